What follows belongs to an exercise in optimizing a design on an open flow for small area and a short achievable clock period; a production flow would make more cautious choices. At most, simulation tests tie the RTL to the original design; equivalence was not proved. Runs are listed by start time; runs that overlapped did not see each other's results, and the first one shown may already differ from the original design. The series may have gaps, and a smaller design here may also do less where the tests do not look. No functional check of the RTL was part of runs 3 to 5, 7, 8, 13 and 16. Power and IR drop assume default switching activity.

## flow/design.v

```verilog
`timescale 1ns / 1ps
module TempVerilogMultiplier(
	 input clk,
    input reset,
    input en,
	 input [31:0] in0,	
	 input [31:0] in1,
	 input [31:0] in2,	
	 input signedOp,
	 output [63:0] out0,
	 output [63:0] out0Pre
    );
	wire s;
	reg [63:0] result;
	wire [63:0] resultPre;
	wire [63:0] level0 [0:31]; 
	reg [63:0] level1 [0:7];
	reg [63:0] level2 [0:1];
	integer i;
	genvar j;
	assign s = signedOp;
	assign out0 = result;
	assign out0Pre = resultPre;
	generate 
		for (j=0; j<31; j=j+1) begin
			assign level0[j] =  (({sign32(in1,s), in1}) << j) & duplicate(in0[j]);
		end;
		for (j=31; j<32; j=j+1) begin
			assign level0[j] =  (s ? -(({sign32(in1,s), in1}) << j) : (({sign32(in1,s), in1}) << j)) & duplicate(in0[j]);
		end;
	endgenerate;
	always @(posedge clk) begin
		for (i=0; i<8; i=i+1) begin
			level1[i] <= level0[i] + level0[i+8] + level0[i+16] + level0[i+24];
		end;
		for (i=0; i<2; i=i+1) begin
			level2[i] <= level1[i] + level1[i+2] + level1[i+4] + level1[i+6];
		end;		
		result <= resultPre; 
	end;
	assign resultPre = level2[0] + level2[1];
	function [63:0] duplicate(b);
		integer k;
	begin
		for (k=0; k<64; k=k+1)
			duplicate[k] = b;
	end;	
	endfunction;
	function [31:0] sign32(input [31:0] b, input s);
		integer k;
	begin
		for (k=0; k<32; k=k+1)
			sign32[k] = b[31] & s;
	end;	
	endfunction;
endmodule
```

## flow/run.sh

```bash
#!/bin/bash
# synth_recipe.tcl (not shown) runs the flow's synth.tcl, then flattens the netlist and writes it again
# the make line also repeats each setting of config.mk as NAME=value (left out here)
make -C /OpenROAD-flow-scripts/flow DESIGN_CONFIG=/design/flow/config.mk WORK_HOME=/design/flow/orfs CLKGATE_MAP_FILE= SYNTH_SCRIPT=/design/flow/synth_recipe.tcl finish
```

## flow/config.mk

```make
export PLATFORM = sky130hd
export DESIGN_NAME = TempVerilogMultiplier
export DESIGN_NICKNAME = TempVerilogMultiplier
export VERILOG_FILES = /design/flow/design.v
export SDC_FILE = /design/flow/constraint.sdc
export NUM_CORES = 4
export LEC_CHECK = 0
export CAP_MARGIN = 20
export CORE_MARGIN = 2
export CORE_UTILIZATION = 40
export SLEW_MARGIN = 20
```

## flow/constraint.sdc

```tcl
create_clock -name core_clock -period 5.6 [get_ports {clk}]
set_input_delay 1.1200 -clock core_clock [delete_from_list [all_inputs] [get_ports {clk}]]
set_output_delay 1.1200 -clock core_clock [all_outputs]
set_load 0.01 [all_outputs]
```

==> metrics.csv, run 1 <==
metric,value,unit
Die ar.,187000,µm²
Fill cells,17347,
crit-path cells,"ha_1, a211o_1, a211oi_2, o22ai_4, a21oi_4, o31ai_4, a31o_4, a31o_2, a21oi_4, o21a_1, o21ai_0, xor2_1, clkdlybuf4s50_1",
synth-to-layout area growth,22.4,%
share of layout cells above drive strength 1,0.152,
Tmin final,5.43,ns
most frequent cell on the critical path,a21oi_4,
post-route clock skew,0.0278,ns
initial antenna violation count,29,
fmax,184,MHz
Synth top area share,0.205,
Overflow after GRT,0,
CP max stage cell,clkdlybuf4s50_1,
die width,433,µm
number of nets in the layout,11227,
top area cells in the synthesized netlist,"fa_1, dfxtp_1, ha_1, and2_1, inv_1",
"Slew Viols, Final",0,
critical path arrival,4.31,ns
crit share post-route,0.970,
crit end category,output pin,
Crit Path Max Fanout,4,
fraction of registers with async set/reset,0,
Post-synth EDFFs,0,
synth warn,3,
Fin Hold WS,0.329,ns
DRT iter0 DRCs,3531,
CP top delay family,compound AO/OA/AOI/OAI gates,
post-synth top area cell,fa_1,
"count leader, synth",inv_1,
Worst-Margin Slew,0.921,ns
Synth Register Bits,675,
TritonCTS buffer count,85,
drt pass-1 iters,6,
Worst EP required,4.48,ns
first-pass GRT wire length,362000,µm
via-per-instance ratio,5.13,
Total GRT Usage,0.253,
Cell Rows,157,
Final Hold Viols,0,
# DRC,0,
IO Port Bufs,193,
worst hold path class,reg2reg,
Post-synth top cells,"inv_1, and2_1, ha_1",
post-synth cell types,97,
# Max-Cap Violations,0,
Sink Count,675,
largest net degree at the start of global routing,34,
status,no timing/DRC/antenna violations,
final WL,237000,µm
antenna-violating nets left,0,
Slew headroom,0.382,
DR vias,62313,
"Top FF cell, synth",dfxtp_1,
WL per Instance,19.5,µm
Post-Syn Area per Cell,8.62,µm²
Post-Synthesis Net Count,10155,
vias in the first global route,63543,
die height,433,µm
sequential area share after synthesis,0.184,
Syn Inst Count,8531,
CP bufs+invs,1,
GP Congestion,0.967,
H-tree levels,3,
Worst Setup Start Kind,register,
max incr delay on CP,0.56,ns
critical setup path kind,reg2out,
# setup viols final,0,
Ports,228,
Root Buffer,clkbuf_16,
Starting Density,0.402,
Placeable Area,183000,µm²
"Cell Area, Synth",73500,µm²
"Clk pin slew, worst setup/hold paths",0.06,ns
CTS tree,done,
post-DP HPWL,194000,µm
Max Root-Sink Buffers,3,
"Clk Latency, worst-skew pair",0.74,ns
-- cells in the final DEF (no fill, tap or decap), types with 66 or more instances in the layout --
master / instances
a21o_1: 438
a21oi_1: 569
and2_1: 828
and3_1: 104
buf_12: 78
buf_4: 1096
clkbuf_16: 85
clkdlybuf4s50_1: 152
dfxtp_1: 670
fa_1: 751
ha_1: 766
inv_1: 1283
nand2_1: 534
nand2b_1: 72
nand3_1: 110
nand4_1: 102
nor2_1: 257
nor2b_1: 74
o21a_1: 66
o21ai_0: 263
o21bai_1: 82
xnor2_1: 352
xor2_1: 213
-- final cells by class --
cell class | count | area [µm²] | area share
Multi-Input combinational cell | 6191 | 54000 | 0.600
Sequential cell | 675 | 13500 | 0.150
Timing Repair Buffer | 1367 | 11600 | 0.128
Inverter | 1283 | 4820 | 0.0535
Tap cell | 2464 | 3080 | 0.0342
Clock buffer | 106 | 2330 | 0.0258
Clock inverter | 54 | 686 | 0.00762
Antenna cell | 16 | 40.0 | 0.000445
-- cells by family (layout without fill, tap and decap cells) --
| family | after synthesis | count (layout) | share of synthesized area |
|---|---|---|---|
| AOI/OAI and AO/OA | 1839 | 1839 | 0.163 |
| adders and majority gates | 1524 | 1524 | 0.336 |
| muxes | 4 | 4 | 0.000544 |
| buffers and inverters | 1665 | 2810 | 0.0853 |
| and+or+nand+nor | 2258 | 2258 | 0.164 |
| other | 0 | 16 | 0 |
| DFF | 675 | 675 | 0.184 |
| xor gates and xnor gates | 566 | 566 | 0.0674 |
-- what timing repair did --
item | 4_1_cts | 5_1_grt
endpoints found under the setup margin | 24 | 17
hold buffers | 0 | 0
gates resized for setup | 57 | 25
setup buffers | 1 | 3
endpoints found under the hold margin | 0 | 0
pin swaps | 5 | 8
-- layer usage --
| layer | share of wire | vias to the layer above | track usage |
|---|---|---|---|
| met5 | 0 | - | 0 |
| met3 | 0.059 | 424 | 0.0294 |
| li1 | - | 30109 | - |
| met1 | 0.44 | 30136 | 0.334 |
| met2 | 0.46 | 1644 | 0.424 |
| met4 | 0.037 | 0 | 0.0921 |
-- worst paths after layout --
kind,start,endpoint,slack [ns],cells past startpoint
worst max-delay path,level2[0][2]$_DFF_P_,out0Pre[58],0.17,13
worst min-delay path,level1[0][1]$_DFF_P_,level2[0][1]$_DFF_P_,0.33,0
worst max register to register,level1[2][18]$_DFF_P_,level2[0][51]$_DFF_P_,0.46,15
worst min register to register,level1[0][1]$_DFF_P_,level2[0][1]$_DFF_P_,0.33,0
-- stage by stage --
| step | setup TNS, ns | cells | utilization | setup slack (ns) | cell area [µm²] |
|---|---|---|---|---|---|
| finish | 0 | 12156 | 0.492 | 0.166 | 90000 |
| global route | -0.0142 | 12143 | 0.492 | -0.00853 | 90000 |
| detailed placement | -32.24 | 11976 | 0.474 | -0.545 | 86700 |
| CTS | -0.0422 | 12137 | 0.492 | -0.0387 | 89900 |
| global placement | -29.81 | 11976 | 0.474 | -0.538 | 86700 |
| floorplan | 0 | 8531 | - | 0.0220 | 73500 |
-- registers in the layout, summed over array words and instances, names as in the netlist --
register / flops
level2: 127
result: 64
level1: 484
Power of run 1 is not shown: the default activity estimate is doubtful for this run.
==> run 2: too many edits to list; what changed since run 1 <==
flow/design.v: 56 -> 2577 lines; modules unchanged: 0
  TempVerilogMultiplier: edited, 55 -> 2577 lines, shown in part
  code outside the modules changed too, not shown
==> module TempVerilogMultiplier, changes in run 2, first 80 of 2628 lines <==
@@ -1,55 +1,2577 @@
 module TempVerilogMultiplier(
-	 input clk,
+    input clk,
     input reset,
     input en,
-	 input [31:0] in0,	
-	 input [31:0] in1,
-	 input [31:0] in2,	
-	 input signedOp,
-	 output [63:0] out0,
-	 output [63:0] out0Pre
+    input [31:0] in0,
+    input [31:0] in1,
+    input [31:0] in2,
+    input signedOp,
+    output [63:0] out0,
+    output [63:0] out0Pre
     );
-	wire s;
-	reg [63:0] result;
-	wire [63:0] resultPre;
-	wire [63:0] level0 [0:31]; 
-	reg [63:0] level1 [0:7];
-	reg [63:0] level2 [0:1];
-	integer i;
-	genvar j;
-	assign s = signedOp;
-	assign out0 = result;
-	assign out0Pre = resultPre;
-	generate 
-		for (j=0; j<31; j=j+1) begin
-			assign level0[j] =  (({sign32(in1,s), in1}) << j) & duplicate(in0[j]);
-		end;
-		for (j=31; j<32; j=j+1) begin
-			assign level0[j] =  (s ? -(({sign32(in1,s), in1}) << j) : (({sign32(in1,s), in1}) << j)) & duplicate(in0[j]);
-		end;
-	endgenerate;
-	always @(posedge clk) begin
-		for (i=0; i<8; i=i+1) begin
-			level1[i] <= level0[i] + level0[i+8] + level0[i+16] + level0[i+24];
-		end;
-		for (i=0; i<2; i=i+1) begin
-			level2[i] <= level1[i] + level1[i+2] + level1[i+4] + level1[i+6];
-		end;		
-		result <= resultPre; 
-	end;
-	assign resultPre = level2[0] + level2[1];
-	function [63:0] duplicate(b);
-		integer k;
-	begin
-		for (k=0; k<64; k=k+1)
-			duplicate[k] = b;
-	end;	
-	endfunction;
-	function [31:0] sign32(input [31:0] b, input s);
-		integer k;
-	begin
-		for (k=0; k<32; k=k+1)
-			sign32[k] = b[31] & s;
-	end;	
-	endfunction;
+  reg [31:0] xr;
+  reg xs;
+  reg bneg0;
+  reg bone0;
+  reg btwo0;
+  reg bneg1;
+  reg bone1;
+  reg btwo1;
+  reg bneg2;
+  reg bone2;
+  reg btwo2;
+  reg bneg3;
+  reg bone3;
+  reg btwo3;
+  reg bneg4;
+  reg bone4;
+  reg btwo4;
+  reg bneg5;
==> metrics.csv, run 2 <==
metric,value,unit,change
leading registers by flop count,"result: 64 flops, xr: 32 flops",,
DR vias,22942,,-63%
max incr delay on CP,0.61,ns,+0.05 ns
synth-to-layout area growth,13.3,%,
largest net degree at the start of global routing,34,,unchanged
CP max stage cell,clkdlybuf4s50_1,,
Final Hold Viols,0,,unchanged
"Top FF cell, synth",dfxtp_1,,
Starting Density,0.402,,about the same
Die ar.,79800,µm²,-57%
Worst-Margin Slew,0.881,ns,-0.0397 ns
Fin Hold WS,0.481,ns,+0.153 ns
Tmin final,5.32,ns,-0.115 ns
Post-Synthesis Net Count,3881,,-62%
"Clk pin slew, worst setup/hold paths",0.06,ns,about the same
share of layout cells above drive strength 1,0.0809,,-0.0709
worst hold start,pr1_0$_DFF_P_,,
# Max-Cap Violations,0,,unchanged
Hold Buf Count CTS,0,,unchanged
r2r startpoint,xr[3]$_DFF_P_,,
"Clk Latency, worst-skew pair",0.58,ns,-0.16 ns
TritonCTS buffer count,36,,-58%
# setup viols final,0,,unchanged
post-DP HPWL,72500,µm,-63%
GP Congestion,0.943,,-2.5%
die height,282,µm,-35%
unrepaired setup endpoints after global routing,no,,
Placeable Area,77100,µm²,-58%
Top reg by flops,result,,
Synth top area share,0.302,,+0.0974
initial antenna violation count,3,,-90%
fmax,188,MHz,+2.2%
Syn Inst Count,3173,,-63%
Total GRT Usage,0.244,,-0.00864
first-pass GRT wire length,147000,µm,-59%
most frequent cell on the critical path,buf_4,,
synth warn,1,,-2
Worst EP required,4.48,ns,about the same
worst r2r dst,pr1_29$_DFF_P_,,
crit share post-route,0.950,,-0.0205
Worst Setup Start Kind,register,,
setup_tns,0,ns,unchanged
WL per Instance,22.6,µm,+16%
Final Util,0.456,,-0.0365
CP top delay family,compound AO/OA/AOI/OAI gates,,
R2R setup slack,0.69,ns,+0.23 ns
# DRC,0,,unchanged
Post-synth EDFFs,0,,unchanged
antenna-violating nets left,0,,unchanged
CP startpoint,pr0_0$_DFF_P_,,
"Slew Viols, Final",0,,unchanged
Slew headroom,0.412,,+0.0301
fraction of registers with async set/reset,0,,unchanged
Overflow after GRT,0,,unchanged
drt pass-1 iters,7,,+1
critical path arrival,4.20,ns,-0.11 ns
status,no timing/DRC/antenna violations,,
post-synth cell types,63,,-35%
CTS tree,done,,
IO Port Bufs,193,,unchanged
Hold Path End,result[0]$_DFF_P_,,
Cell Rows,102,,-35%
top area cells in the synthesized netlist,"fa_1, dfxtp_1, a22oi_1, xnor2_1, xor2_1",,
Crit Path Max Fanout,6,,+2
"commonest non-fill, non-tap cells in the layout","a22oi_1, fa_1, inv_1",,
WHS Path Cells,1,,+1
Post-Syn Area per Cell,9.77,µm²,+13%
Max Root-Sink Buffers,3,,unchanged
crit end category,output pin,,
crit-path cells,"ha_1, ha_1, a211o_1, nor3b_4, o211ai_1, buf_4, a21oi_1, buf_4, o311ai_2, buf_4, nand2_2, a21o_2, a21oi_1, xnor2_1, clkdlybuf4s50_1",,
post-synth top area cell,fa_1,,
Sink Count,273,,-60%
"leading cell type in the layout, fill and taps excluded",a22oi_1,,
Synth Register Bits,273,,-60%
Worst Reg-to-Reg Cells,11,,-4
"count leader, synth",a22oi_1,,
number of nets in the layout,3885,,-65%
"Cell Area, Synth",31000,µm²,-58%
CP bufs+invs,4,,+3
number of flip-flops in the largest register,64,,-87%
Root Buffer,clkbuf_16,,
DRT iter0 DRCs,2295,,-35%
Post-synth top cells,"a22oi_1, fa_1, inv_1",,
H-tree levels,2,,-1
critical setup path kind,reg2out,,
via-per-instance ratio,5.41,,+5.5%
Ports,228,,unchanged
vias in the first global route,23735,,-63%
post-route clock skew,0.0299,ns,+0.00203 ns
sequential area share after synthesis,0.176,,-0.00751
die width,282,µm,-35%
final WL,95700,µm,-60%
worst hold path class,reg2reg,,
[run 2: final cells by class]
class / count / area [µm²]
inverter: 458 / 1720
antenna: 1 / 2.50
tap: 1040 / 1300
multi-input combinational: 2052 / 22100
clock buffer: 45 / 1000
fill: 7376 / 42000
timing repair buffer: 356 / 3210
clock inverter: 18 / 270
sequential: 273 / 5480
[run 2: cells by family (layout without fill, tap and decap cells)]
| group | Yosys count | after routing | share of synthesized area |
|---|---|---|---|
| xor+xnor | 601 | 601 | 0.170 |
| fa+ha+maj | 608 | 608 | 0.359 |
| compound gates | 651 | 651 | 0.152 |
| simple gates | 192 | 192 | 0.0325 |
| buf+inv | 848 | 877 | 0.110 |
| other cells | 0 | 1 | 0 |
| flops | 273 | 273 | 0.176 |
[run 2: how the worst max path moves through the flow]
stage,depth (start not counted),to
floorplan,13,pr1_37$_DFF_P_
global placement,12,out0Pre[37]
detailed placement,12,out0Pre[37]
CTS,14,out0Pre[62]
global route,13,out0Pre[62]
finish,15,out0Pre[50]
[run 2: what timing repair did]
item | in CTS | in global routing
pin swaps | 0 | 1
cloned | 0 | 0
setup endpoints to repair | 1 | 10
resized for setup | 1 | 4
buffers inserted | 0 | 1
[run 2: routing by layer]
layer / GRT usage / part of all wire / wire [µm]
met5: 0 / 0.000084 / 8
met4: 0.0714 / 0.030 / 2830
met3: 0.0747 / 0.11 / 10900
met2: 0.374 / 0.44 / 42500
met1: 0.332 / 0.41 / 39500
[run 2: through the flow]
| stage | cell area [µm²] | setup WS (ns) | cells |
|---|---|---|---|
| after global placement | 33800 | 0.600 | 4178 |
| after detailed placement | 33800 | 0.624 | 4178 |
| after CTS | 35100 | 0.0168 | 4241 |
| after global routing | 35100 | 0.00250 | 4243 |
| final | 35100 | 0.280 | 4243 |
| after floorplan | 31000 | 0.892 | 3173 |
Power of run 2 is not shown: the default activity estimate is doubtful for this run.
## Run 3: large edit since run 2, in outline
flow/design.v: 2577 -> 3057 lines; modules unchanged: 0
  TempVerilogMultiplier: edited, 2577 -> 3057 lines, shown in part
==> module TempVerilogMultiplier as of run 3, first 127 of 3057 lines <==
module TempVerilogMultiplier(
    input clk,
    input reset,
    input en,
    input [31:0] in0,
    input [31:0] in1,
    input [31:0] in2,
    input signedOp,
    output [63:0] out0,
    output [63:0] out0Pre
    );
  reg [31:0] xr;
  reg xs;
  reg bneg0;
  reg bone0;
  reg btwo0;
  reg bneg1;
  reg bone1;
  reg btwo1;
  reg bneg2;
  reg bone2;
  reg btwo2;
  reg bneg3;
  reg bone3;
  reg btwo3;
  reg bneg4;
  reg bone4;
  reg btwo4;
  reg bneg5;
  reg bone5;
  reg btwo5;
  reg bneg6;
  reg bone6;
  reg btwo6;
  reg bneg7;
  reg bone7;
  reg btwo7;
  reg bneg8;
  reg bone8;
  reg btwo8;
  reg bneg9;
  reg bone9;
  reg btwo9;
  reg bneg10;
  reg bone10;
  reg btwo10;
  reg bneg11;
  reg bone11;
  reg btwo11;
  reg bneg12;
  reg bone12;
  reg btwo12;
  reg bneg13;
  reg bone13;
  reg btwo13;
  reg bneg14;
  reg bone14;
  reg btwo14;
  reg bneg15;
  reg bone15;
  reg btwo15;
  reg bone16;
  reg pr0_0;
  reg pr1_0;
  reg pr0_1;
  reg pr0_2;
  reg pr1_2;
  reg pr0_3;
  reg pr1_3;
  reg pr0_4;
  reg pr1_4;
  reg pr0_5;
  reg pr1_5;
  reg pr0_6;
  reg pr1_6;
  reg pr0_7;
  reg pr1_7;
  reg pr0_8;
  reg pr1_8;
  reg pr0_9;
  reg pr1_9;
  reg pr0_10;
  reg pr1_10;
  reg pr0_11;
  reg pr1_11;
  reg pr0_12;
  reg pr1_12;
  reg pr0_13;
  reg pr1_13;
  reg pr0_14;
  reg pr1_14;
  reg pr0_15;
  reg pr1_15;
  reg pr0_16;
  reg pr1_16;
  reg pr0_17;
  reg pr1_17;
  reg pr0_18;
  reg pr1_18;
  reg pr0_19;
  reg pr1_19;
  reg pr0_20;
  reg pr1_20;
  reg pr0_21;
  reg pr1_21;
  reg pr0_22;
  reg pr1_22;
  reg pr0_23;
  reg pr1_23;
  reg pr0_24;
  reg pr1_24;
  reg pr0_25;
  reg pr1_25;
  reg pr0_26;
  reg pr1_26;
  reg pr0_27;
  reg pr1_27;
  reg pr0_28;
  reg pr1_28;
  reg pr0_29;
  reg pr1_29;
  reg pr0_30;
  reg pr1_30;
  reg pr0_31;
  reg pr1_31;
  reg pr0_32;
  reg pr1_32;
--- a/flow/config.mk
+++ b/flow/config.mk
@@ -8,4 +8,5 @@
 export CAP_MARGIN = 20
 export CORE_MARGIN = 2
 export CORE_UTILIZATION = 40
+export SETUP_SLACK_MARGIN = 1.2
 export SLEW_MARGIN = 20
==> metrics.csv, run 3 <==
metric,value,unit,change
status,no timing/DRC/antenna violations,,
Worst Setup Start Kind,register,,
synth-to-layout area growth,19.8,%,
Synth Register Bits,273,,unchanged
Slew headroom,0.587,,+0.175
WL per Instance,24.7,µm,+9.4%
Total GRT Usage,0.251,,+0.00695
"count leader, synth",a22oi_1,,
# setup viols final,0,,unchanged
Tmin final,4.72,ns,-0.604 ns
share of layout cells above drive strength 1,0.202,,+0.121
number of diodes,0,,-1
CTS tree,done,,
GP Congestion,0.945,,+0.23%
r2r startpoint,bone16$_DFF_P_,,
initial antenna violation count,0,,-3
Overflow after GRT,0,,unchanged
Crit Path Max Fanout,4,,-2
CP startpoint,pr1_5$_DFF_P_,,
crit end category,output pin,,
Worst-Margin Slew,0.618,ns,-0.264 ns
Starting Density,0.404,,+0.00138
Post-Syn Area per Cell,10.3,µm²,+5.3%
post-synth cell types,51,,-19%
busiest grt layer,met2,,
unrepaired setup endpoints after global routing,yes,,
leading registers by flop count,"result: 64 flops, xr: 32 flops",,
number of nets in the layout,3722,,-4.2%
Root Buffer,clkbuf_16,,
antenna-violating nets left,0,,unchanged
vias in the first global route,24169,,+1.8%
sequential area share after synthesis,0.182,,+0.00592
Die ar.,77200,µm²,-3.2%
# Max-Cap Violations,0,,unchanged
Worst EP required,4.48,ns,about the same
worst hold path class,reg2reg,,
top area cells in the synthesized netlist,"fa_1, dfxtp_1, xor2_1, a22oi_1, ha_1",,
Top reg by flops,result,,
drt pass-1 iters,6,,-1
Worst Reg-to-Reg Cells,9,,-2
Post-synth top cells,"a22oi_1, xor2_1, fa_1",,
largest net degree at the start of global routing,35,,+2.9%
Final Hold Viols,0,,unchanged
DR vias,22979,,+0.16%
Post-synth EDFFs,0,,unchanged
TritonCTS buffer count,35,,-2.8%
grt met2 use,0.390,,+0.0162
"commonest non-fill, non-tap cells in the layout","a22oi_1, xor2_1, fa_1",,
via-per-instance ratio,5.73,,+6.0%
crit share post-route,0.842,,-0.108
fmax,212,MHz,+13%
Placeable Area,74300,µm²,-3.6%
setup_tns,0,ns,unchanged
"Clk Latency, worst-skew pair",0.57,ns,about the same
fraction of registers with async set/reset,0,,unchanged
Syn Inst Count,2916,,-8.1%
post-DP HPWL,72700,µm,+0.25%
number of flip-flops in the largest register,64,,unchanged
die width,278,µm,-1.6%
Post-Synthesis Net Count,3624,,-6.6%
"Top FF cell, synth",dfxtp_1,,
"leading cell type in the layout, fill and taps excluded",a22oi_1,,
DRT iter0 DRCs,2363,,+3.0%
"Cell Area, Synth",30000,µm²,-3.3%
Max Root-Sink Buffers,3,,unchanged
"Clk pin slew, worst setup/hold paths",0.06,ns,about the same
# DRC,0,,unchanged
Cell Rows,100,,-2.0%
H-tree levels,2,,unchanged
IO Port Bufs,193,,unchanged
Ports,228,,unchanged
Final Util,0.484,,+0.0279
Sink Count,273,,unchanged
critical setup path kind,reg2out,,
critical path arrival,3.60,ns,-0.60 ns
die height,278,µm,-1.6%
R2R setup slack,1.26,ns,+0.57 ns
worst hold start,pr1_0$_DFF_P_,,
met3 usage,0.0714,,-0.00324
synth warn,1,,unchanged
"Slew Viols, Final",0,,unchanged
worst r2r dst,pr1_43$_DFF_P_,,
grt met1 use,0.337,,+0.00540
first-pass GRT wire length,148000,µm,+0.65%
post-route clock skew,0.0293,ns,-0.000604 ns
final WL,98900,µm,+3.3%
Synth top area share,0.312,,+0.0102
Setup crit end,out0Pre[63],,
post-synth top area cell,fa_1,,
run 3: changes by cell type after synthesis, sizes merged, moves of 5 or more:
| cell | delta |
|---|---|
| inv | -241 |
| xnor2 | -184 |
| xor2 | +183 |
| nand2 | -5 |
| o21ai | +5 |
| buf | -5 |
run 3: worst min path at each step:
stage | end | slack [ns] | cells past startpoint
floorplan | pr0_0$_DFF_P_ | 0.33 | 0
CTS | result[0]$_DFF_P_ | 0.50 | 1
global route | result[0]$_DFF_P_ | 0.51 | 1
finish | result[0]$_DFF_P_ | 0.49 | 1
global placement | result[0]$_DFF_P_ | 0.46 | 1
detailed placement | result[0]$_DFF_P_ | 0.47 | 1
run 3: metal layers:
layer / wire length, µm / share of wire / vias up
met5: 0 / 0 / -
met4: 3850 / 0.039 / 0
met3: 11200 / 0.11 / 246
met2: 44500 / 0.45 / 1402
met1: 39300 / 0.40 / 11559
li1: - / - / 9772
run 3: worst max-delay path, cell delays in order (launching register included):
cell and delay, ns:
dfxtp_2 0.33, ha_4 0.27, o211ai_1 0.16, o211ai_4 0.31
nand4b_4 0.20, a2111oi_4 0.34, buf_6 0.20, o21ai_4 0.08
o21ai_4 0.16, a21oi_4 0.14, o311a_1 0.32, a311oi_2 0.27
buf_2 0.20
run 3: timing repair:
item,in CTS,in global routing
gates resized for setup,359,195
pin swaps,65,82
buffers inserted,23,73
hold buffers,0,0
setup endpoints to repair,101,82
cloned,1,1
run 3: cell families after synthesis:
family,synth area share
AND/OR/NAND/NOR,0.0301
buffers and inverters,0.0838
AO/OA/AOI/OAI,0.158
adder cells (fa/ha/maj),0.371
multiplexers,0.000334
flip-flops,0.182
XOR/XNOR,0.175
run 3: stage by stage:
stage               setup WS (ns)  hold WS, ns  instance area [µm²]  instances
floorplan                    1.18        0.329                30100       2916
global placement            0.579        0.463                32700       3848
detailed placement          0.538        0.469                32700       3848
CTS                         0.891        0.496                34700       3935
global route                0.771        0.510                35900       4009
finish                      0.884        0.489                35900       4009
run 3: final cells by class:
cell class / count / area [µm²]
multi-input combinational: 2037 / 23000
clock buffer: 45 / 973
inverter: 217 / 817
timing repair buffer: 450 / 4010
clock inverter: 18 / 249
sequential: 273 / 5720
fill: 6824 / 38400
tap: 969 / 1210
Power of run 3 is not shown: the default activity estimate is doubtful for this run.
--- run 4: outline of the changes from run 3 ---
flow/design.v: 3057 -> 2352 lines; modules unchanged: 0
  TempVerilogMultiplier: edited, 3057 -> 2352 lines, shown in part
==> module TempVerilogMultiplier, changes in run 4, first 113 of 5119 lines <==
@@ -11,60 +11,66 @@
     );
   reg [31:0] xr;
   reg xs;
+  reg [33:0] x3r;
   reg bneg0;
-  reg bone0;
-  reg btwo0;
+  reg bm1_0;
+  reg bm3_0;
+  reg bm2_0;
+  reg bm4_0;
   reg bneg1;
-  reg bone1;
-  reg btwo1;
+  reg bm1_1;
+  reg bm3_1;
+  reg bm2_1;
+  reg bm4_1;
   reg bneg2;
-  reg bone2;
-  reg btwo2;
+  reg bm1_2;
+  reg bm3_2;
+  reg bm2_2;
+  reg bm4_2;
   reg bneg3;
-  reg bone3;
-  reg btwo3;
+  reg bm1_3;
+  reg bm3_3;
+  reg bm2_3;
+  reg bm4_3;
   reg bneg4;
-  reg bone4;
-  reg btwo4;
+  reg bm1_4;
+  reg bm3_4;
+  reg bm2_4;
+  reg bm4_4;
   reg bneg5;
-  reg bone5;
-  reg btwo5;
+  reg bm1_5;
+  reg bm3_5;
+  reg bm2_5;
+  reg bm4_5;
   reg bneg6;
-  reg bone6;
-  reg btwo6;
+  reg bm1_6;
+  reg bm3_6;
+  reg bm2_6;
+  reg bm4_6;
   reg bneg7;
-  reg bone7;
-  reg btwo7;
+  reg bm1_7;
+  reg bm3_7;
+  reg bm2_7;
+  reg bm4_7;
   reg bneg8;
-  reg bone8;
-  reg btwo8;
+  reg bm1_8;
+  reg bm3_8;
+  reg bm2_8;
+  reg bm4_8;
   reg bneg9;
-  reg bone9;
-  reg btwo9;
+  reg bm1_9;
+  reg bm3_9;
+  reg bm2_9;
+  reg bm4_9;
   reg bneg10;
-  reg bone10;
-  reg btwo10;
-  reg bneg11;
-  reg bone11;
-  reg btwo11;
-  reg bneg12;
-  reg bone12;
-  reg btwo12;
-  reg bneg13;
-  reg bone13;
-  reg btwo13;
-  reg bneg14;
-  reg bone14;
-  reg btwo14;
-  reg bneg15;
-  reg bone15;
-  reg btwo15;
-  reg bone16;
+  reg bm1_10;
+  reg bm3_10;
+  reg bm2_10;
+  reg bm4_10;
   reg pr0_0;
   reg pr1_0;
   reg pr0_1;
   reg pr0_2;
-  reg pr1_2;
   reg pr0_3;
   reg pr1_3;
   reg pr0_4;
@@ -189,2869 +195,2158 @@
   reg pr1_63;
   reg [63:0] result;
   assign out0 = result;
-  wire pp1 = ((bone0 & xr[0])) ^ bneg0;
-  wire pp2 = ((bone0 & xr[1]) | (btwo0 & xr[0])) ^ bneg0;
-  wire pp3 = ((bone0 & xr[2]) | (btwo0 & xr[1])) ^ bneg0;
==> metrics.csv, run 4 <==
metric,value,unit,change
Max Root-Sink Buffers,3,,unchanged
"count leader, synth",xor2_1,,
setup_tns,0,ns,unchanged
Final Util,0.472,,-0.0113
sequential area share after synthesis,0.208,,+0.0257
Crit Path Max Fanout,4,,unchanged
fraction of registers with async set/reset,0,,unchanged
# setup viols final,0,,unchanged
synth-to-layout area growth,17.2,%,
initial antenna violation count,0,,unchanged
worst hold path class,reg2reg,,
top area cells in the synthesized netlist,"dfxtp_1, fa_1, xor2_1, a221oi_1, a22o_1",,
"Clk pin slew, worst setup/hold paths",0.06,ns,about the same
Worst Setup Start Kind,register,,
Slew headroom,0.309,,-0.278
H-tree levels,2,,unchanged
worst setup margin,0.646,ns,-0.238 ns
Post-Synthesis Net Count,3641,,+0.47%
R2R setup slack,1.27,ns,about the same
antenna-violating nets left,0,,unchanged
worst hold start,pr0_0$_DFF_P_,,
drt pass-1 iters,8,,+2
Die ar.,77100,µm²,-0.18%
post-route clock skew,0.0236,ns,-0.00571 ns
GP Congestion,0.970,,+2.6%
Synth Register Bits,311,,+14%
Sink Count,311,,+14%
DR vias,25546,,+11%
Post-synth top cells,"xor2_1, a221oi_1, a22o_1",,
critical path arrival,3.83,ns,+0.23 ns
CTS tree,done,,
Worst EP required,4.48,ns,about the same
via-per-instance ratio,6.25,,+9.0%
Post-Syn Area per Cell,9.74,µm²,-5.3%
Total GRT Usage,0.270,,+0.0190
DRT iter0 DRCs,2773,,+17%
number of nets in the layout,3658,,-1.7%
"leading cell type in the layout, fill and taps excluded",xor2_1,,
"Clk Latency, worst-skew pair",0.58,ns,about the same
Root Buffer,clkbuf_16,,
WL per Instance,26.1,µm,+5.9%
Hold Buf Count CTS,0,,unchanged
Fill cells,6969,,+2.1%
area of the multi-input gates,21900,µm²,-4.5%
WHS Path Cells,1,,unchanged
first-pass GRT wire length,160000,µm,+7.8%
Sequential cell area,6340,µm²,+11%
# DRC,0,,unchanged
die height,278,µm,about the same
Placeable Area,74300,µm²,unchanged
Tmin final,4.95,ns,+0.238 ns
critical setup path kind,reg2out,,
worst r2r dst,pr0_36$_DFF_P_,,
Leak Pwr,14.7,nW,
Final Hold Viols,0,,unchanged
die width,278,µm,about the same
share of layout cells above drive strength 1,0.181,,-0.0213
Cell Rows,100,,unchanged
leading registers by flop count,"result: 64 flops, x3r: 33 flops, xr: 32 flops",,
fmax,202,MHz,-4.8%
"commonest non-fill, non-tap cells in the layout","xor2_1, a22o_1, a221oi_1",,
IO Port Bufs,193,,unchanged
vias in the first global route,25608,,+6.0%
post-synth cell types,67,,+31%
Hold Path End,result[0]$_DFF_P_,,
dpl ws,0.331,ns,-0.208 ns
Worst-Margin Slew,1.04,ns,+0.418 ns
number of flip-flops in the largest register,64,,unchanged
Ports,228,,unchanged
TritonCTS buffer count,38,,+8.6%
synth warn,1,,unchanged
"Top FF cell, synth",dfxtp_1,,
Syn Inst Count,3075,,+5.5%
Synth top area share,0.208,,-0.104
Post-synth EDFFs,0,,unchanged
final WL,107000,µm,+8.0%
Starting Density,0.403,,-0.000758
Overflow after GRT,0,,unchanged
post-DP HPWL,78400,µm,+7.7%
unrepaired setup endpoints after global routing,yes,,
post-synth top area cell,dfxtp_1,,
maximum vdd ir drop,0.291,mV,
pwr/cell area,654,nW/µm²,
Fin Hold WS,0.486,ns,-0.00287 ns
"Slew Viols, Final",0,,unchanged
number of diodes,0,,unchanged
# Max-Cap Violations,0,,unchanged
r2r startpoint,x3r[30]$_DFF_P_,,
"Cell Area, Synth",29900,µm²,-0.19%
status,no timing/DRC/antenna violations,,
crit share post-route,0.885,,+0.0426
largest net degree at the start of global routing,36,,+2.9%
crit end category,output pin,,
Top reg by flops,result,,
Worst Reg-to-Reg Cells,11,,+2
-- run 4: layer usage --
layer  up-vias  GRT usage  share of wire
met4         2      0.124          0.051
met1     12468      0.355           0.40
met3       368     0.0861           0.12
li1      11037          -              -
met5         -    0.00750        0.00072
met2      1671      0.403           0.42
-- run 4: final cells by class --
class,count,share of cell area
clock buffer,45,0.0290
clock inverter,24,0.00784
inverter,207,0.0221
multi-input combinational,2120,0.625
sequential,311,0.181
tap,969,0.0345
timing repair buffer,414,0.101
-- run 4: repair_timing --
item | in CTS | in global routing
gates resized for setup | 275 | 153
setup buffers | 26 | 27
pin swaps | 53 | 65
setup endpoints to repair | 66 | 76
cloned | 0 | 0
-- run 4: worst max-delay path by stage --
stage	start	end	slack, ns	cells past startpoint
6_report	pr1_13$_DFF_P_	out0Pre[63]	0.65	17
2_1_floorplan	bneg2$_DFF_P_	pr1_35$_DFF_P_	1.30	12
3_3_place_gp	pr0_0$_DFF_P_	out0Pre[63]	0.33	13
4_1_cts	pr1_13$_DFF_P_	out0Pre[63]	0.61	17
5_1_grt	pr0_35$_DFF_P_	out0Pre[58]	0.47	14
3_5_place_dp	pr0_14$_DFF_P_	out0Pre[63]	0.33	13
-- run 4: cell families (layout without fill, tap and decap cells) --
group | after synthesis | in the layout | share of synthesized area
flops | 311 | 311 | 0.208
fa+ha+maj | 466 | 466 | 0.266
compound gates | 942 | 942 | 0.259
buf+inv | 644 | 690 | 0.0888
xor+xnor | 470 | 470 | 0.138
simple gates | 242 | 242 | 0.0403
-- run 4: through the flow --
stage          std cells  area, µm²  total power [mW]
2_1_floorplan       3075      29900              14.8
3_3_place_gp        3968      32500              19.4
3_5_place_dp        3968      32500              19.6
4_1_cts             4063      34400              22.5
5_1_grt             4090      35100              25.5
6_report            4090      35100              23.0
-- run 4: critical path, stage by stage, from the launching register on --
cell and delay [ns]:
dfxtp_1 0.33, ha_4 0.30, nand4_4 0.13, nor4b_4 0.38, a2111oi_4 0.09, buf_4 0.17, a211oi_4 0.25, buf_12 0.15
o31ai_4 0.07, buf_12 0.15, o31ai_4 0.22, buf_12 0.16, a31oi_4 0.10, o21ai_2 0.18, buf_4 0.15, a31oi_4 0.10
xnor2_2 0.15, buf_2 0.15
-- run 4: power breakdown --
part / switching [mW] / total (mW) / leakage [nW] / internal (mW)
clock: 1.05 / 2.52 / 0.632 / 1.47
sequential: 0.768 / 4.16 / 2.63 / 3.40
combinational: 8.63 / 16.3 / 11.5 / 7.66
total: 10.5 / 23.0 / 14.7 / 12.5
==> run 5, diff against run 4 <==
==> flow/design.v: back to that of run 3 <==
==> flow/flow/run.sh (new file) <==
#!/bin/bash
# Own layout flow: the standard ORFS flow with two changes:
#  - synthesis runs Yosys's synth with -noabc (in addition to -nofsm -noshare), so the
#    carry-save adder cells written in the RTL reach extract_fa as written (no inverters
#    between full adders); the final ABC mapping of the remaining logic is unchanged.
#  - port buffers are plain sky130_fd_sc_hd__buf_1 cells instead of the default choice.
set -euo pipefail
HERE=$(pwd)
sed 's/yosys synth -nofsm -noshare/yosys synth -nofsm -noshare -noabc/' synth_recipe.tcl > my_synth.tcl
EXTRA=()
if [[ -f flow/extra_make_args ]]; then
  while IFS= read -r line; do [[ -n "$line" ]] && EXTRA+=("$line"); done < flow/extra_make_args
fi
bash standard.sh SYNTH_SCRIPT="$HERE/my_synth.tcl" \
  "BUFFER_PORTS_ARGS=-buffer_cell sky130_fd_sc_hd__buf_1" "${EXTRA[@]}" finish > standard_flow.log 2>&1
==> flow/standard.sh (new file) <==
#!/bin/bash
# synth_recipe.tcl (not shown) runs the flow's synth.tcl, then flattens the netlist and writes it again
# the make line also repeats each setting of config.mk as NAME=value (left out here)
make -C /OpenROAD-flow-scripts/flow DESIGN_CONFIG=/design/flow/config.mk WORK_HOME=/design/flow/orfs CLKGATE_MAP_FILE= SYNTH_SCRIPT=/design/flow/synth_recipe.tcl "${@:-finish}"
removed: flow/run.sh
==> metrics.csv, run 5 <==
metric,value,unit,change
status,no timing/DRC/antenna violations,,
leading registers by flop count,"result: 64 flops, xr: 32 flops",,
Post-Synthesis Net Count,3544,,-2.7%
synth warn,1,,unchanged
post-synth cell types,60,,-10%
share of layout cells above drive strength 1,0.166,,-0.0144
Worst-Margin Slew,0.868,ns,-0.168 ns
Syn Inst Count,2836,,-7.8%
"Slew Viols, Final",0,,unchanged
WHS Path Cells,1,,unchanged
Post-synth EDFFs,0,,unchanged
setup_tns,0,ns,unchanged
die height,276,µm,-0.50%
crit end category,output pin,,
"Top FF cell, synth",dfxtp_1,,
"leading cell type in the layout, fill and taps excluded",xnor2_1,,
# Max-Cap Violations,0,,unchanged
Worst Setup Start Kind,register,,
Worst Reg-to-Reg Cells,8,,-3
Final Hold Viols,0,,unchanged
WL per Instance,25.5,µm,-2.6%
Fill cells,6723,,-3.5%
antenna-violating nets left,0,,unchanged
Hold Buf Count CTS,0,,unchanged
synth-to-layout area growth,14.6,%,
worst hold path class,reg2reg,,
IO Port Bufs,193,,unchanged
critical path arrival,3.63,ns,-0.20 ns
critical setup path kind,reg2out,,
Max Root-Sink Buffers,3,,unchanged
Post-Syn Area per Cell,10.5,µm²,+7.3%
"Clk Latency, worst-skew pair",0.57,ns,about the same
top area cells in the synthesized netlist,"fa_1, dfxtp_1, xnor2_1, a22oi_1, ha_1",,
Crit Path Max Fanout,6,,+2
Worst EP required,4.48,ns,about the same
worst r2r dst,pr1_35$_DFF_P_,,
first-pass GRT wire length,146000,µm,-8.4%
# setup viols final,0,,unchanged
vias in the first global route,24110,,-5.8%
Total GRT Usage,0.249,,-0.0215
GP Congestion,0.927,,-4.4%
worst hold start,pr0_1$_DFF_P_,,
R2R setup slack,1.22,ns,-0.05 ns
Sequential cell area,5710,µm²,-9.9%
fmax,211,MHz,+4.3%
number of nets in the layout,3584,,-2.0%
Sink Count,273,,-12%
Die ar.,76300,µm²,-0.99%
CTS tree,done,,
Synth top area share,0.316,,+0.108
Root Buffer,clkbuf_16,,
"commonest non-fill, non-tap cells in the layout","xnor2_1, a22oi_1, fa_1",,
H-tree levels,2,,unchanged
fraction of registers with async set/reset,0,,unchanged
Top reg by flops,result,,
Cell Rows,99,,-1.0%
Slew headroom,0.421,,+0.111
number of flip-flops in the largest register,64,,unchanged
CP startpoint,pr0_9$_DFF_P_,,
Tmin final,4.75,ns,-0.205 ns
Hold Path End,result[1]$_DFF_P_,,
sequential area share after synthesis,0.184,,-0.0236
DRT iter0 DRCs,2503,,-9.7%
Ports,228,,unchanged
drt pass-1 iters,7,,-1
Overflow after GRT,0,,unchanged
post-synth top area cell,fa_1,,
die width,276,µm,-0.50%
"Clk pin slew, worst setup/hold paths",0.06,ns,about the same
"count leader, synth",xnor2_1,,
Post-synth top cells,"xnor2_1, a22oi_1, fa_1",,
unrepaired setup endpoints after global routing,yes,,
largest net degree at the start of global routing,35,,-2.8%
Starting Density,0.405,,+0.00203
via-per-instance ratio,5.94,,-4.9%
final WL,98200,µm,-8.1%
Placeable Area,73200,µm²,-1.5%
crit share post-route,0.848,,-0.0365
post-route clock skew,0.0379,ns,+0.0143 ns
"Cell Area, Synth",29600,µm²,-1.0%
post-DP HPWL,70200,µm,-10%
TritonCTS buffer count,36,,-5.3%
DR vias,22911,,-10%
Synth Register Bits,273,,-12%
area of the multi-input gates,22900,µm²,+4.4%
# DRC,0,,unchanged
r2r startpoint,bone15$_DFF_P_,,
initial antenna violation count,4,,+4
[run 5: changes by cell type in the layout (fill, tap and decap cells not counted), sizes merged, moves of 140 or more]
cell	previous run	this run
a221oi	343	5
xor2	362	49
a22o	341	0
xnor2	108	538
fa	284	468
clkdlybuf4s50	140	0
a22oi	12	512
[run 5: metal layers]
metal / vias to the layer above / track usage / part of all wire
li1: 9618 / - / -
met5: - / 0 / 0.00026
met1: 11606 / 0.324 / 0.40
met4: 4 / 0.0957 / 0.042
met3: 268 / 0.0753 / 0.11
met2: 1415 / 0.388 / 0.45
[run 5: final cells by class]
type,instances,share of cell area
antenna,2,0.000147
inverter,74,0.00829
timing repair buffer,392,0.0799
multi-input combinational,2099,0.674
clock buffer,48,0.0302
sequential,273,0.168
clock inverter,12,0.00376
tap,959,0.0353
[run 5: cells by family after synthesis]
kind of cell	after synthesis	share of synthesized area
fa+ha+maj	608	0.375
simple gates	249	0.0392
buf+inv	464	0.0669
compound gates	654	0.161
mux	1	0.000338
flops	273	0.184
xor+xnor	587	0.173
[run 5: worst max-delay path, cell delays in order, from the launching register on]
cell      delay (ns)
dfxtp_2         0.33
ha_4            0.27
nand4_1         0.22
a211oi_4        0.29
buf_6           0.15
nor2_4          0.05
o21ai_4         0.23
o221ai_4        0.16
buf_8           0.18
o31a_1          0.34
buf_4           0.17
and2b_2         0.23
a21oi_2         0.06
xnor2_1         0.21
buf_2           0.16
[run 5: worst max-delay path by stage]
stage / end / slack, ns / cells past startpoint
2_1_floorplan: pr1_29$_DFF_P_ / 1.21 / 10
3_3_place_gp: out0Pre[62] / 0.57 / 12
3_5_place_dp: out0Pre[62] / 0.53 / 12
4_1_cts: out0Pre[59] / 0.86 / 12
5_1_grt: out0Pre[60] / 0.72 / 14
6_report: out0Pre[60] / 0.85 / 14
[run 5: per-stage QoR]
stage	setup WS (ns)	cell area, µm²	instances	hold WS [ns]	utilization
global route	0.723	34000	3858	0.530	0.464
floorplan	1.21	29700	2836	0.329	-
detailed placement	0.530	31000	3744	0.496	0.423
finish	0.850	34000	3859	0.500	0.464
global placement	0.569	31000	3744	0.491	0.423
CTS	0.865	33000	3822	0.514	0.451
[run 5: what timing repair did]
action | in CTS | in global routing
gates cloned | 1 | 6
endpoints found under the setup margin | 83 | 62
setup buffers | 17 | 29
gates resized for setup | 216 | 165
pin swaps | 35 | 56
endpoints found under the hold margin | 0 | 0
Power of run 5 is not shown: the default activity estimate is doubtful for this run.
==> run 6: too many edits to list; what changed since run 5 <==
flow/design.v: 3057 -> 2305 lines; modules unchanged: 0
  TempVerilogMultiplier: edited, 3057 -> 2305 lines, shown in part
==> module TempVerilogMultiplier, changes in run 6, first 125 of 5318 lines <==
@@ -11,3047 +11,2295 @@
     );
   reg [31:0] xr;
   reg xs;
+  reg [33:0] x3r;
   reg bneg0;
-  reg bone0;
-  reg btwo0;
+  reg bm1_0;
+  reg bm3_0;
+  reg bm2_0;
+  reg bm4_0;
   reg bneg1;
-  reg bone1;
-  reg btwo1;
+  reg bm1_1;
+  reg bm3_1;
+  reg bm2_1;
+  reg bm4_1;
   reg bneg2;
-  reg bone2;
-  reg btwo2;
+  reg bm1_2;
+  reg bm3_2;
+  reg bm2_2;
+  reg bm4_2;
   reg bneg3;
-  reg bone3;
-  reg btwo3;
+  reg bm1_3;
+  reg bm3_3;
+  reg bm2_3;
+  reg bm4_3;
   reg bneg4;
-  reg bone4;
-  reg btwo4;
+  reg bm1_4;
+  reg bm3_4;
+  reg bm2_4;
+  reg bm4_4;
   reg bneg5;
-  reg bone5;
-  reg btwo5;
+  reg bm1_5;
+  reg bm3_5;
+  reg bm2_5;
+  reg bm4_5;
   reg bneg6;
-  reg bone6;
-  reg btwo6;
+  reg bm1_6;
+  reg bm3_6;
+  reg bm2_6;
+  reg bm4_6;
   reg bneg7;
-  reg bone7;
-  reg btwo7;
+  reg bm1_7;
+  reg bm3_7;
+  reg bm2_7;
+  reg bm4_7;
   reg bneg8;
-  reg bone8;
-  reg btwo8;
+  reg bm1_8;
+  reg bm3_8;
+  reg bm2_8;
+  reg bm4_8;
   reg bneg9;
-  reg bone9;
-  reg btwo9;
+  reg bm1_9;
+  reg bm3_9;
+  reg bm2_9;
+  reg bm4_9;
   reg bneg10;
-  reg bone10;
-  reg btwo10;
-  reg bneg11;
-  reg bone11;
-  reg btwo11;
-  reg bneg12;
-  reg bone12;
-  reg btwo12;
-  reg bneg13;
-  reg bone13;
-  reg btwo13;
-  reg bneg14;
-  reg bone14;
-  reg btwo14;
-  reg bneg15;
-  reg bone15;
-  reg btwo15;
-  reg bone16;
-  reg pr0_0;
-  reg pr1_0;
-  reg pr0_1;
-  reg pr0_2;
-  reg pr1_2;
-  reg pr0_3;
-  reg pr1_3;
-  reg pr0_4;
-  reg pr1_4;
-  reg pr0_5;
-  reg pr1_5;
-  reg pr0_6;
-  reg pr1_6;
-  reg pr0_7;
-  reg pr1_7;
-  reg pr0_8;
-  reg pr1_8;
-  reg pr0_9;
-  reg pr1_9;
-  reg pr0_10;
-  reg pr1_10;
-  reg pr0_11;
-  reg pr1_11;
-  reg pr0_12;
-  reg pr1_12;
-  reg pr0_13;
-  reg pr1_13;
-  reg pr0_14;
-  reg pr1_14;
-  reg pr0_15;
-  reg pr1_15;
==> metrics.csv, run 6 <==
metric,value,unit,change
status,no timing/DRC/antenna violations,,
final WL,106000,µm,+7.5%
critical setup path kind,reg2reg,,
post-DP HPWL,77600,µm,+10%
Post-synth EDFFs,0,,unchanged
Root Buffer,clkbuf_16,,
clock power share,0.104,,
Sink Count,306,,+12%
Post-Synthesis Net Count,3555,,+0.31%
leading registers by flop count,"result: 64 flops, x3r: 33 flops, xr: 32 flops",,
dpl ws,0.621,ns,+0.0902 ns
Final Hold Viols,0,,unchanged
Syn Inst Count,2984,,+5.2%
Crit Path Max Fanout,19,,+13
worst hold path class,reg2reg,,
post-synth cell types,68,,+13%
synth-to-layout area growth,14.1,%,
Cell Rows,99,,unchanged
# setup viols final,0,,unchanged
first-pass GRT wire length,157000,µm,+7.2%
pwr/cell area,704,nW/µm²,
via-per-instance ratio,6.42,,+8.1%
worst setup margin,1.23,ns,+0.381 ns
Synth Register Bits,306,,+12%
share of layout cells above drive strength 1,0.185,,+0.0189
die height,276,µm,-0.15%
unrepaired setup endpoints after global routing,yes,,
number of nets in the layout,3519,,-1.8%
post-synth top area cell,dfxtp_1,,
GP Congestion,0.961,,+3.6%
CTS tree,done,,
"Top FF cell, synth",dfxtp_1,,
sw frac,0.453,,
"leading cell type in the layout, fill and taps excluded",xnor2_1,,
TritonCTS buffer count,37,,+2.8%
maximum vdd ir drop,0.520,mV,
vias in the first global route,24605,,+2.1%
crit end category,register,,
# DRC,0,,unchanged
"Clk pin slew, worst setup/hold paths",0.06,ns,about the same
Tmin final,4.37,ns,-0.381 ns
H-tree levels,2,,unchanged
setup_tns,0,ns,unchanged
Overflow after GRT,0,,unchanged
antenna-violating nets left,0,,unchanged
Die ar.,76100,µm²,-0.30%
Post-synth top cells,"xnor2_1, clkbuf_1, a221oi_1",,
drt pass-1 iters,16,,+9
Leak Pwr,12.9,nW,
sequential area share after synthesis,0.207,,+0.0229
Total GRT Usage,0.271,,+0.0223
Psw,10.8,mW,
P_int,13.0,mW,
# Max-Cap Violations,0,,unchanged
crit share post-route,0.780,,-0.0681
"count leader, synth",xnor2_1,,
Max Root-Sink Buffers,3,,unchanged
critical path arrival,4.83,ns,+1.20 ns
number of flip-flops in the largest register,64,,unchanged
combinational share of power,0.711,,
DRT iter0 DRCs,3141,,+25%
Ports,228,,unchanged
post-route clock skew,0.0224,ns,-0.0154 ns
initial antenna violation count,3,,-1
Hold Buf Count CTS,0,,unchanged
Synth top area share,0.207,,-0.109
IO Port Bufs,193,,unchanged
Slew headroom,0.422,,+0.000831
"Clk Latency, worst-skew pair",0.58,ns,about the same
Top reg by flops,result,,
Worst EP required,6.06,ns,+1.58 ns
Sequential Power Share,0.185,,
top area cells in the synthesized netlist,"dfxtp_1, fa_1, xnor2_1, a221oi_1, a22o_1",,
fraction of registers with async set/reset,0,,unchanged
Worst-Margin Slew,0.867,ns,-0.0000610 ns
Placeable Area,73100,µm²,-0.17%
die width,276,µm,-0.15%
largest net degree at the start of global routing,36,,+2.9%
DR vias,25261,,+10%
"Slew Viols, Final",0,,unchanged
WL per Instance,26.8,µm,+5.4%
fmax,229,MHz,+8.7%
Worst Setup Start Kind,register,,
synth warn,1,,unchanged
"Cell Area, Synth",29600,µm²,-0.31%
Post-Syn Area per Cell,9.90,µm²,-5.3%
"commonest non-fill, non-tap cells in the layout","xnor2_1, a22o_1, a221oi_1",,
Starting Density,0.404,,-0.000563
-- run 6: cell types whose count changed after synthesis, sizes merged, moves of 28 or more --
cell / before / now
inv: 74 / 112
clkbuf: 293 / 363
a22o: 0 / 341
a31oi: 1 / 29
fa: 468 / 284
a221oi: 5 / 344
dfxtp: 273 / 306
xor2: 49 / 81
xnor2: 538 / 388
a22oi: 512 / 12
a21o: 11 / 41
ha: 140 / 187
nand2: 101 / 69
-- run 6: cell type report --
| type | count | area (µm²) |
|---|---|---|
| diodes | 3 | 7.51 |
| clock buffers | 52 | 1070 |
| clock inverters | 14 | 189 |
| fillers | 6868 | 39400 |
| inverters | 112 | 420 |
| multi-input cells | 2119 | 22200 |
| flip-flops and latches | 306 | 6360 |
| well taps | 959 | 1200 |
| repair buffers | 372 | 2260 |
-- run 6: stage by stage --
step	utilization	cells	cell area, µm²	power, mW	hold WS, ns
final	0.462	3937	33700	23.7	0.349
after global routing	0.462	3937	33700	26.7	0.358
after CTS	0.451	3927	33000	23.8	0.351
after detailed placement	0.423	3851	30900	20.9	0.339
after global placement	0.423	3851	30900	20.5	0.338
after floorplan	-	2984	29700	16.5	0.332
-- run 6: path summary, 6_finish.rpt --
kind                            slack [ns]  depth (start not counted)                 to          start
worst max-delay path                  1.23                         10       rg41$_DFF_P_  bm1_8$_DFF_P_
worst min register to register        0.35                          0  result[5]$_DFF_P_   plo5$_DFF_P_
worst min-delay path                  0.35                          0  result[5]$_DFF_P_   plo5$_DFF_P_
worst max register to register        1.23                         10       rg41$_DFF_P_  bm1_8$_DFF_P_
-- run 6: kinds of logic (layout without fill, tap and decap cells) --
group / after synthesis / after routing / share of synthesized area
compound gates: 945 / 945 / 0.263
xor+xnor: 469 / 469 / 0.139
fa+ha+maj: 471 / 471 / 0.272
buf+inv: 559 / 550 / 0.0791
flops: 306 / 306 / 0.207
mux: 2 / 2 / 0.000677
other cells: 0 / 3 / 0
simple gates: 232 / 232 / 0.0390
-- run 6: worst max-delay path: stages, from the launching register on --
cell      delay [ns]
dfxtp_2         0.65
buf_4           0.37
a221oi_1        0.16
xnor2_1         0.35
fa_1            0.52
fa_1            0.41
fa_1            0.48
fa_1            0.40
fa_1            0.43
ha_1            0.31
a21o_1          0.16
-- run 6: layer usage --
metal  vias up  track usage  routed length [µm]
li1      10783            -                   -
met1     12421        0.373               44300
met2      1712        0.393               43500
met3       345       0.0919               13700
met4         0       0.0948                4190
met5         -            0                   0
-- run 6: power groups by stage --
stage	Sequential, mW	Combinational, mW	Clock [mW]
global route	4.44	19.6	2.63
floorplan	3.98	12.6	0
CTS	4.31	17.0	2.56
finish	4.38	16.9	2.47
detailed placement	4.33	16.5	0
global placement	4.31	16.2	0
-- run 6: timing repair --
action | CTS | global route
setup endpoints to repair | 72 | 39
pin swaps | 28 | 53
setup buffers | 10 | 7
gates resized for setup | 218 | 153
==> run 7: too many edits to list; what changed since run 6 <==
flow/design.v: 2305 -> 2321 lines; modules unchanged: 0
  TempVerilogMultiplier: edited, 2305 -> 2321 lines, shown in part
==> module TempVerilogMultiplier as of run 7, first 138 of 2321 lines <==
module TempVerilogMultiplier(
    input clk,
    input reset,
    input en,
    input [31:0] in0,
    input [31:0] in1,
    input [31:0] in2,
    input signedOp,
    output [63:0] out0,
    output [63:0] out0Pre
    );
  reg [31:0] xr;
  reg xs;
  reg [33:0] x3r;
  reg bneg0;
  reg bm1_0;
  reg bm3_0;
  reg bm2_0;
  reg bm4_0;
  reg bneg1;
  reg bm1_1;
  reg bm3_1;
  reg bm2_1;
  reg bm4_1;
  reg bneg2;
  reg bm1_2;
  reg bm3_2;
  reg bm2_2;
  reg bm4_2;
  reg bneg3;
  reg bm1_3;
  reg bm3_3;
  reg bm2_3;
  reg bm4_3;
  reg bneg4;
  reg bm1_4;
  reg bm3_4;
  reg bm2_4;
  reg bm4_4;
  reg bneg5;
  reg bm1_5;
  reg bm3_5;
  reg bm2_5;
  reg bm4_5;
  reg bneg6;
  reg bm1_6;
  reg bm3_6;
  reg bm2_6;
  reg bm4_6;
  reg bneg7;
  reg bm1_7;
  reg bm3_7;
  reg bm2_7;
  reg bm4_7;
  reg bneg8;
  reg bm1_8;
  reg bm3_8;
  reg bm2_8;
  reg bm4_8;
  reg bneg9;
  reg bm1_9;
  reg bm3_9;
  reg bm2_9;
  reg bm4_9;
  reg bneg10;
  reg bm1_10;
  reg bm3_10;
  reg bm2_10;
  reg bm4_10;
  reg plo0;
  reg plo1;
  reg plo2;
  reg plo3;
  reg plo4;
  reg plo5;
  reg plo6;
  reg plo7;
  reg rp0;
  reg rg0;
  reg rp1;
  reg rg1;
  reg rp2;
  reg rg2;
  reg rp3;
  reg rg3;
  reg rp4;
  reg rg4;
  reg rp5;
  reg rg5;
  reg rp6;
  reg rg6;
  reg rp7;
  reg rg7;
  reg rp8;
  reg rg8;
  reg rp9;
  reg rg9;
  reg rp10;
  reg rg10;
  reg rp11;
  reg rg11;
  reg rp12;
  reg rg12;
  reg rp13;
  reg rg13;
  reg rp14;
  reg rg14;
  reg rp15;
  reg rg15;
  reg rp16;
  reg rg16;
  reg rp17;
  reg rg17;
  reg rp18;
  reg rg18;
  reg rp19;
  reg rg19;
  reg rp20;
  reg rg20;
  reg rp21;
  reg rg21;
  reg rp22;
  reg rg22;
  reg rp23;
  reg rg23;
  reg rp24;
  reg rg24;
  reg rp25;
  reg rg25;
  reg rp26;
  reg rg26;
  reg rp27;
  reg rg27;
  reg rp28;
  reg rg28;
  reg rp29;
  reg rg29;
  reg rp30;
==> metrics.csv, run 7 <==
metric,value,unit,change
unrepaired setup endpoints after global routing,yes,,
"Top FF cell, synth",dfxtp_1,,
status,no timing/DRC/antenna violations,,
Placeable Area,71400,µm²,-2.4%
"Clk Latency, worst-skew pair",0.57,ns,about the same
"Slew Viols, Final",0,,unchanged
share of layout cells above drive strength 1,0.210,,+0.0248
pwr/cell area,701,nW/µm²,-0.45%
Ports,228,,unchanged
DR vias,24872,,-1.5%
initial antenna violation count,2,,-1
final WL,108000,µm,+2.0%
Syn Inst Count,2892,,-3.1%
H-tree levels,2,,unchanged
post-DP HPWL,74000,µm,-4.7%
Top reg by flops,result,,
leading registers by flop count,"result: 64 flops, x3r: 33 flops, xr: 32 flops",,
Post-synth EDFFs,0,,unchanged
post-synth top area cell,fa_1,,
die height,272,µm,-1.4%
Post-Synthesis Net Count,3440,,-3.2%
worst hold start,plo1$_DFF_P_,,
Overflow after GRT,0,,unchanged
R2R setup slack,1.12,ns,-0.12 ns
synth-to-layout area growth,16.7,%,
Slew headroom,0.508,,+0.0863
synth warn,1,,unchanged
"leading cell type in the layout, fill and taps excluded",xnor2_1,,
setup_tns,0,ns,unchanged
vias in the first global route,24658,,+0.22%
critical setup path kind,reg2reg,,
GP Congestion,0.938,,-2.4%
Max Root-Sink Buffers,3,,unchanged
sequential area share after synthesis,0.201,,-0.00670
worst r2r dst,rg27$_DFF_P_,,
fmax,223,MHz,-2.6%
critical path arrival,4.93,ns,+0.10 ns
Synth top area share,0.215,,+0.00723
Synth Register Bits,288,,-5.9%
Tmin final,4.48,ns,+0.117 ns
Post-Syn Area per Cell,9.94,µm²,+0.35%
Sink Count,288,,-5.9%
Leak Pwr,12.6,nW,-2.4%
"Clk pin slew, worst setup/hold paths",0.06,ns,about the same
# setup viols final,0,,unchanged
WHS Path Cells,0,,unchanged
"commonest non-fill, non-tap cells in the layout","xnor2_1, a22o_1, a221oi_1, fa_1, dfxtp_1",,
maximum vdd ir drop,0.476,mV,-8.6%
"count leader, synth",xnor2_1,,
r2r startpoint,bm3_2$_DFF_P_,,
Post-synth top cells,"xnor2_1, clkbuf_1, a221oi_1",,
Fill cells,6624,,-3.6%
largest net degree at the start of global routing,36,,unchanged
IO Port Bufs,193,,unchanged
Crit Path Max Fanout,8,,-11
Worst EP required,6.04,ns,-0.02 ns
TritonCTS buffer count,35,,-5.4%
number of nets in the layout,3425,,-2.7%
crit share post-route,0.801,,+0.0208
Final Power,23.5,mW,-1.0%
drt pass-1 iters,8,,-8
Starting Density,0.403,,-0.00160
via-per-instance ratio,6.46,,+0.69%
number of flip-flops in the largest register,64,,unchanged
Worst Setup Start Kind,register,,
first-pass GRT wire length,157000,µm,-0.23%
post-route clock skew,0.0260,ns,+0.00354 ns
number of diodes,0,,-3
Hold Path End,result[1]$_DFF_P_,,
die width,272,µm,-1.4%
Die ar.,74000,µm²,-2.7%
antenna-violating nets left,0,,unchanged
top area cells in the synthesized netlist,"fa_1, dfxtp_1, xnor2_1, a221oi_1, a22o_1",,
"Cell Area, Synth",28700,µm²,-2.7%
post-synth cell types,60,,-12%
# DRC,0,,unchanged
WL per Instance,28.0,µm,+4.3%
Cell Rows,98,,-1.0%
Worst Reg-to-Reg Cells,12,,+2
DRT iter0 DRCs,3304,,+5.2%
worst hold path class,reg2reg,,
CTS tree,done,,
crit end category,register,,
Root Buffer,clkbuf_16,,
Worst-Margin Slew,0.738,ns,-0.129 ns
fraction of registers with async set/reset,0,,unchanged
# Max-Cap Violations,0,,unchanged
Final Hold Viols,0,,unchanged
Total GRT Usage,0.278,,+0.00717
[run 7: worst max-delay path by stage]
stage,from,end,cells past startpoint
after floorplan,bm3_6$_DFF_P_,rg27$_DFF_P_,13
after global placement,bm3_4$_DFF_P_,rg23$_DFF_P_,12
after detailed placement,xr[27]$_DFF_P_,rg39$_DFF_P_,11
after CTS,rp22$_DFF_P_,out0Pre[63],10
after global routing,xr[25]$_DFF_P_,rg27$_DFF_P_,12
final,bm3_2$_DFF_P_,rg27$_DFF_P_,12
[run 7: logic make-up (layout without fill, tap and decap cells)]
kind of cell / after synthesis / in the layout / synth area share
XOR/XNOR: 472 / 472 / 0.144
buffers and inverters: 549 / 557 / 0.0801
flip-flops: 288 / 288 / 0.201
AND/OR/NAND/NOR: 235 / 235 / 0.0403
adder cells (fa/ha/maj): 448 / 448 / 0.275
AO/OA/AOI/OAI: 900 / 900 / 0.260
[run 7: report_power, final]
part	leakage, nW	internal (mW)	switching, mW
logic	9.57	8.11	8.83
clock network	0.606	1.50	0.938
registers	2.44	3.31	0.803
total	12.6	12.9	10.6
[run 7: per-stage QoR]
step | area [µm²] | hold slack, ns | utilization | instances | setup WS, ns
2_1_floorplan | 28900 | 0.332 | - | 2892 | 1.20
3_3_place_gp | 30100 | 0.332 | 0.421 | 3739 | 0.732
3_5_place_dp | 30100 | 0.333 | 0.421 | 3739 | 0.649
4_1_cts | 32300 | 0.347 | 0.453 | 3815 | 1.16
5_1_grt | 33500 | 0.352 | 0.470 | 3850 | 1.05
6_report | 33500 | 0.345 | 0.470 | 3850 | 1.12
[run 7: what timing repair did]
item	CTS	global route
cloned	1	3
gates resized for setup	244	176
hold buffers	0	0
setup buffers	15	32
endpoints found under the setup margin	81	45
pin swaps	56	68
[run 7: final cells by class]
cell class                      instances  area, µm²  area share
Clock inverter                         16        233     0.00694
Clock buffer                           44       1000      0.0298
Multi-Input combinational cell       2055      22000       0.657
Inverter                               99        372      0.0111
Tap cell                              950       1190      0.0354
Timing Repair Buffer                  398       2750      0.0819
Sequential cell                       288       5970       0.178
[run 7: critical path: stages, from the launching register on]
cell and delay (ns):
dfxtp_4 0.40, buf_4 0.18, a22o_1 0.23, a221oi_2 0.19
xnor2_1 0.14, fa_2 0.45, fa_2 0.44, fa_2 0.55
fa_1 0.45, fa_2 0.40, fa_1 0.44, ha_1 0.32
a21o_1 0.16
[run 7: metal layers]
layer | vias to the layer above | share of wire | track usage
li1 | 10467 | - | -
met1 | 12308 | 0.40 | 0.372
met2 | 1739 | 0.42 | 0.408
met3 | 356 | 0.13 | 0.0925
met4 | 2 | 0.048 | 0.123
met5 | - | 0.00012 | 0
==> run 8, diff against run 7 <==
--- a/flow/config.mk
+++ b/flow/config.mk
@@ -8,5 +8,5 @@
 export CAP_MARGIN = 20
 export CORE_MARGIN = 2
 export CORE_UTILIZATION = 40
-export SETUP_SLACK_MARGIN = 1.2
+export SETUP_SLACK_MARGIN = 1.0
 export SLEW_MARGIN = 20
==> metrics.csv, run 8 <==
metric,value,unit,change
Placeable Area,71400,µm²,unchanged
simple logic cell fraction of the synthesized area,0.0403,,unchanged
Post-synth top cells,"xnor2_1, clkbuf_1, a221oi_1",,
stages on the worst setup path,11,,-1
worst hold start,plo5$_DFF_P_,,
# DRC,0,,unchanged
Final Instance Area,32700,µm²,-2.6%
"count leader, synth",xnor2_1,,
Fill cells,6650,,+0.39%
synth-to-layout area growth,13.6,%,
crit-path cells,"buf_4, a22o_1, a221oi_1, xnor2_1, fa_2, fa_1, fa_1, fa_1, fa_1, fa_1, ha_1",,
Post-synth EDFFs,0,,unchanged
leading registers by flop count,"result: 64 flops, x3r: 33 flops, xr: 32 flops",,
Root Buffer,clkbuf_16,,
Final Power,22.9,mW,-2.4%
"Cell Area, Synth",28700,µm²,unchanged
Ports,228,,unchanged
Leak Pwr,12.4,nW,-1.8%
Max Used Layer,met5,,
sequential area share after synthesis,0.201,,unchanged
TritonCTS buffer count,38,,+8.6%
Top reg by flops,result,,
unrepaired setup endpoints after global routing,yes,,
WL per Instance,27.0,µm,-3.4%
WHS Path Cells,0,,unchanged
post-synth top area cell,fa_1,,
CP top delay family,adder cells,,
WL met2,44200,µm,-2.6%
largest net degree at the start of global routing,36,,unchanged
Starting Density,0.403,,unchanged
fmax,218,MHz,-2.2%
number of flip-flops in the largest register,64,,unchanged
worst hold path class,reg2reg,,
Post-Synthesis Net Count,3440,,unchanged
Post-Synth Adder-Cell Area,0.275,,unchanged
Cell Rows,98,,unchanged
r2r startpoint,bm3_1$_DFF_P_,,
GP Congestion,0.944,,+0.66%
Finished Layout Cells,3856,,+0.16%
crit share post-route,0.819,,+0.0183
Worst Reg-to-Reg Cells,11,,-1
fraction of registers with async set/reset,0,,unchanged
post-DP HPWL,74600,µm,+0.81%
via-per-instance ratio,6.41,,-0.73%
post-synth cell types,60,,unchanged
initial antenna violation count,2,,unchanged
max incr delay on CP,0.62,ns,+0.07 ns
IO Port Bufs,193,,unchanged
antenna-violating nets left,0,,unchanged
Tmin final,4.59,ns,+0.102 ns
number of nets in the layout,3425,,unchanged
critical path arrival,5.05,ns,+0.12 ns
post-synthesis mux area share,0,,unchanged
Worst Setup Start Kind,register,,
H-tree levels,2,,unchanged
top area cells in the synthesized netlist,"fa_1, dfxtp_1, xnor2_1, a221oi_1, a22o_1",,
Final Hold Viols,0,,unchanged
synth warn,1,,unchanged
CP max stage cell,fa_1,,
vias in the first global route,25028,,+1.5%
Synth top area share,0.215,,unchanged
"Slew Viols, Final",0,,unchanged
drt pass-1 iters,7,,-1
first-pass GRT wire length,155000,µm,-0.95%
die width,272,µm,unchanged
WL met3,13600,µm,-4.3%
complex-gate fraction of the synthesized area,0.260,,unchanged
post-route clock skew,0.0292,ns,+0.00322 ns
met1 WL,42000,µm,-2.2%
Sink Count,288,,unchanged
Max Root-Sink Buffers,3,,unchanged
pwr/cell area,702,nW/µm²,+0.24%
most frequent cell on the critical path,fa_1,,
DRT iter0 DRCs,2952,,-11%
Placed Cells incl. Taps,3766,,+0.72%
setup_tns,0,ns,unchanged
Crit Path Max Fanout,14,,+6
CP bufs+invs,1,,unchanged
# Max-Cap Violations,0,,unchanged
share of layout cells above drive strength 1,0.162,,-0.0479
worst r2r dst,rp21$_DFF_P_,,
CTS tree,done,,
XOR/XNOR share of the synthesized area,0.144,,unchanged
status,no timing/DRC/antenna violations,,
final WL,104000,µm,-3.3%
"commonest non-fill, non-tap cells in the layout","xnor2_1, a22o_1, a221oi_1",,
DR vias,24728,,-0.58%
die height,272,µm,unchanged
crit end category,register,,
R2R setup slack,1.01,ns,-0.10 ns
Slew headroom,0.425,,-0.0830
main combinational cell family by area after synthesis,adder cells,,
Worst-Margin Slew,0.861,ns,+0.123 ns
Worst EP required,6.06,ns,+0.02 ns
"leading cell type in the layout, fill and taps excluded",xnor2_1,,
Die ar.,74000,µm²,unchanged
"Top FF cell, synth",dfxtp_1,,
Placed Area,30300,µm²,+0.69%
Post-Syn Area per Cell,9.94,µm²,unchanged
critical setup path kind,reg2reg,,
Hold Path End,result[5]$_DFF_P_,,
Total GRT Usage,0.275,,-0.00346
"Clk pin slew, worst setup/hold paths",0.06,ns,about the same
Syn Inst Count,2892,,unchanged
"Clk Latency, worst-skew pair",0.57,ns,about the same
maximum vdd ir drop,0.474,mV,-0.45%
# setup viols final,0,,unchanged
Overflow after GRT,0,,unchanged
Synth Register Bits,288,,unchanged
## run 8: cell types whose count changed in the layout (fill, tap and decap cells not counted), moves of 7 or more
cell      previous run  this run
a221oi_1           218       278
a221oi_2           124        64
fa_1               218       270
fa_2                90        38
buf_4              141       170
buf_6               34        16
xnor2_1            376       386
xnor2_2             14         4
dfxtp_4             43        35
ha_1               132       140
buf_8                9         2
## run 8: worst max path at each step
| stage | from | end | slack, ns |
|---|---|---|---|
| after floorplan | bm3_1$_DFF_P_ | rg33$_DFF_P_ | 1.05 |
| after global placement | xr[28]$_DFF_P_ | rg27$_DFF_P_ | 0.57 |
| after detailed placement | xr[28]$_DFF_P_ | rg27$_DFF_P_ | 0.52 |
| after CTS | xr[30]$_DFF_P_ | rg27$_DFF_P_ | 0.98 |
| after global routing | xr[25]$_DFF_P_ | rg27$_DFF_P_ | 0.95 |
| final | bm3_1$_DFF_P_ | rp21$_DFF_P_ | 1.01 |
## run 8: timing repair
| item | in CTS | in global routing |
|---|---|---|
| buffers inserted | 7 | 14 |
| hold buffers | 0 | 0 |
| gates resized for setup | 87 | 156 |
| pin swaps | 2 | 30 |
| gates cloned | 0 | 0 |
| endpoints found under the setup margin | 50 | 34 |
## run 8: cells by family (layout without fill, tap and decap cells)
family	Yosys count	in the layout
xor gates and xnor gates	472	472
buffers and inverters	549	562
other	0	1
adders and majority gates	448	448
and+or+nand+nor	235	235
DFF	288	288
AOI/OAI and AO/OA	900	900
## run 8: layout make-up
class                   count  area [µm²]  area share
diodes                      1        2.50   0.0000766
clock buffers              44        1000      0.0307
clock inverters            24         328      0.0100
inverters                  99         372      0.0114
multi-input cells        2055       21300       0.653
flip-flops and latches    288        5950       0.182
well taps                 950        1190      0.0364
repair buffers            395        2500      0.0765
## run 8: where the power goes
group,internal [mW],leakage (nW),switching [mW],total (mW)
Sequential,3.31,2.44,0.806,4.12
Combinational,7.62,9.33,8.62,16.2
Clock,1.58,0.631,0.993,2.57
Total,12.5,12.4,10.4,22.9
## run 8: per-layer routing
layer	vias up	GRT usage
met5	-	0.00513
met4	4	0.112
met3	318	0.0993
met2	1717	0.408
met1	12225	0.361
li1	10464	-
## run 8: metrics by stage
step                 util  hold slack (ns)  setup WS [ns]
floorplan               -            0.332           1.05
global placement    0.424            0.331          0.568
detailed placement  0.424            0.338          0.520
CTS                 0.447            0.345          0.978
global route        0.458            0.354          0.949
finish              0.458            0.347           1.01
## Run 9: large edit since run 8, in outline
flow/design.v: 2321 -> 2527 lines; modules unchanged: 0
  TempVerilogMultiplier: edited, 2321 -> 2527 lines, shown in part
==> module TempVerilogMultiplier as of run 9, first 138 of 2527 lines <==
module TempVerilogMultiplier(
    input clk,
    input reset,
    input en,
    input [31:0] in0,
    input [31:0] in1,
    input [31:0] in2,
    input signedOp,
    output [63:0] out0,
    output [63:0] out0Pre
    );
  reg [31:0] xr;
  reg xs;
  reg [33:0] x3r;
  reg bneg0;
  reg bm1_0;
  reg bm3_0;
  reg bm2_0;
  reg bm4_0;
  reg bneg1;
  reg bm1_1;
  reg bm3_1;
  reg bm2_1;
  reg bm4_1;
  reg bneg2;
  reg bm1_2;
  reg bm3_2;
  reg bm2_2;
  reg bm4_2;
  reg bneg3;
  reg bm1_3;
  reg bm3_3;
  reg bm2_3;
  reg bm4_3;
  reg bneg4;
  reg bm1_4;
  reg bm3_4;
  reg bm2_4;
  reg bm4_4;
  reg bneg5;
  reg bm1_5;
  reg bm3_5;
  reg bm2_5;
  reg bm4_5;
  reg bneg6;
  reg bm1_6;
  reg bm3_6;
  reg bm2_6;
  reg bm4_6;
  reg bneg7;
  reg bm1_7;
  reg bm3_7;
  reg bm2_7;
  reg bm4_7;
  reg bneg8;
  reg bm1_8;
  reg bm3_8;
  reg bm2_8;
  reg bm4_8;
  reg bneg9;
  reg bm1_9;
  reg bm3_9;
  reg bm2_9;
  reg bm4_9;
  reg bneg10;
  reg bm1_10;
  reg bm3_10;
  reg bm2_10;
  reg bm4_10;
  reg plo0;
  reg plo1;
  reg plo2;
  reg plo3;
  reg plo4;
  reg plo5;
  reg plo6;
  reg rp0;
  reg rg0;
  reg rp1;
  reg rg1;
  reg rp2;
  reg rg2;
  reg rp3;
  reg rg3;
  reg rp4;
  reg rg4;
  reg rp5;
  reg rg5;
  reg rp6;
  reg rg6;
  reg rp7;
  reg rg7;
  reg rp8;
  reg rg8;
  reg rp9;
  reg rg9;
  reg rp10;
  reg rg10;
  reg rp11;
  reg rg11;
  reg rp12;
  reg rg12;
  reg rp13;
  reg rg13;
  reg rp14;
  reg rg14;
  reg rp15;
  reg rg15;
  reg rp16;
  reg rg16;
  reg rp17;
  reg rg17;
  reg rp18;
  reg rg18;
  reg rp19;
  reg rg19;
  reg rp20;
  reg rg20;
  reg rp21;
  reg rg21;
  reg rp22;
  reg rg22;
  reg rp23;
  reg rg23;
  reg rp24;
  reg rg24;
  reg rp25;
  reg rg25;
  reg rp26;
  reg rg26;
  reg rp27;
  reg rg27;
  reg rp28;
  reg rg28;
  reg rp29;
  reg rg29;
  reg rp30;
  reg rg30;
--- a/flow/config.mk
+++ b/flow/config.mk
@@ -8,5 +8,5 @@
 export CAP_MARGIN = 20
 export CORE_MARGIN = 2
 export CORE_UTILIZATION = 40
-export SETUP_SLACK_MARGIN = 1.0
+export SETUP_SLACK_MARGIN = 1.2
 export SLEW_MARGIN = 20
==> metrics.csv, run 9 <==
metric,value,unit,change
Top reg by flops,result,,
Post-synth top cells,"xnor2_1, clkbuf_1, a221oi_1",,
Total GRT Usage,0.270,,-0.00481
sequential area share after synthesis,0.210,,+0.00980
Die ar.,75000,µm²,+1.3%
critical setup path kind,reg2reg,,
DR vias,24576,,-0.61%
status,no timing/DRC/antenna violations,,
Placeable Area,71700,µm²,+0.52%
initial antenna violation count,6,,+4
number of flip-flops in the largest register,64,,unchanged
crit share post-route,0.781,,-0.0382
final WL,104000,µm,-0.20%
Final Instance Area,34000,µm²,+4.0%
largest net degree at the start of global routing,36,,unchanged
Worst-Margin Slew,0.671,ns,-0.190 ns
R2R setup slack,1.23,ns,+0.21 ns
WL met2,43800,µm,-1.0%
Slew headroom,0.553,,+0.128
synth warn,1,,unchanged
die height,274,µm,+0.64%
Post-synth EDFFs,0,,unchanged
"count leader, synth",xnor2_1,,
CTS tree,done,,
synth-to-layout area growth,16.7,%,
CP startpoint,bm3_3$_DFF_P_,,
post-DP HPWL,74500,µm,-0.12%
setup_tns,0,ns,unchanged
WL per Instance,26.7,µm,-1.1%
worst r2r dst,rg31$_DFF_P_,,
# Max-Cap Violations,0,,unchanged
post-route clock skew,0.0342,ns,+0.00503 ns
WL met3,13900,µm,+2.1%
Worst EP required,6.03,ns,-0.03 ns
critical path arrival,4.81,ns,-0.24 ns
leading registers by flop count,"result: 64 flops, x3r: 33 flops, xr: 32 flops",,
"Slew Viols, Final",0,,unchanged
Overflow after GRT,0,,unchanged
post-synth cell types,58,,-3.3%
fraction of registers with async set/reset,0,,unchanged
crit end category,register,,
fmax,229,MHz,+4.9%
Worst Setup Start Kind,register,,
met1 WL,42600,µm,+1.3%
Root Buffer,clkbuf_16,,
Starting Density,0.406,,+0.00315
IO Port Bufs,193,,unchanged
# setup viols final,0,,unchanged
post-synth top area cell,dfxtp_1,,
Post-Synthesis Net Count,3471,,+0.90%
Syn Inst Count,2886,,-0.21%
Synth Register Bits,306,,+6.3%
antenna-violating nets left,0,,unchanged
Finished Layout Cells,3891,,+0.91%
GP Congestion,0.943,,-0.15%
"leading cell type in the layout, fill and taps excluded",xnor2_1,,
Cell Rows,98,,unchanged
Worst Reg-to-Reg Cells,12,,+1
r2r startpoint,bm3_3$_DFF_P_,,
Post-Syn Area per Cell,10.1,µm²,+1.5%
"Clk Latency, worst-skew pair",0.57,ns,about the same
Placed Cells incl. Taps,3746,,-0.53%
Placed Area,30500,µm²,+0.63%
TritonCTS buffer count,37,,-2.6%
"Cell Area, Synth",29100,µm²,+1.3%
# DRC,0,,unchanged
vias in the first global route,24534,,-2.0%
Synth top area share,0.210,,-0.00413
number of nets in the layout,3494,,+2.0%
top area cells in the synthesized netlist,"dfxtp_1, fa_1, xnor2_1, a221oi_1, a22o_1",,
"Clk pin slew, worst setup/hold paths",0.06,ns,about the same
Setup crit end,rg31$_DFF_P_,,
worst hold path class,reg2reg,,
unrepaired setup endpoints after global routing,yes,,
H-tree levels,2,,unchanged
Final Hold Viols,0,,unchanged
share of layout cells above drive strength 1,0.214,,+0.0515
via-per-instance ratio,6.32,,-1.5%
Crit Path Max Fanout,10,,-4
drt pass-1 iters,8,,+1
Max Root-Sink Buffers,3,,unchanged
"commonest non-fill, non-tap cells in the layout","xnor2_1, a22o_1, a221oi_1",,
first-pass GRT wire length,155000,µm,-0.33%
Max Used Layer,met4,,
Sink Count,306,,+6.3%
Tmin final,4.37,ns,-0.214 ns
Ports,228,,unchanged
"Top FF cell, synth",dfxtp_1,,
die width,274,µm,+0.64%
DRT iter0 DRCs,2826,,-4.3%
run 9: layer usage:
layer,global-route usage,vias to the layer above
li1,-,10513
met4,0.0982,0
met3,0.102,291
met2,0.394,1584
met1,0.361,12188
met5,0,-
run 9: cells by family (layout without fill, tap and decap cells):
| family | count (synthesis) | in the layout | share of synthesized area |
|---|---|---|---|
| adder cells (fa/ha/maj) | 485 | 485 | 0.286 |
| flip-flops | 306 | 306 | 0.210 |
| AND/OR/NAND/NOR | 202 | 202 | 0.0313 |
| other | 0 | 6 | 0 |
| multiplexers | 4 | 4 | 0.00146 |
| buffers and inverters | 544 | 593 | 0.0784 |
| AO/OA/AOI/OAI | 892 | 892 | 0.257 |
| XOR/XNOR | 453 | 453 | 0.136 |
run 9: what timing repair did:
item                       in CTS  in global routing
cloned                          1                  2
pin swaps                      45                 95
setup endpoints to repair      66                 44
setup buffers                  15                 56
hold buffers                    0                  0
gates resized for setup       220                192
run 9: worst min path at each step:
| stage | startpoint | to | slack [ns] | cells past startpoint |
|---|---|---|---|---|
| after floorplan | plo0$_DFF_P_ | result[0]$_DFF_P_ | 0.33 | 0 |
| after global placement | plo6$_DFF_P_ | result[6]$_DFF_P_ | 0.34 | 0 |
| after detailed placement | plo3$_DFF_P_ | result[3]$_DFF_P_ | 0.34 | 0 |
| after CTS | plo2$_DFF_P_ | result[2]$_DFF_P_ | 0.35 | 0 |
| after global routing | plo2$_DFF_P_ | result[2]$_DFF_P_ | 0.35 | 0 |
| final | plo2$_DFF_P_ | result[2]$_DFF_P_ | 0.34 | 0 |
run 9: stage by stage:
stage / hold slack (ns) / worst slack, ns / util
2_1_floorplan: 0.332 / 1.20 / -
3_3_place_gp: 0.340 / 0.713 / 0.425
3_5_place_dp: 0.340 / 0.683 / 0.425
4_1_cts: 0.346 / 1.20 / 0.455
5_1_grt: 0.352 / 1.09 / 0.474
6_report: 0.343 / 1.23 / 0.474
run 9: cell type report:
class	instances	area (µm²)
Fill cell	6622	37700
Multi-Input combinational cell	2036	22000
Sequential cell	306	6360
Timing Repair Buffer	430	2840
Tap cell	950	1190
Clock buffer	49	1030
Inverter	98	368
Clock inverter	16	208
Antenna cell	6	15.0
run 9: critical path, cell delays in order (launching register included):
cell	delay (ns)
dfxtp_4	0.38
buf_6	0.16
a22o_1	0.24
a221oi_2	0.19
xor2_1	0.27
fa_1	0.48
inv_2	0.13
fa_2	0.45
fa_1	0.56
fa_1	0.43
fa_1	0.47
ha_1	0.32
a21o_1	0.16
Power of run 9 is not shown: the default activity estimate is doubtful for this run.
==> run 10, diff against run 9 <==
--- a/flow/config.mk
+++ b/flow/config.mk
@@ -8,5 +8,7 @@
 export CAP_MARGIN = 20
 export CORE_MARGIN = 2
 export CORE_UTILIZATION = 40
+export CTS_CLUSTER_DIAMETER = 150
+export CTS_CLUSTER_SIZE = 30
 export SETUP_SLACK_MARGIN = 1.2
 export SLEW_MARGIN = 20
==> metrics.csv, run 10 <==
metric,value,unit,change
antenna-violating nets left,0,,unchanged
Crit Path Max Fanout,4,,-6
Max Root-Sink Buffers,3,,unchanged
number of flip-flops in the largest register,64,,unchanged
H-tree levels,1,,-1
initial antenna violation count,6,,unchanged
Final Hold Viols,0,,unchanged
"Slew Viols, Final",0,,unchanged
largest net degree at the start of global routing,36,,unchanged
post-DP HPWL,74500,µm,unchanged
Sink Count,306,,unchanged
Post-synth EDFFs,0,,unchanged
"Cell Area, Synth",29100,µm²,unchanged
"leading cell type in the layout, fill and taps excluded",xnor2_1,,
crit end category,output pin,,
"count leader, synth",xnor2_1,,
drt pass-1 iters,8,,unchanged
Root Buffer,clkbuf_16,,
IO Port Bufs,193,,unchanged
"Clk pin slew, worst setup/hold paths",0.11,ns,+0.05 ns
Total GRT Usage,0.269,,-0.00111
R2R setup slack,1.22,ns,about the same
Overflow after GRT,0,,unchanged
fmax,226,MHz,-1.4%
post-route clock skew,0.0282,ns,-0.00601 ns
critical setup path kind,reg2out,,
Worst Reg-to-Reg Cells,12,,unchanged
max incr delay on CP,0.49,ns,-0.07 ns
CP bufs+invs,2,,unchanged
"Clk Latency, worst-skew pair",0.57,ns,about the same
Placeable Area,71700,µm²,unchanged
vias in the first global route,24413,,-0.49%
Worst EP required,4.48,ns,-1.55 ns
Post-synth top cells,"xnor2_1, clkbuf_1, a221oi_1",,
crit share post-route,0.792,,+0.0108
WHS Path Cells,0,,unchanged
die width,274,µm,unchanged
# Max-Cap Violations,0,,unchanged
critical path arrival,3.31,ns,-1.50 ns
top area cells in the synthesized netlist,"dfxtp_1, fa_1, xnor2_1, a221oi_1, a22o_1",,
Top reg by flops,result,,
sequential area share after synthesis,0.210,,unchanged
Post-Synthesis Net Count,3471,,unchanged
CTS tree,done,,
first-pass GRT wire length,155000,µm,about the same
worst hold path class,reg2reg,,
Ports,228,,unchanged
Hold Path End,result[6]$_DFF_P_,,
number of nets in the layout,3465,,-0.83%
Post-Syn Area per Cell,10.1,µm²,unchanged
leading registers by flop count,"result: 64 flops, x3r: 33 flops, xr: 32 flops",,
post-synth top area cell,dfxtp_1,,
share of layout cells above drive strength 1,0.202,,-0.0120
synth-to-layout area growth,13.3,%,
WL per Instance,27.0,µm,+0.83%
worst hold start,plo6$_DFF_P_,,
status,no timing/DRC/antenna violations,,
synth warn,1,,unchanged
DRT iter0 DRCs,2876,,+1.8%
r2r startpoint,bm3_3$_DFF_P_,,
Synth Register Bits,306,,unchanged
setup_tns,0,ns,unchanged
crit-path cells,"a311oi_4, o31ai_4, a32oi_4, a211oi_4, o211ai_1, a21oi_2, buf_4, or4b_4, o311ai_4, buf_2",,
CP max stage cell,or4b_4,,
post-synth cell types,58,,unchanged
"commonest non-fill, non-tap cells in the layout","xnor2_1, a22o_1, a221oi_1",,
Die ar.,75000,µm²,unchanged
unrepaired setup endpoints after global routing,yes,,
# setup viols final,0,,unchanged
Starting Density,0.406,,unchanged
Worst Setup Start Kind,register,,
via-per-instance ratio,6.40,,+1.3%
Worst-Margin Slew,0.668,ns,-0.00269 ns
Slew headroom,0.554,,+0.00179
fraction of registers with async set/reset,0,,unchanged
die height,274,µm,unchanged
Tmin final,4.43,ns,+0.0603 ns
Syn Inst Count,2886,,unchanged
final WL,103000,µm,-0.55%
Hold Buf Count CTS,0,,unchanged
CP top delay family,compound AO/OA/AOI/OAI gates,,
TritonCTS buffer count,14,,-62%
worst r2r dst,rg31$_DFF_P_,,
# DRC,0,,unchanged
DR vias,24563,,-0.053%
GP Congestion,0.943,,unchanged
"Top FF cell, synth",dfxtp_1,,
Cell Rows,98,,unchanged
Synth top area share,0.210,,unchanged
-- run 10: cell types whose count changed in the layout (fill, tap and decap cells not counted), moves of 4 or more --
cell | previous run | this run
bufinv_16 | 4 | 0
dfxtp_1 | 211 | 203
fa_2 | 66 | 62
buf_4 | 185 | 192
clkbuf_16 | 39 | 16
buf_6 | 38 | 22
dfxtp_2 | 50 | 55
clkbuf_1 | 6 | 0
fa_1 | 233 | 237
buf_8 | 2 | 6
clkbuf_8 | 6 | 1
-- run 10: kinds of logic (layout without fill, tap and decap cells) --
logic type               after synthesis  count (layout)  synth area share
buffers and inverters                544             540            0.0784
AND/OR/NAND/NOR                      202             202            0.0313
adder cells (fa/ha/maj)              485             485             0.286
flip-flops                           306             306             0.210
multiplexers                           4               4           0.00146
other                                  0               6                 0
XOR/XNOR                             453             453             0.136
AO/OA/AOI/OAI                        892             892             0.257
-- run 10: repair_timing --
item	4_1_cts	5_1_grt
setup endpoints to repair	64	47
buffers inserted	28	38
gates resized for setup	217	183
pin swaps	46	89
cloned	1	1
-- run 10: area by class of cell --
class / instances / area, µm²
fillers: 6715 / 38800
diodes: 6 / 15.0
clock buffers: 16 / 389
flip-flops and latches: 306 / 6370
well taps: 950 / 1190
repair buffers: 424 / 2720
multi-input cells: 2036 / 21900
inverters: 98 / 368
clock inverters: 2 / 25.0
-- run 10: worst max-delay path by stage --
stage                        from      endpoint  slack [ns]  cells after the start
floorplan           bm3_5$_DFF_P_  rg29$_DFF_P_        1.20                     13
CTS                   rg9$_DFF_P_   out0Pre[52]        1.15                     10
global placement    bm4_2$_DFF_P_  rg23$_DFF_P_        0.71                     12
global route          rg9$_DFF_P_   out0Pre[52]        1.03                     10
detailed placement  bm4_2$_DFF_P_  rg23$_DFF_P_        0.68                     12
finish                rg9$_DFF_P_   out0Pre[52]        1.17                     10
-- run 10: metrics by stage --
step	util	cells	cell area (µm²)	hold slack [ns]	setup WS [ns]
after floorplan	-	2886	29200	0.332	1.20
after global placement	0.425	3746	30500	0.340	0.713
after global routing	0.460	3838	33000	0.366	1.03
after detailed placement	0.425	3746	30500	0.340	0.683
after CTS	0.444	3793	31900	0.360	1.15
final	0.460	3838	33000	0.358	1.17
-- run 10: per-layer routing --
metal,GRT usage,vias up,share of wire
met5,0,-,0
met4,0.0933,0,0.035
met3,0.0851,290,0.13
met2,0.396,1684,0.42
met1,0.369,12155,0.41
li1,-,10434,-
Power of run 10 is not shown: the default activity estimate is doubtful for this run.
==> run 11, diff against run 10 <==
--- a/flow/config.mk
+++ b/flow/config.mk
@@ -10,5 +10,5 @@
 export CORE_UTILIZATION = 40
 export CTS_CLUSTER_DIAMETER = 150
 export CTS_CLUSTER_SIZE = 30
-export SETUP_SLACK_MARGIN = 1.2
+export SETUP_SLACK_MARGIN = 1.0
 export SLEW_MARGIN = 20
==> metrics.csv, run 11 <==
metric,value,unit,change
crit share post-route,0.817,,+0.0253
Synth top area share,0.210,,unchanged
worst setup margin,1.02,ns,-0.142 ns
DRT iter0 DRCs,2968,,+3.2%
number of flip-flops in the largest register,64,,unchanged
number of nets in the layout,3422,,-1.2%
vias in the first global route,24239,,-0.71%
critical setup path kind,reg2reg,,
crit end category,register,,
WL per Instance,27.4,µm,+1.7%
post-synth cell types,58,,unchanged
share of layout cells above drive strength 1,0.128,,-0.0733
Cell Rows,98,,unchanged
maximum vdd ir drop,0.521,mV,
fmax,219,MHz,-3.1%
worst hold path class,reg2reg,,
synth-to-layout area growth,8.38,%,
dpl ws,0.726,ns,+0.0429 ns
Total GRT Usage,0.271,,+0.00195
post-route clock skew,0.0216,ns,-0.00657 ns
Sink Count,306,,unchanged
Fill cells,6847,,+2.0%
critical path arrival,5.05,ns,+1.74 ns
unrepaired setup endpoints after global routing,yes,,
Ports,228,,unchanged
Final Hold Viols,0,,unchanged
"Slew Viols, Final",0,,unchanged
Slew headroom,0.365,,-0.189
die height,274,µm,unchanged
H-tree levels,1,,unchanged
die width,274,µm,unchanged
Root Buffer,clkbuf_16,,
Starting Density,0.406,,unchanged
synth warn,1,,unchanged
post-DP HPWL,76700,µm,+2.9%
Crit Path Max Fanout,21,,+17
Post-synth top cells,"xnor2_1, clkbuf_1, a221oi_1",,
Hold Buf Count CTS,0,,unchanged
first-pass GRT wire length,155000,µm,about the same
Overflow after GRT,0,,unchanged
via-per-instance ratio,6.38,,-0.31%
Post-Synthesis Net Count,3471,,unchanged
final WL,104000,µm,+0.36%
Synth Register Bits,306,,unchanged
CTS tree,done,,
IO Port Bufs,193,,unchanged
number of diodes,0,,-6
sequential area share after synthesis,0.210,,unchanged
Top reg by flops,result,,
Final Util,0.440,,-0.0198
"Top FF cell, synth",dfxtp_1,,
top area cells in the synthesized netlist,"dfxtp_1, fa_1, xnor2_1, a221oi_1, a22o_1",,
# Max-Cap Violations,0,,unchanged
"leading cell type in the layout, fill and taps excluded",xnor2_1,,
Post-synth EDFFs,0,,unchanged
Die ar.,75000,µm²,unchanged
"Cell Area, Synth",29100,µm²,unchanged
Tmin final,4.58,ns,+0.142 ns
initial antenna violation count,0,,-6
GP Congestion,0.964,,+2.2%
Max Root-Sink Buffers,3,,unchanged
"Clk Latency, worst-skew pair",0.56,ns,about the same
"count leader, synth",xnor2_1,,
# setup viols final,0,,unchanged
"Clk pin slew, worst setup/hold paths",0.11,ns,about the same
fraction of registers with async set/reset,0,,unchanged
largest net degree at the start of global routing,36,,unchanged
drt pass-1 iters,6,,-2
post-synth top area cell,dfxtp_1,,
Worst EP required,6.07,ns,+1.59 ns
Worst-Margin Slew,0.951,ns,+0.283 ns
Post-Syn Area per Cell,10.1,µm²,unchanged
TritonCTS buffer count,14,,unchanged
setup_tns,0,ns,unchanged
# DRC,0,,unchanged
"commonest non-fill, non-tap cells in the layout","xnor2_1, a22o_1, a221oi_1",,
Placeable Area,71700,µm²,unchanged
pwr/cell area,705,nW/µm²,
Leak Pwr,12.3,nW,
leading registers by flop count,"result: 64 flops, x3r: 33 flops, xr: 32 flops",,
status,no timing/DRC/antenna violations,,
Syn Inst Count,2886,,unchanged
Worst Setup Start Kind,register,,
DR vias,24168,,-1.6%
antenna-violating nets left,0,,unchanged
[run 11: cell counts after synthesis]
No cell type changed its count.
[run 11: path summary, 6_finish.rpt]
| kind | from | end | slack, ns | cells after the start |
|---|---|---|---|---|
| worst max-delay path | xr[12]$_DFF_P_ | rg31$_DFF_P_ | 1.02 | 12 |
| worst max register to register | xr[12]$_DFF_P_ | rg31$_DFF_P_ | 1.02 | 12 |
| worst min-delay path | plo0$_DFF_P_ | result[0]$_DFF_P_ | 0.35 | 0 |
| worst min register to register | plo0$_DFF_P_ | result[0]$_DFF_P_ | 0.35 | 0 |
[run 11: cells by family (layout without fill, tap and decap cells)]
logic type / Yosys count / in the layout / synth area share
xor gates and xnor gates: 453 / 453 / 0.136
muxes: 4 / 4 / 0.00146
and+or+nand+nor: 202 / 202 / 0.0313
buffers and inverters: 544 / 496 / 0.0784
adders and majority gates: 485 / 485 / 0.286
DFF: 306 / 306 / 0.210
AOI/OAI and AO/OA: 892 / 892 / 0.257
[run 11: worst max-delay path, cell delays in order, from the launching register on]
cell,delay (ns)
dfxtp_1,0.32
buf_4,0.23
a22o_1,0.24
a221oi_1,0.35
xnor2_1,0.19
fa_1,0.45
fa_1,0.41
fa_2,0.39
fa_1,0.54
fa_1,0.42
fa_1,0.47
ha_1,0.30
a21o_1,0.15
[run 11: area by class of cell]
cell class	count	area, µm²	share of cell area
well taps	950	1190	0.0377
clock inverters	2	32.5	0.00103
flip-flops and latches	306	6260	0.198
clock buffers	15	375	0.0119
inverters	98	368	0.0117
repair buffers	381	2230	0.0707
multi-input cells	2036	21100	0.669
[run 11: layer usage]
layer | up-vias | wire, µm | global-route usage
met5 | - | 0 | 0
met4 | 0 | 3140 | 0.0827
met3 | 273 | 13500 | 0.0876
met2 | 1584 | 43800 | 0.396
met1 | 11980 | 43500 | 0.377
li1 | 10331 | - | -
[run 11: power by group]
part,internal [mW],switching [mW]
registers,3.49,0.832
clock network,0.495,0.748
logic,7.86,8.82
[run 11: stage by stage]
step                      hold slack (ns)  instances  area, µm²  total power, mW
after CTS                           0.342       3785      31200             22.4
final                               0.346       3788      31600             22.2
after detailed placement            0.336       3761      30500             20.8
after global placement              0.337       3761      30500             20.4
after global routing                0.348       3788      31600             25.2
after floorplan                     0.332       2886      29100             16.4
[run 11: repair_timing]
item | in CTS | in global routing
gates cloned | 0 | 1
endpoints found under the setup margin | 31 | 24
pin swaps | 6 | 15
gates resized for setup | 72 | 85
buffers inserted | 7 | 2
==> run 12, diff against run 11 <==
--- a/flow/config.mk
+++ b/flow/config.mk
@@ -10,5 +10,5 @@
 export CORE_UTILIZATION = 40
 export CTS_CLUSTER_DIAMETER = 150
 export CTS_CLUSTER_SIZE = 30
-export SETUP_SLACK_MARGIN = 1.0
+export SETUP_SLACK_MARGIN = 0.8
 export SLEW_MARGIN = 20
==> metrics.csv, run 12 <==
metric,value,unit,change
Root Buffer,clkbuf_16,,
status,no timing/DRC/antenna violations,,
Top reg by flops,result,,
Ports,228,,unchanged
Post-Syn Area per Cell,10.1,µm²,unchanged
die width,274,µm,unchanged
Crit Path Max Fanout,11,,-48%
Placed Area,30500,µm²,unchanged
die height,274,µm,unchanged
Max Root-Sink Buffers,3,,unchanged
crit share post-route,0.848,,+0.0309
number of diodes,0,,unchanged
Starting Density,0.406,,unchanged
Final Hold Viols,0,,unchanged
unrepaired setup endpoints after global routing,yes,,
"Clk Latency, worst-skew pair",0.56,ns,about the same
Placeable Area,71700,µm²,unchanged
Syn Inst Count,2886,,unchanged
Worst-Margin Slew,0.963,ns,+0.0118 ns
worst setup margin,0.852,ns,-0.173 ns
Sink Count,306,,unchanged
WHS Path Cells,0,,unchanged
DRT iter0 DRCs,2788,,-6.1%
Cell Rows,98,,unchanged
CTS tree,done,,
via-per-instance ratio,6.41,,+0.40%
main combinational cell family by area after synthesis,adder cells,,
first-pass GRT wire length,154000,µm,-0.36%
GP Congestion,0.964,,unchanged
largest net degree at the start of global routing,36,,unchanged
WL per Instance,27.3,µm,-0.29%
Sequential Power Share,0.195,,about the same
setup_tns,0,ns,unchanged
XOR/XNOR share of the synthesized area,0.136,,unchanged
number of nets in the layout,3412,,-0.29%
"count leader, synth",xnor2_1,,
H-tree levels,1,,unchanged
Post-synth EDFFs,0,,unchanged
Slew headroom,0.357,,-0.00789
critical path arrival,5.22,ns,+0.17 ns
worst hold path class,reg2reg,,
"Slew Viols, Final",0,,unchanged
post-DP HPWL,76700,µm,unchanged
Worst Setup Start Kind,register,,
Die ar.,75000,µm²,unchanged
Worst EP required,6.07,ns,about the same
post-synth cell types,58,,unchanged
crit end category,register,,
Fill cells,6881,,+0.50%
initial antenna violation count,0,,unchanged
simple logic cell fraction of the synthesized area,0.0313,,unchanged
Tmin final,4.75,ns,+0.173 ns
Worst Reg-to-Reg Cells,11,,-1
pwr/cell area,709,nW/µm²,+0.57%
dpl ws,0.726,ns,unchanged
Overflow after GRT,0,,unchanged
DR vias,24200,,+0.13%
# setup viols final,0,,unchanged
IO Port Bufs,193,,unchanged
Fin Hold WS,0.347,ns,+0.000439 ns
Psw,10.3,mW,-0.56%
"Cell Area, Synth",29100,µm²,unchanged
Total GRT Usage,0.270,,-0.000957
drt pass-1 iters,7,,+1
Post-Synth Adder-Cell Area,0.286,,unchanged
# Max-Cap Violations,0,,unchanged
post-synth top area cell,dfxtp_1,,
vias in the first global route,24192,,-0.19%
P_int,11.7,mW,-1.0%
sw frac,0.469,,+0.00113
fraction of registers with async set/reset,0,,unchanged
Leak Pwr,12.1,nW,-0.85%
Post-Synthesis Net Count,3471,,unchanged
"Clk pin slew, worst setup/hold paths",0.11,ns,about the same
top area cells in the synthesized netlist,"dfxtp_1, fa_1, xnor2_1, a221oi_1, a22o_1",,
maximum vdd ir drop,0.519,mV,-0.34%
"Top FF cell, synth",dfxtp_1,,
TritonCTS buffer count,14,,unchanged
"leading cell type in the layout, fill and taps excluded",xnor2_1,,
Final Instance Area,31100,µm²,-1.4%
fmax,211,MHz,-3.6%
Post-synth top cells,"xnor2_1, clkbuf_1, a221oi_1",,
post-route clock skew,0.0267,ns,+0.00509 ns
post-synthesis mux area share,0.00146,,unchanged
Hold Buf Count CTS,0,,unchanged
Final Util,0.434,,-0.00600
leading registers by flop count,"result: 64 flops, x3r: 33 flops, xr: 32 flops",,
Synth top area share,0.210,,unchanged
# DRC,0,,unchanged
number of flip-flops in the largest register,64,,unchanged
combinational share of power,0.748,,-0.002
"commonest non-fill, non-tap cells in the layout","xnor2_1, a22o_1, a221oi_1",,
final WL,103000,µm,-0.55%
complex-gate fraction of the synthesized area,0.257,,unchanged
share of layout cells above drive strength 1,0.100,,-0.0278
Synth Register Bits,306,,unchanged
synth-to-layout area growth,6.91,%,
synth warn,1,,unchanged
R2R setup slack,0.85,ns,-0.17 ns
sequential area share after synthesis,0.210,,unchanged
antenna-violating nets left,0,,unchanged
clock power share,0.056,,about the same
critical setup path kind,reg2reg,,
run 12: cell counts after synthesis:
Identical to the previous run, type by type.
run 12: critical path, stage by stage, from the launching register on:
cell,delay [ns]
dfxtp_1,0.83
a22o_1,0.25
a221oi_1,0.05
xnor2_1,0.20
fa_1,0.56
fa_1,0.50
fa_1,0.44
fa_1,0.46
fa_1,0.45
fa_1,0.47
ha_1,0.29
a21o_1,0.15
run 12: power by group through the flow:
stage          Combinational (mW)  Sequential [mW]  Clock [mW]
5_1_grt                      19.3             4.36        1.36
4_1_cts                      16.7             4.25        1.30
3_5_place_dp                 16.5             4.31           0
6_report                     16.5             4.31        1.25
3_3_place_gp                 16.1             4.28           0
2_1_floorplan                12.4             3.97           0
run 12: worst paths after layout:
check | start | end
worst max-delay path | x3r[20]$_DFF_P_ | rg31$_DFF_P_
worst min-delay path | plo0$_DFF_P_ | result[0]$_DFF_P_
worst max register to register | x3r[20]$_DFF_P_ | rg31$_DFF_P_
worst min register to register | plo0$_DFF_P_ | result[0]$_DFF_P_
run 12: per-layer routing:
layer  share of wire  vias to the layer above  global-route usage
li1                -                    10314                   -
met1            0.42                    12017               0.375
met2            0.42                     1616               0.392
met3            0.13                      251              0.0888
met4           0.031                        2              0.0850
met5         0.00049                        -              0.0148
run 12: timing repair:
action	CTS	global route
hold endpoints to repair	0	0
endpoints found under the setup margin	5	16
setup buffers	0	0
pin swaps	0	2
gates resized for setup	9	54
run 12: layout make-up:
cell class                      count  area, µm²  share of cell area
Clock inverter                      2       32.5             0.00105
Clock buffer                       15        375              0.0121
Inverter                           98        368              0.0118
Tap cell                          950       1190              0.0382
Timing Repair Buffer              371       2120              0.0681
Sequential cell                   306       6200               0.199
Multi-Input combinational cell   2036      20800               0.670
run 12: stage by stage:
stage	total power [mW]	cells
global route	25.0	3778
floorplan	16.4	2886
finish	22.1	3778
detailed placement	20.8	3761
CTS	22.3	3778
global placement	20.4	3761
run 12: cell families after synthesis:
family,Yosys count
AO/OA/AOI/OAI,892
buffers and inverters,544
XOR/XNOR,453
flip-flops,306
multiplexers,4
AND/OR/NAND/NOR,202
adder cells (fa/ha/maj),485
==> run 13, diff against run 12 <==
--- a/flow/design.v
+++ b/flow/design.v
@@ -1939,408 +1939,676 @@
   wire g1744 = g1630 | (p1687 & c1628);
   wire g1745 = g1631 | (p1688 & g1744);
   wire p1746 = p1688 & p1687;
-  wire g1747 = g1633 | (p1690 & g1632);
-  wire p1748 = p1690 & p1689;
-  wire g1749 = g1635 | (p1692 & g1634);
-  wire p1750 = p1692 & p1691;
-  wire g1751 = g1637 | (p1694 & g1636);
-  wire p1752 = p1694 & p1693;
-  wire g1753 = g1639 | (p1696 & g1638);
-  wire p1754 = p1696 & p1695;
-  wire g1755 = g1641 | (p1698 & g1640);
-  wire p1756 = p1698 & p1697;
-  wire g1757 = g1643 | (p1700 & g1642);
-  wire p1758 = p1700 & p1699;
-  wire g1759 = g1645 | (p1702 & g1644);
-  wire p1760 = p1702 & p1701;
-  wire g1761 = g1647 | (p1704 & g1646);
-  wire p1762 = p1704 & p1703;
-  wire g1763 = g1649 | (p1706 & g1648);
-  wire p1764 = p1706 & p1705;
-  wire g1765 = g1651 | (p1708 & g1650);
-  wire p1766 = p1708 & p1707;
-  wire g1767 = g1653 | (p1710 & g1652);
-  wire p1768 = p1710 & p1709;
-  wire g1769 = g1655 | (p1712 & g1654);
-  wire p1770 = p1712 & p1711;
-  wire g1771 = g1657 | (p1714 & g1656);
-  wire p1772 = p1714 & p1713;
-  wire g1773 = g1659 | (p1716 & g1658);
-  wire p1774 = p1716 & p1715;
-  wire g1775 = g1661 | (p1718 & g1660);
-  wire p1776 = p1718 & p1717;
-  wire g1777 = g1663 | (p1720 & g1662);
-  wire p1778 = p1720 & p1719;
-  wire g1779 = g1665 | (p1722 & g1664);
-  wire p1780 = p1722 & p1721;
-  wire g1781 = g1667 | (p1724 & g1666);
-  wire p1782 = p1724 & p1723;
-  wire g1783 = g1669 | (p1726 & g1668);
-  wire p1784 = p1726 & p1725;
-  wire g1785 = g1671 | (p1728 & g1670);
-  wire p1786 = p1728 & p1727;
-  wire g1787 = g1673 | (p1730 & g1672);
-  wire p1788 = p1730 & p1729;
-  wire g1789 = g1675 | (p1732 & g1674);
-  wire p1790 = p1732 & p1731;
-  wire g1791 = g1677 | (p1734 & g1676);
-  wire p1792 = p1734 & p1733;
-  wire g1793 = g1679 | (p1736 & g1678);
-  wire p1794 = p1736 & p1735;
-  wire g1795 = g1681 | (p1738 & g1680);
-  wire p1796 = p1738 & p1737;
-  wire g1797 = g1683 | (p1740 & g1682);
-  wire p1798 = p1740 & p1739;
-  wire g1799 = g1685 | (p1742 & g1684);
-  wire p1800 = p1742 & p1741;
-  wire p1801 = rp0 & rp1;
-  wire p1802 = rp2 & rp3;
-  wire p1803 = rp4 & rp5;
-  wire p1804 = rp6 & rp7;
-  wire p1805 = rp8 & rp9;
-  wire p1806 = rp10 & rp11;
-  wire p1807 = rp12 & rp13;
-  wire p1808 = rp14 & rp15;
-  wire p1809 = rp16 & rp17;
-  wire p1810 = rp18 & rp19;
-  wire p1811 = rp20 & rp21;
-  wire p1812 = rp22 & rp23;
-  wire p1813 = rp24 & rp25;
-  wire p1814 = rp26 & rp27;
-  wire p1815 = rp28 & rp29;
-  wire p1816 = rp30 & rp31;
-  wire p1817 = rp32 & rp33;
-  wire p1818 = rp34 & rp35;
-  wire p1819 = rp36 & rp37;
-  wire p1820 = rp38 & rp39;
-  wire p1821 = rp40 & rp41;
-  wire p1822 = rp42 & rp43;
-  wire p1823 = rp44 & rp45;
-  wire p1824 = rp46 & rp47;
-  wire p1825 = rp48 & rp49;
-  wire p1826 = rp50 & rp51;
-  wire p1827 = rp52 & rp53;
-  wire p1828 = rp54 & rp55;
-  wire g1829 = rg2 | (rp2 & rg1);
-  wire p1830 = rp2 & p1801;
-  wire g1831 = rg3 | (p1802 & rg1);
-  wire p1832 = p1802 & p1801;
-  wire g1833 = rg6 | (rp6 & rg5);
-  wire p1834 = rp6 & p1803;
-  wire g1835 = rg7 | (p1804 & rg5);
-  wire p1836 = p1804 & p1803;
-  wire g1837 = rg10 | (rp10 & rg9);
-  wire p1838 = rp10 & p1805;
-  wire g1839 = rg11 | (p1806 & rg9);
-  wire p1840 = p1806 & p1805;
-  wire g1841 = rg14 | (rp14 & rg13);
-  wire p1842 = rp14 & p1807;
-  wire g1843 = rg15 | (p1808 & rg13);
-  wire p1844 = p1808 & p1807;
-  wire g1845 = rg18 | (rp18 & rg17);
-  wire p1846 = rp18 & p1809;
-  wire g1847 = rg19 | (p1810 & rg17);
-  wire p1848 = p1810 & p1809;
-  wire g1849 = rg22 | (rp22 & rg21);
-  wire p1850 = rp22 & p1811;
-  wire g1851 = rg23 | (p1812 & rg21);
-  wire p1852 = p1812 & p1811;
-  wire g1853 = rg26 | (rp26 & rg25);
-  wire p1854 = rp26 & p1813;
-  wire g1855 = rg27 | (p1814 & rg25);
-  wire p1856 = p1814 & p1813;
-  wire g1857 = rg30 | (rp30 & rg29);
-  wire p1858 = rp30 & p1815;
-  wire g1859 = rg31 | (p1816 & rg29);
-  wire p1860 = p1816 & p1815;
-  wire g1861 = rg34 | (rp34 & rg33);
-  wire p1862 = rp34 & p1817;
-  wire g1863 = rg35 | (p1818 & rg33);
-  wire p1864 = p1818 & p1817;
-  wire g1865 = rg38 | (rp38 & rg37);
-  wire p1866 = rp38 & p1819;
-  wire g1867 = rg39 | (p1820 & rg37);
-  wire p1868 = p1820 & p1819;
-  wire g1869 = rg42 | (rp42 & rg41);
-  wire p1870 = rp42 & p1821;
-  wire g1871 = rg43 | (p1822 & rg41);
-  wire p1872 = p1822 & p1821;
-  wire g1873 = rg46 | (rp46 & rg45);
-  wire p1874 = rp46 & p1823;
-  wire g1875 = rg47 | (p1824 & rg45);
-  wire p1876 = p1824 & p1823;
-  wire g1877 = rg50 | (rp50 & rg49);
-  wire p1878 = rp50 & p1825;
-  wire g1879 = rg51 | (p1826 & rg49);
-  wire p1880 = p1826 & p1825;
-  wire g1881 = rg54 | (rp54 & rg53);
-  wire p1882 = rp54 & p1827;
-  wire g1883 = rg55 | (p1828 & rg53);
-  wire p1884 = p1828 & p1827;
-  wire g1885 = rg4 | (rp4 & g1831);
-  wire p1886 = rp4 & p1832;
-  wire g1887 = rg5 | (p1803 & g1831);
-  wire p1888 = p1803 & p1832;
-  wire g1889 = g1833 | (p1834 & g1831);
-  wire p1890 = p1834 & p1832;
-  wire g1891 = g1835 | (p1836 & g1831);
-  wire p1892 = p1836 & p1832;
-  wire g1893 = rg12 | (rp12 & g1839);
-  wire p1894 = rp12 & p1840;
-  wire g1895 = rg13 | (p1807 & g1839);
-  wire p1896 = p1807 & p1840;
-  wire g1897 = g1841 | (p1842 & g1839);
-  wire p1898 = p1842 & p1840;
-  wire g1899 = g1843 | (p1844 & g1839);
-  wire p1900 = p1844 & p1840;
-  wire g1901 = rg20 | (rp20 & g1847);
-  wire p1902 = rp20 & p1848;
-  wire g1903 = rg21 | (p1811 & g1847);
-  wire p1904 = p1811 & p1848;
-  wire g1905 = g1849 | (p1850 & g1847);
-  wire p1906 = p1850 & p1848;
-  wire g1907 = g1851 | (p1852 & g1847);
-  wire p1908 = p1852 & p1848;
-  wire g1909 = rg28 | (rp28 & g1855);
-  wire p1910 = rp28 & p1856;
-  wire g1911 = rg29 | (p1815 & g1855);
-  wire p1912 = p1815 & p1856;
-  wire g1913 = g1857 | (p1858 & g1855);
-  wire p1914 = p1858 & p1856;
-  wire g1915 = g1859 | (p1860 & g1855);
-  wire p1916 = p1860 & p1856;
-  wire g1917 = rg36 | (rp36 & g1863);
-  wire p1918 = rp36 & p1864;
-  wire g1919 = rg37 | (p1819 & g1863);
-  wire p1920 = p1819 & p1864;
-  wire g1921 = g1865 | (p1866 & g1863);
-  wire p1922 = p1866 & p1864;
-  wire g1923 = g1867 | (p1868 & g1863);
-  wire p1924 = p1868 & p1864;
-  wire g1925 = rg44 | (rp44 & g1871);
-  wire p1926 = rp44 & p1872;
-  wire g1927 = rg45 | (p1823 & g1871);
-  wire p1928 = p1823 & p1872;
-  wire g1929 = g1873 | (p1874 & g1871);
-  wire p1930 = p1874 & p1872;
-  wire g1931 = g1875 | (p1876 & g1871);
-  wire p1932 = p1876 & p1872;
-  wire g1933 = rg52 | (rp52 & g1879);
-  wire p1934 = rp52 & p1880;
-  wire g1935 = rg53 | (p1827 & g1879);
-  wire p1936 = p1827 & p1880;
-  wire g1937 = g1881 | (p1882 & g1879);
-  wire p1938 = p1882 & p1880;
-  wire g1939 = g1883 | (p1884 & g1879);
-  wire p1940 = p1884 & p1880;
-  wire g1941 = rg8 | (rp8 & g1891);
-  wire p1942 = rp8 & p1892;
-  wire g1943 = rg9 | (p1805 & g1891);
-  wire p1944 = p1805 & p1892;
-  wire g1945 = g1837 | (p1838 & g1891);
-  wire p1946 = p1838 & p1892;
-  wire g1947 = g1839 | (p1840 & g1891);
-  wire p1948 = p1840 & p1892;
-  wire g1949 = g1893 | (p1894 & g1891);
-  wire p1950 = p1894 & p1892;
-  wire g1951 = g1895 | (p1896 & g1891);
-  wire p1952 = p1896 & p1892;
-  wire g1953 = g1897 | (p1898 & g1891);
-  wire p1954 = p1898 & p1892;
-  wire g1955 = g1899 | (p1900 & g1891);
-  wire p1956 = p1900 & p1892;
-  wire g1957 = rg24 | (rp24 & g1907);
-  wire p1958 = rp24 & p1908;
-  wire g1959 = rg25 | (p1813 & g1907);
-  wire p1960 = p1813 & p1908;
-  wire g1961 = g1853 | (p1854 & g1907);
-  wire p1962 = p1854 & p1908;
-  wire g1963 = g1855 | (p1856 & g1907);
-  wire p1964 = p1856 & p1908;
-  wire g1965 = g1909 | (p1910 & g1907);
-  wire p1966 = p1910 & p1908;
-  wire g1967 = g1911 | (p1912 & g1907);
-  wire p1968 = p1912 & p1908;
-  wire g1969 = g1913 | (p1914 & g1907);
-  wire p1970 = p1914 & p1908;
-  wire g1971 = g1915 | (p1916 & g1907);
-  wire p1972 = p1916 & p1908;
-  wire g1973 = rg40 | (rp40 & g1923);
-  wire p1974 = rp40 & p1924;
-  wire g1975 = rg41 | (p1821 & g1923);
-  wire p1976 = p1821 & p1924;
-  wire g1977 = g1869 | (p1870 & g1923);
-  wire p1978 = p1870 & p1924;
-  wire g1979 = g1871 | (p1872 & g1923);
-  wire p1980 = p1872 & p1924;
-  wire g1981 = g1925 | (p1926 & g1923);
-  wire p1982 = p1926 & p1924;
-  wire g1983 = g1927 | (p1928 & g1923);
-  wire p1984 = p1928 & p1924;
-  wire g1985 = g1929 | (p1930 & g1923);
-  wire p1986 = p1930 & p1924;
-  wire g1987 = g1931 | (p1932 & g1923);
-  wire p1988 = p1932 & p1924;
-  wire g1989 = rg56 | (rp56 & g1939);
-  wire p1990 = rp56 & p1940;
-  wire g1991 = rg16 | (rp16 & g1955);
-  wire p1992 = rp16 & p1956;
-  wire g1993 = rg17 | (p1809 & g1955);
-  wire p1994 = p1809 & p1956;
-  wire g1995 = g1845 | (p1846 & g1955);
-  wire p1996 = p1846 & p1956;
-  wire g1997 = g1847 | (p1848 & g1955);
-  wire p1998 = p1848 & p1956;
-  wire g1999 = g1901 | (p1902 & g1955);
-  wire p2000 = p1902 & p1956;
-  wire g2001 = g1903 | (p1904 & g1955);
-  wire p2002 = p1904 & p1956;
-  wire g2003 = g1905 | (p1906 & g1955);
-  wire p2004 = p1906 & p1956;
-  wire g2005 = g1907 | (p1908 & g1955);
-  wire p2006 = p1908 & p1956;
-  wire g2007 = g1957 | (p1958 & g1955);
-  wire p2008 = p1958 & p1956;
-  wire g2009 = g1959 | (p1960 & g1955);
-  wire p2010 = p1960 & p1956;
-  wire g2011 = g1961 | (p1962 & g1955);
-  wire p2012 = p1962 & p1956;
-  wire g2013 = g1963 | (p1964 & g1955);
-  wire p2014 = p1964 & p1956;
-  wire g2015 = g1965 | (p1966 & g1955);
-  wire p2016 = p1966 & p1956;
-  wire g2017 = g1967 | (p1968 & g1955);
-  wire p2018 = p1968 & p1956;
-  wire g2019 = g1969 | (p1970 & g1955);
-  wire p2020 = p1970 & p1956;
-  wire g2021 = g1971 | (p1972 & g1955);
-  wire p2022 = p1972 & p1956;
-  wire g2023 = rg48 | (rp48 & g1987);
-  wire p2024 = rp48 & p1988;
-  wire g2025 = rg49 | (p1825 & g1987);
-  wire p2026 = p1825 & p1988;
-  wire g2027 = g1877 | (p1878 & g1987);
-  wire p2028 = p1878 & p1988;
-  wire g2029 = g1879 | (p1880 & g1987);
-  wire p2030 = p1880 & p1988;
-  wire g2031 = g1933 | (p1934 & g1987);
-  wire p2032 = p1934 & p1988;
-  wire g2033 = g1935 | (p1936 & g1987);
-  wire p2034 = p1936 & p1988;
-  wire g2035 = g1937 | (p1938 & g1987);
-  wire p2036 = p1938 & p1988;
-  wire g2037 = g1939 | (p1940 & g1987);
-  wire p2038 = p1940 & p1988;
-  wire g2039 = g1989 | (p1990 & g1987);
-  wire p2040 = p1990 & p1988;
-  wire g2041 = rg32 | (rp32 & g2021);
-  wire p2042 = rp32 & p2022;
-  wire g2043 = rg33 | (p1817 & g2021);
-  wire p2044 = p1817 & p2022;
-  wire g2045 = g1861 | (p1862 & g2021);
-  wire p2046 = p1862 & p2022;
-  wire g2047 = g1863 | (p1864 & g2021);
-  wire p2048 = p1864 & p2022;
-  wire g2049 = g1917 | (p1918 & g2021);
-  wire p2050 = p1918 & p2022;
-  wire g2051 = g1919 | (p1920 & g2021);
-  wire p2052 = p1920 & p2022;
-  wire g2053 = g1921 | (p1922 & g2021);
-  wire p2054 = p1922 & p2022;
-  wire g2055 = g1923 | (p1924 & g2021);
-  wire p2056 = p1924 & p2022;
-  wire g2057 = g1973 | (p1974 & g2021);
-  wire p2058 = p1974 & p2022;
-  wire g2059 = g1975 | (p1976 & g2021);
-  wire p2060 = p1976 & p2022;
-  wire g2061 = g1977 | (p1978 & g2021);
-  wire p2062 = p1978 & p2022;
-  wire g2063 = g1979 | (p1980 & g2021);
-  wire p2064 = p1980 & p2022;
-  wire g2065 = g1981 | (p1982 & g2021);
-  wire p2066 = p1982 & p2022;
-  wire g2067 = g1983 | (p1984 & g2021);
-  wire p2068 = p1984 & p2022;
-  wire g2069 = g1985 | (p1986 & g2021);
-  wire p2070 = p1986 & p2022;
-  wire g2071 = g1987 | (p1988 & g2021);
-  wire p2072 = p1988 & p2022;
-  wire g2073 = g2023 | (p2024 & g2021);
-  wire p2074 = p2024 & p2022;
-  wire g2075 = g2025 | (p2026 & g2021);
-  wire p2076 = p2026 & p2022;
-  wire g2077 = g2027 | (p2028 & g2021);
-  wire p2078 = p2028 & p2022;
-  wire g2079 = g2029 | (p2030 & g2021);
-  wire p2080 = p2030 & p2022;
-  wire g2081 = g2031 | (p2032 & g2021);
-  wire p2082 = p2032 & p2022;
-  wire g2083 = g2033 | (p2034 & g2021);
-  wire p2084 = p2034 & p2022;
-  wire g2085 = g2035 | (p2036 & g2021);
-  wire p2086 = p2036 & p2022;
-  wire g2087 = g2037 | (p2038 & g2021);
-  wire p2088 = p2038 & p2022;
-  wire g2089 = g2039 | (p2040 & g2021);
-  wire p2090 = p2040 & p2022;
-  wire sum2091 = rp0 ^ rcin;
-  wire sum2092 = rp1 ^ rg0;
-  wire sum2093 = rp2 ^ rg1;
-  wire sum2094 = rp3 ^ g1829;
-  wire sum2095 = rp4 ^ g1831;
-  wire sum2096 = rp5 ^ g1885;
-  wire sum2097 = rp6 ^ g1887;
-  wire sum2098 = rp7 ^ g1889;
-  wire sum2099 = rp8 ^ g1891;
-  wire sum2100 = rp9 ^ g1941;
-  wire sum2101 = rp10 ^ g1943;
-  wire sum2102 = rp11 ^ g1945;
-  wire sum2103 = rp12 ^ g1947;
-  wire sum2104 = rp13 ^ g1949;
-  wire sum2105 = rp14 ^ g1951;
-  wire sum2106 = rp15 ^ g1953;
-  wire sum2107 = rp16 ^ g1955;
-  wire sum2108 = rp17 ^ g1991;
-  wire sum2109 = rp18 ^ g1993;
-  wire sum2110 = rp19 ^ g1995;
-  wire sum2111 = rp20 ^ g1997;
-  wire sum2112 = rp21 ^ g1999;
-  wire sum2113 = rp22 ^ g2001;
-  wire sum2114 = rp23 ^ g2003;
-  wire sum2115 = rp24 ^ g2005;
-  wire sum2116 = rp25 ^ g2007;
-  wire sum2117 = rp26 ^ g2009;
-  wire sum2118 = rp27 ^ g2011;
-  wire sum2119 = rp28 ^ g2013;
-  wire sum2120 = rp29 ^ g2015;
-  wire sum2121 = rp30 ^ g2017;
-  wire sum2122 = rp31 ^ g2019;
-  wire sum2123 = rp32 ^ g2021;
-  wire sum2124 = rp33 ^ g2041;
-  wire sum2125 = rp34 ^ g2043;
-  wire sum2126 = rp35 ^ g2045;
-  wire sum2127 = rp36 ^ g2047;
-  wire sum2128 = rp37 ^ g2049;
-  wire sum2129 = rp38 ^ g2051;
-  wire sum2130 = rp39 ^ g2053;
-  wire sum2131 = rp40 ^ g2055;
-  wire sum2132 = rp41 ^ g2057;
-  wire sum2133 = rp42 ^ g2059;
-  wire sum2134 = rp43 ^ g2061;
-  wire sum2135 = rp44 ^ g2063;
-  wire sum2136 = rp45 ^ g2065;
-  wire sum2137 = rp46 ^ g2067;
-  wire sum2138 = rp47 ^ g2069;
-  wire sum2139 = rp48 ^ g2071;
-  wire sum2140 = rp49 ^ g2073;
-  wire sum2141 = rp50 ^ g2075;
-  wire sum2142 = rp51 ^ g2077;
-  wire sum2143 = rp52 ^ g2079;
-  wire sum2144 = rp53 ^ g2081;
-  wire sum2145 = rp54 ^ g2083;
-  wire sum2146 = rp55 ^ g2085;
-  wire sum2147 = rp56 ^ g2087;
-  assign out0Pre = {sum2147, sum2146, sum2145, sum2144, sum2143, sum2142, sum2141, sum2140, sum2139, sum2138, sum2137, sum2136, sum2135, sum2134, sum2133, sum2132, sum2131, sum2130, sum2129, sum2128, sum2127, sum2126, sum2125, sum2124, sum2123, sum2122, sum2121, sum2120, sum2119, sum2118, sum2117, sum2116, sum2115, sum2114, sum2113, sum2112, sum2111, sum2110, sum2109, sum2108, sum2107, sum2106, sum2105, sum2104, sum2103, sum2102, sum2101, sum2100, sum2099, sum2098, sum2097, sum2096, sum2095, sum2094, sum2093, sum2092, sum2091, plo6, plo5, plo4, plo3, plo2, plo1, plo0};
+  wire g1747 = g1632 | (p1689 & g1631);
+  wire p1748 = p1689 & p1688;
+  wire g1749 = g1633 | (p1690 & g1632);
+  wire p1750 = p1690 & p1689;
+  wire g1751 = g1634 | (p1691 & g1633);
+  wire p1752 = p1691 & p1690;
+  wire g1753 = g1635 | (p1692 & g1634);
+  wire p1754 = p1692 & p1691;
+  wire g1755 = g1636 | (p1693 & g1635);
+  wire p1756 = p1693 & p1692;
+  wire g1757 = g1637 | (p1694 & g1636);
+  wire p1758 = p1694 & p1693;
+  wire g1759 = g1638 | (p1695 & g1637);
+  wire p1760 = p1695 & p1694;
+  wire g1761 = g1639 | (p1696 & g1638);
+  wire p1762 = p1696 & p1695;
+  wire g1763 = g1640 | (p1697 & g1639);
+  wire p1764 = p1697 & p1696;
+  wire g1765 = g1641 | (p1698 & g1640);
+  wire p1766 = p1698 & p1697;
+  wire g1767 = g1642 | (p1699 & g1641);
+  wire p1768 = p1699 & p1698;
+  wire g1769 = g1643 | (p1700 & g1642);
+  wire p1770 = p1700 & p1699;
+  wire g1771 = g1644 | (p1701 & g1643);
+  wire p1772 = p1701 & p1700;
+  wire g1773 = g1645 | (p1702 & g1644);
+  wire p1774 = p1702 & p1701;
+  wire g1775 = g1646 | (p1703 & g1645);
+  wire p1776 = p1703 & p1702;
+  wire g1777 = g1647 | (p1704 & g1646);
+  wire p1778 = p1704 & p1703;
+  wire g1779 = g1648 | (p1705 & g1647);
+  wire p1780 = p1705 & p1704;
+  wire g1781 = g1649 | (p1706 & g1648);
+  wire p1782 = p1706 & p1705;
+  wire g1783 = g1650 | (p1707 & g1649);
+  wire p1784 = p1707 & p1706;
+  wire g1785 = g1651 | (p1708 & g1650);
+  wire p1786 = p1708 & p1707;
+  wire g1787 = g1652 | (p1709 & g1651);
+  wire p1788 = p1709 & p1708;
+  wire g1789 = g1653 | (p1710 & g1652);
+  wire p1790 = p1710 & p1709;
+  wire g1791 = g1654 | (p1711 & g1653);
+  wire p1792 = p1711 & p1710;
+  wire g1793 = g1655 | (p1712 & g1654);
+  wire p1794 = p1712 & p1711;
+  wire g1795 = g1656 | (p1713 & g1655);
+  wire p1796 = p1713 & p1712;
+  wire g1797 = g1657 | (p1714 & g1656);
+  wire p1798 = p1714 & p1713;
+  wire g1799 = g1658 | (p1715 & g1657);
+  wire p1800 = p1715 & p1714;
+  wire g1801 = g1659 | (p1716 & g1658);
+  wire p1802 = p1716 & p1715;
+  wire g1803 = g1660 | (p1717 & g1659);
+  wire p1804 = p1717 & p1716;
+  wire g1805 = g1661 | (p1718 & g1660);
+  wire p1806 = p1718 & p1717;
+  wire g1807 = g1662 | (p1719 & g1661);
+  wire p1808 = p1719 & p1718;
+  wire g1809 = g1663 | (p1720 & g1662);
+  wire p1810 = p1720 & p1719;
+  wire g1811 = g1664 | (p1721 & g1663);
+  wire p1812 = p1721 & p1720;
+  wire g1813 = g1665 | (p1722 & g1664);
+  wire p1814 = p1722 & p1721;
+  wire g1815 = g1666 | (p1723 & g1665);
+  wire p1816 = p1723 & p1722;
+  wire g1817 = g1667 | (p1724 & g1666);
+  wire p1818 = p1724 & p1723;
+  wire g1819 = g1668 | (p1725 & g1667);
+  wire p1820 = p1725 & p1724;
+  wire g1821 = g1669 | (p1726 & g1668);
+  wire p1822 = p1726 & p1725;
+  wire g1823 = g1670 | (p1727 & g1669);
+  wire p1824 = p1727 & p1726;
+  wire g1825 = g1671 | (p1728 & g1670);
+  wire p1826 = p1728 & p1727;
+  wire g1827 = g1672 | (p1729 & g1671);
+  wire p1828 = p1729 & p1728;
+  wire g1829 = g1673 | (p1730 & g1672);
+  wire p1830 = p1730 & p1729;
+  wire g1831 = g1674 | (p1731 & g1673);
+  wire p1832 = p1731 & p1730;
+  wire g1833 = g1675 | (p1732 & g1674);
+  wire p1834 = p1732 & p1731;
+  wire g1835 = g1676 | (p1733 & g1675);
+  wire p1836 = p1733 & p1732;
+  wire g1837 = g1677 | (p1734 & g1676);
+  wire p1838 = p1734 & p1733;
+  wire g1839 = g1678 | (p1735 & g1677);
+  wire p1840 = p1735 & p1734;
+  wire g1841 = g1679 | (p1736 & g1678);
+  wire p1842 = p1736 & p1735;
+  wire g1843 = g1680 | (p1737 & g1679);
+  wire p1844 = p1737 & p1736;
+  wire g1845 = g1681 | (p1738 & g1680);
+  wire p1846 = p1738 & p1737;
+  wire g1847 = g1682 | (p1739 & g1681);
+  wire p1848 = p1739 & p1738;
+  wire g1849 = g1683 | (p1740 & g1682);
+  wire p1850 = p1740 & p1739;
+  wire g1851 = g1684 | (p1741 & g1683);
+  wire p1852 = p1741 & p1740;
+  wire g1853 = g1685 | (p1742 & g1684);
+  wire p1854 = p1742 & p1741;
+  wire g1855 = g1686 | (p1743 & g1685);
+  wire p1856 = p1743 & p1742;
+  wire p1857 = rp0 & rp1;
+  wire p1858 = rp1 & rp2;
+  wire p1859 = rp2 & rp3;
+  wire p1860 = rp3 & rp4;
+  wire p1861 = rp4 & rp5;
+  wire p1862 = rp5 & rp6;
+  wire p1863 = rp6 & rp7;
+  wire p1864 = rp7 & rp8;
+  wire p1865 = rp8 & rp9;
+  wire p1866 = rp9 & rp10;
+  wire p1867 = rp10 & rp11;
+  wire p1868 = rp11 & rp12;
+  wire p1869 = rp12 & rp13;
+  wire p1870 = rp13 & rp14;
+  wire p1871 = rp14 & rp15;
+  wire p1872 = rp15 & rp16;
+  wire p1873 = rp16 & rp17;
+  wire p1874 = rp17 & rp18;
+  wire p1875 = rp18 & rp19;
+  wire p1876 = rp19 & rp20;
+  wire p1877 = rp20 & rp21;
+  wire p1878 = rp21 & rp22;
+  wire p1879 = rp22 & rp23;
+  wire p1880 = rp23 & rp24;
+  wire p1881 = rp24 & rp25;
+  wire p1882 = rp25 & rp26;
+  wire p1883 = rp26 & rp27;
+  wire p1884 = rp27 & rp28;
+  wire p1885 = rp28 & rp29;
+  wire p1886 = rp29 & rp30;
+  wire p1887 = rp30 & rp31;
+  wire p1888 = rp31 & rp32;
+  wire p1889 = rp32 & rp33;
+  wire p1890 = rp33 & rp34;
+  wire p1891 = rp34 & rp35;
+  wire p1892 = rp35 & rp36;
+  wire p1893 = rp36 & rp37;
+  wire p1894 = rp37 & rp38;
+  wire p1895 = rp38 & rp39;
+  wire p1896 = rp39 & rp40;
+  wire p1897 = rp40 & rp41;
+  wire p1898 = rp41 & rp42;
+  wire p1899 = rp42 & rp43;
+  wire p1900 = rp43 & rp44;
+  wire p1901 = rp44 & rp45;
+  wire p1902 = rp45 & rp46;
+  wire p1903 = rp46 & rp47;
+  wire p1904 = rp47 & rp48;
+  wire p1905 = rp48 & rp49;
+  wire p1906 = rp49 & rp50;
+  wire p1907 = rp50 & rp51;
+  wire p1908 = rp51 & rp52;
+  wire p1909 = rp52 & rp53;
+  wire p1910 = rp53 & rp54;
+  wire p1911 = rp54 & rp55;
+  wire p1912 = rp55 & rp56;
+  wire g1913 = rg2 | (p1858 & rg0);
+  wire p1914 = p1858 & rp0;
+  wire g1915 = rg3 | (p1859 & rg1);
+  wire p1916 = p1859 & p1857;
+  wire g1917 = rg4 | (p1860 & rg2);
+  wire p1918 = p1860 & p1858;
+  wire g1919 = rg5 | (p1861 & rg3);
+  wire p1920 = p1861 & p1859;
+  wire g1921 = rg6 | (p1862 & rg4);
+  wire p1922 = p1862 & p1860;
+  wire g1923 = rg7 | (p1863 & rg5);
+  wire p1924 = p1863 & p1861;
+  wire g1925 = rg8 | (p1864 & rg6);
+  wire p1926 = p1864 & p1862;
+  wire g1927 = rg9 | (p1865 & rg7);
+  wire p1928 = p1865 & p1863;
+  wire g1929 = rg10 | (p1866 & rg8);
+  wire p1930 = p1866 & p1864;
+  wire g1931 = rg11 | (p1867 & rg9);
+  wire p1932 = p1867 & p1865;
+  wire g1933 = rg12 | (p1868 & rg10);
+  wire p1934 = p1868 & p1866;
+  wire g1935 = rg13 | (p1869 & rg11);
+  wire p1936 = p1869 & p1867;
+  wire g1937 = rg14 | (p1870 & rg12);
+  wire p1938 = p1870 & p1868;
+  wire g1939 = rg15 | (p1871 & rg13);
+  wire p1940 = p1871 & p1869;
+  wire g1941 = rg16 | (p1872 & rg14);
+  wire p1942 = p1872 & p1870;
+  wire g1943 = rg17 | (p1873 & rg15);
+  wire p1944 = p1873 & p1871;
+  wire g1945 = rg18 | (p1874 & rg16);
+  wire p1946 = p1874 & p1872;
+  wire g1947 = rg19 | (p1875 & rg17);
+  wire p1948 = p1875 & p1873;
+  wire g1949 = rg20 | (p1876 & rg18);
+  wire p1950 = p1876 & p1874;
+  wire g1951 = rg21 | (p1877 & rg19);
+  wire p1952 = p1877 & p1875;
+  wire g1953 = rg22 | (p1878 & rg20);
+  wire p1954 = p1878 & p1876;
+  wire g1955 = rg23 | (p1879 & rg21);
+  wire p1956 = p1879 & p1877;
+  wire g1957 = rg24 | (p1880 & rg22);
+  wire p1958 = p1880 & p1878;
+  wire g1959 = rg25 | (p1881 & rg23);
+  wire p1960 = p1881 & p1879;
+  wire g1961 = rg26 | (p1882 & rg24);
+  wire p1962 = p1882 & p1880;
+  wire g1963 = rg27 | (p1883 & rg25);
+  wire p1964 = p1883 & p1881;
+  wire g1965 = rg28 | (p1884 & rg26);
+  wire p1966 = p1884 & p1882;
+  wire g1967 = rg29 | (p1885 & rg27);
+  wire p1968 = p1885 & p1883;
+  wire g1969 = rg30 | (p1886 & rg28);
+  wire p1970 = p1886 & p1884;
+  wire g1971 = rg31 | (p1887 & rg29);
+  wire p1972 = p1887 & p1885;
+  wire g1973 = rg32 | (p1888 & rg30);
+  wire p1974 = p1888 & p1886;
+  wire g1975 = rg33 | (p1889 & rg31);
+  wire p1976 = p1889 & p1887;
+  wire g1977 = rg34 | (p1890 & rg32);
+  wire p1978 = p1890 & p1888;
+  wire g1979 = rg35 | (p1891 & rg33);
+  wire p1980 = p1891 & p1889;
+  wire g1981 = rg36 | (p1892 & rg34);
+  wire p1982 = p1892 & p1890;
+  wire g1983 = rg37 | (p1893 & rg35);
+  wire p1984 = p1893 & p1891;
+  wire g1985 = rg38 | (p1894 & rg36);
+  wire p1986 = p1894 & p1892;
+  wire g1987 = rg39 | (p1895 & rg37);
+  wire p1988 = p1895 & p1893;
+  wire g1989 = rg40 | (p1896 & rg38);
+  wire p1990 = p1896 & p1894;
+  wire g1991 = rg41 | (p1897 & rg39);
+  wire p1992 = p1897 & p1895;
+  wire g1993 = rg42 | (p1898 & rg40);
+  wire p1994 = p1898 & p1896;
+  wire g1995 = rg43 | (p1899 & rg41);
+  wire p1996 = p1899 & p1897;
+  wire g1997 = rg44 | (p1900 & rg42);
+  wire p1998 = p1900 & p1898;
+  wire g1999 = rg45 | (p1901 & rg43);
+  wire p2000 = p1901 & p1899;
+  wire g2001 = rg46 | (p1902 & rg44);
+  wire p2002 = p1902 & p1900;
+  wire g2003 = rg47 | (p1903 & rg45);
+  wire p2004 = p1903 & p1901;
+  wire g2005 = rg48 | (p1904 & rg46);
+  wire p2006 = p1904 & p1902;
+  wire g2007 = rg49 | (p1905 & rg47);
+  wire p2008 = p1905 & p1903;
+  wire g2009 = rg50 | (p1906 & rg48);
+  wire p2010 = p1906 & p1904;
+  wire g2011 = rg51 | (p1907 & rg49);
+  wire p2012 = p1907 & p1905;
+  wire g2013 = rg52 | (p1908 & rg50);
+  wire p2014 = p1908 & p1906;
+  wire g2015 = rg53 | (p1909 & rg51);
+  wire p2016 = p1909 & p1907;
+  wire g2017 = rg54 | (p1910 & rg52);
+  wire p2018 = p1910 & p1908;
+  wire g2019 = rg55 | (p1911 & rg53);
+  wire p2020 = p1911 & p1909;
+  wire g2021 = rg56 | (p1912 & rg54);
+  wire p2022 = p1912 & p1910;
+  wire g2023 = g1917 | (p1918 & rg0);
+  wire p2024 = p1918 & rp0;
+  wire g2025 = g1919 | (p1920 & rg1);
+  wire p2026 = p1920 & p1857;
+  wire g2027 = g1921 | (p1922 & g1913);
+  wire p2028 = p1922 & p1914;
+  wire g2029 = g1923 | (p1924 & g1915);
+  wire p2030 = p1924 & p1916;
+  wire g2031 = g1925 | (p1926 & g1917);
+  wire p2032 = p1926 & p1918;
+  wire g2033 = g1927 | (p1928 & g1919);
+  wire p2034 = p1928 & p1920;
+  wire g2035 = g1929 | (p1930 & g1921);
+  wire p2036 = p1930 & p1922;
+  wire g2037 = g1931 | (p1932 & g1923);
+  wire p2038 = p1932 & p1924;
+  wire g2039 = g1933 | (p1934 & g1925);
+  wire p2040 = p1934 & p1926;
+  wire g2041 = g1935 | (p1936 & g1927);
+  wire p2042 = p1936 & p1928;
+  wire g2043 = g1937 | (p1938 & g1929);
+  wire p2044 = p1938 & p1930;
+  wire g2045 = g1939 | (p1940 & g1931);
+  wire p2046 = p1940 & p1932;
+  wire g2047 = g1941 | (p1942 & g1933);
+  wire p2048 = p1942 & p1934;
+  wire g2049 = g1943 | (p1944 & g1935);
+  wire p2050 = p1944 & p1936;
+  wire g2051 = g1945 | (p1946 & g1937);
+  wire p2052 = p1946 & p1938;
+  wire g2053 = g1947 | (p1948 & g1939);
+  wire p2054 = p1948 & p1940;
+  wire g2055 = g1949 | (p1950 & g1941);
+  wire p2056 = p1950 & p1942;
+  wire g2057 = g1951 | (p1952 & g1943);
+  wire p2058 = p1952 & p1944;
+  wire g2059 = g1953 | (p1954 & g1945);
+  wire p2060 = p1954 & p1946;
+  wire g2061 = g1955 | (p1956 & g1947);
+  wire p2062 = p1956 & p1948;
+  wire g2063 = g1957 | (p1958 & g1949);
+  wire p2064 = p1958 & p1950;
+  wire g2065 = g1959 | (p1960 & g1951);
+  wire p2066 = p1960 & p1952;
+  wire g2067 = g1961 | (p1962 & g1953);
+  wire p2068 = p1962 & p1954;
+  wire g2069 = g1963 | (p1964 & g1955);
+  wire p2070 = p1964 & p1956;
+  wire g2071 = g1965 | (p1966 & g1957);
+  wire p2072 = p1966 & p1958;
+  wire g2073 = g1967 | (p1968 & g1959);
+  wire p2074 = p1968 & p1960;
+  wire g2075 = g1969 | (p1970 & g1961);
+  wire p2076 = p1970 & p1962;
+  wire g2077 = g1971 | (p1972 & g1963);
+  wire p2078 = p1972 & p1964;
+  wire g2079 = g1973 | (p1974 & g1965);
+  wire p2080 = p1974 & p1966;
+  wire g2081 = g1975 | (p1976 & g1967);
+  wire p2082 = p1976 & p1968;
+  wire g2083 = g1977 | (p1978 & g1969);
+  wire p2084 = p1978 & p1970;
+  wire g2085 = g1979 | (p1980 & g1971);
+  wire p2086 = p1980 & p1972;
+  wire g2087 = g1981 | (p1982 & g1973);
+  wire p2088 = p1982 & p1974;
+  wire g2089 = g1983 | (p1984 & g1975);
+  wire p2090 = p1984 & p1976;
+  wire g2091 = g1985 | (p1986 & g1977);
+  wire p2092 = p1986 & p1978;
+  wire g2093 = g1987 | (p1988 & g1979);
+  wire p2094 = p1988 & p1980;
+  wire g2095 = g1989 | (p1990 & g1981);
+  wire p2096 = p1990 & p1982;
+  wire g2097 = g1991 | (p1992 & g1983);
+  wire p2098 = p1992 & p1984;
+  wire g2099 = g1993 | (p1994 & g1985);
+  wire p2100 = p1994 & p1986;
+  wire g2101 = g1995 | (p1996 & g1987);
+  wire p2102 = p1996 & p1988;
+  wire g2103 = g1997 | (p1998 & g1989);
+  wire p2104 = p1998 & p1990;
+  wire g2105 = g1999 | (p2000 & g1991);
+  wire p2106 = p2000 & p1992;
+  wire g2107 = g2001 | (p2002 & g1993);
+  wire p2108 = p2002 & p1994;
+  wire g2109 = g2003 | (p2004 & g1995);
+  wire p2110 = p2004 & p1996;
+  wire g2111 = g2005 | (p2006 & g1997);
+  wire p2112 = p2006 & p1998;
+  wire g2113 = g2007 | (p2008 & g1999);
+  wire p2114 = p2008 & p2000;
+  wire g2115 = g2009 | (p2010 & g2001);
+  wire p2116 = p2010 & p2002;
+  wire g2117 = g2011 | (p2012 & g2003);
+  wire p2118 = p2012 & p2004;
+  wire g2119 = g2013 | (p2014 & g2005);
+  wire p2120 = p2014 & p2006;
+  wire g2121 = g2015 | (p2016 & g2007);
+  wire p2122 = p2016 & p2008;
+  wire g2123 = g2017 | (p2018 & g2009);
+  wire p2124 = p2018 & p2010;
+  wire g2125 = g2019 | (p2020 & g2011);
+  wire p2126 = p2020 & p2012;
+  wire g2127 = g2021 | (p2022 & g2013);
+  wire p2128 = p2022 & p2014;
+  wire g2129 = g2031 | (p2032 & rg0);
+  wire p2130 = p2032 & rp0;
+  wire g2131 = g2033 | (p2034 & rg1);
+  wire p2132 = p2034 & p1857;
+  wire g2133 = g2035 | (p2036 & g1913);
+  wire p2134 = p2036 & p1914;
+  wire g2135 = g2037 | (p2038 & g1915);
+  wire p2136 = p2038 & p1916;
+  wire g2137 = g2039 | (p2040 & g2023);
+  wire p2138 = p2040 & p2024;
+  wire g2139 = g2041 | (p2042 & g2025);
+  wire p2140 = p2042 & p2026;
+  wire g2141 = g2043 | (p2044 & g2027);
+  wire p2142 = p2044 & p2028;
+  wire g2143 = g2045 | (p2046 & g2029);
+  wire p2144 = p2046 & p2030;
+  wire g2145 = g2047 | (p2048 & g2031);
+  wire p2146 = p2048 & p2032;
+  wire g2147 = g2049 | (p2050 & g2033);
+  wire p2148 = p2050 & p2034;
+  wire g2149 = g2051 | (p2052 & g2035);
+  wire p2150 = p2052 & p2036;
+  wire g2151 = g2053 | (p2054 & g2037);
+  wire p2152 = p2054 & p2038;
+  wire g2153 = g2055 | (p2056 & g2039);
+  wire p2154 = p2056 & p2040;
+  wire g2155 = g2057 | (p2058 & g2041);
+  wire p2156 = p2058 & p2042;
+  wire g2157 = g2059 | (p2060 & g2043);
+  wire p2158 = p2060 & p2044;
+  wire g2159 = g2061 | (p2062 & g2045);
+  wire p2160 = p2062 & p2046;
+  wire g2161 = g2063 | (p2064 & g2047);
+  wire p2162 = p2064 & p2048;
+  wire g2163 = g2065 | (p2066 & g2049);
+  wire p2164 = p2066 & p2050;
+  wire g2165 = g2067 | (p2068 & g2051);
+  wire p2166 = p2068 & p2052;
+  wire g2167 = g2069 | (p2070 & g2053);
+  wire p2168 = p2070 & p2054;
+  wire g2169 = g2071 | (p2072 & g2055);
+  wire p2170 = p2072 & p2056;
+  wire g2171 = g2073 | (p2074 & g2057);
+  wire p2172 = p2074 & p2058;
+  wire g2173 = g2075 | (p2076 & g2059);
+  wire p2174 = p2076 & p2060;
+  wire g2175 = g2077 | (p2078 & g2061);
+  wire p2176 = p2078 & p2062;
+  wire g2177 = g2079 | (p2080 & g2063);
+  wire p2178 = p2080 & p2064;
+  wire g2179 = g2081 | (p2082 & g2065);
+  wire p2180 = p2082 & p2066;
+  wire g2181 = g2083 | (p2084 & g2067);
+  wire p2182 = p2084 & p2068;
+  wire g2183 = g2085 | (p2086 & g2069);
+  wire p2184 = p2086 & p2070;
+  wire g2185 = g2087 | (p2088 & g2071);
+  wire p2186 = p2088 & p2072;
+  wire g2187 = g2089 | (p2090 & g2073);
+  wire p2188 = p2090 & p2074;
+  wire g2189 = g2091 | (p2092 & g2075);
+  wire p2190 = p2092 & p2076;
+  wire g2191 = g2093 | (p2094 & g2077);
+  wire p2192 = p2094 & p2078;
+  wire g2193 = g2095 | (p2096 & g2079);
+  wire p2194 = p2096 & p2080;
+  wire g2195 = g2097 | (p2098 & g2081);
+  wire p2196 = p2098 & p2082;
+  wire g2197 = g2099 | (p2100 & g2083);
+  wire p2198 = p2100 & p2084;
+  wire g2199 = g2101 | (p2102 & g2085);
+  wire p2200 = p2102 & p2086;
+  wire g2201 = g2103 | (p2104 & g2087);
+  wire p2202 = p2104 & p2088;
+  wire g2203 = g2105 | (p2106 & g2089);
+  wire p2204 = p2106 & p2090;
+  wire g2205 = g2107 | (p2108 & g2091);
+  wire p2206 = p2108 & p2092;
+  wire g2207 = g2109 | (p2110 & g2093);
+  wire p2208 = p2110 & p2094;
+  wire g2209 = g2111 | (p2112 & g2095);
+  wire p2210 = p2112 & p2096;
+  wire g2211 = g2113 | (p2114 & g2097);
+  wire p2212 = p2114 & p2098;
+  wire g2213 = g2115 | (p2116 & g2099);
+  wire p2214 = p2116 & p2100;
+  wire g2215 = g2117 | (p2118 & g2101);
+  wire p2216 = p2118 & p2102;
+  wire g2217 = g2119 | (p2120 & g2103);
+  wire p2218 = p2120 & p2104;
+  wire g2219 = g2121 | (p2122 & g2105);
+  wire p2220 = p2122 & p2106;
+  wire g2221 = g2123 | (p2124 & g2107);
+  wire p2222 = p2124 & p2108;
+  wire g2223 = g2125 | (p2126 & g2109);
+  wire p2224 = p2126 & p2110;
+  wire g2225 = g2127 | (p2128 & g2111);
+  wire p2226 = p2128 & p2112;
+  wire g2227 = g2145 | (p2146 & rg0);
+  wire p2228 = p2146 & rp0;
+  wire g2229 = g2147 | (p2148 & rg1);
+  wire p2230 = p2148 & p1857;
+  wire g2231 = g2149 | (p2150 & g1913);
+  wire p2232 = p2150 & p1914;
+  wire g2233 = g2151 | (p2152 & g1915);
+  wire p2234 = p2152 & p1916;
+  wire g2235 = g2153 | (p2154 & g2023);
+  wire p2236 = p2154 & p2024;
+  wire g2237 = g2155 | (p2156 & g2025);
+  wire p2238 = p2156 & p2026;
+  wire g2239 = g2157 | (p2158 & g2027);
+  wire p2240 = p2158 & p2028;
+  wire g2241 = g2159 | (p2160 & g2029);
+  wire p2242 = p2160 & p2030;
+  wire g2243 = g2161 | (p2162 & g2129);
+  wire p2244 = p2162 & p2130;
+  wire g2245 = g2163 | (p2164 & g2131);
+  wire p2246 = p2164 & p2132;
+  wire g2247 = g2165 | (p2166 & g2133);
+  wire p2248 = p2166 & p2134;
+  wire g2249 = g2167 | (p2168 & g2135);
+  wire p2250 = p2168 & p2136;
+  wire g2251 = g2169 | (p2170 & g2137);
+  wire p2252 = p2170 & p2138;
+  wire g2253 = g2171 | (p2172 & g2139);
+  wire p2254 = p2172 & p2140;
+  wire g2255 = g2173 | (p2174 & g2141);
+  wire p2256 = p2174 & p2142;
+  wire g2257 = g2175 | (p2176 & g2143);
+  wire p2258 = p2176 & p2144;
+  wire g2259 = g2177 | (p2178 & g2145);
+  wire p2260 = p2178 & p2146;
+  wire g2261 = g2179 | (p2180 & g2147);
+  wire p2262 = p2180 & p2148;
+  wire g2263 = g2181 | (p2182 & g2149);
+  wire p2264 = p2182 & p2150;
+  wire g2265 = g2183 | (p2184 & g2151);
+  wire p2266 = p2184 & p2152;
+  wire g2267 = g2185 | (p2186 & g2153);
+  wire p2268 = p2186 & p2154;
+  wire g2269 = g2187 | (p2188 & g2155);
+  wire p2270 = p2188 & p2156;
+  wire g2271 = g2189 | (p2190 & g2157);
+  wire p2272 = p2190 & p2158;
+  wire g2273 = g2191 | (p2192 & g2159);
+  wire p2274 = p2192 & p2160;
+  wire g2275 = g2193 | (p2194 & g2161);
+  wire p2276 = p2194 & p2162;
+  wire g2277 = g2195 | (p2196 & g2163);
+  wire p2278 = p2196 & p2164;
+  wire g2279 = g2197 | (p2198 & g2165);
+  wire p2280 = p2198 & p2166;
+  wire g2281 = g2199 | (p2200 & g2167);
+  wire p2282 = p2200 & p2168;
+  wire g2283 = g2201 | (p2202 & g2169);
+  wire p2284 = p2202 & p2170;
+  wire g2285 = g2203 | (p2204 & g2171);
+  wire p2286 = p2204 & p2172;
+  wire g2287 = g2205 | (p2206 & g2173);
+  wire p2288 = p2206 & p2174;
+  wire g2289 = g2207 | (p2208 & g2175);
+  wire p2290 = p2208 & p2176;
+  wire g2291 = g2209 | (p2210 & g2177);
+  wire p2292 = p2210 & p2178;
+  wire g2293 = g2211 | (p2212 & g2179);
+  wire p2294 = p2212 & p2180;
+  wire g2295 = g2213 | (p2214 & g2181);
+  wire p2296 = p2214 & p2182;
+  wire g2297 = g2215 | (p2216 & g2183);
+  wire p2298 = p2216 & p2184;
+  wire g2299 = g2217 | (p2218 & g2185);
+  wire p2300 = p2218 & p2186;
+  wire g2301 = g2219 | (p2220 & g2187);
+  wire p2302 = p2220 & p2188;
+  wire g2303 = g2221 | (p2222 & g2189);
+  wire p2304 = p2222 & p2190;
+  wire g2305 = g2223 | (p2224 & g2191);
+  wire p2306 = p2224 & p2192;
+  wire g2307 = g2225 | (p2226 & g2193);
+  wire p2308 = p2226 & p2194;
+  wire g2309 = g2259 | (p2260 & rg0);
+  wire p2310 = p2260 & rp0;
+  wire g2311 = g2261 | (p2262 & rg1);
+  wire p2312 = p2262 & p1857;
+  wire g2313 = g2263 | (p2264 & g1913);
+  wire p2314 = p2264 & p1914;
+  wire g2315 = g2265 | (p2266 & g1915);
+  wire p2316 = p2266 & p1916;
+  wire g2317 = g2267 | (p2268 & g2023);
+  wire p2318 = p2268 & p2024;
+  wire g2319 = g2269 | (p2270 & g2025);
+  wire p2320 = p2270 & p2026;
+  wire g2321 = g2271 | (p2272 & g2027);
+  wire p2322 = p2272 & p2028;
+  wire g2323 = g2273 | (p2274 & g2029);
+  wire p2324 = p2274 & p2030;
+  wire g2325 = g2275 | (p2276 & g2129);
+  wire p2326 = p2276 & p2130;
+  wire g2327 = g2277 | (p2278 & g2131);
+  wire p2328 = p2278 & p2132;
+  wire g2329 = g2279 | (p2280 & g2133);
+  wire p2330 = p2280 & p2134;
+  wire g2331 = g2281 | (p2282 & g2135);
+  wire p2332 = p2282 & p2136;
+  wire g2333 = g2283 | (p2284 & g2137);
+  wire p2334 = p2284 & p2138;
+  wire g2335 = g2285 | (p2286 & g2139);
+  wire p2336 = p2286 & p2140;
+  wire g2337 = g2287 | (p2288 & g2141);
+  wire p2338 = p2288 & p2142;
+  wire g2339 = g2289 | (p2290 & g2143);
+  wire p2340 = p2290 & p2144;
+  wire g2341 = g2291 | (p2292 & g2227);
+  wire p2342 = p2292 & p2228;
+  wire g2343 = g2293 | (p2294 & g2229);
+  wire p2344 = p2294 & p2230;
+  wire g2345 = g2295 | (p2296 & g2231);
+  wire p2346 = p2296 & p2232;
+  wire g2347 = g2297 | (p2298 & g2233);
+  wire p2348 = p2298 & p2234;
+  wire g2349 = g2299 | (p2300 & g2235);
+  wire p2350 = p2300 & p2236;
+  wire g2351 = g2301 | (p2302 & g2237);
+  wire p2352 = p2302 & p2238;
+  wire g2353 = g2303 | (p2304 & g2239);
+  wire p2354 = p2304 & p2240;
+  wire g2355 = g2305 | (p2306 & g2241);
+  wire p2356 = p2306 & p2242;
+  wire g2357 = g2307 | (p2308 & g2243);
+  wire p2358 = p2308 & p2244;
+  wire sum2359 = rp0 ^ rcin;
+  wire sum2360 = rp1 ^ rg0;
+  wire sum2361 = rp2 ^ rg1;
+  wire sum2362 = rp3 ^ g1913;
+  wire sum2363 = rp4 ^ g1915;
+  wire sum2364 = rp5 ^ g2023;
+  wire sum2365 = rp6 ^ g2025;
+  wire sum2366 = rp7 ^ g2027;
+  wire sum2367 = rp8 ^ g2029;
+  wire sum2368 = rp9 ^ g2129;
+  wire sum2369 = rp10 ^ g2131;
+  wire sum2370 = rp11 ^ g2133;
+  wire sum2371 = rp12 ^ g2135;
+  wire sum2372 = rp13 ^ g2137;
+  wire sum2373 = rp14 ^ g2139;
+  wire sum2374 = rp15 ^ g2141;
+  wire sum2375 = rp16 ^ g2143;
+  wire sum2376 = rp17 ^ g2227;
+  wire sum2377 = rp18 ^ g2229;
+  wire sum2378 = rp19 ^ g2231;
+  wire sum2379 = rp20 ^ g2233;
+  wire sum2380 = rp21 ^ g2235;
+  wire sum2381 = rp22 ^ g2237;
+  wire sum2382 = rp23 ^ g2239;
+  wire sum2383 = rp24 ^ g2241;
+  wire sum2384 = rp25 ^ g2243;
+  wire sum2385 = rp26 ^ g2245;
+  wire sum2386 = rp27 ^ g2247;
+  wire sum2387 = rp28 ^ g2249;
+  wire sum2388 = rp29 ^ g2251;
+  wire sum2389 = rp30 ^ g2253;
+  wire sum2390 = rp31 ^ g2255;
+  wire sum2391 = rp32 ^ g2257;
+  wire sum2392 = rp33 ^ g2309;
+  wire sum2393 = rp34 ^ g2311;
+  wire sum2394 = rp35 ^ g2313;
+  wire sum2395 = rp36 ^ g2315;
+  wire sum2396 = rp37 ^ g2317;
+  wire sum2397 = rp38 ^ g2319;
+  wire sum2398 = rp39 ^ g2321;
+  wire sum2399 = rp40 ^ g2323;
+  wire sum2400 = rp41 ^ g2325;
+  wire sum2401 = rp42 ^ g2327;
+  wire sum2402 = rp43 ^ g2329;
+  wire sum2403 = rp44 ^ g2331;
+  wire sum2404 = rp45 ^ g2333;
+  wire sum2405 = rp46 ^ g2335;
+  wire sum2406 = rp47 ^ g2337;
+  wire sum2407 = rp48 ^ g2339;
+  wire sum2408 = rp49 ^ g2341;
+  wire sum2409 = rp50 ^ g2343;
+  wire sum2410 = rp51 ^ g2345;
+  wire sum2411 = rp52 ^ g2347;
+  wire sum2412 = rp53 ^ g2349;
+  wire sum2413 = rp54 ^ g2351;
+  wire sum2414 = rp55 ^ g2353;
+  wire sum2415 = rp56 ^ g2355;
+  assign out0Pre = {sum2415, sum2414, sum2413, sum2412, sum2411, sum2410, sum2409, sum2408, sum2407, sum2406, sum2405, sum2404, sum2403, sum2402, sum2401, sum2400, sum2399, sum2398, sum2397, sum2396, sum2395, sum2394, sum2393, sum2392, sum2391, sum2390, sum2389, sum2388, sum2387, sum2386, sum2385, sum2384, sum2383, sum2382, sum2381, sum2380, sum2379, sum2378, sum2377, sum2376, sum2375, sum2374, sum2373, sum2372, sum2371, sum2370, sum2369, sum2368, sum2367, sum2366, sum2365, sum2364, sum2363, sum2362, sum2361, sum2360, sum2359, plo6, plo5, plo4, plo3, plo2, plo1, plo0};
   always @(posedge clk) begin
     xr <= in0;
     xs <= signedOp & in0[31];
@@ -2412,115 +2680,115 @@
     rp1 <= p1688;
     rg1 <= g1745;
     rp2 <= p1689;
-    rg2 <= g1632;
+    rg2 <= g1747;
     rp3 <= p1690;
-    rg3 <= g1747;
+    rg3 <= g1749;
     rp4 <= p1691;
-    rg4 <= g1634;
+    rg4 <= g1751;
     rp5 <= p1692;
-    rg5 <= g1749;
+    rg5 <= g1753;
     rp6 <= p1693;
-    rg6 <= g1636;
+    rg6 <= g1755;
     rp7 <= p1694;
-    rg7 <= g1751;
+    rg7 <= g1757;
     rp8 <= p1695;
-    rg8 <= g1638;
+    rg8 <= g1759;
     rp9 <= p1696;
-    rg9 <= g1753;
+    rg9 <= g1761;
     rp10 <= p1697;
-    rg10 <= g1640;
+    rg10 <= g1763;
     rp11 <= p1698;
-    rg11 <= g1755;
+    rg11 <= g1765;
     rp12 <= p1699;
-    rg12 <= g1642;
+    rg12 <= g1767;
     rp13 <= p1700;
-    rg13 <= g1757;
+    rg13 <= g1769;
     rp14 <= p1701;
-    rg14 <= g1644;
+    rg14 <= g1771;
     rp15 <= p1702;
-    rg15 <= g1759;
+    rg15 <= g1773;
     rp16 <= p1703;
-    rg16 <= g1646;
+    rg16 <= g1775;
     rp17 <= p1704;
-    rg17 <= g1761;
+    rg17 <= g1777;
     rp18 <= p1705;
-    rg18 <= g1648;
+    rg18 <= g1779;
     rp19 <= p1706;
-    rg19 <= g1763;
+    rg19 <= g1781;
     rp20 <= p1707;
-    rg20 <= g1650;
+    rg20 <= g1783;
     rp21 <= p1708;
-    rg21 <= g1765;
+    rg21 <= g1785;
     rp22 <= p1709;
-    rg22 <= g1652;
+    rg22 <= g1787;
     rp23 <= p1710;
-    rg23 <= g1767;
+    rg23 <= g1789;
     rp24 <= p1711;
-    rg24 <= g1654;
+    rg24 <= g1791;
     rp25 <= p1712;
-    rg25 <= g1769;
+    rg25 <= g1793;
     rp26 <= p1713;
-    rg26 <= g1656;
+    rg26 <= g1795;
     rp27 <= p1714;
-    rg27 <= g1771;
+    rg27 <= g1797;
     rp28 <= p1715;
-    rg28 <= g1658;
+    rg28 <= g1799;
     rp29 <= p1716;
-    rg29 <= g1773;
+    rg29 <= g1801;
     rp30 <= p1717;
-    rg30 <= g1660;
+    rg30 <= g1803;
     rp31 <= p1718;
-    rg31 <= g1775;
+    rg31 <= g1805;
     rp32 <= p1719;
-    rg32 <= g1662;
+    rg32 <= g1807;
     rp33 <= p1720;
-    rg33 <= g1777;
+    rg33 <= g1809;
     rp34 <= p1721;
-    rg34 <= g1664;
+    rg34 <= g1811;
     rp35 <= p1722;
-    rg35 <= g1779;
+    rg35 <= g1813;
     rp36 <= p1723;
-    rg36 <= g1666;
+    rg36 <= g1815;
     rp37 <= p1724;
-    rg37 <= g1781;
+    rg37 <= g1817;
     rp38 <= p1725;
-    rg38 <= g1668;
+    rg38 <= g1819;
     rp39 <= p1726;
-    rg39 <= g1783;
+    rg39 <= g1821;
     rp40 <= p1727;
-    rg40 <= g1670;
+    rg40 <= g1823;
     rp41 <= p1728;
-    rg41 <= g1785;
+    rg41 <= g1825;
     rp42 <= p1729;
-    rg42 <= g1672;
+    rg42 <= g1827;
     rp43 <= p1730;
-    rg43 <= g1787;
+    rg43 <= g1829;
     rp44 <= p1731;
-    rg44 <= g1674;
+    rg44 <= g1831;
     rp45 <= p1732;
-    rg45 <= g1789;
+    rg45 <= g1833;
     rp46 <= p1733;
-    rg46 <= g1676;
+    rg46 <= g1835;
     rp47 <= p1734;
-    rg47 <= g1791;
+    rg47 <= g1837;
     rp48 <= p1735;
-    rg48 <= g1678;
+    rg48 <= g1839;
     rp49 <= p1736;
-    rg49 <= g1793;
+    rg49 <= g1841;
     rp50 <= p1737;
-    rg50 <= g1680;
+    rg50 <= g1843;
     rp51 <= p1738;
-    rg51 <= g1795;
+    rg51 <= g1845;
     rp52 <= p1739;
-    rg52 <= g1682;
+    rg52 <= g1847;
     rp53 <= p1740;
-    rg53 <= g1797;
+    rg53 <= g1849;
     rp54 <= p1741;
-    rg54 <= g1684;
+    rg54 <= g1851;
     rp55 <= p1742;
-    rg55 <= g1799;
+    rg55 <= g1853;
     rp56 <= p1743;
-    rg56 <= g1686;
+    rg56 <= g1855;
     rcin <= c1628;
     result <= out0Pre;
   end
--- a/flow/config.mk
+++ b/flow/config.mk
@@ -10,5 +10,5 @@
 export CORE_UTILIZATION = 40
 export CTS_CLUSTER_DIAMETER = 150
 export CTS_CLUSTER_SIZE = 30
-export SETUP_SLACK_MARGIN = 0.8
+export SETUP_SLACK_MARGIN = 1.0
 export SLEW_MARGIN = 20
==> metrics.csv, run 13 <==
metric,value,unit,change
Root Buffer,clkbuf_16,,
"count leader, synth",clkbuf_1,,
Top reg by flops,result,,
share of layout cells above drive strength 1,0.148,,+0.0472
DR vias,25817,,+6.7%
"Slew Viols, Final",0,,unchanged
Post-Syn Area per Cell,9.92,µm²,-1.7%
post-synth cell types,67,,+16%
"Top FF cell, synth",dfxtp_1,,
Cell Rows,100,,+2.0%
Crit Path Max Fanout,13,,+2
Slew headroom,0.433,,+0.0763
"Clk pin slew, worst setup/hold paths",0.11,ns,about the same
Worst Setup Start Kind,register,,
synth warn,1,,unchanged
Synth Register Bits,306,,unchanged
die width,278,µm,+1.6%
Die ar.,77500,µm²,+3.3%
Tmin final,4.66,ns,-0.0867 ns
# setup viols final,0,,unchanged
Worst-Margin Slew,0.850,ns,-0.113 ns
Total GRT Usage,0.275,,+0.00518
vias in the first global route,25208,,+4.2%
Ports,228,,unchanged
"commonest non-fill, non-tap cells in the layout","xnor2_1, a22o_1, a221oi_1",,
Syn Inst Count,3034,,+5.1%
drt pass-1 iters,7,,unchanged
# DRC,0,,unchanged
critical setup path kind,reg2reg,,
critical path arrival,5.11,ns,-0.11 ns
Overflow after GRT,0,,unchanged
WL per Instance,28.1,µm,+2.8%
setup_tns,0,ns,unchanged
H-tree levels,1,,unchanged
DRT iter0 DRCs,3136,,+12%
R2R setup slack,0.94,ns,+0.09 ns
largest net degree at the start of global routing,36,,unchanged
WHS Path Cells,0,,unchanged
IO Port Bufs,193,,unchanged
final WL,111000,µm,+7.5%
Final Hold Viols,0,,unchanged
CTS tree,done,,
post-route clock skew,0.0183,ns,-0.00841 ns
fmax,215,MHz,+1.9%
worst hold path class,reg2reg,,
TritonCTS buffer count,14,,unchanged
GP Congestion,0.954,,-1.0%
fraction of registers with async set/reset,0,,unchanged
Synth top area share,0.204,,-0.00687
Starting Density,0.404,,-0.00161
# Max-Cap Violations,0,,unchanged
initial antenna violation count,1,,+1
crit end category,register,,
Worst Reg-to-Reg Cells,12,,+1
crit share post-route,0.832,,-0.0155
Placeable Area,74400,µm²,+3.8%
synth-to-layout area growth,9.50,%,
Max Root-Sink Buffers,3,,unchanged
antenna-violating nets left,0,,unchanged
status,no timing/DRC/antenna violations,,
sequential area share after synthesis,0.204,,-0.00687
die height,278,µm,+1.6%
first-pass GRT wire length,164000,µm,+6.1%
Post-synth top cells,"clkbuf_1, xnor2_1, a221oi_1",,
via-per-instance ratio,6.54,,+2.0%
Post-synth EDFFs,0,,unchanged
Post-Synthesis Net Count,3614,,+4.1%
post-DP HPWL,81900,µm,+6.9%
unrepaired setup endpoints after global routing,yes,,
Worst EP required,6.05,ns,-0.02 ns
"Clk Latency, worst-skew pair",0.56,ns,about the same
top area cells in the synthesized netlist,"dfxtp_1, fa_1, xnor2_1, a221oi_1, a22o_1",,
"leading cell type in the layout, fill and taps excluded",xnor2_1,,
leading registers by flop count,"result: 64 flops, x3r: 33 flops, xr: 32 flops",,
Sink Count,306,,unchanged
number of nets in the layout,3557,,+4.2%
number of flip-flops in the largest register,64,,unchanged
Hold Buf Count CTS,0,,unchanged
"Cell Area, Synth",30100,µm²,+3.4%
post-synth top area cell,dfxtp_1,,
==> run 13: changes by cell type in the layout (fill, tap and decap cells not counted), moves of 20 or more <==
cell	change
a21o_1	+20
a221oi_1	-44
a221oi_2	+42
a31oi_1	+28
dfxtp_1	-27
dfxtp_4	+21
fa_1	-34
fa_2	+34
nand4_1	+21
xor2_1	+23
==> run 13: routing by layer <==
metal  up-vias  wire length, µm  part of all wire  global-route usage
li1      10945                -                 -                   -
met1     12726            45500              0.41               0.375
met2      1812            46200              0.42               0.402
met3       334            14600              0.13              0.0883
met4         0             4750             0.043               0.106
met5         -                0                 0                   0
==> run 13: worst max-delay path: stages, from the launching register on <==
cell and delay (ns):
dfxtp_2 0.43, buf_4 0.24, a22o_1 0.21, a221oi_1 0.30, xnor2_1 0.16, fa_1 0.52, fa_1 0.45, fa_2 0.40
fa_1 0.46, fa_1 0.45, fa_1 0.47, ha_1 0.30, a21o_1 0.18
==> run 13: through the flow <==
| stage | worst slack, ns | util | instances | area [µm²] | hold WS [ns] |
|---|---|---|---|---|---|
| floorplan | 1.03 | - | 3034 | 30100 | 0.332 |
| global placement | 0.306 | 0.423 | 3911 | 31500 | 0.337 |
| detailed placement | 0.289 | 0.423 | 3911 | 31500 | 0.338 |
| CTS | 1.00 | 0.434 | 3938 | 32300 | 0.345 |
| global route | 0.831 | 0.443 | 3950 | 33000 | 0.355 |
| finish | 0.938 | 0.443 | 3950 | 33000 | 0.342 |
==> run 13: layout make-up <==
| cell class | instances | area [µm²] |
|---|---|---|
| multi-input combinational | 2165 | 22300 |
| tap | 969 | 1210 |
| antenna | 1 | 2.50 |
| clock inverter | 4 | 56.3 |
| fill | 6996 | 41500 |
| sequential | 306 | 6280 |
| timing repair buffer | 397 | 2420 |
| clock buffer | 15 | 375 |
| inverter | 93 | 349 |
==> run 13: repair_timing <==
| item | CTS | global route |
|---|---|---|
| pin swaps | 17 | 17 |
| buffers inserted | 8 | 11 |
| gates resized for setup | 113 | 113 |
| endpoints found under the hold margin | 0 | 0 |
| endpoints found under the setup margin | 53 | 39 |
==> run 13: path summary, 6_finish.rpt <==
path / startpoint / endpoint
max: xr[13]$_DFF_P_ / rg31$_DFF_P_
max reg2reg: xr[13]$_DFF_P_ / rg31$_DFF_P_
min: plo6$_DFF_P_ / result[6]$_DFF_P_
min reg2reg: plo6$_DFF_P_ / result[6]$_DFF_P_
==> run 13: kinds of logic after synthesis <==
logic type | Yosys count | synth area share
adder cells (fa/ha/maj) | 480 | 0.274
flip-flops | 306 | 0.204
XOR/XNOR | 463 | 0.135
multiplexers | 1 | 0.000333
AND/OR/NAND/NOR | 251 | 0.0418
AO/OA/AOI/OAI | 970 | 0.266
buffers and inverters | 563 | 0.0794
Power of run 13 is not shown: the default activity estimate is doubtful for this run.
--- run 14: outline of the changes from run 13 ---
flow/design.v: 2795 -> 2543 lines; modules unchanged: 0
  TempVerilogMultiplier: edited, 2795 -> 2543 lines, shown in part
==> module TempVerilogMultiplier as of run 14, first 138 of 2543 lines <==
module TempVerilogMultiplier(
    input clk,
    input reset,
    input en,
    input [31:0] in0,
    input [31:0] in1,
    input [31:0] in2,
    input signedOp,
    output [63:0] out0,
    output [63:0] out0Pre
    );
  reg [31:0] xr;
  reg xs;
  reg [33:0] x3r;
  reg bneg0;
  reg bm1_0;
  reg bm3_0;
  reg bm2_0;
  reg bm4_0;
  reg bneg1;
  reg bm1_1;
  reg bm3_1;
  reg bm2_1;
  reg bm4_1;
  reg bneg2;
  reg bm1_2;
  reg bm3_2;
  reg bm2_2;
  reg bm4_2;
  reg bneg3;
  reg bm1_3;
  reg bm3_3;
  reg bm2_3;
  reg bm4_3;
  reg bneg4;
  reg bm1_4;
  reg bm3_4;
  reg bm2_4;
  reg bm4_4;
  reg bneg5;
  reg bm1_5;
  reg bm3_5;
  reg bm2_5;
  reg bm4_5;
  reg bneg6;
  reg bm1_6;
  reg bm3_6;
  reg bm2_6;
  reg bm4_6;
  reg bneg7;
  reg bm1_7;
  reg bm3_7;
  reg bm2_7;
  reg bm4_7;
  reg bneg8;
  reg bm1_8;
  reg bm3_8;
  reg bm2_8;
  reg bm4_8;
  reg bneg9;
  reg bm1_9;
  reg bm3_9;
  reg bm2_9;
  reg bm4_9;
  reg bneg10;
  reg bm1_10;
  reg bm3_10;
  reg bm2_10;
  reg bm4_10;
  reg plo0;
  reg plo1;
  reg plo2;
  reg plo3;
  reg plo4;
  reg plo5;
  reg plo6;
  reg plo7;
  reg rp0;
  reg rg0;
  reg rp1;
  reg rg1;
  reg rp2;
  reg rg2;
  reg rp3;
  reg rg3;
  reg rp4;
  reg rg4;
  reg rp5;
  reg rg5;
  reg rp6;
  reg rg6;
  reg rp7;
  reg rg7;
  reg rp8;
  reg rg8;
  reg rp9;
  reg rg9;
  reg rp10;
  reg rg10;
  reg rp11;
  reg rg11;
  reg rp12;
  reg rg12;
  reg rp13;
  reg rg13;
  reg rp14;
  reg rg14;
  reg rp15;
  reg rg15;
  reg rp16;
  reg rg16;
  reg rp17;
  reg rg17;
  reg rp18;
  reg rg18;
  reg rp19;
  reg rg19;
  reg rp20;
  reg rg20;
  reg rp21;
  reg rg21;
  reg rp22;
  reg rg22;
  reg rp23;
  reg rg23;
  reg rp24;
  reg rg24;
  reg rp25;
  reg rg25;
  reg rp26;
  reg rg26;
  reg rp27;
  reg rg27;
  reg rp28;
  reg rg28;
  reg rp29;
  reg rg29;
  reg rp30;
==> metrics.csv, run 14 <==
metric,value,unit,change
status,no timing/DRC/antenna violations,,
top area cells in the synthesized netlist,"fa_1, dfxtp_1, xnor2_1, a221oi_1, a22o_1",,
DR vias,23500,,-9.0%
Top reg by flops,result,,
largest net degree at the start of global routing,37,,+2.8%
CP top delay family,adder cells,,
Leak Pwr,11.9,nW,
Root Buffer,clkbuf_16,,
critical setup path kind,reg2reg,,
"commonest non-fill, non-tap cells in the layout","xnor2_1, a22o_1, fa_1",,
"Top FF cell, synth",dfxtp_1,,
Placed Area,29800,µm²,-5.4%
number of flip-flops in the largest register,64,,unchanged
Worst-Margin Slew,0.873,ns,+0.0226 ns
post-route clock skew,0.0218,ns,+0.00345 ns
die height,270,µm,-2.9%
worst hold start,plo1$_DFF_P_,,
Worst Setup Start Kind,register,,
synth-to-layout area growth,10.9,%,
drt pass-1 iters,6,,-1
crit share post-route,0.809,,-0.0238
number of nets in the layout,3314,,-6.8%
WL per Instance,27.0,µm,-3.9%
Syn Inst Count,2786,,-8.2%
max incr delay on CP,0.47,ns,-0.05 ns
worst r2r dst,rg23$_DFF_P_,,
Post-synth top cells,"xnor2_1, clkbuf_1, a221oi_1, a22o_1, fa_1",,
via-per-instance ratio,6.35,,-2.9%
first-pass GRT wire length,149000,µm,-9.1%
fraction of registers with async set/reset,0,,unchanged
Total GRT Usage,0.263,,-0.0115
"Slew Viols, Final",0,,unchanged
post-synth cell types,61,,-9.0%
Final Hold Viols,0,,unchanged
die width,270,µm,-2.9%
Placeable Area,70000,µm²,-5.9%
Slew headroom,0.418,,-0.0159
crit-path cells,"buf_6, a221oi_1, xnor2_1, buf_4, fa_1, fa_1, fa_1, fa_1, fa_1, ha_1, ha_1, a21o_1",,
pwr/cell area,676,nW/µm²,
maximum vdd ir drop,0.561,mV,
Final Util,0.449,,+0.00619
"count leader, synth",xnor2_1,,
setup_tns,0,ns,unchanged
"Clk pin slew, worst setup/hold paths",0.12,ns,about the same
Tmin final,4.53,ns,-0.133 ns
TritonCTS buffer count,14,,unchanged
R2R setup slack,1.07,ns,+0.13 ns
Hold Path End,result[1]$_DFF_P_,,
WHS Path Cells,0,,unchanged
Starting Density,0.405,,about the same
Hold Buf Count CTS,0,,unchanged
H-tree levels,1,,unchanged
Ports,228,,unchanged
r2r startpoint,bm2_0$_DFF_P_,,
Sink Count,288,,-5.9%
DRT iter0 DRCs,3081,,-1.8%
CP max stage cell,dfxtp_2,,
share of layout cells above drive strength 1,0.161,,+0.0131
# DRC,0,,unchanged
Final Instance Area,31400,µm²,-4.6%
post-synth top area cell,fa_1,,
Overflow after GRT,0,,unchanged
critical path arrival,4.97,ns,-0.14 ns
CTS tree,done,,
vias in the first global route,23686,,-6.0%
Post-Synthesis Net Count,3348,,-7.4%
GP Congestion,0.968,,+1.5%
Post-Syn Area per Cell,10.2,µm²,+2.5%
IO Port Bufs,193,,unchanged
worst hold path class,reg2reg,,
antenna-violating nets left,0,,unchanged
"Clk Latency, worst-skew pair",0.55,ns,about the same
Max Root-Sink Buffers,3,,unchanged
fmax,221,MHz,+2.9%
"Cell Area, Synth",28300,µm²,-5.9%
Synth top area share,0.228,,+0.0247
Worst EP required,6.04,ns,about the same
Worst Reg-to-Reg Cells,12,,unchanged
synth warn,1,,unchanged
"leading cell type in the layout, fill and taps excluded",xnor2_1,,
Synth Register Bits,288,,-5.9%
# setup viols final,0,,unchanged
most frequent cell on the critical path,fa_1,,
post-DP HPWL,72100,µm,-12%
# Max-Cap Violations,0,,unchanged
Cell Rows,97,,-3.0%
Crit Path Max Fanout,28,,+15
CP bufs+invs,2,,+1
Post-synth EDFFs,0,,unchanged
sequential area share after synthesis,0.203,,about the same
unrepaired setup endpoints after global routing,yes,,
initial antenna violation count,5,,+4
Fill cells,6601,,-5.6%
crit end category,register,,
Die ar.,73000,µm²,-5.8%
final WL,100000,µm,-9.9%
leading registers by flop count,"result: 64 flops, x3r: 33 flops, xr: 32 flops",,
run 14: worst register-to-register path: stages (launching register included):
cell      delay (ns)
dfxtp_2         0.47
buf_6           0.31
a221oi_1        0.14
xnor2_1         0.32
buf_4           0.21
fa_1            0.44
fa_1            0.42
fa_1            0.44
fa_1            0.47
fa_1            0.44
ha_1            0.31
ha_1            0.29
a21o_1          0.16
run 14: how the worst max path moves through the flow:
stage / start / end / slack, ns / cells after the start
after floorplan: xs$_DFF_P_ / rg33$_DFF_P_ / 1.02 / 14
after global placement: bm3_1$_DFF_P_ / rg33$_DFF_P_ / 0.71 / 12
after detailed placement: bm4_4$_DFF_P_ / rg23$_DFF_P_ / 0.71 / 12
after CTS: bm3_1$_DFF_P_ / rg33$_DFF_P_ / 0.87 / 12
after global routing: bm3_5$_DFF_P_ / rg33$_DFF_P_ / 0.95 / 12
final: bm2_0$_DFF_P_ / rg23$_DFF_P_ / 1.07 / 12
run 14: cell type report:
cell class                      count  area (µm²)  area share
Tap cell                          940        1180      0.0374
Antenna cell                        6        15.0    0.000478
Timing Repair Buffer              396        2480      0.0790
Clock buffer                       15         375      0.0119
Inverter                           92         345      0.0110
Sequential cell                   288        5910       0.188
Clock inverter                      5        76.3     0.00243
Multi-Input combinational cell   1960       21100       0.670
run 14: cells by family after synthesis:
family | after synthesis | synth area share
compound gates | 850 | 0.254
mux | 1 | 0.000353
fa+ha+maj | 462 | 0.290
flops | 288 | 0.203
xor+xnor | 458 | 0.142
simple gates | 189 | 0.0310
buf+inv | 538 | 0.0798
run 14: per-stage QoR:
stage | cells | hold slack [ns] | power (mW) | setup WS (ns)
detailed placement | 3650 | 0.335 | 19.8 | 0.706
floorplan | 2786 | 0.332 | 15.5 | 1.02
CTS | 3677 | 0.345 | 21.3 | 0.866
global route | 3701 | 0.340 | 24.0 | 0.952
global placement | 3650 | 0.333 | 19.5 | 0.709
finish | 3702 | 0.351 | 21.2 | 1.07
run 14: layer usage:
metal	part of all wire	up-vias	track usage
met3	0.14	286	0.0940
met2	0.43	1590	0.393
met5	0	-	0
met4	0.038	0	0.0958
li1	-	9955	-
met1	0.40	11669	0.350
run 14: timing repair:
| item | in CTS | in global routing |
|---|---|---|
| gates resized for setup | 53 | 188 |
| setup buffers | 7 | 19 |
| pin swaps | 8 | 25 |
| setup endpoints to repair | 45 | 44 |
run 14: report_power, final:
part | switching [mW] | leakage, nW | internal [mW]
combinational | 8.45 | 9.22 | 7.54
sequential | 0.688 | 2.43 | 3.30
clock | 0.720 | 0.222 | 0.550
==> run 15, diff against run 14 <==
--- a/flow/design.v
+++ b/flow/design.v
@@ -1962,402 +1962,374 @@
   wire p1768 = s1638 ^ 1'b0;
   wire g1769 = g1657 | (p1713 & c1656);
   wire g1770 = g1658 | (p1714 & g1769);
-  wire p1771 = p1714 & p1713;
-  wire g1772 = g1660 | (p1716 & g1659);
-  wire p1773 = p1716 & p1715;
-  wire g1774 = g1662 | (p1718 & g1661);
-  wire p1775 = p1718 & p1717;
-  wire g1776 = g1664 | (p1720 & g1663);
-  wire p1777 = p1720 & p1719;
-  wire g1778 = g1666 | (p1722 & g1665);
-  wire p1779 = p1722 & p1721;
-  wire g1780 = g1668 | (p1724 & g1667);
-  wire p1781 = p1724 & p1723;
-  wire g1782 = g1670 | (p1726 & g1669);
-  wire p1783 = p1726 & p1725;
-  wire g1784 = g1672 | (p1728 & g1671);
-  wire p1785 = p1728 & p1727;
-  wire g1786 = g1674 | (p1730 & g1673);
-  wire p1787 = p1730 & p1729;
-  wire g1788 = g1676 | (p1732 & g1675);
-  wire p1789 = p1732 & p1731;
-  wire g1790 = g1678 | (p1734 & g1677);
-  wire p1791 = p1734 & p1733;
-  wire g1792 = g1680 | (p1736 & g1679);
-  wire p1793 = p1736 & p1735;
-  wire g1794 = g1682 | (p1738 & g1681);
-  wire p1795 = p1738 & p1737;
-  wire g1796 = g1684 | (p1740 & g1683);
-  wire p1797 = p1740 & p1739;
-  wire g1798 = g1686 | (p1742 & g1685);
-  wire p1799 = p1742 & p1741;
-  wire g1800 = g1688 | (p1744 & g1687);
-  wire p1801 = p1744 & p1743;
-  wire g1802 = g1690 | (p1746 & g1689);
-  wire p1803 = p1746 & p1745;
-  wire g1804 = g1692 | (p1748 & g1691);
-  wire p1805 = p1748 & p1747;
-  wire g1806 = g1694 | (p1750 & g1693);
-  wire p1807 = p1750 & p1749;
-  wire g1808 = g1696 | (p1752 & g1695);
-  wire p1809 = p1752 & p1751;
-  wire g1810 = g1698 | (p1754 & g1697);
-  wire p1811 = p1754 & p1753;
-  wire g1812 = g1700 | (p1756 & g1699);
-  wire p1813 = p1756 & p1755;
-  wire g1814 = g1702 | (p1758 & g1701);
-  wire p1815 = p1758 & p1757;
-  wire g1816 = g1704 | (p1760 & g1703);
-  wire p1817 = p1760 & p1759;
-  wire g1818 = g1706 | (p1762 & g1705);
-  wire p1819 = p1762 & p1761;
-  wire g1820 = g1708 | (p1764 & g1707);
-  wire p1821 = p1764 & p1763;
-  wire g1822 = g1710 | (p1766 & g1709);
-  wire p1823 = p1766 & p1765;
-  wire g1824 = g1712 | (p1768 & g1711);
-  wire p1825 = p1768 & p1767;
-  wire p1826 = rp0 & rp1;
-  wire p1827 = rp2 & rp3;
-  wire p1828 = rp4 & rp5;
-  wire p1829 = rp6 & rp7;
-  wire p1830 = rp8 & rp9;
-  wire p1831 = rp10 & rp11;
-  wire p1832 = rp12 & rp13;
-  wire p1833 = rp14 & rp15;
-  wire p1834 = rp16 & rp17;
-  wire p1835 = rp18 & rp19;
-  wire p1836 = rp20 & rp21;
-  wire p1837 = rp22 & rp23;
-  wire p1838 = rp24 & rp25;
-  wire p1839 = rp26 & rp27;
-  wire p1840 = rp28 & rp29;
-  wire p1841 = rp30 & rp31;
-  wire p1842 = rp32 & rp33;
-  wire p1843 = rp34 & rp35;
-  wire p1844 = rp36 & rp37;
-  wire p1845 = rp38 & rp39;
-  wire p1846 = rp40 & rp41;
-  wire p1847 = rp42 & rp43;
-  wire p1848 = rp44 & rp45;
-  wire p1849 = rp46 & rp47;
-  wire p1850 = rp48 & rp49;
-  wire p1851 = rp50 & rp51;
-  wire p1852 = rp52 & rp53;
-  wire p1853 = rp54 & rp55;
-  wire g1854 = rg2 | (rp2 & rg1);
-  wire p1855 = rp2 & p1826;
-  wire g1856 = rg3 | (p1827 & rg1);
-  wire p1857 = p1827 & p1826;
-  wire g1858 = rg6 | (rp6 & rg5);
-  wire p1859 = rp6 & p1828;
-  wire g1860 = rg7 | (p1829 & rg5);
-  wire p1861 = p1829 & p1828;
-  wire g1862 = rg10 | (rp10 & rg9);
-  wire p1863 = rp10 & p1830;
-  wire g1864 = rg11 | (p1831 & rg9);
-  wire p1865 = p1831 & p1830;
-  wire g1866 = rg14 | (rp14 & rg13);
-  wire p1867 = rp14 & p1832;
-  wire g1868 = rg15 | (p1833 & rg13);
-  wire p1869 = p1833 & p1832;
-  wire g1870 = rg18 | (rp18 & rg17);
-  wire p1871 = rp18 & p1834;
-  wire g1872 = rg19 | (p1835 & rg17);
-  wire p1873 = p1835 & p1834;
-  wire g1874 = rg22 | (rp22 & rg21);
-  wire p1875 = rp22 & p1836;
-  wire g1876 = rg23 | (p1837 & rg21);
-  wire p1877 = p1837 & p1836;
-  wire g1878 = rg26 | (rp26 & rg25);
-  wire p1879 = rp26 & p1838;
-  wire g1880 = rg27 | (p1839 & rg25);
-  wire p1881 = p1839 & p1838;
-  wire g1882 = rg30 | (rp30 & rg29);
-  wire p1883 = rp30 & p1840;
-  wire g1884 = rg31 | (p1841 & rg29);
-  wire p1885 = p1841 & p1840;
-  wire g1886 = rg34 | (rp34 & rg33);
-  wire p1887 = rp34 & p1842;
-  wire g1888 = rg35 | (p1843 & rg33);
-  wire p1889 = p1843 & p1842;
-  wire g1890 = rg38 | (rp38 & rg37);
-  wire p1891 = rp38 & p1844;
-  wire g1892 = rg39 | (p1845 & rg37);
-  wire p1893 = p1845 & p1844;
-  wire g1894 = rg42 | (rp42 & rg41);
-  wire p1895 = rp42 & p1846;
-  wire g1896 = rg43 | (p1847 & rg41);
-  wire p1897 = p1847 & p1846;
-  wire g1898 = rg46 | (rp46 & rg45);
-  wire p1899 = rp46 & p1848;
-  wire g1900 = rg47 | (p1849 & rg45);
-  wire p1901 = p1849 & p1848;
-  wire g1902 = rg50 | (rp50 & rg49);
-  wire p1903 = rp50 & p1850;
-  wire g1904 = rg51 | (p1851 & rg49);
-  wire p1905 = p1851 & p1850;
-  wire g1906 = rg54 | (rp54 & rg53);
-  wire p1907 = rp54 & p1852;
-  wire g1908 = rg55 | (p1853 & rg53);
-  wire p1909 = p1853 & p1852;
-  wire g1910 = rg4 | (rp4 & g1856);
-  wire p1911 = rp4 & p1857;
-  wire g1912 = rg5 | (p1828 & g1856);
-  wire p1913 = p1828 & p1857;
-  wire g1914 = g1858 | (p1859 & g1856);
-  wire p1915 = p1859 & p1857;
-  wire g1916 = g1860 | (p1861 & g1856);
-  wire p1917 = p1861 & p1857;
-  wire g1918 = rg12 | (rp12 & g1864);
-  wire p1919 = rp12 & p1865;
-  wire g1920 = rg13 | (p1832 & g1864);
-  wire p1921 = p1832 & p1865;
-  wire g1922 = g1866 | (p1867 & g1864);
-  wire p1923 = p1867 & p1865;
-  wire g1924 = g1868 | (p1869 & g1864);
-  wire p1925 = p1869 & p1865;
-  wire g1926 = rg20 | (rp20 & g1872);
-  wire p1927 = rp20 & p1873;
-  wire g1928 = rg21 | (p1836 & g1872);
-  wire p1929 = p1836 & p1873;
-  wire g1930 = g1874 | (p1875 & g1872);
-  wire p1931 = p1875 & p1873;
-  wire g1932 = g1876 | (p1877 & g1872);
-  wire p1933 = p1877 & p1873;
-  wire g1934 = rg28 | (rp28 & g1880);
-  wire p1935 = rp28 & p1881;
-  wire g1936 = rg29 | (p1840 & g1880);
-  wire p1937 = p1840 & p1881;
-  wire g1938 = g1882 | (p1883 & g1880);
-  wire p1939 = p1883 & p1881;
-  wire g1940 = g1884 | (p1885 & g1880);
-  wire p1941 = p1885 & p1881;
-  wire g1942 = rg36 | (rp36 & g1888);
-  wire p1943 = rp36 & p1889;
-  wire g1944 = rg37 | (p1844 & g1888);
-  wire p1945 = p1844 & p1889;
+  wire g1771 = g1660 | (p1716 & g1659);
+  wire g1772 = g1662 | (p1718 & g1661);
+  wire g1773 = g1664 | (p1720 & g1663);
+  wire g1774 = g1666 | (p1722 & g1665);
+  wire g1775 = g1668 | (p1724 & g1667);
+  wire g1776 = g1670 | (p1726 & g1669);
+  wire g1777 = g1672 | (p1728 & g1671);
+  wire g1778 = g1674 | (p1730 & g1673);
+  wire g1779 = g1676 | (p1732 & g1675);
+  wire g1780 = g1680 | (p1736 & g1679);
+  wire g1781 = g1682 | (p1738 & g1681);
+  wire g1782 = g1710 | (p1766 & g1709);
+  wire g1783 = g1712 | (p1768 & g1711);
+  wire p1784 = rp0 & rp1;
+  wire p1785 = rp2 & rp3;
+  wire p1786 = rp4 & rp5;
+  wire p1787 = rp6 & rp7;
+  wire p1788 = rp8 & rp9;
+  wire p1789 = rp10 & rp11;
+  wire p1790 = rp12 & rp13;
+  wire p1791 = rp14 & rp15;
+  wire p1792 = rp16 & rp17;
+  wire p1793 = rp18 & rp19;
+  wire p1794 = rp20 & rp21;
+  wire p1795 = rp22 & rp23;
+  wire p1796 = rp24 & rp25;
+  wire p1797 = rp26 & rp27;
+  wire p1798 = rp28 & rp29;
+  wire p1799 = rp30 & rp31;
+  wire p1800 = rp32 & rp33;
+  wire p1801 = rp34 & rp35;
+  wire p1802 = rp36 & rp37;
+  wire p1803 = rp38 & rp39;
+  wire p1804 = rp40 & rp41;
+  wire p1805 = rp42 & rp43;
+  wire p1806 = rp44 & rp45;
+  wire p1807 = rp46 & rp47;
+  wire p1808 = rp48 & rp49;
+  wire p1809 = rp50 & rp51;
+  wire p1810 = rp52 & rp53;
+  wire p1811 = rp54 & rp55;
+  wire g1812 = rg21 | (rp21 & rg20);
+  wire g1813 = rg27 | (rp27 & rg26);
+  wire g1814 = rg29 | (rp29 & rg28);
+  wire g1815 = rg31 | (rp31 & rg30);
+  wire g1816 = rg33 | (rp33 & rg32);
+  wire g1817 = rg35 | (rp35 & rg34);
+  wire g1818 = rg37 | (rp37 & rg36);
+  wire g1819 = rg39 | (rp39 & rg38);
+  wire g1820 = rg41 | (rp41 & rg40);
+  wire g1821 = rg43 | (rp43 & rg42);
+  wire g1822 = rg45 | (rp45 & rg44);
+  wire g1823 = rg47 | (rp47 & rg46);
+  wire g1824 = rg49 | (rp49 & rg48);
+  wire g1825 = rg51 | (rp51 & rg50);
+  wire g1826 = rg2 | (rp2 & rg1);
+  wire p1827 = rp2 & p1784;
+  wire g1828 = rg3 | (p1785 & rg1);
+  wire p1829 = p1785 & p1784;
+  wire g1830 = rg6 | (rp6 & rg5);
+  wire p1831 = rp6 & p1786;
+  wire g1832 = rg7 | (p1787 & rg5);
+  wire p1833 = p1787 & p1786;
+  wire g1834 = rg10 | (rp10 & rg9);
+  wire p1835 = rp10 & p1788;
+  wire g1836 = rg11 | (p1789 & rg9);
+  wire p1837 = p1789 & p1788;
+  wire g1838 = rg14 | (rp14 & rg13);
+  wire p1839 = rp14 & p1790;
+  wire g1840 = rg15 | (p1791 & rg13);
+  wire p1841 = p1791 & p1790;
+  wire g1842 = rg18 | (rp18 & rg17);
+  wire p1843 = rp18 & p1792;
+  wire g1844 = rg19 | (p1793 & rg17);
+  wire p1845 = p1793 & p1792;
+  wire g1846 = rg22 | (rp22 & g1812);
+  wire p1847 = rp22 & p1794;
+  wire g1848 = rg23 | (p1795 & g1812);
+  wire p1849 = p1795 & p1794;
+  wire g1850 = rg26 | (rp26 & rg25);
+  wire p1851 = rp26 & p1796;
+  wire g1852 = g1813 | (p1797 & rg25);
+  wire p1853 = p1797 & p1796;
+  wire g1854 = rg30 | (rp30 & g1814);
+  wire p1855 = rp30 & p1798;
+  wire g1856 = g1815 | (p1799 & g1814);
+  wire p1857 = p1799 & p1798;
+  wire g1858 = rg34 | (rp34 & g1816);
+  wire p1859 = rp34 & p1800;
+  wire g1860 = g1817 | (p1801 & g1816);
+  wire p1861 = p1801 & p1800;
+  wire g1862 = rg38 | (rp38 & g1818);
+  wire p1863 = rp38 & p1802;
+  wire g1864 = g1819 | (p1803 & g1818);
+  wire p1865 = p1803 & p1802;
+  wire g1866 = rg42 | (rp42 & g1820);
+  wire p1867 = rp42 & p1804;
+  wire g1868 = g1821 | (p1805 & g1820);
+  wire p1869 = p1805 & p1804;
+  wire g1870 = rg46 | (rp46 & g1822);
+  wire p1871 = rp46 & p1806;
+  wire g1872 = g1823 | (p1807 & g1822);
+  wire p1873 = p1807 & p1806;
+  wire g1874 = rg50 | (rp50 & g1824);
+  wire p1875 = rp50 & p1808;
+  wire g1876 = g1825 | (p1809 & g1824);
+  wire p1877 = p1809 & p1808;
+  wire g1878 = rg54 | (rp54 & rg53);
+  wire p1879 = rp54 & p1810;
+  wire g1880 = rg55 | (p1811 & rg53);
+  wire p1881 = p1811 & p1810;
+  wire g1882 = rg4 | (rp4 & g1828);
+  wire p1883 = rp4 & p1829;
+  wire g1884 = rg5 | (p1786 & g1828);
+  wire p1885 = p1786 & p1829;
+  wire g1886 = g1830 | (p1831 & g1828);
+  wire p1887 = p1831 & p1829;
+  wire g1888 = g1832 | (p1833 & g1828);
+  wire p1889 = p1833 & p1829;
+  wire g1890 = rg12 | (rp12 & g1836);
+  wire p1891 = rp12 & p1837;
+  wire g1892 = rg13 | (p1790 & g1836);
+  wire p1893 = p1790 & p1837;
+  wire g1894 = g1838 | (p1839 & g1836);
+  wire p1895 = p1839 & p1837;
+  wire g1896 = g1840 | (p1841 & g1836);
+  wire p1897 = p1841 & p1837;
+  wire g1898 = rg20 | (rp20 & g1844);
+  wire p1899 = rp20 & p1845;
+  wire g1900 = g1812 | (p1794 & g1844);
+  wire p1901 = p1794 & p1845;
+  wire g1902 = g1846 | (p1847 & g1844);
+  wire p1903 = p1847 & p1845;
+  wire g1904 = g1848 | (p1849 & g1844);
+  wire p1905 = p1849 & p1845;
+  wire g1906 = rg28 | (rp28 & g1852);
+  wire p1907 = rp28 & p1853;
+  wire g1908 = g1814 | (p1798 & g1852);
+  wire p1909 = p1798 & p1853;
+  wire g1910 = g1854 | (p1855 & g1852);
+  wire p1911 = p1855 & p1853;
+  wire g1912 = g1856 | (p1857 & g1852);
+  wire p1913 = p1857 & p1853;
+  wire g1914 = rg36 | (rp36 & g1860);
+  wire p1915 = rp36 & p1861;
+  wire g1916 = g1818 | (p1802 & g1860);
+  wire p1917 = p1802 & p1861;
+  wire g1918 = g1862 | (p1863 & g1860);
+  wire p1919 = p1863 & p1861;
+  wire g1920 = g1864 | (p1865 & g1860);
+  wire p1921 = p1865 & p1861;
+  wire g1922 = rg44 | (rp44 & g1868);
+  wire p1923 = rp44 & p1869;
+  wire g1924 = g1822 | (p1806 & g1868);
+  wire p1925 = p1806 & p1869;
+  wire g1926 = g1870 | (p1871 & g1868);
+  wire p1927 = p1871 & p1869;
+  wire g1928 = g1872 | (p1873 & g1868);
+  wire p1929 = p1873 & p1869;
+  wire g1930 = rg52 | (rp52 & g1876);
+  wire p1931 = rp52 & p1877;
+  wire g1932 = rg53 | (p1810 & g1876);
+  wire p1933 = p1810 & p1877;
+  wire g1934 = g1878 | (p1879 & g1876);
+  wire p1935 = p1879 & p1877;
+  wire g1936 = g1880 | (p1881 & g1876);
+  wire p1937 = p1881 & p1877;
+  wire g1938 = rg8 | (rp8 & g1888);
+  wire p1939 = rp8 & p1889;
+  wire g1940 = rg9 | (p1788 & g1888);
+  wire p1941 = p1788 & p1889;
+  wire g1942 = g1834 | (p1835 & g1888);
+  wire p1943 = p1835 & p1889;
+  wire g1944 = g1836 | (p1837 & g1888);
+  wire p1945 = p1837 & p1889;
   wire g1946 = g1890 | (p1891 & g1888);
   wire p1947 = p1891 & p1889;
   wire g1948 = g1892 | (p1893 & g1888);
   wire p1949 = p1893 & p1889;
-  wire g1950 = rg44 | (rp44 & g1896);
-  wire p1951 = rp44 & p1897;
-  wire g1952 = rg45 | (p1848 & g1896);
-  wire p1953 = p1848 & p1897;
-  wire g1954 = g1898 | (p1899 & g1896);
-  wire p1955 = p1899 & p1897;
-  wire g1956 = g1900 | (p1901 & g1896);
-  wire p1957 = p1901 & p1897;
-  wire g1958 = rg52 | (rp52 & g1904);
-  wire p1959 = rp52 & p1905;
-  wire g1960 = rg53 | (p1852 & g1904);
-  wire p1961 = p1852 & p1905;
+  wire g1950 = g1894 | (p1895 & g1888);
+  wire p1951 = p1895 & p1889;
+  wire g1952 = g1896 | (p1897 & g1888);
+  wire p1953 = p1897 & p1889;
+  wire g1954 = rg24 | (rp24 & g1904);
+  wire p1955 = rp24 & p1905;
+  wire g1956 = rg25 | (p1796 & g1904);
+  wire p1957 = p1796 & p1905;
+  wire g1958 = g1850 | (p1851 & g1904);
+  wire p1959 = p1851 & p1905;
+  wire g1960 = g1852 | (p1853 & g1904);
+  wire p1961 = p1853 & p1905;
   wire g1962 = g1906 | (p1907 & g1904);
   wire p1963 = p1907 & p1905;
   wire g1964 = g1908 | (p1909 & g1904);
   wire p1965 = p1909 & p1905;
-  wire g1966 = rg8 | (rp8 & g1916);
-  wire p1967 = rp8 & p1917;
-  wire g1968 = rg9 | (p1830 & g1916);
-  wire p1969 = p1830 & p1917;
-  wire g1970 = g1862 | (p1863 & g1916);
-  wire p1971 = p1863 & p1917;
-  wire g1972 = g1864 | (p1865 & g1916);
-  wire p1973 = p1865 & p1917;
-  wire g1974 = g1918 | (p1919 & g1916);
-  wire p1975 = p1919 & p1917;
-  wire g1976 = g1920 | (p1921 & g1916);
-  wire p1977 = p1921 & p1917;
-  wire g1978 = g1922 | (p1923 & g1916);
-  wire p1979 = p1923 & p1917;
-  wire g1980 = g1924 | (p1925 & g1916);
-  wire p1981 = p1925 & p1917;
-  wire g1982 = rg24 | (rp24 & g1932);
-  wire p1983 = rp24 & p1933;
-  wire g1984 = rg25 | (p1838 & g1932);
-  wire p1985 = p1838 & p1933;
-  wire g1986 = g1878 | (p1879 & g1932);
-  wire p1987 = p1879 & p1933;
-  wire g1988 = g1880 | (p1881 & g1932);
-  wire p1989 = p1881 & p1933;
-  wire g1990 = g1934 | (p1935 & g1932);
-  wire p1991 = p1935 & p1933;
-  wire g1992 = g1936 | (p1937 & g1932);
-  wire p1993 = p1937 & p1933;
-  wire g1994 = g1938 | (p1939 & g1932);
-  wire p1995 = p1939 & p1933;
-  wire g1996 = g1940 | (p1941 & g1932);
-  wire p1997 = p1941 & p1933;
-  wire g1998 = rg40 | (rp40 & g1948);
-  wire p1999 = rp40 & p1949;
-  wire g2000 = rg41 | (p1846 & g1948);
-  wire p2001 = p1846 & p1949;
-  wire g2002 = g1894 | (p1895 & g1948);
-  wire p2003 = p1895 & p1949;
-  wire g2004 = g1896 | (p1897 & g1948);
-  wire p2005 = p1897 & p1949;
-  wire g2006 = g1950 | (p1951 & g1948);
-  wire p2007 = p1951 & p1949;
-  wire g2008 = g1952 | (p1953 & g1948);
-  wire p2009 = p1953 & p1949;
-  wire g2010 = g1954 | (p1955 & g1948);
-  wire p2011 = p1955 & p1949;
-  wire g2012 = g1956 | (p1957 & g1948);
-  wire p2013 = p1957 & p1949;
-  wire g2014 = rg16 | (rp16 & g1980);
-  wire p2015 = rp16 & p1981;
-  wire g2016 = rg17 | (p1834 & g1980);
-  wire p2017 = p1834 & p1981;
-  wire g2018 = g1870 | (p1871 & g1980);
-  wire p2019 = p1871 & p1981;
-  wire g2020 = g1872 | (p1873 & g1980);
-  wire p2021 = p1873 & p1981;
-  wire g2022 = g1926 | (p1927 & g1980);
-  wire p2023 = p1927 & p1981;
-  wire g2024 = g1928 | (p1929 & g1980);
-  wire p2025 = p1929 & p1981;
-  wire g2026 = g1930 | (p1931 & g1980);
-  wire p2027 = p1931 & p1981;
-  wire g2028 = g1932 | (p1933 & g1980);
-  wire p2029 = p1933 & p1981;
-  wire g2030 = g1982 | (p1983 & g1980);
-  wire p2031 = p1983 & p1981;
-  wire g2032 = g1984 | (p1985 & g1980);
-  wire p2033 = p1985 & p1981;
-  wire g2034 = g1986 | (p1987 & g1980);
-  wire p2035 = p1987 & p1981;
-  wire g2036 = g1988 | (p1989 & g1980);
-  wire p2037 = p1989 & p1981;
-  wire g2038 = g1990 | (p1991 & g1980);
-  wire p2039 = p1991 & p1981;
-  wire g2040 = g1992 | (p1993 & g1980);
-  wire p2041 = p1993 & p1981;
-  wire g2042 = g1994 | (p1995 & g1980);
-  wire p2043 = p1995 & p1981;
-  wire g2044 = g1996 | (p1997 & g1980);
-  wire p2045 = p1997 & p1981;
-  wire g2046 = rg48 | (rp48 & g2012);
-  wire p2047 = rp48 & p2013;
-  wire g2048 = rg49 | (p1850 & g2012);
-  wire p2049 = p1850 & p2013;
-  wire g2050 = g1902 | (p1903 & g2012);
-  wire p2051 = p1903 & p2013;
-  wire g2052 = g1904 | (p1905 & g2012);
-  wire p2053 = p1905 & p2013;
-  wire g2054 = g1958 | (p1959 & g2012);
-  wire p2055 = p1959 & p2013;
-  wire g2056 = g1960 | (p1961 & g2012);
-  wire p2057 = p1961 & p2013;
-  wire g2058 = g1962 | (p1963 & g2012);
-  wire p2059 = p1963 & p2013;
-  wire g2060 = g1964 | (p1965 & g2012);
-  wire p2061 = p1965 & p2013;
-  wire g2062 = rg32 | (rp32 & g2044);
-  wire p2063 = rp32 & p2045;
-  wire g2064 = rg33 | (p1842 & g2044);
-  wire p2065 = p1842 & p2045;
-  wire g2066 = g1886 | (p1887 & g2044);
-  wire p2067 = p1887 & p2045;
-  wire g2068 = g1888 | (p1889 & g2044);
-  wire p2069 = p1889 & p2045;
-  wire g2070 = g1942 | (p1943 & g2044);
-  wire p2071 = p1943 & p2045;
-  wire g2072 = g1944 | (p1945 & g2044);
-  wire p2073 = p1945 & p2045;
-  wire g2074 = g1946 | (p1947 & g2044);
-  wire p2075 = p1947 & p2045;
-  wire g2076 = g1948 | (p1949 & g2044);
-  wire p2077 = p1949 & p2045;
-  wire g2078 = g1998 | (p1999 & g2044);
-  wire p2079 = p1999 & p2045;
-  wire g2080 = g2000 | (p2001 & g2044);
-  wire p2081 = p2001 & p2045;
-  wire g2082 = g2002 | (p2003 & g2044);
-  wire p2083 = p2003 & p2045;
-  wire g2084 = g2004 | (p2005 & g2044);
-  wire p2085 = p2005 & p2045;
-  wire g2086 = g2006 | (p2007 & g2044);
-  wire p2087 = p2007 & p2045;
-  wire g2088 = g2008 | (p2009 & g2044);
-  wire p2089 = p2009 & p2045;
-  wire g2090 = g2010 | (p2011 & g2044);
-  wire p2091 = p2011 & p2045;
-  wire g2092 = g2012 | (p2013 & g2044);
-  wire p2093 = p2013 & p2045;
-  wire g2094 = g2046 | (p2047 & g2044);
-  wire p2095 = p2047 & p2045;
-  wire g2096 = g2048 | (p2049 & g2044);
-  wire p2097 = p2049 & p2045;
-  wire g2098 = g2050 | (p2051 & g2044);
-  wire p2099 = p2051 & p2045;
-  wire g2100 = g2052 | (p2053 & g2044);
-  wire p2101 = p2053 & p2045;
-  wire g2102 = g2054 | (p2055 & g2044);
-  wire p2103 = p2055 & p2045;
-  wire g2104 = g2056 | (p2057 & g2044);
-  wire p2105 = p2057 & p2045;
-  wire g2106 = g2058 | (p2059 & g2044);
-  wire p2107 = p2059 & p2045;
-  wire g2108 = g2060 | (p2061 & g2044);
-  wire p2109 = p2061 & p2045;
-  wire sum2110 = rp0 ^ rcin;
-  wire sum2111 = rp1 ^ rg0;
-  wire sum2112 = rp2 ^ rg1;
-  wire sum2113 = rp3 ^ g1854;
-  wire sum2114 = rp4 ^ g1856;
-  wire sum2115 = rp5 ^ g1910;
-  wire sum2116 = rp6 ^ g1912;
-  wire sum2117 = rp7 ^ g1914;
-  wire sum2118 = rp8 ^ g1916;
-  wire sum2119 = rp9 ^ g1966;
-  wire sum2120 = rp10 ^ g1968;
-  wire sum2121 = rp11 ^ g1970;
-  wire sum2122 = rp12 ^ g1972;
-  wire sum2123 = rp13 ^ g1974;
-  wire sum2124 = rp14 ^ g1976;
-  wire sum2125 = rp15 ^ g1978;
-  wire sum2126 = rp16 ^ g1980;
-  wire sum2127 = rp17 ^ g2014;
-  wire sum2128 = rp18 ^ g2016;
-  wire sum2129 = rp19 ^ g2018;
-  wire sum2130 = rp20 ^ g2020;
-  wire sum2131 = rp21 ^ g2022;
-  wire sum2132 = rp22 ^ g2024;
-  wire sum2133 = rp23 ^ g2026;
-  wire sum2134 = rp24 ^ g2028;
-  wire sum2135 = rp25 ^ g2030;
-  wire sum2136 = rp26 ^ g2032;
-  wire sum2137 = rp27 ^ g2034;
-  wire sum2138 = rp28 ^ g2036;
-  wire sum2139 = rp29 ^ g2038;
-  wire sum2140 = rp30 ^ g2040;
-  wire sum2141 = rp31 ^ g2042;
-  wire sum2142 = rp32 ^ g2044;
-  wire sum2143 = rp33 ^ g2062;
-  wire sum2144 = rp34 ^ g2064;
-  wire sum2145 = rp35 ^ g2066;
-  wire sum2146 = rp36 ^ g2068;
-  wire sum2147 = rp37 ^ g2070;
-  wire sum2148 = rp38 ^ g2072;
-  wire sum2149 = rp39 ^ g2074;
-  wire sum2150 = rp40 ^ g2076;
-  wire sum2151 = rp41 ^ g2078;
-  wire sum2152 = rp42 ^ g2080;
-  wire sum2153 = rp43 ^ g2082;
-  wire sum2154 = rp44 ^ g2084;
-  wire sum2155 = rp45 ^ g2086;
-  wire sum2156 = rp46 ^ g2088;
-  wire sum2157 = rp47 ^ g2090;
-  wire sum2158 = rp48 ^ g2092;
-  wire sum2159 = rp49 ^ g2094;
-  wire sum2160 = rp50 ^ g2096;
-  wire sum2161 = rp51 ^ g2098;
-  wire sum2162 = rp52 ^ g2100;
-  wire sum2163 = rp53 ^ g2102;
-  wire sum2164 = rp54 ^ g2104;
-  wire sum2165 = rp55 ^ g2106;
-  assign out0Pre = {sum2165, sum2164, sum2163, sum2162, sum2161, sum2160, sum2159, sum2158, sum2157, sum2156, sum2155, sum2154, sum2153, sum2152, sum2151, sum2150, sum2149, sum2148, sum2147, sum2146, sum2145, sum2144, sum2143, sum2142, sum2141, sum2140, sum2139, sum2138, sum2137, sum2136, sum2135, sum2134, sum2133, sum2132, sum2131, sum2130, sum2129, sum2128, sum2127, sum2126, sum2125, sum2124, sum2123, sum2122, sum2121, sum2120, sum2119, sum2118, sum2117, sum2116, sum2115, sum2114, sum2113, sum2112, sum2111, sum2110, plo7, plo6, plo5, plo4, plo3, plo2, plo1, plo0};
+  wire g1966 = g1910 | (p1911 & g1904);
+  wire p1967 = p1911 & p1905;
+  wire g1968 = g1912 | (p1913 & g1904);
+  wire p1969 = p1913 & p1905;
+  wire g1970 = rg40 | (rp40 & g1920);
+  wire p1971 = rp40 & p1921;
+  wire g1972 = g1820 | (p1804 & g1920);
+  wire p1973 = p1804 & p1921;
+  wire g1974 = g1866 | (p1867 & g1920);
+  wire p1975 = p1867 & p1921;
+  wire g1976 = g1868 | (p1869 & g1920);
+  wire p1977 = p1869 & p1921;
+  wire g1978 = g1922 | (p1923 & g1920);
+  wire p1979 = p1923 & p1921;
+  wire g1980 = g1924 | (p1925 & g1920);
+  wire p1981 = p1925 & p1921;
+  wire g1982 = g1926 | (p1927 & g1920);
+  wire p1983 = p1927 & p1921;
+  wire g1984 = g1928 | (p1929 & g1920);
+  wire p1985 = p1929 & p1921;
+  wire g1986 = rg16 | (rp16 & g1952);
+  wire p1987 = rp16 & p1953;
+  wire g1988 = rg17 | (p1792 & g1952);
+  wire p1989 = p1792 & p1953;
+  wire g1990 = g1842 | (p1843 & g1952);
+  wire p1991 = p1843 & p1953;
+  wire g1992 = g1844 | (p1845 & g1952);
+  wire p1993 = p1845 & p1953;
+  wire g1994 = g1898 | (p1899 & g1952);
+  wire p1995 = p1899 & p1953;
+  wire g1996 = g1900 | (p1901 & g1952);
+  wire p1997 = p1901 & p1953;
+  wire g1998 = g1902 | (p1903 & g1952);
+  wire p1999 = p1903 & p1953;
+  wire g2000 = g1904 | (p1905 & g1952);
+  wire p2001 = p1905 & p1953;
+  wire g2002 = g1954 | (p1955 & g1952);
+  wire p2003 = p1955 & p1953;
+  wire g2004 = g1956 | (p1957 & g1952);
+  wire p2005 = p1957 & p1953;
+  wire g2006 = g1958 | (p1959 & g1952);
+  wire p2007 = p1959 & p1953;
+  wire g2008 = g1960 | (p1961 & g1952);
+  wire p2009 = p1961 & p1953;
+  wire g2010 = g1962 | (p1963 & g1952);
+  wire p2011 = p1963 & p1953;
+  wire g2012 = g1964 | (p1965 & g1952);
+  wire p2013 = p1965 & p1953;
+  wire g2014 = g1966 | (p1967 & g1952);
+  wire p2015 = p1967 & p1953;
+  wire g2016 = g1968 | (p1969 & g1952);
+  wire p2017 = p1969 & p1953;
+  wire g2018 = rg48 | (rp48 & g1984);
+  wire p2019 = rp48 & p1985;
+  wire g2020 = g1824 | (p1808 & g1984);
+  wire p2021 = p1808 & p1985;
+  wire g2022 = g1874 | (p1875 & g1984);
+  wire p2023 = p1875 & p1985;
+  wire g2024 = g1876 | (p1877 & g1984);
+  wire p2025 = p1877 & p1985;
+  wire g2026 = g1930 | (p1931 & g1984);
+  wire p2027 = p1931 & p1985;
+  wire g2028 = g1932 | (p1933 & g1984);
+  wire p2029 = p1933 & p1985;
+  wire g2030 = g1934 | (p1935 & g1984);
+  wire p2031 = p1935 & p1985;
+  wire g2032 = g1936 | (p1937 & g1984);
+  wire p2033 = p1937 & p1985;
+  wire g2034 = rg32 | (rp32 & g2016);
+  wire p2035 = rp32 & p2017;
+  wire g2036 = g1816 | (p1800 & g2016);
+  wire p2037 = p1800 & p2017;
+  wire g2038 = g1858 | (p1859 & g2016);
+  wire p2039 = p1859 & p2017;
+  wire g2040 = g1860 | (p1861 & g2016);
+  wire p2041 = p1861 & p2017;
+  wire g2042 = g1914 | (p1915 & g2016);
+  wire p2043 = p1915 & p2017;
+  wire g2044 = g1916 | (p1917 & g2016);
+  wire p2045 = p1917 & p2017;
+  wire g2046 = g1918 | (p1919 & g2016);
+  wire p2047 = p1919 & p2017;
+  wire g2048 = g1920 | (p1921 & g2016);
+  wire p2049 = p1921 & p2017;
+  wire g2050 = g1970 | (p1971 & g2016);
+  wire p2051 = p1971 & p2017;
+  wire g2052 = g1972 | (p1973 & g2016);
+  wire p2053 = p1973 & p2017;
+  wire g2054 = g1974 | (p1975 & g2016);
+  wire p2055 = p1975 & p2017;
+  wire g2056 = g1976 | (p1977 & g2016);
+  wire p2057 = p1977 & p2017;
+  wire g2058 = g1978 | (p1979 & g2016);
+  wire p2059 = p1979 & p2017;
+  wire g2060 = g1980 | (p1981 & g2016);
+  wire p2061 = p1981 & p2017;
+  wire g2062 = g1982 | (p1983 & g2016);
+  wire p2063 = p1983 & p2017;
+  wire g2064 = g1984 | (p1985 & g2016);
+  wire p2065 = p1985 & p2017;
+  wire g2066 = g2018 | (p2019 & g2016);
+  wire p2067 = p2019 & p2017;
+  wire g2068 = g2020 | (p2021 & g2016);
+  wire p2069 = p2021 & p2017;
+  wire g2070 = g2022 | (p2023 & g2016);
+  wire p2071 = p2023 & p2017;
+  wire g2072 = g2024 | (p2025 & g2016);
+  wire p2073 = p2025 & p2017;
+  wire g2074 = g2026 | (p2027 & g2016);
+  wire p2075 = p2027 & p2017;
+  wire g2076 = g2028 | (p2029 & g2016);
+  wire p2077 = p2029 & p2017;
+  wire g2078 = g2030 | (p2031 & g2016);
+  wire p2079 = p2031 & p2017;
+  wire g2080 = g2032 | (p2033 & g2016);
+  wire p2081 = p2033 & p2017;
+  wire sum2082 = rp0 ^ rcin;
+  wire sum2083 = rp1 ^ rg0;
+  wire sum2084 = rp2 ^ rg1;
+  wire sum2085 = rp3 ^ g1826;
+  wire sum2086 = rp4 ^ g1828;
+  wire sum2087 = rp5 ^ g1882;
+  wire sum2088 = rp6 ^ g1884;
+  wire sum2089 = rp7 ^ g1886;
+  wire sum2090 = rp8 ^ g1888;
+  wire sum2091 = rp9 ^ g1938;
+  wire sum2092 = rp10 ^ g1940;
+  wire sum2093 = rp11 ^ g1942;
+  wire sum2094 = rp12 ^ g1944;
+  wire sum2095 = rp13 ^ g1946;
+  wire sum2096 = rp14 ^ g1948;
+  wire sum2097 = rp15 ^ g1950;
+  wire sum2098 = rp16 ^ g1952;
+  wire sum2099 = rp17 ^ g1986;
+  wire sum2100 = rp18 ^ g1988;
+  wire sum2101 = rp19 ^ g1990;
+  wire sum2102 = rp20 ^ g1992;
+  wire sum2103 = rp21 ^ g1994;
+  wire sum2104 = rp22 ^ g1996;
+  wire sum2105 = rp23 ^ g1998;
+  wire sum2106 = rp24 ^ g2000;
+  wire sum2107 = rp25 ^ g2002;
+  wire sum2108 = rp26 ^ g2004;
+  wire sum2109 = rp27 ^ g2006;
+  wire sum2110 = rp28 ^ g2008;
+  wire sum2111 = rp29 ^ g2010;
+  wire sum2112 = rp30 ^ g2012;
+  wire sum2113 = rp31 ^ g2014;
+  wire sum2114 = rp32 ^ g2016;
+  wire sum2115 = rp33 ^ g2034;
+  wire sum2116 = rp34 ^ g2036;
+  wire sum2117 = rp35 ^ g2038;
+  wire sum2118 = rp36 ^ g2040;
+  wire sum2119 = rp37 ^ g2042;
+  wire sum2120 = rp38 ^ g2044;
+  wire sum2121 = rp39 ^ g2046;
+  wire sum2122 = rp40 ^ g2048;
+  wire sum2123 = rp41 ^ g2050;
+  wire sum2124 = rp42 ^ g2052;
+  wire sum2125 = rp43 ^ g2054;
+  wire sum2126 = rp44 ^ g2056;
+  wire sum2127 = rp45 ^ g2058;
+  wire sum2128 = rp46 ^ g2060;
+  wire sum2129 = rp47 ^ g2062;
+  wire sum2130 = rp48 ^ g2064;
+  wire sum2131 = rp49 ^ g2066;
+  wire sum2132 = rp50 ^ g2068;
+  wire sum2133 = rp51 ^ g2070;
+  wire sum2134 = rp52 ^ g2072;
+  wire sum2135 = rp53 ^ g2074;
+  wire sum2136 = rp54 ^ g2076;
+  wire sum2137 = rp55 ^ g2078;
+  assign out0Pre = {sum2137, sum2136, sum2135, sum2134, sum2133, sum2132, sum2131, sum2130, sum2129, sum2128, sum2127, sum2126, sum2125, sum2124, sum2123, sum2122, sum2121, sum2120, sum2119, sum2118, sum2117, sum2116, sum2115, sum2114, sum2113, sum2112, sum2111, sum2110, sum2109, sum2108, sum2107, sum2106, sum2105, sum2104, sum2103, sum2102, sum2101, sum2100, sum2099, sum2098, sum2097, sum2096, sum2095, sum2094, sum2093, sum2092, sum2091, sum2090, sum2089, sum2088, sum2087, sum2086, sum2085, sum2084, sum2083, sum2082, plo7, plo6, plo5, plo4, plo3, plo2, plo1, plo0};
   always @(posedge clk) begin
     xr <= in0;
     xs <= signedOp & in0[31];
@@ -2432,111 +2404,111 @@
     rp2 <= p1715;
     rg2 <= g1659;
     rp3 <= p1716;
-    rg3 <= g1772;
+    rg3 <= g1771;
     rp4 <= p1717;
     rg4 <= g1661;
     rp5 <= p1718;
-    rg5 <= g1774;
+    rg5 <= g1772;
     rp6 <= p1719;
     rg6 <= g1663;
     rp7 <= p1720;
-    rg7 <= g1776;
+    rg7 <= g1773;
     rp8 <= p1721;
     rg8 <= g1665;
     rp9 <= p1722;
-    rg9 <= g1778;
+    rg9 <= g1774;
     rp10 <= p1723;
     rg10 <= g1667;
     rp11 <= p1724;
-    rg11 <= g1780;
+    rg11 <= g1775;
     rp12 <= p1725;
     rg12 <= g1669;
     rp13 <= p1726;
-    rg13 <= g1782;
+    rg13 <= g1776;
     rp14 <= p1727;
     rg14 <= g1671;
     rp15 <= p1728;
-    rg15 <= g1784;
+    rg15 <= g1777;
     rp16 <= p1729;
     rg16 <= g1673;
     rp17 <= p1730;
-    rg17 <= g1786;
+    rg17 <= g1778;
     rp18 <= p1731;
     rg18 <= g1675;
     rp19 <= p1732;
-    rg19 <= g1788;
+    rg19 <= g1779;
     rp20 <= p1733;
     rg20 <= g1677;
     rp21 <= p1734;
-    rg21 <= g1790;
+    rg21 <= g1678;
     rp22 <= p1735;
     rg22 <= g1679;
     rp23 <= p1736;
-    rg23 <= g1792;
+    rg23 <= g1780;
     rp24 <= p1737;
     rg24 <= g1681;
     rp25 <= p1738;
-    rg25 <= g1794;
+    rg25 <= g1781;
     rp26 <= p1739;
     rg26 <= g1683;
     rp27 <= p1740;
-    rg27 <= g1796;
+    rg27 <= g1684;
     rp28 <= p1741;
     rg28 <= g1685;
     rp29 <= p1742;
-    rg29 <= g1798;
+    rg29 <= g1686;
     rp30 <= p1743;
     rg30 <= g1687;
     rp31 <= p1744;
-    rg31 <= g1800;
+    rg31 <= g1688;
     rp32 <= p1745;
     rg32 <= g1689;
     rp33 <= p1746;
-    rg33 <= g1802;
+    rg33 <= g1690;
     rp34 <= p1747;
     rg34 <= g1691;
     rp35 <= p1748;
-    rg35 <= g1804;
+    rg35 <= g1692;
     rp36 <= p1749;
     rg36 <= g1693;
     rp37 <= p1750;
-    rg37 <= g1806;
+    rg37 <= g1694;
     rp38 <= p1751;
     rg38 <= g1695;
     rp39 <= p1752;
-    rg39 <= g1808;
+    rg39 <= g1696;
     rp40 <= p1753;
     rg40 <= g1697;
     rp41 <= p1754;
-    rg41 <= g1810;
+    rg41 <= g1698;
     rp42 <= p1755;
     rg42 <= g1699;
     rp43 <= p1756;
-    rg43 <= g1812;
+    rg43 <= g1700;
     rp44 <= p1757;
     rg44 <= g1701;
     rp45 <= p1758;
-    rg45 <= g1814;
+    rg45 <= g1702;
     rp46 <= p1759;
     rg46 <= g1703;
     rp47 <= p1760;
-    rg47 <= g1816;
+    rg47 <= g1704;
     rp48 <= p1761;
     rg48 <= g1705;
     rp49 <= p1762;
-    rg49 <= g1818;
+    rg49 <= g1706;
     rp50 <= p1763;
     rg50 <= g1707;
     rp51 <= p1764;
-    rg51 <= g1820;
+    rg51 <= g1708;
     rp52 <= p1765;
     rg52 <= g1709;
     rp53 <= p1766;
-    rg53 <= g1822;
+    rg53 <= g1782;
     rp54 <= p1767;
     rg54 <= g1711;
     rp55 <= p1768;
-    rg55 <= g1824;
+    rg55 <= g1783;
     rcin <= c1656;
     result <= out0Pre;
   end
==> metrics.csv, run 15 <==
metric,value,unit,change
area of the multi-input gates,20600,µm²,-2.2%
Placed Area,29400,µm²,-1.3%
Slew headroom,0.326,,-0.0915
Post-Syn Area per Cell,10.1,µm²,-0.29%
P_int,10.6,mW,-7.3%
combinational share of power,0.742,,-0.010
Ports,228,,unchanged
Syn Inst Count,2777,,-0.32%
"Cell Area, Synth",28200,µm²,-0.61%
Crit Path Max Fanout,25,,-11%
GP Congestion,0.947,,-2.2%
Final Hold Viols,0,,unchanged
Tmin final,4.60,ns,+0.0722 ns
# DRC,0,,unchanged
sw frac,0.471,,+0.00682
Cell Rows,97,,unchanged
Post-synth top cells,"xnor2_1, clkbuf_1, a221oi_1, a22o_1, fa_1",,
Fin Hold WS,0.352,ns,+0.00177 ns
Synth Register Bits,284,,-1.4%
Starting Density,0.403,,-0.00177
clock power share,0.055,,-0.005
Sequential Power Share,0.203,,+0.015
Leak Pwr,11.4,nW,-4.0%
share of layout cells above drive strength 1,0.123,,-0.0376
number of flip-flops in the largest register,64,,unchanged
"count leader, synth",xnor2_1,,
number of nets in the layout,3260,,-1.6%
Fill cells,6709,,+1.6%
Post-synth EDFFs,0,,unchanged
die height,269,µm,-0.30%
drt pass-1 iters,6,,unchanged
crit share post-route,0.822,,+0.0129
Post-Synthesis Net Count,3339,,-0.27%
post-synth top area cell,fa_1,,
"leading cell type in the layout, fill and taps excluded",xnor2_1,,
Final Instance Area,30400,µm²,-3.3%
largest net degree at the start of global routing,37,,unchanged
final WL,98200,µm,-1.9%
DR vias,23315,,-0.79%
synth-to-layout area growth,7.91,%,
"Clk Latency, worst-skew pair",0.55,ns,about the same
leading registers by flop count,"result: 64 flops, x3r: 33 flops, xr: 32 flops",,
initial antenna violation count,2,,-3
Total GRT Usage,0.264,,+0.000577
first-pass GRT wire length,148000,µm,-0.23%
"Slew Viols, Final",0,,unchanged
fmax,217,MHz,-1.6%
TritonCTS buffer count,13,,-1
pwr/cell area,657,nW/µm²,-2.8%
R2R setup slack,1.0,ns,-0.07 ns
Overflow after GRT,0,,unchanged
post-DP HPWL,70800,µm,-1.8%
setup_tns,0,ns,unchanged
unrepaired setup endpoints after global routing,yes,,
post-synth cell types,51,,-16%
dpl ws,0.746,ns,+0.0399 ns
Psw,9.39,mW,-4.7%
top area cells in the synthesized netlist,"fa_1, dfxtp_1, xnor2_1, a221oi_1, a22o_1",,
status,no timing/DRC/antenna violations,,
CTS tree,done,,
Root Buffer,clkbuf_16,,
post-route clock skew,0.0157,ns,-0.00608 ns
Placeable Area,69900,µm²,-0.17%
"Clk pin slew, worst setup/hold paths",0.11,ns,about the same
critical path arrival,5.04,ns,+0.07 ns
worst setup margin,1.00,ns,-0.0722 ns
"Top FF cell, synth",dfxtp_1,,
Final Power,20.0,mW,-6.1%
Top reg by flops,result,,
Sequential cell area,5800,µm²,-1.8%
IO Port Bufs,193,,unchanged
vias in the first global route,23302,,-1.6%
fraction of registers with async set/reset,0,,unchanged
antenna-violating nets left,0,,unchanged
Max Root-Sink Buffers,3,,unchanged
# Max-Cap Violations,0,,unchanged
synth warn,1,,unchanged
sequential area share after synthesis,0.202,,-0.00160
"commonest non-fill, non-tap cells in the layout","xnor2_1, a22o_1, a221oi_1, fa_1, dfxtp_1",,
H-tree levels,1,,unchanged
die width,269,µm,-0.30%
Die ar.,72500,µm²,-0.60%
Worst Setup Start Kind,register,,
via-per-instance ratio,6.41,,+0.96%
worst hold path class,reg2reg,,
Worst EP required,6.04,ns,about the same
crit end category,register,,
maximum vdd ir drop,0.478,mV,-15%
# setup viols final,0,,unchanged
critical setup path kind,reg2reg,,
Sink Count,284,,-1.4%
DRT iter0 DRCs,3272,,+6.2%
Synth top area share,0.230,,+0.00140
WL per Instance,27.0,µm,-0.15%
Worst-Margin Slew,1.01,ns,+0.138 ns
==> run 15: cell count changes in the layout (fill, tap and decap cells not counted), sizes merged, moves of 5 or more <==
cell,before,now
nand3,14,20
buf,395,351
and2,11,6
a31oi,20,14
a21oi,22,28
a31o,9,3
o21ai,39,45
diode,6,1
==> run 15: path summary, 6_finish.rpt <==
kind | from | depth (start not counted) | end
setup reg to reg | bm1_10$_DFF_P_ | 10 | rp38$_DFF_P_
setup / recovery | bm1_10$_DFF_P_ | 10 | rp38$_DFF_P_
hold reg to reg | plo2$_DFF_P_ | 0 | result[2]$_DFF_P_
hold / removal | plo2$_DFF_P_ | 0 | result[2]$_DFF_P_
==> run 15: worst max-delay path, cell delays in order, from the launching register on <==
cell      delay [ns]
dfxtp_1         0.54
buf_12          0.28
a221oi_1        0.48
xnor2_1         0.20
fa_1            0.46
fa_1            0.41
fa_1            0.50
fa_1            0.41
fa_1            0.45
fa_1            0.41
ha_1            0.32
==> run 15: cell families after synthesis <==
kind of cell    share of synthesized area
simple gates                       0.0315
buf+inv                            0.0806
flops                               0.202
xor+xnor                            0.142
fa+ha+maj                           0.291
compound gates                      0.252
==> run 15: routing by layer <==
metal	vias to the layer above	part of all wire	GRT usage
li1	9829	-	-
met1	11531	0.40	0.357
met2	1629	0.42	0.395
met3	326	0.13	0.0818
met4	0	0.041	0.0985
met5	-	0	0
==> run 15: metrics by stage <==
stage                     std cells  utilization
final                          3638        0.435
after global routing           3638        0.435
after CTS                      3631        0.427
after detailed placement       3615        0.421
after global placement         3615        0.421
after floorplan                2777            -
==> run 15: what timing repair did <==
action | CTS | global route
setup endpoints to repair | 41 | 44
resized for setup | 42 | 123
pin swaps | 1 | 14
hold buffers | 0 | 0
setup buffers | 2 | 6
==> run 15: power groups by stage <==
stage	clock (mW)	combinational [mW]	sequential, mW
3_5_place_dp	0	14.9	4.03
3_3_place_gp	0	14.5	4.00
5_1_grt	1.23	17.3	4.11
6_report	1.10	14.8	4.06
2_1_floorplan	0	11.0	3.69
4_1_cts	1.16	15.1	3.99
==> run 15: layout make-up <==
cell class,count,share of cell area
Clock buffer,13,0.0107
Clock inverter,1,0.000535
Tap cell,940,0.0387
Multi-Input combinational cell,1952,0.678
Antenna cell,1,0.0000823
Inverter,96,0.0119
Sequential cell,284,0.191
Timing Repair Buffer,351,0.0695
==> run 16, diff against run 15 <==
--- a/flow/design.v
+++ b/flow/design.v
@@ -1961,178 +1961,178 @@
   wire p1767 = s1635 ^ c1633;
   wire p1768 = s1638 ^ 1'b0;
   wire g1769 = g1657 | (p1713 & c1656);
-  wire g1770 = g1658 | (p1714 & g1769);
-  wire g1771 = g1660 | (p1716 & g1659);
-  wire g1772 = g1662 | (p1718 & g1661);
-  wire g1773 = g1664 | (p1720 & g1663);
-  wire g1774 = g1666 | (p1722 & g1665);
-  wire g1775 = g1668 | (p1724 & g1667);
-  wire g1776 = g1670 | (p1726 & g1669);
-  wire g1777 = g1672 | (p1728 & g1671);
-  wire g1778 = g1674 | (p1730 & g1673);
-  wire g1779 = g1676 | (p1732 & g1675);
-  wire g1780 = g1680 | (p1736 & g1679);
-  wire g1781 = g1682 | (p1738 & g1681);
-  wire g1782 = g1710 | (p1766 & g1709);
-  wire g1783 = g1712 | (p1768 & g1711);
-  wire p1784 = rp0 & rp1;
-  wire p1785 = rp2 & rp3;
-  wire p1786 = rp4 & rp5;
-  wire p1787 = rp6 & rp7;
-  wire p1788 = rp8 & rp9;
-  wire p1789 = rp10 & rp11;
-  wire p1790 = rp12 & rp13;
-  wire p1791 = rp14 & rp15;
-  wire p1792 = rp16 & rp17;
-  wire p1793 = rp18 & rp19;
-  wire p1794 = rp20 & rp21;
-  wire p1795 = rp22 & rp23;
-  wire p1796 = rp24 & rp25;
-  wire p1797 = rp26 & rp27;
-  wire p1798 = rp28 & rp29;
-  wire p1799 = rp30 & rp31;
-  wire p1800 = rp32 & rp33;
-  wire p1801 = rp34 & rp35;
-  wire p1802 = rp36 & rp37;
-  wire p1803 = rp38 & rp39;
-  wire p1804 = rp40 & rp41;
-  wire p1805 = rp42 & rp43;
-  wire p1806 = rp44 & rp45;
-  wire p1807 = rp46 & rp47;
-  wire p1808 = rp48 & rp49;
-  wire p1809 = rp50 & rp51;
-  wire p1810 = rp52 & rp53;
-  wire p1811 = rp54 & rp55;
-  wire g1812 = rg21 | (rp21 & rg20);
-  wire g1813 = rg27 | (rp27 & rg26);
-  wire g1814 = rg29 | (rp29 & rg28);
-  wire g1815 = rg31 | (rp31 & rg30);
-  wire g1816 = rg33 | (rp33 & rg32);
-  wire g1817 = rg35 | (rp35 & rg34);
-  wire g1818 = rg37 | (rp37 & rg36);
-  wire g1819 = rg39 | (rp39 & rg38);
-  wire g1820 = rg41 | (rp41 & rg40);
-  wire g1821 = rg43 | (rp43 & rg42);
-  wire g1822 = rg45 | (rp45 & rg44);
-  wire g1823 = rg47 | (rp47 & rg46);
-  wire g1824 = rg49 | (rp49 & rg48);
-  wire g1825 = rg51 | (rp51 & rg50);
-  wire g1826 = rg2 | (rp2 & rg1);
-  wire p1827 = rp2 & p1784;
-  wire g1828 = rg3 | (p1785 & rg1);
-  wire p1829 = p1785 & p1784;
-  wire g1830 = rg6 | (rp6 & rg5);
-  wire p1831 = rp6 & p1786;
-  wire g1832 = rg7 | (p1787 & rg5);
-  wire p1833 = p1787 & p1786;
-  wire g1834 = rg10 | (rp10 & rg9);
-  wire p1835 = rp10 & p1788;
-  wire g1836 = rg11 | (p1789 & rg9);
-  wire p1837 = p1789 & p1788;
-  wire g1838 = rg14 | (rp14 & rg13);
-  wire p1839 = rp14 & p1790;
-  wire g1840 = rg15 | (p1791 & rg13);
-  wire p1841 = p1791 & p1790;
-  wire g1842 = rg18 | (rp18 & rg17);
-  wire p1843 = rp18 & p1792;
-  wire g1844 = rg19 | (p1793 & rg17);
-  wire p1845 = p1793 & p1792;
-  wire g1846 = rg22 | (rp22 & g1812);
-  wire p1847 = rp22 & p1794;
-  wire g1848 = rg23 | (p1795 & g1812);
-  wire p1849 = p1795 & p1794;
-  wire g1850 = rg26 | (rp26 & rg25);
-  wire p1851 = rp26 & p1796;
-  wire g1852 = g1813 | (p1797 & rg25);
-  wire p1853 = p1797 & p1796;
-  wire g1854 = rg30 | (rp30 & g1814);
-  wire p1855 = rp30 & p1798;
-  wire g1856 = g1815 | (p1799 & g1814);
-  wire p1857 = p1799 & p1798;
-  wire g1858 = rg34 | (rp34 & g1816);
-  wire p1859 = rp34 & p1800;
-  wire g1860 = g1817 | (p1801 & g1816);
-  wire p1861 = p1801 & p1800;
-  wire g1862 = rg38 | (rp38 & g1818);
-  wire p1863 = rp38 & p1802;
-  wire g1864 = g1819 | (p1803 & g1818);
-  wire p1865 = p1803 & p1802;
-  wire g1866 = rg42 | (rp42 & g1820);
-  wire p1867 = rp42 & p1804;
-  wire g1868 = g1821 | (p1805 & g1820);
-  wire p1869 = p1805 & p1804;
-  wire g1870 = rg46 | (rp46 & g1822);
-  wire p1871 = rp46 & p1806;
-  wire g1872 = g1823 | (p1807 & g1822);
-  wire p1873 = p1807 & p1806;
-  wire g1874 = rg50 | (rp50 & g1824);
-  wire p1875 = rp50 & p1808;
-  wire g1876 = g1825 | (p1809 & g1824);
-  wire p1877 = p1809 & p1808;
-  wire g1878 = rg54 | (rp54 & rg53);
-  wire p1879 = rp54 & p1810;
-  wire g1880 = rg55 | (p1811 & rg53);
-  wire p1881 = p1811 & p1810;
+  wire p1770 = rp0 & rp1;
+  wire p1771 = rp2 & rp3;
+  wire p1772 = rp4 & rp5;
+  wire p1773 = rp6 & rp7;
+  wire p1774 = rp8 & rp9;
+  wire p1775 = rp10 & rp11;
+  wire p1776 = rp12 & rp13;
+  wire p1777 = rp14 & rp15;
+  wire p1778 = rp16 & rp17;
+  wire p1779 = rp18 & rp19;
+  wire p1780 = rp20 & rp21;
+  wire p1781 = rp22 & rp23;
+  wire p1782 = rp24 & rp25;
+  wire p1783 = rp26 & rp27;
+  wire p1784 = rp28 & rp29;
+  wire p1785 = rp30 & rp31;
+  wire p1786 = rp32 & rp33;
+  wire p1787 = rp34 & rp35;
+  wire p1788 = rp36 & rp37;
+  wire p1789 = rp38 & rp39;
+  wire p1790 = rp40 & rp41;
+  wire p1791 = rp42 & rp43;
+  wire p1792 = rp44 & rp45;
+  wire p1793 = rp46 & rp47;
+  wire p1794 = rp48 & rp49;
+  wire p1795 = rp50 & rp51;
+  wire p1796 = rp52 & rp53;
+  wire p1797 = rp54 & rp55;
+  wire g1798 = rg1 | (rp1 & rg0);
+  wire g1799 = rg3 | (rp3 & rg2);
+  wire g1800 = rg5 | (rp5 & rg4);
+  wire g1801 = rg7 | (rp7 & rg6);
+  wire g1802 = rg9 | (rp9 & rg8);
+  wire g1803 = rg11 | (rp11 & rg10);
+  wire g1804 = rg13 | (rp13 & rg12);
+  wire g1805 = rg15 | (rp15 & rg14);
+  wire g1806 = rg17 | (rp17 & rg16);
+  wire g1807 = rg19 | (rp19 & rg18);
+  wire g1808 = rg21 | (rp21 & rg20);
+  wire g1809 = rg23 | (rp23 & rg22);
+  wire g1810 = rg25 | (rp25 & rg24);
+  wire g1811 = rg27 | (rp27 & rg26);
+  wire g1812 = rg29 | (rp29 & rg28);
+  wire g1813 = rg31 | (rp31 & rg30);
+  wire g1814 = rg33 | (rp33 & rg32);
+  wire g1815 = rg35 | (rp35 & rg34);
+  wire g1816 = rg37 | (rp37 & rg36);
+  wire g1817 = rg39 | (rp39 & rg38);
+  wire g1818 = rg41 | (rp41 & rg40);
+  wire g1819 = rg43 | (rp43 & rg42);
+  wire g1820 = rg45 | (rp45 & rg44);
+  wire g1821 = rg47 | (rp47 & rg46);
+  wire g1822 = rg49 | (rp49 & rg48);
+  wire g1823 = rg51 | (rp51 & rg50);
+  wire g1824 = rg53 | (rp53 & rg52);
+  wire g1825 = rg55 | (rp55 & rg54);
+  wire g1826 = rg2 | (rp2 & g1798);
+  wire p1827 = rp2 & p1770;
+  wire g1828 = g1799 | (p1771 & g1798);
+  wire p1829 = p1771 & p1770;
+  wire g1830 = rg6 | (rp6 & g1800);
+  wire p1831 = rp6 & p1772;
+  wire g1832 = g1801 | (p1773 & g1800);
+  wire p1833 = p1773 & p1772;
+  wire g1834 = rg10 | (rp10 & g1802);
+  wire p1835 = rp10 & p1774;
+  wire g1836 = g1803 | (p1775 & g1802);
+  wire p1837 = p1775 & p1774;
+  wire g1838 = rg14 | (rp14 & g1804);
+  wire p1839 = rp14 & p1776;
+  wire g1840 = g1805 | (p1777 & g1804);
+  wire p1841 = p1777 & p1776;
+  wire g1842 = rg18 | (rp18 & g1806);
+  wire p1843 = rp18 & p1778;
+  wire g1844 = g1807 | (p1779 & g1806);
+  wire p1845 = p1779 & p1778;
+  wire g1846 = rg22 | (rp22 & g1808);
+  wire p1847 = rp22 & p1780;
+  wire g1848 = g1809 | (p1781 & g1808);
+  wire p1849 = p1781 & p1780;
+  wire g1850 = rg26 | (rp26 & g1810);
+  wire p1851 = rp26 & p1782;
+  wire g1852 = g1811 | (p1783 & g1810);
+  wire p1853 = p1783 & p1782;
+  wire g1854 = rg30 | (rp30 & g1812);
+  wire p1855 = rp30 & p1784;
+  wire g1856 = g1813 | (p1785 & g1812);
+  wire p1857 = p1785 & p1784;
+  wire g1858 = rg34 | (rp34 & g1814);
+  wire p1859 = rp34 & p1786;
+  wire g1860 = g1815 | (p1787 & g1814);
+  wire p1861 = p1787 & p1786;
+  wire g1862 = rg38 | (rp38 & g1816);
+  wire p1863 = rp38 & p1788;
+  wire g1864 = g1817 | (p1789 & g1816);
+  wire p1865 = p1789 & p1788;
+  wire g1866 = rg42 | (rp42 & g1818);
+  wire p1867 = rp42 & p1790;
+  wire g1868 = g1819 | (p1791 & g1818);
+  wire p1869 = p1791 & p1790;
+  wire g1870 = rg46 | (rp46 & g1820);
+  wire p1871 = rp46 & p1792;
+  wire g1872 = g1821 | (p1793 & g1820);
+  wire p1873 = p1793 & p1792;
+  wire g1874 = rg50 | (rp50 & g1822);
+  wire p1875 = rp50 & p1794;
+  wire g1876 = g1823 | (p1795 & g1822);
+  wire p1877 = p1795 & p1794;
+  wire g1878 = rg54 | (rp54 & g1824);
+  wire p1879 = rp54 & p1796;
+  wire g1880 = g1825 | (p1797 & g1824);
+  wire p1881 = p1797 & p1796;
   wire g1882 = rg4 | (rp4 & g1828);
   wire p1883 = rp4 & p1829;
-  wire g1884 = rg5 | (p1786 & g1828);
-  wire p1885 = p1786 & p1829;
+  wire g1884 = g1800 | (p1772 & g1828);
+  wire p1885 = p1772 & p1829;
   wire g1886 = g1830 | (p1831 & g1828);
   wire p1887 = p1831 & p1829;
   wire g1888 = g1832 | (p1833 & g1828);
   wire p1889 = p1833 & p1829;
   wire g1890 = rg12 | (rp12 & g1836);
   wire p1891 = rp12 & p1837;
-  wire g1892 = rg13 | (p1790 & g1836);
-  wire p1893 = p1790 & p1837;
+  wire g1892 = g1804 | (p1776 & g1836);
+  wire p1893 = p1776 & p1837;
   wire g1894 = g1838 | (p1839 & g1836);
   wire p1895 = p1839 & p1837;
   wire g1896 = g1840 | (p1841 & g1836);
   wire p1897 = p1841 & p1837;
   wire g1898 = rg20 | (rp20 & g1844);
   wire p1899 = rp20 & p1845;
-  wire g1900 = g1812 | (p1794 & g1844);
-  wire p1901 = p1794 & p1845;
+  wire g1900 = g1808 | (p1780 & g1844);
+  wire p1901 = p1780 & p1845;
   wire g1902 = g1846 | (p1847 & g1844);
   wire p1903 = p1847 & p1845;
   wire g1904 = g1848 | (p1849 & g1844);
   wire p1905 = p1849 & p1845;
   wire g1906 = rg28 | (rp28 & g1852);
   wire p1907 = rp28 & p1853;
-  wire g1908 = g1814 | (p1798 & g1852);
-  wire p1909 = p1798 & p1853;
+  wire g1908 = g1812 | (p1784 & g1852);
+  wire p1909 = p1784 & p1853;
   wire g1910 = g1854 | (p1855 & g1852);
   wire p1911 = p1855 & p1853;
   wire g1912 = g1856 | (p1857 & g1852);
   wire p1913 = p1857 & p1853;
   wire g1914 = rg36 | (rp36 & g1860);
   wire p1915 = rp36 & p1861;
-  wire g1916 = g1818 | (p1802 & g1860);
-  wire p1917 = p1802 & p1861;
+  wire g1916 = g1816 | (p1788 & g1860);
+  wire p1917 = p1788 & p1861;
   wire g1918 = g1862 | (p1863 & g1860);
   wire p1919 = p1863 & p1861;
   wire g1920 = g1864 | (p1865 & g1860);
   wire p1921 = p1865 & p1861;
   wire g1922 = rg44 | (rp44 & g1868);
   wire p1923 = rp44 & p1869;
-  wire g1924 = g1822 | (p1806 & g1868);
-  wire p1925 = p1806 & p1869;
+  wire g1924 = g1820 | (p1792 & g1868);
+  wire p1925 = p1792 & p1869;
   wire g1926 = g1870 | (p1871 & g1868);
   wire p1927 = p1871 & p1869;
   wire g1928 = g1872 | (p1873 & g1868);
   wire p1929 = p1873 & p1869;
   wire g1930 = rg52 | (rp52 & g1876);
   wire p1931 = rp52 & p1877;
-  wire g1932 = rg53 | (p1810 & g1876);
-  wire p1933 = p1810 & p1877;
+  wire g1932 = g1824 | (p1796 & g1876);
+  wire p1933 = p1796 & p1877;
   wire g1934 = g1878 | (p1879 & g1876);
   wire p1935 = p1879 & p1877;
   wire g1936 = g1880 | (p1881 & g1876);
   wire p1937 = p1881 & p1877;
   wire g1938 = rg8 | (rp8 & g1888);
   wire p1939 = rp8 & p1889;
-  wire g1940 = rg9 | (p1788 & g1888);
-  wire p1941 = p1788 & p1889;
+  wire g1940 = g1802 | (p1774 & g1888);
+  wire p1941 = p1774 & p1889;
   wire g1942 = g1834 | (p1835 & g1888);
   wire p1943 = p1835 & p1889;
   wire g1944 = g1836 | (p1837 & g1888);
@@ -2147,8 +2147,8 @@
   wire p1953 = p1897 & p1889;
   wire g1954 = rg24 | (rp24 & g1904);
   wire p1955 = rp24 & p1905;
-  wire g1956 = rg25 | (p1796 & g1904);
-  wire p1957 = p1796 & p1905;
+  wire g1956 = g1810 | (p1782 & g1904);
+  wire p1957 = p1782 & p1905;
   wire g1958 = g1850 | (p1851 & g1904);
   wire p1959 = p1851 & p1905;
   wire g1960 = g1852 | (p1853 & g1904);
@@ -2163,8 +2163,8 @@
   wire p1969 = p1913 & p1905;
   wire g1970 = rg40 | (rp40 & g1920);
   wire p1971 = rp40 & p1921;
-  wire g1972 = g1820 | (p1804 & g1920);
-  wire p1973 = p1804 & p1921;
+  wire g1972 = g1818 | (p1790 & g1920);
+  wire p1973 = p1790 & p1921;
   wire g1974 = g1866 | (p1867 & g1920);
   wire p1975 = p1867 & p1921;
   wire g1976 = g1868 | (p1869 & g1920);
@@ -2179,8 +2179,8 @@
   wire p1985 = p1929 & p1921;
   wire g1986 = rg16 | (rp16 & g1952);
   wire p1987 = rp16 & p1953;
-  wire g1988 = rg17 | (p1792 & g1952);
-  wire p1989 = p1792 & p1953;
+  wire g1988 = g1806 | (p1778 & g1952);
+  wire p1989 = p1778 & p1953;
   wire g1990 = g1842 | (p1843 & g1952);
   wire p1991 = p1843 & p1953;
   wire g1992 = g1844 | (p1845 & g1952);
@@ -2211,8 +2211,8 @@
   wire p2017 = p1969 & p1953;
   wire g2018 = rg48 | (rp48 & g1984);
   wire p2019 = rp48 & p1985;
-  wire g2020 = g1824 | (p1808 & g1984);
-  wire p2021 = p1808 & p1985;
+  wire g2020 = g1822 | (p1794 & g1984);
+  wire p2021 = p1794 & p1985;
   wire g2022 = g1874 | (p1875 & g1984);
   wire p2023 = p1875 & p1985;
   wire g2024 = g1876 | (p1877 & g1984);
@@ -2227,8 +2227,8 @@
   wire p2033 = p1937 & p1985;
   wire g2034 = rg32 | (rp32 & g2016);
   wire p2035 = rp32 & p2017;
-  wire g2036 = g1816 | (p1800 & g2016);
-  wire p2037 = p1800 & p2017;
+  wire g2036 = g1814 | (p1786 & g2016);
+  wire p2037 = p1786 & p2017;
   wire g2038 = g1858 | (p1859 & g2016);
   wire p2039 = p1859 & p2017;
   wire g2040 = g1860 | (p1861 & g2016);
@@ -2275,7 +2275,7 @@
   wire p2081 = p2033 & p2017;
   wire sum2082 = rp0 ^ rcin;
   wire sum2083 = rp1 ^ rg0;
-  wire sum2084 = rp2 ^ rg1;
+  wire sum2084 = rp2 ^ g1798;
   wire sum2085 = rp3 ^ g1826;
   wire sum2086 = rp4 ^ g1828;
   wire sum2087 = rp5 ^ g1882;
@@ -2400,43 +2400,43 @@
     rp0 <= p1713;
     rg0 <= g1769;
     rp1 <= p1714;
-    rg1 <= g1770;
+    rg1 <= g1658;
     rp2 <= p1715;
     rg2 <= g1659;
     rp3 <= p1716;
-    rg3 <= g1771;
+    rg3 <= g1660;
     rp4 <= p1717;
     rg4 <= g1661;
     rp5 <= p1718;
-    rg5 <= g1772;
+    rg5 <= g1662;
     rp6 <= p1719;
     rg6 <= g1663;
     rp7 <= p1720;
-    rg7 <= g1773;
+    rg7 <= g1664;
     rp8 <= p1721;
     rg8 <= g1665;
     rp9 <= p1722;
-    rg9 <= g1774;
+    rg9 <= g1666;
     rp10 <= p1723;
     rg10 <= g1667;
     rp11 <= p1724;
-    rg11 <= g1775;
+    rg11 <= g1668;
     rp12 <= p1725;
     rg12 <= g1669;
     rp13 <= p1726;
-    rg13 <= g1776;
+    rg13 <= g1670;
     rp14 <= p1727;
     rg14 <= g1671;
     rp15 <= p1728;
-    rg15 <= g1777;
+    rg15 <= g1672;
     rp16 <= p1729;
     rg16 <= g1673;
     rp17 <= p1730;
-    rg17 <= g1778;
+    rg17 <= g1674;
     rp18 <= p1731;
     rg18 <= g1675;
     rp19 <= p1732;
-    rg19 <= g1779;
+    rg19 <= g1676;
     rp20 <= p1733;
     rg20 <= g1677;
     rp21 <= p1734;
@@ -2444,11 +2444,11 @@
     rp22 <= p1735;
     rg22 <= g1679;
     rp23 <= p1736;
-    rg23 <= g1780;
+    rg23 <= g1680;
     rp24 <= p1737;
     rg24 <= g1681;
     rp25 <= p1738;
-    rg25 <= g1781;
+    rg25 <= g1682;
     rp26 <= p1739;
     rg26 <= g1683;
     rp27 <= p1740;
@@ -2504,11 +2504,11 @@
     rp52 <= p1765;
     rg52 <= g1709;
     rp53 <= p1766;
-    rg53 <= g1782;
+    rg53 <= g1710;
     rp54 <= p1767;
     rg54 <= g1711;
     rp55 <= p1768;
-    rg55 <= g1783;
+    rg55 <= g1712;
     rcin <= c1656;
     result <= out0Pre;
   end
==> metrics.csv, run 16 <==
metric,value,unit,change
status,no timing/DRC/antenna violations,,
Final Power,19.8,mW,-0.54%
# DRC,0,,unchanged
Root Buffer,clkbuf_16,,
"count leader, synth",xnor2_1,,
post-synth cell types,63,,+24%
"Clk pin slew, worst setup/hold paths",0.11,ns,about the same
Psw,9.36,mW,-0.37%
Placed Cells incl. Taps,3638,,+0.64%
critical setup path kind,reg2reg,,
Leak Pwr,11.6,nW,+1.8%
DRT iter0 DRCs,2766,,-15%
GP Congestion,0.906,,-4.4%
worst setup margin,0.969,ns,-0.0307 ns
crit end category,register,,
largest net degree at the start of global routing,36,,-2.7%
dpl ws,0.816,ns,+0.0703 ns
Worst Setup Start Kind,register,,
"Cell Area, Synth",28300,µm²,+0.40%
DR vias,23451,,+0.58%
synth-to-layout area growth,8.20,%,
die height,270,µm,+0.19%
maximum vdd ir drop,0.723,mV,+51%
"Top FF cell, synth",dfxtp_1,,
post-synth top area cell,fa_1,,
Worst-Margin Slew,1.17,ns,+0.161 ns
Cell Rows,97,,unchanged
WL per Instance,26.9,µm,-0.45%
Synth top area share,0.229,,-0.000904
Ports,228,,unchanged
Overflow after GRT,0,,unchanged
Synth Register Bits,283,,-0.35%
Crit Path Max Fanout,10,,-60%
Starting Density,0.404,,+0.000892
sequential area share after synthesis,0.200,,-0.00150
Total GRT Usage,0.260,,-0.00349
Post-synth top cells,"xnor2_1, clkbuf_1, a22o_1",,
synth warn,1,,unchanged
fmax,216,MHz,-0.66%
number of flip-flops in the largest register,64,,unchanged
post-route clock skew,0.0136,ns,-0.00204 ns
share of layout cells above drive strength 1,0.125,,+0.00217
setup_tns,0,ns,unchanged
unrepaired setup endpoints after global routing,yes,,
Finished Layout Cells,3674,,+0.99%
worst hold path class,reg2reg,,
leading registers by flop count,"result: 64 flops, x3r: 33 flops, xr: 32 flops",,
post-DP HPWL,71900,µm,+1.7%
fraction of registers with async set/reset,0,,unchanged
Sink Count,283,,-0.35%
"Clk Latency, worst-skew pair",0.55,ns,about the same
first-pass GRT wire length,148000,µm,-0.41%
Top reg by flops,result,,
Post-Syn Area per Cell,10.2,µm²,+0.14%
Max Root-Sink Buffers,3,,unchanged
Syn Inst Count,2784,,+0.25%
clock power share,0.056,,about the same
TritonCTS buffer count,13,,unchanged
IO Port Bufs,193,,unchanged
Placeable Area,70000,µm²,+0.17%
H-tree levels,1,,unchanged
top area cells in the synthesized netlist,"fa_1, dfxtp_1, xnor2_1, a22o_1, a221oi_1",,
Tmin final,4.63,ns,+0.0307 ns
Hold Buf Count CTS,0,,unchanged
CTS tree,done,,
die width,270,µm,+0.19%
drt pass-1 iters,7,,+1
combinational share of power,0.740,,-0.002
Post-synth EDFFs,0,,unchanged
final WL,98700,µm,+0.53%
via-per-instance ratio,6.38,,-0.40%
"Slew Viols, Final",0,,unchanged
vias in the first global route,23441,,+0.60%
P_int,10.5,mW,-0.69%
Final Util,0.437,,+0.00214
# Max-Cap Violations,0,,unchanged
antenna-violating nets left,0,,unchanged
Slew headroom,0.219,,-0.107
Final Hold Viols,0,,unchanged
critical path arrival,5.13,ns,+0.09 ns
# setup viols final,0,,unchanged
"commonest non-fill, non-tap cells in the layout","xnor2_1, a22o_1, a221oi_1",,
Die ar.,72800,µm²,+0.39%
Post-Synthesis Net Count,3347,,+0.24%
Worst EP required,6.10,ns,+0.06 ns
initial antenna violation count,4,,+2
Sequential Power Share,0.204,,about the same
crit share post-route,0.827,,+0.00548
sw frac,0.472,,+0.000790
number of nets in the layout,3292,,+0.98%
"leading cell type in the layout, fill and taps excluded",xnor2_1,,
pwr/cell area,649,nW/µm²,-1.2%
[run 16: cell types whose count changed after synthesis, moves of 4 or more]
cell / before / now
a31oi_1: 14 / 19
or2_2: 0 / 4
a21oi_1: 28 / 22
a21o_1: 17 / 23
xnor2_1: 379 / 374
clkbuf_1: 355 / 359
o21ai_0: 45 / 39
xor2_1: 78 / 82
nor2_1: 40 / 34
[run 16: final cells by class]
cell class | count | area (µm²)
inverters | 93 | 349
diodes | 4 | 10.0
clock buffers | 13 | 325
multi-input cells | 1960 | 20700
repair buffers | 378 | 2270
well taps | 940 | 1180
clock inverters | 3 | 23.8
flip-flops and latches | 283 | 5770
fillers | 6690 | 39400
[run 16: through the flow]
stage | instance area (µm²) | hold WS (ns)
detailed placement | 29600 | 0.334
global route | 30600 | 0.368
global placement | 29600 | 0.337
CTS | 30100 | 0.358
finish | 30600 | 0.357
floorplan | 28300 | 0.332
[run 16: path summary, 6_finish.rpt]
path	cells after the start	from	to	slack [ns]
min	0	plo6$_DFF_P_	result[6]$_DFF_P_	0.36
max	9	xr[1]$_DFF_P_	rp21$_DFF_P_	0.97
max reg2reg	9	xr[1]$_DFF_P_	rp21$_DFF_P_	0.97
min reg2reg	0	plo6$_DFF_P_	result[6]$_DFF_P_	0.36
[run 16: logic make-up after synthesis]
logic type | share of synthesized area
flip-flops | 0.200
buffers and inverters | 0.0804
adder cells (fa/ha/maj) | 0.291
XOR/XNOR | 0.141
AND/OR/NAND/NOR | 0.0313
AO/OA/AOI/OAI | 0.256
[run 16: worst max-delay path, stage by stage (launching register included)]
cell and delay [ns]:
dfxtp_2 0.45, a222oi_1 1.05, xnor2_1 0.25, fa_2 0.45, fa_2 0.37, fa_2 0.36, fa_1 0.54, fa_1 0.45
fa_2 0.39, ha_4 0.27
[run 16: power by group through the flow]
| stage | logic, mW | registers, mW | clock network, mW |
|---|---|---|---|
| 2_1_floorplan | 10.8 | 3.68 | 0 |
| 4_1_cts | 14.7 | 3.97 | 1.17 |
| 3_3_place_gp | 14.0 | 4.00 | 0 |
| 6_report | 14.7 | 4.04 | 1.11 |
| 3_5_place_dp | 14.5 | 4.02 | 0 |
| 5_1_grt | 17.4 | 4.09 | 1.23 |
[run 16: layer usage]
layer	wire length (µm)	GRT usage	vias up
li1	-	-	9930
met1	40800	0.357	11603
met2	41600	0.387	1611
met3	12700	0.0813	307
met4	3600	0.0898	0
met5	0	0	-
[run 16: repair_timing]
| item | CTS | global route |
|---|---|---|
| endpoints found under the setup margin | 48 | 47 |
| gates resized for setup | 36 | 106 |
| buffers inserted | 6 | 8 |
| endpoints found under the hold margin | 0 | 0 |
| cloned | 0 | 2 |
| pin swaps | 6 | 20 |
==> run 17, diff against run 16 <==
--- a/flow/design.v
+++ b/flow/design.v
@@ -1961,178 +1961,178 @@
   wire p1767 = s1635 ^ c1633;
   wire p1768 = s1638 ^ 1'b0;
   wire g1769 = g1657 | (p1713 & c1656);
-  wire p1770 = rp0 & rp1;
-  wire p1771 = rp2 & rp3;
-  wire p1772 = rp4 & rp5;
-  wire p1773 = rp6 & rp7;
-  wire p1774 = rp8 & rp9;
-  wire p1775 = rp10 & rp11;
-  wire p1776 = rp12 & rp13;
-  wire p1777 = rp14 & rp15;
-  wire p1778 = rp16 & rp17;
-  wire p1779 = rp18 & rp19;
-  wire p1780 = rp20 & rp21;
-  wire p1781 = rp22 & rp23;
-  wire p1782 = rp24 & rp25;
-  wire p1783 = rp26 & rp27;
-  wire p1784 = rp28 & rp29;
-  wire p1785 = rp30 & rp31;
-  wire p1786 = rp32 & rp33;
-  wire p1787 = rp34 & rp35;
-  wire p1788 = rp36 & rp37;
-  wire p1789 = rp38 & rp39;
-  wire p1790 = rp40 & rp41;
-  wire p1791 = rp42 & rp43;
-  wire p1792 = rp44 & rp45;
-  wire p1793 = rp46 & rp47;
-  wire p1794 = rp48 & rp49;
-  wire p1795 = rp50 & rp51;
-  wire p1796 = rp52 & rp53;
-  wire p1797 = rp54 & rp55;
-  wire g1798 = rg1 | (rp1 & rg0);
-  wire g1799 = rg3 | (rp3 & rg2);
-  wire g1800 = rg5 | (rp5 & rg4);
-  wire g1801 = rg7 | (rp7 & rg6);
-  wire g1802 = rg9 | (rp9 & rg8);
-  wire g1803 = rg11 | (rp11 & rg10);
-  wire g1804 = rg13 | (rp13 & rg12);
-  wire g1805 = rg15 | (rp15 & rg14);
-  wire g1806 = rg17 | (rp17 & rg16);
-  wire g1807 = rg19 | (rp19 & rg18);
-  wire g1808 = rg21 | (rp21 & rg20);
-  wire g1809 = rg23 | (rp23 & rg22);
-  wire g1810 = rg25 | (rp25 & rg24);
-  wire g1811 = rg27 | (rp27 & rg26);
-  wire g1812 = rg29 | (rp29 & rg28);
-  wire g1813 = rg31 | (rp31 & rg30);
-  wire g1814 = rg33 | (rp33 & rg32);
-  wire g1815 = rg35 | (rp35 & rg34);
-  wire g1816 = rg37 | (rp37 & rg36);
-  wire g1817 = rg39 | (rp39 & rg38);
-  wire g1818 = rg41 | (rp41 & rg40);
-  wire g1819 = rg43 | (rp43 & rg42);
-  wire g1820 = rg45 | (rp45 & rg44);
-  wire g1821 = rg47 | (rp47 & rg46);
-  wire g1822 = rg49 | (rp49 & rg48);
-  wire g1823 = rg51 | (rp51 & rg50);
-  wire g1824 = rg53 | (rp53 & rg52);
-  wire g1825 = rg55 | (rp55 & rg54);
-  wire g1826 = rg2 | (rp2 & g1798);
-  wire p1827 = rp2 & p1770;
-  wire g1828 = g1799 | (p1771 & g1798);
-  wire p1829 = p1771 & p1770;
-  wire g1830 = rg6 | (rp6 & g1800);
-  wire p1831 = rp6 & p1772;
-  wire g1832 = g1801 | (p1773 & g1800);
-  wire p1833 = p1773 & p1772;
-  wire g1834 = rg10 | (rp10 & g1802);
-  wire p1835 = rp10 & p1774;
-  wire g1836 = g1803 | (p1775 & g1802);
-  wire p1837 = p1775 & p1774;
-  wire g1838 = rg14 | (rp14 & g1804);
-  wire p1839 = rp14 & p1776;
-  wire g1840 = g1805 | (p1777 & g1804);
-  wire p1841 = p1777 & p1776;
-  wire g1842 = rg18 | (rp18 & g1806);
-  wire p1843 = rp18 & p1778;
-  wire g1844 = g1807 | (p1779 & g1806);
-  wire p1845 = p1779 & p1778;
-  wire g1846 = rg22 | (rp22 & g1808);
-  wire p1847 = rp22 & p1780;
-  wire g1848 = g1809 | (p1781 & g1808);
-  wire p1849 = p1781 & p1780;
-  wire g1850 = rg26 | (rp26 & g1810);
-  wire p1851 = rp26 & p1782;
-  wire g1852 = g1811 | (p1783 & g1810);
-  wire p1853 = p1783 & p1782;
-  wire g1854 = rg30 | (rp30 & g1812);
-  wire p1855 = rp30 & p1784;
-  wire g1856 = g1813 | (p1785 & g1812);
-  wire p1857 = p1785 & p1784;
-  wire g1858 = rg34 | (rp34 & g1814);
-  wire p1859 = rp34 & p1786;
-  wire g1860 = g1815 | (p1787 & g1814);
-  wire p1861 = p1787 & p1786;
-  wire g1862 = rg38 | (rp38 & g1816);
-  wire p1863 = rp38 & p1788;
-  wire g1864 = g1817 | (p1789 & g1816);
-  wire p1865 = p1789 & p1788;
-  wire g1866 = rg42 | (rp42 & g1818);
-  wire p1867 = rp42 & p1790;
-  wire g1868 = g1819 | (p1791 & g1818);
-  wire p1869 = p1791 & p1790;
-  wire g1870 = rg46 | (rp46 & g1820);
-  wire p1871 = rp46 & p1792;
-  wire g1872 = g1821 | (p1793 & g1820);
-  wire p1873 = p1793 & p1792;
-  wire g1874 = rg50 | (rp50 & g1822);
-  wire p1875 = rp50 & p1794;
-  wire g1876 = g1823 | (p1795 & g1822);
-  wire p1877 = p1795 & p1794;
-  wire g1878 = rg54 | (rp54 & g1824);
-  wire p1879 = rp54 & p1796;
-  wire g1880 = g1825 | (p1797 & g1824);
-  wire p1881 = p1797 & p1796;
+  wire g1770 = g1660 | (p1716 & g1659);
+  wire g1771 = g1710 | (p1766 & g1709);
+  wire g1772 = g1712 | (p1768 & g1711);
+  wire p1773 = rp0 & rp1;
+  wire p1774 = rp2 & rp3;
+  wire p1775 = rp4 & rp5;
+  wire p1776 = rp6 & rp7;
+  wire p1777 = rp8 & rp9;
+  wire p1778 = rp10 & rp11;
+  wire p1779 = rp12 & rp13;
+  wire p1780 = rp14 & rp15;
+  wire p1781 = rp16 & rp17;
+  wire p1782 = rp18 & rp19;
+  wire p1783 = rp20 & rp21;
+  wire p1784 = rp22 & rp23;
+  wire p1785 = rp24 & rp25;
+  wire p1786 = rp26 & rp27;
+  wire p1787 = rp28 & rp29;
+  wire p1788 = rp30 & rp31;
+  wire p1789 = rp32 & rp33;
+  wire p1790 = rp34 & rp35;
+  wire p1791 = rp36 & rp37;
+  wire p1792 = rp38 & rp39;
+  wire p1793 = rp40 & rp41;
+  wire p1794 = rp42 & rp43;
+  wire p1795 = rp44 & rp45;
+  wire p1796 = rp46 & rp47;
+  wire p1797 = rp48 & rp49;
+  wire p1798 = rp50 & rp51;
+  wire p1799 = rp52 & rp53;
+  wire p1800 = rp54 & rp55;
+  wire g1801 = rg1 | (rp1 & rg0);
+  wire g1802 = rg5 | (rp5 & rg4);
+  wire g1803 = rg7 | (rp7 & rg6);
+  wire g1804 = rg9 | (rp9 & rg8);
+  wire g1805 = rg11 | (rp11 & rg10);
+  wire g1806 = rg13 | (rp13 & rg12);
+  wire g1807 = rg15 | (rp15 & rg14);
+  wire g1808 = rg17 | (rp17 & rg16);
+  wire g1809 = rg19 | (rp19 & rg18);
+  wire g1810 = rg21 | (rp21 & rg20);
+  wire g1811 = rg23 | (rp23 & rg22);
+  wire g1812 = rg25 | (rp25 & rg24);
+  wire g1813 = rg27 | (rp27 & rg26);
+  wire g1814 = rg29 | (rp29 & rg28);
+  wire g1815 = rg31 | (rp31 & rg30);
+  wire g1816 = rg33 | (rp33 & rg32);
+  wire g1817 = rg35 | (rp35 & rg34);
+  wire g1818 = rg37 | (rp37 & rg36);
+  wire g1819 = rg39 | (rp39 & rg38);
+  wire g1820 = rg41 | (rp41 & rg40);
+  wire g1821 = rg43 | (rp43 & rg42);
+  wire g1822 = rg45 | (rp45 & rg44);
+  wire g1823 = rg47 | (rp47 & rg46);
+  wire g1824 = rg49 | (rp49 & rg48);
+  wire g1825 = rg51 | (rp51 & rg50);
+  wire g1826 = rg2 | (rp2 & g1801);
+  wire p1827 = rp2 & p1773;
+  wire g1828 = rg3 | (p1774 & g1801);
+  wire p1829 = p1774 & p1773;
+  wire g1830 = rg6 | (rp6 & g1802);
+  wire p1831 = rp6 & p1775;
+  wire g1832 = g1803 | (p1776 & g1802);
+  wire p1833 = p1776 & p1775;
+  wire g1834 = rg10 | (rp10 & g1804);
+  wire p1835 = rp10 & p1777;
+  wire g1836 = g1805 | (p1778 & g1804);
+  wire p1837 = p1778 & p1777;
+  wire g1838 = rg14 | (rp14 & g1806);
+  wire p1839 = rp14 & p1779;
+  wire g1840 = g1807 | (p1780 & g1806);
+  wire p1841 = p1780 & p1779;
+  wire g1842 = rg18 | (rp18 & g1808);
+  wire p1843 = rp18 & p1781;
+  wire g1844 = g1809 | (p1782 & g1808);
+  wire p1845 = p1782 & p1781;
+  wire g1846 = rg22 | (rp22 & g1810);
+  wire p1847 = rp22 & p1783;
+  wire g1848 = g1811 | (p1784 & g1810);
+  wire p1849 = p1784 & p1783;
+  wire g1850 = rg26 | (rp26 & g1812);
+  wire p1851 = rp26 & p1785;
+  wire g1852 = g1813 | (p1786 & g1812);
+  wire p1853 = p1786 & p1785;
+  wire g1854 = rg30 | (rp30 & g1814);
+  wire p1855 = rp30 & p1787;
+  wire g1856 = g1815 | (p1788 & g1814);
+  wire p1857 = p1788 & p1787;
+  wire g1858 = rg34 | (rp34 & g1816);
+  wire p1859 = rp34 & p1789;
+  wire g1860 = g1817 | (p1790 & g1816);
+  wire p1861 = p1790 & p1789;
+  wire g1862 = rg38 | (rp38 & g1818);
+  wire p1863 = rp38 & p1791;
+  wire g1864 = g1819 | (p1792 & g1818);
+  wire p1865 = p1792 & p1791;
+  wire g1866 = rg42 | (rp42 & g1820);
+  wire p1867 = rp42 & p1793;
+  wire g1868 = g1821 | (p1794 & g1820);
+  wire p1869 = p1794 & p1793;
+  wire g1870 = rg46 | (rp46 & g1822);
+  wire p1871 = rp46 & p1795;
+  wire g1872 = g1823 | (p1796 & g1822);
+  wire p1873 = p1796 & p1795;
+  wire g1874 = rg50 | (rp50 & g1824);
+  wire p1875 = rp50 & p1797;
+  wire g1876 = g1825 | (p1798 & g1824);
+  wire p1877 = p1798 & p1797;
+  wire g1878 = rg54 | (rp54 & rg53);
+  wire p1879 = rp54 & p1799;
+  wire g1880 = rg55 | (p1800 & rg53);
+  wire p1881 = p1800 & p1799;
   wire g1882 = rg4 | (rp4 & g1828);
   wire p1883 = rp4 & p1829;
-  wire g1884 = g1800 | (p1772 & g1828);
-  wire p1885 = p1772 & p1829;
+  wire g1884 = g1802 | (p1775 & g1828);
+  wire p1885 = p1775 & p1829;
   wire g1886 = g1830 | (p1831 & g1828);
   wire p1887 = p1831 & p1829;
   wire g1888 = g1832 | (p1833 & g1828);
   wire p1889 = p1833 & p1829;
   wire g1890 = rg12 | (rp12 & g1836);
   wire p1891 = rp12 & p1837;
-  wire g1892 = g1804 | (p1776 & g1836);
-  wire p1893 = p1776 & p1837;
+  wire g1892 = g1806 | (p1779 & g1836);
+  wire p1893 = p1779 & p1837;
   wire g1894 = g1838 | (p1839 & g1836);
   wire p1895 = p1839 & p1837;
   wire g1896 = g1840 | (p1841 & g1836);
   wire p1897 = p1841 & p1837;
   wire g1898 = rg20 | (rp20 & g1844);
   wire p1899 = rp20 & p1845;
-  wire g1900 = g1808 | (p1780 & g1844);
-  wire p1901 = p1780 & p1845;
+  wire g1900 = g1810 | (p1783 & g1844);
+  wire p1901 = p1783 & p1845;
   wire g1902 = g1846 | (p1847 & g1844);
   wire p1903 = p1847 & p1845;
   wire g1904 = g1848 | (p1849 & g1844);
   wire p1905 = p1849 & p1845;
   wire g1906 = rg28 | (rp28 & g1852);
   wire p1907 = rp28 & p1853;
-  wire g1908 = g1812 | (p1784 & g1852);
-  wire p1909 = p1784 & p1853;
+  wire g1908 = g1814 | (p1787 & g1852);
+  wire p1909 = p1787 & p1853;
   wire g1910 = g1854 | (p1855 & g1852);
   wire p1911 = p1855 & p1853;
   wire g1912 = g1856 | (p1857 & g1852);
   wire p1913 = p1857 & p1853;
   wire g1914 = rg36 | (rp36 & g1860);
   wire p1915 = rp36 & p1861;
-  wire g1916 = g1816 | (p1788 & g1860);
-  wire p1917 = p1788 & p1861;
+  wire g1916 = g1818 | (p1791 & g1860);
+  wire p1917 = p1791 & p1861;
   wire g1918 = g1862 | (p1863 & g1860);
   wire p1919 = p1863 & p1861;
   wire g1920 = g1864 | (p1865 & g1860);
   wire p1921 = p1865 & p1861;
   wire g1922 = rg44 | (rp44 & g1868);
   wire p1923 = rp44 & p1869;
-  wire g1924 = g1820 | (p1792 & g1868);
-  wire p1925 = p1792 & p1869;
+  wire g1924 = g1822 | (p1795 & g1868);
+  wire p1925 = p1795 & p1869;
   wire g1926 = g1870 | (p1871 & g1868);
   wire p1927 = p1871 & p1869;
   wire g1928 = g1872 | (p1873 & g1868);
   wire p1929 = p1873 & p1869;
   wire g1930 = rg52 | (rp52 & g1876);
   wire p1931 = rp52 & p1877;
-  wire g1932 = g1824 | (p1796 & g1876);
-  wire p1933 = p1796 & p1877;
+  wire g1932 = rg53 | (p1799 & g1876);
+  wire p1933 = p1799 & p1877;
   wire g1934 = g1878 | (p1879 & g1876);
   wire p1935 = p1879 & p1877;
   wire g1936 = g1880 | (p1881 & g1876);
   wire p1937 = p1881 & p1877;
   wire g1938 = rg8 | (rp8 & g1888);
   wire p1939 = rp8 & p1889;
-  wire g1940 = g1802 | (p1774 & g1888);
-  wire p1941 = p1774 & p1889;
+  wire g1940 = g1804 | (p1777 & g1888);
+  wire p1941 = p1777 & p1889;
   wire g1942 = g1834 | (p1835 & g1888);
   wire p1943 = p1835 & p1889;
   wire g1944 = g1836 | (p1837 & g1888);
@@ -2147,8 +2147,8 @@
   wire p1953 = p1897 & p1889;
   wire g1954 = rg24 | (rp24 & g1904);
   wire p1955 = rp24 & p1905;
-  wire g1956 = g1810 | (p1782 & g1904);
-  wire p1957 = p1782 & p1905;
+  wire g1956 = g1812 | (p1785 & g1904);
+  wire p1957 = p1785 & p1905;
   wire g1958 = g1850 | (p1851 & g1904);
   wire p1959 = p1851 & p1905;
   wire g1960 = g1852 | (p1853 & g1904);
@@ -2163,8 +2163,8 @@
   wire p1969 = p1913 & p1905;
   wire g1970 = rg40 | (rp40 & g1920);
   wire p1971 = rp40 & p1921;
-  wire g1972 = g1818 | (p1790 & g1920);
-  wire p1973 = p1790 & p1921;
+  wire g1972 = g1820 | (p1793 & g1920);
+  wire p1973 = p1793 & p1921;
   wire g1974 = g1866 | (p1867 & g1920);
   wire p1975 = p1867 & p1921;
   wire g1976 = g1868 | (p1869 & g1920);
@@ -2179,8 +2179,8 @@
   wire p1985 = p1929 & p1921;
   wire g1986 = rg16 | (rp16 & g1952);
   wire p1987 = rp16 & p1953;
-  wire g1988 = g1806 | (p1778 & g1952);
-  wire p1989 = p1778 & p1953;
+  wire g1988 = g1808 | (p1781 & g1952);
+  wire p1989 = p1781 & p1953;
   wire g1990 = g1842 | (p1843 & g1952);
   wire p1991 = p1843 & p1953;
   wire g1992 = g1844 | (p1845 & g1952);
@@ -2211,8 +2211,8 @@
   wire p2017 = p1969 & p1953;
   wire g2018 = rg48 | (rp48 & g1984);
   wire p2019 = rp48 & p1985;
-  wire g2020 = g1822 | (p1794 & g1984);
-  wire p2021 = p1794 & p1985;
+  wire g2020 = g1824 | (p1797 & g1984);
+  wire p2021 = p1797 & p1985;
   wire g2022 = g1874 | (p1875 & g1984);
   wire p2023 = p1875 & p1985;
   wire g2024 = g1876 | (p1877 & g1984);
@@ -2227,8 +2227,8 @@
   wire p2033 = p1937 & p1985;
   wire g2034 = rg32 | (rp32 & g2016);
   wire p2035 = rp32 & p2017;
-  wire g2036 = g1814 | (p1786 & g2016);
-  wire p2037 = p1786 & p2017;
+  wire g2036 = g1816 | (p1789 & g2016);
+  wire p2037 = p1789 & p2017;
   wire g2038 = g1858 | (p1859 & g2016);
   wire p2039 = p1859 & p2017;
   wire g2040 = g1860 | (p1861 & g2016);
@@ -2275,7 +2275,7 @@
   wire p2081 = p2033 & p2017;
   wire sum2082 = rp0 ^ rcin;
   wire sum2083 = rp1 ^ rg0;
-  wire sum2084 = rp2 ^ g1798;
+  wire sum2084 = rp2 ^ g1801;
   wire sum2085 = rp3 ^ g1826;
   wire sum2086 = rp4 ^ g1828;
   wire sum2087 = rp5 ^ g1882;
@@ -2404,7 +2404,7 @@
     rp2 <= p1715;
     rg2 <= g1659;
     rp3 <= p1716;
-    rg3 <= g1660;
+    rg3 <= g1770;
     rp4 <= p1717;
     rg4 <= g1661;
     rp5 <= p1718;
@@ -2504,11 +2504,11 @@
     rp52 <= p1765;
     rg52 <= g1709;
     rp53 <= p1766;
-    rg53 <= g1710;
+    rg53 <= g1771;
     rp54 <= p1767;
     rg54 <= g1711;
     rp55 <= p1768;
-    rg55 <= g1712;
+    rg55 <= g1772;
     rcin <= c1656;
     result <= out0Pre;
   end
==> metrics.csv, run 17 <==
metric,value,unit,change
"Cell Area, Synth",28200,µm²,about the same
"Slew Viols, Final",0,,unchanged
WL per Instance,26.8,µm,-0.39%
number of flip-flops in the largest register,64,,unchanged
post-DP HPWL,70800,µm,-1.5%
"Top FF cell, synth",dfxtp_1,,
crit share post-route,0.816,,-0.0105
top area cells in the synthesized netlist,"fa_1, dfxtp_1, xnor2_1, a22o_1, a221oi_1",,
worst hold path class,reg2reg,,
GP Congestion,0.923,,+1.9%
drt pass-1 iters,6,,-1
vias in the first global route,23306,,-0.58%
largest net degree at the start of global routing,36,,unchanged
share of layout cells above drive strength 1,0.116,,-0.00956
critical path arrival,5.00,ns,-0.13 ns
"Clk pin slew, worst setup/hold paths",0.11,ns,about the same
Tmin final,4.57,ns,-0.0589 ns
post-route clock skew,0.0280,ns,+0.0143 ns
die height,270,µm,about the same
Synth Register Bits,283,,unchanged
H-tree levels,1,,unchanged
critical setup path kind,reg2reg,,
maximum vdd ir drop,0.385,mV,-47%
Final Util,0.433,,-0.00356
crit end category,register,,
# setup viols final,0,,unchanged
post-synth cell types,58,,-7.9%
Syn Inst Count,2783,,-0.036%
Synth top area share,0.229,,about the same
Sink Count,283,,unchanged
Fin Hold WS,0.354,ns,-0.00235 ns
"count leader, synth",xnor2_1,,
status,no timing/DRC/antenna violations,,
# Max-Cap Violations,0,,unchanged
initial antenna violation count,5,,+1
CTS tree,done,,
area of the multi-input gates,20600,µm²,-0.36%
synth warn,1,,unchanged
via-per-instance ratio,6.39,,about the same
Max Root-Sink Buffers,3,,unchanged
Post-Synthesis Net Count,3346,,-0.030%
setup_tns,0,ns,unchanged
Final Power,19.5,mW,-1.5%
synth-to-layout area growth,7.42,%,
leading registers by flop count,"result: 64 flops, x3r: 33 flops, xr: 32 flops",,
# DRC,0,,unchanged
first-pass GRT wire length,147000,µm,-0.20%
"commonest non-fill, non-tap cells in the layout","xnor2_1, a22o_1, a221oi_1",,
Slew headroom,0.361,,+0.142
DR vias,23319,,-0.56%
pwr/cell area,644,nW/µm²,-0.72%
Hold Buf Count CTS,0,,unchanged
Placeable Area,70000,µm²,unchanged
number of nets in the layout,3266,,-0.79%
Ports,228,,unchanged
Placed Area,29400,µm²,-0.48%
Die ar.,72800,µm²,about the same
Worst Setup Start Kind,register,,
die width,270,µm,about the same
Post-Syn Area per Cell,10.2,µm²,about the same
Root Buffer,clkbuf_16,,
Post-synth EDFFs,0,,unchanged
Worst-Margin Slew,0.959,ns,-0.213 ns
final WL,97700,µm,-1.0%
Crit Path Max Fanout,11,,+1
Final Instance Area,30300,µm²,-0.81%
Top reg by flops,result,,
fmax,219,MHz,+1.3%
fraction of registers with async set/reset,0,,unchanged
TritonCTS buffer count,13,,unchanged
sequential area share after synthesis,0.201,,about the same
Overflow after GRT,0,,unchanged
Starting Density,0.403,,about the same
Total GRT Usage,0.261,,+0.000443
post-synth top area cell,fa_1,,
Leak Pwr,11.4,nW,-1.4%
Cell Rows,97,,unchanged
WHS Path Cells,0,,unchanged
unrepaired setup endpoints after global routing,yes,,
Fill cells,6761,,+1.1%
Final Hold Viols,0,,unchanged
Sequential cell area,5790,µm²,+0.33%
IO Port Bufs,193,,unchanged
Worst EP required,6.02,ns,-0.08 ns
"leading cell type in the layout, fill and taps excluded",xnor2_1,,
"Clk Latency, worst-skew pair",0.55,ns,about the same
antenna-violating nets left,0,,unchanged
DRT iter0 DRCs,2650,,-4.2%
Post-synth top cells,"xnor2_1, clkbuf_1, a22o_1",,
Worst Reg-to-Reg Cells,10,,+1
-- run 17: metal layers --
layer  vias to the layer above  share of wire  global-route usage
met5                         -         0.0019              0.0184
met4                         4          0.038              0.0934
met3                       308           0.13              0.0839
met2                      1637           0.41               0.379
met1                     11499           0.41               0.360
li1                       9871              -                   -
-- run 17: final timing paths --
path / startpoint / end / slack [ns]
max: x3r[12]$_DFF_P_ / rp27$_DFF_P_ / 1.03
min reg2reg: plo7$_DFF_P_ / result[7]$_DFF_P_ / 0.35
max reg2reg: x3r[12]$_DFF_P_ / rp27$_DFF_P_ / 1.03
min: plo7$_DFF_P_ / result[7]$_DFF_P_ / 0.35
-- run 17: cell families (layout without fill, tap and decap cells) --
| logic type | Yosys count | count (layout) | synth area share |
|---|---|---|---|
| xor gates and xnor gates | 456 | 456 | 0.141 |
| AOI/OAI and AO/OA | 854 | 854 | 0.256 |
| other | 0 | 5 | 0 |
| DFF | 283 | 283 | 0.201 |
| and+or+nand+nor | 189 | 189 | 0.0316 |
| adders and majority gates | 463 | 463 | 0.291 |
| buffers and inverters | 538 | 460 | 0.0800 |
-- run 17: report_power, final --
part	internal (mW)	total (mW)	switching (mW)
sequential	3.22	4.07	0.849
clock	0.472	1.14	0.670
combinational	6.68	14.3	7.66
-- run 17: layout make-up --
class / count / share of cell area
diodes: 5 / 0.000412
clock buffers: 16 / 0.0121
clock inverters: 1 / 0.000536
inverters: 92 / 0.0114
multi-input cells: 1962 / 0.679
flip-flops and latches: 283 / 0.191
well taps: 940 / 0.0388
repair buffers: 351 / 0.0673
-- run 17: through the flow --
step,worst slack [ns],cells
finish,1.03,3650
global route,0.962,3649
CTS,0.928,3641
detailed placement,0.730,3620
global placement,0.718,3620
floorplan,1.16,2783
-- run 17: critical path: stages, from the launching register on --
cell and delay (ns):
dfxtp_1 0.86, a22o_1 0.26, a221oi_1 0.05, xnor2_1 0.19, fa_1 0.56, fa_2 0.43, fa_1 0.44, fa_1 0.45
fa_1 0.46, fa_1 0.47, ha_1 0.28
-- run 17: what timing repair did --
| action | 4_1_cts | 5_1_grt |
|---|---|---|
| gates resized for setup | 35 | 112 |
| endpoints found under the setup margin | 50 | 45 |
| pin swaps | 4 | 6 |
| buffers inserted | 4 | 4 |
| cloned | 0 | 0 |
==> run 18, diff against run 17 <==
--- a/flow/config.mk
+++ b/flow/config.mk
@@ -10,5 +10,6 @@
 export CORE_UTILIZATION = 40
 export CTS_CLUSTER_DIAMETER = 150
 export CTS_CLUSTER_SIZE = 30
+export PLACE_DENSITY = 0.7
 export SETUP_SLACK_MARGIN = 1.0
 export SLEW_MARGIN = 20
==> metrics.csv, run 18 <==
metric,value,unit,change
"leading cell type in the layout, fill and taps excluded",xnor2_1,,
Post-synth top cells,"xnor2_1, clkbuf_1, a22o_1",,
TritonCTS buffer count,14,,+1
Synth top area share,0.229,,unchanged
Overflow after GRT,0,,unchanged
pwr/cell area,654,nW/µm²,+1.5%
WL per Instance,25.7,µm,-4.1%
Slew headroom,0.332,,-0.0288
unrepaired setup endpoints after global routing,yes,,
drt pass-1 iters,8,,+2
Sequential cell area,5770,µm²,-0.32%
status,no timing/DRC/antenna violations,,
"count leader, synth",xnor2_1,,
number of flip-flops in the largest register,64,,unchanged
"Clk Latency, worst-skew pair",0.55,ns,about the same
post-synth top area cell,fa_1,,
worst r2r dst,rp38$_DFF_P_,,
Post-synth EDFFs,0,,unchanged
Hold Buf Count CTS,0,,unchanged
"Top FF cell, synth",dfxtp_1,,
first-pass GRT wire length,141000,µm,-4.2%
crit share post-route,0.825,,+0.00859
share of layout cells above drive strength 1,0.107,,-0.00830
Tmin final,4.62,ns,+0.0481 ns
crit end category,register,,
Worst EP required,6.03,ns,about the same
die width,270,µm,unchanged
"commonest non-fill, non-tap cells in the layout","xnor2_1, a22o_1, a221oi_1",,
die height,270,µm,unchanged
Cell Rows,97,,unchanged
Max Root-Sink Buffers,3,,unchanged
setup_tns,0,ns,unchanged
post-route clock skew,0.0236,ns,-0.00442 ns
Syn Inst Count,2783,,unchanged
Post-Syn Area per Cell,10.2,µm²,unchanged
post-synth cell types,58,,unchanged
maximum vdd ir drop,0.470,mV,+22%
r2r startpoint,x3r[10]$_DFF_P_,,
Finished Layout Cells,3645,,-0.14%
CTS tree,done,,
CP startpoint,x3r[10]$_DFF_P_,,
Crit Path Max Fanout,12,,+1
Worst-Margin Slew,1.00,ns,+0.0431 ns
Leak Pwr,11.4,nW,-0.41%
"Clk pin slew, worst setup/hold paths",0.11,ns,about the same
Setup crit end,rp38$_DFF_P_,,
Top reg by flops,result,,
# Max-Cap Violations,0,,unchanged
Post-Synthesis Net Count,3346,,unchanged
critical setup path kind,reg2reg,,
Ports,228,,unchanged
CP top delay family,adder cells,,
synth-to-layout area growth,7.05,%,
initial antenna violation count,2,,-3
number of nets in the layout,3260,,-0.18%
post-DP HPWL,65700,µm,-7.3%
CP max stage cell,dfxtp_1,,
"Cell Area, Synth",28200,µm²,unchanged
synth warn,1,,unchanged
Worst Reg-to-Reg Cells,10,,unchanged
leading registers by flop count,"result: 64 flops, x3r: 33 flops, xr: 32 flops",,
antenna-violating nets left,0,,unchanged
Placeable Area,70000,µm²,unchanged
sequential area share after synthesis,0.201,,unchanged
vias in the first global route,23135,,-0.73%
H-tree levels,1,,unchanged
via-per-instance ratio,6.47,,+1.2%
DRT iter0 DRCs,3608,,+36%
Total GRT Usage,0.249,,-0.0120
Sink Count,283,,unchanged
worst hold path class,reg2reg,,
largest net degree at the start of global routing,36,,unchanged
R2R setup slack,0.98,ns,-0.05 ns
DR vias,23567,,+1.1%
Root Buffer,clkbuf_16,,
GP Congestion,1.01,,+9.8%
fraction of registers with async set/reset,0,,unchanged
# setup viols final,0,,unchanged
Final Hold Viols,0,,unchanged
CP bufs+invs,0,,unchanged
max incr delay on CP,0.85,ns,about the same
Worst Setup Start Kind,register,,
Final Power,19.8,mW,+1.2%
Synth Register Bits,283,,unchanged
critical path arrival,5.05,ns,+0.05 ns
Die ar.,72800,µm²,unchanged
"Slew Viols, Final",0,,unchanged
most frequent cell on the critical path,fa_1,,
fmax,216,MHz,-1.0%
IO Port Bufs,193,,unchanged
crit-path cells,"a22o_1, a221oi_1, xnor2_1, fa_1, fa_1, fa_1, fa_2, fa_1, fa_1, ha_1",,
# DRC,0,,unchanged
Fin Hold WS,0.356,ns,+0.00175 ns
Fill cells,6642,,-1.8%
Final Util,0.432,,-0.00148
stages on the worst setup path,10,,unchanged
Placed Cells incl. Taps,3613,,-0.19%
final WL,93500,µm,-4.3%
Starting Density,0.403,,unchanged
area of the multi-input gates,20500,µm²,-0.27%
top area cells in the synthesized netlist,"fa_1, dfxtp_1, xnor2_1, a22o_1, a221oi_1",,
run 18: cell counts after synthesis:
No cell type changed its count.
run 18: layout make-up:
class                   instances  area share
diodes                          5    0.000414
clock buffers                  15      0.0124
clock inverters                 4     0.00178
inverters                      92      0.0114
multi-input cells            1962       0.679
flip-flops and latches        283       0.191
well taps                     940      0.0389
repair buffers                344      0.0650
run 18: how the worst min path moves through the flow:
stage	startpoint	end	slack, ns	depth (start not counted)
detailed placement	plo7$_DFF_P_	result[7]$_DFF_P_	0.34	0
global placement	plo7$_DFF_P_	result[7]$_DFF_P_	0.33	0
finish	plo1$_DFF_P_	result[1]$_DFF_P_	0.36	0
global route	plo1$_DFF_P_	result[1]$_DFF_P_	0.36	0
floorplan	plo0$_DFF_P_	result[0]$_DFF_P_	0.33	0
CTS	plo7$_DFF_P_	result[7]$_DFF_P_	0.36	0
run 18: routing by layer:
metal / routed length, µm / up-vias / GRT usage
li1: - / 9860 / -
met1: 36000 / 11327 / 0.318
met2: 38000 / 1919 / 0.360
met3: 14500 / 461 / 0.115
met4: 4950 / 0 / 0.106
met5: 0 / - / 0
run 18: cell families (layout without fill, tap and decap cells):
family	after synthesis	in the layout	synth area share
AO/OA/AOI/OAI	854	854	0.256
XOR/XNOR	456	456	0.141
adder cells (fa/ha/maj)	463	463	0.291
buffers and inverters	538	455	0.0800
flip-flops	283	283	0.201
other	0	5	0
AND/OR/NAND/NOR	189	189	0.0316
run 18: what timing repair did:
action / in CTS / in global routing
resized for setup: 32 / 84
endpoints found under the setup margin: 41 / 54
pin swaps: 1 / 12
setup buffers: 3 / 5
run 18: through the flow:
step	setup slack [ns]	area, µm²
CTS	1.01	29900
floorplan	1.16	28200
global route	0.934	30200
global placement	0.835	29400
finish	0.980	30200
detailed placement	0.821	29400
run 18: power breakdown:
group | internal, mW | leakage [nW] | switching [mW] | total, mW
sequential | 3.22 | 2.39 | 0.833 | 4.05
combinational | 6.69 | 8.80 | 7.81 | 14.5
clock | 0.509 | 0.211 | 0.713 | 1.22
total | 10.4 | 11.4 | 9.36 | 19.8
==> run 19, diff against run 18 <==
--- a/flow/config.mk
+++ b/flow/config.mk
@@ -10,6 +10,5 @@
 export CORE_UTILIZATION = 40
 export CTS_CLUSTER_DIAMETER = 150
 export CTS_CLUSTER_SIZE = 30
-export PLACE_DENSITY = 0.7
-export SETUP_SLACK_MARGIN = 1.0
+export SETUP_SLACK_MARGIN = 1.1
 export SLEW_MARGIN = 20
==> metrics.csv, run 19 <==
metric,value,unit,change
top area cells in the synthesized netlist,"fa_1, dfxtp_1, xnor2_1, a22o_1, a221oi_1",,
Placed Cells incl. Taps,3620,,+0.19%
DR vias,23337,,-0.98%
Placeable Area,70000,µm²,unchanged
worst hold start,plo7$_DFF_P_,,
DRT iter0 DRCs,2582,,-28%
Slew headroom,0.415,,+0.0834
Psw,9.28,mW,-0.87%
crit-path cells,"a22o_1, a221oi_1, xnor2_1, fa_1, fa_2, fa_1, fa_1, fa_1, fa_1, ha_1",,
critical setup path kind,reg2reg,,
crit end category,register,,
"commonest non-fill, non-tap cells in the layout","xnor2_1, a22o_1, a221oi_1",,
Post-Syn Area per Cell,10.2,µm²,unchanged
via-per-instance ratio,6.36,,-1.6%
Final Instance Area,31000,µm²,+2.4%
worst hold path class,reg2reg,,
synth-to-layout area growth,9.58,%,
post-synth top area cell,fa_1,,
IO Port Bufs,193,,unchanged
Overflow after GRT,0,,unchanged
share of layout cells above drive strength 1,0.151,,+0.0434
GP Congestion,0.923,,-8.9%
max incr delay on CP,0.62,ns,-0.23 ns
first-pass GRT wire length,148000,µm,+4.7%
# setup viols final,0,,unchanged
Post-synth top cells,"xnor2_1, clkbuf_1, a22o_1",,
Placed Area,29400,µm²,+0.18%
final WL,98400,µm,+5.2%
Die ar.,72800,µm²,unchanged
post-DP HPWL,70800,µm,+7.9%
Syn Inst Count,2783,,unchanged
Post-synth EDFFs,0,,unchanged
number of nets in the layout,3287,,+0.83%
Tmin final,4.45,ns,-0.167 ns
sw frac,0.469,,-0.00467
die height,270,µm,unchanged
crit share post-route,0.795,,-0.0298
Max Root-Sink Buffers,3,,unchanged
Ports,228,,unchanged
Fill cells,6693,,+0.77%
post-synth cell types,58,,unchanged
synth warn,1,,unchanged
status,no timing/DRC/antenna violations,,
Final Power,19.8,mW,+0.12%
"Cell Area, Synth",28200,µm²,unchanged
Synth top area share,0.229,,unchanged
combinational share of power,0.736,,+0.003
"count leader, synth",xnor2_1,,
number of flip-flops in the largest register,64,,unchanged
initial antenna violation count,4,,+2
"Top FF cell, synth",dfxtp_1,,
"Clk pin slew, worst setup/hold paths",0.11,ns,about the same
Sequential cell area,5850,µm²,+1.4%
Worst EP required,6.03,ns,about the same
"Clk Latency, worst-skew pair",0.55,ns,about the same
pwr/cell area,640,nW/µm²,-2.2%
leading registers by flop count,"result: 64 flops, x3r: 33 flops, xr: 32 flops",,
fraction of registers with async set/reset,0,,unchanged
die width,270,µm,unchanged
# DRC,0,,unchanged
Worst Setup Start Kind,register,,
setup_tns,0,ns,unchanged
Crit Path Max Fanout,11,,-1
post-route clock skew,0.0237,ns,+0.000133 ns
Top reg by flops,result,,
CP max stage cell,fa_1,,
H-tree levels,1,,unchanged
CTS tree,done,,
largest net degree at the start of global routing,36,,unchanged
drt pass-1 iters,7,,-1
clock power share,0.058,,-0.004
WL per Instance,26.8,µm,+4.5%
Synth Register Bits,283,,unchanged
most frequent cell on the critical path,fa_1,,
Leak Pwr,11.7,nW,+2.3%
"leading cell type in the layout, fill and taps excluded",xnor2_1,,
Total GRT Usage,0.262,,+0.0128
Sink Count,283,,unchanged
fmax,225,MHz,+3.7%
antenna-violating nets left,0,,unchanged
Root Buffer,clkbuf_16,,
Finished Layout Cells,3669,,+0.66%
P_int,10.5,mW,+1.0%
r2r startpoint,x3r[26]$_DFF_P_,,
unrepaired setup endpoints after global routing,yes,,
Post-Synthesis Net Count,3346,,unchanged
critical path arrival,4.88,ns,-0.17 ns
Final Hold Viols,0,,unchanged
sequential area share after synthesis,0.201,,unchanged
Cell Rows,97,,unchanged
area of the multi-input gates,20900,µm²,+2.0%
Starting Density,0.403,,unchanged
TritonCTS buffer count,13,,-1
vias in the first global route,23433,,+1.3%
maximum vdd ir drop,0.399,mV,-15%
Sequential Power Share,0.206,,about the same
"Slew Viols, Final",0,,unchanged
Worst-Margin Slew,0.877,ns,-0.125 ns
CP startpoint,x3r[26]$_DFF_P_,,
# Max-Cap Violations,0,,unchanged
## run 19: critical path: cells and delay by family (launching register included)
| kind | cells | cell delay (ns) |
|---|---|---|
| compound gates | 2 | 0.51 |
| xor+xnor | 1 | 0.16 |
| fa+ha+maj | 7 | 3.20 |
| flops | 1 | 0.48 |
## run 19: per-layer routing
| layer | share of wire | global-route usage | routed length [µm] |
|---|---|---|---|
| met5 | 0.0011 | 0.00987 | 106 |
| met4 | 0.040 | 0.0991 | 3960 |
| met3 | 0.13 | 0.0854 | 13200 |
| met2 | 0.41 | 0.380 | 40600 |
| met1 | 0.41 | 0.359 | 40500 |
## run 19: kinds of logic after synthesis
family / share of synthesized area
AOI/OAI and AO/OA: 0.256
adders and majority gates: 0.291
DFF: 0.201
xor gates and xnor gates: 0.141
buffers and inverters: 0.0800
and+or+nand+nor: 0.0316
## run 19: final cells by class
class,count,share of cell area
Sequential cell,283,0.189
Clock inverter,1,0.000525
Inverter,92,0.0112
Tap cell,940,0.0380
Antenna cell,3,0.000243
Multi-Input combinational cell,1962,0.677
Clock buffer,16,0.0118
Timing Repair Buffer,372,0.0726
## run 19: final timing paths
check | endpoint | slack [ns] | cells after the start
max | rp27$_DFF_P_ | 1.15 | 10
min | result[7]$_DFF_P_ | 0.35 | 0
max reg2reg | rp27$_DFF_P_ | 1.15 | 10
min reg2reg | result[7]$_DFF_P_ | 0.35 | 0
## run 19: power by group through the flow
stage | Sequential [mW] | Combinational, mW | Clock, mW
final | 4.07 | 14.6 | 1.14
after global routing | 4.12 | 17.3 | 1.26
after CTS | 4.01 | 14.7 | 1.19
after detailed placement | 4.04 | 14.4 | 0
after global placement | 4.01 | 14.0 | 0
after floorplan | 3.68 | 10.8 | 0
## run 19: what timing repair did
action	in CTS	in global routing
cloned	0	1
hold buffers	0	0
gates resized for setup	92	158
setup buffers	11	17
endpoints found under the setup margin	67	58
pin swaps	8	29
endpoints found under the hold margin	0	0
## run 19: per-stage QoR
| step | hold WS, ns | setup slack, ns | utilization |
|---|---|---|---|
| after floorplan | 0.332 | 1.16 | - |
| after global placement | 0.334 | 0.718 | 0.420 |
| after detailed placement | 0.339 | 0.730 | 0.420 |
| after CTS | 0.361 | 1.10 | 0.430 |
| after global routing | 0.364 | 1.05 | 0.442 |
| final | 0.354 | 1.15 | 0.442 |

[port drivers added, routing unchanged]
How much do the figures lean on ideal ports? The routed layouts below were timed once more, with nothing changed but the port constraints.
Step 1 assumes that a clkbuf_16 drives the clock port and a buf_2 every other input.
Step 2 adds t to the input delays and takes it off the output delays; t is the mean of the earliest and latest rising clock arrival at the registers after step 1. Input paths then give back, and output paths get back, about the clock's delay inside the block.
a / b / c = no drivers / after step 1 / after step 2; a / b = the first two.
run | t, ns | setup WS [ns] | clock arrival spread, ns | pins driven straight from the clock port
run 1 | 0.796 | 0.166 / 0.087 / -0.521 | 0.037 / 0.038 | 1
run 2 | 0.633 | 0.280 / 0.216 / 0.685 | 0.032 / 0.032 | 1
run 3 | 0.625 | 0.884 / 0.819 / 1.263 | 0.030 / 0.030 | 1
run 4 | 0.631 | 0.646 / 0.584 / 0.911 | 0.028 / 0.027 | 1
run 5 | 0.617 | 0.850 / 0.782 / 1.220 | 0.038 / 0.038 | 1
run 6 | 0.627 | 1.232 / 1.232 / 1.232 | 0.025 / 0.025 | 1
run 7 | 0.621 | 1.115 / 1.115 / 1.115 | 0.026 / 0.027 | 1
run 8 | 0.623 | 1.013 / 1.013 / 1.013 | 0.030 / 0.029 | 1
run 9 | 0.619 | 1.226 / 1.159 / 1.061 | 0.034 / 0.034 | 1
run 10 | 0.610 | 1.166 / 1.108 / 1.090 | 0.032 / 0.032 | 1
run 11 | 0.613 | 1.025 / 1.025 / 1.025 | 0.025 / 0.025 | 1
run 12 | 0.621 | 0.852 / 0.852 / 0.852 | 0.031 / 0.031 | 1
run 13 | 0.607 | 0.938 / 0.938 / 0.938 | 0.020 / 0.021 | 1
run 14 | 0.603 | 1.072 / 1.072 / 0.781 | 0.023 / 0.023 | 1
run 15 | 0.604 | 1.000 / 1.000 / 0.816 | 0.017 / 0.018 | 1
run 16 | 0.602 | 0.969 / 0.969 / 0.969 | 0.015 / 0.016 | 1
run 17 | 0.595 | 1.028 / 1.028 / 1.028 | 0.028 / 0.029 | 1
run 18 | 0.598 | 0.980 / 0.980 / 0.980 | 0.024 / 0.024 | 1
run 19 | 0.601 | 1.146 / 1.146 / 1.146 | 0.025 / 0.024 | 1
With both steps, setup timing fails in run 1, where it was met with ideal ports. The setup slack of run 1, which loses most, moves by -0.079 ns with the drivers and by -0.687 ns with both steps.
